What follows belongs to an exercise in optimizing a design on an open flow for small area and a short achievable clock period; a production flow would make more cautious choices.
RTL that was checked went through simulation tests only; none was proved equivalent to the original.
Runs are listed by start time; runs that overlapped did not see each other's results, and the first one shown may already differ from the original design.
Not every run is shown, and edits may drop behaviour that the tests do not exercise.
Function not checked in runs 1 to 6, 10 to 13, 15 to 17 and 23: the RTL went through the layout flow alone.
No driver is modelled on the clock port, so clocking that relies on it looks cheaper here than on a real chip.
Power and IR drop assume default switching activity.

===== flow/run.sh =====
#!/bin/bash
# synth_recipe.tcl (not shown) runs the flow's synth.tcl, then flattens the netlist and writes it again
# the make line also repeats each setting of config.mk as NAME=value (left out here)
make -C /OpenROAD-flow-scripts/flow DESIGN_CONFIG=/design/flow/config.mk WORK_HOME=/design/flow/orfs CLKGATE_MAP_FILE= SYNTH_SCRIPT=/design/flow/synth_recipe.tcl finish

===== flow/config.mk =====
export PLATFORM = sky130hd
export DESIGN_NAME = fp_mult
export DESIGN_NICKNAME = fp_mult
export VERILOG_FILES = /design/flow/design.v
export SDC_FILE = /design/flow/constraint.sdc
export NUM_CORES = 4
export LEC_CHECK = 0
export CAP_MARGIN = 20
export CORE_MARGIN = 2
export CORE_UTILIZATION = 40
export SLEW_MARGIN = 20

===== flow/constraint.sdc =====
create_clock -name core_clock -period 9.0 [get_ports {clock}]
set_input_delay 1.8000 -clock core_clock [delete_from_list [all_inputs] [get_ports {clock}]]
set_output_delay 1.8000 -clock core_clock [all_outputs]
set_load 0.01 [all_outputs]

===== flow/design.v =====
module fp_mult( 
input logic [31:0]    dataA,
input logic [31:0]    dataB,
input logic clock,
output logic [31:0]   result
);
logic          sign_a; 
logic          sign_b;
logic          sign_result;
logic [7:0]    exp_a;
logic [7:0]    exp_b;
logic [8:0]    exp_result;
logic [8:0]    exp_result_final;
logic [23:0]   mantissa_a; 
logic [23:0]   mantissa_b;
logic [47:0]   mantissa_result; 
logic [22:0]   normalized_mantissa;
logic          overflow;
assign sign_a = dataA[31];
assign sign_b = dataB[31];
assign exp_a = dataA[30:23];
assign exp_b = dataB[30:23];
assign mantissa_a = {1'b1, dataA[22:0]};
assign mantissa_b = {1'b1, dataB[22:0]};
assign mantissa_result = mantissa_a * mantissa_b;
assign exp_result = exp_a + exp_b - 8'd127;
assign sign_result = sign_a ^ sign_b;
logic          sign_result_1;
logic [7:0]    exp_a_1;
logic [7:0]    exp_b_1;
logic [31:0]   dataA_1;
logic [31:0]   dataB_1;
always_ff @(posedge clock) begin
    sign_result_1 <= sign_result;
    exp_a_1 <= exp_a;
    exp_b_1 <= exp_b;
    dataA_1 <= dataA;
    dataB_1 <= dataB;
end
always_ff @(posedge clock) begin
    if (mantissa_result[47]) begin
        exp_result_final <= exp_result + 1'b1;
        normalized_mantissa <= mantissa_result[46:23];
    end
    else begin
        normalized_mantissa <= mantissa_result[45:22];
        exp_result_final <= exp_result;
    end
end
assign overflow = exp_result_final[8];
logic          sign_result_2;
logic [7:0]    exp_a_2;
logic [7:0]    exp_b_2;
logic [31:0]   dataA_2;
logic [31:0]   dataB_2;
logic          overflow_2;
logic [8:0]    exp_result_final_2;
logic [22:0]   normalized_mantissa_2;
always_ff @(posedge clock) begin
    sign_result_2 <= sign_result_1;
    exp_a_2 <= exp_a_1;
    exp_b_2 <= exp_b_1;
    dataA_2 <= dataA_1;
    dataB_2 <= dataB_1;
    overflow_2 <= overflow;
    exp_result_final_2 <= exp_result_final;
    normalized_mantissa_2 <= normalized_mantissa;
end
always@(posedge clock) begin
    if (exp_a_2==8'hff || exp_b_2==8'hff) begin
        if ((exp_a_2==8'hff && dataA_2[22:0]==0 && dataB_2>0 && dataB_2[30:0]<=31'h7f000000)
           ||(exp_b_2==8'hff && dataB_2[22:0]==0 && dataA_2>0 && dataA_2[30:0]<=31'h7f000000)) begin
            result <= {sign_result_2, 8'hff, 23'b0};
           end
        else begin
            result <= {sign_result_2, 8'hff, 23'b1};
        end
    end
    else if (dataA_2==32'b0 || dataB_2==32'b0) begin
        result <= 32'b0;
    end
    else if (overflow_2) begin
        result <= {sign_result_2, 8'hff, 23'b0};
    end
    else begin
        result <= {sign_result_2, exp_result_final_2[7:0], normalized_mantissa_2};
    end
end
endmodule

==> flow_metrics.env, run 1 <==
export IMPL_status="timing/DRC/antenna clean"
export IMPL_setup_ws_ns=0.361
export IMPL_avgRoutedWirePerCell_um=18.3
export IMPL_wl_um=63500
export IMPL_start_kind="input port"
export IMPL_synth_cell_types=56
export IMPL_first_global_vias=18500
export IMPL_synth_area_leader_cell="fa_1"
export IMPL_layout_nets=3413
export IMPL_synth_top_area_share_pct=39.9
export IMPL_fp_coreArea_um2=60100
export IMPL_gr_total_overflow=0
export IMPL_whs_endpoint="dataA_2[23]$_DFF_P_"
export IMPL_r2r_end="result[31]$_DFF_P_"
export IMPL_async_flop_share_pct=0
export IMPL_max_clock_freq_mhz=116
export IMPL_cts_tree="yes"
export IMPL_rows=90
export IMPL_min_path_cells=0
export IMPL_syn_to_final_growth_pct=15.9
export IMPL_criticalPathCategory="input port to flop"
export IMPL_hold_start="dataA_1[23]$_DFF_P_"
export IMPL_reg2reg_from="dataA_2[0]$_DFF_P_"
export IMPL_slew_limit_headroom_pct=49.6
export IMPL_gr_usage_all_layers_pct=20.9
export IMPL_h_tree_depth=1
export IMPL_tightest_slew_ns=0.751
export IMPL_cts_path_max_buffers=3
export IMPL_synthesis_nets=3255
export IMPL_die_x_um=250
export IMPL_cp_required_ns=9.38
export IMPL_critPathLaunch="dataA[8]"
export IMPL_drv_cap=0
export IMPL_worstSkewPairLatency_ns=0.51
export IMPL_post_place_ws_ns=-0.197
export IMPL_gp_congestion=0.920
export IMPL_ctsHoldBuffers=0
export IMPL_setup_viol=0
export IMPL_r2r_setup_slack_ns=6.27
export IMPL_ff2ff_path_depth=6
export IMPL_synth_edff_count=0
export IMPL_cts_root_buf="clkbuf_16"
export IMPL_vias=16900
export IMPL_cp_max_fo=13
export IMPL_post_dp_hpwl_um=53400
export IMPL_ys_warn_count=1
export IMPL_fin_worst_skew_ns=0.0218
export IMPL_synth_cells=2523
export IMPL_synthTopCellsByArea="fa_1, dfxtp_1, ha_1, inv_1, and2_1"
export IMPL_synth_main_ff_cell="dfxtp_1"
export IMPL_syn_area_per_cell_um2=9.59
export IMPL_clk_pin_slew_ns=0.06
export IMPL_io_pin_count=97
export IMPL_grt_pass1_wl_um=102000
export IMPL_die_area_um2=62500
export IMPL_hp_class="flop to flop"
export IMPL_via_per_inst=4.86
export IMPL_grt_setup_unrepaired="no"
export IMPL_endpoint_kind="flop"
export IMPL_final_min_clock_period_ns=8.64
export IMPL_grt_max_degree=29
export IMPL_cts_buffers=22
export IMPL_drt_iter0_markers=1003
export IMPL_drive_gt1_share_pct=7.30
export IMPL_drv_slew=0
export IMPL_netlist_area_um2=24200
export IMPL_firstDrtPassIters=5
export IMPL_die_h_um=250
export IMPL_antenna_left=0
export IMPL_initial_utilization_pct=40.2
export IMPL_port_buffers=96
export IMPL_synth_seq_cells=226
export IMPL_tns_ns=0
export IMPL_critPathArrivalTime_ns=9.01
export IMPL_seq_area_frac_synth_pct=18.7
export IMPL_drc=0
export IMPL_diodes=0
export IMPL_antenna_found_initial=0
export IMPL_finalCritPeriodShare_pct=96.0
export IMPL_cts_sinks=226
export IMPL_hold_viol=0
==> placed cells by master, fill, tap and decap left out, types with 15 or more instances in the layout <==
cell	count
nand3_1	15
a21oi_1	56
buf_12	35
xnor2_1	26
nor2_1	58
clkdlybuf4s50_1	96
fa_1	482
o21ai_0	29
ha_1	185
dfxtp_1	226
buf_4	107
nand2_1	298
inv_1	607
xor2_1	18
nand4_1	20
nor4_1	15
and2_1	263
clkbuf_16	22
==> worst max-delay path by stage <==
stage	end	slack, ns	depth (start not counted)
after global placement	normalized_mantissa[13]$_DFF_P_	-0.21	26
after detailed placement	normalized_mantissa[13]$_DFF_P_	-0.20	26
final	normalized_mantissa[19]$_DFF_P_	0.36	24
after CTS	normalized_mantissa[0]$_DFF_P_	0.32	25
after floorplan	normalized_mantissa[6]$_DFF_P_	0.66	27
after global routing	normalized_mantissa[10]$_DFF_P_	0.05	28
==> Yosys cell counts, types with 3 or more instances <==
library cell,n
xnor2_1,26
xor2_1,18
a21oi_1,56
inv_1,607
buf_1,3
and3_1,4
nor3_1,8
and2_1,263
dfxtp_1,226
o21ai_0,29
nand4_1,20
mux2_2,13
a211oi_1,4
nand2b_1,4
nor2b_1,3
mux2i_1,6
o21bai_1,10
nand2_1,298
ha_1,185
and4_1,3
a31oi_1,5
clkbuf_1,97
nor2_1,59
nand3_1,15
or3_1,3
o21a_1,12
fa_1,482
nor4_1,15
a21o_1,14
==> flip-flops by register name (all words and copies together), names as in the netlist, 8 cells and up <==
signal,cells
result,32
normalized_mantissa,23
exp_result_final,9
dataA_2,32
dataB_1,32
dataA_1,32
dataB_2,32
normalized_mantissa_2,23
exp_result_final_2,8
==> critical path: stages <==
cell and delay [ns]:
clkdlybuf4s50_1 0.76, buf_4 0.29, nand2_1 0.10, fa_1 0.52, inv_1 0.06, fa_1 0.58
fa_1 0.46, fa_1 0.55, fa_1 0.43, fa_1 0.49, inv_1 0.05, fa_1 0.57
inv_1 0.07, ha_1 0.30, a21oi_1 0.26, nand2_1 0.08, a211oi_1 0.33, nand3_1 0.14
o21ai_0 0.31, o21ai_0 0.15, buf_4 0.16, a31oi_1 0.19, xor2_1 0.23, mux2i_1 0.12
==> per-stage QoR <==
stage	instance area, um^2	utilization (%)	hold slack (ns)	std cells
floorplan	24200	-	0.310	2523
global placement	27300	45.3	0.310	3439
detailed placement	27300	45.3	0.312	3439
CTS	28000	46.6	0.313	3479
global route	28100	46.7	0.323	3479
finish	28100	46.7	0.315	3479
==> cells by family after synthesis <==
logic type / share of synthesized area, %
flip-flops: 18.7
multiplexers: 0.853
buffers and inverters: 11.1
AND/OR/NAND/NOR: 14.3
AO/OA/AOI/OAI: 3.96
adder cells (fa/ha/maj): 49.4
XOR/XNOR: 1.59
==> metal layers <==
metal	global-route usage, %	vias to the layer above	wire (um)	part of all wire [%]
met5	0	-	0	0
met4	4.84	0	1600	2.5
met3	3.22	97	4940	7.8
met2	33.7	565	28700	45
met1	29.6	8525	28300	45
li1	-	7723	-	-
==> final cells by class <==
type	instances	area, um^2
Clock buffer	27	589
Clock inverter	13	206
Fill cell	5656	32100
Inverter	609	2290
Multi-Input combinational cell	1584	17000
Sequential cell	226	4520
Tap cell	782	978
Timing Repair Buffer	238	2460
==> what timing repair did <==
item                       CTS  global route
resized for setup            0             1
setup buffers                0             0
setup endpoints to repair    0            19
Power of run 1 is not shown: default switching activity piles up to over one toggle a cycle in this logic, so the estimate is an artifact.
==> run 2, diff against run 1 <==
==> flow/design.v (replaced) <==
module fp_mult(
input logic [31:0]    dataA,
input logic [31:0]    dataB,
input logic clock,
output logic [31:0]   result
);
logic [7:0] ea, eb;
assign ea = dataA[30:23];
assign eb = dataB[30:23];
logic a_ff, b_ff, a_zero, b_zero, a_small, b_small;
assign a_ff = &ea;
assign b_ff = &eb;
assign a_zero = (dataA == 32'h0);
assign b_zero = (dataB == 32'h0);
assign a_small = (dataA[30:0] <= 31'h7f000000);
assign b_small = (dataB[30:0] <= 31'h7f000000);
logic sp_any, sp_inf;
assign sp_any = a_ff | b_ff;
assign sp_inf = (a_ff & (dataA[22:0] == 23'h0) & ~b_zero & b_small)
              | (b_ff & (dataB[22:0] == 23'h0) & ~a_zero & a_small);
logic [8:0] er;
assign er = {1'b0, ea} + {1'b0, eb} + 9'h181;    
logic [22:0] ma, mb;
logic        s1, nan1, inf1, zero1;
logic [8:0]  er1;
always_ff @(posedge clock) begin
    ma    <= dataA[22:0];
    mb    <= dataB[22:0];
    s1    <= dataA[31] ^ dataB[31];
    nan1  <= sp_any & ~sp_inf;
    inf1  <= sp_any & sp_inf;
    zero1 <= ~sp_any & (a_zero | b_zero);    
    er1   <= er;
end
wire bo0;
wire bt0;
wire pp0_0;
wire pp0_1;
wire pp0_2;
wire pp0_3;
wire pp0_4;
wire pp0_5;
wire pp0_6;
wire pp0_7;
wire pp0_8;
wire pp0_9;
wire pp0_10;
wire pp0_11;
wire pp0_12;
wire pp0_13;
wire pp0_14;
wire pp0_15;
wire pp0_16;
wire pp0_17;
wire pp0_18;
wire pp0_19;
wire pp0_20;
wire pp0_21;
wire pp0_22;
wire pp0_23;
wire pp0_24;
wire bnn0;
wire bo1;
wire bt1;
wire pp1_0;
wire pp1_1;
wire pp1_2;
wire pp1_3;
wire pp1_4;
wire pp1_5;
wire pp1_6;
wire pp1_7;
wire pp1_8;
wire pp1_9;
wire pp1_10;
wire pp1_11;
wire pp1_12;
wire pp1_13;
wire pp1_14;
wire pp1_15;
wire pp1_16;
wire pp1_17;
wire pp1_18;
wire pp1_19;
wire pp1_20;
wire pp1_21;
wire pp1_22;
wire pp1_23;
wire pp1_24;
wire bnn1;
wire bo2;
wire bt2;
wire pp2_0;
wire pp2_1;
wire pp2_2;
wire pp2_3;
wire pp2_4;
wire pp2_5;
wire pp2_6;
wire pp2_7;
wire pp2_8;
wire pp2_9;
wire pp2_10;
wire pp2_11;
wire pp2_12;
wire pp2_13;
wire pp2_14;
wire pp2_15;
wire pp2_16;
wire pp2_17;
wire pp2_18;
wire pp2_19;
wire pp2_20;
wire pp2_21;
wire pp2_22;
wire pp2_23;
wire pp2_24;
wire bnn2;
wire bo3;
wire bt3;
wire pp3_0;
wire pp3_1;
wire pp3_2;
wire pp3_3;
wire pp3_4;
wire pp3_5;
wire pp3_6;
wire pp3_7;
wire pp3_8;
wire pp3_9;
wire pp3_10;
wire pp3_11;
wire pp3_12;
wire pp3_13;
wire pp3_14;
wire pp3_15;
wire pp3_16;
wire pp3_17;
wire pp3_18;
wire pp3_19;
wire pp3_20;
wire pp3_21;
wire pp3_22;
wire pp3_23;
wire pp3_24;
wire bnn3;
wire bo4;
wire bt4;
wire pp4_0;
wire pp4_1;
wire pp4_2;
wire pp4_3;
wire pp4_4;
wire pp4_5;
wire pp4_6;
wire pp4_7;
wire pp4_8;
wire pp4_9;
wire pp4_10;
wire pp4_11;
wire pp4_12;
wire pp4_13;
wire pp4_14;
wire pp4_15;
wire pp4_16;
wire pp4_17;
wire pp4_18;
wire pp4_19;
wire pp4_20;
wire pp4_21;
wire pp4_22;
wire pp4_23;
wire pp4_24;
wire bnn4;
wire bo5;
wire bt5;
wire pp5_0;
wire pp5_1;
wire pp5_2;
wire pp5_3;
wire pp5_4;
wire pp5_5;
wire pp5_6;
wire pp5_7;
wire pp5_8;
wire pp5_9;
wire pp5_10;
wire pp5_11;
wire pp5_12;
wire pp5_13;
wire pp5_14;
wire pp5_15;
wire pp5_16;
wire pp5_17;
wire pp5_18;
wire pp5_19;
wire pp5_20;
wire pp5_21;
wire pp5_22;
wire pp5_23;
wire pp5_24;
wire bnn5;
wire bo6;
wire bt6;
wire pp6_0;
wire pp6_1;
wire pp6_2;
wire pp6_3;
wire pp6_4;
wire pp6_5;
wire pp6_6;
wire pp6_7;
wire pp6_8;
wire pp6_9;
wire pp6_10;
wire pp6_11;
wire pp6_12;
wire pp6_13;
wire pp6_14;
wire pp6_15;
wire pp6_16;
wire pp6_17;
wire pp6_18;
wire pp6_19;
wire pp6_20;
wire pp6_21;
wire pp6_22;
wire pp6_23;
wire pp6_24;
wire bnn6;
wire bo7;
wire bt7;
wire pp7_0;
wire pp7_1;
wire pp7_2;
wire pp7_3;
wire pp7_4;
wire pp7_5;
wire pp7_6;
wire pp7_7;
wire pp7_8;
wire pp7_9;
wire pp7_10;
wire pp7_11;
wire pp7_12;
wire pp7_13;
wire pp7_14;
wire pp7_15;
wire pp7_16;
wire pp7_17;
wire pp7_18;
wire pp7_19;
wire pp7_20;
wire pp7_21;
wire pp7_22;
wire pp7_23;
wire pp7_24;
wire bnn7;
wire bo8;
wire bt8;
wire pp8_0;
wire pp8_1;
wire pp8_2;
wire pp8_3;
wire pp8_4;
wire pp8_5;
wire pp8_6;
wire pp8_7;
wire pp8_8;
wire pp8_9;
wire pp8_10;
wire pp8_11;
wire pp8_12;
wire pp8_13;
wire pp8_14;
wire pp8_15;
wire pp8_16;
wire pp8_17;
wire pp8_18;
wire pp8_19;
wire pp8_20;
wire pp8_21;
wire pp8_22;
wire pp8_23;
wire pp8_24;
wire bnn8;
wire bo9;
wire bt9;
wire pp9_0;
wire pp9_1;
wire pp9_2;
wire pp9_3;
wire pp9_4;
wire pp9_5;
wire pp9_6;
wire pp9_7;
wire pp9_8;
wire pp9_9;
wire pp9_10;
wire pp9_11;
wire pp9_12;
wire pp9_13;
wire pp9_14;
wire pp9_15;
wire pp9_16;
wire pp9_17;
wire pp9_18;
wire pp9_19;
wire pp9_20;
wire pp9_21;
wire pp9_22;
wire pp9_23;
wire pp9_24;
wire bnn9;
wire bo10;
wire bt10;
wire pp10_0;
wire pp10_1;
wire pp10_2;
wire pp10_3;
wire pp10_4;
wire pp10_5;
wire pp10_6;
wire pp10_7;
wire pp10_8;
wire pp10_9;
wire pp10_10;
wire pp10_11;
wire pp10_12;
wire pp10_13;
wire pp10_14;
wire pp10_15;
wire pp10_16;
wire pp10_17;
wire pp10_18;
wire pp10_19;
wire pp10_20;
wire pp10_21;
wire pp10_22;
wire pp10_23;
wire pp10_24;
wire bnn10;
wire bo11;
wire bt11;
wire pp11_0;
wire pp11_1;
wire pp11_2;
wire pp11_3;
wire pp11_4;
wire pp11_5;
wire pp11_6;
wire pp11_7;
wire pp11_8;
wire pp11_9;
wire pp11_10;
wire pp11_11;
wire pp11_12;
wire pp11_13;
wire pp11_14;
wire pp11_15;
wire pp11_16;
wire pp11_17;
wire pp11_18;
wire pp11_19;
wire pp11_20;
wire pp11_21;
wire pp11_22;
wire pp11_23;
wire pp11_24;
wire pp12_0;
wire pp12_1;
wire pp12_2;
wire pp12_3;
wire pp12_4;
wire pp12_5;
wire pp12_6;
wire pp12_7;
wire pp12_8;
wire pp12_9;
wire pp12_10;
wire pp12_11;
wire pp12_12;
wire pp12_13;
wire pp12_14;
wire pp12_15;
wire pp12_16;
wire pp12_17;
wire pp12_18;
wire pp12_19;
wire pp12_20;
wire pp12_21;
wire pp12_22;
wire k1;
wire k2;
wire k3;
wire k4;
wire k5;
wire k6;
wire k7;
wire k8;
wire k9;
wire k10;
wire k11;
wire k12;
wire k13;
wire k14;
wire s15;
wire c16;
wire s17;
wire c18;
wire s19;
wire c20;
wire s21;
wire c22;
wire s23;
wire c24;
wire s25;
wire c26;
wire s27;
wire c28;
wire s29;
wire c30;
wire s31;
wire c32;
wire s33;
wire c34;
wire s35;
wire c36;
wire s37;
wire c38;
wire s39;
wire c40;
wire s41;
wire c42;
wire s43;
wire c44;
wire s45;
wire c46;
wire s47;
wire c48;
wire s49;
wire c50;
wire s51;
wire c52;
wire s53;
wire c54;
wire s55;
wire c56;
wire s57;
wire c58;
wire s59;
wire c60;
wire s61;
wire c62;
wire s63;
wire c64;
wire s65;
wire c66;
wire s67;
wire c68;
wire s69;
wire c70;
wire s71;
wire c72;
wire s73;
wire c74;
wire s75;
wire c76;
wire s77;
wire c78;
wire s79;
wire c80;
wire s81;
wire c82;
wire s83;
wire c84;
wire s85;
wire c86;
wire s87;
wire c88;
wire s89;
wire c90;
wire s91;
wire c92;
wire s93;
wire c94;
wire s95;
wire c96;
wire s97;
wire c98;
wire s99;
wire c100;
wire s101;
wire c102;
wire s103;
wire c104;
wire s105;
wire c106;
wire s107;
wire c108;
wire s109;
wire c110;
wire s111;
wire c112;
wire s113;
wire c114;
wire s115;
wire c116;
wire s117;
wire c118;
wire s119;
wire c120;
wire s121;
wire c122;
wire s123;
wire c124;
wire s125;
wire c126;
wire s127;
wire c128;
wire s129;
wire c130;
wire s131;
wire c132;
wire s133;
wire c134;
wire s135;
wire c136;
wire s137;
wire c138;
wire s139;
wire c140;
wire s141;
wire c142;
wire s143;
wire c144;
wire s145;
wire c146;
wire s147;
wire c148;
wire s149;
wire c150;
wire s151;
wire c152;
wire s153;
wire c154;
wire s155;
wire c156;
wire s157;
wire c158;
wire s159;
wire c160;
wire s161;
wire c162;
wire s163;
wire c164;
wire s165;
wire c166;
wire s167;
wire c168;
wire s169;
wire c170;
wire s171;
wire c172;
wire s173;
wire c174;
wire s175;
wire c176;
wire s177;
wire c178;
wire s179;
wire c180;
wire s181;
wire c182;
wire s183;
wire c184;
wire s185;
wire c186;
wire s187;
wire c188;
wire s189;
wire c190;
wire s191;
wire c192;
wire s193;
wire c194;
wire s195;
wire c196;
wire s197;
wire c198;
wire s199;
wire c200;
wire s201;
wire c202;
wire s203;
wire c204;
wire s205;
wire c206;
wire s207;
wire c208;
wire s209;
wire c210;
wire s211;
wire c212;
wire s213;
wire c214;
wire s215;
wire c216;
wire s217;
wire c218;
wire s219;
wire c220;
wire s221;
wire c222;
wire s223;
wire c224;
wire s225;
wire c226;
wire s227;
wire c228;
wire s229;
wire c230;
wire s231;
wire c232;
wire s233;
wire c234;
wire s235;
wire c236;
wire s237;
wire c238;
wire s239;
wire c240;
wire s241;
wire c242;
wire s243;
wire c244;
wire s245;
wire c246;
wire s247;
wire c248;
wire s249;
wire c250;
wire s251;
wire c252;
wire s253;
wire c254;
wire s255;
wire c256;
wire s257;
wire c258;
wire s259;
wire c260;
wire s261;
wire c262;
wire s263;
wire c264;
wire s265;
wire c266;
wire s267;
wire c268;
wire s269;
wire c270;
wire s271;
wire c272;
wire s273;
wire c274;
wire s275;
wire c276;
wire s277;
wire c278;
wire s279;
wire c280;
wire s281;
wire c282;
wire s283;
wire c284;
wire s285;
wire c286;
wire s287;
wire c288;
wire s289;
wire c290;
wire s291;
wire c292;
wire s293;
wire c294;
wire s295;
wire c296;
wire s297;
wire c298;
wire s299;
wire c300;
wire s301;
wire c302;
wire s303;
wire c304;
wire s305;
wire c306;
wire s307;
wire c308;
wire s309;
wire c310;
wire s311;
wire c312;
wire s313;
wire c314;
wire s315;
wire c316;
wire s317;
wire c318;
wire s319;
wire c320;
wire s321;
wire c322;
wire s323;
wire c324;
wire s325;
wire c326;
wire s327;
wire c328;
wire s329;
wire c330;
wire s331;
wire c332;
wire s333;
wire c334;
wire s335;
wire c336;
wire s337;
wire c338;
wire s339;
wire c340;
wire s341;
wire c342;
wire s343;
wire c344;
wire s345;
wire c346;
wire s347;
wire c348;
wire s349;
wire c350;
wire s351;
wire c352;
wire s353;
wire c354;
wire s355;
wire c356;
wire s357;
wire c358;
wire s359;
wire c360;
wire s361;
wire c362;
wire s363;
wire c364;
wire s365;
wire c366;
wire s367;
wire c368;
wire s369;
wire c370;
wire s371;
wire c372;
wire s373;
wire c374;
wire s375;
wire c376;
wire s377;
wire c378;
wire s379;
wire c380;
wire s381;
wire c382;
wire s383;
wire c384;
wire s385;
wire c386;
wire s387;
wire c388;
wire s389;
wire c390;
wire s391;
wire c392;
wire s393;
wire c394;
wire s395;
wire c396;
wire s397;
wire c398;
wire s399;
wire c400;
wire s401;
wire c402;
wire s403;
wire c404;
wire s405;
wire c406;
wire s407;
wire c408;
wire s409;
wire c410;
wire s411;
wire c412;
wire s413;
wire c414;
wire s415;
wire c416;
wire s417;
wire c418;
wire s419;
wire c420;
wire s421;
wire c422;
wire s423;
wire c424;
wire s425;
wire c426;
wire s427;
wire c428;
wire s429;
wire c430;
wire s431;
wire c432;
wire s433;
wire c434;
wire s435;
wire c436;
wire s437;
wire c438;
wire s439;
wire c440;
wire s441;
wire c442;
wire s443;
wire c444;
wire s445;
wire c446;
wire s447;
wire c448;
wire s449;
wire c450;
wire s451;
wire c452;
wire s453;
wire c454;
wire s455;
wire c456;
wire s457;
wire c458;
wire s459;
wire c460;
wire s461;
wire c462;
wire s463;
wire c464;
wire s465;
wire c466;
wire s467;
wire c468;
wire s469;
wire c470;
wire s471;
wire c472;
wire s473;
wire c474;
wire s475;
wire c476;
wire s477;
wire c478;
wire s479;
wire c480;
wire s481;
wire c482;
wire s483;
wire c484;
wire s485;
wire c486;
wire s487;
wire c488;
wire s489;
wire c490;
wire s491;
wire c492;
wire s493;
wire c494;
wire s495;
wire c496;
wire s497;
wire c498;
wire s499;
wire c500;
wire s501;
wire c502;
wire s503;
wire c504;
wire s505;
wire c506;
wire s507;
wire c508;
wire s509;
wire c510;
wire s511;
wire c512;
wire s513;
wire c514;
wire s515;
wire c516;
wire s517;
wire c518;
wire s519;
wire c520;
wire s521;
wire c522;
wire s523;
wire c524;
wire s525;
wire c526;
wire s527;
wire c528;
wire s529;
wire c530;
wire s531;
wire c532;
wire s533;
wire c534;
wire s535;
wire c536;
wire s537;
wire c538;
wire s539;
wire c540;
wire s541;
wire c542;
wire s543;
wire c544;
wire s545;
wire c546;
wire s547;
wire c548;
wire s549;
wire c550;
wire s551;
wire c552;
wire s553;
wire c554;
wire s555;
wire c556;
wire s557;
wire c558;
wire s559;
wire c560;
wire s561;
wire c562;
wire s563;
wire c564;
wire s565;
wire c566;
wire s567;
wire c568;
wire s569;
wire c570;
wire s571;
wire c572;
wire s573;
wire c574;
wire s575;
wire c576;
wire s577;
wire c578;
wire s579;
wire c580;
wire s581;
wire c582;
logic r2_0_0;
logic r2_0_1;
logic r2_1_0;
logic r2_2_0;
logic r2_2_1;
logic r2_2_2;
logic r2_3_0;
logic r2_3_1;
logic r2_4_0;
logic r2_4_1;
logic r2_4_2;
logic r2_5_0;
logic r2_5_1;
logic r2_5_2;
logic r2_6_0;
logic r2_6_1;
logic r2_6_2;
logic r2_7_0;
logic r2_7_1;
logic r2_7_2;
logic r2_8_0;
logic r2_8_1;
logic r2_8_2;
logic r2_9_0;
logic r2_9_1;
logic r2_9_2;
logic r2_10_0;
logic r2_10_1;
logic r2_10_2;
logic r2_11_0;
logic r2_11_1;
logic r2_11_2;
logic r2_12_0;
logic r2_12_1;
logic r2_12_2;
logic r2_13_0;
logic r2_13_1;
logic r2_13_2;
logic r2_14_0;
logic r2_14_1;
logic r2_14_2;
logic r2_15_0;
logic r2_15_1;
logic r2_15_2;
logic r2_16_0;
logic r2_16_1;
logic r2_16_2;
logic r2_17_0;
logic r2_17_1;
logic r2_17_2;
logic r2_18_0;
logic r2_18_1;
logic r2_18_2;
logic r2_19_0;
logic r2_19_1;
logic r2_19_2;
logic r2_20_0;
logic r2_20_1;
logic r2_20_2;
logic r2_21_0;
logic r2_21_1;
logic r2_21_2;
logic r2_22_0;
logic r2_22_1;
logic r2_22_2;
logic r2_23_0;
logic r2_23_1;
logic r2_23_2;
logic r2_24_0;
logic r2_24_1;
logic r2_24_2;
logic r2_25_0;
logic r2_25_1;
logic r2_25_2;
logic r2_26_0;
logic r2_26_1;
logic r2_26_2;
logic r2_27_0;
logic r2_27_1;
logic r2_27_2;
logic r2_28_0;
logic r2_28_1;
logic r2_28_2;
logic r2_29_0;
logic r2_29_1;
logic r2_29_2;
logic r2_30_0;
logic r2_30_1;
logic r2_30_2;
logic r2_31_0;
logic r2_31_1;
logic r2_31_2;
logic r2_32_0;
logic r2_32_1;
logic r2_32_2;
logic r2_33_0;
logic r2_33_1;
logic r2_33_2;
logic r2_34_0;
logic r2_34_1;
logic r2_34_2;
logic r2_35_0;
logic r2_35_1;
logic r2_35_2;
logic r2_36_0;
logic r2_36_1;
logic r2_36_2;
logic r2_37_0;
logic r2_37_1;
logic r2_37_2;
logic r2_38_0;
logic r2_38_1;
logic r2_38_2;
logic r2_39_0;
logic r2_39_1;
logic r2_39_2;
logic r2_40_0;
logic r2_40_1;
logic r2_40_2;
logic r2_41_0;
logic r2_41_1;
logic r2_41_2;
logic r2_42_0;
logic r2_42_1;
logic r2_42_2;
logic r2_43_0;
logic r2_43_1;
logic r2_43_2;
logic r2_44_0;
logic r2_44_1;
logic r2_44_2;
logic r2_45_0;
logic r2_45_1;
logic r2_45_2;
logic r2_46_0;
logic r2_46_1;
logic r2_46_2;
logic r2_47_0;
assign bo0 = mb[0];
assign bt0 = ((mb[1] & ~mb[0]));
assign pp0_0 = (((bo0 & ma[0])) ^ mb[1]);
assign pp0_1 = (((bo0 & ma[1]) | (bt0 & ma[0])) ^ mb[1]);
assign pp0_2 = (((bo0 & ma[2]) | (bt0 & ma[1])) ^ mb[1]);
assign pp0_3 = (((bo0 & ma[3]) | (bt0 & ma[2])) ^ mb[1]);
assign pp0_4 = (((bo0 & ma[4]) | (bt0 & ma[3])) ^ mb[1]);
assign pp0_5 = (((bo0 & ma[5]) | (bt0 & ma[4])) ^ mb[1]);
assign pp0_6 = (((bo0 & ma[6]) | (bt0 & ma[5])) ^ mb[1]);
assign pp0_7 = (((bo0 & ma[7]) | (bt0 & ma[6])) ^ mb[1]);
assign pp0_8 = (((bo0 & ma[8]) | (bt0 & ma[7])) ^ mb[1]);
assign pp0_9 = (((bo0 & ma[9]) | (bt0 & ma[8])) ^ mb[1]);
assign pp0_10 = (((bo0 & ma[10]) | (bt0 & ma[9])) ^ mb[1]);
assign pp0_11 = (((bo0 & ma[11]) | (bt0 & ma[10])) ^ mb[1]);
assign pp0_12 = (((bo0 & ma[12]) | (bt0 & ma[11])) ^ mb[1]);
assign pp0_13 = (((bo0 & ma[13]) | (bt0 & ma[12])) ^ mb[1]);
assign pp0_14 = (((bo0 & ma[14]) | (bt0 & ma[13])) ^ mb[1]);
assign pp0_15 = (((bo0 & ma[15]) | (bt0 & ma[14])) ^ mb[1]);
assign pp0_16 = (((bo0 & ma[16]) | (bt0 & ma[15])) ^ mb[1]);
assign pp0_17 = (((bo0 & ma[17]) | (bt0 & ma[16])) ^ mb[1]);
assign pp0_18 = (((bo0 & ma[18]) | (bt0 & ma[17])) ^ mb[1]);
assign pp0_19 = (((bo0 & ma[19]) | (bt0 & ma[18])) ^ mb[1]);
assign pp0_20 = (((bo0 & ma[20]) | (bt0 & ma[19])) ^ mb[1]);
assign pp0_21 = (((bo0 & ma[21]) | (bt0 & ma[20])) ^ mb[1]);
assign pp0_22 = (((bo0 & ma[22]) | (bt0 & ma[21])) ^ mb[1]);
assign pp0_23 = (((bo0) | (bt0 & ma[22])) ^ mb[1]);
assign pp0_24 = (((bt0)) ^ mb[1]);
assign bnn0 = ~mb[1];
assign bo1 = (mb[2] ^ mb[1]);
assign bt1 = ((mb[3] & ~mb[2] & ~mb[1]) | (~mb[3] & mb[2] & mb[1]));
assign pp1_0 = (((bo1 & ma[0])) ^ mb[3]);
assign pp1_1 = (((bo1 & ma[1]) | (bt1 & ma[0])) ^ mb[3]);
assign pp1_2 = (((bo1 & ma[2]) | (bt1 & ma[1])) ^ mb[3]);
assign pp1_3 = (((bo1 & ma[3]) | (bt1 & ma[2])) ^ mb[3]);
assign pp1_4 = (((bo1 & ma[4]) | (bt1 & ma[3])) ^ mb[3]);
assign pp1_5 = (((bo1 & ma[5]) | (bt1 & ma[4])) ^ mb[3]);
assign pp1_6 = (((bo1 & ma[6]) | (bt1 & ma[5])) ^ mb[3]);
assign pp1_7 = (((bo1 & ma[7]) | (bt1 & ma[6])) ^ mb[3]);
assign pp1_8 = (((bo1 & ma[8]) | (bt1 & ma[7])) ^ mb[3]);
assign pp1_9 = (((bo1 & ma[9]) | (bt1 & ma[8])) ^ mb[3]);
assign pp1_10 = (((bo1 & ma[10]) | (bt1 & ma[9])) ^ mb[3]);
assign pp1_11 = (((bo1 & ma[11]) | (bt1 & ma[10])) ^ mb[3]);
assign pp1_12 = (((bo1 & ma[12]) | (bt1 & ma[11])) ^ mb[3]);
assign pp1_13 = (((bo1 & ma[13]) | (bt1 & ma[12])) ^ mb[3]);
assign pp1_14 = (((bo1 & ma[14]) | (bt1 & ma[13])) ^ mb[3]);
assign pp1_15 = (((bo1 & ma[15]) | (bt1 & ma[14])) ^ mb[3]);
assign pp1_16 = (((bo1 & ma[16]) | (bt1 & ma[15])) ^ mb[3]);
assign pp1_17 = (((bo1 & ma[17]) | (bt1 & ma[16])) ^ mb[3]);
assign pp1_18 = (((bo1 & ma[18]) | (bt1 & ma[17])) ^ mb[3]);
assign pp1_19 = (((bo1 & ma[19]) | (bt1 & ma[18])) ^ mb[3]);
assign pp1_20 = (((bo1 & ma[20]) | (bt1 & ma[19])) ^ mb[3]);
assign pp1_21 = (((bo1 & ma[21]) | (bt1 & ma[20])) ^ mb[3]);
assign pp1_22 = (((bo1 & ma[22]) | (bt1 & ma[21])) ^ mb[3]);
assign pp1_23 = (((bo1) | (bt1 & ma[22])) ^ mb[3]);
assign pp1_24 = (((bt1)) ^ mb[3]);
assign bnn1 = ~mb[3];
assign bo2 = (mb[4] ^ mb[3]);
assign bt2 = ((mb[5] & ~mb[4] & ~mb[3]) | (~mb[5] & mb[4] & mb[3]));
assign pp2_0 = (((bo2 & ma[0])) ^ mb[5]);
assign pp2_1 = (((bo2 & ma[1]) | (bt2 & ma[0])) ^ mb[5]);
assign pp2_2 = (((bo2 & ma[2]) | (bt2 & ma[1])) ^ mb[5]);
assign pp2_3 = (((bo2 & ma[3]) | (bt2 & ma[2])) ^ mb[5]);
assign pp2_4 = (((bo2 & ma[4]) | (bt2 & ma[3])) ^ mb[5]);
assign pp2_5 = (((bo2 & ma[5]) | (bt2 & ma[4])) ^ mb[5]);
assign pp2_6 = (((bo2 & ma[6]) | (bt2 & ma[5])) ^ mb[5]);
assign pp2_7 = (((bo2 & ma[7]) | (bt2 & ma[6])) ^ mb[5]);
assign pp2_8 = (((bo2 & ma[8]) | (bt2 & ma[7])) ^ mb[5]);
assign pp2_9 = (((bo2 & ma[9]) | (bt2 & ma[8])) ^ mb[5]);
assign pp2_10 = (((bo2 & ma[10]) | (bt2 & ma[9])) ^ mb[5]);
assign pp2_11 = (((bo2 & ma[11]) | (bt2 & ma[10])) ^ mb[5]);
assign pp2_12 = (((bo2 & ma[12]) | (bt2 & ma[11])) ^ mb[5]);
assign pp2_13 = (((bo2 & ma[13]) | (bt2 & ma[12])) ^ mb[5]);
assign pp2_14 = (((bo2 & ma[14]) | (bt2 & ma[13])) ^ mb[5]);
assign pp2_15 = (((bo2 & ma[15]) | (bt2 & ma[14])) ^ mb[5]);
assign pp2_16 = (((bo2 & ma[16]) | (bt2 & ma[15])) ^ mb[5]);
assign pp2_17 = (((bo2 & ma[17]) | (bt2 & ma[16])) ^ mb[5]);
assign pp2_18 = (((bo2 & ma[18]) | (bt2 & ma[17])) ^ mb[5]);
assign pp2_19 = (((bo2 & ma[19]) | (bt2 & ma[18])) ^ mb[5]);
assign pp2_20 = (((bo2 & ma[20]) | (bt2 & ma[19])) ^ mb[5]);
assign pp2_21 = (((bo2 & ma[21]) | (bt2 & ma[20])) ^ mb[5]);
assign pp2_22 = (((bo2 & ma[22]) | (bt2 & ma[21])) ^ mb[5]);
assign pp2_23 = (((bo2) | (bt2 & ma[22])) ^ mb[5]);
assign pp2_24 = (((bt2)) ^ mb[5]);
assign bnn2 = ~mb[5];
assign bo3 = (mb[6] ^ mb[5]);
assign bt3 = ((mb[7] & ~mb[6] & ~mb[5]) | (~mb[7] & mb[6] & mb[5]));
assign pp3_0 = (((bo3 & ma[0])) ^ mb[7]);
assign pp3_1 = (((bo3 & ma[1]) | (bt3 & ma[0])) ^ mb[7]);
assign pp3_2 = (((bo3 & ma[2]) | (bt3 & ma[1])) ^ mb[7]);
assign pp3_3 = (((bo3 & ma[3]) | (bt3 & ma[2])) ^ mb[7]);
assign pp3_4 = (((bo3 & ma[4]) | (bt3 & ma[3])) ^ mb[7]);
assign pp3_5 = (((bo3 & ma[5]) | (bt3 & ma[4])) ^ mb[7]);
assign pp3_6 = (((bo3 & ma[6]) | (bt3 & ma[5])) ^ mb[7]);
assign pp3_7 = (((bo3 & ma[7]) | (bt3 & ma[6])) ^ mb[7]);
assign pp3_8 = (((bo3 & ma[8]) | (bt3 & ma[7])) ^ mb[7]);
assign pp3_9 = (((bo3 & ma[9]) | (bt3 & ma[8])) ^ mb[7]);
assign pp3_10 = (((bo3 & ma[10]) | (bt3 & ma[9])) ^ mb[7]);
assign pp3_11 = (((bo3 & ma[11]) | (bt3 & ma[10])) ^ mb[7]);
assign pp3_12 = (((bo3 & ma[12]) | (bt3 & ma[11])) ^ mb[7]);
assign pp3_13 = (((bo3 & ma[13]) | (bt3 & ma[12])) ^ mb[7]);
assign pp3_14 = (((bo3 & ma[14]) | (bt3 & ma[13])) ^ mb[7]);
assign pp3_15 = (((bo3 & ma[15]) | (bt3 & ma[14])) ^ mb[7]);
assign pp3_16 = (((bo3 & ma[16]) | (bt3 & ma[15])) ^ mb[7]);
assign pp3_17 = (((bo3 & ma[17]) | (bt3 & ma[16])) ^ mb[7]);
assign pp3_18 = (((bo3 & ma[18]) | (bt3 & ma[17])) ^ mb[7]);
assign pp3_19 = (((bo3 & ma[19]) | (bt3 & ma[18])) ^ mb[7]);
assign pp3_20 = (((bo3 & ma[20]) | (bt3 & ma[19])) ^ mb[7]);
assign pp3_21 = (((bo3 & ma[21]) | (bt3 & ma[20])) ^ mb[7]);
assign pp3_22 = (((bo3 & ma[22]) | (bt3 & ma[21])) ^ mb[7]);
assign pp3_23 = (((bo3) | (bt3 & ma[22])) ^ mb[7]);
assign pp3_24 = (((bt3)) ^ mb[7]);
assign bnn3 = ~mb[7];
assign bo4 = (mb[8] ^ mb[7]);
assign bt4 = ((mb[9] & ~mb[8] & ~mb[7]) | (~mb[9] & mb[8] & mb[7]));
assign pp4_0 = (((bo4 & ma[0])) ^ mb[9]);
assign pp4_1 = (((bo4 & ma[1]) | (bt4 & ma[0])) ^ mb[9]);
assign pp4_2 = (((bo4 & ma[2]) | (bt4 & ma[1])) ^ mb[9]);
assign pp4_3 = (((bo4 & ma[3]) | (bt4 & ma[2])) ^ mb[9]);
assign pp4_4 = (((bo4 & ma[4]) | (bt4 & ma[3])) ^ mb[9]);
assign pp4_5 = (((bo4 & ma[5]) | (bt4 & ma[4])) ^ mb[9]);
assign pp4_6 = (((bo4 & ma[6]) | (bt4 & ma[5])) ^ mb[9]);
assign pp4_7 = (((bo4 & ma[7]) | (bt4 & ma[6])) ^ mb[9]);
assign pp4_8 = (((bo4 & ma[8]) | (bt4 & ma[7])) ^ mb[9]);
assign pp4_9 = (((bo4 & ma[9]) | (bt4 & ma[8])) ^ mb[9]);
assign pp4_10 = (((bo4 & ma[10]) | (bt4 & ma[9])) ^ mb[9]);
assign pp4_11 = (((bo4 & ma[11]) | (bt4 & ma[10])) ^ mb[9]);
assign pp4_12 = (((bo4 & ma[12]) | (bt4 & ma[11])) ^ mb[9]);
assign pp4_13 = (((bo4 & ma[13]) | (bt4 & ma[12])) ^ mb[9]);
assign pp4_14 = (((bo4 & ma[14]) | (bt4 & ma[13])) ^ mb[9]);
assign pp4_15 = (((bo4 & ma[15]) | (bt4 & ma[14])) ^ mb[9]);
assign pp4_16 = (((bo4 & ma[16]) | (bt4 & ma[15])) ^ mb[9]);
assign pp4_17 = (((bo4 & ma[17]) | (bt4 & ma[16])) ^ mb[9]);
assign pp4_18 = (((bo4 & ma[18]) | (bt4 & ma[17])) ^ mb[9]);
assign pp4_19 = (((bo4 & ma[19]) | (bt4 & ma[18])) ^ mb[9]);
assign pp4_20 = (((bo4 & ma[20]) | (bt4 & ma[19])) ^ mb[9]);
assign pp4_21 = (((bo4 & ma[21]) | (bt4 & ma[20])) ^ mb[9]);
assign pp4_22 = (((bo4 & ma[22]) | (bt4 & ma[21])) ^ mb[9]);
assign pp4_23 = (((bo4) | (bt4 & ma[22])) ^ mb[9]);
assign pp4_24 = (((bt4)) ^ mb[9]);
assign bnn4 = ~mb[9];
assign bo5 = (mb[10] ^ mb[9]);
assign bt5 = ((mb[11] & ~mb[10] & ~mb[9]) | (~mb[11] & mb[10] & mb[9]));
assign pp5_0 = (((bo5 & ma[0])) ^ mb[11]);
assign pp5_1 = (((bo5 & ma[1]) | (bt5 & ma[0])) ^ mb[11]);
assign pp5_2 = (((bo5 & ma[2]) | (bt5 & ma[1])) ^ mb[11]);
assign pp5_3 = (((bo5 & ma[3]) | (bt5 & ma[2])) ^ mb[11]);
assign pp5_4 = (((bo5 & ma[4]) | (bt5 & ma[3])) ^ mb[11]);
assign pp5_5 = (((bo5 & ma[5]) | (bt5 & ma[4])) ^ mb[11]);
assign pp5_6 = (((bo5 & ma[6]) | (bt5 & ma[5])) ^ mb[11]);
assign pp5_7 = (((bo5 & ma[7]) | (bt5 & ma[6])) ^ mb[11]);
assign pp5_8 = (((bo5 & ma[8]) | (bt5 & ma[7])) ^ mb[11]);
assign pp5_9 = (((bo5 & ma[9]) | (bt5 & ma[8])) ^ mb[11]);
assign pp5_10 = (((bo5 & ma[10]) | (bt5 & ma[9])) ^ mb[11]);
assign pp5_11 = (((bo5 & ma[11]) | (bt5 & ma[10])) ^ mb[11]);
assign pp5_12 = (((bo5 & ma[12]) | (bt5 & ma[11])) ^ mb[11]);
assign pp5_13 = (((bo5 & ma[13]) | (bt5 & ma[12])) ^ mb[11]);
assign pp5_14 = (((bo5 & ma[14]) | (bt5 & ma[13])) ^ mb[11]);
assign pp5_15 = (((bo5 & ma[15]) | (bt5 & ma[14])) ^ mb[11]);
assign pp5_16 = (((bo5 & ma[16]) | (bt5 & ma[15])) ^ mb[11]);
assign pp5_17 = (((bo5 & ma[17]) | (bt5 & ma[16])) ^ mb[11]);
assign pp5_18 = (((bo5 & ma[18]) | (bt5 & ma[17])) ^ mb[11]);
assign pp5_19 = (((bo5 & ma[19]) | (bt5 & ma[18])) ^ mb[11]);
assign pp5_20 = (((bo5 & ma[20]) | (bt5 & ma[19])) ^ mb[11]);
assign pp5_21 = (((bo5 & ma[21]) | (bt5 & ma[20])) ^ mb[11]);
assign pp5_22 = (((bo5 & ma[22]) | (bt5 & ma[21])) ^ mb[11]);
assign pp5_23 = (((bo5) | (bt5 & ma[22])) ^ mb[11]);
assign pp5_24 = (((bt5)) ^ mb[11]);
assign bnn5 = ~mb[11];
assign bo6 = (mb[12] ^ mb[11]);
assign bt6 = ((mb[13] & ~mb[12] & ~mb[11]) | (~mb[13] & mb[12] & mb[11]));
assign pp6_0 = (((bo6 & ma[0])) ^ mb[13]);
assign pp6_1 = (((bo6 & ma[1]) | (bt6 & ma[0])) ^ mb[13]);
assign pp6_2 = (((bo6 & ma[2]) | (bt6 & ma[1])) ^ mb[13]);
assign pp6_3 = (((bo6 & ma[3]) | (bt6 & ma[2])) ^ mb[13]);
assign pp6_4 = (((bo6 & ma[4]) | (bt6 & ma[3])) ^ mb[13]);
assign pp6_5 = (((bo6 & ma[5]) | (bt6 & ma[4])) ^ mb[13]);
assign pp6_6 = (((bo6 & ma[6]) | (bt6 & ma[5])) ^ mb[13]);
assign pp6_7 = (((bo6 & ma[7]) | (bt6 & ma[6])) ^ mb[13]);
assign pp6_8 = (((bo6 & ma[8]) | (bt6 & ma[7])) ^ mb[13]);
assign pp6_9 = (((bo6 & ma[9]) | (bt6 & ma[8])) ^ mb[13]);
assign pp6_10 = (((bo6 & ma[10]) | (bt6 & ma[9])) ^ mb[13]);
assign pp6_11 = (((bo6 & ma[11]) | (bt6 & ma[10])) ^ mb[13]);
assign pp6_12 = (((bo6 & ma[12]) | (bt6 & ma[11])) ^ mb[13]);
assign pp6_13 = (((bo6 & ma[13]) | (bt6 & ma[12])) ^ mb[13]);
assign pp6_14 = (((bo6 & ma[14]) | (bt6 & ma[13])) ^ mb[13]);
assign pp6_15 = (((bo6 & ma[15]) | (bt6 & ma[14])) ^ mb[13]);
assign pp6_16 = (((bo6 & ma[16]) | (bt6 & ma[15])) ^ mb[13]);
assign pp6_17 = (((bo6 & ma[17]) | (bt6 & ma[16])) ^ mb[13]);
assign pp6_18 = (((bo6 & ma[18]) | (bt6 & ma[17])) ^ mb[13]);
assign pp6_19 = (((bo6 & ma[19]) | (bt6 & ma[18])) ^ mb[13]);
assign pp6_20 = (((bo6 & ma[20]) | (bt6 & ma[19])) ^ mb[13]);
assign pp6_21 = (((bo6 & ma[21]) | (bt6 & ma[20])) ^ mb[13]);
assign pp6_22 = (((bo6 & ma[22]) | (bt6 & ma[21])) ^ mb[13]);
assign pp6_23 = (((bo6) | (bt6 & ma[22])) ^ mb[13]);
assign pp6_24 = (((bt6)) ^ mb[13]);
assign bnn6 = ~mb[13];
assign bo7 = (mb[14] ^ mb[13]);
assign bt7 = ((mb[15] & ~mb[14] & ~mb[13]) | (~mb[15] & mb[14] & mb[13]));
assign pp7_0 = (((bo7 & ma[0])) ^ mb[15]);
assign pp7_1 = (((bo7 & ma[1]) | (bt7 & ma[0])) ^ mb[15]);
assign pp7_2 = (((bo7 & ma[2]) | (bt7 & ma[1])) ^ mb[15]);
assign pp7_3 = (((bo7 & ma[3]) | (bt7 & ma[2])) ^ mb[15]);
assign pp7_4 = (((bo7 & ma[4]) | (bt7 & ma[3])) ^ mb[15]);
assign pp7_5 = (((bo7 & ma[5]) | (bt7 & ma[4])) ^ mb[15]);
assign pp7_6 = (((bo7 & ma[6]) | (bt7 & ma[5])) ^ mb[15]);
assign pp7_7 = (((bo7 & ma[7]) | (bt7 & ma[6])) ^ mb[15]);
assign pp7_8 = (((bo7 & ma[8]) | (bt7 & ma[7])) ^ mb[15]);
assign pp7_9 = (((bo7 & ma[9]) | (bt7 & ma[8])) ^ mb[15]);
assign pp7_10 = (((bo7 & ma[10]) | (bt7 & ma[9])) ^ mb[15]);
assign pp7_11 = (((bo7 & ma[11]) | (bt7 & ma[10])) ^ mb[15]);
assign pp7_12 = (((bo7 & ma[12]) | (bt7 & ma[11])) ^ mb[15]);
assign pp7_13 = (((bo7 & ma[13]) | (bt7 & ma[12])) ^ mb[15]);
assign pp7_14 = (((bo7 & ma[14]) | (bt7 & ma[13])) ^ mb[15]);
assign pp7_15 = (((bo7 & ma[15]) | (bt7 & ma[14])) ^ mb[15]);
assign pp7_16 = (((bo7 & ma[16]) | (bt7 & ma[15])) ^ mb[15]);
assign pp7_17 = (((bo7 & ma[17]) | (bt7 & ma[16])) ^ mb[15]);
assign pp7_18 = (((bo7 & ma[18]) | (bt7 & ma[17])) ^ mb[15]);
assign pp7_19 = (((bo7 & ma[19]) | (bt7 & ma[18])) ^ mb[15]);
assign pp7_20 = (((bo7 & ma[20]) | (bt7 & ma[19])) ^ mb[15]);
assign pp7_21 = (((bo7 & ma[21]) | (bt7 & ma[20])) ^ mb[15]);
assign pp7_22 = (((bo7 & ma[22]) | (bt7 & ma[21])) ^ mb[15]);
assign pp7_23 = (((bo7) | (bt7 & ma[22])) ^ mb[15]);
assign pp7_24 = (((bt7)) ^ mb[15]);
assign bnn7 = ~mb[15];
assign bo8 = (mb[16] ^ mb[15]);
assign bt8 = ((mb[17] & ~mb[16] & ~mb[15]) | (~mb[17] & mb[16] & mb[15]));
assign pp8_0 = (((bo8 & ma[0])) ^ mb[17]);
assign pp8_1 = (((bo8 & ma[1]) | (bt8 & ma[0])) ^ mb[17]);
assign pp8_2 = (((bo8 & ma[2]) | (bt8 & ma[1])) ^ mb[17]);
assign pp8_3 = (((bo8 & ma[3]) | (bt8 & ma[2])) ^ mb[17]);
assign pp8_4 = (((bo8 & ma[4]) | (bt8 & ma[3])) ^ mb[17]);
assign pp8_5 = (((bo8 & ma[5]) | (bt8 & ma[4])) ^ mb[17]);
assign pp8_6 = (((bo8 & ma[6]) | (bt8 & ma[5])) ^ mb[17]);
assign pp8_7 = (((bo8 & ma[7]) | (bt8 & ma[6])) ^ mb[17]);
assign pp8_8 = (((bo8 & ma[8]) | (bt8 & ma[7])) ^ mb[17]);
assign pp8_9 = (((bo8 & ma[9]) | (bt8 & ma[8])) ^ mb[17]);
assign pp8_10 = (((bo8 & ma[10]) | (bt8 & ma[9])) ^ mb[17]);
assign pp8_11 = (((bo8 & ma[11]) | (bt8 & ma[10])) ^ mb[17]);
assign pp8_12 = (((bo8 & ma[12]) | (bt8 & ma[11])) ^ mb[17]);
assign pp8_13 = (((bo8 & ma[13]) | (bt8 & ma[12])) ^ mb[17]);
assign pp8_14 = (((bo8 & ma[14]) | (bt8 & ma[13])) ^ mb[17]);
assign pp8_15 = (((bo8 & ma[15]) | (bt8 & ma[14])) ^ mb[17]);
assign pp8_16 = (((bo8 & ma[16]) | (bt8 & ma[15])) ^ mb[17]);
assign pp8_17 = (((bo8 & ma[17]) | (bt8 & ma[16])) ^ mb[17]);
assign pp8_18 = (((bo8 & ma[18]) | (bt8 & ma[17])) ^ mb[17]);
assign pp8_19 = (((bo8 & ma[19]) | (bt8 & ma[18])) ^ mb[17]);
assign pp8_20 = (((bo8 & ma[20]) | (bt8 & ma[19])) ^ mb[17]);
assign pp8_21 = (((bo8 & ma[21]) | (bt8 & ma[20])) ^ mb[17]);
assign pp8_22 = (((bo8 & ma[22]) | (bt8 & ma[21])) ^ mb[17]);
assign pp8_23 = (((bo8) | (bt8 & ma[22])) ^ mb[17]);
assign pp8_24 = (((bt8)) ^ mb[17]);
assign bnn8 = ~mb[17];
assign bo9 = (mb[18] ^ mb[17]);
assign bt9 = ((mb[19] & ~mb[18] & ~mb[17]) | (~mb[19] & mb[18] & mb[17]));
assign pp9_0 = (((bo9 & ma[0])) ^ mb[19]);
assign pp9_1 = (((bo9 & ma[1]) | (bt9 & ma[0])) ^ mb[19]);
assign pp9_2 = (((bo9 & ma[2]) | (bt9 & ma[1])) ^ mb[19]);
assign pp9_3 = (((bo9 & ma[3]) | (bt9 & ma[2])) ^ mb[19]);
assign pp9_4 = (((bo9 & ma[4]) | (bt9 & ma[3])) ^ mb[19]);
assign pp9_5 = (((bo9 & ma[5]) | (bt9 & ma[4])) ^ mb[19]);
assign pp9_6 = (((bo9 & ma[6]) | (bt9 & ma[5])) ^ mb[19]);
assign pp9_7 = (((bo9 & ma[7]) | (bt9 & ma[6])) ^ mb[19]);
assign pp9_8 = (((bo9 & ma[8]) | (bt9 & ma[7])) ^ mb[19]);
assign pp9_9 = (((bo9 & ma[9]) | (bt9 & ma[8])) ^ mb[19]);
assign pp9_10 = (((bo9 & ma[10]) | (bt9 & ma[9])) ^ mb[19]);
assign pp9_11 = (((bo9 & ma[11]) | (bt9 & ma[10])) ^ mb[19]);
assign pp9_12 = (((bo9 & ma[12]) | (bt9 & ma[11])) ^ mb[19]);
assign pp9_13 = (((bo9 & ma[13]) | (bt9 & ma[12])) ^ mb[19]);
assign pp9_14 = (((bo9 & ma[14]) | (bt9 & ma[13])) ^ mb[19]);
assign pp9_15 = (((bo9 & ma[15]) | (bt9 & ma[14])) ^ mb[19]);
assign pp9_16 = (((bo9 & ma[16]) | (bt9 & ma[15])) ^ mb[19]);
assign pp9_17 = (((bo9 & ma[17]) | (bt9 & ma[16])) ^ mb[19]);
assign pp9_18 = (((bo9 & ma[18]) | (bt9 & ma[17])) ^ mb[19]);
assign pp9_19 = (((bo9 & ma[19]) | (bt9 & ma[18])) ^ mb[19]);
assign pp9_20 = (((bo9 & ma[20]) | (bt9 & ma[19])) ^ mb[19]);
assign pp9_21 = (((bo9 & ma[21]) | (bt9 & ma[20])) ^ mb[19]);
assign pp9_22 = (((bo9 & ma[22]) | (bt9 & ma[21])) ^ mb[19]);
assign pp9_23 = (((bo9) | (bt9 & ma[22])) ^ mb[19]);
assign pp9_24 = (((bt9)) ^ mb[19]);
assign bnn9 = ~mb[19];
assign bo10 = (mb[20] ^ mb[19]);
assign bt10 = ((mb[21] & ~mb[20] & ~mb[19]) | (~mb[21] & mb[20] & mb[19]));
assign pp10_0 = (((bo10 & ma[0])) ^ mb[21]);
assign pp10_1 = (((bo10 & ma[1]) | (bt10 & ma[0])) ^ mb[21]);
assign pp10_2 = (((bo10 & ma[2]) | (bt10 & ma[1])) ^ mb[21]);
assign pp10_3 = (((bo10 & ma[3]) | (bt10 & ma[2])) ^ mb[21]);
assign pp10_4 = (((bo10 & ma[4]) | (bt10 & ma[3])) ^ mb[21]);
assign pp10_5 = (((bo10 & ma[5]) | (bt10 & ma[4])) ^ mb[21]);
assign pp10_6 = (((bo10 & ma[6]) | (bt10 & ma[5])) ^ mb[21]);
assign pp10_7 = (((bo10 & ma[7]) | (bt10 & ma[6])) ^ mb[21]);
assign pp10_8 = (((bo10 & ma[8]) | (bt10 & ma[7])) ^ mb[21]);
assign pp10_9 = (((bo10 & ma[9]) | (bt10 & ma[8])) ^ mb[21]);
assign pp10_10 = (((bo10 & ma[10]) | (bt10 & ma[9])) ^ mb[21]);
assign pp10_11 = (((bo10 & ma[11]) | (bt10 & ma[10])) ^ mb[21]);
assign pp10_12 = (((bo10 & ma[12]) | (bt10 & ma[11])) ^ mb[21]);
assign pp10_13 = (((bo10 & ma[13]) | (bt10 & ma[12])) ^ mb[21]);
assign pp10_14 = (((bo10 & ma[14]) | (bt10 & ma[13])) ^ mb[21]);
assign pp10_15 = (((bo10 & ma[15]) | (bt10 & ma[14])) ^ mb[21]);
assign pp10_16 = (((bo10 & ma[16]) | (bt10 & ma[15])) ^ mb[21]);
assign pp10_17 = (((bo10 & ma[17]) | (bt10 & ma[16])) ^ mb[21]);
assign pp10_18 = (((bo10 & ma[18]) | (bt10 & ma[17])) ^ mb[21]);
assign pp10_19 = (((bo10 & ma[19]) | (bt10 & ma[18])) ^ mb[21]);
assign pp10_20 = (((bo10 & ma[20]) | (bt10 & ma[19])) ^ mb[21]);
assign pp10_21 = (((bo10 & ma[21]) | (bt10 & ma[20])) ^ mb[21]);
assign pp10_22 = (((bo10 & ma[22]) | (bt10 & ma[21])) ^ mb[21]);
assign pp10_23 = (((bo10) | (bt10 & ma[22])) ^ mb[21]);
assign pp10_24 = (((bt10)) ^ mb[21]);
assign bnn10 = ~mb[21];
assign bo11 = (mb[22] ^ mb[21]);
assign bt11 = ((~mb[22] & ~mb[21]));
assign pp11_0 = ~((bo11 & ma[0]));
assign pp11_1 = ~((bo11 & ma[1]) | (bt11 & ma[0]));
assign pp11_2 = ~((bo11 & ma[2]) | (bt11 & ma[1]));
assign pp11_3 = ~((bo11 & ma[3]) | (bt11 & ma[2]));
assign pp11_4 = ~((bo11 & ma[4]) | (bt11 & ma[3]));
assign pp11_5 = ~((bo11 & ma[5]) | (bt11 & ma[4]));
assign pp11_6 = ~((bo11 & ma[6]) | (bt11 & ma[5]));
assign pp11_7 = ~((bo11 & ma[7]) | (bt11 & ma[6]));
assign pp11_8 = ~((bo11 & ma[8]) | (bt11 & ma[7]));
assign pp11_9 = ~((bo11 & ma[9]) | (bt11 & ma[8]));
assign pp11_10 = ~((bo11 & ma[10]) | (bt11 & ma[9]));
assign pp11_11 = ~((bo11 & ma[11]) | (bt11 & ma[10]));
assign pp11_12 = ~((bo11 & ma[12]) | (bt11 & ma[11]));
assign pp11_13 = ~((bo11 & ma[13]) | (bt11 & ma[12]));
assign pp11_14 = ~((bo11 & ma[14]) | (bt11 & ma[13]));
assign pp11_15 = ~((bo11 & ma[15]) | (bt11 & ma[14]));
assign pp11_16 = ~((bo11 & ma[16]) | (bt11 & ma[15]));
assign pp11_17 = ~((bo11 & ma[17]) | (bt11 & ma[16]));
assign pp11_18 = ~((bo11 & ma[18]) | (bt11 & ma[17]));
assign pp11_19 = ~((bo11 & ma[19]) | (bt11 & ma[18]));
assign pp11_20 = ~((bo11 & ma[20]) | (bt11 & ma[19]));
assign pp11_21 = ~((bo11 & ma[21]) | (bt11 & ma[20]));
assign pp11_22 = ~((bo11 & ma[22]) | (bt11 & ma[21]));
assign pp11_23 = ~((bo11) | (bt11 & ma[22]));
assign pp11_24 = ~((bt11));
assign pp12_0 = ((ma[0]));
assign pp12_1 = ((ma[1]));
assign pp12_2 = ((ma[2]));
assign pp12_3 = ((ma[3]));
assign pp12_4 = ((ma[4]));
assign pp12_5 = ((ma[5]));
assign pp12_6 = ((ma[6]));
assign pp12_7 = ((ma[7]));
assign pp12_8 = ((ma[8]));
assign pp12_9 = ((ma[9]));
assign pp12_10 = ((ma[10]));
assign pp12_11 = ((ma[11]));
assign pp12_12 = ((ma[12]));
assign pp12_13 = ((ma[13]));
assign pp12_14 = ((ma[14]));
assign pp12_15 = ((ma[15]));
assign pp12_16 = ((ma[16]));
assign pp12_17 = ((ma[17]));
assign pp12_18 = ((ma[18]));
assign pp12_19 = ((ma[19]));
assign pp12_20 = ((ma[20]));
assign pp12_21 = ((ma[21]));
assign pp12_22 = ((ma[22]));
assign k1 = ~pp0_22;
assign k2 = ~bnn0;
assign k3 = ~bnn0;
assign k4 = ~pp2_24;
assign k5 = ~pp3_24;
assign k6 = ~pp4_24;
assign k7 = ~pp5_24;
assign k8 = ~pp6_24;
assign k9 = ~pp7_24;
assign k10 = ~pp8_24;
assign k11 = ~pp9_24;
assign k12 = ~pp10_24;
assign k13 = ~pp11_24;
assign k14 = ~pp11_24;
assign s15 = mb[17] ^ pp0_16;
assign c16 = mb[17] & pp0_16;
assign s17 = pp0_17 ^ pp1_15;
assign c18 = pp0_17 & pp1_15;
assign s19 = mb[19] ^ pp0_18 ^ pp1_16;
assign c20 = (mb[19] & pp0_18) | (mb[19] & pp1_16) | (pp0_18 & pp1_16);
assign s21 = pp2_14 ^ pp3_12;
assign c22 = pp2_14 & pp3_12;
assign s23 = pp0_19 ^ pp1_17 ^ pp2_15;
assign c24 = (pp0_19 & pp1_17) | (pp0_19 & pp2_15) | (pp1_17 & pp2_15);
assign s25 = pp3_13 ^ pp4_11;
assign c26 = pp3_13 & pp4_11;
assign s27 = mb[21] ^ pp0_20 ^ pp1_18;
assign c28 = (mb[21] & pp0_20) | (mb[21] & pp1_18) | (pp0_20 & pp1_18);
assign s29 = pp2_16 ^ pp3_14 ^ pp4_12;
assign c30 = (pp2_16 & pp3_14) | (pp2_16 & pp4_12) | (pp3_14 & pp4_12);
assign s31 = pp5_10 ^ pp6_8;
assign c32 = pp5_10 & pp6_8;
assign s33 = pp0_21 ^ pp1_19 ^ pp2_17;
assign c34 = (pp0_21 & pp1_19) | (pp0_21 & pp2_17) | (pp1_19 & pp2_17);
assign s35 = pp3_15 ^ pp4_13 ^ pp5_11;
assign c36 = (pp3_15 & pp4_13) | (pp3_15 & pp5_11) | (pp4_13 & pp5_11);
assign s37 = pp6_9 ^ pp7_7;
assign c38 = pp6_9 & pp7_7;
assign s39 = pp1_20 ^ pp2_18 ^ pp3_16;
assign c40 = (pp1_20 & pp2_18) | (pp1_20 & pp3_16) | (pp2_18 & pp3_16);
assign s41 = pp4_14 ^ pp5_12 ^ pp6_10;
assign c42 = (pp4_14 & pp5_12) | (pp4_14 & pp6_10) | (pp5_12 & pp6_10);
assign s43 = pp7_8 ^ pp8_6 ^ pp9_4;
assign c44 = (pp7_8 & pp8_6) | (pp7_8 & pp9_4) | (pp8_6 & pp9_4);
assign s45 = pp0_23 ^ pp1_21 ^ pp2_19;
assign c46 = (pp0_23 & pp1_21) | (pp0_23 & pp2_19) | (pp1_21 & pp2_19);
assign s47 = pp3_17 ^ pp4_15 ^ pp5_13;
assign c48 = (pp3_17 & pp4_15) | (pp3_17 & pp5_13) | (pp4_15 & pp5_13);
assign s49 = pp6_11 ^ pp7_9 ^ pp8_7;
assign c50 = (pp6_11 & pp7_9) | (pp6_11 & pp8_7) | (pp7_9 & pp8_7);
assign s51 = pp9_5 ^ pp10_3;
assign c52 = pp9_5 & pp10_3;
assign s53 = pp0_24 ^ pp1_22 ^ pp2_20;
assign c54 = (pp0_24 & pp1_22) | (pp0_24 & pp2_20) | (pp1_22 & pp2_20);
assign s55 = pp3_18 ^ pp4_16 ^ pp5_14;
assign c56 = (pp3_18 & pp4_16) | (pp3_18 & pp5_14) | (pp4_16 & pp5_14);
assign s57 = pp6_12 ^ pp7_10 ^ pp8_8;
assign c58 = (pp6_12 & pp7_10) | (pp6_12 & pp8_8) | (pp7_10 & pp8_8);
assign s59 = pp9_6 ^ pp10_4 ^ pp11_2;
assign c60 = (pp9_6 & pp10_4) | (pp9_6 & pp11_2) | (pp10_4 & pp11_2);
assign s61 = k2 ^ pp1_23 ^ pp2_21;
assign c62 = (k2 & pp1_23) | (k2 & pp2_21) | (pp1_23 & pp2_21);
assign s63 = pp3_19 ^ pp4_17 ^ pp5_15;
assign c64 = (pp3_19 & pp4_17) | (pp3_19 & pp5_15) | (pp4_17 & pp5_15);
assign s65 = pp6_13 ^ pp7_11 ^ pp8_9;
assign c66 = (pp6_13 & pp7_11) | (pp6_13 & pp8_9) | (pp7_11 & pp8_9);
assign s67 = pp9_7 ^ pp10_5 ^ pp11_3;
assign c68 = (pp9_7 & pp10_5) | (pp9_7 & pp11_3) | (pp10_5 & pp11_3);
assign s69 = k3 ^ pp1_24 ^ pp2_22;
assign c70 = (k3 & pp1_24) | (k3 & pp2_22) | (pp1_24 & pp2_22);
assign s71 = pp3_20 ^ pp4_18 ^ pp5_16;
assign c72 = (pp3_20 & pp4_18) | (pp3_20 & pp5_16) | (pp4_18 & pp5_16);
assign s73 = pp6_14 ^ pp7_12 ^ pp8_10;
assign c74 = (pp6_14 & pp7_12) | (pp6_14 & pp8_10) | (pp7_12 & pp8_10);
assign s75 = pp9_8 ^ pp10_6 ^ pp11_4;
assign c76 = (pp9_8 & pp10_6) | (pp9_8 & pp11_4) | (pp10_6 & pp11_4);
assign s77 = bnn1 ^ bnn0 ^ pp2_23;
assign c78 = (bnn1 & bnn0) | (bnn1 & pp2_23) | (bnn0 & pp2_23);
assign s79 = pp3_21 ^ pp4_19 ^ pp5_17;
assign c80 = (pp3_21 & pp4_19) | (pp3_21 & pp5_17) | (pp4_19 & pp5_17);
assign s81 = pp6_15 ^ pp7_13 ^ pp8_11;
assign c82 = (pp6_15 & pp7_13) | (pp6_15 & pp8_11) | (pp7_13 & pp8_11);
assign s83 = pp9_9 ^ pp10_7 ^ pp11_5;
assign c84 = (pp9_9 & pp10_7) | (pp9_9 & pp11_5) | (pp10_7 & pp11_5);
assign s85 = pp3_22 ^ pp4_20 ^ pp5_18;
assign c86 = (pp3_22 & pp4_20) | (pp3_22 & pp5_18) | (pp4_20 & pp5_18);
assign s87 = pp6_16 ^ pp7_14 ^ pp8_12;
assign c88 = (pp6_16 & pp7_14) | (pp6_16 & pp8_12) | (pp7_14 & pp8_12);
assign s89 = pp9_10 ^ pp10_8 ^ pp11_6;
assign c90 = (pp9_10 & pp10_8) | (pp9_10 & pp11_6) | (pp10_8 & pp11_6);
assign s91 = bnn2 ^ pp3_23 ^ pp4_21;
assign c92 = (bnn2 & pp3_23) | (bnn2 & pp4_21) | (pp3_23 & pp4_21);
assign s93 = pp5_19 ^ pp6_17 ^ pp7_15;
assign c94 = (pp5_19 & pp6_17) | (pp5_19 & pp7_15) | (pp6_17 & pp7_15);
assign s95 = pp8_13 ^ pp9_11 ^ pp10_9;
assign c96 = (pp8_13 & pp9_11) | (pp8_13 & pp10_9) | (pp9_11 & pp10_9);
assign s97 = pp4_22 ^ pp5_20 ^ pp6_18;
assign c98 = (pp4_22 & pp5_20) | (pp4_22 & pp6_18) | (pp5_20 & pp6_18);
assign s99 = pp7_16 ^ pp8_14 ^ pp9_12;
assign c100 = (pp7_16 & pp8_14) | (pp7_16 & pp9_12) | (pp8_14 & pp9_12);
assign s101 = bnn3 ^ pp4_23 ^ pp5_21;
assign c102 = (bnn3 & pp4_23) | (bnn3 & pp5_21) | (pp4_23 & pp5_21);
assign s103 = pp6_19 ^ pp7_17 ^ pp8_15;
assign c104 = (pp6_19 & pp7_17) | (pp6_19 & pp8_15) | (pp7_17 & pp8_15);
assign s105 = pp5_22 ^ pp6_20 ^ pp7_18;
assign c106 = (pp5_22 & pp6_20) | (pp5_22 & pp7_18) | (pp6_20 & pp7_18);
assign s107 = bnn4 ^ pp5_23 ^ pp6_21;
assign c108 = (bnn4 & pp5_23) | (bnn4 & pp6_21) | (pp5_23 & pp6_21);
assign s109 = mb[11] ^ pp0_10;
assign c110 = mb[11] & pp0_10;
assign s111 = pp0_11 ^ pp1_9;
assign c112 = pp0_11 & pp1_9;
assign s113 = mb[13] ^ pp0_12 ^ pp1_10;
assign c114 = (mb[13] & pp0_12) | (mb[13] & pp1_10) | (pp0_12 & pp1_10);
assign s115 = pp2_8 ^ pp3_6;
assign c116 = pp2_8 & pp3_6;
assign s117 = pp0_13 ^ pp1_11 ^ pp2_9;
assign c118 = (pp0_13 & pp1_11) | (pp0_13 & pp2_9) | (pp1_11 & pp2_9);
assign s119 = pp3_7 ^ pp4_5;
assign c120 = pp3_7 & pp4_5;
assign s121 = mb[15] ^ pp0_14 ^ pp1_12;
assign c122 = (mb[15] & pp0_14) | (mb[15] & pp1_12) | (pp0_14 & pp1_12);
assign s123 = pp2_10 ^ pp3_8 ^ pp4_6;
assign c124 = (pp2_10 & pp3_8) | (pp2_10 & pp4_6) | (pp3_8 & pp4_6);
assign s125 = pp5_4 ^ pp6_2;
assign c126 = pp5_4 & pp6_2;
assign s127 = pp0_15 ^ pp1_13 ^ pp2_11;
assign c128 = (pp0_15 & pp1_13) | (pp0_15 & pp2_11) | (pp1_13 & pp2_11);
assign s129 = pp3_9 ^ pp4_7 ^ pp5_5;
assign c130 = (pp3_9 & pp4_7) | (pp3_9 & pp5_5) | (pp4_7 & pp5_5);
assign s131 = pp6_3 ^ pp7_1;
assign c132 = pp6_3 & pp7_1;
assign s133 = pp1_14 ^ pp2_12 ^ pp3_10;
assign c134 = (pp1_14 & pp2_12) | (pp1_14 & pp3_10) | (pp2_12 & pp3_10);
assign s135 = pp4_8 ^ pp5_6 ^ pp6_4;
assign c136 = (pp4_8 & pp5_6) | (pp4_8 & pp6_4) | (pp5_6 & pp6_4);
assign s137 = pp7_2 ^ pp8_0 ^ s15;
assign c138 = (pp7_2 & pp8_0) | (pp7_2 & s15) | (pp8_0 & s15);
assign s139 = pp2_13 ^ pp3_11 ^ pp4_9;
assign c140 = (pp2_13 & pp3_11) | (pp2_13 & pp4_9) | (pp3_11 & pp4_9);
assign s141 = pp5_7 ^ pp6_5 ^ pp7_3;
assign c142 = (pp5_7 & pp6_5) | (pp5_7 & pp7_3) | (pp6_5 & pp7_3);
assign s143 = pp8_1 ^ c16 ^ s17;
assign c144 = (pp8_1 & c16) | (pp8_1 & s17) | (c16 & s17);
assign s145 = pp4_10 ^ pp5_8 ^ pp6_6;
assign c146 = (pp4_10 & pp5_8) | (pp4_10 & pp6_6) | (pp5_8 & pp6_6);
assign s147 = pp7_4 ^ pp8_2 ^ pp9_0;
assign c148 = (pp7_4 & pp8_2) | (pp7_4 & pp9_0) | (pp8_2 & pp9_0);
assign s149 = c18 ^ s21 ^ s19;
assign c150 = (c18 & s21) | (c18 & s19) | (s21 & s19);
assign s151 = pp5_9 ^ pp6_7 ^ pp7_5;
assign c152 = (pp5_9 & pp6_7) | (pp5_9 & pp7_5) | (pp6_7 & pp7_5);
assign s153 = pp8_3 ^ pp9_1 ^ c22;
assign c154 = (pp8_3 & pp9_1) | (pp8_3 & c22) | (pp9_1 & c22);
assign s155 = s25 ^ c20 ^ s23;
assign c156 = (s25 & c20) | (s25 & s23) | (c20 & s23);
assign s157 = pp7_6 ^ pp8_4 ^ pp9_2;
assign c158 = (pp7_6 & pp8_4) | (pp7_6 & pp9_2) | (pp8_4 & pp9_2);
assign s159 = pp10_0 ^ c26 ^ s31;
assign c160 = (pp10_0 & c26) | (pp10_0 & s31) | (c26 & s31);
assign s161 = c24 ^ s27 ^ s29;
assign c162 = (c24 & s27) | (c24 & s29) | (s27 & s29);
assign s163 = pp8_5 ^ pp9_3 ^ pp10_1;
assign c164 = (pp8_5 & pp9_3) | (pp8_5 & pp10_1) | (pp9_3 & pp10_1);
assign s165 = c32 ^ s37 ^ c28;
assign c166 = (c32 & s37) | (c32 & c28) | (s37 & c28);
assign s167 = c30 ^ s33 ^ s35;
assign c168 = (c30 & s33) | (c30 & s35) | (s33 & s35);
assign s169 = pp10_2 ^ pp11_0 ^ k1;
assign c170 = (pp10_2 & pp11_0) | (pp10_2 & k1) | (pp11_0 & k1);
assign s171 = c38 ^ c34 ^ c36;
assign c172 = (c38 & c34) | (c38 & c36) | (c34 & c36);
assign s173 = s39 ^ s41 ^ s43;
assign c174 = (s39 & s41) | (s39 & s43) | (s41 & s43);
assign s175 = pp11_1 ^ pp0_22 ^ s51;
assign c176 = (pp11_1 & pp0_22) | (pp11_1 & s51) | (pp0_22 & s51);
assign s177 = c40 ^ c42 ^ c44;
assign c178 = (c40 & c42) | (c40 & c44) | (c42 & c44);
assign s179 = s45 ^ s47 ^ s49;
assign c180 = (s45 & s47) | (s45 & s49) | (s47 & s49);
assign s181 = pp12_0 ^ c52 ^ c46;
assign c182 = (pp12_0 & c52) | (pp12_0 & c46) | (c52 & c46);
assign s183 = c48 ^ c50 ^ s53;
assign c184 = (c48 & c50) | (c48 & s53) | (c50 & s53);
assign s185 = s55 ^ s57 ^ s59;
assign c186 = (s55 & s57) | (s55 & s59) | (s57 & s59);
assign s187 = pp12_1 ^ c54 ^ c56;
assign c188 = (pp12_1 & c54) | (pp12_1 & c56) | (c54 & c56);
assign s189 = c58 ^ c60 ^ s61;
assign c190 = (c58 & c60) | (c58 & s61) | (c60 & s61);
assign s191 = s63 ^ s65 ^ s67;
assign c192 = (s63 & s65) | (s63 & s67) | (s65 & s67);
assign s193 = pp12_2 ^ c62 ^ c64;
assign c194 = (pp12_2 & c62) | (pp12_2 & c64) | (c62 & c64);
assign s195 = c66 ^ c68 ^ s69;
assign c196 = (c66 & c68) | (c66 & s69) | (c68 & s69);
assign s197 = s71 ^ s73 ^ s75;
assign c198 = (s71 & s73) | (s71 & s75) | (s73 & s75);
assign s199 = pp12_3 ^ c70 ^ c72;
assign c200 = (pp12_3 & c70) | (pp12_3 & c72) | (c70 & c72);
assign s201 = c74 ^ c76 ^ s77;
assign c202 = (c74 & c76) | (c74 & s77) | (c76 & s77);
assign s203 = s79 ^ s81 ^ s83;
assign c204 = (s79 & s81) | (s79 & s83) | (s81 & s83);
assign s205 = pp12_4 ^ k4 ^ c78;
assign c206 = (pp12_4 & k4) | (pp12_4 & c78) | (k4 & c78);
assign s207 = c80 ^ c82 ^ c84;
assign c208 = (c80 & c82) | (c80 & c84) | (c82 & c84);
assign s209 = s85 ^ s87 ^ s89;
assign c210 = (s85 & s87) | (s85 & s89) | (s87 & s89);
assign s211 = pp11_7 ^ pp12_5 ^ pp2_24;
assign c212 = (pp11_7 & pp12_5) | (pp11_7 & pp2_24) | (pp12_5 & pp2_24);
assign s213 = c86 ^ c88 ^ c90;
assign c214 = (c86 & c88) | (c86 & c90) | (c88 & c90);
assign s215 = s91 ^ s93 ^ s95;
assign c216 = (s91 & s93) | (s91 & s95) | (s93 & s95);
assign s217 = pp10_10 ^ pp11_8 ^ pp12_6;
assign c218 = (pp10_10 & pp11_8) | (pp10_10 & pp12_6) | (pp11_8 & pp12_6);
assign s219 = k5 ^ c92 ^ c94;
assign c220 = (k5 & c92) | (k5 & c94) | (c92 & c94);
assign s221 = c96 ^ s97 ^ s99;
assign c222 = (c96 & s97) | (c96 & s99) | (s97 & s99);
assign s223 = pp9_13 ^ pp10_11 ^ pp11_9;
assign c224 = (pp9_13 & pp10_11) | (pp9_13 & pp11_9) | (pp10_11 & pp11_9);
assign s225 = pp12_7 ^ pp3_24 ^ c98;
assign c226 = (pp12_7 & pp3_24) | (pp12_7 & c98) | (pp3_24 & c98);
assign s227 = c100 ^ s101 ^ s103;
assign c228 = (c100 & s101) | (c100 & s103) | (s101 & s103);
assign s229 = pp8_16 ^ pp9_14 ^ pp10_12;
assign c230 = (pp8_16 & pp9_14) | (pp8_16 & pp10_12) | (pp9_14 & pp10_12);
assign s231 = pp11_10 ^ pp12_8 ^ k6;
assign c232 = (pp11_10 & pp12_8) | (pp11_10 & k6) | (pp12_8 & k6);
assign s233 = c102 ^ c104 ^ s105;
assign c234 = (c102 & c104) | (c102 & s105) | (c104 & s105);
assign s235 = pp7_19 ^ pp8_17 ^ pp9_15;
assign c236 = (pp7_19 & pp8_17) | (pp7_19 & pp9_15) | (pp8_17 & pp9_15);
assign s237 = pp10_13 ^ pp11_11 ^ pp12_9;
assign c238 = (pp10_13 & pp11_11) | (pp10_13 & pp12_9) | (pp11_11 & pp12_9);
assign s239 = pp4_24 ^ c106 ^ s107;
assign c240 = (pp4_24 & c106) | (pp4_24 & s107) | (c106 & s107);
assign s241 = pp6_22 ^ pp7_20 ^ pp8_18;
assign c242 = (pp6_22 & pp7_20) | (pp6_22 & pp8_18) | (pp7_20 & pp8_18);
assign s243 = pp9_16 ^ pp10_14 ^ pp11_12;
assign c244 = (pp9_16 & pp10_14) | (pp9_16 & pp11_12) | (pp10_14 & pp11_12);
assign s245 = pp12_10 ^ k7 ^ c108;
assign c246 = (pp12_10 & k7) | (pp12_10 & c108) | (k7 & c108);
assign s247 = bnn5 ^ pp6_23 ^ pp7_21;
assign c248 = (bnn5 & pp6_23) | (bnn5 & pp7_21) | (pp6_23 & pp7_21);
assign s249 = pp8_19 ^ pp9_17 ^ pp10_15;
assign c250 = (pp8_19 & pp9_17) | (pp8_19 & pp10_15) | (pp9_17 & pp10_15);
assign s251 = pp11_13 ^ pp12_11 ^ pp5_24;
assign c252 = (pp11_13 & pp12_11) | (pp11_13 & pp5_24) | (pp12_11 & pp5_24);
assign s253 = pp7_22 ^ pp8_20 ^ pp9_18;
assign c254 = (pp7_22 & pp8_20) | (pp7_22 & pp9_18) | (pp8_20 & pp9_18);
assign s255 = pp10_16 ^ pp11_14 ^ pp12_12;
assign c256 = (pp10_16 & pp11_14) | (pp10_16 & pp12_12) | (pp11_14 & pp12_12);
assign s257 = bnn6 ^ pp7_23 ^ pp8_21;
assign c258 = (bnn6 & pp7_23) | (bnn6 & pp8_21) | (pp7_23 & pp8_21);
assign s259 = pp9_19 ^ pp10_17 ^ pp11_15;
assign c260 = (pp9_19 & pp10_17) | (pp9_19 & pp11_15) | (pp10_17 & pp11_15);
assign s261 = pp8_22 ^ pp9_20 ^ pp10_18;
assign c262 = (pp8_22 & pp9_20) | (pp8_22 & pp10_18) | (pp9_20 & pp10_18);
assign s263 = bnn7 ^ pp8_23 ^ pp9_21;
assign c264 = (bnn7 & pp8_23) | (bnn7 & pp9_21) | (pp8_23 & pp9_21);
assign s265 = mb[7] ^ pp0_6;
assign c266 = mb[7] & pp0_6;
assign s267 = pp0_7 ^ pp1_5;
assign c268 = pp0_7 & pp1_5;
assign s269 = mb[9] ^ pp0_8 ^ pp1_6;
assign c270 = (mb[9] & pp0_8) | (mb[9] & pp1_6) | (pp0_8 & pp1_6);
assign s271 = pp2_4 ^ pp3_2;
assign c272 = pp2_4 & pp3_2;
assign s273 = pp0_9 ^ pp1_7 ^ pp2_5;
assign c274 = (pp0_9 & pp1_7) | (pp0_9 & pp2_5) | (pp1_7 & pp2_5);
assign s275 = pp3_3 ^ pp4_1;
assign c276 = pp3_3 & pp4_1;
assign s277 = pp1_8 ^ pp2_6 ^ pp3_4;
assign c278 = (pp1_8 & pp2_6) | (pp1_8 & pp3_4) | (pp2_6 & pp3_4);
assign s279 = pp4_2 ^ pp5_0 ^ s109;
assign c280 = (pp4_2 & pp5_0) | (pp4_2 & s109) | (pp5_0 & s109);
assign s281 = pp2_7 ^ pp3_5 ^ pp4_3;
assign c282 = (pp2_7 & pp3_5) | (pp2_7 & pp4_3) | (pp3_5 & pp4_3);
assign s283 = pp5_1 ^ c110 ^ s111;
assign c284 = (pp5_1 & c110) | (pp5_1 & s111) | (c110 & s111);
assign s285 = pp4_4 ^ pp5_2 ^ pp6_0;
assign c286 = (pp4_4 & pp5_2) | (pp4_4 & pp6_0) | (pp5_2 & pp6_0);
assign s287 = c112 ^ s115 ^ s113;
assign c288 = (c112 & s115) | (c112 & s113) | (s115 & s113);
assign s289 = pp5_3 ^ pp6_1 ^ c116;
assign c290 = (pp5_3 & pp6_1) | (pp5_3 & c116) | (pp6_1 & c116);
assign s291 = s119 ^ c114 ^ s117;
assign c292 = (s119 & c114) | (s119 & s117) | (c114 & s117);
assign s293 = pp7_0 ^ c120 ^ s125;
assign c294 = (pp7_0 & c120) | (pp7_0 & s125) | (c120 & s125);
assign s295 = c118 ^ s121 ^ s123;
assign c296 = (c118 & s121) | (c118 & s123) | (s121 & s123);
assign s297 = c126 ^ s131 ^ c122;
assign c298 = (c126 & s131) | (c126 & c122) | (s131 & c122);
assign s299 = c124 ^ s127 ^ s129;
assign c300 = (c124 & s127) | (c124 & s129) | (s127 & s129);
assign s301 = c132 ^ c128 ^ c130;
assign c302 = (c132 & c128) | (c132 & c130) | (c128 & c130);
assign s303 = s133 ^ s135 ^ s137;
assign c304 = (s133 & s135) | (s133 & s137) | (s135 & s137);
assign s305 = c134 ^ c136 ^ s139;
assign c306 = (c134 & c136) | (c134 & s139) | (c136 & s139);
assign s307 = s141 ^ c138 ^ s143;
assign c308 = (s141 & c138) | (s141 & s143) | (c138 & s143);
assign s309 = c140 ^ c142 ^ s145;
assign c310 = (c140 & c142) | (c140 & s145) | (c142 & s145);
assign s311 = s147 ^ c144 ^ s149;
assign c312 = (s147 & c144) | (s147 & s149) | (c144 & s149);
assign s313 = c146 ^ c148 ^ s151;
assign c314 = (c146 & c148) | (c146 & s151) | (c148 & s151);
assign s315 = s153 ^ c150 ^ s155;
assign c316 = (s153 & c150) | (s153 & s155) | (c150 & s155);
assign s317 = c152 ^ s157 ^ c154;
assign c318 = (c152 & s157) | (c152 & c154) | (s157 & c154);
assign s319 = s159 ^ c156 ^ s161;
assign c320 = (s159 & c156) | (s159 & s161) | (c156 & s161);
assign s321 = c158 ^ s163 ^ c160;
assign c322 = (c158 & s163) | (c158 & c160) | (s163 & c160);
assign s323 = c162 ^ s165 ^ s167;
assign c324 = (c162 & s165) | (c162 & s167) | (s165 & s167);
assign s325 = c164 ^ s169 ^ c166;
assign c326 = (c164 & s169) | (c164 & c166) | (s169 & c166);
assign s327 = c168 ^ s171 ^ s173;
assign c328 = (c168 & s171) | (c168 & s173) | (s171 & s173);
assign s329 = c170 ^ c172 ^ s175;
assign c330 = (c170 & c172) | (c170 & s175) | (c172 & s175);
assign s331 = c174 ^ s177 ^ s179;
assign c332 = (c174 & s177) | (c174 & s179) | (s177 & s179);
assign s333 = c176 ^ c178 ^ c180;
assign c334 = (c176 & c178) | (c176 & c180) | (c178 & c180);
assign s335 = s181 ^ s183 ^ s185;
assign c336 = (s181 & s183) | (s181 & s185) | (s183 & s185);
assign s337 = c182 ^ c184 ^ c186;
assign c338 = (c182 & c184) | (c182 & c186) | (c184 & c186);
assign s339 = s187 ^ s189 ^ s191;
assign c340 = (s187 & s189) | (s187 & s191) | (s189 & s191);
assign s341 = c188 ^ c190 ^ c192;
assign c342 = (c188 & c190) | (c188 & c192) | (c190 & c192);
assign s343 = s193 ^ s195 ^ s197;
assign c344 = (s193 & s195) | (s193 & s197) | (s195 & s197);
assign s345 = c194 ^ c196 ^ c198;
assign c346 = (c194 & c196) | (c194 & c198) | (c196 & c198);
assign s347 = s199 ^ s201 ^ s203;
assign c348 = (s199 & s201) | (s199 & s203) | (s201 & s203);
assign s349 = c200 ^ c202 ^ c204;
assign c350 = (c200 & c202) | (c200 & c204) | (c202 & c204);
assign s351 = s205 ^ s207 ^ s209;
assign c352 = (s205 & s207) | (s205 & s209) | (s207 & s209);
assign s353 = s211 ^ c206 ^ c208;
assign c354 = (s211 & c206) | (s211 & c208) | (c206 & c208);
assign s355 = c210 ^ s213 ^ s215;
assign c356 = (c210 & s213) | (c210 & s215) | (s213 & s215);
assign s357 = c212 ^ s217 ^ c214;
assign c358 = (c212 & s217) | (c212 & c214) | (s217 & c214);
assign s359 = c216 ^ s219 ^ s221;
assign c360 = (c216 & s219) | (c216 & s221) | (s219 & s221);
assign s361 = c218 ^ s223 ^ c220;
assign c362 = (c218 & s223) | (c218 & c220) | (s223 & c220);
assign s363 = c222 ^ s225 ^ s227;
assign c364 = (c222 & s225) | (c222 & s227) | (s225 & s227);
assign s365 = c224 ^ s229 ^ s231;
assign c366 = (c224 & s229) | (c224 & s231) | (s229 & s231);
assign s367 = c226 ^ c228 ^ s233;
assign c368 = (c226 & c228) | (c226 & s233) | (c228 & s233);
assign s369 = c230 ^ c232 ^ s235;
assign c370 = (c230 & c232) | (c230 & s235) | (c232 & s235);
assign s371 = s237 ^ c234 ^ s239;
assign c372 = (s237 & c234) | (s237 & s239) | (c234 & s239);
assign s373 = c236 ^ c238 ^ s241;
assign c374 = (c236 & c238) | (c236 & s241) | (c238 & s241);
assign s375 = s243 ^ c240 ^ s245;
assign c376 = (s243 & c240) | (s243 & s245) | (c240 & s245);
assign s377 = c242 ^ c244 ^ s247;
assign c378 = (c242 & c244) | (c242 & s247) | (c244 & s247);
assign s379 = s249 ^ s251 ^ c246;
assign c380 = (s249 & s251) | (s249 & c246) | (s251 & c246);
assign s381 = k8 ^ c248 ^ c250;
assign c382 = (k8 & c248) | (k8 & c250) | (c248 & c250);
assign s383 = c252 ^ s253 ^ s255;
assign c384 = (c252 & s253) | (c252 & s255) | (s253 & s255);
assign s385 = pp12_13 ^ pp6_24 ^ c254;
assign c386 = (pp12_13 & pp6_24) | (pp12_13 & c254) | (pp6_24 & c254);
assign s387 = c256 ^ s257 ^ s259;
assign c388 = (c256 & s257) | (c256 & s259) | (s257 & s259);
assign s389 = pp11_16 ^ pp12_14 ^ k9;
assign c390 = (pp11_16 & pp12_14) | (pp11_16 & k9) | (pp12_14 & k9);
assign s391 = c258 ^ c260 ^ s261;
assign c392 = (c258 & c260) | (c258 & s261) | (c260 & s261);
assign s393 = pp10_19 ^ pp11_17 ^ pp12_15;
assign c394 = (pp10_19 & pp11_17) | (pp10_19 & pp12_15) | (pp11_17 & pp12_15);
assign s395 = pp7_24 ^ c262 ^ s263;
assign c396 = (pp7_24 & c262) | (pp7_24 & s263) | (c262 & s263);
assign s397 = pp9_22 ^ pp10_20 ^ pp11_18;
assign c398 = (pp9_22 & pp10_20) | (pp9_22 & pp11_18) | (pp10_20 & pp11_18);
assign s399 = pp12_16 ^ k10 ^ c264;
assign c400 = (pp12_16 & k10) | (pp12_16 & c264) | (k10 & c264);
assign s401 = bnn8 ^ pp9_23 ^ pp10_21;
assign c402 = (bnn8 & pp9_23) | (bnn8 & pp10_21) | (pp9_23 & pp10_21);
assign s403 = pp11_19 ^ pp12_17 ^ pp8_24;
assign c404 = (pp11_19 & pp12_17) | (pp11_19 & pp8_24) | (pp12_17 & pp8_24);
assign s405 = pp10_22 ^ pp11_20 ^ pp12_18;
assign c406 = (pp10_22 & pp11_20) | (pp10_22 & pp12_18) | (pp11_20 & pp12_18);
assign s407 = bnn9 ^ pp10_23 ^ pp11_21;
assign c408 = (bnn9 & pp10_23) | (bnn9 & pp11_21) | (pp10_23 & pp11_21);
assign s409 = mb[5] ^ pp0_4;
assign c410 = mb[5] & pp0_4;
assign s411 = pp0_5 ^ pp1_3;
assign c412 = pp0_5 & pp1_3;
assign s413 = pp1_4 ^ pp2_2 ^ pp3_0;
assign c414 = (pp1_4 & pp2_2) | (pp1_4 & pp3_0) | (pp2_2 & pp3_0);
assign s415 = pp2_3 ^ pp3_1 ^ c266;
assign c416 = (pp2_3 & pp3_1) | (pp2_3 & c266) | (pp3_1 & c266);
assign s417 = pp4_0 ^ c268 ^ s271;
assign c418 = (pp4_0 & c268) | (pp4_0 & s271) | (c268 & s271);
assign s419 = c272 ^ s275 ^ c270;
assign c420 = (c272 & s275) | (c272 & c270) | (s275 & c270);
assign s421 = c276 ^ c274 ^ s277;
assign c422 = (c276 & c274) | (c276 & s277) | (c274 & s277);
assign s423 = c278 ^ s281 ^ c280;
assign c424 = (c278 & s281) | (c278 & c280) | (s281 & c280);
assign s425 = c282 ^ s285 ^ c284;
assign c426 = (c282 & s285) | (c282 & c284) | (s285 & c284);
assign s427 = c286 ^ s289 ^ c288;
assign c428 = (c286 & s289) | (c286 & c288) | (s289 & c288);
assign s429 = c290 ^ s293 ^ c292;
assign c430 = (c290 & s293) | (c290 & c292) | (s293 & c292);
assign s431 = c294 ^ c296 ^ s297;
assign c432 = (c294 & c296) | (c294 & s297) | (c296 & s297);
assign s433 = c298 ^ c300 ^ s301;
assign c434 = (c298 & c300) | (c298 & s301) | (c300 & s301);
assign s435 = c302 ^ s305 ^ c304;
assign c436 = (c302 & s305) | (c302 & c304) | (s305 & c304);
assign s437 = c306 ^ s309 ^ c308;
assign c438 = (c306 & s309) | (c306 & c308) | (s309 & c308);
assign s439 = c310 ^ s313 ^ c312;
assign c440 = (c310 & s313) | (c310 & c312) | (s313 & c312);
assign s441 = c314 ^ s317 ^ c316;
assign c442 = (c314 & s317) | (c314 & c316) | (s317 & c316);
assign s443 = c318 ^ s321 ^ c320;
assign c444 = (c318 & s321) | (c318 & c320) | (s321 & c320);
assign s445 = c322 ^ s325 ^ c324;
assign c446 = (c322 & s325) | (c322 & c324) | (s325 & c324);
assign s447 = c326 ^ s329 ^ c328;
assign c448 = (c326 & s329) | (c326 & c328) | (s329 & c328);
assign s449 = c330 ^ c332 ^ s333;
assign c450 = (c330 & c332) | (c330 & s333) | (c332 & s333);
assign s451 = c334 ^ c336 ^ s337;
assign c452 = (c334 & c336) | (c334 & s337) | (c336 & s337);
assign s453 = c338 ^ c340 ^ s341;
assign c454 = (c338 & c340) | (c338 & s341) | (c340 & s341);
assign s455 = c342 ^ c344 ^ s345;
assign c456 = (c342 & c344) | (c342 & s345) | (c344 & s345);
assign s457 = c346 ^ c348 ^ s349;
assign c458 = (c346 & c348) | (c346 & s349) | (c348 & s349);
assign s459 = c350 ^ s353 ^ c352;
assign c460 = (c350 & s353) | (c350 & c352) | (s353 & c352);
assign s461 = c354 ^ s357 ^ c356;
assign c462 = (c354 & s357) | (c354 & c356) | (s357 & c356);
assign s463 = c358 ^ s361 ^ c360;
assign c464 = (c358 & s361) | (c358 & c360) | (s361 & c360);
assign s465 = s365 ^ c362 ^ c364;
assign c466 = (s365 & c362) | (s365 & c364) | (c362 & c364);
assign s467 = c366 ^ s369 ^ c368;
assign c468 = (c366 & s369) | (c366 & c368) | (s369 & c368);
assign s469 = c370 ^ s373 ^ c372;
assign c470 = (c370 & s373) | (c370 & c372) | (s373 & c372);
assign s471 = c374 ^ s377 ^ c376;
assign c472 = (c374 & s377) | (c374 & c376) | (s377 & c376);
assign s473 = c378 ^ s381 ^ s383;
assign c474 = (c378 & s381) | (c378 & s383) | (s381 & s383);
assign s475 = c382 ^ c384 ^ s385;
assign c476 = (c382 & c384) | (c382 & s385) | (c384 & s385);
assign s477 = s389 ^ c386 ^ c388;
assign c478 = (s389 & c386) | (s389 & c388) | (c386 & c388);
assign s479 = c390 ^ s393 ^ c392;
assign c480 = (c390 & s393) | (c390 & c392) | (s393 & c392);
assign s481 = c394 ^ s397 ^ c396;
assign c482 = (c394 & s397) | (c394 & c396) | (s397 & c396);
assign s483 = c398 ^ s401 ^ s403;
assign c484 = (c398 & s401) | (c398 & s403) | (s401 & s403);
assign s485 = k11 ^ c402 ^ c404;
assign c486 = (k11 & c402) | (k11 & c404) | (c402 & c404);
assign s487 = pp12_19 ^ pp9_24 ^ c406;
assign c488 = (pp12_19 & pp9_24) | (pp12_19 & c406) | (pp9_24 & c406);
assign s489 = pp11_22 ^ pp12_20 ^ k12;
assign c490 = (pp11_22 & pp12_20) | (pp11_22 & k12) | (pp12_20 & k12);
assign s491 = bnn10 ^ pp11_23 ^ pp12_21;
assign c492 = (bnn10 & pp11_23) | (bnn10 & pp12_21) | (pp11_23 & pp12_21);
assign s493 = r2_2_0 ^ r2_2_1;
assign c494 = r2_2_0 & r2_2_1;
assign s495 = r2_3_0 ^ r2_3_1;
assign c496 = r2_3_0 & r2_3_1;
assign s497 = r2_4_0 ^ r2_4_1 ^ r2_4_2;
assign c498 = (r2_4_0 & r2_4_1) | (r2_4_0 & r2_4_2) | (r2_4_1 & r2_4_2);
assign s499 = r2_5_0 ^ r2_5_1 ^ r2_5_2;
assign c500 = (r2_5_0 & r2_5_1) | (r2_5_0 & r2_5_2) | (r2_5_1 & r2_5_2);
assign s501 = r2_6_0 ^ r2_6_1 ^ r2_6_2;
assign c502 = (r2_6_0 & r2_6_1) | (r2_6_0 & r2_6_2) | (r2_6_1 & r2_6_2);
assign s503 = r2_7_0 ^ r2_7_1 ^ r2_7_2;
assign c504 = (r2_7_0 & r2_7_1) | (r2_7_0 & r2_7_2) | (r2_7_1 & r2_7_2);
assign s505 = r2_8_0 ^ r2_8_1 ^ r2_8_2;
assign c506 = (r2_8_0 & r2_8_1) | (r2_8_0 & r2_8_2) | (r2_8_1 & r2_8_2);
assign s507 = r2_9_0 ^ r2_9_1 ^ r2_9_2;
assign c508 = (r2_9_0 & r2_9_1) | (r2_9_0 & r2_9_2) | (r2_9_1 & r2_9_2);
assign s509 = r2_10_0 ^ r2_10_1 ^ r2_10_2;
assign c510 = (r2_10_0 & r2_10_1) | (r2_10_0 & r2_10_2) | (r2_10_1 & r2_10_2);
assign s511 = r2_11_0 ^ r2_11_1 ^ r2_11_2;
assign c512 = (r2_11_0 & r2_11_1) | (r2_11_0 & r2_11_2) | (r2_11_1 & r2_11_2);
assign s513 = r2_12_0 ^ r2_12_1 ^ r2_12_2;
assign c514 = (r2_12_0 & r2_12_1) | (r2_12_0 & r2_12_2) | (r2_12_1 & r2_12_2);
assign s515 = r2_13_0 ^ r2_13_1 ^ r2_13_2;
assign c516 = (r2_13_0 & r2_13_1) | (r2_13_0 & r2_13_2) | (r2_13_1 & r2_13_2);
assign s517 = r2_14_0 ^ r2_14_1 ^ r2_14_2;
assign c518 = (r2_14_0 & r2_14_1) | (r2_14_0 & r2_14_2) | (r2_14_1 & r2_14_2);
assign s519 = r2_15_0 ^ r2_15_1 ^ r2_15_2;
assign c520 = (r2_15_0 & r2_15_1) | (r2_15_0 & r2_15_2) | (r2_15_1 & r2_15_2);
assign s521 = r2_16_0 ^ r2_16_1 ^ r2_16_2;
assign c522 = (r2_16_0 & r2_16_1) | (r2_16_0 & r2_16_2) | (r2_16_1 & r2_16_2);
assign s523 = r2_17_0 ^ r2_17_1 ^ r2_17_2;
assign c524 = (r2_17_0 & r2_17_1) | (r2_17_0 & r2_17_2) | (r2_17_1 & r2_17_2);
assign s525 = r2_18_0 ^ r2_18_1 ^ r2_18_2;
assign c526 = (r2_18_0 & r2_18_1) | (r2_18_0 & r2_18_2) | (r2_18_1 & r2_18_2);
assign s527 = r2_19_0 ^ r2_19_1 ^ r2_19_2;
assign c528 = (r2_19_0 & r2_19_1) | (r2_19_0 & r2_19_2) | (r2_19_1 & r2_19_2);
assign s529 = r2_20_0 ^ r2_20_1 ^ r2_20_2;
assign c530 = (r2_20_0 & r2_20_1) | (r2_20_0 & r2_20_2) | (r2_20_1 & r2_20_2);
assign s531 = r2_21_0 ^ r2_21_1 ^ r2_21_2;
assign c532 = (r2_21_0 & r2_21_1) | (r2_21_0 & r2_21_2) | (r2_21_1 & r2_21_2);
assign s533 = r2_22_0 ^ r2_22_1 ^ r2_22_2;
assign c534 = (r2_22_0 & r2_22_1) | (r2_22_0 & r2_22_2) | (r2_22_1 & r2_22_2);
assign s535 = r2_23_0 ^ r2_23_1 ^ r2_23_2;
assign c536 = (r2_23_0 & r2_23_1) | (r2_23_0 & r2_23_2) | (r2_23_1 & r2_23_2);
assign s537 = r2_24_0 ^ r2_24_1 ^ r2_24_2;
assign c538 = (r2_24_0 & r2_24_1) | (r2_24_0 & r2_24_2) | (r2_24_1 & r2_24_2);
assign s539 = r2_25_0 ^ r2_25_1 ^ r2_25_2;
assign c540 = (r2_25_0 & r2_25_1) | (r2_25_0 & r2_25_2) | (r2_25_1 & r2_25_2);
assign s541 = r2_26_0 ^ r2_26_1 ^ r2_26_2;
assign c542 = (r2_26_0 & r2_26_1) | (r2_26_0 & r2_26_2) | (r2_26_1 & r2_26_2);
assign s543 = r2_27_0 ^ r2_27_1 ^ r2_27_2;
assign c544 = (r2_27_0 & r2_27_1) | (r2_27_0 & r2_27_2) | (r2_27_1 & r2_27_2);
assign s545 = r2_28_0 ^ r2_28_1 ^ r2_28_2;
assign c546 = (r2_28_0 & r2_28_1) | (r2_28_0 & r2_28_2) | (r2_28_1 & r2_28_2);
assign s547 = r2_29_0 ^ r2_29_1 ^ r2_29_2;
assign c548 = (r2_29_0 & r2_29_1) | (r2_29_0 & r2_29_2) | (r2_29_1 & r2_29_2);
assign s549 = r2_30_0 ^ r2_30_1 ^ r2_30_2;
assign c550 = (r2_30_0 & r2_30_1) | (r2_30_0 & r2_30_2) | (r2_30_1 & r2_30_2);
assign s551 = r2_31_0 ^ r2_31_1 ^ r2_31_2;
assign c552 = (r2_31_0 & r2_31_1) | (r2_31_0 & r2_31_2) | (r2_31_1 & r2_31_2);
assign s553 = r2_32_0 ^ r2_32_1 ^ r2_32_2;
assign c554 = (r2_32_0 & r2_32_1) | (r2_32_0 & r2_32_2) | (r2_32_1 & r2_32_2);
assign s555 = r2_33_0 ^ r2_33_1 ^ r2_33_2;
assign c556 = (r2_33_0 & r2_33_1) | (r2_33_0 & r2_33_2) | (r2_33_1 & r2_33_2);
assign s557 = r2_34_0 ^ r2_34_1 ^ r2_34_2;
assign c558 = (r2_34_0 & r2_34_1) | (r2_34_0 & r2_34_2) | (r2_34_1 & r2_34_2);
assign s559 = r2_35_0 ^ r2_35_1 ^ r2_35_2;
assign c560 = (r2_35_0 & r2_35_1) | (r2_35_0 & r2_35_2) | (r2_35_1 & r2_35_2);
assign s561 = r2_36_0 ^ r2_36_1 ^ r2_36_2;
assign c562 = (r2_36_0 & r2_36_1) | (r2_36_0 & r2_36_2) | (r2_36_1 & r2_36_2);
assign s563 = r2_37_0 ^ r2_37_1 ^ r2_37_2;
assign c564 = (r2_37_0 & r2_37_1) | (r2_37_0 & r2_37_2) | (r2_37_1 & r2_37_2);
assign s565 = r2_38_0 ^ r2_38_1 ^ r2_38_2;
assign c566 = (r2_38_0 & r2_38_1) | (r2_38_0 & r2_38_2) | (r2_38_1 & r2_38_2);
assign s567 = r2_39_0 ^ r2_39_1 ^ r2_39_2;
assign c568 = (r2_39_0 & r2_39_1) | (r2_39_0 & r2_39_2) | (r2_39_1 & r2_39_2);
assign s569 = r2_40_0 ^ r2_40_1 ^ r2_40_2;
assign c570 = (r2_40_0 & r2_40_1) | (r2_40_0 & r2_40_2) | (r2_40_1 & r2_40_2);
assign s571 = r2_41_0 ^ r2_41_1 ^ r2_41_2;
assign c572 = (r2_41_0 & r2_41_1) | (r2_41_0 & r2_41_2) | (r2_41_1 & r2_41_2);
assign s573 = r2_42_0 ^ r2_42_1 ^ r2_42_2;
assign c574 = (r2_42_0 & r2_42_1) | (r2_42_0 & r2_42_2) | (r2_42_1 & r2_42_2);
assign s575 = r2_43_0 ^ r2_43_1 ^ r2_43_2;
assign c576 = (r2_43_0 & r2_43_1) | (r2_43_0 & r2_43_2) | (r2_43_1 & r2_43_2);
assign s577 = r2_44_0 ^ r2_44_1 ^ r2_44_2;
assign c578 = (r2_44_0 & r2_44_1) | (r2_44_0 & r2_44_2) | (r2_44_1 & r2_44_2);
assign s579 = r2_45_0 ^ r2_45_1 ^ r2_45_2;
assign c580 = (r2_45_0 & r2_45_1) | (r2_45_0 & r2_45_2) | (r2_45_1 & r2_45_2);
assign s581 = r2_46_0 ^ r2_46_1 ^ r2_46_2;
assign c582 = (r2_46_0 & r2_46_1) | (r2_46_0 & r2_46_2) | (r2_46_1 & r2_46_2);
logic s2, nan2, inf2, zero2;
logic [8:0] er2;
always_ff @(posedge clock) begin
    s2    <= s1;
    nan2  <= nan1;
    inf2  <= inf1;
    zero2 <= zero1;
    er2   <= er1;
    r2_0_0 <= mb[1];
    r2_0_1 <= pp0_0;
    r2_1_0 <= pp0_1;
    r2_2_0 <= mb[3];
    r2_2_1 <= pp0_2;
    r2_2_2 <= pp1_0;
    r2_3_0 <= pp0_3;
    r2_3_1 <= pp1_1;
    r2_4_0 <= s409;
    r2_4_1 <= pp1_2;
    r2_4_2 <= pp2_0;
    r2_5_0 <= c410;
    r2_5_1 <= s411;
    r2_5_2 <= pp2_1;
    r2_6_0 <= c412;
    r2_6_1 <= s413;
    r2_6_2 <= s265;
    r2_7_0 <= c414;
    r2_7_1 <= s415;
    r2_7_2 <= s267;
    r2_8_0 <= c416;
    r2_8_1 <= s417;
    r2_8_2 <= s269;
    r2_9_0 <= c418;
    r2_9_1 <= s419;
    r2_9_2 <= s273;
    r2_10_0 <= c420;
    r2_10_1 <= s421;
    r2_10_2 <= s279;
    r2_11_0 <= c422;
    r2_11_1 <= s423;
    r2_11_2 <= s283;
    r2_12_0 <= c424;
    r2_12_1 <= s425;
    r2_12_2 <= s287;
    r2_13_0 <= c426;
    r2_13_1 <= s427;
    r2_13_2 <= s291;
    r2_14_0 <= c428;
    r2_14_1 <= s429;
    r2_14_2 <= s295;
    r2_15_0 <= c430;
    r2_15_1 <= s431;
    r2_15_2 <= s299;
    r2_16_0 <= c432;
    r2_16_1 <= s433;
    r2_16_2 <= s303;
    r2_17_0 <= c434;
    r2_17_1 <= s435;
    r2_17_2 <= s307;
    r2_18_0 <= c436;
    r2_18_1 <= s437;
    r2_18_2 <= s311;
    r2_19_0 <= c438;
    r2_19_1 <= s439;
    r2_19_2 <= s315;
    r2_20_0 <= c440;
    r2_20_1 <= s441;
    r2_20_2 <= s319;
    r2_21_0 <= c442;
    r2_21_1 <= s443;
    r2_21_2 <= s323;
    r2_22_0 <= c444;
    r2_22_1 <= s445;
    r2_22_2 <= s327;
    r2_23_0 <= c446;
    r2_23_1 <= s447;
    r2_23_2 <= s331;
    r2_24_0 <= c448;
    r2_24_1 <= s449;
    r2_24_2 <= s335;
    r2_25_0 <= c450;
    r2_25_1 <= s451;
    r2_25_2 <= s339;
    r2_26_0 <= c452;
    r2_26_1 <= s453;
    r2_26_2 <= s343;
    r2_27_0 <= c454;
    r2_27_1 <= s455;
    r2_27_2 <= s347;
    r2_28_0 <= c456;
    r2_28_1 <= s457;
    r2_28_2 <= s351;
    r2_29_0 <= c458;
    r2_29_1 <= s459;
    r2_29_2 <= s355;
    r2_30_0 <= c460;
    r2_30_1 <= s461;
    r2_30_2 <= s359;
    r2_31_0 <= c462;
    r2_31_1 <= s463;
    r2_31_2 <= s363;
    r2_32_0 <= c464;
    r2_32_1 <= s465;
    r2_32_2 <= s367;
    r2_33_0 <= c466;
    r2_33_1 <= s467;
    r2_33_2 <= s371;
    r2_34_0 <= c468;
    r2_34_1 <= s469;
    r2_34_2 <= s375;
    r2_35_0 <= c470;
    r2_35_1 <= s471;
    r2_35_2 <= s379;
    r2_36_0 <= c472;
    r2_36_1 <= s473;
    r2_36_2 <= c380;
    r2_37_0 <= c474;
    r2_37_1 <= s475;
    r2_37_2 <= s387;
    r2_38_0 <= c476;
    r2_38_1 <= s477;
    r2_38_2 <= s391;
    r2_39_0 <= c478;
    r2_39_1 <= s479;
    r2_39_2 <= s395;
    r2_40_0 <= c480;
    r2_40_1 <= s481;
    r2_40_2 <= s399;
    r2_41_0 <= c482;
    r2_41_1 <= s483;
    r2_41_2 <= c400;
    r2_42_0 <= c484;
    r2_42_1 <= s485;
    r2_42_2 <= s405;
    r2_43_0 <= c486;
    r2_43_1 <= s487;
    r2_43_2 <= s407;
    r2_44_0 <= c488;
    r2_44_1 <= s489;
    r2_44_2 <= c408;
    r2_45_0 <= c490;
    r2_45_1 <= s491;
    r2_45_2 <= pp10_24;
    r2_46_0 <= c492;
    r2_46_1 <= pp12_22;
    r2_46_2 <= k13;
    r2_47_0 <= k14;
end
wire [47:0] px = {c582, c580, c578, c576, c574, c572, c570, c568, c566, c564, c562, c560, c558, c556, c554, c552, c550, c548, c546, c544, c542, c540, c538, c536, c534, c532, c530, c528, c526, c524, c522, c520, c518, c516, c514, c512, c510, c508, c506, c504, c502, c500, c498, c496, c494, s493, r2_1_0, r2_0_0};
wire [47:0] py = {r2_47_0, s581, s579, s577, s575, s573, s571, s569, s567, s565, s563, s561, s559, s557, s555, s553, s551, s549, s547, s545, s543, s541, s539, s537, s535, s533, s531, s529, s527, s525, s523, s521, s519, s517, s515, s513, s511, s509, s507, s505, s503, s501, s499, s497, s495, r2_2_2, 1'b0, r2_0_1};
wire [47:0] p = px + py;      
wire [8:0]  e = er2 + {8'h0, p[47]};
wire [22:0] m = p[47] ? p[45:23] : p[44:22];
always_ff @(posedge clock) begin
    if (nan2)
        result <= {s2, 8'hff, 23'h1};
    else if (inf2)
        result <= {s2, 8'hff, 23'h0};
    else if (zero2)
        result <= 32'h0;
    else if (e[8])
        result <= {s2, 8'hff, 23'h0};
    else
        result <= {s2, e[7:0], m};
end
endmodule
==> run 2 against run 1 <==
Worst setup slack better by 2.8 ns. Die area increased by 3.2%. Synthesized area is 3.3% higher. Largest cell class unchanged.
==> flow_metrics.env, run 2 <==
export IMPL_status="timing/DRC/antenna clean"
export IMPL_synthesis_nets=3683
export IMPL_critPathArrivalTime_ns=6.36
export IMPL_holdWs_ns=0.324
export IMPL_cts_path_max_buffers=3
export IMPL_async_flop_share_pct=0
export IMPL_via_per_inst=5.90
export IMPL_fin_worst_skew_ns=0.0273
export IMPL_endpoint_kind="flop"
export IMPL_ys_warn_count=1
export IMPL_synth_main_ff_cell="dfxtp_1"
export IMPL_seq_area_frac_synth_pct=19.3
export IMPL_antenna_found_initial=1
export IMPL_final_cell_mix="a21oi_1, nor2_1, nand2_1"
export IMPL_syn_to_final_growth_pct=8.18
export IMPL_synth_edff_count=0
export IMPL_fp_coreArea_um2=61700
export IMPL_rows=91
export IMPL_drive_gt1_share_pct=4.80
export IMPL_yosysMostFrequentCell="a21oi_1"
export IMPL_final_min_clock_period_ns=5.87
export IMPL_synthTopCellsByArea="fa_1, dfxtp_1, a21oi_1, nor2_1, nand2_1"
export IMPL_cts_root_buf="clkbuf_16"
export IMPL_hp_class="flop to flop"
export IMPL_grt_setup_unrepaired="no"
export IMPL_total_power_mw=9.21
export IMPL_powerDensity_nw_per_um2=341
export IMPL_slowest_delay_ns=0.62
export IMPL_slew_limit_headroom_pct=27.8
export IMPL_cts_tree="yes"
export IMPL_cp_max_fo=26
export IMPL_tns_ns=0
export IMPL_synth_top_area_share_pct=21.1
export IMPL_clk_pin_slew_ns=0.06
export IMPL_tightest_slew_ns=1.08
export IMPL_critPathTopFamily="compound AO/OA/AOI/OAI gates"
export IMPL_gp_congestion=0.906
export IMPL_criticalPathCategory="flop to flop"
export IMPL_avgRoutedWirePerCell_um=21.0
export IMPL_setup_ws_ns=3.13
export IMPL_finalCritPeriodShare_pct=65.2
export IMPL_synth_cells=3271
export IMPL_firstDrtPassIters=8
export IMPL_worstSkewPairLatency_ns=0.59
export IMPL_netlist_area_um2=25000
export IMPL_hold_viol=0
export IMPL_drv_cap=0
export IMPL_final_common_cell="a21oi_1"
export IMPL_cts_buffers=27
export IMPL_drc=0
export IMPL_vias=23400
export IMPL_max_clock_freq_mhz=170
export IMPL_synth_common_cells="a21oi_1, nor2_1, nand2_1"
export IMPL_wl_um=83400
export IMPL_initial_utilization_pct=40.5
export IMPL_syn_area_per_cell_um2=7.64
export IMPL_die_h_um=254
export IMPL_drv_slew=0
export IMPL_diodes=0
export IMPL_synth_area_leader_cell="fa_1"
export IMPL_port_buffers=96
export IMPL_crit_chain="inv_1, fa_1, inv_1, ha_1, nor3_1, a221oi_1, o2111ai_1, a21oi_1, o311a_1, o211a_4, o211ai_4, inv_2, ha_1, ha_1, nand3_1, nor2_1, nand3_1, nor2_1, nor4b_2, nand2b_1, buf_4, or2_1, o22ai_1"
export IMPL_largest_register_ffs=32
export IMPL_cp_required_ns=9.50
export IMPL_die_area_um2=64500
export IMPL_crit_slowest_cell="nor4b_2"
export IMPL_h_tree_depth=1
export IMPL_crit_path_frequent_cell="ha_1"
export IMPL_grt_pass1_wl_um=129000
export IMPL_largest_register="result"
export IMPL_io_pin_count=97
export IMPL_cts_sinks=241
export IMPL_gr_usage_all_layers_pct=25.4
export IMPL_die_x_um=254
export IMPL_grt_max_degree=92
export IMPL_antenna_left=0
export IMPL_postCtsSetupBuffers=0
export IMPL_worst_path_buf_inv=4
export IMPL_first_global_vias=22000
export IMPL_cts_resized_gates=0
export IMPL_reg_largest_list="result x32, ma x23, mb x23"
export IMPL_ctsHoldBuffers=0
export IMPL_gr_total_overflow=0
export IMPL_p_leak_nw=11.0
export IMPL_ir_worst_vdd_v=0.000228
export IMPL_setup_viol=0
export IMPL_post_dp_hpwl_um=58500
export IMPL_synth_seq_cells=241
export IMPL_synth_cell_types=69
export IMPL_post_place_ws_ns=3.10
export IMPL_drt_iter0_markers=2816
export IMPL_layout_nets=3519
export IMPL_start_kind="flop"
-- run 2: cell types whose count changed in the layout (fill, tap and decap cells not counted), sizes merged, moves of 193 or more --
cell,change
nor2,+285
and2,-244
o21ai,+193
fa,-219
inv,-327
a21oi,+301
-- run 2: worst paths after layout --
check                 startpoint               endpoint  slack (ns)  cells past startpoint
hold / removal    er1[3]$_DFF_P_         er2[3]$_DFF_P_        0.32                      0
hold reg to reg   er1[3]$_DFF_P_         er2[3]$_DFF_P_        0.32                      0
setup reg to reg  r2_4_0$_DFF_P_  result[19]$_SDFF_PP0_        3.13                     23
setup / recovery  r2_4_0$_DFF_P_  result[19]$_SDFF_PP0_        3.13                     23
-- run 2: kinds of logic (layout without fill, tap and decap cells) --
family                   after synthesis  after routing  synth area share (%)
adder cells (fa/ha/maj)              407            407                  27.7
XOR/XNOR                              76             76                  2.66
AND/OR/NAND/NOR                      828            828                  13.8
AO/OA/AOI/OAI                       1078           1078                  26.8
multiplexers                           2              2                0.0801
flip-flops                           241            241                  19.3
buffers and inverters                639            495                  9.68
-- run 2: metal layers --
metal,vias up,track usage (%),share of wire (%)
met5,-,0,0
met4,0,7.43,2.6
met3,138,4.50,9.4
met2,1092,38.7,43
met1,11300,36.8,45
li1,10900,-,-
-- run 2: final cells by class --
type | instances | area [um^2]
tap | 837 | 1050
clock inverter | 12 | 87.6
fill | 6223 | 34700
inverter | 286 | 1070
multi-input combinational | 2391 | 17800
sequential | 241 | 4860
timing repair buffer | 160 | 1440
clock buffer | 37 | 753
-- run 2: where the power goes --
group | switching [mW] | total (mW) | internal, mW
registers | 0.181 | 1.65 | 1.47
logic | 3.94 | 6.49 | 2.55
clock network | 0.476 | 1.07 | 0.590
total | 4.60 | 9.21 | 4.61
-- run 2: per-stage QoR --
stage	cell area, um^2	util (%)	std cells
final	27000	43.8	3964
after global routing	27000	43.8	3964
after CTS	27000	43.8	3964
after detailed placement	26200	42.4	3915
after global placement	26200	42.4	3915
after floorplan	25000	-	3271
==> run 3, diff against run 2 <==
--- a/flow/design.v
+++ b/flow/design.v
@@ -977,139 +977,96 @@
 logic r2_1_0;
 logic r2_2_0;
 logic r2_2_1;
-logic r2_2_2;
 logic r2_3_0;
 logic r2_3_1;
 logic r2_4_0;
 logic r2_4_1;
-logic r2_4_2;
 logic r2_5_0;
 logic r2_5_1;
-logic r2_5_2;
 logic r2_6_0;
 logic r2_6_1;
-logic r2_6_2;
 logic r2_7_0;
 logic r2_7_1;
-logic r2_7_2;
 logic r2_8_0;
 logic r2_8_1;
-logic r2_8_2;
 logic r2_9_0;
 logic r2_9_1;
-logic r2_9_2;
 logic r2_10_0;
 logic r2_10_1;
-logic r2_10_2;
 logic r2_11_0;
 logic r2_11_1;
-logic r2_11_2;
 logic r2_12_0;
 logic r2_12_1;
-logic r2_12_2;
 logic r2_13_0;
 logic r2_13_1;
-logic r2_13_2;
 logic r2_14_0;
 logic r2_14_1;
-logic r2_14_2;
 logic r2_15_0;
 logic r2_15_1;
-logic r2_15_2;
 logic r2_16_0;
 logic r2_16_1;
-logic r2_16_2;
 logic r2_17_0;
 logic r2_17_1;
-logic r2_17_2;
 logic r2_18_0;
 logic r2_18_1;
-logic r2_18_2;
 logic r2_19_0;
 logic r2_19_1;
-logic r2_19_2;
 logic r2_20_0;
 logic r2_20_1;
-logic r2_20_2;
 logic r2_21_0;
 logic r2_21_1;
-logic r2_21_2;
 logic r2_22_0;
 logic r2_22_1;
-logic r2_22_2;
 logic r2_23_0;
 logic r2_23_1;
-logic r2_23_2;
 logic r2_24_0;
 logic r2_24_1;
-logic r2_24_2;
 logic r2_25_0;
 logic r2_25_1;
-logic r2_25_2;
 logic r2_26_0;
 logic r2_26_1;
-logic r2_26_2;
 logic r2_27_0;
 logic r2_27_1;
-logic r2_27_2;
 logic r2_28_0;
 logic r2_28_1;
-logic r2_28_2;
 logic r2_29_0;
 logic r2_29_1;
-logic r2_29_2;
 logic r2_30_0;
 logic r2_30_1;
-logic r2_30_2;
 logic r2_31_0;
 logic r2_31_1;
-logic r2_31_2;
 logic r2_32_0;
 logic r2_32_1;
-logic r2_32_2;
 logic r2_33_0;
 logic r2_33_1;
-logic r2_33_2;
 logic r2_34_0;
 logic r2_34_1;
-logic r2_34_2;
 logic r2_35_0;
 logic r2_35_1;
-logic r2_35_2;
 logic r2_36_0;
 logic r2_36_1;
-logic r2_36_2;
 logic r2_37_0;
 logic r2_37_1;
-logic r2_37_2;
 logic r2_38_0;
 logic r2_38_1;
-logic r2_38_2;
 logic r2_39_0;
 logic r2_39_1;
-logic r2_39_2;
 logic r2_40_0;
 logic r2_40_1;
-logic r2_40_2;
 logic r2_41_0;
 logic r2_41_1;
-logic r2_41_2;
 logic r2_42_0;
 logic r2_42_1;
-logic r2_42_2;
 logic r2_43_0;
 logic r2_43_1;
-logic r2_43_2;
 logic r2_44_0;
 logic r2_44_1;
-logic r2_44_2;
 logic r2_45_0;
 logic r2_45_1;
-logic r2_45_2;
 logic r2_46_0;
 logic r2_46_1;
-logic r2_46_2;
 logic r2_47_0;
+logic r2_47_1;
 assign bo0 = mb[0];
 assign bt0 = ((mb[1] & ~mb[0]));
 assign pp0_0 = (((bo0 & ma[0])) ^ mb[1]);
@@ -1960,96 +1917,96 @@
 assign c490 = (pp11_22 & pp12_20) | (pp11_22 & k12) | (pp12_20 & k12);
 assign s491 = bnn10 ^ pp11_23 ^ pp12_21;
 assign c492 = (bnn10 & pp11_23) | (bnn10 & pp12_21) | (pp11_23 & pp12_21);
-assign s493 = r2_2_0 ^ r2_2_1;
-assign c494 = r2_2_0 & r2_2_1;
-assign s495 = r2_3_0 ^ r2_3_1;
-assign c496 = r2_3_0 & r2_3_1;
-assign s497 = r2_4_0 ^ r2_4_1 ^ r2_4_2;
-assign c498 = (r2_4_0 & r2_4_1) | (r2_4_0 & r2_4_2) | (r2_4_1 & r2_4_2);
-assign s499 = r2_5_0 ^ r2_5_1 ^ r2_5_2;
-assign c500 = (r2_5_0 & r2_5_1) | (r2_5_0 & r2_5_2) | (r2_5_1 & r2_5_2);
-assign s501 = r2_6_0 ^ r2_6_1 ^ r2_6_2;
-assign c502 = (r2_6_0 & r2_6_1) | (r2_6_0 & r2_6_2) | (r2_6_1 & r2_6_2);
-assign s503 = r2_7_0 ^ r2_7_1 ^ r2_7_2;
-assign c504 = (r2_7_0 & r2_7_1) | (r2_7_0 & r2_7_2) | (r2_7_1 & r2_7_2);
-assign s505 = r2_8_0 ^ r2_8_1 ^ r2_8_2;
-assign c506 = (r2_8_0 & r2_8_1) | (r2_8_0 & r2_8_2) | (r2_8_1 & r2_8_2);
-assign s507 = r2_9_0 ^ r2_9_1 ^ r2_9_2;
-assign c508 = (r2_9_0 & r2_9_1) | (r2_9_0 & r2_9_2) | (r2_9_1 & r2_9_2);
-assign s509 = r2_10_0 ^ r2_10_1 ^ r2_10_2;
-assign c510 = (r2_10_0 & r2_10_1) | (r2_10_0 & r2_10_2) | (r2_10_1 & r2_10_2);
-assign s511 = r2_11_0 ^ r2_11_1 ^ r2_11_2;
-assign c512 = (r2_11_0 & r2_11_1) | (r2_11_0 & r2_11_2) | (r2_11_1 & r2_11_2);
-assign s513 = r2_12_0 ^ r2_12_1 ^ r2_12_2;
-assign c514 = (r2_12_0 & r2_12_1) | (r2_12_0 & r2_12_2) | (r2_12_1 & r2_12_2);
-assign s515 = r2_13_0 ^ r2_13_1 ^ r2_13_2;
-assign c516 = (r2_13_0 & r2_13_1) | (r2_13_0 & r2_13_2) | (r2_13_1 & r2_13_2);
-assign s517 = r2_14_0 ^ r2_14_1 ^ r2_14_2;
-assign c518 = (r2_14_0 & r2_14_1) | (r2_14_0 & r2_14_2) | (r2_14_1 & r2_14_2);
-assign s519 = r2_15_0 ^ r2_15_1 ^ r2_15_2;
-assign c520 = (r2_15_0 & r2_15_1) | (r2_15_0 & r2_15_2) | (r2_15_1 & r2_15_2);
-assign s521 = r2_16_0 ^ r2_16_1 ^ r2_16_2;
-assign c522 = (r2_16_0 & r2_16_1) | (r2_16_0 & r2_16_2) | (r2_16_1 & r2_16_2);
-assign s523 = r2_17_0 ^ r2_17_1 ^ r2_17_2;
-assign c524 = (r2_17_0 & r2_17_1) | (r2_17_0 & r2_17_2) | (r2_17_1 & r2_17_2);
-assign s525 = r2_18_0 ^ r2_18_1 ^ r2_18_2;
-assign c526 = (r2_18_0 & r2_18_1) | (r2_18_0 & r2_18_2) | (r2_18_1 & r2_18_2);
-assign s527 = r2_19_0 ^ r2_19_1 ^ r2_19_2;
-assign c528 = (r2_19_0 & r2_19_1) | (r2_19_0 & r2_19_2) | (r2_19_1 & r2_19_2);
-assign s529 = r2_20_0 ^ r2_20_1 ^ r2_20_2;
-assign c530 = (r2_20_0 & r2_20_1) | (r2_20_0 & r2_20_2) | (r2_20_1 & r2_20_2);
-assign s531 = r2_21_0 ^ r2_21_1 ^ r2_21_2;
-assign c532 = (r2_21_0 & r2_21_1) | (r2_21_0 & r2_21_2) | (r2_21_1 & r2_21_2);
-assign s533 = r2_22_0 ^ r2_22_1 ^ r2_22_2;
-assign c534 = (r2_22_0 & r2_22_1) | (r2_22_0 & r2_22_2) | (r2_22_1 & r2_22_2);
-assign s535 = r2_23_0 ^ r2_23_1 ^ r2_23_2;
-assign c536 = (r2_23_0 & r2_23_1) | (r2_23_0 & r2_23_2) | (r2_23_1 & r2_23_2);
-assign s537 = r2_24_0 ^ r2_24_1 ^ r2_24_2;
-assign c538 = (r2_24_0 & r2_24_1) | (r2_24_0 & r2_24_2) | (r2_24_1 & r2_24_2);
-assign s539 = r2_25_0 ^ r2_25_1 ^ r2_25_2;
-assign c540 = (r2_25_0 & r2_25_1) | (r2_25_0 & r2_25_2) | (r2_25_1 & r2_25_2);
-assign s541 = r2_26_0 ^ r2_26_1 ^ r2_26_2;
-assign c542 = (r2_26_0 & r2_26_1) | (r2_26_0 & r2_26_2) | (r2_26_1 & r2_26_2);
-assign s543 = r2_27_0 ^ r2_27_1 ^ r2_27_2;
-assign c544 = (r2_27_0 & r2_27_1) | (r2_27_0 & r2_27_2) | (r2_27_1 & r2_27_2);
-assign s545 = r2_28_0 ^ r2_28_1 ^ r2_28_2;
-assign c546 = (r2_28_0 & r2_28_1) | (r2_28_0 & r2_28_2) | (r2_28_1 & r2_28_2);
-assign s547 = r2_29_0 ^ r2_29_1 ^ r2_29_2;
-assign c548 = (r2_29_0 & r2_29_1) | (r2_29_0 & r2_29_2) | (r2_29_1 & r2_29_2);
-assign s549 = r2_30_0 ^ r2_30_1 ^ r2_30_2;
-assign c550 = (r2_30_0 & r2_30_1) | (r2_30_0 & r2_30_2) | (r2_30_1 & r2_30_2);
-assign s551 = r2_31_0 ^ r2_31_1 ^ r2_31_2;
-assign c552 = (r2_31_0 & r2_31_1) | (r2_31_0 & r2_31_2) | (r2_31_1 & r2_31_2);
-assign s553 = r2_32_0 ^ r2_32_1 ^ r2_32_2;
-assign c554 = (r2_32_0 & r2_32_1) | (r2_32_0 & r2_32_2) | (r2_32_1 & r2_32_2);
-assign s555 = r2_33_0 ^ r2_33_1 ^ r2_33_2;
-assign c556 = (r2_33_0 & r2_33_1) | (r2_33_0 & r2_33_2) | (r2_33_1 & r2_33_2);
-assign s557 = r2_34_0 ^ r2_34_1 ^ r2_34_2;
-assign c558 = (r2_34_0 & r2_34_1) | (r2_34_0 & r2_34_2) | (r2_34_1 & r2_34_2);
-assign s559 = r2_35_0 ^ r2_35_1 ^ r2_35_2;
-assign c560 = (r2_35_0 & r2_35_1) | (r2_35_0 & r2_35_2) | (r2_35_1 & r2_35_2);
-assign s561 = r2_36_0 ^ r2_36_1 ^ r2_36_2;
-assign c562 = (r2_36_0 & r2_36_1) | (r2_36_0 & r2_36_2) | (r2_36_1 & r2_36_2);
-assign s563 = r2_37_0 ^ r2_37_1 ^ r2_37_2;
-assign c564 = (r2_37_0 & r2_37_1) | (r2_37_0 & r2_37_2) | (r2_37_1 & r2_37_2);
-assign s565 = r2_38_0 ^ r2_38_1 ^ r2_38_2;
-assign c566 = (r2_38_0 & r2_38_1) | (r2_38_0 & r2_38_2) | (r2_38_1 & r2_38_2);
-assign s567 = r2_39_0 ^ r2_39_1 ^ r2_39_2;
-assign c568 = (r2_39_0 & r2_39_1) | (r2_39_0 & r2_39_2) | (r2_39_1 & r2_39_2);
-assign s569 = r2_40_0 ^ r2_40_1 ^ r2_40_2;
-assign c570 = (r2_40_0 & r2_40_1) | (r2_40_0 & r2_40_2) | (r2_40_1 & r2_40_2);
-assign s571 = r2_41_0 ^ r2_41_1 ^ r2_41_2;
-assign c572 = (r2_41_0 & r2_41_1) | (r2_41_0 & r2_41_2) | (r2_41_1 & r2_41_2);
-assign s573 = r2_42_0 ^ r2_42_1 ^ r2_42_2;
-assign c574 = (r2_42_0 & r2_42_1) | (r2_42_0 & r2_42_2) | (r2_42_1 & r2_42_2);
-assign s575 = r2_43_0 ^ r2_43_1 ^ r2_43_2;
-assign c576 = (r2_43_0 & r2_43_1) | (r2_43_0 & r2_43_2) | (r2_43_1 & r2_43_2);
-assign s577 = r2_44_0 ^ r2_44_1 ^ r2_44_2;
-assign c578 = (r2_44_0 & r2_44_1) | (r2_44_0 & r2_44_2) | (r2_44_1 & r2_44_2);
-assign s579 = r2_45_0 ^ r2_45_1 ^ r2_45_2;
-assign c580 = (r2_45_0 & r2_45_1) | (r2_45_0 & r2_45_2) | (r2_45_1 & r2_45_2);
-assign s581 = r2_46_0 ^ r2_46_1 ^ r2_46_2;
-assign c582 = (r2_46_0 & r2_46_1) | (r2_46_0 & r2_46_2) | (r2_46_1 & r2_46_2);
+assign s493 = mb[3] ^ pp0_2;
+assign c494 = mb[3] & pp0_2;
+assign s495 = pp0_3 ^ pp1_1;
+assign c496 = pp0_3 & pp1_1;
+assign s497 = pp1_2 ^ pp2_0 ^ s409;
+assign c498 = (pp1_2 & pp2_0) | (pp1_2 & s409) | (pp2_0 & s409);
+assign s499 = pp2_1 ^ c410 ^ s411;
+assign c500 = (pp2_1 & c410) | (pp2_1 & s411) | (c410 & s411);
+assign s501 = c412 ^ s265 ^ s413;
+assign c502 = (c412 & s265) | (c412 & s413) | (s265 & s413);
+assign s503 = s267 ^ c414 ^ s415;
+assign c504 = (s267 & c414) | (s267 & s415) | (c414 & s415);
+assign s505 = s269 ^ c416 ^ s417;
+assign c506 = (s269 & c416) | (s269 & s417) | (c416 & s417);
+assign s507 = s273 ^ c418 ^ s419;
+assign c508 = (s273 & c418) | (s273 & s419) | (c418 & s419);
+assign s509 = c420 ^ s279 ^ s421;
+assign c510 = (c420 & s279) | (c420 & s421) | (s279 & s421);
+assign s511 = s283 ^ c422 ^ s423;
+assign c512 = (s283 & c422) | (s283 & s423) | (c422 & s423);
+assign s513 = s287 ^ c424 ^ s425;
+assign c514 = (s287 & c424) | (s287 & s425) | (c424 & s425);
+assign s515 = s291 ^ c426 ^ s427;
+assign c516 = (s291 & c426) | (s291 & s427) | (c426 & s427);
+assign s517 = s295 ^ c428 ^ s429;
+assign c518 = (s295 & c428) | (s295 & s429) | (c428 & s429);
+assign s519 = s299 ^ c430 ^ s431;
+assign c520 = (s299 & c430) | (s299 & s431) | (c430 & s431);
+assign s521 = c432 ^ s303 ^ s433;
+assign c522 = (c432 & s303) | (c432 & s433) | (s303 & s433);
+assign s523 = c434 ^ s307 ^ s435;
+assign c524 = (c434 & s307) | (c434 & s435) | (s307 & s435);
+assign s525 = s311 ^ c436 ^ s437;
+assign c526 = (s311 & c436) | (s311 & s437) | (c436 & s437);
+assign s527 = s315 ^ c438 ^ s439;
+assign c528 = (s315 & c438) | (s315 & s439) | (c438 & s439);
+assign s529 = s319 ^ c440 ^ s441;
+assign c530 = (s319 & c440) | (s319 & s441) | (c440 & s441);
+assign s531 = s323 ^ c442 ^ s443;
+assign c532 = (s323 & c442) | (s323 & s443) | (c442 & s443);
+assign s533 = s327 ^ c444 ^ s445;
+assign c534 = (s327 & c444) | (s327 & s445) | (c444 & s445);
+assign s535 = s331 ^ c446 ^ s447;
+assign c536 = (s331 & c446) | (s331 & s447) | (c446 & s447);
+assign s537 = s335 ^ c448 ^ s449;
+assign c538 = (s335 & c448) | (s335 & s449) | (c448 & s449);
+assign s539 = s339 ^ c450 ^ s451;
+assign c540 = (s339 & c450) | (s339 & s451) | (c450 & s451);
+assign s541 = s343 ^ c452 ^ s453;
+assign c542 = (s343 & c452) | (s343 & s453) | (c452 & s453);
+assign s543 = s347 ^ c454 ^ s455;
+assign c544 = (s347 & c454) | (s347 & s455) | (c454 & s455);
+assign s545 = s351 ^ c456 ^ s457;
+assign c546 = (s351 & c456) | (s351 & s457) | (c456 & s457);
+assign s547 = s355 ^ c458 ^ s459;
+assign c548 = (s355 & c458) | (s355 & s459) | (c458 & s459);
+assign s549 = s359 ^ c460 ^ s461;
+assign c550 = (s359 & c460) | (s359 & s461) | (c460 & s461);
+assign s551 = s363 ^ c462 ^ s463;
+assign c552 = (s363 & c462) | (s363 & s463) | (c462 & s463);
+assign s553 = s367 ^ c464 ^ s465;
+assign c554 = (s367 & c464) | (s367 & s465) | (c464 & s465);
+assign s555 = s371 ^ c466 ^ s467;
+assign c556 = (s371 & c466) | (s371 & s467) | (c466 & s467);
+assign s557 = s375 ^ c468 ^ s469;
+assign c558 = (s375 & c468) | (s375 & s469) | (c468 & s469);
+assign s559 = s379 ^ c470 ^ s471;
+assign c560 = (s379 & c470) | (s379 & s471) | (c470 & s471);
+assign s561 = c380 ^ s473 ^ c472;
+assign c562 = (c380 & s473) | (c380 & c472) | (s473 & c472);
+assign s563 = s387 ^ c474 ^ s475;
+assign c564 = (s387 & c474) | (s387 & s475) | (c474 & s475);
+assign s565 = s391 ^ c476 ^ s477;
+assign c566 = (s391 & c476) | (s391 & s477) | (c476 & s477);
+assign s567 = s395 ^ c478 ^ s479;
+assign c568 = (s395 & c478) | (s395 & s479) | (c478 & s479);
+assign s569 = s399 ^ c480 ^ s481;
+assign c570 = (s399 & c480) | (s399 & s481) | (c480 & s481);
+assign s571 = c400 ^ s483 ^ c482;
+assign c572 = (c400 & s483) | (c400 & c482) | (s483 & c482);
+assign s573 = s405 ^ c484 ^ s485;
+assign c574 = (s405 & c484) | (s405 & s485) | (c484 & s485);
+assign s575 = s407 ^ c486 ^ s487;
+assign c576 = (s407 & c486) | (s407 & s487) | (c486 & s487);
+assign s577 = c408 ^ s489 ^ c488;
+assign c578 = (c408 & s489) | (c408 & c488) | (s489 & c488);
+assign s579 = pp10_24 ^ c490 ^ s491;
+assign c580 = (pp10_24 & c490) | (pp10_24 & s491) | (c490 & s491);
+assign s581 = pp12_22 ^ k13 ^ c492;
+assign c582 = (pp12_22 & k13) | (pp12_22 & c492) | (k13 & c492);
 logic s2, nan2, inf2, zero2;
 logic [8:0] er2;
 always_ff @(posedge clock) begin
@@ -2061,144 +2018,101 @@
     r2_0_0 <= mb[1];
     r2_0_1 <= pp0_0;
     r2_1_0 <= pp0_1;
-    r2_2_0 <= mb[3];
-    r2_2_1 <= pp0_2;
-    r2_2_2 <= pp1_0;
-    r2_3_0 <= pp0_3;
-    r2_3_1 <= pp1_1;
-    r2_4_0 <= s409;
-    r2_4_1 <= pp1_2;
-    r2_4_2 <= pp2_0;
-    r2_5_0 <= c410;
-    r2_5_1 <= s411;
-    r2_5_2 <= pp2_1;
-    r2_6_0 <= c412;
-    r2_6_1 <= s413;
-    r2_6_2 <= s265;
-    r2_7_0 <= c414;
-    r2_7_1 <= s415;
-    r2_7_2 <= s267;
-    r2_8_0 <= c416;
-    r2_8_1 <= s417;
-    r2_8_2 <= s269;
-    r2_9_0 <= c418;
-    r2_9_1 <= s419;
-    r2_9_2 <= s273;
-    r2_10_0 <= c420;
-    r2_10_1 <= s421;
-    r2_10_2 <= s279;
-    r2_11_0 <= c422;
-    r2_11_1 <= s423;
-    r2_11_2 <= s283;
-    r2_12_0 <= c424;
-    r2_12_1 <= s425;
-    r2_12_2 <= s287;
-    r2_13_0 <= c426;
-    r2_13_1 <= s427;
-    r2_13_2 <= s291;
-    r2_14_0 <= c428;
-    r2_14_1 <= s429;
-    r2_14_2 <= s295;
-    r2_15_0 <= c430;
-    r2_15_1 <= s431;
-    r2_15_2 <= s299;
-    r2_16_0 <= c432;
-    r2_16_1 <= s433;
-    r2_16_2 <= s303;
-    r2_17_0 <= c434;
-    r2_17_1 <= s435;
-    r2_17_2 <= s307;
-    r2_18_0 <= c436;
-    r2_18_1 <= s437;
-    r2_18_2 <= s311;
-    r2_19_0 <= c438;
-    r2_19_1 <= s439;
-    r2_19_2 <= s315;
-    r2_20_0 <= c440;
-    r2_20_1 <= s441;
-    r2_20_2 <= s319;
-    r2_21_0 <= c442;
-    r2_21_1 <= s443;
-    r2_21_2 <= s323;
-    r2_22_0 <= c444;
-    r2_22_1 <= s445;
-    r2_22_2 <= s327;
-    r2_23_0 <= c446;
-    r2_23_1 <= s447;
-    r2_23_2 <= s331;
-    r2_24_0 <= c448;
-    r2_24_1 <= s449;
-    r2_24_2 <= s335;
-    r2_25_0 <= c450;
-    r2_25_1 <= s451;
-    r2_25_2 <= s339;
-    r2_26_0 <= c452;
-    r2_26_1 <= s453;
-    r2_26_2 <= s343;
-    r2_27_0 <= c454;
-    r2_27_1 <= s455;
-    r2_27_2 <= s347;
-    r2_28_0 <= c456;
-    r2_28_1 <= s457;
-    r2_28_2 <= s351;
-    r2_29_0 <= c458;
-    r2_29_1 <= s459;
-    r2_29_2 <= s355;
-    r2_30_0 <= c460;
-    r2_30_1 <= s461;
-    r2_30_2 <= s359;
-    r2_31_0 <= c462;
-    r2_31_1 <= s463;
-    r2_31_2 <= s363;
-    r2_32_0 <= c464;
-    r2_32_1 <= s465;
-    r2_32_2 <= s367;
-    r2_33_0 <= c466;
-    r2_33_1 <= s467;
-    r2_33_2 <= s371;
-    r2_34_0 <= c468;
-    r2_34_1 <= s469;
-    r2_34_2 <= s375;
-    r2_35_0 <= c470;
-    r2_35_1 <= s471;
-    r2_35_2 <= s379;
-    r2_36_0 <= c472;
-    r2_36_1 <= s473;
-    r2_36_2 <= c380;
-    r2_37_0 <= c474;
-    r2_37_1 <= s475;
-    r2_37_2 <= s387;
-    r2_38_0 <= c476;
-    r2_38_1 <= s477;
-    r2_38_2 <= s391;
-    r2_39_0 <= c478;
-    r2_39_1 <= s479;
-    r2_39_2 <= s395;
-    r2_40_0 <= c480;
-    r2_40_1 <= s481;
-    r2_40_2 <= s399;
-    r2_41_0 <= c482;
-    r2_41_1 <= s483;
-    r2_41_2 <= c400;
-    r2_42_0 <= c484;
-    r2_42_1 <= s485;
-    r2_42_2 <= s405;
-    r2_43_0 <= c486;
-    r2_43_1 <= s487;
-    r2_43_2 <= s407;
-    r2_44_0 <= c488;
-    r2_44_1 <= s489;
-    r2_44_2 <= c408;
-    r2_45_0 <= c490;
-    r2_45_1 <= s491;
-    r2_45_2 <= pp10_24;
-    r2_46_0 <= c492;
-    r2_46_1 <= pp12_22;
-    r2_46_2 <= k13;
-    r2_47_0 <= k14;
+    r2_2_0 <= s493;
+    r2_2_1 <= pp1_0;
+    r2_3_0 <= c494;
+    r2_3_1 <= s495;
+    r2_4_0 <= c496;
+    r2_4_1 <= s497;
+    r2_5_0 <= c498;
+    r2_5_1 <= s499;
+    r2_6_0 <= c500;
+    r2_6_1 <= s501;
+    r2_7_0 <= c502;
+    r2_7_1 <= s503;
+    r2_8_0 <= c504;
+    r2_8_1 <= s505;
+    r2_9_0 <= c506;
+    r2_9_1 <= s507;
+    r2_10_0 <= c508;
+    r2_10_1 <= s509;
+    r2_11_0 <= c510;
+    r2_11_1 <= s511;
+    r2_12_0 <= c512;
+    r2_12_1 <= s513;
+    r2_13_0 <= c514;
+    r2_13_1 <= s515;
+    r2_14_0 <= c516;
+    r2_14_1 <= s517;
+    r2_15_0 <= c518;
+    r2_15_1 <= s519;
+    r2_16_0 <= c520;
+    r2_16_1 <= s521;
+    r2_17_0 <= c522;
+    r2_17_1 <= s523;
+    r2_18_0 <= c524;
+    r2_18_1 <= s525;
+    r2_19_0 <= c526;
+    r2_19_1 <= s527;
+    r2_20_0 <= c528;
+    r2_20_1 <= s529;
+    r2_21_0 <= c530;
+    r2_21_1 <= s531;
+    r2_22_0 <= c532;
+    r2_22_1 <= s533;
+    r2_23_0 <= c534;
+    r2_23_1 <= s535;
+    r2_24_0 <= c536;
+    r2_24_1 <= s537;
+    r2_25_0 <= c538;
+    r2_25_1 <= s539;
+    r2_26_0 <= c540;
+    r2_26_1 <= s541;
+    r2_27_0 <= c542;
+    r2_27_1 <= s543;
+    r2_28_0 <= c544;
+    r2_28_1 <= s545;
+    r2_29_0 <= c546;
+    r2_29_1 <= s547;
+    r2_30_0 <= c548;
+    r2_30_1 <= s549;
+    r2_31_0 <= c550;
+    r2_31_1 <= s551;
+    r2_32_0 <= c552;
+    r2_32_1 <= s553;
+    r2_33_0 <= c554;
+    r2_33_1 <= s555;
+    r2_34_0 <= c556;
+    r2_34_1 <= s557;
+    r2_35_0 <= c558;
+    r2_35_1 <= s559;
+    r2_36_0 <= c560;
+    r2_36_1 <= s561;
+    r2_37_0 <= c562;
+    r2_37_1 <= s563;
+    r2_38_0 <= c564;
+    r2_38_1 <= s565;
+    r2_39_0 <= c566;
+    r2_39_1 <= s567;
+    r2_40_0 <= c568;
+    r2_40_1 <= s569;
+    r2_41_0 <= c570;
+    r2_41_1 <= s571;
+    r2_42_0 <= c572;
+    r2_42_1 <= s573;
+    r2_43_0 <= c574;
+    r2_43_1 <= s575;
+    r2_44_0 <= c576;
+    r2_44_1 <= s577;
+    r2_45_0 <= c578;
+    r2_45_1 <= s579;
+    r2_46_0 <= c580;
+    r2_46_1 <= s581;
+    r2_47_0 <= c582;
+    r2_47_1 <= k14;
 end
-wire [47:0] px = {c582, c580, c578, c576, c574, c572, c570, c568, c566, c564, c562, c560, c558, c556, c554, c552, c550, c548, c546, c544, c542, c540, c538, c536, c534, c532, c530, c528, c526, c524, c522, c520, c518, c516, c514, c512, c510, c508, c506, c504, c502, c500, c498, c496, c494, s493, r2_1_0, r2_0_0};
-wire [47:0] py = {r2_47_0, s581, s579, s577, s575, s573, s571, s569, s567, s565, s563, s561, s559, s557, s555, s553, s551, s549, s547, s545, s543, s541, s539, s537, s535, s533, s531, s529, s527, s525, s523, s521, s519, s517, s515, s513, s511, s509, s507, s505, s503, s501, s499, s497, s495, r2_2_2, 1'b0, r2_0_1};
+wire [47:0] px = {r2_47_0, r2_46_0, r2_45_0, r2_44_0, r2_43_0, r2_42_0, r2_41_0, r2_40_0, r2_39_0, r2_38_0, r2_37_0, r2_36_0, r2_35_0, r2_34_0, r2_33_0, r2_32_0, r2_31_0, r2_30_0, r2_29_0, r2_28_0, r2_27_0, r2_26_0, r2_25_0, r2_24_0, r2_23_0, r2_22_0, r2_21_0, r2_20_0, r2_19_0, r2_18_0, r2_17_0, r2_16_0, r2_15_0, r2_14_0, r2_13_0, r2_12_0, r2_11_0, r2_10_0, r2_9_0, r2_8_0, r2_7_0, r2_6_0, r2_5_0, r2_4_0, r2_3_0, r2_2_0, r2_1_0, r2_0_0};
+wire [47:0] py = {r2_47_1, r2_46_1, r2_45_1, r2_44_1, r2_43_1, r2_42_1, r2_41_1, r2_40_1, r2_39_1, r2_38_1, r2_37_1, r2_36_1, r2_35_1, r2_34_1, r2_33_1, r2_32_1, r2_31_1, r2_30_1, r2_29_1, r2_28_1, r2_27_1, r2_26_1, r2_25_1, r2_24_1, r2_23_1, r2_22_1, r2_21_1, r2_20_1, r2_19_1, r2_18_1, r2_17_1, r2_16_1, r2_15_1, r2_14_1, r2_13_1, r2_12_1, r2_11_1, r2_10_1, r2_9_1, r2_8_1, r2_7_1, r2_6_1, r2_5_1, r2_4_1, r2_3_1, r2_2_1, 1'b0, r2_0_1};
 wire [47:0] p = px + py;      
 wire [8:0]  e = er2 + {8'h0, p[47]};
 wire [22:0] m = p[47] ? p[45:23] : p[44:22];
==> run 3 against run 2 <==
Still clean on timing, DRC and antenna. Via count decreased by 0.35%. Sequential power decreased by 17%. Worst setup slack improved by 0.38 ns. Die area decreased by 2.5%. Register-to-register slack improved by 0.38 ns. Combinational power decreased by about 20%. Critical path depth decreased by 4. Largest cell class unchanged.
==> flow_metrics.env, run 3 <==
export IMPL_tightest_slew_ns=1.14
export IMPL_total_power_mw=7.39
export IMPL_async_flop_share_pct=0
export IMPL_gr_usage_all_layers_pct=26.7
export IMPL_drv_cap=0
export IMPL_grt_setup_unrepaired="no"
export IMPL_gr_total_overflow=0
export IMPL_syn_area_per_cell_um2=7.61
export IMPL_crit_path_frequent_cell="ha_1"
export IMPL_finalCritPeriodShare_pct=61.0
export IMPL_final_min_clock_period_ns=5.49
export IMPL_reg_largest_list="result x32, ma x23, mb x23"
export IMPL_setup_viol=0
export IMPL_clk_pin_slew_ns=0.09
export IMPL_slew_limit_headroom_pct=24.2
export IMPL_drc=0
export IMPL_vias=23300
export IMPL_final_cell_mix="a21oi_1, nor2_1, inv_1"
export IMPL_max_clock_freq_mhz=182
export IMPL_drv_slew=0
export IMPL_worst_path_buf_inv=1
export IMPL_endpoint_kind="flop"
export IMPL_gp_congestion=0.924
export IMPL_synth_cells=3199
export IMPL_wl_met1_um=36200
export IMPL_ctsHoldBuffers=0
export IMPL_die_area_um2=62900
export IMPL_die_x_um=251
export IMPL_via_per_inst=6.08
export IMPL_synth_area_leader_cell="fa_1"
export IMPL_rows=90
export IMPL_synth_edff_count=0
export IMPL_postCtsSetupBuffers=0
export IMPL_setup_ws_ns=3.51
export IMPL_yosysMostFrequentCell="nor2_1"
export IMPL_ir_worst_vdd_v=0.000154
export IMPL_layout_nets=3451
export IMPL_port_buffers=96
export IMPL_netlist_area_um2=24400
export IMPL_crit_chain="ha_1, a21oi_1, o21ai_1, o31ai_1, a31oi_1, a221oi_2, a21boi_1, nor4_1, a211oi_4, inv_1, ha_1, ha_1, nand3_1, nor2_1, nand3_1, nand2_1, nor4b_2, nand2b_1, a211oi_1"
export IMPL_grt_max_degree=96
export IMPL_hp_class="flop to flop"
export IMPL_crit_slowest_cell="nand2b_1"
export IMPL_seq_area_frac_synth_pct=16.4
export IMPL_final_common_cell="a21oi_1"
export IMPL_synth_cell_types=66
export IMPL_die_h_um=251
export IMPL_multi_input_area_um2=17900
export IMPL_critPathArrivalTime_ns=5.88
export IMPL_h_tree_depth=4
export IMPL_drt_iter0_markers=2875
export IMPL_firstDrtPassIters=9
export IMPL_largest_register="result"
export IMPL_cts_root_buf="clkbuf_16"
export IMPL_slowest_delay_ns=0.68
export IMPL_start_kind="flop"
export IMPL_highest_layer="met5"
export IMPL_cp_max_fo=23
export IMPL_critPathTopFamily="simple AND/OR/NAND/NOR gates"
export IMPL_fillers=5896
export IMPL_synth_seq_cells=199
export IMPL_powerDensity_nw_per_um2=282
export IMPL_largest_register_ffs=32
export IMPL_synth_main_ff_cell="dfxtp_1"
export IMPL_antenna_found_initial=4
export IMPL_synthesis_nets=3612
export IMPL_cts_path_max_buffers=2
export IMPL_criticalPathCategory="flop to flop"
export IMPL_avgRoutedWirePerCell_um=22.1
export IMPL_first_global_vias=22100
export IMPL_cts_buffers=17
export IMPL_cts_resized_gates=0
export IMPL_wl_um=84800
export IMPL_hold_viol=0
export IMPL_wl_met2_um=36700
export IMPL_initial_utilization_pct=40.4
export IMPL_fin_worst_skew_ns=0.0275
export IMPL_drive_gt1_share_pct=4.39
export IMPL_post_place_ws_ns=3.53
export IMPL_grt_pass1_wl_um=130000
export IMPL_ys_warn_count=1
export IMPL_status="timing/DRC/antenna clean"
export IMPL_antenna_left=0
export IMPL_synth_common_cells="nor2_1, a21oi_1, inv_1"
export IMPL_regArea_um2=4020
export IMPL_syn_to_final_growth_pct=7.56
export IMPL_cts_tree="yes"
export IMPL_post_dp_hpwl_um=58800
export IMPL_worstSkewPairLatency_ns=0.50
export IMPL_fin_util_pct=43.5
export IMPL_cts_sinks=199
export IMPL_synth_top_area_share_pct=21.6
export IMPL_p_leak_nw=10.7
export IMPL_synthTopCellsByArea="fa_1, dfxtp_1, a21oi_1, nor2_1, inv_1"
export IMPL_tns_ns=0
export IMPL_wl_met3_um=9270
export IMPL_cp_required_ns=9.39
export IMPL_io_pin_count=97
export IMPL_fp_coreArea_um2=60200
==> run 3: cell types whose count changed in the layout (fill, tap and decap cells not counted), moves of 22 or more <==
| cell | before | now |
|---|---|---|
| a211oi_1 | 53 | 108 |
| a21oi_1 | 357 | 327 |
| a221oi_1 | 68 | 44 |
| dfxtp_1 | 219 | 178 |
| inv_1 | 278 | 318 |
| nand2_1 | 334 | 273 |
| o21ai_0 | 219 | 189 |
| o22ai_1 | 132 | 94 |
| o311a_1 | 19 | 41 |
==> run 3: kinds of logic after synthesis <==
| logic type | Yosys count | share of synthesized area [%] |
|---|---|---|
| multiplexers | 23 | 0.945 |
| adder cells (fa/ha/maj) | 404 | 28.3 |
| buffers and inverters | 666 | 10.3 |
| AO/OA/AOI/OAI | 1056 | 27.8 |
| AND/OR/NAND/NOR | 774 | 13.5 |
| XOR/XNOR | 77 | 2.77 |
| flip-flops | 199 | 16.4 |
==> run 3: cell type report <==
type,count,area share (%)
Multi-Input combinational cell,2334,68.3
Sequential cell,199,15.3
Clock buffer,17,1.62
Timing Repair Buffer,161,5.53
Antenna cell,2,0.0191
Clock inverter,15,0.802
Tap cell,782,3.74
Inverter,325,4.66
==> run 3: power breakdown <==
group / internal, mW / switching (mW) / leakage [nW]
Clock: 0.387 / 0.434 / 0.305
Sequential: 1.25 / 0.123 / 1.68
Combinational: 2.08 / 3.12 / 8.72
==> run 3: path summary, 6_finish.rpt <==
check | end | depth (start not counted) | slack, ns | from
hold / removal | er2[4]$_DFF_P_ | 0 | 0.33 | er1[4]$_DFF_P_
setup reg to reg | result[18]$_SDFF_PP0_ | 19 | 3.51 | r2_10_1$_DFF_P_
hold reg to reg | er2[4]$_DFF_P_ | 0 | 0.33 | er1[4]$_DFF_P_
setup / recovery | result[18]$_SDFF_PP0_ | 19 | 3.51 | r2_10_1$_DFF_P_
==> run 3: stage by stage <==
step | std cells | hold slack (ns) | instance area, um^2
after floorplan | 3199 | 0.310 | 24400
after global placement | 3801 | 0.313 | 25500
after detailed placement | 3801 | 0.313 | 25500
after CTS | 3833 | 0.332 | 26200
after global routing | 3833 | 0.335 | 26200
final | 3835 | 0.330 | 26200
==> run 3: metal layers <==
| metal | up-vias | GRT usage [%] |
|---|---|---|
| met3 | 153 | 7.08 |
| met5 | - | 0 |
| met4 | 2 | 9.14 |
| met1 | 11200 | 37.0 |
| li1 | 10700 | - |
| met2 | 1307 | 40.1 |
## Run 4: large edit since run 3, in outline
flow/design.v: 2131 -> 2722 lines; modules unchanged: 0
  fp_mult: edited, 2131 -> 2714 lines, shown in part
  fp_mult_fa: new, 4 lines
  fp_mult_ha: new, 4 lines
==> module fp_mult, changes in run 4, first 18 of 4259 lines <==
@@ -4,740 +4,537 @@
 input logic clock,
 output logic [31:0]   result
 );
-logic [7:0] ea, eb;
-assign ea = dataA[30:23];
-assign eb = dataB[30:23];
-logic a_ff, b_ff, a_zero, b_zero, a_small, b_small;
-assign a_ff = &ea;
-assign b_ff = &eb;
-assign a_zero = (dataA == 32'h0);
-assign b_zero = (dataB == 32'h0);
-assign a_small = (dataA[30:0] <= 31'h7f000000);
-assign b_small = (dataB[30:0] <= 31'h7f000000);
+logic a_ff, b_ff, a_zero, b_zero, a_small, b_small, a_mz, b_mz;
+assign a_ff = &dataA[30:23];
+assign b_ff = &dataB[30:23];
+assign a_mz = ~|dataA[22:0];
==> module fp_mult_fa as of run 4 <==
module fp_mult_fa(input logic a, input logic b, input logic c, output logic s, output logic co);
assign s = a ^ b ^ c;
assign co = (a & b) | (a & c) | (b & c);
endmodule
==> module fp_mult_ha as of run 4 <==
module fp_mult_ha(input logic a, input logic b, output logic s, output logic co);
assign s = a ^ b;
assign co = a & b;
endmodule
--- a/flow/config.mk
+++ b/flow/config.mk
@@ -8,4 +8,6 @@
 export CAP_MARGIN = 20
 export CORE_MARGIN = 2
 export CORE_UTILIZATION = 40
+export SETUP_SLACK_MARGIN = 5
 export SLEW_MARGIN = 20
+export SYNTH_HIERARCHICAL = 1
==> run 4 against run 3 <==
Die area shrank 22%. Fmax up 43%. Register-to-register slack better by 1.6 ns. Clock skew rose by 0.0016 ns.
==> flow_metrics.env, run 4 <==
export IMPL_reg2reg_from="r2_16_0$_DFF_P_"
export IMPL_fin_area_um2=21700
export IMPL_netlist_area_um2=18900
export IMPL_cts_buffers=31
export IMPL_final_min_clock_period_ns=3.85
export IMPL_status="timing/DRC/antenna clean"
export IMPL_largest_register_ffs=32
export IMPL_drv_slew=0
export IMPL_synthSimpleGateAreaFrac_pct=5.18
export IMPL_antenna_found_initial=1
export IMPL_synth_seq_cells=260
export IMPL_synth_xor_area_share_pct=14.5
export IMPL_p_leak_nw=8.20
export IMPL_max_clock_freq_mhz=260
export IMPL_tightest_slew_ns=1.09
export IMPL_synth_edff_count=0
export IMPL_final_common_cell="xnor2_1"
export IMPL_worstSkewPairLatency_ns=0.58
export IMPL_crit_chain="fa_1, ha_1, nand4_1, nor4_4, a211oi_2, a21oi_2, or3_1, fa_1, xnor2_1, or4_1, a21oi_1"
export IMPL_firstDrtPassIters=18
export IMPL_syn_to_final_growth_pct=14.6
export IMPL_powerDensity_nw_per_um2=398
export IMPL_crit_end="result[10]$_DFF_P_"
export IMPL_min_path_cells=0
export IMPL_grt_setup_unrepaired="no"
export IMPL_cp_depth=11
export IMPL_post_dp_hpwl_um=35700
export IMPL_rows=79
export IMPL_largest_register="result"
export IMPL_gr_usage_all_layers_pct=22.7
export IMPL_critPathArrivalTime_ns=4.34
export IMPL_cts_tree="yes"
export IMPL_die_h_um=222
export IMPL_yosysMostFrequentCell="xnor2_1"
export IMPL_drv_cap=0
export IMPL_final_cell_mix="xnor2_1, fa_1, a22oi_1"
export IMPL_wl_um=55900
export IMPL_crit_path_frequent_cell="fa_1"
export IMPL_setup_viol=0
export IMPL_fp_coreArea_um2=46700
export IMPL_port_buffers=96
export IMPL_placed_cell_area_um2=20500
export IMPL_clk_pin_slew_ns=0.06
export IMPL_grt_max_degree=31
export IMPL_synthTopCellsByArea="fa_1, dfxtp_1, xnor2_1, a22oi_1, ha_1"
export IMPL_tns_ns=0
export IMPL_cts_path_max_buffers=3
export IMPL_synth_area_leader_cell="fa_1"
export IMPL_fillers=4287
export IMPL_cp_max_fo=4
export IMPL_post_place_ws_ns=4.56
export IMPL_r2r_setup_slack_ns=5.15
export IMPL_critPathLaunch="r2_16_0$_DFF_P_"
export IMPL_ff2ff_path_depth=11
export IMPL_h_tree_depth=1
export IMPL_drive_gt1_share_pct=8.37
export IMPL_endpoint_kind="flop"
export IMPL_total_power_mw=8.64
export IMPL_gr_total_overflow=0
export IMPL_slowest_delay_ns=0.52
export IMPL_cts_root_buf="clkbuf_16"
export IMPL_die_area_um2=49100
export IMPL_synth_compound_gate_area_share_pct=15.6
export IMPL_drc=0
export IMPL_critPathTopFamily="adder cells"
export IMPL_synth_top_family_by_area="adder cells"
export IMPL_die_x_um=222
export IMPL_avgRoutedWirePerCell_um=23.8
export IMPL_hold_start="s1$_DFF_P_"
export IMPL_synth_main_ff_cell="dfxtp_1"
export IMPL_async_flop_share_pct=0
export IMPL_cp_required_ns=9.50
export IMPL_diodes=0
export IMPL_grtUsageMet2_pct=37.0
export IMPL_synth_cells=1671
export IMPL_first_global_vias=15100
export IMPL_synthesis_nets=2080
export IMPL_fin_worst_skew_ns=0.0291
export IMPL_crit_slowest_cell="fa_1"
export IMPL_hp_class="flop to flop"
export IMPL_reg_largest_list="result x32, ma x23, er2 x9"
export IMPL_start_kind="flop"
export IMPL_seq_area_frac_synth_pct=27.5
export IMPL_synth_fa_ha_area_share_pct=33.3
export IMPL_antenna_left=0
export IMPL_synth_cell_types=68
export IMPL_fin_util_pct=46.5
export IMPL_setup_ws_ns=5.15
export IMPL_io_pin_count=97
export IMPL_slew_limit_headroom_pct=27.3
export IMPL_grt_pass1_wl_um=86700
export IMPL_gp_congestion=0.835
export IMPL_r2r_end="result[10]$_DFF_P_"
export IMPL_ir_worst_vdd_v=0.000227
export IMPL_syn_area_per_cell_um2=11.3
export IMPL_drt_iter0_markers=1228
export IMPL_worst_path_buf_inv=0
export IMPL_hold_viol=0
export IMPL_top_usage_layer="met2"
export IMPL_via_per_inst=5.87
export IMPL_gr_usage_met1_pct=29.5
export IMPL_ys_warn_count=7
export IMPL_grt_use_met3_pct=5.19
export IMPL_synth_top_area_share_pct=28.2
export IMPL_finalCritPeriodShare_pct=42.7
export IMPL_synth_common_cells="xnor2_1, fa_1, a22oi_1"
export IMPL_criticalPathCategory="flop to flop"
export IMPL_cts_sinks=260
export IMPL_vias=13800
export IMPL_initial_utilization_pct=40.6
export IMPL_muxShareOfSynthArea_pct=0.271
export IMPL_layout_nets=2130
## run 4: cell types whose count changed after synthesis, moves of 106 or more
cell and delta:
nand2_1 -233, a21oi_1 -292, o21ai_0 -167, nor2_1 -296
xnor2_1 +246, a211oi_1 -106, a22oi_1 +176, clkbuf_1 -166
inv_1 -279
## run 4: how the worst min path moves through the flow
stage,end,slack [ns]
after floorplan,inf2$_DFF_P_,0.31
after global placement,s2$_DFF_P_,0.32
after detailed placement,s2$_DFF_P_,0.31
after CTS,s2$_DFF_P_,0.34
after global routing,s2$_DFF_P_,0.34
final,s2$_DFF_P_,0.33
## run 4: cell type report
| class | instances | area [um^2] | share of cell area, % |
|---|---|---|---|
| Clock buffer | 41 | 883 | 4.07 |
| Clock inverter | 15 | 250 | 1.15 |
| Inverter | 39 | 146 | 0.675 |
| Multi-Input combinational cell | 1239 | 13100 | 60.3 |
| Sequential cell | 260 | 5210 | 24.0 |
| Tap cell | 607 | 759 | 3.50 |
| Timing Repair Buffer | 150 | 1370 | 6.30 |
## run 4: power breakdown
group          internal (mW)  switching [mW]
registers               1.60           0.197
logic                   2.36            3.11
clock network          0.861           0.513
## run 4: worst reg2reg max path: stages, from the launching register on
cell,delay [ns]
dfxtp_1,0.33
fa_1,0.52
ha_1,0.32
nand4_1,0.20
nor4_4,0.07
a211oi_2,0.42
a21oi_2,0.17
or3_1,0.46
fa_1,0.43
xnor2_1,0.25
or4_1,0.44
a21oi_1,0.15
## run 4: repair_timing
action | 4_1_cts | 5_1_grt
pin swaps | 2 | 0
hold buffers | 0 | 0
setup buffers | 1 | 0
gates cloned | 1 | 0
resized for setup | 1 | 2
endpoints found under the setup margin | 15 | 3
## run 4: per-module statistics from Yosys, one instance, submodules excluded
module,flops+latches,cell area (um^2)
fp_mult_fa,0,20.0
fp_mult_ha,0,12.5
fp_mult,260,13400
## run 4: cells by family (layout without fill, tap and decap cells)
family,Yosys count,in the layout
AO/OA/AOI/OAI,395,395
adder cells (fa/ha/maj),344,344
XOR/XNOR,314,314
flip-flops,260,260
AND/OR/NAND/NOR,180,181
buffers and inverters,173,245
multiplexers,5,5
## run 4: layer usage
layer  vias up  share of wire [%]
met5         -              0.032
met4         2                3.2
met3       145                9.8
met2       824                 46
met1      6924                 41
li1       5900                  -
## run 4: metrics by stage
step           hold slack [ns]  std cells
2_1_floorplan            0.310       1671
3_3_place_gp             0.317       2293
5_1_grt                  0.341       2351
6_report                 0.330       2351
3_5_place_dp             0.314       2293
4_1_cts                  0.336       2351
==> run 5, diff against run 4 <==
--- a/flow/config.mk
+++ b/flow/config.mk
@@ -8,6 +8,5 @@
 export CAP_MARGIN = 20
 export CORE_MARGIN = 2
 export CORE_UTILIZATION = 40
-export SETUP_SLACK_MARGIN = 5
 export SLEW_MARGIN = 20
 export SYNTH_HIERARCHICAL = 1
==> run 5 against run 4 <==
Still clean. Via count about the same. Clock power hardly changed. Register-to-register slack got worse by 0.34 ns. Sequential power is essentially flat. Wire length is 0.19% lower. Utilization down 0.072 points.
==> flow_metrics.env, run 5 <==
export IMPL_worstSkewPairLatency_ns=0.59
export IMPL_cp_max_fo=33
export IMPL_slowest_delay_ns=0.64
export IMPL_vias=13800
export IMPL_largest_register_ffs=32
export IMPL_largest_register="result"
export IMPL_seq_area_frac_synth_pct=27.5
export IMPL_final_min_clock_period_ns=4.19
export IMPL_setup_ws_ns=4.81
export IMPL_crit_chain="fa_1, ha_1, nand4_1, nor4_2, a211oi_1, a21oi_2, o31ai_4, or3_4, nand3_4, or4_1, a21oi_1"
export IMPL_critPathArrivalTime_ns=4.69
export IMPL_synth_area_leader_cell="fa_1"
export IMPL_tightest_slew_ns=1.06
export IMPL_synth_top_area_share_pct=28.2
export IMPL_die_h_um=222
export IMPL_post_place_ws_ns=4.56
export IMPL_post_dp_hpwl_um=35700
export IMPL_synthTopCellsByArea="fa_1, dfxtp_1, xnor2_1, a22oi_1, ha_1"
export IMPL_synth_seq_cells=260
export IMPL_endpoint_kind="flop"
export IMPL_avgRoutedWirePerCell_um=23.7
export IMPL_r2r_setup_slack_ns=4.81
export IMPL_wl_um=55800
export IMPL_netlist_area_um2=18900
export IMPL_io_pin_count=97
export IMPL_async_flop_share_pct=0
export IMPL_synth_edff_count=0
export IMPL_gr_total_overflow=0
export IMPL_fp_coreArea_um2=46700
export IMPL_slew_limit_headroom_pct=29.2
export IMPL_final_cell_mix="xnor2_1, fa_1, a22oi_1"
export IMPL_gp_congestion=0.835
export IMPL_via_per_inst=5.88
export IMPL_syn_area_per_cell_um2=11.3
export IMPL_cts_path_max_buffers=3
export IMPL_finalCritPeriodShare_pct=46.6
export IMPL_grt_max_degree=34
export IMPL_cts_resized_gates=0
export IMPL_grt_pass1_wl_um=86400
export IMPL_synth_cell_types=68
export IMPL_drc=0
export IMPL_cts_buffers=31
export IMPL_diodes=0
export IMPL_antenna_found_initial=1
export IMPL_postCtsSetupBuffers=0
export IMPL_powerDensity_nw_per_um2=398
export IMPL_ys_warn_count=7
export IMPL_cts_root_buf="clkbuf_16"
export IMPL_synth_common_cells="xnor2_1, fa_1, a22oi_1"
export IMPL_grt_setup_unrepaired="no"
export IMPL_h_tree_depth=1
export IMPL_die_area_um2=49100
export IMPL_yosysMostFrequentCell="xnor2_1"
export IMPL_p_leak_nw=8.18
export IMPL_hp_class="flop to flop"
export IMPL_synthesis_nets=2080
export IMPL_drive_gt1_share_pct=8.15
export IMPL_die_x_um=222
export IMPL_crit_slowest_cell="a211oi_1"
export IMPL_start_kind="flop"
export IMPL_reg_largest_list="result x32, ma x23, er2 x9"
export IMPL_ir_worst_vdd_v=0.000229
export IMPL_drv_cap=0
export IMPL_final_common_cell="xnor2_1"
export IMPL_syn_to_final_growth_pct=14.5
export IMPL_drv_slew=0
export IMPL_criticalPathCategory="flop to flop"
export IMPL_antenna_left=0
export IMPL_gr_usage_all_layers_pct=22.6
export IMPL_hold_viol=0
export IMPL_fin_worst_skew_ns=0.0312
export IMPL_clk_pin_slew_ns=0.06
export IMPL_cts_sinks=260
export IMPL_rows=79
export IMPL_drt_iter0_markers=1225
export IMPL_layout_nets=2128
export IMPL_status="timing/DRC/antenna clean"
export IMPL_synth_cells=1671
export IMPL_initial_utilization_pct=40.6
export IMPL_first_global_vias=15000
export IMPL_cp_required_ns=9.50
export IMPL_ctsHoldBuffers=0
export IMPL_firstDrtPassIters=17
export IMPL_tns_ns=0
export IMPL_setup_viol=0
export IMPL_port_buffers=96
export IMPL_synth_main_ff_cell="dfxtp_1"
export IMPL_cts_tree="yes"
export IMPL_max_clock_freq_mhz=239
==> run 5: cell counts after synthesis <==
No cell type changed its count.
==> run 5: power breakdown <==
part	internal (mW)	switching, mW
sequential	1.60	0.196
combinational	2.35	3.10
clock	0.861	0.514
total	4.81	3.81
==> run 5: layer usage <==
layer  track usage (%)  up-vias  wire length, um
met5                 0        -               18
met4              8.61        2             2000
met3              5.18      170             5410
met2              36.9      817            25700
met1              29.4     6926            22700
li1                  -     5892                -
==> run 5: kinds of logic (layout without fill, tap and decap cells) <==
| kind of cell | after synthesis | count (layout) | share of synthesized area [%] |
|---|---|---|---|
| buf+inv | 173 | 244 | 3.57 |
| simple gates | 180 | 180 | 5.18 |
| fa+ha+maj | 344 | 344 | 33.3 |
| xor+xnor | 314 | 314 | 14.5 |
| mux | 5 | 5 | 0.271 |
| flops | 260 | 260 | 27.5 |
| compound gates | 395 | 395 | 15.6 |
==> run 5: final timing paths <==
path | start | endpoint | depth (start not counted)
min | s1$_DFF_P_ | s2$_DFF_P_ | 0
max reg2reg | r2_16_0$_DFF_P_ | result[14]$_DFF_P_ | 11
max | r2_16_0$_DFF_P_ | result[14]$_DFF_P_ | 11
min reg2reg | s1$_DFF_P_ | s2$_DFF_P_ | 0
==> run 5: per-stage QoR <==
step / utilization (%) / std cells / hold slack (ns) / power [mW] / cell area, um^2
floorplan: - / 1671 / 0.310 / 5.57 / 18900
global placement: 44.0 / 2293 / 0.317 / 7.11 / 20500
detailed placement: 44.0 / 2293 / 0.314 / 7.22 / 20500
CTS: 46.4 / 2349 / 0.336 / 8.64 / 21700
global route: 46.4 / 2349 / 0.341 / 9.33 / 21700
finish: 46.4 / 2349 / 0.330 / 8.62 / 21700
==> run 5: modules after synthesis (local to each module, per instance) <==
module | times used | flip-flops and latches
fp_mult | 1 | 260
fp_mult_fa | 263 | 0
fp_mult_ha | 21 | 0
==> run 5: worst max-delay path: cells and delay by family, from the launching register on <==
kind	cells	cell delay, ns
DFF	1	0.33
AOI/OAI and AO/OA	4	1.49
adders and majority gates	2	0.84
and+or+nand+nor	5	1.43
==> run 5: final cells by class <==
cell class	instances	area [um^2]
Tap cell	607	759
Sequential cell	260	5210
Fill cell	4291	25000
Inverter	39	146
Timing Repair Buffer	149	1360
Multi-Input combinational cell	1238	13100
Clock buffer	41	883
Clock inverter	15	250
==> run 6, diff against run 5 <==
--- a/flow/design.v
+++ b/flow/design.v
@@ -4,19 +4,98 @@
 input logic clock,
 output logic [31:0]   result
 );
+logic [22:0] ma;
+logic [7:0]  ea1, eb1;
+logic        sa1, sb1;
+logic bo0;
+logic bt0;
+logic bn0;
+logic bo1;
+logic bt1;
+logic bn1;
+logic bo2;
+logic bt2;
+logic bn2;
+logic bo3;
+logic bt3;
+logic bn3;
+logic bo4;
+logic bt4;
+logic bn4;
+logic bo5;
+logic bt5;
+logic bn5;
+logic bo6;
+logic bt6;
+logic bn6;
+logic bo7;
+logic bt7;
+logic bn7;
+logic bo8;
+logic bt8;
+logic bn8;
+logic bo9;
+logic bt9;
+logic bn9;
+logic bo10;
+logic bt10;
+logic bn10;
+logic bo11;
+logic bt11;
+always_ff @(posedge clock) begin
+    ma  <= dataA[22:0];
+    ea1 <= dataA[30:23];
+    eb1 <= dataB[30:23];
+    sa1 <= dataA[31];
+    sb1 <= dataB[31];
+    bo0 <= dataB[0];
+    bt0 <= (dataB[1] & ~dataB[0]);
+    bn0 <= dataB[1];
+    bo1 <= (dataB[2] ^ dataB[1]);
+    bt1 <= ((dataB[3] & ~dataB[2] & ~dataB[1]) | (~dataB[3] & dataB[2] & dataB[1]));
+    bn1 <= dataB[3];
+    bo2 <= (dataB[4] ^ dataB[3]);
+    bt2 <= ((dataB[5] & ~dataB[4] & ~dataB[3]) | (~dataB[5] & dataB[4] & dataB[3]));
+    bn2 <= dataB[5];
+    bo3 <= (dataB[6] ^ dataB[5]);
+    bt3 <= ((dataB[7] & ~dataB[6] & ~dataB[5]) | (~dataB[7] & dataB[6] & dataB[5]));
+    bn3 <= dataB[7];
+    bo4 <= (dataB[8] ^ dataB[7]);
+    bt4 <= ((dataB[9] & ~dataB[8] & ~dataB[7]) | (~dataB[9] & dataB[8] & dataB[7]));
+    bn4 <= dataB[9];
+    bo5 <= (dataB[10] ^ dataB[9]);
+    bt5 <= ((dataB[11] & ~dataB[10] & ~dataB[9]) | (~dataB[11] & dataB[10] & dataB[9]));
+    bn5 <= dataB[11];
+    bo6 <= (dataB[12] ^ dataB[11]);
+    bt6 <= ((dataB[13] & ~dataB[12] & ~dataB[11]) | (~dataB[13] & dataB[12] & dataB[11]));
+    bn6 <= dataB[13];
+    bo7 <= (dataB[14] ^ dataB[13]);
+    bt7 <= ((dataB[15] & ~dataB[14] & ~dataB[13]) | (~dataB[15] & dataB[14] & dataB[13]));
+    bn7 <= dataB[15];
+    bo8 <= (dataB[16] ^ dataB[15]);
+    bt8 <= ((dataB[17] & ~dataB[16] & ~dataB[15]) | (~dataB[17] & dataB[16] & dataB[15]));
+    bn8 <= dataB[17];
+    bo9 <= (dataB[18] ^ dataB[17]);
+    bt9 <= ((dataB[19] & ~dataB[18] & ~dataB[17]) | (~dataB[19] & dataB[18] & dataB[17]));
+    bn9 <= dataB[19];
+    bo10 <= (dataB[20] ^ dataB[19]);
+    bt10 <= ((dataB[21] & ~dataB[20] & ~dataB[19]) | (~dataB[21] & dataB[20] & dataB[19]));
+    bn10 <= dataB[21];
+    bo11 <= (dataB[22] ^ dataB[21]);
+    bt11 <= (~dataB[22] & ~dataB[21]);
+end
 logic a_ff, b_ff, a_zero, b_zero, a_small, b_small, a_mz, b_mz;
-assign a_ff = &dataA[30:23];
-assign b_ff = &dataB[30:23];
-assign a_mz = ~|dataA[22:0];
-assign b_mz = ~|dataB[22:0];
-assign a_zero = a_mz & ~|dataA[31:23];
-assign b_zero = b_mz & ~|dataB[31:23];
-assign a_small = ~&dataA[30:24] | ~|dataA[23:0];
-assign b_small = ~&dataB[30:24] | ~|dataB[23:0];
+assign a_ff = &ea1;
+assign b_ff = &eb1;
+assign a_mz = ~|ma;
+assign b_mz = ~|{bo0, bo1, bo2, bo3, bo4, bo5, bo6, bo7, bo8, bo9, bo10, bo11, bn0, bn1, bn2, bn3, bn4, bn5, bn6, bn7, bn8, bn9, bn10};
+assign a_zero = a_mz & ~|ea1 & ~sa1;
+assign b_zero = b_mz & ~|eb1 & ~sb1;
+assign a_small = ~&ea1[7:1] | (~ea1[0] & a_mz);
+assign b_small = ~&eb1[7:1] | (~eb1[0] & b_mz);
 logic sp_any, sp_inf;
 assign sp_any = a_ff | b_ff;
 assign sp_inf = (a_ff & a_mz & ~b_zero & b_small) | (b_ff & b_mz & ~a_zero & a_small);
-logic [7:0] ea1, eb1;
 logic [8:0] ex, er;
 wire g1248;
 wire g1249;
@@ -106,87 +185,6 @@
 assign sum1290 = gg1281;
 assign ex = {sum1290, sum1289, sum1288, sum1287, sum1286, sum1285, sum1284, sum1283, sum1282};
 assign er = {~(ex[8] ^ ex[7]), ~ex[7], ex[6:0]};
-logic [22:0] ma;
-logic        s1, nan1, inf1, zero1;
-logic bo0;
-logic bt0;
-logic bn0;
-logic bo1;
-logic bt1;
-logic bn1;
-logic bo2;
-logic bt2;
-logic bn2;
-logic bo3;
-logic bt3;
-logic bn3;
-logic bo4;
-logic bt4;
-logic bn4;
-logic bo5;
-logic bt5;
-logic bn5;
-logic bo6;
-logic bt6;
-logic bn6;
-logic bo7;
-logic bt7;
-logic bn7;
-logic bo8;
-logic bt8;
-logic bn8;
-logic bo9;
-logic bt9;
-logic bn9;
-logic bo10;
-logic bt10;
-logic bn10;
-logic bo11;
-logic bt11;
-always_ff @(posedge clock) begin
-    ma    <= dataA[22:0];
-    s1    <= dataA[31] ^ dataB[31];
-    nan1  <= sp_any & ~sp_inf;
-    inf1  <= sp_any & sp_inf;
-    zero1 <= ~sp_any & (a_zero | b_zero);    
-    ea1   <= dataA[30:23];
-    eb1   <= dataB[30:23];
-    bo0 <= dataB[0];
-    bt0 <= (dataB[1] & ~dataB[0]);
-    bn0 <= dataB[1];
-    bo1 <= (dataB[2] ^ dataB[1]);
-    bt1 <= ((dataB[3] & ~dataB[2] & ~dataB[1]) | (~dataB[3] & dataB[2] & dataB[1]));
-    bn1 <= dataB[3];
-    bo2 <= (dataB[4] ^ dataB[3]);
-    bt2 <= ((dataB[5] & ~dataB[4] & ~dataB[3]) | (~dataB[5] & dataB[4] & dataB[3]));
-    bn2 <= dataB[5];
-    bo3 <= (dataB[6] ^ dataB[5]);
-    bt3 <= ((dataB[7] & ~dataB[6] & ~dataB[5]) | (~dataB[7] & dataB[6] & dataB[5]));
-    bn3 <= dataB[7];
-    bo4 <= (dataB[8] ^ dataB[7]);
-    bt4 <= ((dataB[9] & ~dataB[8] & ~dataB[7]) | (~dataB[9] & dataB[8] & dataB[7]));
-    bn4 <= dataB[9];
-    bo5 <= (dataB[10] ^ dataB[9]);
-    bt5 <= ((dataB[11] & ~dataB[10] & ~dataB[9]) | (~dataB[11] & dataB[10] & dataB[9]));
-    bn5 <= dataB[11];
-    bo6 <= (dataB[12] ^ dataB[11]);
-    bt6 <= ((dataB[13] & ~dataB[12] & ~dataB[11]) | (~dataB[13] & dataB[12] & dataB[11]));
-    bn6 <= dataB[13];
-    bo7 <= (dataB[14] ^ dataB[13]);
-    bt7 <= ((dataB[15] & ~dataB[14] & ~dataB[13]) | (~dataB[15] & dataB[14] & dataB[13]));
-    bn7 <= dataB[15];
-    bo8 <= (dataB[16] ^ dataB[15]);
-    bt8 <= ((dataB[17] & ~dataB[16] & ~dataB[15]) | (~dataB[17] & dataB[16] & dataB[15]));
-    bn8 <= dataB[17];
-    bo9 <= (dataB[18] ^ dataB[17]);
-    bt9 <= ((dataB[19] & ~dataB[18] & ~dataB[17]) | (~dataB[19] & dataB[18] & dataB[17]));
-    bn9 <= dataB[19];
-    bo10 <= (dataB[20] ^ dataB[19]);
-    bt10 <= ((dataB[21] & ~dataB[20] & ~dataB[19]) | (~dataB[21] & dataB[20] & dataB[19]));
-    bn10 <= dataB[21];
-    bo11 <= (dataB[22] ^ dataB[21]);
-    bt11 <= (~dataB[22] & ~dataB[21]);
-end
 wire pp0_0_1;
 wire pp0_1_2;
 wire pp0_2_3;
@@ -2538,10 +2536,10 @@
 logic s2, nan2, inf2, zero2;
 logic [8:0] er2;
 always_ff @(posedge clock) begin
-    s2    <= s1;
-    nan2  <= nan1;
-    inf2  <= inf1;
-    zero2 <= zero1;
+    s2    <= sa1 ^ sb1;
+    nan2  <= sp_any & ~sp_inf;
+    inf2  <= sp_any & sp_inf;
+    zero2 <= ~sp_any & (a_zero | b_zero);    
     er2   <= er;
     r2_0_0 <= bn0;
     r2_0_1 <= pp0_0_1;
--- a/flow/config.mk
+++ b/flow/config.mk
@@ -8,5 +8,6 @@
 export CAP_MARGIN = 20
 export CORE_MARGIN = 2
 export CORE_UTILIZATION = 40
+export SETUP_SLACK_MARGIN = 5
 export SLEW_MARGIN = 20
 export SYNTH_HIERARCHICAL = 1
==> run 6 against run 5 <==
Still clean on timing, DRC and antenna. Sequential share of layout area is essentially flat. Hold slack gained 0.14 ns. Combinational power is essentially flat. Largest power group unchanged. Highest routed layer is now met4.
==> flow_metrics.env, run 6 <==
export IMPL_status="timing/DRC/antenna clean"
export IMPL_avgRoutedWirePerCell_um=24.5
export IMPL_cts_root_buf="clkbuf_16"
export IMPL_die_area_um2=48900
export IMPL_wl_met3_um=5700
export IMPL_synthesis_nets=2107
export IMPL_p_seq_share_pct=20.8
export IMPL_setup_ws_ns=5.17
export IMPL_gr_total_overflow=0
export IMPL_syn_area_per_cell_um2=11.1
export IMPL_ir_worst_vdd_v=0.000196
export IMPL_setup_viol=0
export IMPL_holdWs_ns=0.472
export IMPL_drv_slew=0
export IMPL_cp_required_ns=9.50
export IMPL_rows=79
export IMPL_synthTopCellsByArea="fa_1, dfxtp_1, xnor2_1, a22oi_1, ha_1"
export IMPL_first_global_vias=15200
export IMPL_powerDensity_nw_per_um2=398
export IMPL_tightest_slew_ns=0.959
export IMPL_reg_largest_list="result x32, ma x23, er2 x9"
export IMPL_async_flop_share_pct=0
export IMPL_final_common_cell="xnor2_1"
export IMPL_swShare_pct=44.1
export IMPL_grt_max_degree=34
export IMPL_wl_met1_um=24200
export IMPL_antenna_left=0
export IMPL_hp_class="flop to flop"
export IMPL_synth_edff_count=0
export IMPL_layout_nets=2123
export IMPL_worstSkewPairLatency_ns=0.58
export IMPL_combPwrFrac_pct=63.7
export IMPL_cp_max_fo=16
export IMPL_synth_seq_cells=258
export IMPL_drc=0
export IMPL_syn_to_final_growth_pct=14.0
export IMPL_slew_limit_headroom_pct=34.4
export IMPL_gp_congestion=0.826
export IMPL_post_place_ws_ns=4.84
export IMPL_synth_top_area_share_pct=28.3
export IMPL_criticalPathCategory="flop to flop"
export IMPL_grt_pass1_wl_um=89300
export IMPL_max_clock_freq_mhz=261
export IMPL_p_clk_share_pct=15.6
export IMPL_largest_register_ffs=32
export IMPL_critPathArrivalTime_ns=4.32
export IMPL_crit_end="result[10]$_DFF_P_"
export IMPL_cts_path_max_buffers=3
export IMPL_cts_buffers=31
export IMPL_synth_cell_types=62
export IMPL_gr_usage_all_layers_pct=23.3
export IMPL_antenna_found_initial=0
export IMPL_yosysMostFrequentCell="xnor2_1"
export IMPL_firstDrtPassIters=6
export IMPL_fp_coreArea_um2=46600
export IMPL_r2r_end="result[10]$_DFF_P_"
export IMPL_reg2reg_from="r2_21_0$_DFF_P_"
export IMPL_fin_worst_skew_ns=0.0155
export IMPL_endpoint_kind="flop"
export IMPL_initial_utilization_pct=40.5
export IMPL_io_pin_count=97
export IMPL_clk_pin_slew_ns=0.06
export IMPL_synth_main_ff_cell="dfxtp_1"
export IMPL_vias=13900
export IMPL_die_h_um=221
export IMPL_netlist_area_um2=18900
export IMPL_p_int_mw=4.79
export IMPL_cts_tree="yes"
export IMPL_ctsHoldBuffers=0
export IMPL_final_cell_mix="xnor2_1, fa_1, a22oi_1"
export IMPL_synth_common_cells="xnor2_1, fa_1, a22oi_1"
export IMPL_highest_layer="met4"
export IMPL_post_dp_hpwl_um=35900
export IMPL_wl_met2_um=25600
export IMPL_finalCritPeriodShare_pct=42.5
export IMPL_ys_warn_count=7
export IMPL_final_min_clock_period_ns=3.83
export IMPL_hold_viol=0
export IMPL_largest_register="result"
export IMPL_die_x_um=221
export IMPL_h_tree_depth=1
export IMPL_synth_area_leader_cell="fa_1"
export IMPL_power_switching_mw=3.77
export IMPL_drt_iter0_markers=1528
export IMPL_wl_um=57500
export IMPL_tns_ns=0
export IMPL_port_buffers=96
export IMPL_grt_setup_unrepaired="yes"
export IMPL_total_power_mw=8.57
export IMPL_drive_gt1_share_pct=7.71
export IMPL_seq_area_frac_synth_pct=27.4
export IMPL_critPathLaunch="r2_21_0$_DFF_P_"
export IMPL_cts_sinks=258
export IMPL_drv_cap=0
export IMPL_synth_cells=1698
export IMPL_via_per_inst=5.94
export IMPL_ff2ff_path_depth=11
export IMPL_r2r_setup_slack_ns=5.17
export IMPL_start_kind="flop"
export IMPL_p_leak_nw=8.05
-- run 6: routing by layer --
layer | vias up | GRT usage, %
li1 | 5884 | -
met5 | - | 0
met4 | 0 | 8.62
met1 | 7013 | 31.8
met3 | 172 | 5.54
met2 | 873 | 36.0
-- run 6: per-stage QoR --
step	utilization [%]	instance area (um^2)	std cells
after floorplan	-	18900	1698
after CTS	46.2	21500	2345
after global routing	46.2	21500	2346
after detailed placement	43.8	20400	2287
after global placement	43.8	20400	2287
final	46.2	21500	2347
-- run 6: kinds of logic after synthesis --
logic type	after synthesis	share of synthesized area, %
compound gates	394	15.1
xor+xnor	315	14.6
fa+ha+maj	344	33.4
buf+inv	207	4.14
flops	258	27.4
mux	5	0.278
simple gates	175	5.08
-- run 6: power by group through the flow --
stage          combinational [mW]  clock [mW]  sequential, mW
4_1_cts                      5.38        1.36            1.79
6_report                     5.46        1.33            1.78
3_3_place_gp                 5.27           0            1.80
5_1_grt                      6.06        1.41            1.82
2_1_floorplan                3.67           0            1.79
3_5_place_dp                 5.35           0            1.81
-- run 6: how the worst min path moves through the flow --
stage | cells after the start | from | end
6_report | 1 | sb1$_DFF_P_ | s2$_DFF_P_
5_1_grt | 1 | sa1$_DFF_P_ | s2$_DFF_P_
4_1_cts | 1 | s2$_DFF_P_ | result[31]$_DFF_P_
3_5_place_dp | 1 | s2$_DFF_P_ | result[31]$_DFF_P_
3_3_place_gp | 1 | s2$_DFF_P_ | result[31]$_DFF_P_
2_1_floorplan | 0 | bn1$_DFF_P_ | r2_2_0$_DFF_P_
-- run 6: timing repair --
item	in CTS	in global routing
endpoints found under the setup margin	16	28
pin swaps	1	2
setup buffers	0	1
hold endpoints to repair	0	0
resized for setup	1	2
-- run 6: cell type report --
class | count | area, um^2
timing repair buffer | 153 | 1390
clock inverter | 20 | 251
inverter | 37 | 139
sequential | 258 | 5170
fill | 4229 | 25000
antenna | 1 | 2.50
tap | 607 | 759
multi-input combinational | 1233 | 12900
clock buffer | 38 | 862
-- run 6: Yosys stat by module, one instance, submodules excluded --
| module | copies in the design | cells | cell area [um^2] |
|---|---|---|---|
| fp_mult | 1 | 1414 | 13300 |
| fp_mult_ha | 21 | 1 | 12.5 |
| fp_mult_fa | 263 | 1 | 20.0 |
-- run 6: critical path, cell delays in order, from the launching register on --
cell	delay, ns
dfxtp_1	0.31
fa_1	0.49
ha_1	0.31
nand3_1	0.15
nor4_4	0.39
o211ai_1	0.19
a21oi_2	0.33
o31ai_4	0.13
o211a_4	0.30
or3_4	0.47
or4_1	0.52
a21oi_1	0.16
==> run 7, diff against run 6 <==
--- a/flow/design.v
+++ b/flow/design.v
@@ -1437,139 +1437,96 @@
 logic r2_1_0;
 logic r2_2_0;
 logic r2_2_1;
-logic r2_2_2;
 logic r2_3_0;
 logic r2_3_1;
 logic r2_4_0;
 logic r2_4_1;
-logic r2_4_2;
 logic r2_5_0;
 logic r2_5_1;
-logic r2_5_2;
 logic r2_6_0;
 logic r2_6_1;
-logic r2_6_2;
 logic r2_7_0;
 logic r2_7_1;
-logic r2_7_2;
 logic r2_8_0;
 logic r2_8_1;
-logic r2_8_2;
 logic r2_9_0;
 logic r2_9_1;
-logic r2_9_2;
 logic r2_10_0;
 logic r2_10_1;
-logic r2_10_2;
 logic r2_11_0;
 logic r2_11_1;
-logic r2_11_2;
 logic r2_12_0;
 logic r2_12_1;
-logic r2_12_2;
 logic r2_13_0;
 logic r2_13_1;
-logic r2_13_2;
 logic r2_14_0;
 logic r2_14_1;
-logic r2_14_2;
 logic r2_15_0;
 logic r2_15_1;
-logic r2_15_2;
 logic r2_16_0;
 logic r2_16_1;
-logic r2_16_2;
 logic r2_17_0;
 logic r2_17_1;
-logic r2_17_2;
 logic r2_18_0;
 logic r2_18_1;
-logic r2_18_2;
 logic r2_19_0;
 logic r2_19_1;
-logic r2_19_2;
 logic r2_20_0;
 logic r2_20_1;
-logic r2_20_2;
 logic r2_21_0;
 logic r2_21_1;
-logic r2_21_2;
 logic r2_22_0;
 logic r2_22_1;
-logic r2_22_2;
 logic r2_23_0;
 logic r2_23_1;
-logic r2_23_2;
 logic r2_24_0;
 logic r2_24_1;
-logic r2_24_2;
 logic r2_25_0;
 logic r2_25_1;
-logic r2_25_2;
 logic r2_26_0;
 logic r2_26_1;
-logic r2_26_2;
 logic r2_27_0;
 logic r2_27_1;
-logic r2_27_2;
 logic r2_28_0;
 logic r2_28_1;
-logic r2_28_2;
 logic r2_29_0;
 logic r2_29_1;
-logic r2_29_2;
 logic r2_30_0;
 logic r2_30_1;
-logic r2_30_2;
 logic r2_31_0;
 logic r2_31_1;
-logic r2_31_2;
 logic r2_32_0;
 logic r2_32_1;
-logic r2_32_2;
 logic r2_33_0;
 logic r2_33_1;
-logic r2_33_2;
 logic r2_34_0;
 logic r2_34_1;
-logic r2_34_2;
 logic r2_35_0;
 logic r2_35_1;
-logic r2_35_2;
 logic r2_36_0;
 logic r2_36_1;
-logic r2_36_2;
 logic r2_37_0;
 logic r2_37_1;
-logic r2_37_2;
 logic r2_38_0;
 logic r2_38_1;
-logic r2_38_2;
 logic r2_39_0;
 logic r2_39_1;
-logic r2_39_2;
 logic r2_40_0;
 logic r2_40_1;
-logic r2_40_2;
 logic r2_41_0;
 logic r2_41_1;
-logic r2_41_2;
 logic r2_42_0;
 logic r2_42_1;
-logic r2_42_2;
 logic r2_43_0;
 logic r2_43_1;
-logic r2_43_2;
 logic r2_44_0;
 logic r2_44_1;
-logic r2_44_2;
 logic r2_45_0;
 logic r2_45_1;
-logic r2_45_2;
 logic r2_46_0;
 logic r2_46_1;
-logic r2_46_2;
 logic r2_47_0;
+logic r2_47_1;
 assign pp0_0_1 = ((bo0 & ma[0]) ^ bn0);
 assign pp0_1_2 = (((bo0 & ma[1]) | (bt0 & ma[0])) ^ bn0);
 assign pp0_2_3 = (((bo0 & ma[2]) | (bt0 & ma[1])) ^ bn0);
@@ -2157,146 +2114,146 @@
 fp_mult_fa u_s821 (.a(pp12_19_331), .b(pp9_24_259), .c(c740), .s(s821), .co(c822));
 fp_mult_fa u_s823 (.a(pp11_22_309), .b(pp12_20_332), .c(k346), .s(s823), .co(c824));
 fp_mult_fa u_s825 (.a(nn286), .b(pp11_23_310), .c(pp12_21_333), .s(s825), .co(c826));
-fp_mult_ha u_s827 (.a(r2_2_0), .b(r2_2_1), .s(s827), .co(c828));
-fp_mult_ha u_s829 (.a(r2_3_0), .b(r2_3_1), .s(s829), .co(c830));
-fp_mult_fa u_s831 (.a(r2_4_0), .b(r2_4_1), .c(r2_4_2), .s(s831), .co(c832));
-fp_mult_fa u_s833 (.a(r2_5_0), .b(r2_5_1), .c(r2_5_2), .s(s833), .co(c834));
-fp_mult_fa u_s835 (.a(r2_6_0), .b(r2_6_1), .c(r2_6_2), .s(s835), .co(c836));
-fp_mult_fa u_s837 (.a(r2_7_0), .b(r2_7_1), .c(r2_7_2), .s(s837), .co(c838));
-fp_mult_fa u_s839 (.a(r2_8_0), .b(r2_8_1), .c(r2_8_2), .s(s839), .co(c840));
-fp_mult_fa u_s841 (.a(r2_9_0), .b(r2_9_1), .c(r2_9_2), .s(s841), .co(c842));
-fp_mult_fa u_s843 (.a(r2_10_0), .b(r2_10_1), .c(r2_10_2), .s(s843), .co(c844));
-fp_mult_fa u_s845 (.a(r2_11_0), .b(r2_11_1), .c(r2_11_2), .s(s845), .co(c846));
-fp_mult_fa u_s847 (.a(r2_12_0), .b(r2_12_1), .c(r2_12_2), .s(s847), .co(c848));
-fp_mult_fa u_s849 (.a(r2_13_0), .b(r2_13_1), .c(r2_13_2), .s(s849), .co(c850));
-fp_mult_fa u_s851 (.a(r2_14_0), .b(r2_14_1), .c(r2_14_2), .s(s851), .co(c852));
-fp_mult_fa u_s853 (.a(r2_15_0), .b(r2_15_1), .c(r2_15_2), .s(s853), .co(c854));
-fp_mult_fa u_s855 (.a(r2_16_0), .b(r2_16_1), .c(r2_16_2), .s(s855), .co(c856));
-fp_mult_fa u_s857 (.a(r2_17_0), .b(r2_17_1), .c(r2_17_2), .s(s857), .co(c858));
-fp_mult_fa u_s859 (.a(r2_18_0), .b(r2_18_1), .c(r2_18_2), .s(s859), .co(c860));
-fp_mult_fa u_s861 (.a(r2_19_0), .b(r2_19_1), .c(r2_19_2), .s(s861), .co(c862));
-fp_mult_fa u_s863 (.a(r2_20_0), .b(r2_20_1), .c(r2_20_2), .s(s863), .co(c864));
-fp_mult_fa u_s865 (.a(r2_21_0), .b(r2_21_1), .c(r2_21_2), .s(s865), .co(c866));
-fp_mult_fa u_s867 (.a(r2_22_0), .b(r2_22_1), .c(r2_22_2), .s(s867), .co(c868));
-fp_mult_fa u_s869 (.a(r2_23_0), .b(r2_23_1), .c(r2_23_2), .s(s869), .co(c870));
-fp_mult_fa u_s871 (.a(r2_24_0), .b(r2_24_1), .c(r2_24_2), .s(s871), .co(c872));
-fp_mult_fa u_s873 (.a(r2_25_0), .b(r2_25_1), .c(r2_25_2), .s(s873), .co(c874));
-fp_mult_fa u_s875 (.a(r2_26_0), .b(r2_26_1), .c(r2_26_2), .s(s875), .co(c876));
-fp_mult_fa u_s877 (.a(r2_27_0), .b(r2_27_1), .c(r2_27_2), .s(s877), .co(c878));
-fp_mult_fa u_s879 (.a(r2_28_0), .b(r2_28_1), .c(r2_28_2), .s(s879), .co(c880));
-fp_mult_fa u_s881 (.a(r2_29_0), .b(r2_29_1), .c(r2_29_2), .s(s881), .co(c882));
-fp_mult_fa u_s883 (.a(r2_30_0), .b(r2_30_1), .c(r2_30_2), .s(s883), .co(c884));
-fp_mult_fa u_s885 (.a(r2_31_0), .b(r2_31_1), .c(r2_31_2), .s(s885), .co(c886));
-fp_mult_fa u_s887 (.a(r2_32_0), .b(r2_32_1), .c(r2_32_2), .s(s887), .co(c888));
-fp_mult_fa u_s889 (.a(r2_33_0), .b(r2_33_1), .c(r2_33_2), .s(s889), .co(c890));
-fp_mult_fa u_s891 (.a(r2_34_0), .b(r2_34_1), .c(r2_34_2), .s(s891), .co(c892));
-fp_mult_fa u_s893 (.a(r2_35_0), .b(r2_35_1), .c(r2_35_2), .s(s893), .co(c894));
-fp_mult_fa u_s895 (.a(r2_36_0), .b(r2_36_1), .c(r2_36_2), .s(s895), .co(c896));
-fp_mult_fa u_s897 (.a(r2_37_0), .b(r2_37_1), .c(r2_37_2), .s(s897), .co(c898));
-fp_mult_fa u_s899 (.a(r2_38_0), .b(r2_38_1), .c(r2_38_2), .s(s899), .co(c900));
-fp_mult_fa u_s901 (.a(r2_39_0), .b(r2_39_1), .c(r2_39_2), .s(s901), .co(c902));
-fp_mult_fa u_s903 (.a(r2_40_0), .b(r2_40_1), .c(r2_40_2), .s(s903), .co(c904));
-fp_mult_fa u_s905 (.a(r2_41_0), .b(r2_41_1), .c(r2_41_2), .s(s905), .co(c906));
-fp_mult_fa u_s907 (.a(r2_42_0), .b(r2_42_1), .c(r2_42_2), .s(s907), .co(c908));
-fp_mult_fa u_s909 (.a(r2_43_0), .b(r2_43_1), .c(r2_43_2), .s(s909), .co(c910));
-fp_mult_fa u_s911 (.a(r2_44_0), .b(r2_44_1), .c(r2_44_2), .s(s911), .co(c912));
-fp_mult_fa u_s913 (.a(r2_45_0), .b(r2_45_1), .c(r2_45_2), .s(s913), .co(c914));
-fp_mult_fa u_s915 (.a(r2_46_0), .b(r2_46_1), .c(r2_46_2), .s(s915), .co(c916));
+fp_mult_ha u_s827 (.a(bn1), .b(pp0_2_3), .s(s827), .co(c828));
+fp_mult_ha u_s829 (.a(pp0_3_4), .b(pp1_1_28), .s(s829), .co(c830));
+fp_mult_fa u_s831 (.a(pp1_2_29), .b(pp2_0_53), .c(s743), .s(s831), .co(c832));
+fp_mult_fa u_s833 (.a(pp2_1_54), .b(c744), .c(s745), .s(s833), .co(c834));
+fp_mult_fa u_s835 (.a(c746), .b(s599), .c(s747), .s(s835), .co(c836));
+fp_mult_fa u_s837 (.a(s601), .b(c748), .c(s749), .s(s837), .co(c838));
+fp_mult_fa u_s839 (.a(s603), .b(c750), .c(s751), .s(s839), .co(c840));
+fp_mult_fa u_s841 (.a(s607), .b(c752), .c(s753), .s(s841), .co(c842));
+fp_mult_fa u_s843 (.a(c754), .b(s613), .c(s755), .s(s843), .co(c844));
+fp_mult_fa u_s845 (.a(s617), .b(c756), .c(s757), .s(s845), .co(c846));
+fp_mult_fa u_s847 (.a(s621), .b(c758), .c(s759), .s(s847), .co(c848));
+fp_mult_fa u_s849 (.a(s625), .b(c760), .c(s761), .s(s849), .co(c850));
+fp_mult_fa u_s851 (.a(s629), .b(c762), .c(s763), .s(s851), .co(c852));
+fp_mult_fa u_s853 (.a(s633), .b(c764), .c(s765), .s(s853), .co(c854));
+fp_mult_fa u_s855 (.a(c766), .b(s637), .c(s767), .s(s855), .co(c856));
+fp_mult_fa u_s857 (.a(c768), .b(s641), .c(s769), .s(s857), .co(c858));
+fp_mult_fa u_s859 (.a(s645), .b(c770), .c(s771), .s(s859), .co(c860));
+fp_mult_fa u_s861 (.a(s649), .b(c772), .c(s773), .s(s861), .co(c862));
+fp_mult_fa u_s863 (.a(s653), .b(c774), .c(s775), .s(s863), .co(c864));
+fp_mult_fa u_s865 (.a(s657), .b(c776), .c(s777), .s(s865), .co(c866));
+fp_mult_fa u_s867 (.a(s661), .b(c778), .c(s779), .s(s867), .co(c868));
+fp_mult_fa u_s869 (.a(s665), .b(c780), .c(s781), .s(s869), .co(c870));
+fp_mult_fa u_s871 (.a(s669), .b(c782), .c(s783), .s(s871), .co(c872));
+fp_mult_fa u_s873 (.a(s673), .b(c784), .c(s785), .s(s873), .co(c874));
+fp_mult_fa u_s875 (.a(s677), .b(c786), .c(s787), .s(s875), .co(c876));
+fp_mult_fa u_s877 (.a(s681), .b(c788), .c(s789), .s(s877), .co(c878));
+fp_mult_fa u_s879 (.a(s685), .b(c790), .c(s791), .s(s879), .co(c880));
+fp_mult_fa u_s881 (.a(s689), .b(c792), .c(s793), .s(s881), .co(c882));
+fp_mult_fa u_s883 (.a(s693), .b(c794), .c(s795), .s(s883), .co(c884));
+fp_mult_fa u_s885 (.a(s697), .b(c796), .c(s797), .s(s885), .co(c886));
+fp_mult_fa u_s887 (.a(s701), .b(c798), .c(s799), .s(s887), .co(c888));
+fp_mult_fa u_s889 (.a(s705), .b(c800), .c(s801), .s(s889), .co(c890));
+fp_mult_fa u_s891 (.a(s709), .b(c802), .c(s803), .s(s891), .co(c892));
+fp_mult_fa u_s893 (.a(s713), .b(c804), .c(s805), .s(s893), .co(c894));
+fp_mult_fa u_s895 (.a(c714), .b(s807), .c(c806), .s(s895), .co(c896));
+fp_mult_fa u_s897 (.a(s721), .b(c808), .c(s809), .s(s897), .co(c898));
+fp_mult_fa u_s899 (.a(s725), .b(c810), .c(s811), .s(s899), .co(c900));
+fp_mult_fa u_s901 (.a(s729), .b(c812), .c(s813), .s(s901), .co(c902));
+fp_mult_fa u_s903 (.a(s733), .b(c814), .c(s815), .s(s903), .co(c904));
+fp_mult_fa u_s905 (.a(c734), .b(s817), .c(c816), .s(s905), .co(c906));
+fp_mult_fa u_s907 (.a(s739), .b(c818), .c(s819), .s(s907), .co(c908));
+fp_mult_fa u_s909 (.a(s741), .b(c820), .c(s821), .s(s909), .co(c910));
+fp_mult_fa u_s911 (.a(c742), .b(s823), .c(c822), .s(s911), .co(c912));
+fp_mult_fa u_s913 (.a(pp10_24_285), .b(c824), .c(s825), .s(s913), .co(c914));
+fp_mult_fa u_s915 (.a(pp12_22_334), .b(k347), .c(c826), .s(s915), .co(c916));
 assign g917 = (r2_0_0 & r2_0_1);
-assign g918 = (s827 & r2_2_2);
-assign g919 = (c828 & s829);
-assign g920 = (c830 & s831);
-assign g921 = (c832 & s833);
-assign g922 = (c834 & s835);
-assign g923 = (c836 & s837);
-assign g924 = (c838 & s839);
-assign g925 = (c840 & s841);
-assign g926 = (c842 & s843);
-assign g927 = (c844 & s845);
-assign g928 = (c846 & s847);
-assign g929 = (c848 & s849);
-assign g930 = (c850 & s851);
-assign g931 = (c852 & s853);
-assign g932 = (c854 & s855);
-assign g933 = (c856 & s857);
-assign g934 = (c858 & s859);
-assign g935 = (c860 & s861);
-assign g936 = (c862 & s863);
-assign g937 = (c864 & s865);
-assign g938 = (c866 & s867);
-assign g939 = (c868 & s869);
-assign g940 = (c870 & s871);
-assign g941 = (c872 & s873);
-assign g942 = (c874 & s875);
-assign g943 = (c876 & s877);
-assign g944 = (c878 & s879);
-assign g945 = (c880 & s881);
-assign g946 = (c882 & s883);
-assign g947 = (c884 & s885);
-assign g948 = (c886 & s887);
-assign g949 = (c888 & s889);
-assign g950 = (c890 & s891);
-assign g951 = (c892 & s893);
-assign g952 = (c894 & s895);
-assign g953 = (c896 & s897);
-assign g954 = (c898 & s899);
-assign g955 = (c900 & s901);
-assign g956 = (c902 & s903);
-assign g957 = (c904 & s905);
-assign g958 = (c906 & s907);
-assign g959 = (c908 & s909);
-assign g960 = (c910 & s911);
-assign g961 = (c912 & s913);
-assign g962 = (c914 & s915);
-assign g963 = (c916 & r2_47_0);
+assign g918 = (r2_2_0 & r2_2_1);
+assign g919 = (r2_3_0 & r2_3_1);
+assign g920 = (r2_4_0 & r2_4_1);
+assign g921 = (r2_5_0 & r2_5_1);
+assign g922 = (r2_6_0 & r2_6_1);
+assign g923 = (r2_7_0 & r2_7_1);
+assign g924 = (r2_8_0 & r2_8_1);
+assign g925 = (r2_9_0 & r2_9_1);
+assign g926 = (r2_10_0 & r2_10_1);
+assign g927 = (r2_11_0 & r2_11_1);
+assign g928 = (r2_12_0 & r2_12_1);
+assign g929 = (r2_13_0 & r2_13_1);
+assign g930 = (r2_14_0 & r2_14_1);
+assign g931 = (r2_15_0 & r2_15_1);
+assign g932 = (r2_16_0 & r2_16_1);
+assign g933 = (r2_17_0 & r2_17_1);
+assign g934 = (r2_18_0 & r2_18_1);
+assign g935 = (r2_19_0 & r2_19_1);
+assign g936 = (r2_20_0 & r2_20_1);
+assign g937 = (r2_21_0 & r2_21_1);
+assign g938 = (r2_22_0 & r2_22_1);
+assign g939 = (r2_23_0 & r2_23_1);
+assign g940 = (r2_24_0 & r2_24_1);
+assign g941 = (r2_25_0 & r2_25_1);
+assign g942 = (r2_26_0 & r2_26_1);
+assign g943 = (r2_27_0 & r2_27_1);
+assign g944 = (r2_28_0 & r2_28_1);
+assign g945 = (r2_29_0 & r2_29_1);
+assign g946 = (r2_30_0 & r2_30_1);
+assign g947 = (r2_31_0 & r2_31_1);
+assign g948 = (r2_32_0 & r2_32_1);
+assign g949 = (r2_33_0 & r2_33_1);
+assign g950 = (r2_34_0 & r2_34_1);
+assign g951 = (r2_35_0 & r2_35_1);
+assign g952 = (r2_36_0 & r2_36_1);
+assign g953 = (r2_37_0 & r2_37_1);
+assign g954 = (r2_38_0 & r2_38_1);
+assign g955 = (r2_39_0 & r2_39_1);
+assign g956 = (r2_40_0 & r2_40_1);
+assign g957 = (r2_41_0 & r2_41_1);
+assign g958 = (r2_42_0 & r2_42_1);
+assign g959 = (r2_43_0 & r2_43_1);
+assign g960 = (r2_44_0 & r2_44_1);
+assign g961 = (r2_45_0 & r2_45_1);
+assign g962 = (r2_46_0 & r2_46_1);
+assign g963 = (r2_47_0 & r2_47_1);
 assign p964 = (r2_0_0 ^ r2_0_1);
 assign p965 = r2_1_0;
-assign p966 = (s827 ^ r2_2_2);
-assign p967 = (c828 ^ s829);
-assign p968 = (c830 ^ s831);
-assign p969 = (c832 ^ s833);
-assign p970 = (c834 ^ s835);
-assign p971 = (c836 ^ s837);
-assign p972 = (c838 ^ s839);
-assign p973 = (c840 ^ s841);
-assign p974 = (c842 ^ s843);
-assign p975 = (c844 ^ s845);
-assign p976 = (c846 ^ s847);
-assign p977 = (c848 ^ s849);
-assign p978 = (c850 ^ s851);
-assign p979 = (c852 ^ s853);
-assign p980 = (c854 ^ s855);
-assign p981 = (c856 ^ s857);
-assign p982 = (c858 ^ s859);
-assign p983 = (c860 ^ s861);
-assign p984 = (c862 ^ s863);
-assign p985 = (c864 ^ s865);
-assign p986 = (c866 ^ s867);
-assign p987 = (c868 ^ s869);
-assign p988 = (c870 ^ s871);
-assign p989 = (c872 ^ s873);
-assign p990 = (c874 ^ s875);
-assign p991 = (c876 ^ s877);
-assign p992 = (c878 ^ s879);
-assign p993 = (c880 ^ s881);
-assign p994 = (c882 ^ s883);
-assign p995 = (c884 ^ s885);
-assign p996 = (c886 ^ s887);
-assign p997 = (c888 ^ s889);
-assign p998 = (c890 ^ s891);
-assign p999 = (c892 ^ s893);
-assign p1000 = (c894 ^ s895);
-assign p1001 = (c896 ^ s897);
-assign p1002 = (c898 ^ s899);
-assign p1003 = (c900 ^ s901);
-assign p1004 = (c902 ^ s903);
-assign p1005 = (c904 ^ s905);
-assign p1006 = (c906 ^ s907);
-assign p1007 = (c908 ^ s909);
-assign p1008 = (c910 ^ s911);
-assign p1009 = (c912 ^ s913);
-assign p1010 = (c914 ^ s915);
-assign p1011 = (c916 ^ r2_47_0);
+assign p966 = (r2_2_0 ^ r2_2_1);
+assign p967 = (r2_3_0 ^ r2_3_1);
+assign p968 = (r2_4_0 ^ r2_4_1);
+assign p969 = (r2_5_0 ^ r2_5_1);
+assign p970 = (r2_6_0 ^ r2_6_1);
+assign p971 = (r2_7_0 ^ r2_7_1);
+assign p972 = (r2_8_0 ^ r2_8_1);
+assign p973 = (r2_9_0 ^ r2_9_1);
+assign p974 = (r2_10_0 ^ r2_10_1);
+assign p975 = (r2_11_0 ^ r2_11_1);
+assign p976 = (r2_12_0 ^ r2_12_1);
+assign p977 = (r2_13_0 ^ r2_13_1);
+assign p978 = (r2_14_0 ^ r2_14_1);
+assign p979 = (r2_15_0 ^ r2_15_1);
+assign p980 = (r2_16_0 ^ r2_16_1);
+assign p981 = (r2_17_0 ^ r2_17_1);
+assign p982 = (r2_18_0 ^ r2_18_1);
+assign p983 = (r2_19_0 ^ r2_19_1);
+assign p984 = (r2_20_0 ^ r2_20_1);
+assign p985 = (r2_21_0 ^ r2_21_1);
+assign p986 = (r2_22_0 ^ r2_22_1);
+assign p987 = (r2_23_0 ^ r2_23_1);
+assign p988 = (r2_24_0 ^ r2_24_1);
+assign p989 = (r2_25_0 ^ r2_25_1);
+assign p990 = (r2_26_0 ^ r2_26_1);
+assign p991 = (r2_27_0 ^ r2_27_1);
+assign p992 = (r2_28_0 ^ r2_28_1);
+assign p993 = (r2_29_0 ^ r2_29_1);
+assign p994 = (r2_30_0 ^ r2_30_1);
+assign p995 = (r2_31_0 ^ r2_31_1);
+assign p996 = (r2_32_0 ^ r2_32_1);
+assign p997 = (r2_33_0 ^ r2_33_1);
+assign p998 = (r2_34_0 ^ r2_34_1);
+assign p999 = (r2_35_0 ^ r2_35_1);
+assign p1000 = (r2_36_0 ^ r2_36_1);
+assign p1001 = (r2_37_0 ^ r2_37_1);
+assign p1002 = (r2_38_0 ^ r2_38_1);
+assign p1003 = (r2_39_0 ^ r2_39_1);
+assign p1004 = (r2_40_0 ^ r2_40_1);
+assign p1005 = (r2_41_0 ^ r2_41_1);
+assign p1006 = (r2_42_0 ^ r2_42_1);
+assign p1007 = (r2_43_0 ^ r2_43_1);
+assign p1008 = (r2_44_0 ^ r2_44_1);
+assign p1009 = (r2_45_0 ^ r2_45_1);
+assign p1010 = (r2_46_0 ^ r2_46_1);
+assign p1011 = (r2_47_0 ^ r2_47_1);
 assign g1012 = g917;
 assign gg1013 = (p965 & g1012);
 assign gg1014 = (g919 | (p967 & g918));
@@ -2544,141 +2501,98 @@
     r2_0_0 <= bn0;
     r2_0_1 <= pp0_0_1;
     r2_1_0 <= pp0_1_2;
-    r2_2_0 <= bn1;
-    r2_2_1 <= pp0_2_3;
-    r2_2_2 <= pp1_0_27;
-    r2_3_0 <= pp0_3_4;
-    r2_3_1 <= pp1_1_28;
-    r2_4_0 <= s743;
-    r2_4_1 <= pp1_2_29;
-    r2_4_2 <= pp2_0_53;
-    r2_5_0 <= c744;
-    r2_5_1 <= s745;
-    r2_5_2 <= pp2_1_54;
-    r2_6_0 <= c746;
-    r2_6_1 <= s747;
-    r2_6_2 <= s599;
-    r2_7_0 <= c748;
-    r2_7_1 <= s749;
-    r2_7_2 <= s601;
-    r2_8_0 <= c750;
-    r2_8_1 <= s751;
-    r2_8_2 <= s603;
-    r2_9_0 <= c752;
-    r2_9_1 <= s753;
-    r2_9_2 <= s607;
-    r2_10_0 <= c754;
-    r2_10_1 <= s755;
-    r2_10_2 <= s613;
-    r2_11_0 <= c756;
-    r2_11_1 <= s757;
-    r2_11_2 <= s617;
-    r2_12_0 <= c758;
-    r2_12_1 <= s759;
-    r2_12_2 <= s621;
-    r2_13_0 <= c760;
-    r2_13_1 <= s761;
-    r2_13_2 <= s625;
-    r2_14_0 <= c762;
-    r2_14_1 <= s763;
-    r2_14_2 <= s629;
-    r2_15_0 <= c764;
-    r2_15_1 <= s765;
-    r2_15_2 <= s633;
-    r2_16_0 <= c766;
-    r2_16_1 <= s767;
-    r2_16_2 <= s637;
-    r2_17_0 <= c768;
-    r2_17_1 <= s769;
-    r2_17_2 <= s641;
-    r2_18_0 <= c770;
-    r2_18_1 <= s771;
-    r2_18_2 <= s645;
-    r2_19_0 <= c772;
-    r2_19_1 <= s773;
-    r2_19_2 <= s649;
-    r2_20_0 <= c774;
-    r2_20_1 <= s775;
-    r2_20_2 <= s653;
-    r2_21_0 <= c776;
-    r2_21_1 <= s777;
-    r2_21_2 <= s657;
-    r2_22_0 <= c778;
-    r2_22_1 <= s779;
-    r2_22_2 <= s661;
-    r2_23_0 <= c780;
-    r2_23_1 <= s781;
-    r2_23_2 <= s665;
-    r2_24_0 <= c782;
-    r2_24_1 <= s783;
-    r2_24_2 <= s669;
-    r2_25_0 <= c784;
-    r2_25_1 <= s785;
-    r2_25_2 <= s673;
-    r2_26_0 <= c786;
-    r2_26_1 <= s787;
-    r2_26_2 <= s677;
-    r2_27_0 <= c788;
-    r2_27_1 <= s789;
-    r2_27_2 <= s681;
-    r2_28_0 <= c790;
-    r2_28_1 <= s791;
-    r2_28_2 <= s685;
-    r2_29_0 <= c792;
-    r2_29_1 <= s793;
-    r2_29_2 <= s689;
-    r2_30_0 <= c794;
-    r2_30_1 <= s795;
-    r2_30_2 <= s693;
-    r2_31_0 <= c796;
-    r2_31_1 <= s797;
-    r2_31_2 <= s697;
-    r2_32_0 <= c798;
-    r2_32_1 <= s799;
-    r2_32_2 <= s701;
-    r2_33_0 <= c800;
-    r2_33_1 <= s801;
-    r2_33_2 <= s705;
-    r2_34_0 <= c802;
-    r2_34_1 <= s803;
-    r2_34_2 <= s709;
-    r2_35_0 <= c804;
-    r2_35_1 <= s805;
-    r2_35_2 <= s713;
-    r2_36_0 <= c806;
-    r2_36_1 <= s807;
-    r2_36_2 <= c714;
-    r2_37_0 <= c808;
-    r2_37_1 <= s809;
-    r2_37_2 <= s721;
-    r2_38_0 <= c810;
-    r2_38_1 <= s811;
-    r2_38_2 <= s725;
-    r2_39_0 <= c812;
-    r2_39_1 <= s813;
-    r2_39_2 <= s729;
-    r2_40_0 <= c814;
-    r2_40_1 <= s815;
-    r2_40_2 <= s733;
-    r2_41_0 <= c816;
-    r2_41_1 <= s817;
-    r2_41_2 <= c734;
-    r2_42_0 <= c818;
-    r2_42_1 <= s819;
-    r2_42_2 <= s739;
-    r2_43_0 <= c820;
-    r2_43_1 <= s821;
-    r2_43_2 <= s741;
-    r2_44_0 <= c822;
-    r2_44_1 <= s823;
-    r2_44_2 <= c742;
-    r2_45_0 <= c824;
-    r2_45_1 <= s825;
-    r2_45_2 <= pp10_24_285;
-    r2_46_0 <= c826;
-    r2_46_1 <= pp12_22_334;
-    r2_46_2 <= k347;
-    r2_47_0 <= k348;
+    r2_2_0 <= s827;
+    r2_2_1 <= pp1_0_27;
+    r2_3_0 <= c828;
+    r2_3_1 <= s829;
+    r2_4_0 <= c830;
+    r2_4_1 <= s831;
+    r2_5_0 <= c832;
+    r2_5_1 <= s833;
+    r2_6_0 <= c834;
+    r2_6_1 <= s835;
+    r2_7_0 <= c836;
+    r2_7_1 <= s837;
+    r2_8_0 <= c838;
+    r2_8_1 <= s839;
+    r2_9_0 <= c840;
+    r2_9_1 <= s841;
+    r2_10_0 <= c842;
+    r2_10_1 <= s843;
+    r2_11_0 <= c844;
+    r2_11_1 <= s845;
+    r2_12_0 <= c846;
+    r2_12_1 <= s847;
+    r2_13_0 <= c848;
+    r2_13_1 <= s849;
+    r2_14_0 <= c850;
+    r2_14_1 <= s851;
+    r2_15_0 <= c852;
+    r2_15_1 <= s853;
+    r2_16_0 <= c854;
+    r2_16_1 <= s855;
+    r2_17_0 <= c856;
+    r2_17_1 <= s857;
+    r2_18_0 <= c858;
+    r2_18_1 <= s859;
+    r2_19_0 <= c860;
+    r2_19_1 <= s861;
+    r2_20_0 <= c862;
+    r2_20_1 <= s863;
+    r2_21_0 <= c864;
+    r2_21_1 <= s865;
+    r2_22_0 <= c866;
+    r2_22_1 <= s867;
+    r2_23_0 <= c868;
+    r2_23_1 <= s869;
+    r2_24_0 <= c870;
+    r2_24_1 <= s871;
+    r2_25_0 <= c872;
+    r2_25_1 <= s873;
+    r2_26_0 <= c874;
+    r2_26_1 <= s875;
+    r2_27_0 <= c876;
+    r2_27_1 <= s877;
+    r2_28_0 <= c878;
+    r2_28_1 <= s879;
+    r2_29_0 <= c880;
+    r2_29_1 <= s881;
+    r2_30_0 <= c882;
+    r2_30_1 <= s883;
+    r2_31_0 <= c884;
+    r2_31_1 <= s885;
+    r2_32_0 <= c886;
+    r2_32_1 <= s887;
+    r2_33_0 <= c888;
+    r2_33_1 <= s889;
+    r2_34_0 <= c890;
+    r2_34_1 <= s891;
+    r2_35_0 <= c892;
+    r2_35_1 <= s893;
+    r2_36_0 <= c894;
+    r2_36_1 <= s895;
+    r2_37_0 <= c896;
+    r2_37_1 <= s897;
+    r2_38_0 <= c898;
+    r2_38_1 <= s899;
+    r2_39_0 <= c900;
+    r2_39_1 <= s901;
+    r2_40_0 <= c902;
+    r2_40_1 <= s903;
+    r2_41_0 <= c904;
+    r2_41_1 <= s905;
+    r2_42_0 <= c906;
+    r2_42_1 <= s907;
+    r2_43_0 <= c908;
+    r2_43_1 <= s909;
+    r2_44_0 <= c910;
+    r2_44_1 <= s911;
+    r2_45_0 <= c912;
+    r2_45_1 <= s913;
+    r2_46_0 <= c914;
+    r2_46_1 <= s915;
+    r2_47_0 <= c916;
+    r2_47_1 <= k348;
 end
 logic [47:22] p;
 assign p = {sum1247, sum1246, sum1245, sum1244, sum1243, sum1242, sum1241, sum1240, sum1239, sum1238, sum1237, sum1236, sum1235, sum1234, sum1233, sum1232, sum1231, sum1230, sum1229, sum1228, sum1227, sum1226, sum1225, sum1224, sum1223, sum1222};
==> run 7 against run 6 <==
Still clean. Die area is 3.8% lower. Non-clock buffer count fell by 14. Sequential share of layout area down 2.8 points. Clock-buffer cell count fell by 6. Combinational power shrank 16%. Synthesized area is 3.9% lower. Critical endpoint is now r2_22_1$_DFF_P_. Highest routed layer unchanged.
==> flow_metrics.env, run 7 <==
export IMPL_ff2ff_path_depth=6
export IMPL_worst_path_buf_inv=0
export IMPL_largest_register_ffs=32
export IMPL_rows=78
export IMPL_reg2reg_from="bn0$_DFF_P_"
export IMPL_synth_main_ff_cell="dfxtp_1"
export IMPL_avgRoutedWirePerCell_um=23.5
export IMPL_hp_class="flop to flop"
export IMPL_die_area_um2=47100
export IMPL_fillers=4173
export IMPL_r2r_setup_slack_ns=5.16
export IMPL_grt_max_degree=34
export IMPL_slowest_delay_ns=1.00
export IMPL_antenna_found_initial=0
export IMPL_power_switching_mw=3.14
export IMPL_status="timing/DRC/antenna clean"
export IMPL_drt_iter0_markers=1543
export IMPL_netlist_area_um2=18100
export IMPL_antenna_left=0
export IMPL_async_flop_share_pct=0
export IMPL_cts_buffers=26
export IMPL_final_common_cell="xnor2_1"
export IMPL_die_h_um=217
export IMPL_synth_seq_cells=216
export IMPL_synth_cells=1654
export IMPL_criticalPathCategory="flop to flop"
export IMPL_h_tree_depth=1
export IMPL_ys_warn_count=7
export IMPL_synthesis_nets=2063
export IMPL_synth_edff_count=0
export IMPL_swShare_pct=43.2
export IMPL_ctsHoldBuffers=0
export IMPL_port_buffers=96
export IMPL_clk_pin_slew_ns=0.06
export IMPL_synth_common_cells="xnor2_1, fa_1, a22oi_1"
export IMPL_combPwrFrac_pct=63.5
export IMPL_firstDrtPassIters=6
export IMPL_syn_area_per_cell_um2=11.0
export IMPL_layout_nets=2061
export IMPL_cts_path_max_buffers=3
export IMPL_first_global_vias=14100
export IMPL_critPathTopFamily="adder cells"
export IMPL_cp_depth=6
export IMPL_seq_area_frac_synth_pct=23.8
export IMPL_fin_worst_skew_ns=0.0423
export IMPL_cts_sinks=216
export IMPL_worstSkewPairLatency_ns=0.59
export IMPL_finalCritPeriodShare_pct=42.6
export IMPL_synth_area_leader_cell="fa_1"
export IMPL_syn_to_final_growth_pct=12.8
export IMPL_ir_worst_vdd_v=0.000211
export IMPL_crit_chain="xnor2_1, fa_1, fa_1, fa_1, fa_1, fa_1"
export IMPL_via_per_inst=5.85
export IMPL_endpoint_kind="flop"
export IMPL_cts_tree="yes"
export IMPL_tightest_slew_ns=1.02
export IMPL_final_cell_mix="xnor2_1, fa_1, a22oi_1"
export IMPL_p_seq_share_pct=21.1
export IMPL_dpl_cell_count=2224
export IMPL_wl_um=53300
export IMPL_drv_cap=0
export IMPL_post_dp_hpwl_um=34300
export IMPL_cp_required_ns=9.44
export IMPL_grt_setup_unrepaired="no"
export IMPL_max_clock_freq_mhz=261
export IMPL_synth_cell_types=68
export IMPL_start_kind="flop"
export IMPL_drv_slew=0
export IMPL_fp_coreArea_um2=45100
export IMPL_critPathArrivalTime_ns=4.27
export IMPL_synth_top_area_share_pct=29.5
export IMPL_p_clk_share_pct=15.4
export IMPL_cts_root_buf="clkbuf_16"
export IMPL_gr_usage_all_layers_pct=23.0
export IMPL_final_min_clock_period_ns=3.84
export IMPL_io_pin_count=97
export IMPL_diodes=0
export IMPL_p_int_mw=4.13
export IMPL_tns_ns=0
export IMPL_gp_congestion=0.913
export IMPL_gr_total_overflow=0
export IMPL_crit_path_frequent_cell="fa_1"
export IMPL_postCtsSetupBuffers=0
export IMPL_cp_max_fo=30
export IMPL_yosysMostFrequentCell="xnor2_1"
export IMPL_largest_register="result"
export IMPL_drc=0
export IMPL_drive_gt1_share_pct=7.91
export IMPL_slew_limit_headroom_pct=31.8
export IMPL_vias=13300
export IMPL_fin_cells=2269
export IMPL_critPathLaunch="bn0$_DFF_P_"
export IMPL_die_x_um=217
export IMPL_min_path_cells=1
export IMPL_synthTopCellsByArea="fa_1, dfxtp_1, xnor2_1, a22oi_1, ha_1"
export IMPL_powerDensity_nw_per_um2=355
export IMPL_hold_viol=0
export IMPL_setup_viol=0
export IMPL_initial_utilization_pct=40.2
export IMPL_crit_end="r2_22_1$_DFF_P_"
export IMPL_grt_pass1_wl_um=83100
export IMPL_crit_slowest_cell="dfxtp_2"
export IMPL_reg_largest_list="result x32, ma x23, er2 x9"
export IMPL_r2r_end="r2_22_1$_DFF_P_"
export IMPL_p_leak_nw=7.55
## run 7: per-stage QoR
stage | setup slack [ns] | total power [mW] | util (%) | area (um^2) | hold slack [ns]
floorplan | 5.21 | 4.69 | - | 18100 | 0.408
CTS | 5.00 | 7.27 | 45.3 | 20400 | 0.466
global placement | 4.89 | 5.99 | 43.3 | 19500 | 0.456
detailed placement | 4.86 | 6.12 | 43.3 | 19500 | 0.448
finish | 5.16 | 7.27 | 45.4 | 20500 | 0.462
global route | 5.04 | 7.96 | 45.4 | 20500 | 0.490
## run 7: how the worst min path moves through the flow
stage | start | to | slack [ns]
2_1_floorplan | bn0$_DFF_P_ | r2_0_0$_DFF_P_ | 0.41
6_report | s2$_DFF_P_ | result[31]$_DFF_P_ | 0.46
4_1_cts | s2$_DFF_P_ | result[31]$_DFF_P_ | 0.47
5_1_grt | s2$_DFF_P_ | result[31]$_DFF_P_ | 0.49
3_5_place_dp | sb1$_DFF_P_ | s2$_DFF_P_ | 0.45
3_3_place_gp | s2$_DFF_P_ | result[31]$_DFF_P_ | 0.46
## run 7: modules after synthesis, one instance, submodules excluded
module,copies in the design,area (um^2)
fp_mult_fa,263,20.0
fp_mult_ha,21,12.5
fp_mult,1,12600
## run 7: layout make-up
type	instances	area, um^2	share of cell area (%)
timing repair buffer	139	1280	6.28
multi-input combinational	1232	13000	63.7
sequential	216	4340	21.2
tap	600	751	3.67
inverter	37	139	0.679
clock inverter	13	201	0.985
clock buffer	32	703	3.44
## run 7: what timing repair did
action	in CTS	in global routing
gates resized for setup	10	5
pin swaps	0	0
endpoints found under the setup margin	29	25
## run 7: power by group through the flow
stage                     Sequential (mW)  Combinational, mW  Clock (mW)
final                                1.54               4.61        1.12
after floorplan                      1.49               3.19           0
after global routing                 1.56               5.21        1.18
after global placement               1.55               4.44           0
after detailed placement             1.55               4.57           0
after CTS                            1.53               4.60        1.14
## run 7: kinds of logic after synthesis
kind of cell	synth area share (%)
and+or+nand+nor	5.36
DFF	23.8
AOI/OAI and AO/OA	16.2
adders and majority gates	34.8
muxes	0.276
buffers and inverters	4.41
xor gates and xnor gates	15.1
## run 7: worst reg2reg max path, delay by kind of cell (launching register included)
family / cells / cell delay (ns)
adder cells (fa/ha/maj): 5 / 2.45
flip-flops: 1 / 1.00
XOR/XNOR: 1 / 0.25
## run 7: metal layers
metal	part of all wire [%]	vias to the layer above	routed length, um	GRT usage [%]
met4	3.0	0	1620	6.89
li1	-	5705	-	-
met3	11	119	5860	6.32
met2	43	782	23100	34.8
met5	0	-	0	0
met1	43	6678	22700	32.0
==> run 8, diff against run 7 <==
--- a/flow/config.mk
+++ b/flow/config.mk
@@ -5,9 +5,9 @@
 export SDC_FILE = /design/flow/constraint.sdc
 export NUM_CORES = 4
 export LEC_CHECK = 0
-export CAP_MARGIN = 20
+export CAP_MARGIN = 80
 export CORE_MARGIN = 2
 export CORE_UTILIZATION = 40
 export SETUP_SLACK_MARGIN = 5
-export SLEW_MARGIN = 20
+export SLEW_MARGIN = 80
 export SYNTH_HIERARCHICAL = 1
==> run 8 against run 7 <==
Still clean. Critical path depth rose by 11. Hold slack improved by 0.0019 ns. Sequential power about the same. Utilization increased by 2.9 points. Worst setup slack better by 0.024 ns. Sequential share of layout area down 1.1 points. Clock-buffer cell count grew 2. Clock power fell by 5%. Highest routed layer unchanged.
==> flow_metrics.env, run 8 <==
export IMPL_status="timing/DRC/antenna clean"
export IMPL_r2r_setup_slack_ns=5.19
export IMPL_holdWs_ns=0.464
export IMPL_synthesis_nets=2063
export IMPL_worstSkewPairLatency_ns=0.57
export IMPL_drv_cap=0
export IMPL_h_tree_depth=1
export IMPL_synth_cell_types=68
export IMPL_port_buffers=96
export IMPL_initial_utilization_pct=40.2
export IMPL_syn_area_per_cell_um2=11.0
export IMPL_synth_cells=1654
export IMPL_ff2ff_path_depth=17
export IMPL_avgRoutedWirePerCell_um=23.0
export IMPL_critPathArrivalTime_ns=4.26
export IMPL_multi_input_area_um2=13300
export IMPL_tightest_slew_ns=0.301
export IMPL_cp_max_fo=7
export IMPL_synth_main_ff_cell="dfxtp_1"
export IMPL_setup_viol=0
export IMPL_total_power_mw=7.50
export IMPL_synthTopCellsByArea="fa_1, dfxtp_1, xnor2_1, a22oi_1, ha_1"
export IMPL_placed_cell_area_um2=20600
export IMPL_first_global_vias=14300
export IMPL_fin_area_um2=21800
export IMPL_ys_warn_count=7
export IMPL_synth_seq_cells=216
export IMPL_setup_ws_ns=5.19
export IMPL_fin_cells=2330
export IMPL_ir_worst_vdd_v=0.000203
export IMPL_finalCritPeriodShare_pct=42.4
export IMPL_drive_gt1_share_pct=12.4
export IMPL_die_h_um=217
export IMPL_syn_to_final_growth_pct=20.1
export IMPL_io_pin_count=97
export IMPL_min_path_cells=1
export IMPL_power_switching_mw=3.25
export IMPL_layout_nets=2123
export IMPL_slowest_delay_ns=0.42
export IMPL_fin_util_pct=48.3
export IMPL_fillers=4082
export IMPL_whs_endpoint="result[31]$_DFF_P_"
export IMPL_regArea_um2=4390
export IMPL_post_dp_hpwl_um=37200
export IMPL_final_common_cell="xnor2_1"
export IMPL_drt_iter0_markers=1555
export IMPL_netlist_area_um2=18100
export IMPL_rows=78
export IMPL_cts_path_max_buffers=3
export IMPL_synth_area_leader_cell="fa_1"
export IMPL_start_kind="flop"
export IMPL_final_min_clock_period_ns=3.81
export IMPL_grt_setup_unrepaired="no"
export IMPL_fin_worst_skew_ns=0.0152
export IMPL_cts_root_buf="clkbuf_16"
export IMPL_criticalPathCategory="flop to flop"
export IMPL_cts_buffers=27
export IMPL_final_cell_mix="xnor2_1, fa_1, a22oi_1"
export IMPL_die_area_um2=47100
export IMPL_r2r_end="result[30]$_DFF_P_"
export IMPL_combPwrFrac_pct=65.8
export IMPL_swShare_pct=43.4
export IMPL_gr_usage_all_layers_pct=22.8
export IMPL_slew_limit_headroom_pct=79.8
export IMPL_fp_coreArea_um2=45100
export IMPL_reg_largest_list="result x32, ma x23, er2 x9"
export IMPL_hold_viol=0
export IMPL_p_clk_share_pct=14.1
export IMPL_cts_sinks=216
export IMPL_grt_max_degree=31
export IMPL_cp_required_ns=9.45
export IMPL_firstDrtPassIters=7
export IMPL_clk_pin_slew_ns=0.05
export IMPL_drv_slew=0
export IMPL_gr_total_overflow=0
export IMPL_seq_area_frac_synth_pct=23.8
export IMPL_largest_register="result"
export IMPL_wl_um=53600
export IMPL_p_int_mw=4.25
export IMPL_drc=0
export IMPL_die_x_um=217
export IMPL_vias=13400
export IMPL_async_flop_share_pct=0
export IMPL_p_leak_nw=8.09
export IMPL_max_clock_freq_mhz=262
export IMPL_grt_pass1_wl_um=83100
export IMPL_crit_chain="ha_1, nand3_2, nor4_4, buf_2, buf_1, o211ai_1, buf_2, clkdlybuf4s25_1, a21oi_4, o31ai_4, clkbuf_2, or3_4, a31oi_4, buf_2, o21bai_4, clkbuf_4, o211ai_2"
export IMPL_hold_start="s2$_DFF_P_"
export IMPL_antenna_left=0
export IMPL_hp_class="flop to flop"
export IMPL_crit_path_frequent_cell="buf_2"
export IMPL_largest_register_ffs=32
export IMPL_gp_congestion=0.913
export IMPL_p_seq_share_pct=20.1
export IMPL_endpoint_kind="flop"
export IMPL_tns_ns=0
export IMPL_cts_tree="yes"
export IMPL_antenna_found_initial=0
export IMPL_diodes=0
export IMPL_yosysMostFrequentCell="xnor2_1"
export IMPL_crit_slowest_cell="or3_4"
export IMPL_synth_common_cells="xnor2_1, fa_1, a22oi_1"
export IMPL_via_per_inst=5.75
export IMPL_post_place_ws_ns=4.86
export IMPL_synth_edff_count=0
export IMPL_powerDensity_nw_per_um2=344
export IMPL_dpl_cell_count=2277
export IMPL_synth_top_area_share_pct=29.5
export IMPL_reg2reg_from="r2_20_1$_DFF_P_"
run 8: Yosys stat by module (local to each module, per instance):
| module | flip-flops and latches | area, um^2 | copies in the design |
|---|---|---|---|
| fp_mult_fa | 0 | 20.0 | 263 |
| fp_mult | 216 | 12600 | 1 |
| fp_mult_ha | 0 | 12.5 | 21 |
run 8: repair_timing:
item / 4_1_cts / 5_1_grt
endpoints found under the setup margin: 6 / 8
gates resized for setup: 3 / 2
buffers inserted: 0 / 1
pin swaps: 0 / 1
hold buffers: 0 / 0
run 8: how the worst max path moves through the flow:
stage,startpoint,to,slack (ns),cells after the start
final,r2_20_1$_DFF_P_,result[30]$_DFF_P_,5.19,17
after global routing,r2_19_1$_DFF_P_,result[30]$_DFF_P_,5.01,17
after CTS,r2_21_0$_DFF_P_,result[30]$_DFF_P_,5.06,17
after floorplan,bn6$_DFF_P_,r2_25_1$_DFF_P_,5.21,8
after global placement,ma[20]$_DFF_P_,r2_24_1$_DFF_P_,4.89,7
after detailed placement,r2_20_1$_DFF_P_,result[30]$_DFF_P_,4.86,17
run 8: routing by layer:
layer / routed length, um / vias up / track usage, %
met1: 22800 / 6717 / 31.6
li1: - / 5829 / -
met5: 0 / - / 0
met4: 1470 / 0 / 6.53
met3: 5210 / 109 / 5.42
met2: 24100 / 735 / 35.8
run 8: logic make-up after synthesis:
kind of cell | count (synthesis) | share of synthesized area, %
AOI/OAI and AO/OA | 392 | 16.2
adders and majority gates | 344 | 34.8
xor gates and xnor gates | 313 | 15.1
DFF | 216 | 23.8
buffers and inverters | 206 | 4.41
and+or+nand+nor | 178 | 5.36
muxes | 5 | 0.276
run 8: critical path, delay by kind of cell (launching register included):
kind / cells / cell delay [ns]
flip-flops: 1 / 0.32
AO/OA/AOI/OAI: 6 / 0.83
AND/OR/NAND/NOR: 3 / 0.86
adder cells (fa/ha/maj): 1 / 0.31
buffers and inverters: 7 / 1.36
run 8: final cells by class:
class                           instances  share of cell area [%]
Tap cell                              600                    3.45
Clock inverter                         11                   0.632
Clock buffer                           34                    3.31
Inverter                               37                   0.638
Multi-Input combinational cell       1232                    61.2
Timing Repair Buffer                  200                    10.6
Sequential cell                       216                    20.1
run 8: power groups by stage:
stage	clock [mW]	combinational (mW)	sequential [mW]
6_report	1.06	4.94	1.51
5_1_grt	1.13	5.51	1.53
4_1_cts	1.09	4.86	1.51
3_5_place_dp	0	4.82	1.53
3_3_place_gp	0	4.44	1.55
2_1_floorplan	0	3.19	1.49
==> run 9, diff against run 8 <==
--- a/flow/config.mk
+++ b/flow/config.mk
@@ -5,9 +5,9 @@
 export SDC_FILE = /design/flow/constraint.sdc
 export NUM_CORES = 4
 export LEC_CHECK = 0
-export CAP_MARGIN = 80
+export CAP_MARGIN = 50
 export CORE_MARGIN = 2
 export CORE_UTILIZATION = 40
 export SETUP_SLACK_MARGIN = 5
-export SLEW_MARGIN = 80
+export SLEW_MARGIN = 60
 export SYNTH_HIERARCHICAL = 1
==> run 9 against run 8 <==
Still clean on timing, DRC and antenna. First-iteration DRC count is 1.9% lower. Sequential power hardly changed. Utilization is 2.8 points lower. Synthesized cell count stayed put. Hold slack worse by 0.0017 ns. Non-clock buffer count is 56 lower. Wire length is 1.9% lower. Clock power is 4% lower. Critical endpoint is now r2_27_1$_DFF_P_. Highest routed layer unchanged.
==> flow_metrics.env, run 9 <==
export IMPL_status="timing/DRC/antenna clean"
export IMPL_synth_area_leader_cell="fa_1"
export IMPL_synthesis_nets=2063
export IMPL_cts_sinks=216
export IMPL_avgRoutedWirePerCell_um=23.1
export IMPL_antenna_found_initial=0
export IMPL_cts_resized_gates=0
export IMPL_post_dp_hpwl_um=34300
export IMPL_yosysMostFrequentCell="xnor2_1"
export IMPL_worstSkewPairLatency_ns=0.57
export IMPL_syn_area_per_cell_um2=11.0
export IMPL_synth_top_area_share_pct=29.5
export IMPL_final_common_cell="xnor2_1"
export IMPL_fin_util_pct=45.5
export IMPL_ff2ff_path_depth=8
export IMPL_seq_area_frac_synth_pct=23.8
export IMPL_synth_common_cells="xnor2_1, fa_1, a22oi_1"
export IMPL_tns_ns=0
export IMPL_drt_iter0_markers=1525
export IMPL_ys_warn_count=7
export IMPL_grt_setup_unrepaired="no"
export IMPL_multi_input_area_um2=13000
export IMPL_cts_tree="yes"
export IMPL_cp_max_fo=26
export IMPL_synthTopCellsByArea="fa_1, dfxtp_1, xnor2_1, a22oi_1, ha_1"
export IMPL_cts_root_buf="clkbuf_16"
export IMPL_ir_worst_vdd_v=0.000208
export IMPL_via_per_inst=5.77
export IMPL_synth_edff_count=0
export IMPL_netlist_area_um2=18100
export IMPL_largest_register_ffs=32
export IMPL_gr_total_overflow=0
export IMPL_fp_coreArea_um2=45100
export IMPL_fillers=4219
export IMPL_drv_slew=0
export IMPL_drc=0
export IMPL_first_global_vias=14100
export IMPL_vias=13100
export IMPL_die_area_um2=47100
export IMPL_regArea_um2=4380
export IMPL_start_kind="flop"
export IMPL_synth_cells=1654
export IMPL_reg_largest_list="result x32, ma x23, er2 x9"
export IMPL_layout_nets=2066
export IMPL_reg2reg_from="ma[14]$_DFF_P_"
export IMPL_synth_cell_types=68
export IMPL_die_h_um=217
export IMPL_endpoint_kind="flop"
export IMPL_r2r_setup_slack_ns=5.35
export IMPL_fin_worst_skew_ns=0.0190
export IMPL_slew_limit_headroom_pct=60.3
export IMPL_setup_viol=0
export IMPL_cts_path_max_buffers=3
export IMPL_grt_max_degree=34
export IMPL_drive_gt1_share_pct=8.11
export IMPL_ctsHoldBuffers=0
export IMPL_hold_start="s2$_DFF_P_"
export IMPL_final_cell_mix="xnor2_1, fa_1, a22oi_1"
export IMPL_r2r_end="r2_27_1$_DFF_P_"
export IMPL_drv_cap=0
export IMPL_initial_utilization_pct=40.2
export IMPL_max_clock_freq_mhz=274
export IMPL_hold_viol=0
export IMPL_finalCritPeriodShare_pct=40.6
export IMPL_postCtsSetupBuffers=0
export IMPL_synth_main_ff_cell="dfxtp_1"
export IMPL_async_flop_share_pct=0
export IMPL_syn_to_final_growth_pct=13.1
export IMPL_largest_register="result"
export IMPL_critPathArrivalTime_ns=4.08
export IMPL_h_tree_depth=1
export IMPL_powerDensity_nw_per_um2=349
export IMPL_port_buffers=96
export IMPL_criticalPathCategory="flop to flop"
export IMPL_synth_seq_cells=216
export IMPL_whs_endpoint="result[31]$_DFF_P_"
export IMPL_grt_pass1_wl_um=82400
export IMPL_antenna_left=0
export IMPL_rows=78
export IMPL_gp_congestion=0.913
export IMPL_firstDrtPassIters=5
export IMPL_final_min_clock_period_ns=3.65
export IMPL_p_leak_nw=7.55
export IMPL_clk_pin_slew_ns=0.06
export IMPL_wl_um=52600
export IMPL_diodes=0
export IMPL_die_x_um=217
export IMPL_gr_usage_all_layers_pct=22.7
export IMPL_hp_class="flop to flop"
export IMPL_cts_buffers=26
export IMPL_min_path_cells=1
export IMPL_tightest_slew_ns=0.596
export IMPL_cp_required_ns=9.43
export IMPL_io_pin_count=97
run 9: cell types whose count changed in the layout (fill, tap and decap cells not counted), sizes merged, moves of 2 or more:
cell	before	now
clkbuf	42	34
clkdlybuf4s50	103	96
clkinv	2	5
buf	87	48
clkinvlp	4	6
run 9: how the worst max path moves through the flow:
stage          depth (start not counted)                 end       startpoint  slack, ns
2_1_floorplan                          8     r2_25_1$_DFF_P_      bn6$_DFF_P_       5.21
3_3_place_gp                           7     r2_24_1$_DFF_P_   ma[20]$_DFF_P_       4.89
3_5_place_dp                          10  result[10]$_DFF_P_  r2_21_0$_DFF_P_       5.25
4_1_cts                               10  result[10]$_DFF_P_  r2_20_1$_DFF_P_       5.25
5_1_grt                               10  result[10]$_DFF_P_  r2_20_1$_DFF_P_       5.17
6_report                               8     r2_27_1$_DFF_P_   ma[14]$_DFF_P_       5.35
run 9: modules after synthesis, one instance, submodules excluded:
| module | flops+latches | cell area (um^2) |
|---|---|---|
| fp_mult | 216 | 12600 |
| fp_mult_fa | 0 | 20.0 |
| fp_mult_ha | 0 | 12.5 |
run 9: routing by layer:
layer / vias to the layer above / share of wire, % / global-route usage (%)
li1: 5725 / - / -
met1: 6592 / 44 / 31.9
met2: 708 / 44 / 35.2
met3: 118 / 9.6 / 5.12
met4: 0 / 2.7 / 6.05
met5: - / 0 / 0
run 9: cell type report:
type,instances,area share [%]
inverters,37,0.677
well taps,600,3.66
clock inverters,14,0.640
flip-flops and latches,216,21.3
clock buffers,34,3.46
multi-input cells,1232,63.5
repair buffers,144,6.68
run 9: power breakdown:
group,switching [mW],internal (mW),total (mW)
clock,0.432,0.590,1.02
sequential,0.169,1.36,1.53
combinational,2.52,2.10,4.61
run 9: metrics by stage:
| step | std cells | area [um^2] | setup slack [ns] | hold WS, ns | power [mW] |
|---|---|---|---|---|---|
| floorplan | 1654 | 18100 | 5.21 | 0.408 | 4.69 |
| global placement | 2224 | 19500 | 4.89 | 0.456 | 5.99 |
| detailed placement | 2226 | 19600 | 5.25 | 0.439 | 6.11 |
| CTS | 2274 | 20400 | 5.25 | 0.462 | 7.16 |
| global route | 2277 | 20500 | 5.17 | 0.484 | 7.84 |
| finish | 2277 | 20500 | 5.35 | 0.462 | 7.17 |
run 9: kinds of logic after synthesis:
group	share of synthesized area [%]
AOI/OAI and AO/OA	16.2
xor gates and xnor gates	15.1
adders and majority gates	34.8
buffers and inverters	4.41
DFF	23.8
muxes	0.276
and+or+nand+nor	5.36
run 9: worst max-delay path, stage by stage (launching register included):
cell	delay [ns]
dfxtp_1	0.31
buf_4	0.38
a22oi_1	0.18
xnor2_1	0.18
fa_1	0.64
fa_1	0.45
fa_1	0.41
fa_1	0.54
fa_1	0.40
--- run 10: outline of the changes from run 9 ---
flow/design.v: 2634 -> 2506 lines; modules unchanged: 2
  fp_mult: edited, 2626 -> 2498 lines, shown in part
==> module fp_mult, changes in run 10, first 57 of 1436 lines <==
@@ -97,93 +97,93 @@
 assign sp_any = a_ff | b_ff;
 assign sp_inf = (a_ff & a_mz & ~b_zero & b_small) | (b_ff & b_mz & ~a_zero & a_small);
 logic [8:0] ex, er;
-wire g1248;
-wire g1249;
-wire g1250;
-wire g1251;
-wire g1252;
-wire g1253;
-wire g1254;
-wire g1255;
-wire p1256;
-wire p1257;
-wire p1258;
-wire p1259;
-wire p1260;
-wire p1261;
-wire p1262;
-wire p1263;
-wire g1264;
-wire gg1265;
-wire gg1266;
-wire pp1267;
-wire gg1268;
-wire pp1269;
-wire gg1270;
-wire pp1271;
-wire gg1272;
-wire gg1273;
-wire gg1274;
-wire pp1275;
-wire gg1276;
-wire pp1277;
-wire gg1278;
-wire gg1279;
-wire gg1280;
-wire gg1281;
-wire sum1282;
-wire sum1283;
-wire sum1284;
-wire sum1285;
-wire sum1286;
-wire sum1287;
-wire sum1288;
-wire sum1289;
-wire sum1290;
-assign g1248 = (ea1[0] & eb1[0]);
-assign g1249 = (ea1[1] & eb1[1]);
-assign g1250 = (ea1[2] & eb1[2]);
-assign g1251 = (ea1[3] & eb1[3]);
-assign g1252 = (ea1[4] & eb1[4]);
-assign g1253 = (ea1[5] & eb1[5]);
-assign g1254 = (ea1[6] & eb1[6]);
-assign g1255 = (ea1[7] & eb1[7]);
-assign p1256 = (ea1[0] ^ eb1[0]);
-assign p1257 = (ea1[1] ^ eb1[1]);
==> run 10 against run 9 <==
Register-to-register slack got worse by 0.12 ns. Clock-buffer cell count fell by 17. Via count shrank 0.11%. Global-route usage up 0.22 points. Clock power decreased by about 20%. Worst setup slack got worse by 0.12 ns. Sequential power is 9.8% lower. Sequential share of layout area is 1.6 points lower. Wire length fell by 0.82%. Clock skew down 0.0028 ns. Synthesized cell count fell by 0.48%.
==> flow_metrics.env, run 10 <==
export IMPL_status="timing/DRC/antenna clean"
export IMPL_ys_warn_count=7
export IMPL_worstSkewPairLatency_ns=0.48
export IMPL_wl_met1_um=22200
export IMPL_drv_cap=0
export IMPL_cp_max_fo=7
export IMPL_largest_register="result"
export IMPL_antenna_left=0
export IMPL_start_kind="flop"
export IMPL_finalCritPeriodShare_pct=41.9
export IMPL_firstDrtPassIters=6
export IMPL_cts_sinks=196
export IMPL_via_per_inst=5.83
export IMPL_synth_top_area_share_pct=30.3
export IMPL_max_clock_freq_mhz=265
export IMPL_synth_area_leader_cell="fa_1"
export IMPL_wl_met2_um=23900
export IMPL_fin_util_pct=45.4
export IMPL_cp_required_ns=9.40
export IMPL_drive_gt1_share_pct=6.98
export IMPL_synth_cell_types=65
export IMPL_tns_ns=0
export IMPL_p_leak_nw=7.41
export IMPL_wl_um=52100
export IMPL_clk_pin_slew_ns=0.08
export IMPL_slew_limit_headroom_pct=60.8
export IMPL_syn_area_per_cell_um2=10.8
export IMPL_port_buffers=96
export IMPL_synthTopCellsByArea="fa_1, dfxtp_1, xnor2_1, a22oi_1, ha_1"
export IMPL_synth_cells=1646
export IMPL_hold_viol=0
export IMPL_die_area_um2=46000
export IMPL_die_h_um=215
export IMPL_cts_tree="yes"
export IMPL_cts_buffers=17
export IMPL_die_x_um=215
export IMPL_vias=13100
export IMPL_highest_layer="met4"
export IMPL_fin_worst_skew_ns=0.0162
export IMPL_grt_max_degree=29
export IMPL_gr_usage_all_layers_pct=22.9
export IMPL_seq_area_frac_synth_pct=22.1
export IMPL_wl_met3_um=4650
export IMPL_yosysMostFrequentCell="xnor2_1"
export IMPL_reg2reg_from="r2_13_0$_DFF_P_"
export IMPL_ir_worst_vdd_v=0.000164
export IMPL_gp_congestion=0.872
export IMPL_synth_common_cells="xnor2_1, fa_1, a22oi_1"
export IMPL_gr_total_overflow=0
export IMPL_drv_slew=0
export IMPL_fp_coreArea_um2=44000
export IMPL_endpoint_kind="flop"
export IMPL_critPathArrivalTime_ns=4.17
export IMPL_r2r_end="result[22]$_DFF_P_"
export IMPL_synth_main_ff_cell="dfxtp_1"
export IMPL_whs_endpoint="s2$_DFF_P_"
export IMPL_layout_nets=2058
export IMPL_grt_setup_unrepaired="no"
export IMPL_hold_start="sb1$_DFF_P_"
export IMPL_h_tree_depth=4
export IMPL_powerDensity_nw_per_um2=339
export IMPL_antenna_found_initial=1
export IMPL_diodes=0
export IMPL_io_pin_count=97
export IMPL_setup_viol=0
export IMPL_final_common_cell="xnor2_1"
export IMPL_async_flop_share_pct=0
export IMPL_hp_class="flop to flop"
export IMPL_cts_root_buf="clkbuf_16"
export IMPL_syn_to_final_growth_pct=12.6
export IMPL_ctsHoldBuffers=0
export IMPL_drc=0
export IMPL_min_path_cells=1
export IMPL_drt_iter0_markers=1292
export IMPL_initial_utilization_pct=40.3
export IMPL_reg_largest_list="result x32, ma x23, er2 x9"
export IMPL_cts_path_max_buffers=2
export IMPL_largest_register_ffs=32
export IMPL_final_cell_mix="xnor2_1, fa_1, a22oi_1"
export IMPL_ff2ff_path_depth=13
export IMPL_grt_pass1_wl_um=81200
export IMPL_postCtsSetupBuffers=0
export IMPL_rows=77
export IMPL_synth_seq_cells=196
export IMPL_criticalPathCategory="flop to flop"
export IMPL_final_min_clock_period_ns=3.77
export IMPL_tightest_slew_ns=0.588
export IMPL_post_dp_hpwl_um=34400
export IMPL_netlist_area_um2=17700
export IMPL_first_global_vias=14000
export IMPL_synthesis_nets=2056
export IMPL_total_power_mw=6.77
export IMPL_r2r_setup_slack_ns=5.23
export IMPL_synth_edff_count=0
export IMPL_holdWs_ns=0.466
export IMPL_avgRoutedWirePerCell_um=23.1
run 10: worst max-delay path by stage:
stage / startpoint / endpoint / slack [ns] / cells past startpoint
after floorplan: bn6$_DFF_P_ / r2_25_1$_DFF_P_ / 5.21 / 8
after global placement: ma[18]$_DFF_P_ / r2_30_1$_DFF_P_ / 4.80 / 7
after detailed placement: r2_13_0$_DFF_P_ / result[22]$_DFF_P_ / 4.99 / 13
after CTS: r2_13_0$_DFF_P_ / result[22]$_DFF_P_ / 5.06 / 13
after global routing: r2_13_0$_DFF_P_ / result[22]$_DFF_P_ / 5.05 / 13
final: r2_13_0$_DFF_P_ / result[22]$_DFF_P_ / 5.23 / 13
run 10: area by class of cell:
| cell class | count | area, um^2 |
|---|---|---|
| Clock buffer | 17 | 425 |
| Clock inverter | 15 | 218 |
| Fill cell | 4103 | 24000 |
| Inverter | 41 | 154 |
| Multi-Input combinational cell | 1240 | 13100 |
| Sequential cell | 196 | 3940 |
| Tap cell | 592 | 741 |
| Timing Repair Buffer | 152 | 1440 |
run 10: layer usage:
layer	track usage [%]	up-vias
met3	5.56	106
met2	36.0	672
li1	-	5724
met5	0	-
met1	30.8	6626
met4	8.19	0
run 10: worst max-delay path, cell delays in order, from the launching register on:
cell and delay [ns]:
dfxtp_1 0.31, ha_1 0.32, a211o_1 0.29, a31oi_2 0.31, nor3_2 0.15, o21ai_2 0.31
a21o_2 0.28, a21boi_0 0.13, o31ai_1 0.36, nand2b_1 0.13, fa_1 0.39, xnor2_1 0.15
or4_1 0.40, o22ai_1 0.16
run 10: stage by stage:
step	cells	worst slack (ns)	cell area (um^2)
after detailed placement	2219	4.99	19200
after global placement	2218	4.80	19200
after floorplan	1646	5.21	17700
after global routing	2253	5.05	20000
final	2253	5.23	20000
after CTS	2251	5.06	19900
run 10: logic make-up (layout without fill, tap and decap cells):
family / after synthesis / in the layout / share of synthesized area [%]
AO/OA/AOI/OAI: 407 / 407 / 16.6
XOR/XNOR: 308 / 308 / 15.3
adder cells (fa/ha/maj): 345 / 345 / 35.7
buffers and inverters: 210 / 225 / 4.51
flip-flops: 196 / 196 / 22.1
multiplexers: 5 / 5 / 0.282
AND/OR/NAND/NOR: 175 / 175 / 5.50
run 10: power by group:
group	total, mW	internal (mW)	switching (mW)
registers	1.38	1.24	0.133
clock network	0.818	0.410	0.408
logic	4.58	2.11	2.46
run 10: Yosys stat by module (local to each module, per instance):
module      cells inside  copies in the design  area (um^2)  flops+latches
fp_mult             1362                     1        12200            196
fp_mult_fa             1                   263         20.0              0
fp_mult_ha             1                    21         12.5              0
run 10: repair_timing:
action	CTS	global route
pin swaps	0	0
resized for setup	1	2
setup endpoints to repair	2	2
==> run 11, diff against run 10 <==
==> flow/flow/run.sh (new file) <==
#!/bin/bash
set -o pipefail
export BUFFER_PORTS_ARGS="-buffer_cell sky130_fd_sc_hd__buf_2"
echo "export BUFFER_PORTS_ARGS = -buffer_cell sky130_fd_sc_hd__buf_2" >> config.mk
bash standard.sh > standard.log 2>&1
==> flow/standard.sh (new file) <==
#!/bin/bash
# synth_recipe.tcl (not shown) runs the flow's synth.tcl, then flattens the netlist and writes it again
# the make line also repeats each setting of config.mk as NAME=value (left out here)
make -C /OpenROAD-flow-scripts/flow DESIGN_CONFIG=/design/flow/config.mk WORK_HOME=/design/flow/orfs CLKGATE_MAP_FILE= SYNTH_SCRIPT=/design/flow/synth_recipe.tcl "${@:-finish}"
--- a/flow/config.mk
+++ b/flow/config.mk
@@ -11,3 +11,4 @@
 export SETUP_SLACK_MARGIN = 5
 export SLEW_MARGIN = 60
 export SYNTH_HIERARCHICAL = 1
+export BUFFER_PORTS_ARGS = -buffer_cell sky130_fd_sc_hd__buf_2
removed: flow/run.sh
==> run 11 against run 10 <==
Non-clock buffer count down 4. Critical path type unchanged. Clock skew is 0.0053 ns lower. Utilization fell by 1.2 points. Still clean. Total power shrank 1.2%. Clock power rose by 1%. Synthesized cell count did not move. Hold slack worse by 0.0037 ns. Flip-flop and latch count did not move.
==> flow_metrics.env, run 11 <==
export IMPL_fin_cells=2249
export IMPL_grt_max_degree=29
export IMPL_setup_ws_ns=5.28
export IMPL_ys_warn_count=7
export IMPL_fillers=4186
export IMPL_layout_nets=2054
export IMPL_criticalPathCategory="flop to flop"
export IMPL_syn_to_final_growth_pct=9.66
export IMPL_synthesis_nets=2056
export IMPL_synth_cell_types=65
export IMPL_die_h_um=215
export IMPL_tightest_slew_ns=0.598
export IMPL_cp_required_ns=9.41
export IMPL_regArea_um2=3950
export IMPL_wl_um=51300
export IMPL_tns_ns=0
export IMPL_post_dp_hpwl_um=34000
export IMPL_synth_top_area_share_pct=30.3
export IMPL_crit_slowest_cell="fa_1"
export IMPL_powerDensity_nw_per_um2=344
export IMPL_vias=13200
export IMPL_final_cell_mix="xnor2_1, fa_1, a22oi_1"
export IMPL_h_tree_depth=4
export IMPL_synth_cells=1646
export IMPL_drive_gt1_share_pct=12.6
export IMPL_gp_congestion=0.816
export IMPL_rows=77
export IMPL_via_per_inst=5.87
export IMPL_cts_sinks=196
export IMPL_largest_register_ffs=32
export IMPL_setup_viol=0
export IMPL_fin_worst_skew_ns=0.0109
export IMPL_drc=0
export IMPL_fp_coreArea_um2=44000
export IMPL_antenna_found_initial=3
export IMPL_avgRoutedWirePerCell_um=22.8
export IMPL_largest_register="result"
export IMPL_ctsHoldBuffers=0
export IMPL_first_global_vias=14200
export IMPL_reg_largest_list="result x32, ma x23, er2 x9"
export IMPL_cp_max_fo=7
export IMPL_dpl_cell_count=2216
export IMPL_hold_viol=0
export IMPL_drv_cap=0
export IMPL_gr_usage_all_layers_pct=22.7
export IMPL_final_min_clock_period_ns=3.72
export IMPL_start_kind="flop"
export IMPL_die_area_um2=46000
export IMPL_cts_resized_gates=0
export IMPL_gr_total_overflow=0
export IMPL_max_clock_freq_mhz=269
export IMPL_io_pin_count=97
export IMPL_synth_main_ff_cell="dfxtp_1"
export IMPL_synth_area_leader_cell="fa_1"
export IMPL_slew_limit_headroom_pct=60.1
export IMPL_multi_input_area_um2=13100
export IMPL_drt_iter0_markers=1327
export IMPL_drv_slew=0
export IMPL_synthTopCellsByArea="fa_1, dfxtp_1, xnor2_1, a22oi_1, ha_1"
export IMPL_netlist_area_um2=17700
export IMPL_slowest_delay_ns=0.39
export IMPL_finalCritPeriodShare_pct=41.3
export IMPL_postCtsSetupBuffers=0
export IMPL_diodes=0
export IMPL_hp_class="flop to flop"
export IMPL_worstSkewPairLatency_ns=0.49
export IMPL_synth_seq_cells=196
export IMPL_grt_pass1_wl_um=80900
export IMPL_crit_chain="ha_1, a211o_1, a31oi_1, nor3_2, o21ai_2, a21o_1, a21boi_0, o31ai_1, nand2b_1, fa_1, xnor2_1, or4_1, o22ai_1"
export IMPL_endpoint_kind="flop"
export IMPL_firstDrtPassIters=5
export IMPL_cts_path_max_buffers=2
export IMPL_syn_area_per_cell_um2=10.8
export IMPL_status="timing/DRC/antenna clean"
export IMPL_port_buffers=96
export IMPL_fin_util_pct=44.2
export IMPL_seq_area_frac_synth_pct=22.1
export IMPL_cts_root_buf="clkbuf_16"
export IMPL_ir_worst_vdd_v=0.000173
export IMPL_cts_tree="yes"
export IMPL_async_flop_share_pct=0
export IMPL_antenna_left=0
export IMPL_initial_utilization_pct=40.3
export IMPL_die_x_um=215
export IMPL_post_place_ws_ns=5.18
export IMPL_grt_setup_unrepaired="no"
export IMPL_cts_buffers=17
export IMPL_synth_common_cells="xnor2_1, fa_1, a22oi_1"
export IMPL_yosysMostFrequentCell="xnor2_1"
export IMPL_critPathArrivalTime_ns=4.13
export IMPL_clk_pin_slew_ns=0.08
export IMPL_synth_edff_count=0
export IMPL_final_common_cell="xnor2_1"
export IMPL_p_leak_nw=7.40
run 11: changes by cell type in the layout (fill, tap and decap cells not counted), moves of 2 or more:
cell             delta
inv_8               -2
dfxtp_1             -2
buf_4               -2
buf_2              +96
clkdlybuf4s50_1    -96
buf_12              -2
inv_12              +3
run 11: metal layers:
| metal | up-vias | GRT usage [%] | part of all wire, % |
|---|---|---|---|
| met3 | 115 | 5.93 | 9.1 |
| met2 | 728 | 36.5 | 47 |
| li1 | 5720 | - | - |
| met5 | - | 0 | 0.072 |
| met1 | 6622 | 29.3 | 42 |
| met4 | 6 | 8.43 | 2.7 |
run 11: stage by stage:
stage                     hold slack, ns  instance area, um^2  total power [mW]
after floorplan                    0.416                17700              4.58
after global placement             0.444                18700              5.69
after detailed placement           0.450                18700              5.86
after CTS                          0.467                19400              6.71
after global routing               0.491                19400              7.36
final                              0.462                19400              6.69
run 11: final cells by class:
| cell class | instances | area share (%) |
|---|---|---|
| Multi-Input combinational cell | 1240 | 67.1 |
| Sequential cell | 196 | 20.3 |
| Timing Repair Buffer | 148 | 4.64 |
| Tap cell | 592 | 3.81 |
| Clock buffer | 17 | 2.19 |
| Clock inverter | 15 | 1.16 |
| Inverter | 41 | 0.791 |
run 11: cells by family (layout without fill, tap and decap cells):
family / Yosys count / count (layout) / share of synthesized area, %
compound gates: 407 / 407 / 16.6
fa+ha+maj: 345 / 345 / 35.7
xor+xnor: 308 / 308 / 15.3
buf+inv: 210 / 221 / 4.51
flops: 196 / 196 / 22.1
simple gates: 175 / 175 / 5.50
mux: 5 / 5 / 0.282
run 11: critical path: cells and delay by family, from the launching register on:
family          cells  cell delay (ns)
fa+ha+maj           2             0.70
xor+xnor            1             0.14
compound gates      7             1.83
simple gates        3             0.66
flops               1             0.31
run 11: power by group:
part	switching, mW	internal [mW]	total (mW)
Clock	0.435	0.393	0.828
Sequential	0.134	1.24	1.38
Combinational	2.45	2.03	4.48
run 11: Yosys stat by module, one instance, submodules excluded:
module	cells	flip-flops and latches	times used
fp_mult_fa	1	0	263
fp_mult_ha	1	0	21
fp_mult	1362	196	1
run 11: worst paths after layout:
kind / endpoint / slack (ns) / depth (start not counted) / from
min: s2$_DFF_P_ / 0.46 / 1 / sb1$_DFF_P_
max: result[22]$_DFF_P_ / 5.28 / 13 / r2_13_0$_DFF_P_
min reg2reg: s2$_DFF_P_ / 0.46 / 1 / sb1$_DFF_P_
max reg2reg: result[22]$_DFF_P_ / 5.28 / 13 / r2_13_0$_DFF_P_
==> run 12, diff against run 11 <==
==> flow/run.sh (new file) <==
#!/bin/bash
# synth_recipe.tcl (not shown) runs the flow's synth.tcl, then flattens the netlist and writes it again
# the make line also repeats each setting of config.mk as NAME=value (left out here)
make -C /OpenROAD-flow-scripts/flow DESIGN_CONFIG=/design/flow/config.mk WORK_HOME=/design/flow/orfs CLKGATE_MAP_FILE= SYNTH_SCRIPT=/design/flow/synth_recipe.tcl finish
--- a/flow/config.mk
+++ b/flow/config.mk
@@ -7,8 +7,7 @@
 export LEC_CHECK = 0
 export CAP_MARGIN = 50
 export CORE_MARGIN = 2
-export CORE_UTILIZATION = 40
+export CORE_UTILIZATION = 60
 export SETUP_SLACK_MARGIN = 5
 export SLEW_MARGIN = 60
 export SYNTH_HIERARCHICAL = 1
-export BUFFER_PORTS_ARGS = -buffer_cell sky130_fd_sc_hd__buf_2
removed: flow/flow/run.sh
removed: flow/standard.sh
==> run 12 against run 11 <==
Still clean on timing, DRC and antenna. Utilization rose by 24 points. Clock skew up 0.0073 ns. Final area increased by 0.75%. Synthesized cell count did not move. Highest routed layer is now met4.
==> flow_metrics.env, run 12 <==
export IMPL_syn_area_per_cell_um2=10.8
export IMPL_fin_util_pct=67.7
export IMPL_setup_ws_ns=5.15
export IMPL_netlist_area_um2=17700
export IMPL_min_path_cells=1
export IMPL_cts_path_max_buffers=2
export IMPL_r2r_end="r2_28_1$_DFF_P_"
export IMPL_firstDrtPassIters=6
export IMPL_drive_gt1_share_pct=6.82
export IMPL_criticalPathCategory="flop to flop"
export IMPL_ff2ff_path_depth=8
export IMPL_final_min_clock_period_ns=3.85
export IMPL_status="timing/DRC/antenna clean"
export IMPL_reg_largest_list="result x32, ma x23, er2 x9"
export IMPL_synth_edff_count=0
export IMPL_synth_top_family_by_area="adder cells"
export IMPL_synthSimpleGateAreaFrac_pct=5.50
export IMPL_hold_viol=0
export IMPL_slew_limit_headroom_pct=58.7
export IMPL_final_common_cell="xnor2_1"
export IMPL_vias=13400
export IMPL_port_buffers=96
export IMPL_drc=0
export IMPL_cts_sinks=196
export IMPL_largest_register_ffs=32
export IMPL_async_flop_share_pct=0
export IMPL_drv_cap=0
export IMPL_post_dp_hpwl_um=32300
export IMPL_setup_viol=0
export IMPL_antenna_found_initial=1
export IMPL_whs_endpoint="result[31]$_DFF_P_"
export IMPL_hp_class="flop to flop"
export IMPL_ir_worst_vdd_v=0.000165
export IMPL_synth_cells=1646
export IMPL_ys_warn_count=7
export IMPL_gr_total_overflow=0
export IMPL_drv_slew=0
export IMPL_gp_congestion=0.871
export IMPL_cp_required_ns=9.33
export IMPL_synth_seq_cells=196
export IMPL_critPathArrivalTime_ns=4.19
export IMPL_via_per_inst=6.55
export IMPL_yosysMostFrequentCell="xnor2_1"
export IMPL_cts_tree="yes"
export IMPL_powerDensity_nw_per_um2=342
export IMPL_clk_pin_slew_ns=0.07
export IMPL_start_kind="flop"
export IMPL_antenna_left=0
export IMPL_diodes=0
export IMPL_cts_buffers=17
export IMPL_avgRoutedWirePerCell_um=24.5
export IMPL_post_place_ws_ns=4.95
export IMPL_synth_area_leader_cell="fa_1"
export IMPL_synthTopCellsByArea="fa_1, dfxtp_1, xnor2_1, a22oi_1, ha_1"
export IMPL_cp_max_fo=23
export IMPL_synth_compound_gate_area_share_pct=16.6
export IMPL_synth_top_area_share_pct=30.3
export IMPL_largest_register="result"
export IMPL_cts_root_buf="clkbuf_16"
export IMPL_muxShareOfSynthArea_pct=0.282
export IMPL_endpoint_kind="flop"
export IMPL_initial_utilization_pct=61.3
export IMPL_p_leak_nw=7.34
export IMPL_layout_nets=2054
export IMPL_tns_ns=0
export IMPL_r2r_setup_slack_ns=5.15
export IMPL_rows=62
export IMPL_fp_coreArea_um2=28900
export IMPL_synth_common_cells="xnor2_1, fa_1, a22oi_1"
export IMPL_die_h_um=176
export IMPL_reg2reg_from="bo5$_DFF_P_"
export IMPL_final_cell_mix="xnor2_1, fa_1, a22oi_1"
export IMPL_finalCritPeriodShare_pct=42.8
export IMPL_synth_fa_ha_area_share_pct=35.7
export IMPL_tightest_slew_ns=0.620
export IMPL_synth_main_ff_cell="dfxtp_1"
export IMPL_hold_start="s2$_DFF_P_"
export IMPL_synth_cell_types=65
export IMPL_synth_xor_area_share_pct=15.3
export IMPL_max_clock_freq_mhz=259
export IMPL_h_tree_depth=4
export IMPL_worstSkewPairLatency_ns=0.47
export IMPL_holdWs_ns=0.449
export IMPL_syn_to_final_growth_pct=10.5
export IMPL_total_power_mw=6.70
export IMPL_die_x_um=176
export IMPL_gr_usage_all_layers_pct=33.5
export IMPL_seq_area_frac_synth_pct=22.1
export IMPL_wl_um=49900
export IMPL_drt_iter0_markers=1387
export IMPL_grt_max_degree=29
export IMPL_fin_worst_skew_ns=0.0182
export IMPL_first_global_vias=14200
export IMPL_grt_setup_unrepaired="no"
export IMPL_ctsHoldBuffers=0
export IMPL_io_pin_count=97
export IMPL_grt_pass1_wl_um=78800
export IMPL_die_area_um2=31000
export IMPL_synthesis_nets=2056
-- run 12: kinds of logic (layout without fill, tap and decap cells) --
group	after synthesis	count (layout)
flip-flops	196	196
AND/OR/NAND/NOR	175	175
multiplexers	5	5
AO/OA/AOI/OAI	407	407
adder cells (fa/ha/maj)	345	345
XOR/XNOR	308	308
buffers and inverters	210	221
-- run 12: worst max-delay path by stage --
stage	slack, ns	from	end
finish	5.15	bo5$_DFF_P_	r2_28_1$_DFF_P_
global route	5.09	r2_13_0$_DFF_P_	result[22]$_DFF_P_
CTS	5.04	r2_13_0$_DFF_P_	result[22]$_DFF_P_
detailed placement	4.95	r2_13_0$_DFF_P_	result[22]$_DFF_P_
global placement	4.91	ma[19]$_DFF_P_	r2_29_1$_DFF_P_
floorplan	5.21	bn6$_DFF_P_	r2_25_1$_DFF_P_
-- run 12: where the power goes --
| group | internal [mW] | leakage (nW) | total [mW] | switching, mW |
|---|---|---|---|---|
| clock | 0.398 | 0.287 | 0.780 | 0.382 |
| sequential | 1.24 | 1.65 | 1.38 | 0.140 |
| combinational | 2.11 | 5.40 | 4.54 | 2.44 |
| total | 3.75 | 7.34 | 6.70 | 2.96 |
-- run 12: routing by layer --
metal / vias to the layer above / routed length (um) / global-route usage, %
li1: 5715 / - / -
met1: 6668 / 19700 / 42.9
met4: 0 / 1650 / 13.3
met5: - / 0 / 0
met2: 837 / 23600 / 54.2
met3: 143 / 4970 / 9.45
-- run 12: worst max-delay path, stage by stage, from the launching register on --
cell     delay, ns
dfxtp_1       0.48
buf_4         0.40
a22oi_1       0.16
xnor2_1       0.25
fa_1          0.50
fa_1          0.55
fa_1          0.41
fa_1          0.54
fa_1          0.43
-- run 12: timing repair --
item,CTS,global route
resized for setup,1,2
setup endpoints to repair,2,2
cloned,0,0
setup buffers,0,0
-- run 12: cell type report --
cell class / count / area [um^2]
flip-flops and latches: 196 / 3960
multi-input cells: 1240 / 13100
fillers: 2225 / 9340
clock buffers: 19 / 433
clock inverters: 13 / 164
repair buffers: 148 / 1350
inverters: 41 / 154
well taps: 384 / 480
-- run 12: per-module statistics from Yosys, one instance, submodules excluded --
module      flip-flops and latches  cell area (um^2)  cells  times used
fp_mult                        196             12200   1362           1
fp_mult_fa                       0              20.0      1         263
fp_mult_ha                       0              12.5      1          21
-- run 12: stage by stage --
step | cells | cell area [um^2]
5_1_grt | 2041 | 19600
3_3_place_gp | 2008 | 18900
3_5_place_dp | 2009 | 19000
6_report | 2041 | 19600
4_1_cts | 2041 | 19600
2_1_floorplan | 1646 | 17700
==> run 13, diff against run 12 <==
==> flow/flow/run.sh (new file) <==
#!/bin/bash
set -o pipefail
export BUFFER_PORTS_ARGS="-buffer_cell sky130_fd_sc_hd__buf_2"
bash standard.sh SETUP_SLACK_MARGIN=6.3 finish > standard.log 2>&1
==> flow/standard.sh (new file) <==
#!/bin/bash
# synth_recipe.tcl (not shown) runs the flow's synth.tcl, then flattens the netlist and writes it again
# the make line also repeats each setting of config.mk as NAME=value (left out here)
make -C /OpenROAD-flow-scripts/flow DESIGN_CONFIG=/design/flow/config.mk WORK_HOME=/design/flow/orfs CLKGATE_MAP_FILE= SYNTH_SCRIPT=/design/flow/synth_recipe.tcl "${@:-finish}"
--- a/flow/config.mk
+++ b/flow/config.mk
@@ -7,7 +7,7 @@
 export LEC_CHECK = 0
 export CAP_MARGIN = 50
 export CORE_MARGIN = 2
-export CORE_UTILIZATION = 60
+export CORE_UTILIZATION = 40
 export SETUP_SLACK_MARGIN = 5
 export SLEW_MARGIN = 60
 export SYNTH_HIERARCHICAL = 1
removed: flow/run.sh
==> run 13 against run 12 <==
Combinational power grew 43%. Worst setup slack gained 0.35 ns. Utilization shrank 12 points. Critical path depth is the same. First-iteration DRC count grew 17%. Non-clock buffer count grew 149. Die area grew 49%. Global-route usage shrank 5.5 points. Synthesized area is the same.
==> flow_metrics.env, run 13 <==
export IMPL_async_flop_share_pct=0
export IMPL_holdWs_ns=0.476
export IMPL_die_x_um=215
export IMPL_synth_main_ff_cell="dfxtp_1"
export IMPL_antenna_left=0
export IMPL_antenna_found_initial=0
export IMPL_initial_utilization_pct=40.3
export IMPL_hold_start="sb1$_DFF_P_"
export IMPL_synth_top_area_share_pct=30.3
export IMPL_diodes=0
export IMPL_total_power_mw=8.67
export IMPL_gr_usage_all_layers_pct=28.0
export IMPL_drv_cap=0
export IMPL_grt_setup_unrepaired="yes"
export IMPL_reg2reg_from="ma[9]$_DFF_P_"
export IMPL_grt_max_degree=29
export IMPL_port_buffers=96
export IMPL_max_clock_freq_mhz=285
export IMPL_cts_tree="yes"
export IMPL_worstSkewPairLatency_ns=0.52
export IMPL_reg_largest_list="result x32, ma x23, er2 x9"
export IMPL_ys_warn_count=7
export IMPL_critPathArrivalTime_ns=3.90
export IMPL_min_path_cells=1
export IMPL_fin_worst_skew_ns=0.0256
export IMPL_fin_area_um2=24400
export IMPL_drt_iter0_markers=1629
export IMPL_p_leak_nw=9.06
export IMPL_muxShareOfSynthArea_pct=0.282
export IMPL_drv_slew=0
export IMPL_synth_fa_ha_area_share_pct=35.7
export IMPL_die_area_um2=46000
export IMPL_largest_register="result"
export IMPL_wl_met3_um=7840
export IMPL_status="timing/DRC/antenna clean"
export IMPL_wl_met1_um=23900
export IMPL_setup_viol=0
export IMPL_endpoint_kind="flop"
export IMPL_die_h_um=215
export IMPL_ir_worst_vdd_v=0.000233
export IMPL_r2r_setup_slack_ns=5.50
export IMPL_yosysMostFrequentCell="xnor2_1"
export IMPL_fp_coreArea_um2=44000
export IMPL_via_per_inst=6.12
export IMPL_synth_xor_area_share_pct=15.3
export IMPL_tns_ns=0
export IMPL_start_kind="flop"
export IMPL_criticalPathCategory="flop to flop"
export IMPL_largest_register_ffs=32
export IMPL_synthTopCellsByArea="fa_1, dfxtp_1, xnor2_1, a22oi_1, ha_1"
export IMPL_synth_compound_gate_area_share_pct=16.6
export IMPL_synth_cell_types=65
export IMPL_synthSimpleGateAreaFrac_pct=5.50
export IMPL_wl_um=65100
export IMPL_clk_pin_slew_ns=0.08
export IMPL_seq_area_frac_synth_pct=22.1
export IMPL_cp_required_ns=9.39
export IMPL_dpl_cell_count=2213
export IMPL_layout_nets=2203
export IMPL_post_dp_hpwl_um=34700
export IMPL_highest_layer="met4"
export IMPL_grt_pass1_wl_um=95800
export IMPL_cp_max_fo=10
export IMPL_placed_cell_area_um2=19400
export IMPL_hold_viol=0
export IMPL_slew_limit_headroom_pct=61.8
export IMPL_cts_sinks=196
export IMPL_fillers=3545
export IMPL_synth_top_family_by_area="adder cells"
export IMPL_netlist_area_um2=17700
export IMPL_final_min_clock_period_ns=3.50
export IMPL_synth_seq_cells=196
export IMPL_fin_cells=2398
export IMPL_syn_to_final_growth_pct=37.4
export IMPL_synthesis_nets=2056
export IMPL_vias=14700
export IMPL_rows=77
export IMPL_cts_buffers=17
export IMPL_hp_class="flop to flop"
export IMPL_avgRoutedWirePerCell_um=27.1
export IMPL_gp_congestion=0.868
export IMPL_drc=0
export IMPL_synth_edff_count=0
export IMPL_ff2ff_path_depth=8
export IMPL_wl_met2_um=29700
export IMPL_io_pin_count=97
export IMPL_first_global_vias=15400
export IMPL_r2r_end="r2_30_1$_DFF_P_"
export IMPL_powerDensity_nw_per_um2=356
export IMPL_final_cell_mix="xnor2_1, fa_2, a22oi_2"
export IMPL_gr_total_overflow=0
export IMPL_synth_cells=1646
export IMPL_finalCritPeriodShare_pct=38.9
export IMPL_synth_common_cells="xnor2_1, fa_1, a22oi_1"
export IMPL_drive_gt1_share_pct=45.0
export IMPL_final_common_cell="xnor2_1"
export IMPL_synth_area_leader_cell="fa_1"
export IMPL_firstDrtPassIters=6
export IMPL_cts_path_max_buffers=2
export IMPL_whs_endpoint="s2$_DFF_P_"
export IMPL_h_tree_depth=4
export IMPL_syn_area_per_cell_um2=10.8
export IMPL_cts_root_buf="clkbuf_16"
export IMPL_tightest_slew_ns=0.567
==> run 13: Yosys stat by module (local to each module, per instance) <==
module | cell area [um^2] | cells inside
fp_mult_fa | 20.0 | 1
fp_mult | 12200 | 1362
fp_mult_ha | 12.5 | 1
==> run 13: layer usage <==
layer	vias up	track usage (%)
li1	6041	-
met1	7370	34.2
met2	1007	43.6
met3	257	9.35
met4	0	15.9
met5	-	0
==> run 13: final cells by class <==
type	instances	area (um^2)	area share [%]
multi-input cells	1240	15100	61.9
well taps	592	741	3.04
clock buffers	19	433	1.78
flip-flops and latches	196	4070	16.7
repair buffers	297	3720	15.3
inverters	41	154	0.632
clock inverters	13	163	0.667
==> run 13: cells by family after synthesis <==
family,Yosys count
flip-flops,196
XOR/XNOR,308
AND/OR/NAND/NOR,175
multiplexers,5
buffers and inverters,210
AO/OA/AOI/OAI,407
adder cells (fa/ha/maj),345
==> run 13: worst max-delay path by stage <==
stage	startpoint	endpoint
2_1_floorplan	bo5$_DFF_P_	r2_24_1$_DFF_P_
3_3_place_gp	ma[13]$_DFF_P_	r2_26_1$_DFF_P_
3_5_place_dp	ma[20]$_DFF_P_	r2_30_1$_DFF_P_
4_1_cts	bo6$_DFF_P_	r2_33_1$_DFF_P_
5_1_grt	bo8$_DFF_P_	r2_30_1$_DFF_P_
6_report	ma[9]$_DFF_P_	r2_30_1$_DFF_P_
==> run 13: worst max-delay path: stages (launching register included) <==
cell	delay, ns
dfxtp_4	0.43
buf_12	0.18
a22oi_2	0.09
xnor2_1	0.27
fa_1	0.52
fa_2	0.51
fa_2	0.37
fa_2	0.57
fa_2	0.43
==> run 13: stage by stage <==
| stage | util (%) | worst slack [ns] |
|---|---|---|
| final | 55.3 | 5.50 |
| after global routing | 55.3 | 5.47 |
| after CTS | 52.6 | 5.59 |
| after detailed placement | 44.0 | 5.17 |
| after global placement | 43.9 | 5.14 |
| after floorplan | - | 5.71 |
==> run 13: what timing repair did <==
action / in CTS / in global routing
resized for setup: 392 / 175
setup buffers: 99 / 28
endpoints found under the setup margin: 130 / 127
hold buffers: 0 / 0
pin swaps: 138 / 99
endpoints found under the hold margin: 0 / 0
cloned: 20 / 6
==> run 13: report_power, final <==
part	internal [mW]	switching, mW	total (mW)
sequential	1.26	0.154	1.41
clock	0.397	0.387	0.784
combinational	3.23	3.25	6.48
total	4.89	3.79	8.67
## Run 14: large edit since run 13, in outline
flow/design.v: 2506 -> 2484 lines; modules unchanged: 2
  fp_mult: edited, 2498 -> 2476 lines, shown in part
==> module fp_mult, changes in run 14, first 44 of 1083 lines <==
@@ -97,93 +97,93 @@
 assign sp_any = a_ff | b_ff;
 assign sp_inf = (a_ff & a_mz & ~b_zero & b_small) | (b_ff & b_mz & ~a_zero & a_small);
 logic [8:0] ex, er;
+wire g1197;
+wire g1198;
+wire g1199;
+wire g1200;
+wire g1201;
+wire g1202;
+wire g1203;
 wire g1204;
-wire g1205;
-wire g1206;
-wire g1207;
-wire g1208;
-wire g1209;
-wire g1210;
-wire g1211;
+wire p1205;
+wire p1206;
+wire p1207;
+wire p1208;
+wire p1209;
+wire p1210;
+wire p1211;
 wire p1212;
-wire p1213;
-wire p1214;
-wire p1215;
-wire p1216;
-wire p1217;
-wire p1218;
-wire p1219;
-wire g1220;
+wire g1213;
+wire gg1214;
+wire gg1215;
+wire pp1216;
+wire gg1217;
+wire pp1218;
+wire gg1219;
+wire pp1220;
 wire gg1221;
==> flow/flow/run.sh (replaced) <==
#!/bin/bash
set -o pipefail
export BUFFER_PORTS_ARGS="-buffer_cell sky130_fd_sc_hd__buf_2"
echo "export BUFFER_PORTS_ARGS = -buffer_cell sky130_fd_sc_hd__buf_2" >> config.mk
bash standard.sh > standard.log 2>&1
--- a/flow/config.mk
+++ b/flow/config.mk
@@ -11,3 +11,4 @@
 export SETUP_SLACK_MARGIN = 5
 export SLEW_MARGIN = 60
 export SYNTH_HIERARCHICAL = 1
+export BUFFER_PORTS_ARGS = -buffer_cell sky130_fd_sc_hd__buf_2
==> run 14 against run 13 <==
First-iteration DRC count is 19% lower. Die area fell by 1.2%. Worst setup slack got worse by 0.15 ns. Synthesized area down 1.3%. Flip-flop and latch count stayed put. Clock power fell by 3.3%. Clock-buffer cell count did not move. Fmax fell by 4.2%. Critical endpoint is now r2_32_1$_DFF_P_. Utilization decreased by 11 points. Non-clock buffer count down 145. Synthesized cell count is 2.2% lower. Via count shrank 11%.
==> flow_metrics.env, run 14 <==
export IMPL_hold_viol=0
export IMPL_dpl_cell_count=2180
export IMPL_final_common_cell="xnor2_1"
export IMPL_grt_use_met3_pct=6.90
export IMPL_final_min_clock_period_ns=3.66
export IMPL_synth_cells=1609
export IMPL_vias=13000
export IMPL_rows=76
export IMPL_slowest_delay_ns=0.52
export IMPL_synth_edff_count=0
export IMPL_critPathArrivalTime_ns=4.03
export IMPL_finalCritPeriodShare_pct=40.6
export IMPL_reg_largest_list="result x32, ma x23, er2 x9"
export IMPL_crit_chain="buf_4, a22oi_1, xnor2_1, fa_1, fa_1, fa_1, fa_1, fa_1"
export IMPL_grt_setup_unrepaired="no"
export IMPL_drc=0
export IMPL_post_place_ws_ns=5.39
export IMPL_status="timing/DRC/antenna clean"
export IMPL_critPathLaunch="ma[21]$_DFF_P_"
export IMPL_layout_nets=2024
export IMPL_grtUsageMet2_pct=36.1
export IMPL_grt_max_degree=29
export IMPL_avgRoutedWirePerCell_um=23.6
export IMPL_endpoint_kind="flop"
export IMPL_crit_slowest_cell="fa_1"
export IMPL_r2r_setup_slack_ns=5.34
export IMPL_synth_top_area_share_pct=30.6
export IMPL_top_usage_layer="met2"
export IMPL_syn_area_per_cell_um2=10.9
export IMPL_synthTopCellsByArea="fa_1, dfxtp_1, xnor2_1, a22oi_1, ha_1"
export IMPL_initial_utilization_pct=40.6
export IMPL_via_per_inst=5.89
export IMPL_synthesis_nets=2019
export IMPL_gr_usage_all_layers_pct=23.5
export IMPL_gr_total_overflow=0
export IMPL_async_flop_share_pct=0
export IMPL_p_leak_nw=7.30
export IMPL_max_clock_freq_mhz=273
export IMPL_tns_ns=0
export IMPL_cp_max_fo=26
export IMPL_antenna_left=0
export IMPL_synth_seq_cells=196
export IMPL_first_global_vias=13600
export IMPL_ir_worst_vdd_v=0.000177
export IMPL_port_buffers=96
export IMPL_fin_area_um2=19100
export IMPL_crit_path_frequent_cell="fa_1"
export IMPL_crit_end="r2_32_1$_DFF_P_"
export IMPL_synth_cell_types=63
export IMPL_die_h_um=213
export IMPL_syn_to_final_growth_pct=9.17
export IMPL_drv_cap=0
export IMPL_cts_path_max_buffers=2
export IMPL_cts_resized_gates=0
export IMPL_start_kind="flop"
export IMPL_ys_warn_count=7
export IMPL_drt_iter0_markers=1325
export IMPL_worstSkewPairLatency_ns=0.49
export IMPL_drive_gt1_share_pct=12.6
export IMPL_gr_usage_met1_pct=30.5
export IMPL_setup_viol=0
export IMPL_antenna_found_initial=0
export IMPL_criticalPathCategory="flop to flop"
export IMPL_wl_um=52200
export IMPL_die_area_um2=45500
export IMPL_io_pin_count=97
export IMPL_drv_slew=0
export IMPL_firstDrtPassIters=6
export IMPL_post_dp_hpwl_um=33500
export IMPL_total_power_mw=6.47
export IMPL_largest_register="result"
export IMPL_synth_main_ff_cell="dfxtp_1"
export IMPL_seq_area_frac_synth_pct=22.4
export IMPL_postCtsSetupBuffers=0
export IMPL_fin_worst_skew_ns=0.0182
export IMPL_grt_pass1_wl_um=79200
export IMPL_fin_cells=2212
export IMPL_fp_coreArea_um2=43200
export IMPL_yosysMostFrequentCell="xnor2_1"
export IMPL_ctsHoldBuffers=0
export IMPL_synth_area_leader_cell="fa_1"
export IMPL_gp_congestion=0.885
export IMPL_synth_common_cells="xnor2_1, fa_1, a22oi_1"
export IMPL_placed_cell_area_um2=18500
export IMPL_ff2ff_path_depth=8
export IMPL_largest_register_ffs=32
export IMPL_tightest_slew_ns=0.610
export IMPL_cts_sinks=196
export IMPL_slew_limit_headroom_pct=59.4
export IMPL_h_tree_depth=4
export IMPL_diodes=0
export IMPL_final_cell_mix="xnor2_1, fa_1, a22oi_1"
export IMPL_netlist_area_um2=17500
export IMPL_hp_class="flop to flop"
export IMPL_die_x_um=213
export IMPL_r2r_end="r2_32_1$_DFF_P_"
export IMPL_powerDensity_nw_per_um2=339
export IMPL_cts_buffers=17
export IMPL_clk_pin_slew_ns=0.09
export IMPL_setup_ws_ns=5.34
export IMPL_cp_required_ns=9.38
export IMPL_cts_root_buf="clkbuf_16"
export IMPL_reg2reg_from="ma[21]$_DFF_P_"
export IMPL_cts_tree="yes"
[run 14: report_power, final]
part / internal (mW) / switching, mW / leakage (nW)
logic: 1.97 / 2.38 / 5.37
clock network: 0.375 / 0.383 / 0.283
registers: 1.24 / 0.123 / 1.65
[run 14: through the flow]
| stage | hold slack, ns | util (%) |
|---|---|---|
| final | 0.454 | 44.3 |
| after global routing | 0.482 | 44.3 |
| after CTS | 0.457 | 44.2 |
| after detailed placement | 0.445 | 42.9 |
| after global placement | 0.429 | 42.8 |
| after floorplan | 0.414 | - |
[run 14: layout make-up]
cell class	count	area, um^2
Fill cell	4104	24100
Clock inverter	13	135
Timing Repair Buffer	152	908
Multi-Input combinational cell	1214	12800
Tap cell	585	732
Clock buffer	19	443
Inverter	33	124
Sequential cell	196	3940
[run 14: modules after synthesis (local to each module, per instance)]
module | times used | flip-flops and latches | cells | cell area (um^2)
fp_mult_fa | 263 | 0 | 1 | 20.0
fp_mult | 1 | 196 | 1325 | 12000
fp_mult_ha | 21 | 0 | 1 | 12.5
[run 14: worst min-delay path by stage]
stage	startpoint	to	slack, ns	cells after the start
final	s2$_DFF_P_	result[31]$_DFF_P_	0.45	1
after global routing	s2$_DFF_P_	result[31]$_DFF_P_	0.48	1
after CTS	s2$_DFF_P_	result[31]$_DFF_P_	0.46	1
after detailed placement	s2$_DFF_P_	result[31]$_DFF_P_	0.44	1
after global placement	s2$_DFF_P_	result[31]$_DFF_P_	0.43	1
after floorplan	s2$_DFF_P_	result[31]$_DFF_P_	0.41	1
[run 14: metal layers]
metal | part of all wire (%) | wire, um
met5 | 0 | 0
met4 | 3.5 | 1810
met3 | 11 | 5550
met2 | 45 | 23300
met1 | 41 | 21500
[run 14: logic make-up after synthesis]
kind of cell | share of synthesized area, %
adders and majority gates | 36.1
xor gates and xnor gates | 15.8
muxes | 0.379
DFF | 22.4
and+or+nand+nor | 4.42
buffers and inverters | 4.38
AOI/OAI and AO/OA | 16.5
[run 14: critical path, delay by kind of cell, from the launching register on]
kind | cells | cell delay, ns
AO/OA/AOI/OAI | 1 | 0.18
XOR/XNOR | 1 | 0.34
adder cells (fa/ha/maj) | 5 | 2.35
buffers and inverters | 1 | 0.38
flip-flops | 1 | 0.31
## Run 15: large edit since run 14, in outline
flow/design.v: 2484 -> 2518 lines; modules unchanged: 2
  fp_mult: edited, 2476 -> 2498 lines, not shown
  fp_mult_fx: new, 6 lines
  fp_mult_x2: new, 3 lines
  fp_mult_mj: new, 3 lines
==> module fp_mult_fx as of run 15 <==
module fp_mult_fx(input logic a, input logic b, input logic c, output logic s, output logic co);
logic ab;
fp_mult_x2 u_x0 (.a(a), .b(b), .y(ab));
fp_mult_x2 u_x1 (.a(ab), .b(c), .y(s));
fp_mult_mj u_mj (.a(a), .b(b), .c(c), .y(co));
endmodule
==> module fp_mult_x2 as of run 15 <==
module fp_mult_x2(input logic a, input logic b, output logic y);
assign y = a ^ b;
endmodule
==> module fp_mult_mj as of run 15 <==
module fp_mult_mj(input logic a, input logic b, input logic c, output logic y);
assign y = (a & b) | (a & c) | (b & c);
endmodule
==> run 15 against run 14 <==
Clock power shrank 1%. Worst setup slack improved by 0.011 ns. Synthesized area grew 6.0%. Fmax grew 0.29%. Clock skew down 0.0042 ns. Non-clock buffer count grew 2. Die area is 5.9% higher. Global-route usage increased by 0.36 points. Clock-buffer cell count shrank 1. Sequential share of layout area shrank 0.72 points. Flip-flop and latch count increased by 4. Still clean on timing, DRC and antenna.
==> flow_metrics.env, run 15 <==
export IMPL_start_kind="flop"
export IMPL_cts_resized_gates=0
export IMPL_final_cell_mix="xnor2_1, xor2_1, a22oi_1"
export IMPL_synth_edff_count=0
export IMPL_diodes=0
export IMPL_hp_class="flop to flop"
export IMPL_ff2ff_path_depth=10
export IMPL_initial_utilization_pct=40.7
export IMPL_gr_usage_all_layers_pct=23.9
export IMPL_slowest_delay_ns=0.59
export IMPL_gp_congestion=0.887
export IMPL_die_x_um=219
export IMPL_cts_tree="yes"
export IMPL_cp_required_ns=9.37
export IMPL_synth_seq_cells=200
export IMPL_critPathArrivalTime_ns=4.02
export IMPL_p_seq_share_pct=18.8
export IMPL_synth_compound_gate_area_share_pct=15.5
export IMPL_p_int_mw=3.92
export IMPL_final_min_clock_period_ns=3.65
export IMPL_synthTopCellsByArea="dfxtp_1, fa_1, xnor2_1, xor2_1, a22oi_1"
export IMPL_synth_top_family_by_area="adder cells"
export IMPL_grt_pass1_wl_um=86600
export IMPL_synthSimpleGateAreaFrac_pct=4.43
export IMPL_synth_cell_types=61
export IMPL_swShare_pct=46.6
export IMPL_largest_register="result"
export IMPL_layout_nets=2131
export IMPL_cp_max_fo=12
export IMPL_netlist_area_um2=18600
export IMPL_finalCritPeriodShare_pct=40.5
export IMPL_p_clk_share_pct=10.2
export IMPL_tightest_slew_ns=0.619
export IMPL_via_per_inst=5.86
export IMPL_powerDensity_nw_per_um2=364
export IMPL_avgRoutedWirePerCell_um=23.2
export IMPL_drv_cap=0
export IMPL_setup_viol=0
export IMPL_largest_register_ffs=32
export IMPL_total_power_mw=7.34
export IMPL_slew_limit_headroom_pct=58.7
export IMPL_fin_worst_skew_ns=0.0140
export IMPL_seq_area_frac_synth_pct=21.6
export IMPL_min_path_cells=1
export IMPL_drv_slew=0
export IMPL_final_common_cell="xnor2_1"
export IMPL_syn_to_final_growth_pct=8.76
export IMPL_die_h_um=219
export IMPL_antenna_left=0
export IMPL_combPwrFrac_pct=71.0
export IMPL_synth_xor_area_share_pct=25.7
export IMPL_p_leak_nw=7.84
export IMPL_criticalPathCategory="flop to flop"
export IMPL_synth_top_area_share_pct=21.6
export IMPL_async_flop_share_pct=0
export IMPL_synth_fa_ha_area_share_pct=28.6
export IMPL_status="timing/DRC/antenna clean"
export IMPL_syn_area_per_cell_um2=10.1
export IMPL_rows=78
export IMPL_cts_buffers=17
export IMPL_synthesis_nets=2125
export IMPL_ir_worst_vdd_v=0.000214
export IMPL_worstSkewPairLatency_ns=0.48
export IMPL_reg_largest_list="result x32, ma x23, er2 x9"
export IMPL_hold_viol=0
export IMPL_crit_chain="ha_1, nand4_1, o21bai_1, o21ai_0, a311oi_4, o31ai_4, o221ai_4, nor2_4, or4_4, o31ai_2"
export IMPL_muxShareOfSynthArea_pct=0
export IMPL_antenna_found_initial=0
export IMPL_power_switching_mw=3.42
export IMPL_drive_gt1_share_pct=17.3
export IMPL_firstDrtPassIters=6
export IMPL_synth_main_ff_cell="dfxtp_1"
export IMPL_fp_coreArea_um2=45600
export IMPL_synth_cells=1832
export IMPL_clk_pin_slew_ns=0.08
export IMPL_ctsHoldBuffers=0
export IMPL_endpoint_kind="flop"
export IMPL_max_clock_freq_mhz=274
export IMPL_grt_setup_unrepaired="no"
export IMPL_cts_sinks=200
export IMPL_synth_common_cells="xnor2_1, xor2_1, a22oi_1"
export IMPL_vias=14400
export IMPL_synth_area_leader_cell="dfxtp_1"
export IMPL_cts_path_max_buffers=2
export IMPL_drt_iter0_markers=1305
export IMPL_wl_um=56800
export IMPL_ys_warn_count=7
export IMPL_drc=0
export IMPL_io_pin_count=97
export IMPL_grt_max_degree=31
export IMPL_post_dp_hpwl_um=36700
export IMPL_h_tree_depth=4
export IMPL_cts_root_buf="clkbuf_16"
export IMPL_port_buffers=96
export IMPL_tns_ns=0
export IMPL_gr_total_overflow=0
export IMPL_die_area_um2=48200
export IMPL_postCtsSetupBuffers=0
export IMPL_yosysMostFrequentCell="xnor2_1"
export IMPL_first_global_vias=14900
export IMPL_crit_slowest_cell="or4_4"
run 15: critical path: cells and delay by family (launching register included):
kind                     cells  cell delay, ns
flip-flops                   1            0.31
AO/OA/AOI/OAI                6            1.93
AND/OR/NAND/NOR              3            0.99
adder cells (fa/ha/maj)      1            0.29
run 15: power by group through the flow:
stage | sequential, mW | clock [mW] | combinational (mW)
after CTS | 1.38 | 0.768 | 5.18
after global placement | 1.40 | 0 | 5.02
final | 1.38 | 0.749 | 5.21
after floorplan | 1.40 | 0 | 3.94
after global routing | 1.41 | 0.799 | 5.72
after detailed placement | 1.40 | 0 | 5.15
run 15: stage by stage:
| stage | cell area [um^2] | worst slack (ns) | hold WS [ns] | instances | utilization (%) |
|---|---|---|---|---|---|
| floorplan | 18600 | 5.53 | 0.414 | 1832 | - |
| global placement | 19600 | 5.19 | 0.422 | 2416 | 42.9 |
| detailed placement | 19600 | 5.42 | 0.427 | 2419 | 43.1 |
| CTS | 20200 | 5.39 | 0.445 | 2451 | 44.3 |
| global route | 20200 | 5.20 | 0.456 | 2451 | 44.3 |
| finish | 20200 | 5.35 | 0.440 | 2451 | 44.3 |
run 15: routing by layer:
layer  up-vias  global-route usage (%)  wire length (um)
li1       6376                       -                 -
met1      7155                    28.8             22800
met2       683                    41.0             27700
met3       152                    3.85              4110
met4         0                    11.9              2260
met5         -                       0                 0
run 15: cell families after synthesis:
group / Yosys count
xor gates and xnor gates: 545
buffers and inverters: 202
AOI/OAI and AO/OA: 394
DFF: 200
adders and majority gates: 345
and+or+nand+nor: 146
run 15: worst paths after layout:
check / startpoint / end / slack (ns)
worst max-delay path: r2_19_0$_DFF_P_ / result[22]$_DFF_P_ / 5.35
worst min-delay path: s2$_DFF_P_ / result[31]$_DFF_P_ / 0.44
worst max register to register: r2_19_0$_DFF_P_ / result[22]$_DFF_P_ / 5.35
worst min register to register: s2$_DFF_P_ / result[31]$_DFF_P_ / 0.44
run 15: layout make-up:
type	count	area, um^2
fillers	4320	25400
multi-input cells	1430	13800
flip-flops and latches	200	4020
repair buffers	154	922
well taps	600	751
clock buffers	18	429
clock inverters	14	136
inverters	35	131
run 15: per-module statistics from Yosys, one instance, submodules excluded, a selection:
module,cells,copies in the design
fp_mult,1314,1
fp_mult_fa,1,146
fp_mult_ha,1,21
fp_mult_mj,1,117
fp_mult_x2,1,234
==> run 16: too many edits to list; what changed since run 15 <==
flow/design.v: 2518 -> 2540 lines; modules unchanged: 5
  fp_mult: edited, 2498 -> 2520 lines, shown in part
==> module fp_mult, changes in run 16, first 74 of 1686 lines <==
@@ -97,93 +97,93 @@
 assign sp_any = a_ff | b_ff;
 assign sp_inf = (a_ff & a_mz & ~b_zero & b_small) | (b_ff & b_mz & ~a_zero & a_small);
 logic [8:0] ex, er;
-wire g1204;
-wire g1205;
-wire g1206;
-wire g1207;
-wire g1208;
-wire g1209;
-wire g1210;
 wire g1211;
-wire p1212;
-wire p1213;
-wire p1214;
-wire p1215;
-wire p1216;
-wire p1217;
-wire p1218;
+wire g1212;
+wire g1213;
+wire g1214;
+wire g1215;
+wire g1216;
+wire g1217;
+wire g1218;
 wire p1219;
-wire g1220;
-wire gg1221;
-wire gg1222;
-wire pp1223;
-wire gg1224;
-wire pp1225;
-wire gg1226;
-wire pp1227;
+wire p1220;
+wire p1221;
+wire p1222;
+wire p1223;
+wire p1224;
+wire p1225;
+wire p1226;
+wire g1227;
 wire gg1228;
 wire gg1229;
-wire gg1230;
-wire pp1231;
-wire gg1232;
-wire pp1233;
-wire gg1234;
+wire pp1230;
+wire gg1231;
+wire pp1232;
+wire gg1233;
+wire pp1234;
 wire gg1235;
 wire gg1236;
 wire gg1237;
-wire sum1238;
-wire sum1239;
-wire sum1240;
-wire sum1241;
-wire sum1242;
-wire sum1243;
-wire sum1244;
+wire pp1238;
+wire gg1239;
+wire pp1240;
+wire gg1241;
+wire gg1242;
+wire gg1243;
+wire gg1244;
 wire sum1245;
 wire sum1246;
==> run 16 against run 15 <==
First-iteration DRC count is 2.0% higher. Combinational power increased by 4.8%. Total power increased by 8.5%. Worst setup slack better by 0.020 ns. Synthesized area increased by 2.2%. Final area is 3.5% higher. Sequential power up 9%. Non-clock buffer count increased by 1. Largest cell class unchanged. Global-route usage down 1.4 points. Via count increased by 4.0%.
==> flow_metrics.env, run 16 <==
export IMPL_status="timing/DRC/antenna clean"
export IMPL_synth_fa_ha_area_share_pct=26.8
export IMPL_antenna_found_initial=0
export IMPL_synth_top_area_share_pct=21.4
export IMPL_cts_resized_gates=0
export IMPL_ff2ff_path_depth=12
export IMPL_finalCritPeriodShare_pct=40.3
export IMPL_max_clock_freq_mhz=276
export IMPL_fin_cells=2546
export IMPL_cts_root_buf="clkbuf_16"
export IMPL_drive_gt1_share_pct=18.1
export IMPL_hold_start="s2$_DFF_P_"
export IMPL_die_x_um=222
export IMPL_cp_required_ns=9.44
export IMPL_cts_tree="yes"
export IMPL_post_place_ws_ns=5.49
export IMPL_cts_sinks=203
export IMPL_io_pin_count=97
export IMPL_seq_area_frac_synth_pct=21.4
export IMPL_grt_setup_unrepaired="no"
export IMPL_synthSimpleGateAreaFrac_pct=4.60
export IMPL_wl_um=56100
export IMPL_layout_nets=2195
export IMPL_powerDensity_nw_per_um2=381
export IMPL_syn_area_per_cell_um2=9.92
export IMPL_grt_max_degree=31
export IMPL_regArea_um2=4080
export IMPL_grt_pass1_wl_um=87700
export IMPL_dpl_cell_count=2504
export IMPL_synth_top_family_by_area="XOR/XNOR gates"
export IMPL_rows=79
export IMPL_initial_utilization_pct=40.7
export IMPL_final_common_cell="xor2_1"
export IMPL_endpoint_kind="flop"
export IMPL_vias=14900
export IMPL_synth_area_leader_cell="dfxtp_1"
export IMPL_via_per_inst=5.87
export IMPL_synth_common_cells="xor2_1, xnor2_1, a22oi_1"
export IMPL_first_global_vias=15200
export IMPL_reg_largest_list="result x32, ma x23, er2 x9"
export IMPL_synth_compound_gate_area_share_pct=15.4
export IMPL_largest_register_ffs=32
export IMPL_diodes=0
export IMPL_post_dp_hpwl_um=37000
export IMPL_cp_max_fo=26
export IMPL_fillers=4504
export IMPL_criticalPathCategory="flop to flop"
export IMPL_avgRoutedWirePerCell_um=22.0
export IMPL_muxShareOfSynthArea_pct=0.211
export IMPL_die_area_um2=49200
export IMPL_fin_worst_skew_ns=0.0266
export IMPL_gr_total_overflow=0
export IMPL_hp_class="flop to flop"
export IMPL_largest_register="result"
export IMPL_final_cell_mix="xor2_1, xnor2_1, a22oi_1"
export IMPL_antenna_left=0
export IMPL_synth_seq_cells=203
export IMPL_r2r_end="r2_25_p$_DFF_P_"
export IMPL_async_flop_share_pct=0
export IMPL_synth_cell_types=63
export IMPL_clk_pin_slew_ns=0.05
export IMPL_reg2reg_from="ma[17]$_DFF_P_"
export IMPL_hold_viol=0
export IMPL_synth_cells=1913
export IMPL_r2r_setup_slack_ns=5.37
export IMPL_whs_endpoint="result[31]$_DFF_P_"
export IMPL_min_path_cells=1
export IMPL_h_tree_depth=1
export IMPL_final_min_clock_period_ns=3.63
export IMPL_firstDrtPassIters=7
export IMPL_drt_iter0_markers=1331
export IMPL_ir_worst_vdd_v=0.000190
export IMPL_tns_ns=0
export IMPL_setup_ws_ns=5.37
export IMPL_synthTopCellsByArea="dfxtp_1, xor2_1, fa_1, xnor2_1, a22oi_1"
export IMPL_ctsHoldBuffers=0
export IMPL_port_buffers=96
export IMPL_critPathArrivalTime_ns=4.07
export IMPL_syn_to_final_growth_pct=10.1
export IMPL_fp_coreArea_um2=46700
export IMPL_multi_input_area_um2=14200
export IMPL_synth_edff_count=0
export IMPL_yosysMostFrequentCell="xor2_1"
export IMPL_slew_limit_headroom_pct=59.7
export IMPL_synthesis_nets=2182
export IMPL_drc=0
export IMPL_p_leak_nw=8.18
export IMPL_drv_cap=0
export IMPL_synth_main_ff_cell="dfxtp_1"
export IMPL_worstSkewPairLatency_ns=0.57
export IMPL_gr_usage_all_layers_pct=22.5
export IMPL_gp_congestion=0.837
export IMPL_drv_slew=0
export IMPL_setup_viol=0
export IMPL_die_h_um=222
export IMPL_cts_path_max_buffers=3
export IMPL_netlist_area_um2=19000
export IMPL_tightest_slew_ns=0.604
export IMPL_synth_xor_area_share_pct=27.5
export IMPL_ys_warn_count=7
export IMPL_postCtsSetupBuffers=0
export IMPL_cts_buffers=25
export IMPL_start_kind="flop"
## run 16: changes by cell type after synthesis, moves of 4 or more
cell,change
fa_1,-26
nor4_1,-5
mux2i_1,+4
a21o_1,-5
xor2_1,+48
nor2_1,+15
nand2b_1,+10
a21oi_1,+5
and4_1,+4
clkbuf_1,-4
o21ai_0,+10
nor3_1,-9
o31ai_1,-6
maj3_2,+24
## run 16: modules after synthesis (local to each module, per instance), a selection
module	flip-flops and latches	area, um^2	times used
fp_mult_fa	0	20.0	122
fp_mult_mj	0	11.3	141
fp_mult	203	12200	1
fp_mult_x2	0	8.76	282
fp_mult_ha	0	12.5	21
## run 16: worst max path at each step
| stage | startpoint | to |
|---|---|---|
| global route | ma[17]$_DFF_P_ | r2_25_p$_DFF_P_ |
| floorplan | bn0$_DFF_P_ | r2_16_p$_DFF_P_ |
| finish | ma[17]$_DFF_P_ | r2_25_p$_DFF_P_ |
| global placement | ma[19]$_DFF_P_ | r2_25_p$_DFF_P_ |
| detailed placement | ma[17]$_DFF_P_ | r2_25_p$_DFF_P_ |
| CTS | ma[17]$_DFF_P_ | r2_25_p$_DFF_P_ |
## run 16: stage by stage
stage                     utilization, %  power (mW)  hold WS, ns  area, um^2
after floorplan                        -        5.70        0.414       19000
after global placement              42.9        6.78        0.422       20000
after detailed placement            43.0        6.99        0.432       20000
after CTS                           44.7        8.04        0.445       20800
after global routing                44.8        8.75        0.466       20900
final                               44.8        7.96        0.442       20900
## run 16: area by class of cell
| cell class | count | area share (%) |
|---|---|---|
| clock buffers | 32 | 3.31 |
| clock inverters | 8 | 0.539 |
| inverters | 35 | 0.629 |
| multi-input cells | 1506 | 67.9 |
| repair buffers | 155 | 4.52 |
| flip-flops and latches | 203 | 19.5 |
| well taps | 607 | 3.64 |
## run 16: cell families (layout without fill, tap and decap cells)
| group | count (synthesis) | count (layout) |
|---|---|---|
| AO/OA/AOI/OAI | 404 | 404 |
| XOR/XNOR | 593 | 593 |
| adder cells (fa/ha/maj) | 345 | 345 |
| buffers and inverters | 204 | 230 |
| flip-flops | 203 | 203 |
| multiplexers | 4 | 4 |
| AND/OR/NAND/NOR | 160 | 160 |
## run 16: power breakdown
part           switching [mW]  internal, mW
logic                    2.99          2.47
clock network           0.409         0.597
registers               0.172          1.33
total                    3.57          4.39
## run 16: worst max-delay path, cell delays in order (launching register included)
cell	delay (ns)
dfxtp_1	0.34
buf_4	0.39
a22oi_1	0.18
xnor2_1	0.29
xor2_1	0.22
xor2_1	0.32
xor2_1	0.22
xor2_1	0.33
maj3_2	0.30
xor2_1	0.16
xor2_1	0.12
maj3_2	0.32
ha_1	0.28
## run 16: per-layer routing
metal  wire [um]  GRT usage, %  vias up
li1            -             -     6672
met1       23100          28.6     7471
met2       26700          38.2      654
met3        4350          3.98      137
met4        1900          8.22        0
met5           0             0        -
## Run 17: large edit since run 16, in outline
flow/design.v: 2540 -> 2518 lines; modules unchanged: 5
  fp_mult: edited, 2520 -> 2498 lines, shown in part
==> module fp_mult, changes in run 17, first 74 of 1387 lines <==
@@ -97,93 +97,93 @@
 assign sp_any = a_ff | b_ff;
 assign sp_inf = (a_ff & a_mz & ~b_zero & b_small) | (b_ff & b_mz & ~a_zero & a_small);
 logic [8:0] ex, er;
+wire g1204;
+wire g1205;
+wire g1206;
+wire g1207;
+wire g1208;
+wire g1209;
+wire g1210;
 wire g1211;
-wire g1212;
-wire g1213;
-wire g1214;
-wire g1215;
-wire g1216;
-wire g1217;
-wire g1218;
+wire p1212;
+wire p1213;
+wire p1214;
+wire p1215;
+wire p1216;
+wire p1217;
+wire p1218;
 wire p1219;
-wire p1220;
-wire p1221;
-wire p1222;
-wire p1223;
-wire p1224;
-wire p1225;
-wire p1226;
-wire g1227;
+wire g1220;
+wire gg1221;
+wire gg1222;
+wire pp1223;
+wire gg1224;
+wire pp1225;
+wire gg1226;
+wire pp1227;
 wire gg1228;
 wire gg1229;
-wire pp1230;
-wire gg1231;
-wire pp1232;
-wire gg1233;
-wire pp1234;
+wire gg1230;
+wire pp1231;
+wire gg1232;
+wire pp1233;
+wire gg1234;
 wire gg1235;
 wire gg1236;
 wire gg1237;
-wire pp1238;
-wire gg1239;
-wire pp1240;
-wire gg1241;
-wire gg1242;
-wire gg1243;
-wire gg1244;
+wire sum1238;
+wire sum1239;
+wire sum1240;
+wire sum1241;
+wire sum1242;
+wire sum1243;
+wire sum1244;
 wire sum1245;
 wire sum1246;
==> run 17 against run 16 <==
Critical path type unchanged. Utilization shrank 0.86 points. Cell count shrank 2.4%. Synthesized cell count shrank 2.6%. Global-route usage grew 0.91 points. Final area shrank 2.6%. Critical endpoint is now r2_26_p$_DFF_P_. Still clean on timing, DRC and antenna. Highest routed layer unchanged. Sequential share of layout area grew 0.17 points. Total power shrank 3.0%. Critical path depth shrank 1.
==> flow_metrics.env, run 17 <==
export IMPL_status="timing/DRC/antenna clean"
export IMPL_post_dp_hpwl_um=36700
export IMPL_max_clock_freq_mhz=263
export IMPL_post_place_ws_ns=5.34
export IMPL_drc=0
export IMPL_netlist_area_um2=18700
export IMPL_grt_max_degree=31
export IMPL_diodes=0
export IMPL_drive_gt1_share_pct=17.3
export IMPL_grtUsageMet2_pct=38.5
export IMPL_reg2reg_from="bn6$_DFF_P_"
export IMPL_finalCritPeriodShare_pct=42.2
export IMPL_hold_viol=0
export IMPL_worstSkewPairLatency_ns=0.51
export IMPL_reg_largest_list="result x32, ma x23, er2 x9"
export IMPL_cts_path_max_buffers=2
export IMPL_final_cell_mix="xnor2_1, a22oi_1, xor2_1"
export IMPL_final_min_clock_period_ns=3.80
export IMPL_final_common_cell="xnor2_1"
export IMPL_wl_um=56100
export IMPL_drv_cap=0
export IMPL_fin_util_pct=43.9
export IMPL_fin_cells=2486
export IMPL_endpoint_kind="flop"
export IMPL_firstDrtPassIters=5
export IMPL_gr_total_overflow=0
export IMPL_cp_required_ns=9.40
export IMPL_die_h_um=220
export IMPL_crit_slowest_cell="dfxtp_1"
export IMPL_yosysMostFrequentCell="xnor2_1"
export IMPL_synth_edff_count=0
export IMPL_drv_slew=0
export IMPL_synth_top_area_share_pct=21.3
export IMPL_critPathLaunch="bn6$_DFF_P_"
export IMPL_async_flop_share_pct=0
export IMPL_p_leak_nw=7.89
export IMPL_clk_pin_slew_ns=0.09
export IMPL_synth_cell_types=66
export IMPL_grt_use_met3_pct=5.98
export IMPL_top_usage_layer="met2"
export IMPL_synthTopCellsByArea="dfxtp_1, fa_1, xnor2_1, xor2_1, a22oi_1"
export IMPL_slowest_delay_ns=0.55
export IMPL_tns_ns=0
export IMPL_tightest_slew_ns=0.621
export IMPL_postCtsSetupBuffers=0
export IMPL_largest_register_ffs=32
export IMPL_fin_worst_skew_ns=0.0120
export IMPL_fin_area_um2=20400
export IMPL_first_global_vias=14700
export IMPL_vias=14400
export IMPL_ys_warn_count=7
export IMPL_r2r_setup_slack_ns=5.20
export IMPL_synthesis_nets=2156
export IMPL_synth_main_ff_cell="dfxtp_1"
export IMPL_ir_worst_vdd_v=0.000263
export IMPL_cp_max_fo=22
export IMPL_start_kind="flop"
export IMPL_crit_chain="buf_4, xnor2_1, xor2_1, xor2_1, xor2_1, xor2_1, maj3_2, xor2_1, xor2_1, maj3_2, ha_1"
export IMPL_placed_cell_area_um2=19700
export IMPL_holdWs_ns=0.447
export IMPL_io_pin_count=97
export IMPL_powerDensity_nw_per_um2=379
export IMPL_setup_viol=0
export IMPL_die_area_um2=48500
export IMPL_via_per_inst=5.78
export IMPL_fp_coreArea_um2=46400
export IMPL_crit_end="r2_26_p$_DFF_P_"
export IMPL_die_x_um=220
export IMPL_synth_cells=1863
export IMPL_seq_area_frac_synth_pct=21.3
export IMPL_cts_root_buf="clkbuf_16"
export IMPL_dpl_cell_count=2454
export IMPL_synth_common_cells="xnor2_1, a22oi_1, xor2_1"
export IMPL_cts_buffers=17
export IMPL_drt_iter0_markers=1152
export IMPL_gr_usage_all_layers_pct=23.4
export IMPL_cts_tree="yes"
export IMPL_criticalPathCategory="flop to flop"
export IMPL_r2r_end="r2_26_p$_DFF_P_"
export IMPL_ctsHoldBuffers=0
export IMPL_slew_limit_headroom_pct=58.6
export IMPL_total_power_mw=7.72
export IMPL_gr_usage_met1_pct=29.2
export IMPL_synth_area_leader_cell="dfxtp_1"
export IMPL_crit_path_frequent_cell="xor2_1"
export IMPL_initial_utilization_pct=40.3
export IMPL_antenna_found_initial=1
export IMPL_syn_area_per_cell_um2=10.0
export IMPL_port_buffers=96
export IMPL_ff2ff_path_depth=11
export IMPL_largest_register="result"
export IMPL_grt_pass1_wl_um=84900
export IMPL_setup_ws_ns=5.20
export IMPL_synth_seq_cells=199
export IMPL_gp_congestion=0.906
export IMPL_h_tree_depth=4
export IMPL_grt_setup_unrepaired="no"
export IMPL_syn_to_final_growth_pct=8.96
export IMPL_avgRoutedWirePerCell_um=22.6
export IMPL_cts_resized_gates=0
export IMPL_antenna_left=0
export IMPL_rows=79
export IMPL_layout_nets=2159
export IMPL_cts_sinks=199
export IMPL_hp_class="flop to flop"
export IMPL_critPathArrivalTime_ns=4.20
==> run 17: cell families after synthesis <==
logic type | synth area share, %
xor+xnor | 25.4
flops | 21.3
compound gates | 16.1
simple gates | 4.65
buf+inv | 4.27
fa+ha+maj | 28.3
==> run 17: per-module statistics from Yosys (local to each module, per instance), a selection <==
module      flops+latches  cells  area [um^2]  times used
fp_mult_ha              0      1         12.5          21
fp_mult_x2              0      1         8.76         234
fp_mult               199   1345        12100           1
fp_mult_fa              0      1         20.0         146
fp_mult_mj              0      1         11.3         117
==> run 17: layer usage <==
| layer | wire length [um] | up-vias | part of all wire, % |
|---|---|---|---|
| met4 | 1670 | 0 | 3.0 |
| met2 | 26700 | 614 | 48 |
| met1 | 23000 | 7150 | 41 |
| met5 | 0 | - | 0 |
| met3 | 4650 | 115 | 8.3 |
| li1 | - | 6485 | - |
==> run 17: critical path: cells and delay by family, from the launching register on <==
family / cells / cell delay (ns)
xor+xnor: 7 / 1.79
fa+ha+maj: 3 / 0.80
buf+inv: 1 / 0.52
flops: 1 / 0.55
==> run 17: worst min-delay path by stage <==
stage,from,end,cells past startpoint
3_3_place_gp,s2$_DFF_P_,result[31]$_DFF_P_,1
5_1_grt,s2$_DFF_P_,result[31]$_DFF_P_,1
2_1_floorplan,s2$_DFF_P_,result[31]$_DFF_P_,1
6_report,s2$_DFF_P_,result[31]$_DFF_P_,1
4_1_cts,s2$_DFF_P_,result[31]$_DFF_P_,1
3_5_place_dp,s2$_DFF_P_,result[31]$_DFF_P_,1
==> run 17: area by class of cell <==
| cell class | instances | area, um^2 |
|---|---|---|
| Clock buffer | 18 | 439 |
| Clock inverter | 14 | 176 |
| Fill cell | 4355 | 26000 |
| Inverter | 37 | 139 |
| Multi-Input combinational cell | 1459 | 13900 |
| Sequential cell | 199 | 4010 |
| Tap cell | 607 | 759 |
| Timing Repair Buffer | 152 | 913 |
==> run 17: power by group <==
group / internal (mW) / switching [mW] / total [mW]
Sequential: 1.30 / 0.194 / 1.49
Combinational: 2.46 / 2.97 / 5.43
Clock: 0.384 / 0.424 / 0.807
==> run 18, diff against run 17 <==
==> flow/design.v: back to that of run 14 <==
--- a/flow/config.mk
+++ b/flow/config.mk
@@ -5,10 +5,10 @@
 export SDC_FILE = /design/flow/constraint.sdc
 export NUM_CORES = 4
 export LEC_CHECK = 0
-export CAP_MARGIN = 50
+export CAP_MARGIN = 40
 export CORE_MARGIN = 2
 export CORE_UTILIZATION = 40
 export SETUP_SLACK_MARGIN = 5
-export SLEW_MARGIN = 60
+export SLEW_MARGIN = 40
 export SYNTH_HIERARCHICAL = 1
 export BUFFER_PORTS_ARGS = -buffer_cell sky130_fd_sc_hd__buf_2
==> run 18 against run 17 <==
Still clean on timing, DRC and antenna. Final area is 6.2% lower. Combinational power is about 20% lower. Synthesized area is 6.3% lower. Register-to-register slack better by 0.03 ns. Non-clock buffer count is 1 lower. Clock power is 2% lower. Sequential share of layout area is 0.90 points higher. Clock skew is 0.0023 ns higher. Flip-flop and latch count is 3 lower. Global-route usage is 0.18 points higher. Cell count is 11% lower. Critical endpoint is now r2_28_1$_DFF_P_. Highest routed layer unchanged.
==> flow_metrics.env, run 18 <==
export IMPL_cts_sinks=196
export IMPL_tns_ns=0
export IMPL_die_h_um=213
export IMPL_cts_tree="yes"
export IMPL_endpoint_kind="flop"
export IMPL_cp_max_fo=24
export IMPL_grt_pass1_wl_um=79600
export IMPL_postCtsSetupBuffers=0
export IMPL_grt_max_degree=29
export IMPL_r2r_end="r2_28_1$_DFF_P_"
export IMPL_ir_worst_vdd_v=0.000173
export IMPL_hp_class="flop to flop"
export IMPL_hold_start="s2$_DFF_P_"
export IMPL_cp_required_ns=9.37
export IMPL_combPwrFrac_pct=66.7
export IMPL_synth_seq_cells=196
export IMPL_cts_root_buf="clkbuf_16"
export IMPL_synthTopCellsByArea="fa_1, dfxtp_1, xnor2_1, a22oi_1, ha_1"
export IMPL_cts_path_max_buffers=2
export IMPL_p_leak_nw=7.29
export IMPL_first_global_vias=13600
export IMPL_r2r_setup_slack_ns=5.23
export IMPL_cts_resized_gates=0
export IMPL_drv_cap=0
export IMPL_synth_top_area_share_pct=30.6
export IMPL_initial_utilization_pct=40.6
export IMPL_cts_buffers=17
export IMPL_ctsHoldBuffers=0
export IMPL_h_tree_depth=4
export IMPL_synth_common_cells="xnor2_1, fa_1, a22oi_1"
export IMPL_setup_ws_ns=5.23
export IMPL_fp_coreArea_um2=43200
export IMPL_p_int_mw=3.60
export IMPL_reg_largest_list="result x32, ma x23, er2 x9"
export IMPL_p_seq_share_pct=21.1
export IMPL_synth_area_leader_cell="fa_1"
export IMPL_swShare_pct=44.4
export IMPL_criticalPathCategory="flop to flop"
export IMPL_grt_setup_unrepaired="no"
export IMPL_final_min_clock_period_ns=3.77
export IMPL_powerDensity_nw_per_um2=339
export IMPL_synth_main_ff_cell="dfxtp_1"
export IMPL_post_place_ws_ns=5.33
export IMPL_placed_cell_area_um2=18500
export IMPL_diodes=0
export IMPL_drv_slew=0
export IMPL_worstSkewPairLatency_ns=0.49
export IMPL_whs_endpoint="result[31]$_DFF_P_"
export IMPL_port_buffers=96
export IMPL_max_clock_freq_mhz=265
export IMPL_io_pin_count=97
export IMPL_start_kind="flop"
export IMPL_via_per_inst=5.90
export IMPL_critPathArrivalTime_ns=4.14
export IMPL_yosysMostFrequentCell="xnor2_1"
export IMPL_gp_congestion=0.885
export IMPL_reg2reg_from="bt4$_DFF_P_"
export IMPL_min_path_cells=1
export IMPL_fin_area_um2=19100
export IMPL_rows=76
export IMPL_syn_area_per_cell_um2=10.9
export IMPL_antenna_found_initial=0
export IMPL_ys_warn_count=7
export IMPL_synth_cell_types=63
export IMPL_final_common_cell="xnor2_1"
export IMPL_async_flop_share_pct=0
export IMPL_hold_viol=0
export IMPL_avgRoutedWirePerCell_um=23.6
export IMPL_finalCritPeriodShare_pct=41.9
export IMPL_largest_register_ffs=32
export IMPL_setup_viol=0
export IMPL_layout_nets=2023
export IMPL_power_switching_mw=2.88
export IMPL_antenna_left=0
export IMPL_drt_iter0_markers=1345
export IMPL_gr_usage_all_layers_pct=23.6
export IMPL_die_area_um2=45500
export IMPL_largest_register="result"
export IMPL_firstDrtPassIters=8
export IMPL_syn_to_final_growth_pct=9.07
export IMPL_drc=0
export IMPL_post_dp_hpwl_um=33600
export IMPL_p_clk_share_pct=12.2
export IMPL_vias=13000
export IMPL_tightest_slew_ns=0.685
export IMPL_slew_limit_headroom_pct=54.3
export IMPL_ff2ff_path_depth=7
export IMPL_wl_um=52200
export IMPL_status="timing/DRC/antenna clean"
export IMPL_fin_worst_skew_ns=0.0142
export IMPL_gr_total_overflow=0
export IMPL_final_cell_mix="xnor2_1, fa_1, a22oi_1"
export IMPL_clk_pin_slew_ns=0.08
export IMPL_netlist_area_um2=17500
export IMPL_die_x_um=213
export IMPL_synth_cells=1609
export IMPL_drive_gt1_share_pct=12.4
export IMPL_synthesis_nets=2019
export IMPL_seq_area_frac_synth_pct=22.4
export IMPL_synth_edff_count=0
## run 18: changes by cell type after synthesis, sizes merged, moves of 5 or more
cell	change
o21a	-5
xnor2	+6
nor3	-7
a21oi	+7
xor2	-231
maj3	-117
fa	+119
a22oi	-5
## run 18: area by class of cell
type	count	area, um^2
flip-flops and latches	196	3930
repair buffers	151	893
fillers	4088	24100
clock inverters	13	169
well taps	585	732
inverters	33	124
multi-input cells	1214	12800
clock buffers	19	433
## run 18: kinds of logic (layout without fill, tap and decap cells)
kind of cell	after synthesis	after routing	synth area share (%)
AOI/OAI and AO/OA	401	401	16.5
DFF	196	196	22.4
xor gates and xnor gates	316	316	15.8
muxes	4	4	0.379
adders and majority gates	345	345	36.1
buffers and inverters	199	216	4.38
and+or+nand+nor	148	148	4.42
## run 18: worst max-delay path, stage by stage (launching register included)
cell and delay (ns):
dfxtp_2 0.75, a22oi_1 0.20, xnor2_1 0.26, fa_1 0.48, fa_1 0.47, fa_1 0.50, fa_1 0.59, fa_1 0.40
## run 18: worst max-delay path by stage
stage | from | end | slack [ns] | cells past startpoint
after global placement | bt10$_DFF_P_ | r2_28_1$_DFF_P_ | 4.94 | 7
after CTS | bt10$_DFF_P_ | r2_28_1$_DFF_P_ | 5.32 | 7
after detailed placement | bt10$_DFF_P_ | r2_28_1$_DFF_P_ | 5.33 | 7
after floorplan | bn6$_DFF_P_ | r2_25_1$_DFF_P_ | 5.21 | 8
final | bt4$_DFF_P_ | r2_28_1$_DFF_P_ | 5.23 | 7
after global routing | bt10$_DFF_P_ | r2_28_1$_DFF_P_ | 5.15 | 7
## run 18: modules after synthesis, one instance, submodules excluded
module / flops+latches / copies in the design / cells inside
fp_mult: 196 / 1 / 1325
fp_mult_fa: 0 / 263 / 1
fp_mult_ha: 0 / 21 / 1
## run 18: metal layers
metal,global-route usage [%],share of wire [%]
met1,31.2,41
met2,36.3,45
met3,6.44,10
met4,10.2,3.7
met5,0,0
## run 18: stage by stage
| step | utilization (%) | total power [mW] | instances | hold WS, ns |
|---|---|---|---|---|
| after floorplan | - | 4.47 | 1609 | 0.414 |
| after global placement | 42.8 | 5.56 | 2179 | 0.429 |
| after detailed placement | 42.9 | 5.68 | 2179 | 0.445 |
| after CTS | 44.2 | 6.50 | 2211 | 0.457 |
| after global routing | 44.2 | 7.11 | 2211 | 0.482 |
| final | 44.2 | 6.48 | 2211 | 0.454 |
## run 18: power by group through the flow
stage / combinational [mW] / sequential (mW) / clock [mW]
after floorplan: 3.09 / 1.37 / 0
after global placement: 4.17 / 1.38 / 0
after global routing: 4.89 / 1.39 / 0.838
after CTS: 4.33 / 1.37 / 0.811
final: 4.32 / 1.37 / 0.789
after detailed placement: 4.30 / 1.38 / 0
==> run 19, diff against run 18 <==
==> flow/flow/run.sh (replaced) <==
#!/bin/bash
set -o pipefail
export BUFFER_PORTS_ARGS="-buffer_cell sky130_fd_sc_hd__buf_2"
export PRE_CTS_TCL="$PWD/flow/skew.tcl"
export SKEW_CELL="sky130_fd_sc_hd__clkdlybuf4s25_1"
bash standard.sh > standard.log 2>&1
==> flow/flow/skew.tcl (new file) <==
set block [ord::get_db_block]
set db [ord::get_db]
set clk_net [$block findNet clock]
set dly_master [$db findMaster $::env(SKEW_CELL)]
set late_net [odb::dbNet_create $block clk_late]
$late_net setSigType CLOCK
set dly [odb::dbInst_create $block $dly_master clk_late_dly]
[$dly findITerm A] connect $clk_net
[$dly findITerm X] connect $late_net
set n 0
set sx 0
set sy 0
foreach inst [$block getInsts] {
  set nm [$inst getName]
  if {![regexp {^(r2_|cl\$|s2\$|nan2\$|inf2\$|zero2\$|er2\[|result\[)} $nm]} continue
  set it [$inst findITerm CLK]
  if {$it eq "NULL" || $it eq ""} continue
  $it disconnect
  $it connect $late_net
  set loc [$inst getLocation]
  incr sx [lindex $loc 0]
  incr sy [lindex $loc 1]
  incr n
}
puts "skew: $n registers moved to clk_late"
$dly setLocation [expr {$sx / $n}] [expr {$sy / $n}]
$dly setPlacementStatus PLACED
==> flow/config.mk (replaced) <==
export PLATFORM = sky130hd
export DESIGN_NAME = fp_mult
export DESIGN_NICKNAME = fp_mult
export VERILOG_FILES = /design/flow/design.v
export SDC_FILE = /design/flow/constraint.sdc
export NUM_CORES = 4
export LEC_CHECK = 0
export CAP_MARGIN = 50
export CORE_MARGIN = 2
export CORE_UTILIZATION = 40
export SETUP_SLACK_MARGIN = 5
export SLEW_MARGIN = 60
export SYNTH_HIERARCHICAL = 1
==> run 19 against run 18 <==
Critical endpoint unchanged. Still clean. Critical path depth rose by 1. Wire length increased by 1.8%. Combinational power grew 1%. Critical path type unchanged. Cell count is 1.1% higher.
==> flow_metrics.env, run 19 <==
export IMPL_status="timing/DRC/antenna clean"
export IMPL_synth_area_leader_cell="fa_1"
export IMPL_fin_cells=2235
export IMPL_syn_to_final_growth_pct=11.6
export IMPL_powerDensity_nw_per_um2=352
export IMPL_gp_congestion=0.885
export IMPL_syn_area_per_cell_um2=10.9
export IMPL_drv_slew=0
export IMPL_post_dp_hpwl_um=33500
export IMPL_yosysMostFrequentCell="xnor2_1"
export IMPL_synth_cell_types=63
export IMPL_avgRoutedWirePerCell_um=23.8
export IMPL_ff2ff_path_depth=8
export IMPL_diodes=0
export IMPL_vias=13100
export IMPL_dpl_cell_count=2180
export IMPL_gr_usage_all_layers_pct=24.0
export IMPL_tightest_slew_ns=0.608
export IMPL_largest_register="result"
export IMPL_reg2reg_from="bo6$_DFF_P_"
export IMPL_p_clk_share_pct=16.6
export IMPL_max_clock_freq_mhz=281
export IMPL_crit_path_frequent_cell="fa_1"
export IMPL_synth_main_ff_cell="dfxtp_1"
export IMPL_slowest_delay_ns=0.62
export IMPL_ir_worst_vdd_v=0.000184
export IMPL_seq_area_frac_synth_pct=22.4
export IMPL_r2r_setup_slack_ns=5.44
export IMPL_ctsHoldBuffers=0
export IMPL_criticalPathCategory="flop to flop"
export IMPL_drt_iter0_markers=1448
export IMPL_gr_total_overflow=0
export IMPL_synth_cells=1609
export IMPL_worst_path_buf_inv=1
export IMPL_critPathLaunch="bo6$_DFF_P_"
export IMPL_crit_chain="buf_4, a22oi_1, xnor2_1, fa_1, fa_1, fa_1, fa_1, fa_1"
export IMPL_start_kind="flop"
export IMPL_wl_um=53200
export IMPL_largest_register_ffs=32
export IMPL_grt_max_degree=29
export IMPL_antenna_found_initial=0
export IMPL_setup_viol=0
export IMPL_grt_setup_unrepaired="no"
export IMPL_endpoint_kind="flop"
export IMPL_worstSkewPairLatency_ns=0.93
export IMPL_cts_resized_gates=0
export IMPL_netlist_area_um2=17500
export IMPL_layout_nets=2040
export IMPL_synth_edff_count=0
export IMPL_first_global_vias=13700
export IMPL_rows=76
export IMPL_final_min_clock_period_ns=3.56
export IMPL_synthTopCellsByArea="fa_1, dfxtp_1, xnor2_1, a22oi_1, ha_1"
export IMPL_tns_ns=0
export IMPL_grt_pass1_wl_um=80200
export IMPL_synth_top_area_share_pct=30.6
export IMPL_fin_worst_skew_ns=0.128
export IMPL_die_h_um=213
export IMPL_initial_utilization_pct=40.6
export IMPL_cp_depth=8
export IMPL_p_seq_share_pct=19.9
export IMPL_drc=0
export IMPL_hp_class="flop to flop"
export IMPL_synth_seq_cells=196
export IMPL_async_flop_share_pct=0
export IMPL_critPathArrivalTime_ns=4.36
export IMPL_postCtsSetupBuffers=0
export IMPL_swShare_pct=43.6
export IMPL_p_int_mw=3.88
export IMPL_clk_pin_slew_ns=0.07
export IMPL_crit_end="r2_28_1$_DFF_P_"
export IMPL_power_switching_mw=3.00
export IMPL_firstDrtPassIters=6
export IMPL_synth_common_cells="xnor2_1, fa_1, a22oi_1"
export IMPL_drive_gt1_share_pct=13.8
export IMPL_final_common_cell="xnor2_1"
export IMPL_cts_tree="yes"
export IMPL_antenna_left=0
export IMPL_p_leak_nw=7.49
export IMPL_final_cell_mix="xnor2_1, fa_1, a22oi_1"
export IMPL_port_buffers=96
export IMPL_fp_coreArea_um2=43200
export IMPL_synthesis_nets=2019
export IMPL_drv_cap=0
export IMPL_finalCritPeriodShare_pct=39.5
export IMPL_die_x_um=213
export IMPL_ys_warn_count=7
export IMPL_reg_largest_list="result x32, ma x23, er2 x9"
export IMPL_die_area_um2=45500
export IMPL_io_pin_count=97
export IMPL_slew_limit_headroom_pct=59.5
export IMPL_cp_max_fo=25
export IMPL_combPwrFrac_pct=63.5
export IMPL_critPathTopFamily="adder cells"
export IMPL_crit_slowest_cell="fa_1"
export IMPL_via_per_inst=5.85
export IMPL_hold_viol=0
export IMPL_r2r_end="r2_28_1$_DFF_P_"
export IMPL_cp_required_ns=9.80
run 19: cell counts after synthesis:
Identical to the previous run, type by type.
run 19: kinds of logic (layout without fill, tap and decap cells):
kind of cell	Yosys count	after routing	share of synthesized area, %
AO/OA/AOI/OAI	401	401	16.5
XOR/XNOR	316	316	15.8
adder cells (fa/ha/maj)	345	345	36.1
buffers and inverters	199	240	4.38
flip-flops	196	196	22.4
multiplexers	4	4	0.379
AND/OR/NAND/NOR	148	148	4.42
run 19: worst min-delay path by stage:
| stage | end | start | cells after the start | slack [ns] |
|---|---|---|---|---|
| 6_report | s2$_DFF_P_ | sa1$_DFF_P_ | 1 | 0.33 |
| 5_1_grt | s2$_DFF_P_ | sa1$_DFF_P_ | 1 | 0.39 |
| 4_1_cts | s2$_DFF_P_ | sa1$_DFF_P_ | 1 | 0.39 |
| 3_5_place_dp | result[31]$_DFF_P_ | s2$_DFF_P_ | 1 | 0.44 |
| 3_3_place_gp | result[31]$_DFF_P_ | s2$_DFF_P_ | 1 | 0.43 |
| 2_1_floorplan | result[31]$_DFF_P_ | s2$_DFF_P_ | 1 | 0.41 |
run 19: layer usage:
layer / vias up / GRT usage (%) / wire length (um)
met5: - / 0.445 / 41
met4: 2 / 11.0 / 1910
met3: 155 / 7.21 / 5870
met2: 814 / 36.5 / 23700
met1: 6509 / 31.3 / 21600
li1: 5601 / - / -
run 19: power by group through the flow:
stage	Sequential [mW]	Clock, mW	Combinational [mW]
3_3_place_gp	1.38	0	4.17
6_report	1.37	1.14	4.37
4_1_cts	1.37	1.18	4.34
5_1_grt	1.39	1.21	4.92
2_1_floorplan	1.37	0	3.09
3_5_place_dp	1.38	0	4.31
run 19: Yosys stat by module, one instance, submodules excluded:
module | cell area (um^2) | copies in the design | flip-flops and latches | cells inside
fp_mult_ha | 12.5 | 21 | 0 | 1
fp_mult | 12000 | 1 | 196 | 1325
fp_mult_fa | 20.0 | 263 | 0 | 1
run 19: through the flow:
stage / util (%) / setup slack, ns / instance area [um^2] / total power [mW] / hold slack (ns)
final: 45.3 / 5.44 / 19500 / 6.87 / 0.328
after global routing: 45.3 / 5.33 / 19500 / 7.52 / 0.395
after CTS: 45.1 / 5.46 / 19500 / 6.89 / 0.391
after detailed placement: 42.9 / 5.39 / 18500 / 5.70 / 0.445
after global placement: 42.8 / 4.94 / 18500 / 5.56 / 0.429
after floorplan: - / 5.21 / 17500 / 4.47 / 0.414
run 19: layout make-up, without the clock buffers:
| class | instances | area (um^2) |
|---|---|---|
| inverters | 33 | 124 |
| well taps | 585 | 732 |
| fillers | 4078 | 23600 |
| clock inverters | 21 | 174 |
| repair buffers | 153 | 932 |
| plain buffers | 1 | 10.0 |
| multi-input cells | 1214 | 12800 |
| flip-flops and latches | 196 | 3940 |
run 19: worst register-to-register path: cells and delay by family, from the launching register on:
family | cells | cell delay, ns
buffers and inverters | 1 | 0.39
adders and majority gates | 5 | 2.47
AOI/OAI and AO/OA | 1 | 0.19
DFF | 1 | 0.31
xor gates and xnor gates | 1 | 0.19
==> run 20, diff against run 19 <==
--- a/flow/design.v
+++ b/flow/design.v
@@ -97,93 +97,113 @@
 assign sp_any = a_ff | b_ff;
 assign sp_inf = (a_ff & a_mz & ~b_zero & b_small) | (b_ff & b_mz & ~a_zero & a_small);
 logic [8:0] ex, er;
-wire g1197;
-wire g1198;
-wire g1199;
-wire g1200;
-wire g1201;
-wire g1202;
-wire g1203;
-wire g1204;
-wire p1205;
-wire p1206;
-wire p1207;
-wire p1208;
-wire p1209;
-wire p1210;
-wire p1211;
-wire p1212;
-wire g1213;
-wire gg1214;
-wire gg1215;
-wire pp1216;
-wire gg1217;
-wire pp1218;
-wire gg1219;
-wire pp1220;
-wire gg1221;
-wire gg1222;
-wire gg1223;
-wire pp1224;
-wire gg1225;
-wire pp1226;
-wire gg1227;
-wire gg1228;
-wire gg1229;
-wire gg1230;
-wire sum1231;
-wire sum1232;
-wire sum1233;
-wire sum1234;
-wire sum1235;
-wire sum1236;
-wire sum1237;
-wire sum1238;
-wire sum1239;
-assign g1197 = (ea1[0] & eb1[0]);
-assign g1198 = (ea1[1] & eb1[1]);
-assign g1199 = (ea1[2] & eb1[2]);
-assign g1200 = (ea1[3] & eb1[3]);
-assign g1201 = (ea1[4] & eb1[4]);
-assign g1202 = (ea1[5] & eb1[5]);
-assign g1203 = (ea1[6] & eb1[6]);
-assign g1204 = (ea1[7] & eb1[7]);
-assign p1205 = (ea1[0] ^ eb1[0]);
-assign p1206 = (ea1[1] ^ eb1[1]);
-assign p1207 = (ea1[2] ^ eb1[2]);
-assign p1208 = (ea1[3] ^ eb1[3]);
-assign p1209 = (ea1[4] ^ eb1[4]);
-assign p1210 = (ea1[5] ^ eb1[5]);
-assign p1211 = (ea1[6] ^ eb1[6]);
-assign p1212 = (ea1[7] ^ eb1[7]);
-assign g1213 = (g1197 | p1205);
-assign gg1214 = (g1198 | (p1206 & g1213));
-assign gg1215 = (g1200 | (p1208 & g1199));
-assign pp1216 = (p1208 & p1207);
-assign gg1217 = (g1202 | (p1210 & g1201));
-assign pp1218 = (p1210 & p1209);
-assign gg1219 = (g1204 | (p1212 & g1203));
-assign pp1220 = (p1212 & p1211);
-assign gg1221 = (g1199 | (p1207 & gg1214));
-assign gg1222 = (gg1215 | (pp1216 & gg1214));
-assign gg1223 = (g1203 | (p1211 & gg1217));
-assign pp1224 = (p1211 & pp1218);
-assign gg1225 = (gg1219 | (pp1220 & gg1217));
-assign pp1226 = (pp1220 & pp1218);
-assign gg1227 = (g1201 | (p1209 & gg1222));
-assign gg1228 = (gg1217 | (pp1218 & gg1222));
-assign gg1229 = (gg1223 | (pp1224 & gg1222));
-assign gg1230 = (gg1225 | (pp1226 & gg1222));
-assign sum1231 = ~p1205;
-assign sum1232 = (p1206 ^ g1213);
-assign sum1233 = (p1207 ^ gg1214);
-assign sum1234 = (p1208 ^ gg1221);
-assign sum1235 = (p1209 ^ gg1222);
-assign sum1236 = (p1210 ^ gg1227);
-assign sum1237 = (p1211 ^ gg1228);
-assign sum1238 = (p1212 ^ gg1229);
-assign sum1239 = gg1230;
-assign ex = {sum1239, sum1238, sum1237, sum1236, sum1235, sum1234, sum1233, sum1232, sum1231};
+wire g1335;
+wire g1336;
+wire g1337;
+wire g1338;
+wire g1339;
+wire g1340;
+wire g1341;
+wire g1342;
+wire p1343;
+wire p1344;
+wire p1345;
+wire p1346;
+wire p1347;
+wire p1348;
+wire p1349;
+wire p1350;
+wire g1351;
+wire gg1352;
+wire gg1353;
+wire pp1354;
+wire gg1355;
+wire pp1356;
+wire gg1357;
+wire pp1358;
+wire gg1359;
+wire pp1360;
+wire gg1361;
+wire pp1362;
+wire gg1363;
+wire pp1364;
+wire gg1365;
+wire gg1366;
+wire gg1367;
+wire pp1368;
+wire gg1369;
+wire pp1370;
+wire gg1371;
+wire pp1372;
+wire gg1373;
+wire pp1374;
+wire gg1375;
+wire gg1376;
+wire gg1377;
+wire gg1378;
+wire sum1379;
+wire sum1380;
+wire sum1381;
+wire sum1382;
+wire sum1383;
+wire sum1384;
+wire sum1385;
+wire sum1386;
+wire sum1387;
+assign g1335 = (ea1[0] & eb1[0]);
+assign g1336 = (ea1[1] & eb1[1]);
+assign g1337 = (ea1[2] & eb1[2]);
+assign g1338 = (ea1[3] & eb1[3]);
+assign g1339 = (ea1[4] & eb1[4]);
+assign g1340 = (ea1[5] & eb1[5]);
+assign g1341 = (ea1[6] & eb1[6]);
+assign g1342 = (ea1[7] & eb1[7]);
+assign p1343 = (ea1[0] ^ eb1[0]);
+assign p1344 = (ea1[1] ^ eb1[1]);
+assign p1345 = (ea1[2] ^ eb1[2]);
+assign p1346 = (ea1[3] ^ eb1[3]);
+assign p1347 = (ea1[4] ^ eb1[4]);
+assign p1348 = (ea1[5] ^ eb1[5]);
+assign p1349 = (ea1[6] ^ eb1[6]);
+assign p1350 = (ea1[7] ^ eb1[7]);
+assign g1351 = (g1335 | p1343);
+assign gg1352 = (g1336 | (p1344 & g1351));
+assign gg1353 = (g1337 | (p1345 & g1336));
+assign pp1354 = (p1345 & p1344);
+assign gg1355 = (g1338 | (p1346 & g1337));
+assign pp1356 = (p1346 & p1345);
+assign gg1357 = (g1339 | (p1347 & g1338));
+assign pp1358 = (p1347 & p1346);
+assign gg1359 = (g1340 | (p1348 & g1339));
+assign pp1360 = (p1348 & p1347);
+assign gg1361 = (g1341 | (p1349 & g1340));
+assign pp1362 = (p1349 & p1348);
+assign gg1363 = (g1342 | (p1350 & g1341));
+assign pp1364 = (p1350 & p1349);
+assign gg1365 = (gg1353 | (pp1354 & g1351));
+assign gg1366 = (gg1355 | (pp1356 & gg1352));
+assign gg1367 = (gg1357 | (pp1358 & gg1353));
+assign pp1368 = (pp1358 & pp1354);
+assign gg1369 = (gg1359 | (pp1360 & gg1355));
+assign pp1370 = (pp1360 & pp1356);
+assign gg1371 = (gg1361 | (pp1362 & gg1357));
+assign pp1372 = (pp1362 & pp1358);
+assign gg1373 = (gg1363 | (pp1364 & gg1359));
+assign pp1374 = (pp1364 & pp1360);
+assign gg1375 = (gg1367 | (pp1368 & g1351));
+assign gg1376 = (gg1369 | (pp1370 & gg1352));
+assign gg1377 = (gg1371 | (pp1372 & gg1365));
+assign gg1378 = (gg1373 | (pp1374 & gg1366));
+assign sum1379 = ~p1343;
+assign sum1380 = (p1344 ^ g1351);
+assign sum1381 = (p1345 ^ gg1352);
+assign sum1382 = (p1346 ^ gg1365);
+assign sum1383 = (p1347 ^ gg1366);
+assign sum1384 = (p1348 ^ gg1375);
+assign sum1385 = (p1349 ^ gg1376);
+assign sum1386 = (p1350 ^ gg1377);
+assign sum1387 = gg1378;
+assign ex = {sum1387, sum1386, sum1385, sum1384, sum1383, sum1382, sum1381, sum1380, sum1379};
 assign er = {~(ex[8] ^ ex[7]), ~ex[7], ex[6:0]};
 wire pp0_0_1;
 wire pp0_1_2;
@@ -1247,7 +1267,7 @@
 wire gg1060;
 wire pp1061;
 wire gg1062;
-wire gg1063;
+wire pp1063;
 wire gg1064;
 wire pp1065;
 wire gg1066;
@@ -1281,7 +1301,7 @@
 wire gg1094;
 wire pp1095;
 wire gg1096;
-wire gg1097;
+wire pp1097;
 wire gg1098;
 wire gg1099;
 wire gg1100;
@@ -1311,13 +1331,13 @@
 wire gg1124;
 wire pp1125;
 wire gg1126;
-wire gg1127;
+wire pp1127;
 wire gg1128;
-wire gg1129;
+wire pp1129;
 wire gg1130;
-wire gg1131;
+wire pp1131;
 wire gg1132;
-wire gg1133;
+wire pp1133;
 wire gg1134;
 wire pp1135;
 wire gg1136;
@@ -1335,52 +1355,190 @@
 wire gg1148;
 wire pp1149;
 wire gg1150;
-wire gg1151;
+wire pp1151;
 wire gg1152;
-wire gg1153;
+wire pp1153;
 wire gg1154;
-wire gg1155;
+wire pp1155;
 wire gg1156;
-wire gg1157;
+wire pp1157;
 wire gg1158;
-wire gg1159;
+wire pp1159;
 wire gg1160;
-wire gg1161;
+wire pp1161;
 wire gg1162;
-wire gg1163;
+wire pp1163;
 wire gg1164;
-wire gg1165;
+wire pp1165;
 wire gg1166;
 wire gg1167;
 wire gg1168;
 wire gg1169;
 wire gg1170;
-wire sum1171;
-wire sum1172;
-wire sum1173;
-wire sum1174;
-wire sum1175;
-wire sum1176;
-wire sum1177;
-wire sum1178;
-wire sum1179;
-wire sum1180;
-wire sum1181;
-wire sum1182;
-wire sum1183;
-wire sum1184;
-wire sum1185;
-wire sum1186;
-wire sum1187;
-wire sum1188;
-wire sum1189;
-wire sum1190;
-wire sum1191;
-wire sum1192;
-wire sum1193;
-wire sum1194;
-wire sum1195;
-wire sum1196;
+wire pp1171;
+wire gg1172;
+wire pp1173;
+wire gg1174;
+wire pp1175;
+wire gg1176;
+wire pp1177;
+wire gg1178;
+wire pp1179;
+wire gg1180;
+wire pp1181;
+wire gg1182;
+wire pp1183;
+wire gg1184;
+wire pp1185;
+wire gg1186;
+wire pp1187;
+wire gg1188;
+wire pp1189;
+wire gg1190;
+wire pp1191;
+wire gg1192;
+wire pp1193;
+wire gg1194;
+wire pp1195;
+wire gg1196;
+wire pp1197;
+wire gg1198;
+wire pp1199;
+wire gg1200;
+wire pp1201;
+wire gg1202;
+wire pp1203;
+wire gg1204;
+wire pp1205;
+wire gg1206;
+wire pp1207;
+wire gg1208;
+wire pp1209;
+wire gg1210;
+wire pp1211;
+wire gg1212;
+wire pp1213;
+wire gg1214;
+wire pp1215;
+wire gg1216;
+wire pp1217;
+wire gg1218;
+wire pp1219;
+wire gg1220;
+wire pp1221;
+wire gg1222;
+wire pp1223;
+wire gg1224;
+wire pp1225;
+wire gg1226;
+wire pp1227;
+wire gg1228;
+wire gg1229;
+wire gg1230;
+wire gg1231;
+wire gg1232;
+wire gg1233;
+wire gg1234;
+wire gg1235;
+wire gg1236;
+wire pp1237;
+wire gg1238;
+wire pp1239;
+wire gg1240;
+wire pp1241;
+wire gg1242;
+wire pp1243;
+wire gg1244;
+wire pp1245;
+wire gg1246;
+wire pp1247;
+wire gg1248;
+wire pp1249;
+wire gg1250;
+wire pp1251;
+wire gg1252;
+wire pp1253;
+wire gg1254;
+wire pp1255;
+wire gg1256;
+wire pp1257;
+wire gg1258;
+wire pp1259;
+wire gg1260;
+wire pp1261;
+wire gg1262;
+wire pp1263;
+wire gg1264;
+wire pp1265;
+wire gg1266;
+wire pp1267;
+wire gg1268;
+wire pp1269;
+wire gg1270;
+wire pp1271;
+wire gg1272;
+wire pp1273;
+wire gg1274;
+wire pp1275;
+wire gg1276;
+wire pp1277;
+wire gg1278;
+wire gg1279;
+wire gg1280;
+wire gg1281;
+wire gg1282;
+wire gg1283;
+wire gg1284;
+wire gg1285;
+wire gg1286;
+wire gg1287;
+wire gg1288;
+wire gg1289;
+wire gg1290;
+wire gg1291;
+wire gg1292;
+wire gg1293;
+wire gg1294;
+wire pp1295;
+wire gg1296;
+wire pp1297;
+wire gg1298;
+wire pp1299;
+wire gg1300;
+wire pp1301;
+wire gg1302;
+wire pp1303;
+wire gg1304;
+wire gg1305;
+wire gg1306;
+wire gg1307;
+wire gg1308;
+wire sum1309;
+wire sum1310;
+wire sum1311;
+wire sum1312;
+wire sum1313;
+wire sum1314;
+wire sum1315;
+wire sum1316;
+wire sum1317;
+wire sum1318;
+wire sum1319;
+wire sum1320;
+wire sum1321;
+wire sum1322;
+wire sum1323;
+wire sum1324;
+wire sum1325;
+wire sum1326;
+wire sum1327;
+wire sum1328;
+wire sum1329;
+wire sum1330;
+wire sum1331;
+wire sum1332;
+wire sum1333;
+wire sum1334;
 logic cl;
 logic r2_11_0;
 logic r2_11_1;
@@ -2199,175 +2357,313 @@
 assign p1025 = (r2_47_0 ^ r2_47_1);
 assign g1026 = (g952 | (p989 & cl));
 assign gg1027 = (g953 | (p990 & g1026));
-assign gg1028 = (g955 | (p992 & g954));
-assign pp1029 = (p992 & p991);
-assign gg1030 = (g957 | (p994 & g956));
-assign pp1031 = (p994 & p993);
-assign gg1032 = (g959 | (p996 & g958));
-assign pp1033 = (p996 & p995);
-assign gg1034 = (g961 | (p998 & g960));
-assign pp1035 = (p998 & p997);
-assign gg1036 = (g963 | (p1000 & g962));
-assign pp1037 = (p1000 & p999);
-assign gg1038 = (g965 | (p1002 & g964));
-assign pp1039 = (p1002 & p1001);
-assign gg1040 = (g967 | (p1004 & g966));
-assign pp1041 = (p1004 & p1003);
-assign gg1042 = (g969 | (p1006 & g968));
-assign pp1043 = (p1006 & p1005);
-assign gg1044 = (g971 | (p1008 & g970));
-assign pp1045 = (p1008 & p1007);
-assign gg1046 = (g973 | (p1010 & g972));
-assign pp1047 = (p1010 & p1009);
-assign gg1048 = (g975 | (p1012 & g974));
-assign pp1049 = (p1012 & p1011);
-assign gg1050 = (g977 | (p1014 & g976));
-assign pp1051 = (p1014 & p1013);
-assign gg1052 = (g979 | (p1016 & g978));
-assign pp1053 = (p1016 & p1015);
-assign gg1054 = (g981 | (p1018 & g980));
-assign pp1055 = (p1018 & p1017);
-assign gg1056 = (g983 | (p1020 & g982));
-assign pp1057 = (p1020 & p1019);
-assign gg1058 = (g985 | (p1022 & g984));
-assign pp1059 = (p1022 & p1021);
-assign gg1060 = (g987 | (p1024 & g986));
-assign pp1061 = (p1024 & p1023);
-assign gg1062 = (g954 | (p991 & gg1027));
-assign gg1063 = (gg1028 | (pp1029 & gg1027));
-assign gg1064 = (g958 | (p995 & gg1030));
-assign pp1065 = (p995 & pp1031);
-assign gg1066 = (gg1032 | (pp1033 & gg1030));
-assign pp1067 = (pp1033 & pp1031);
-assign gg1068 = (g962 | (p999 & gg1034));
-assign pp1069 = (p999 & pp1035);
-assign gg1070 = (gg1036 | (pp1037 & gg1034));
-assign pp1071 = (pp1037 & pp1035);
-assign gg1072 = (g966 | (p1003 & gg1038));
-assign pp1073 = (p1003 & pp1039);
-assign gg1074 = (gg1040 | (pp1041 & gg1038));
-assign pp1075 = (pp1041 & pp1039);
-assign gg1076 = (g970 | (p1007 & gg1042));
-assign pp1077 = (p1007 & pp1043);
-assign gg1078 = (gg1044 | (pp1045 & gg1042));
-assign pp1079 = (pp1045 & pp1043);
-assign gg1080 = (g974 | (p1011 & gg1046));
-assign pp1081 = (p1011 & pp1047);
-assign gg1082 = (gg1048 | (pp1049 & gg1046));
-assign pp1083 = (pp1049 & pp1047);
-assign gg1084 = (g978 | (p1015 & gg1050));
-assign pp1085 = (p1015 & pp1051);
-assign gg1086 = (gg1052 | (pp1053 & gg1050));
-assign pp1087 = (pp1053 & pp1051);
-assign gg1088 = (g982 | (p1019 & gg1054));
-assign pp1089 = (p1019 & pp1055);
-assign gg1090 = (gg1056 | (pp1057 & gg1054));
-assign pp1091 = (pp1057 & pp1055);
-assign gg1092 = (g986 | (p1023 & gg1058));
-assign pp1093 = (p1023 & pp1059);
-assign gg1094 = (gg1060 | (pp1061 & gg1058));
-assign pp1095 = (pp1061 & pp1059);
-assign gg1096 = (g956 | (p993 & gg1063));
-assign gg1097 = (gg1030 | (pp1031 & gg1063));
-assign gg1098 = (gg1064 | (pp1065 & gg1063));
-assign gg1099 = (gg1066 | (pp1067 & gg1063));
-assign gg1100 = (g964 | (p1001 & gg1070));
-assign pp1101 = (p1001 & pp1071);
-assign gg1102 = (gg1038 | (pp1039 & gg1070));
-assign pp1103 = (pp1039 & pp1071);
-assign gg1104 = (gg1072 | (pp1073 & gg1070));
-assign pp1105 = (pp1073 & pp1071);
-assign gg1106 = (gg1074 | (pp1075 & gg1070));
-assign pp1107 = (pp1075 & pp1071);
-assign gg1108 = (g972 | (p1009 & gg1078));
-assign pp1109 = (p1009 & pp1079);
-assign gg1110 = (gg1046 | (pp1047 & gg1078));
-assign pp1111 = (pp1047 & pp1079);
-assign gg1112 = (gg1080 | (pp1081 & gg1078));
-assign pp1113 = (pp1081 & pp1079);
-assign gg1114 = (gg1082 | (pp1083 & gg1078));
-assign pp1115 = (pp1083 & pp1079);
-assign gg1116 = (g980 | (p1017 & gg1086));
-assign pp1117 = (p1017 & pp1087);
-assign gg1118 = (gg1054 | (pp1055 & gg1086));
-assign pp1119 = (pp1055 & pp1087);
-assign gg1120 = (gg1088 | (pp1089 & gg1086));
-assign pp1121 = (pp1089 & pp1087);
-assign gg1122 = (gg1090 | (pp1091 & gg1086));
-assign pp1123 = (pp1091 & pp1087);
-assign gg1124 = (g988 | (p1025 & gg1094));
-assign pp1125 = (p1025 & pp1095);
-assign gg1126 = (g960 | (p997 & gg1099));
-assign gg1127 = (gg1034 | (pp1035 & gg1099));
-assign gg1128 = (gg1068 | (pp1069 & gg1099));
-assign gg1129 = (gg1070 | (pp1071 & gg1099));
-assign gg1130 = (gg1100 | (pp1101 & gg1099));
-assign gg1131 = (gg1102 | (pp1103 & gg1099));
-assign gg1132 = (gg1104 | (pp1105 & gg1099));
-assign gg1133 = (gg1106 | (pp1107 & gg1099));
-assign gg1134 = (g976 | (p1013 & gg1114));
-assign pp1135 = (p1013 & pp1115);
-assign gg1136 = (gg1050 | (pp1051 & gg1114));
-assign pp1137 = (pp1051 & pp1115);
-assign gg1138 = (gg1084 | (pp1085 & gg1114));
-assign pp1139 = (pp1085 & pp1115);
-assign gg1140 = (gg1086 | (pp1087 & gg1114));
-assign pp1141 = (pp1087 & pp1115);
-assign gg1142 = (gg1116 | (pp1117 & gg1114));
-assign pp1143 = (pp1117 & pp1115);
-assign gg1144 = (gg1118 | (pp1119 & gg1114));
-assign pp1145 = (pp1119 & pp1115);
-assign gg1146 = (gg1120 | (pp1121 & gg1114));
-assign pp1147 = (pp1121 & pp1115);
-assign gg1148 = (gg1122 | (pp1123 & gg1114));
-assign pp1149 = (pp1123 & pp1115);
-assign gg1150 = (g968 | (p1005 & gg1133));
-assign gg1151 = (gg1042 | (pp1043 & gg1133));
-assign gg1152 = (gg1076 | (pp1077 & gg1133));
-assign gg1153 = (gg1078 | (pp1079 & gg1133));
-assign gg1154 = (gg1108 | (pp1109 & gg1133));
-assign gg1155 = (gg1110 | (pp1111 & gg1133));
-assign gg1156 = (gg1112 | (pp1113 & gg1133));
-assign gg1157 = (gg1114 | (pp1115 & gg1133));
-assign gg1158 = (gg1134 | (pp1135 & gg1133));
-assign gg1159 = (gg1136 | (pp1137 & gg1133));
-assign gg1160 = (gg1138 | (pp1139 & gg1133));
-assign gg1161 = (gg1140 | (pp1141 & gg1133));
-assign gg1162 = (gg1142 | (pp1143 & gg1133));
-assign gg1163 = (gg1144 | (pp1145 & gg1133));
-assign gg1164 = (gg1146 | (pp1147 & gg1133));
-assign gg1165 = (gg1148 | (pp1149 & gg1133));
-assign gg1166 = (g984 | (p1021 & gg1165));
-assign gg1167 = (gg1058 | (pp1059 & gg1165));
-assign gg1168 = (gg1092 | (pp1093 & gg1165));
-assign gg1169 = (gg1094 | (pp1095 & gg1165));
-assign gg1170 = (gg1124 | (pp1125 & gg1165));
-assign sum1171 = (p1000 ^ gg1128);
-assign sum1172 = (p1001 ^ gg1129);
-assign sum1173 = (p1002 ^ gg1130);
-assign sum1174 = (p1003 ^ gg1131);
-assign sum1175 = (p1004 ^ gg1132);
-assign sum1176 = (p1005 ^ gg1133);
-assign sum1177 = (p1006 ^ gg1150);
-assign sum1178 = (p1007 ^ gg1151);
-assign sum1179 = (p1008 ^ gg1152);
-assign sum1180 = (p1009 ^ gg1153);
-assign sum1181 = (p1010 ^ gg1154);
-assign sum1182 = (p1011 ^ gg1155);
-assign sum1183 = (p1012 ^ gg1156);
-assign sum1184 = (p1013 ^ gg1157);
-assign sum1185 = (p1014 ^ gg1158);
-assign sum1186 = (p1015 ^ gg1159);
-assign sum1187 = (p1016 ^ gg1160);
-assign sum1188 = (p1017 ^ gg1161);
-assign sum1189 = (p1018 ^ gg1162);
-assign sum1190 = (p1019 ^ gg1163);
-assign sum1191 = (p1020 ^ gg1164);
-assign sum1192 = (p1021 ^ gg1165);
-assign sum1193 = (p1022 ^ gg1166);
-assign sum1194 = (p1023 ^ gg1167);
-assign sum1195 = (p1024 ^ gg1168);
-assign sum1196 = (p1025 ^ gg1169);
+assign gg1028 = (g954 | (p991 & g953));
+assign pp1029 = (p991 & p990);
+assign gg1030 = (g955 | (p992 & g954));
+assign pp1031 = (p992 & p991);
+assign gg1032 = (g956 | (p993 & g955));
+assign pp1033 = (p993 & p992);
+assign gg1034 = (g957 | (p994 & g956));
+assign pp1035 = (p994 & p993);
+assign gg1036 = (g958 | (p995 & g957));
+assign pp1037 = (p995 & p994);
+assign gg1038 = (g959 | (p996 & g958));
+assign pp1039 = (p996 & p995);
+assign gg1040 = (g960 | (p997 & g959));
+assign pp1041 = (p997 & p996);
+assign gg1042 = (g961 | (p998 & g960));
+assign pp1043 = (p998 & p997);
+assign gg1044 = (g962 | (p999 & g961));
+assign pp1045 = (p999 & p998);
+assign gg1046 = (g963 | (p1000 & g962));
+assign pp1047 = (p1000 & p999);
+assign gg1048 = (g964 | (p1001 & g963));
+assign pp1049 = (p1001 & p1000);
+assign gg1050 = (g965 | (p1002 & g964));
+assign pp1051 = (p1002 & p1001);
+assign gg1052 = (g966 | (p1003 & g965));
+assign pp1053 = (p1003 & p1002);
+assign gg1054 = (g967 | (p1004 & g966));
+assign pp1055 = (p1004 & p1003);
+assign gg1056 = (g968 | (p1005 & g967));
+assign pp1057 = (p1005 & p1004);
+assign gg1058 = (g969 | (p1006 & g968));
+assign pp1059 = (p1006 & p1005);
+assign gg1060 = (g970 | (p1007 & g969));
+assign pp1061 = (p1007 & p1006);
+assign gg1062 = (g971 | (p1008 & g970));
+assign pp1063 = (p1008 & p1007);
+assign gg1064 = (g972 | (p1009 & g971));
+assign pp1065 = (p1009 & p1008);
+assign gg1066 = (g973 | (p1010 & g972));
+assign pp1067 = (p1010 & p1009);
+assign gg1068 = (g974 | (p1011 & g973));
+assign pp1069 = (p1011 & p1010);
+assign gg1070 = (g975 | (p1012 & g974));
+assign pp1071 = (p1012 & p1011);
+assign gg1072 = (g976 | (p1013 & g975));
+assign pp1073 = (p1013 & p1012);
+assign gg1074 = (g977 | (p1014 & g976));
+assign pp1075 = (p1014 & p1013);
+assign gg1076 = (g978 | (p1015 & g977));
+assign pp1077 = (p1015 & p1014);
+assign gg1078 = (g979 | (p1016 & g978));
+assign pp1079 = (p1016 & p1015);
+assign gg1080 = (g980 | (p1017 & g979));
+assign pp1081 = (p1017 & p1016);
+assign gg1082 = (g981 | (p1018 & g980));
+assign pp1083 = (p1018 & p1017);
+assign gg1084 = (g982 | (p1019 & g981));
+assign pp1085 = (p1019 & p1018);
+assign gg1086 = (g983 | (p1020 & g982));
+assign pp1087 = (p1020 & p1019);
+assign gg1088 = (g984 | (p1021 & g983));
+assign pp1089 = (p1021 & p1020);
+assign gg1090 = (g985 | (p1022 & g984));
+assign pp1091 = (p1022 & p1021);
+assign gg1092 = (g986 | (p1023 & g985));
+assign pp1093 = (p1023 & p1022);
+assign gg1094 = (g987 | (p1024 & g986));
+assign pp1095 = (p1024 & p1023);
+assign gg1096 = (g988 | (p1025 & g987));
+assign pp1097 = (p1025 & p1024);
+assign gg1098 = (gg1028 | (pp1029 & g1026));
+assign gg1099 = (gg1030 | (pp1031 & gg1027));
+assign gg1100 = (gg1032 | (pp1033 & gg1028));
+assign pp1101 = (pp1033 & pp1029);
+assign gg1102 = (gg1034 | (pp1035 & gg1030));
+assign pp1103 = (pp1035 & pp1031);
+assign gg1104 = (gg1036 | (pp1037 & gg1032));
+assign pp1105 = (pp1037 & pp1033);
+assign gg1106 = (gg1038 | (pp1039 & gg1034));
+assign pp1107 = (pp1039 & pp1035);
+assign gg1108 = (gg1040 | (pp1041 & gg1036));
+assign pp1109 = (pp1041 & pp1037);
+assign gg1110 = (gg1042 | (pp1043 & gg1038));
+assign pp1111 = (pp1043 & pp1039);
+assign gg1112 = (gg1044 | (pp1045 & gg1040));
+assign pp1113 = (pp1045 & pp1041);
+assign gg1114 = (gg1046 | (pp1047 & gg1042));
+assign pp1115 = (pp1047 & pp1043);
+assign gg1116 = (gg1048 | (pp1049 & gg1044));
+assign pp1117 = (pp1049 & pp1045);
+assign gg1118 = (gg1050 | (pp1051 & gg1046));
+assign pp1119 = (pp1051 & pp1047);
+assign gg1120 = (gg1052 | (pp1053 & gg1048));
+assign pp1121 = (pp1053 & pp1049);
+assign gg1122 = (gg1054 | (pp1055 & gg1050));
+assign pp1123 = (pp1055 & pp1051);
+assign gg1124 = (gg1056 | (pp1057 & gg1052));
+assign pp1125 = (pp1057 & pp1053);
+assign gg1126 = (gg1058 | (pp1059 & gg1054));
+assign pp1127 = (pp1059 & pp1055);
+assign gg1128 = (gg1060 | (pp1061 & gg1056));
+assign pp1129 = (pp1061 & pp1057);
+assign gg1130 = (gg1062 | (pp1063 & gg1058));
+assign pp1131 = (pp1063 & pp1059);
+assign gg1132 = (gg1064 | (pp1065 & gg1060));
+assign pp1133 = (pp1065 & pp1061);
+assign gg1134 = (gg1066 | (pp1067 & gg1062));
+assign pp1135 = (pp1067 & pp1063);
+assign gg1136 = (gg1068 | (pp1069 & gg1064));
+assign pp1137 = (pp1069 & pp1065);
+assign gg1138 = (gg1070 | (pp1071 & gg1066));
+assign pp1139 = (pp1071 & pp1067);
+assign gg1140 = (gg1072 | (pp1073 & gg1068));
+assign pp1141 = (pp1073 & pp1069);
+assign gg1142 = (gg1074 | (pp1075 & gg1070));
+assign pp1143 = (pp1075 & pp1071);
+assign gg1144 = (gg1076 | (pp1077 & gg1072));
+assign pp1145 = (pp1077 & pp1073);
+assign gg1146 = (gg1078 | (pp1079 & gg1074));
+assign pp1147 = (pp1079 & pp1075);
+assign gg1148 = (gg1080 | (pp1081 & gg1076));
+assign pp1149 = (pp1081 & pp1077);
+assign gg1150 = (gg1082 | (pp1083 & gg1078));
+assign pp1151 = (pp1083 & pp1079);
+assign gg1152 = (gg1084 | (pp1085 & gg1080));
+assign pp1153 = (pp1085 & pp1081);
+assign gg1154 = (gg1086 | (pp1087 & gg1082));
+assign pp1155 = (pp1087 & pp1083);
+assign gg1156 = (gg1088 | (pp1089 & gg1084));
+assign pp1157 = (pp1089 & pp1085);
+assign gg1158 = (gg1090 | (pp1091 & gg1086));
+assign pp1159 = (pp1091 & pp1087);
+assign gg1160 = (gg1092 | (pp1093 & gg1088));
+assign pp1161 = (pp1093 & pp1089);
+assign gg1162 = (gg1094 | (pp1095 & gg1090));
+assign pp1163 = (pp1095 & pp1091);
+assign gg1164 = (gg1096 | (pp1097 & gg1092));
+assign pp1165 = (pp1097 & pp1093);
+assign gg1166 = (gg1100 | (pp1101 & g1026));
+assign gg1167 = (gg1102 | (pp1103 & gg1027));
+assign gg1168 = (gg1104 | (pp1105 & gg1098));
+assign gg1169 = (gg1106 | (pp1107 & gg1099));
+assign gg1170 = (gg1108 | (pp1109 & gg1100));
+assign pp1171 = (pp1109 & pp1101);
+assign gg1172 = (gg1110 | (pp1111 & gg1102));
+assign pp1173 = (pp1111 & pp1103);
+assign gg1174 = (gg1112 | (pp1113 & gg1104));
+assign pp1175 = (pp1113 & pp1105);
+assign gg1176 = (gg1114 | (pp1115 & gg1106));
+assign pp1177 = (pp1115 & pp1107);
+assign gg1178 = (gg1116 | (pp1117 & gg1108));
+assign pp1179 = (pp1117 & pp1109);
+assign gg1180 = (gg1118 | (pp1119 & gg1110));
+assign pp1181 = (pp1119 & pp1111);
+assign gg1182 = (gg1120 | (pp1121 & gg1112));
+assign pp1183 = (pp1121 & pp1113);
+assign gg1184 = (gg1122 | (pp1123 & gg1114));
+assign pp1185 = (pp1123 & pp1115);
+assign gg1186 = (gg1124 | (pp1125 & gg1116));
+assign pp1187 = (pp1125 & pp1117);
+assign gg1188 = (gg1126 | (pp1127 & gg1118));
+assign pp1189 = (pp1127 & pp1119);
+assign gg1190 = (gg1128 | (pp1129 & gg1120));
+assign pp1191 = (pp1129 & pp1121);
+assign gg1192 = (gg1130 | (pp1131 & gg1122));
+assign pp1193 = (pp1131 & pp1123);
+assign gg1194 = (gg1132 | (pp1133 & gg1124));
+assign pp1195 = (pp1133 & pp1125);
+assign gg1196 = (gg1134 | (pp1135 & gg1126));
+assign pp1197 = (pp1135 & pp1127);
+assign gg1198 = (gg1136 | (pp1137 & gg1128));
+assign pp1199 = (pp1137 & pp1129);
+assign gg1200 = (gg1138 | (pp1139 & gg1130));
+assign pp1201 = (pp1139 & pp1131);
+assign gg1202 = (gg1140 | (pp1141 & gg1132));
+assign pp1203 = (pp1141 & pp1133);
+assign gg1204 = (gg1142 | (pp1143 & gg1134));
+assign pp1205 = (pp1143 & pp1135);
+assign gg1206 = (gg1144 | (pp1145 & gg1136));
+assign pp1207 = (pp1145 & pp1137);
+assign gg1208 = (gg1146 | (pp1147 & gg1138));
+assign pp1209 = (pp1147 & pp1139);
+assign gg1210 = (gg1148 | (pp1149 & gg1140));
+assign pp1211 = (pp1149 & pp1141);
+assign gg1212 = (gg1150 | (pp1151 & gg1142));
+assign pp1213 = (pp1151 & pp1143);
+assign gg1214 = (gg1152 | (pp1153 & gg1144));
+assign pp1215 = (pp1153 & pp1145);
+assign gg1216 = (gg1154 | (pp1155 & gg1146));
+assign pp1217 = (pp1155 & pp1147);
+assign gg1218 = (gg1156 | (pp1157 & gg1148));
+assign pp1219 = (pp1157 & pp1149);
+assign gg1220 = (gg1158 | (pp1159 & gg1150));
+assign pp1221 = (pp1159 & pp1151);
+assign gg1222 = (gg1160 | (pp1161 & gg1152));
+assign pp1223 = (pp1161 & pp1153);
+assign gg1224 = (gg1162 | (pp1163 & gg1154));
+assign pp1225 = (pp1163 & pp1155);
+assign gg1226 = (gg1164 | (pp1165 & gg1156));
+assign pp1227 = (pp1165 & pp1157);
+assign gg1228 = (gg1170 | (pp1171 & g1026));
+assign gg1229 = (gg1172 | (pp1173 & gg1027));
+assign gg1230 = (gg1174 | (pp1175 & gg1098));
+assign gg1231 = (gg1176 | (pp1177 & gg1099));
+assign gg1232 = (gg1178 | (pp1179 & gg1166));
+assign gg1233 = (gg1180 | (pp1181 & gg1167));
+assign gg1234 = (gg1182 | (pp1183 & gg1168));
+assign gg1235 = (gg1184 | (pp1185 & gg1169));
+assign gg1236 = (gg1186 | (pp1187 & gg1170));
+assign pp1237 = (pp1187 & pp1171);
+assign gg1238 = (gg1188 | (pp1189 & gg1172));
+assign pp1239 = (pp1189 & pp1173);
+assign gg1240 = (gg1190 | (pp1191 & gg1174));
+assign pp1241 = (pp1191 & pp1175);
+assign gg1242 = (gg1192 | (pp1193 & gg1176));
+assign pp1243 = (pp1193 & pp1177);
+assign gg1244 = (gg1194 | (pp1195 & gg1178));
+assign pp1245 = (pp1195 & pp1179);
+assign gg1246 = (gg1196 | (pp1197 & gg1180));
+assign pp1247 = (pp1197 & pp1181);
+assign gg1248 = (gg1198 | (pp1199 & gg1182));
+assign pp1249 = (pp1199 & pp1183);
+assign gg1250 = (gg1200 | (pp1201 & gg1184));
+assign pp1251 = (pp1201 & pp1185);
+assign gg1252 = (gg1202 | (pp1203 & gg1186));
+assign pp1253 = (pp1203 & pp1187);
+assign gg1254 = (gg1204 | (pp1205 & gg1188));
+assign pp1255 = (pp1205 & pp1189);
+assign gg1256 = (gg1206 | (pp1207 & gg1190));
+assign pp1257 = (pp1207 & pp1191);
+assign gg1258 = (gg1208 | (pp1209 & gg1192));
+assign pp1259 = (pp1209 & pp1193);
+assign gg1260 = (gg1210 | (pp1211 & gg1194));
+assign pp1261 = (pp1211 & pp1195);
+assign gg1262 = (gg1212 | (pp1213 & gg1196));
+assign pp1263 = (pp1213 & pp1197);
+assign gg1264 = (gg1214 | (pp1215 & gg1198));
+assign pp1265 = (pp1215 & pp1199);
+assign gg1266 = (gg1216 | (pp1217 & gg1200));
+assign pp1267 = (pp1217 & pp1201);
+assign gg1268 = (gg1218 | (pp1219 & gg1202));
+assign pp1269 = (pp1219 & pp1203);
+assign gg1270 = (gg1220 | (pp1221 & gg1204));
+assign pp1271 = (pp1221 & pp1205);
+assign gg1272 = (gg1222 | (pp1223 & gg1206));
+assign pp1273 = (pp1223 & pp1207);
+assign gg1274 = (gg1224 | (pp1225 & gg1208));
+assign pp1275 = (pp1225 & pp1209);
+assign gg1276 = (gg1226 | (pp1227 & gg1210));
+assign pp1277 = (pp1227 & pp1211);
+assign gg1278 = (gg1236 | (pp1237 & g1026));
+assign gg1279 = (gg1238 | (pp1239 & gg1027));
+assign gg1280 = (gg1240 | (pp1241 & gg1098));
+assign gg1281 = (gg1242 | (pp1243 & gg1099));
+assign gg1282 = (gg1244 | (pp1245 & gg1166));
+assign gg1283 = (gg1246 | (pp1247 & gg1167));
+assign gg1284 = (gg1248 | (pp1249 & gg1168));
+assign gg1285 = (gg1250 | (pp1251 & gg1169));
+assign gg1286 = (gg1252 | (pp1253 & gg1228));
+assign gg1287 = (gg1254 | (pp1255 & gg1229));
+assign gg1288 = (gg1256 | (pp1257 & gg1230));
+assign gg1289 = (gg1258 | (pp1259 & gg1231));
+assign gg1290 = (gg1260 | (pp1261 & gg1232));
+assign gg1291 = (gg1262 | (pp1263 & gg1233));
+assign gg1292 = (gg1264 | (pp1265 & gg1234));
+assign gg1293 = (gg1266 | (pp1267 & gg1235));
+assign gg1294 = (gg1268 | (pp1269 & gg1236));
+assign pp1295 = (pp1269 & pp1237);
+assign gg1296 = (gg1270 | (pp1271 & gg1238));
+assign pp1297 = (pp1271 & pp1239);
+assign gg1298 = (gg1272 | (pp1273 & gg1240));
+assign pp1299 = (pp1273 & pp1241);
+assign gg1300 = (gg1274 | (pp1275 & gg1242));
+assign pp1301 = (pp1275 & pp1243);
+assign gg1302 = (gg1276 | (pp1277 & gg1244));
+assign pp1303 = (pp1277 & pp1245);
+assign gg1304 = (gg1294 | (pp1295 & g1026));
+assign gg1305 = (gg1296 | (pp1297 & gg1027));
+assign gg1306 = (gg1298 | (pp1299 & gg1098));
+assign gg1307 = (gg1300 | (pp1301 & gg1099));
+assign gg1308 = (gg1302 | (pp1303 & gg1166));
+assign sum1309 = (p1000 ^ gg1230);
+assign sum1310 = (p1001 ^ gg1231);
+assign sum1311 = (p1002 ^ gg1232);
+assign sum1312 = (p1003 ^ gg1233);
+assign sum1313 = (p1004 ^ gg1234);
+assign sum1314 = (p1005 ^ gg1235);
+assign sum1315 = (p1006 ^ gg1278);
+assign sum1316 = (p1007 ^ gg1279);
+assign sum1317 = (p1008 ^ gg1280);
+assign sum1318 = (p1009 ^ gg1281);
+assign sum1319 = (p1010 ^ gg1282);
+assign sum1320 = (p1011 ^ gg1283);
+assign sum1321 = (p1012 ^ gg1284);
+assign sum1322 = (p1013 ^ gg1285);
+assign sum1323 = (p1014 ^ gg1286);
+assign sum1324 = (p1015 ^ gg1287);
+assign sum1325 = (p1016 ^ gg1288);
+assign sum1326 = (p1017 ^ gg1289);
+assign sum1327 = (p1018 ^ gg1290);
+assign sum1328 = (p1019 ^ gg1291);
+assign sum1329 = (p1020 ^ gg1292);
+assign sum1330 = (p1021 ^ gg1293);
+assign sum1331 = (p1022 ^ gg1304);
+assign sum1332 = (p1023 ^ gg1305);
+assign sum1333 = (p1024 ^ gg1306);
+assign sum1334 = (p1025 ^ gg1307);
 logic s2, nan2, inf2, zero2;
 logic [8:0] er2;
 always_ff @(posedge clock) begin
@@ -2453,7 +2749,7 @@
     r2_47_1 <= k348;
 end
 logic [47:22] p;
-assign p = {sum1196, sum1195, sum1194, sum1193, sum1192, sum1191, sum1190, sum1189, sum1188, sum1187, sum1186, sum1185, sum1184, sum1183, sum1182, sum1181, sum1180, sum1179, sum1178, sum1177, sum1176, sum1175, sum1174, sum1173, sum1172, sum1171};
+assign p = {sum1334, sum1333, sum1332, sum1331, sum1330, sum1329, sum1328, sum1327, sum1326, sum1325, sum1324, sum1323, sum1322, sum1321, sum1320, sum1319, sum1318, sum1317, sum1316, sum1315, sum1314, sum1313, sum1312, sum1311, sum1310, sum1309};
 logic [8:0] er2i;
 assign er2i[0] = ~er2[0];
 genvar k;
==> run 20 against run 19 <==
Still clean. Critical path depth stayed put. Flip-flop and latch count stayed put. Cell count is 4.5% higher. Register-to-register slack worse by 0.05 ns. Critical endpoint unchanged.
==> flow_metrics.env, run 20 <==
export IMPL_yosysMostFrequentCell="xnor2_1"
export IMPL_p_leak_nw=7.63
export IMPL_reg2reg_from="ma[8]$_DFF_P_"
export IMPL_synth_area_leader_cell="fa_1"
export IMPL_post_place_ws_ns=5.36
export IMPL_postCtsSetupBuffers=0
export IMPL_p_seq_share_pct=18.4
export IMPL_die_area_um2=46900
export IMPL_slew_limit_headroom_pct=59.1
export IMPL_largest_register_ffs=32
export IMPL_gp_congestion=0.929
export IMPL_endpoint_kind="flop"
export IMPL_cts_resized_gates=0
export IMPL_wl_um=55600
export IMPL_max_clock_freq_mhz=277
export IMPL_layout_nets=2130
export IMPL_synth_main_ff_cell="dfxtp_1"
export IMPL_min_path_cells=1
export IMPL_synth_edff_count=0
export IMPL_ir_worst_vdd_v=0.000183
export IMPL_total_power_mw=7.46
export IMPL_fin_area_um2=20100
export IMPL_drt_iter0_markers=1643
export IMPL_seq_area_frac_synth_pct=21.7
export IMPL_initial_utilization_pct=40.7
export IMPL_drc=0
export IMPL_first_global_vias=14800
export IMPL_combPwrFrac_pct=65.6
export IMPL_whs_endpoint="s2$_DFF_P_"
export IMPL_netlist_area_um2=18100
export IMPL_syn_to_final_growth_pct=11.1
export IMPL_synth_common_cells="xnor2_1, a22oi_1, fa_1"
export IMPL_drive_gt1_share_pct=13.5
export IMPL_setup_ws_ns=5.39
export IMPL_synthTopCellsByArea="fa_1, dfxtp_1, xnor2_1, a22oi_1, ha_1"
export IMPL_io_pin_count=97
export IMPL_reg_largest_list="result x32, ma x23, er2 x9"
export IMPL_hold_start="sb1$_DFF_P_"
export IMPL_power_switching_mw=3.37
export IMPL_tns_ns=0
export IMPL_synth_seq_cells=196
export IMPL_final_min_clock_period_ns=3.61
export IMPL_cp_max_fo=26
export IMPL_r2r_end="r2_28_1$_DFF_P_"
export IMPL_post_dp_hpwl_um=35500
export IMPL_async_flop_share_pct=0
export IMPL_grt_pass1_wl_um=86400
export IMPL_diodes=0
export IMPL_hp_class="flop to flop"
export IMPL_synth_top_area_share_pct=29.2
export IMPL_vias=14000
export IMPL_finalCritPeriodShare_pct=40.1
export IMPL_syn_area_per_cell_um2=10.6
export IMPL_port_buffers=96
export IMPL_grt_max_degree=29
export IMPL_avgRoutedWirePerCell_um=23.8
export IMPL_cts_tree="yes"
export IMPL_p_clk_share_pct=15.9
export IMPL_hold_viol=0
export IMPL_largest_register="result"
export IMPL_via_per_inst=5.98
export IMPL_firstDrtPassIters=7
export IMPL_die_x_um=217
export IMPL_r2r_setup_slack_ns=5.39
export IMPL_gr_usage_all_layers_pct=24.4
export IMPL_die_h_um=217
export IMPL_rows=77
export IMPL_synth_cell_types=69
export IMPL_synth_cells=1710
export IMPL_drv_slew=0
export IMPL_criticalPathCategory="flop to flop"
export IMPL_powerDensity_nw_per_um2=371
export IMPL_ff2ff_path_depth=8
export IMPL_setup_viol=0
export IMPL_antenna_found_initial=0
export IMPL_grt_setup_unrepaired="no"
export IMPL_ys_warn_count=7
export IMPL_start_kind="flop"
export IMPL_status="timing/DRC/antenna clean"
export IMPL_gr_total_overflow=0
export IMPL_ctsHoldBuffers=0
export IMPL_placed_cell_area_um2=19100
export IMPL_cp_required_ns=9.82
export IMPL_clk_pin_slew_ns=0.07
export IMPL_tightest_slew_ns=0.613
export IMPL_final_cell_mix="xnor2_1, a22oi_1, fa_1"
export IMPL_synthesis_nets=2117
export IMPL_fin_worst_skew_ns=0.128
export IMPL_swShare_pct=45.1
export IMPL_final_common_cell="xnor2_1"
export IMPL_fp_coreArea_um2=44400
export IMPL_critPathArrivalTime_ns=4.43
export IMPL_p_int_mw=4.09
export IMPL_antenna_left=0
export IMPL_drv_cap=0
export IMPL_worstSkewPairLatency_ns=0.95
[run 20: cell count changes after synthesis, moves of 5 or more]
cell / change
buf_2: +5
nor2_1: +14
nand4_1: +6
nor4_1: +7
a21oi_1: +6
o21ai_0: +10
xor2_1: -6
o21a_1: +8
o211ai_1: +7
nand2_1: +13
inv_1: +12
[run 20: worst max path at each step]
stage | cells past startpoint | endpoint | startpoint | slack, ns
detailed placement | 7 | r2_23_1$_DFF_P_ | bo0$_DFF_P_ | 5.36
finish | 8 | r2_28_1$_DFF_P_ | ma[8]$_DFF_P_ | 5.39
floorplan | 8 | r2_25_1$_DFF_P_ | bn6$_DFF_P_ | 5.21
global placement | 7 | r2_28_1$_DFF_P_ | ma[18]$_DFF_P_ | 4.86
global route | 7 | r2_25_1$_DFF_P_ | bo1$_DFF_P_ | 5.32
CTS | 7 | r2_23_1$_DFF_P_ | bo0$_DFF_P_ | 5.42
[run 20: logic make-up (layout without fill, tap and decap cells)]
| logic type | Yosys count | after routing | share of synthesized area (%) |
|---|---|---|---|
| flip-flops | 196 | 196 | 21.7 |
| XOR/XNOR | 314 | 314 | 15.2 |
| adder cells (fa/ha/maj) | 342 | 342 | 34.6 |
| buffers and inverters | 216 | 249 | 4.65 |
| AND/OR/NAND/NOR | 194 | 194 | 5.71 |
| AO/OA/AOI/OAI | 448 | 448 | 18.2 |
[run 20: worst max-delay path, stage by stage (launching register included)]
cell,delay (ns)
dfxtp_1,0.31
buf_4,0.39
a22oi_1,0.19
xnor2_1,0.19
fa_1,0.65
fa_1,0.46
fa_1,0.41
fa_1,0.50
fa_1,0.47
[run 20: power by group through the flow]
stage	Combinational (mW)	Clock [mW]	Sequential, mW
floorplan	3.47	0	1.36
global placement	4.70	0	1.39
detailed placement	4.84	0	1.39
CTS	4.87	1.22	1.37
global route	5.52	1.25	1.40
finish	4.89	1.19	1.37
[run 20: Yosys stat by module, one instance, submodules excluded]
module / flops+latches / times used / area, um^2
fp_mult: 196 / 1 / 12600
fp_mult_fa: 0 / 263 / 20.0
fp_mult_ha: 0 / 21 / 12.5
[run 20: area by class of cell, without the clock buffers]
type | count | area, um^2
buffer | 1 | 10.0
clock inverter | 22 | 233
fill | 4092 | 24300
inverter | 45 | 169
multi-input combinational | 1298 | 13300
sequential | 196 | 3940
tap | 592 | 741
timing repair buffer | 150 | 902
[run 20: metal layers]
layer  wire length [um]  part of all wire (%)  global-route usage, %
met2              24900                    45                   37.5
met5                  0                     0                      0
met4               1840                   3.3                   10.8
met1              23100                    41                   31.8
met3               5800                    10                   7.06
[run 20: stage by stage]
| stage | hold slack [ns] | utilization, % | std cells |
|---|---|---|---|
| 2_1_floorplan | 0.414 | - | 1710 |
| 3_3_place_gp | 0.431 | 42.9 | 2280 |
| 3_5_place_dp | 0.428 | 42.9 | 2280 |
| 4_1_cts | 0.392 | 45.2 | 2334 |
| 5_1_grt | 0.396 | 45.3 | 2335 |
| 6_report | 0.349 | 45.3 | 2335 |
==> run 21, diff against run 20 <==
==> flow/flow/run.sh (replaced) <==
#!/bin/bash
set -o pipefail
export BUFFER_PORTS_ARGS="-buffer_cell sky130_fd_sc_hd__buf_2"
export POST_CTS_TCL="$PWD/flow/skew.tcl"
export SKEW_CELL="${SKEW_CELL:-sky130_fd_sc_hd__clkdlybuf4s50_1}"
export SKEW_BUF="${SKEW_BUF:-sky130_fd_sc_hd__clkbuf_8}"
bash standard.sh > standard.log 2>&1
==> flow/flow/skew.tcl (replaced) <==
set block [ord::get_db_block]
set db [ord::get_db]
set dly_master [$db findMaster $::env(SKEW_CELL)]
set buf_master [$db findMaster $::env(SKEW_BUF)]
set late {^(r2_|cl\$|s2\$|nan2\$|inf2\$|zero2\$|er2\\?\[|result\\?\[)}
set groups [dict create]
foreach inst [$block getInsts] {
  if {![regexp $late [$inst getName]]} continue
  set it [$inst findITerm CLK]
  if {$it eq "NULL" || $it eq ""} continue
  set net [$it getNet]
  dict lappend groups [$net getName] $it
}
set k 0
set moved 0
dict for {netname iterms} $groups {
  set net [$block findNet $netname]
  set mid_net [odb::dbNet_create $block "clk_late_mid_$k"]
  $mid_net setSigType CLOCK
  set late_net [odb::dbNet_create $block "clk_late_$k"]
  $late_net setSigType CLOCK
  set dly [odb::dbInst_create $block $dly_master "clk_late_dly_$k"]
  [$dly findITerm A] connect $net
  [$dly findITerm X] connect $mid_net
  set buf [odb::dbInst_create $block $buf_master "clk_late_buf_$k"]
  [$buf findITerm A] connect $mid_net
  [$buf findITerm X] connect $late_net
  set sx 0; set sy 0
  foreach it $iterms {
    $it disconnect
    $it connect $late_net
    set loc [[$it getInst] getLocation]
    set sx [expr {$sx + [lindex $loc 0]}]
    set sy [expr {$sy + [lindex $loc 1]}]
  }
  set n [llength $iterms]
  incr moved $n
  $dly setLocation [expr {$sx / $n}] [expr {$sy / $n}]
  $dly setPlacementStatus PLACED
  $buf setLocation [expr {$sx / $n}] [expr {$sy / $n}]
  $buf setPlacementStatus PLACED
  incr k
}
puts "skew: $moved registers on $k leaf nets moved behind $::env(SKEW_CELL) and $::env(SKEW_BUF)"
detailed_placement
check_placement -verbose
estimate_parasitics -placement
report_clock_skew
--- a/flow/config.mk
+++ b/flow/config.mk
@@ -8,6 +8,7 @@
 export CAP_MARGIN = 50
 export CORE_MARGIN = 2
 export CORE_UTILIZATION = 40
+export HOLD_SLACK_MARGIN = 0.1
 export SETUP_SLACK_MARGIN = 5
 export SLEW_MARGIN = 60
 export SYNTH_HIERARCHICAL = 1
==> run 21 against run 20 <==
Fmax increased by 5.1%. Final area increased by 0.56%. Still clean. Sequential share of layout area decreased by 0.11 points. Highest routed layer unchanged. Flip-flop and latch count unchanged. Utilization increased by 0.25 points.
==> flow_metrics.env, run 21 <==
export IMPL_synth_main_ff_cell="dfxtp_1"
export IMPL_die_area_um2=46900
export IMPL_fp_coreArea_um2=44400
export IMPL_tns_ns=0
export IMPL_grt_max_degree=29
export IMPL_setup_ws_ns=5.56
export IMPL_criticalPathCategory="flop to output port"
export IMPL_clk_pin_slew_ns=0.09
export IMPL_synth_cells=1710
export IMPL_start_kind="flop"
export IMPL_fin_worst_skew_ns=0.686
export IMPL_antenna_left=0
export IMPL_gp_congestion=0.929
export IMPL_highest_layer="met4"
export IMPL_synth_top_family_by_area="adder cells"
export IMPL_via_per_inst=5.96
export IMPL_gr_usage_all_layers_pct=23.9
export IMPL_port_buffers=96
export IMPL_die_h_um=217
export IMPL_ys_warn_count=7
export IMPL_wl_met2_um=25100
export IMPL_reg2reg_from="bt11$_DFF_P_"
export IMPL_critPathArrivalTime_ns=1.64
export IMPL_fin_area_um2=20200
export IMPL_diodes=0
export IMPL_firstDrtPassIters=7
export IMPL_post_place_ws_ns=5.36
export IMPL_initial_utilization_pct=40.7
export IMPL_worst_path_buf_inv=1
export IMPL_vias=14000
export IMPL_tightest_slew_ns=0.612
export IMPL_gr_total_overflow=0
export IMPL_max_clock_freq_mhz=291
export IMPL_synth_common_cells="xnor2_1, a22oi_1, fa_1"
export IMPL_critPathTopFamily="flip-flops"
export IMPL_synth_top_area_share_pct=29.2
export IMPL_seq_area_frac_synth_pct=21.7
export IMPL_hold_viol=0
export IMPL_final_cell_mix="xnor2_1, a22oi_1, fa_1"
export IMPL_dpl_cell_count=2280
export IMPL_whs_endpoint="er2[5]$_DFF_P_"
export IMPL_drc=0
export IMPL_synth_fa_ha_area_share_pct=34.6
export IMPL_cts_tree="yes"
export IMPL_drv_cap=0
export IMPL_netlist_area_um2=18100
export IMPL_final_min_clock_period_ns=3.44
export IMPL_yosysMostFrequentCell="xnor2_1"
export IMPL_synth_cell_types=69
export IMPL_placed_cell_area_um2=19100
export IMPL_drive_gt1_share_pct=13.0
export IMPL_syn_to_final_growth_pct=11.7
export IMPL_status="timing/DRC/antenna clean"
export IMPL_drt_iter0_markers=1382
export IMPL_endpoint_kind="output port"
export IMPL_cts_sinks=196
export IMPL_synth_compound_gate_area_share_pct=18.2
export IMPL_syn_area_per_cell_um2=10.6
export IMPL_crit_slowest_cell="dfxtp_1"
export IMPL_synthSimpleGateAreaFrac_pct=5.71
export IMPL_total_power_mw=7.36
export IMPL_async_flop_share_pct=0
export IMPL_wl_met1_um=22900
export IMPL_setup_viol=0
export IMPL_crit_chain="buf_2"
export IMPL_p_leak_nw=7.67
export IMPL_finalCritPeriodShare_pct=38.2
export IMPL_rows=77
export IMPL_final_common_cell="xnor2_1"
export IMPL_avgRoutedWirePerCell_um=23.5
export IMPL_hp_class="flop to flop"
export IMPL_slowest_delay_ns=0.37
export IMPL_synthesis_nets=2117
export IMPL_fin_cells=2356
export IMPL_synthTopCellsByArea="fa_1, dfxtp_1, xnor2_1, a22oi_1, ha_1"
export IMPL_synth_edff_count=0
export IMPL_slew_limit_headroom_pct=59.2
export IMPL_grt_pass1_wl_um=85600
export IMPL_largest_register_ffs=32
export IMPL_layout_nets=2158
export IMPL_r2r_setup_slack_ns=5.75
export IMPL_min_path_cells=3
export IMPL_muxShareOfSynthArea_pct=0
export IMPL_synth_area_leader_cell="fa_1"
export IMPL_wl_met3_um=5710
export IMPL_reg_largest_list="result x32, ma x23, er2 x9"
export IMPL_r2r_end="r2_28_1$_DFF_P_"
export IMPL_grt_setup_unrepaired="no"
export IMPL_first_global_vias=14800
export IMPL_synth_seq_cells=196
export IMPL_drv_slew=0
export IMPL_ff2ff_path_depth=8
export IMPL_io_pin_count=97
export IMPL_powerDensity_nw_per_um2=364
export IMPL_ir_worst_vdd_v=0.000161
export IMPL_cp_max_fo=1
export IMPL_die_x_um=217
export IMPL_hold_start="ea1[5]$_DFF_P_"
export IMPL_synth_xor_area_share_pct=15.2
export IMPL_worstSkewPairLatency_ns=1.15
export IMPL_wl_um=55300
export IMPL_cp_required_ns=7.20
export IMPL_largest_register="result"
export IMPL_antenna_found_initial=0
export IMPL_post_dp_hpwl_um=35500
## run 21: changes by cell type in the layout (fill, tap and decap cells not counted), moves of 2 or more
cell,delta
clkinvlp_4,-2
inv_6,-7
inv_8,-2
clkbuf_16,-14
clkdlybuf4s50_1,+13
clkinv_4,-3
inv_12,+6
clkbuf_8,+13
clkinv_8,+2
dlygate4sd3_1,+15
## run 21: metrics by stage
stage          util, %  hold WS [ns]
2_1_floorplan        -         0.414
3_3_place_gp      42.9         0.431
3_5_place_dp      42.9         0.428
5_1_grt           45.5         0.117
6_report          45.5        0.0862
## run 21: cells by family (layout without fill, tap and decap cells)
group,count (synthesis),count (layout)
AOI/OAI and AO/OA,448,448
xor gates and xnor gates,314,314
DFF,196,196
buffers and inverters,216,270
adders and majority gates,342,342
and+or+nand+nor,194,194
## run 21: worst max path at each step
stage | startpoint | to | slack, ns | cells past startpoint
after floorplan | bn6$_DFF_P_ | r2_25_1$_DFF_P_ | 5.21 | 8
after global placement | ma[18]$_DFF_P_ | r2_28_1$_DFF_P_ | 4.86 | 7
after global routing | result[22]$_DFF_P_ | result[22] | 5.52 | 1
final | result[22]$_DFF_P_ | result[22] | 5.56 | 1
after detailed placement | bo0$_DFF_P_ | r2_23_1$_DFF_P_ | 5.36 | 7
## run 21: per-layer routing
metal	track usage, %	vias up
li1	-	6024
met1	31.6	7065
met2	37.2	830
met3	6.01	123
met4	10.1	0
met5	0	-
## run 21: where the power goes
part | internal [mW] | leakage (nW) | switching (mW) | total (mW)
Sequential | 1.24 | 1.65 | 0.131 | 1.37
Clock | 0.611 | 0.447 | 0.485 | 1.10
Combinational | 2.17 | 5.57 | 2.73 | 4.90
## run 21: cell type report, without the clock buffers
type	count	area [um^2]
timing repair buffer	167	1090
buffer	26	309
clock inverter	15	208
tap	592	741
inverter	45	169
fill	4082	24200
sequential	196	3940
multi-input combinational	1298	13300
## run 21: Yosys stat by module, one instance, submodules excluded
module	times used	cells	cell area (um^2)
fp_mult	1	1426	12600
fp_mult_fa	263	1	20.0
fp_mult_ha	21	1	12.5
==> run 22, diff against run 21 <==
==> flow/flow/run.sh (replaced) <==
#!/bin/bash
set -o pipefail
export BUFFER_PORTS_ARGS="-buffer_cell sky130_fd_sc_hd__buf_2"
export POST_CTS_TCL="$PWD/flow/skew.tcl"
export SKEW_CELL="${SKEW_CELL:-sky130_fd_sc_hd__clkdlybuf4s25_1}"
export SKEW_BUF="${SKEW_BUF:-sky130_fd_sc_hd__clkbuf_8}"
bash standard.sh > standard.log 2>&1
==> run 22 against run 21 <==
Final area decreased by 0.64%. Global-route usage about the same. Worst setup slack improved by 0.21 ns. Combinational power about the same. Critical path depth increased by 7. Utilization decreased by 0.29 points. Critical endpoint is now r2_28_1$_DFF_P_. Largest power group unchanged. Highest routed layer unchanged.
==> flow_metrics.env, run 22 <==
export IMPL_status="timing/DRC/antenna clean"
export IMPL_powerDensity_nw_per_um2=366
export IMPL_diodes=0
export IMPL_firstDrtPassIters=5
export IMPL_grt_pass1_wl_um=85600
export IMPL_combPwrFrac_pct=66.7
export IMPL_synth_top_area_share_pct=29.2
export IMPL_synth_cell_types=69
export IMPL_vias=14000
export IMPL_p_seq_share_pct=18.7
export IMPL_post_dp_hpwl_um=35500
export IMPL_layout_nets=2145
export IMPL_synth_main_ff_cell="dfxtp_1"
export IMPL_tns_ns=0
export IMPL_swShare_pct=45.6
export IMPL_crit_path_frequent_cell="fa_1"
export IMPL_antenna_left=0
export IMPL_ff2ff_path_depth=8
export IMPL_syn_to_final_growth_pct=11.0
export IMPL_seq_area_frac_synth_pct=21.7
export IMPL_largest_register_ffs=32
export IMPL_initial_utilization_pct=40.7
export IMPL_power_switching_mw=3.35
export IMPL_criticalPathCategory="flop to flop"
export IMPL_synth_area_leader_cell="fa_1"
export IMPL_synth_cells=1710
export IMPL_r2r_end="r2_28_1$_DFF_P_"
export IMPL_max_clock_freq_mhz=310
export IMPL_gr_usage_all_layers_pct=23.9
export IMPL_die_h_um=217
export IMPL_p_clk_share_pct=14.7
export IMPL_whs_endpoint="inf2$_DFF_P_"
export IMPL_grt_setup_unrepaired="no"
export IMPL_die_area_um2=46900
export IMPL_antenna_found_initial=0
export IMPL_drt_iter0_markers=1472
export IMPL_rows=77
export IMPL_crit_chain="buf_4, a22oi_1, xnor2_1, fa_1, fa_1, fa_1, fa_1, fa_1"
export IMPL_critPathArrivalTime_ns=4.03
export IMPL_cp_max_fo=26
export IMPL_drv_slew=0
export IMPL_cts_tree="yes"
export IMPL_reg_largest_list="result x32, ma x23, er2 x9"
export IMPL_fin_worst_skew_ns=0.458
export IMPL_fp_coreArea_um2=44400
export IMPL_gr_total_overflow=0
export IMPL_hold_viol=0
export IMPL_slowest_delay_ns=0.63
export IMPL_r2r_setup_slack_ns=5.78
export IMPL_io_pin_count=97
export IMPL_via_per_inst=5.97
export IMPL_avgRoutedWirePerCell_um=23.5
export IMPL_start_kind="flop"
export IMPL_yosysMostFrequentCell="xnor2_1"
export IMPL_drive_gt1_share_pct=13.1
export IMPL_worstSkewPairLatency_ns=0.92
export IMPL_reg2reg_from="ma[8]$_DFF_P_"
export IMPL_synthesis_nets=2117
export IMPL_final_common_cell="xnor2_1"
export IMPL_final_min_clock_period_ns=3.22
export IMPL_wl_um=55200
export IMPL_synthTopCellsByArea="fa_1, dfxtp_1, xnor2_1, a22oi_1, ha_1"
export IMPL_drc=0
export IMPL_final_cell_mix="xnor2_1, a22oi_1, fa_1"
export IMPL_netlist_area_um2=18100
export IMPL_synth_edff_count=0
export IMPL_p_leak_nw=7.61
export IMPL_crit_slowest_cell="fa_1"
export IMPL_ys_warn_count=7
export IMPL_port_buffers=96
export IMPL_hp_class="flop to flop"
export IMPL_finalCritPeriodShare_pct=35.8
export IMPL_endpoint_kind="flop"
export IMPL_tightest_slew_ns=0.625
export IMPL_async_flop_share_pct=0
export IMPL_syn_area_per_cell_um2=10.6
export IMPL_cp_required_ns=9.81
export IMPL_clk_pin_slew_ns=0.09
export IMPL_synth_common_cells="xnor2_1, a22oi_1, fa_1"
export IMPL_setup_viol=0
export IMPL_drv_cap=0
export IMPL_min_path_cells=2
export IMPL_synth_seq_cells=196
export IMPL_critPathTopFamily="adder cells"
export IMPL_grt_max_degree=29
export IMPL_gp_congestion=0.929
export IMPL_p_int_mw=4.00
export IMPL_fin_util_pct=45.2
export IMPL_largest_register="result"
export IMPL_hold_start="eb1[0]$_DFF_P_"
export IMPL_ir_worst_vdd_v=0.000161
export IMPL_slew_limit_headroom_pct=58.3
export IMPL_first_global_vias=14800
export IMPL_die_x_um=217
export IMPL_worst_path_buf_inv=1
export IMPL_cts_sinks=196
==> run 22: cell counts after synthesis <==
Identical to the previous run, type by type.
==> run 22: worst max path at each step <==
stage               slack [ns]           start               to  cells after the start
global route              5.71  ma[13]$_DFF_P_  r2_28_1$_DFF_P_                      8
detailed placement        5.36     bo0$_DFF_P_  r2_23_1$_DFF_P_                      7
finish                    5.78   ma[8]$_DFF_P_  r2_28_1$_DFF_P_                      8
global placement          4.86  ma[18]$_DFF_P_  r2_28_1$_DFF_P_                      7
floorplan                 5.21     bn6$_DFF_P_  r2_25_1$_DFF_P_                      8
==> run 22: cells by family (layout without fill, tap and decap cells) <==
logic type	after synthesis	after routing	synth area share (%)
adders and majority gates	342	342	34.6
buffers and inverters	216	257	4.65
DFF	196	196	21.7
xor gates and xnor gates	314	314	15.2
AOI/OAI and AO/OA	448	448	18.2
and+or+nand+nor	194	194	5.71
==> run 22: modules after synthesis, one instance, submodules excluded <==
module / cell area, um^2 / flops+latches / cells inside
fp_mult_ha: 12.5 / 0 / 1
fp_mult: 12600 / 196 / 1426
fp_mult_fa: 20.0 / 0 / 1
==> run 22: power groups by stage <==
stage | logic, mW | registers [mW] | clock network (mW)
6_report | 4.90 | 1.37 | 1.08
3_5_place_dp | 4.84 | 1.39 | 0
2_1_floorplan | 3.47 | 1.36 | 0
5_1_grt | 5.53 | 1.39 | 1.14
3_3_place_gp | 4.70 | 1.39 | 0
==> run 22: worst reg2reg max path, cell delays in order (launching register included) <==
cell and delay [ns]:
dfxtp_1 0.31, buf_4 0.39, a22oi_1 0.21, xnor2_1 0.19
fa_1 0.63, fa_1 0.46, fa_1 0.41, fa_1 0.50
fa_1 0.47
==> run 22: per-stage QoR <==
stage / setup slack [ns] / cells / total power [mW] / area [um^2] / hold WS, ns
2_1_floorplan: 5.21 / 1710 / 4.84 / 18100 / 0.414
3_3_place_gp: 4.86 / 2280 / 6.09 / 19000 / 0.431
3_5_place_dp: 5.36 / 2280 / 6.23 / 19100 / 0.428
5_1_grt: 5.71 / 2343 / 8.07 / 20100 / 0.125
6_report: 5.78 / 2343 / 7.34 / 20100 / 0.111
==> run 22: routing by layer <==
metal	global-route usage, %	vias up	share of wire (%)	wire length, um
met5	0	-	0	0
met4	10.1	0	3.0	1660
met3	6.13	140	9.8	5420
met2	37.2	777	45	24900
met1	31.5	7084	42	23200
li1	-	5995	-	-
==> run 22: final cells by class, without the clock buffers <==
cell class              instances  area (um^2)
plain buffers                  26          309
clock inverters                15          208
fillers                      4083        24300
inverters                      45          169
multi-input cells            1298        13300
flip-flops and latches        196         3940
well taps                     592          741
repair buffers                154          961
==> run 23, diff against run 22 <==
--- a/flow/design.v
+++ b/flow/design.v
@@ -97,113 +97,93 @@
 assign sp_any = a_ff | b_ff;
 assign sp_inf = (a_ff & a_mz & ~b_zero & b_small) | (b_ff & b_mz & ~a_zero & a_small);
 logic [8:0] ex, er;
-wire g1335;
-wire g1336;
-wire g1337;
-wire g1338;
-wire g1339;
-wire g1340;
-wire g1341;
-wire g1342;
-wire p1343;
-wire p1344;
-wire p1345;
-wire p1346;
-wire p1347;
-wire p1348;
-wire p1349;
-wire p1350;
-wire g1351;
-wire gg1352;
-wire gg1353;
-wire pp1354;
-wire gg1355;
-wire pp1356;
-wire gg1357;
-wire pp1358;
-wire gg1359;
-wire pp1360;
-wire gg1361;
-wire pp1362;
-wire gg1363;
-wire pp1364;
-wire gg1365;
-wire gg1366;
-wire gg1367;
-wire pp1368;
-wire gg1369;
-wire pp1370;
-wire gg1371;
-wire pp1372;
-wire gg1373;
-wire pp1374;
-wire gg1375;
-wire gg1376;
-wire gg1377;
-wire gg1378;
-wire sum1379;
-wire sum1380;
-wire sum1381;
-wire sum1382;
-wire sum1383;
-wire sum1384;
-wire sum1385;
-wire sum1386;
-wire sum1387;
-assign g1335 = (ea1[0] & eb1[0]);
-assign g1336 = (ea1[1] & eb1[1]);
-assign g1337 = (ea1[2] & eb1[2]);
-assign g1338 = (ea1[3] & eb1[3]);
-assign g1339 = (ea1[4] & eb1[4]);
-assign g1340 = (ea1[5] & eb1[5]);
-assign g1341 = (ea1[6] & eb1[6]);
-assign g1342 = (ea1[7] & eb1[7]);
-assign p1343 = (ea1[0] ^ eb1[0]);
-assign p1344 = (ea1[1] ^ eb1[1]);
-assign p1345 = (ea1[2] ^ eb1[2]);
-assign p1346 = (ea1[3] ^ eb1[3]);
-assign p1347 = (ea1[4] ^ eb1[4]);
-assign p1348 = (ea1[5] ^ eb1[5]);
-assign p1349 = (ea1[6] ^ eb1[6]);
-assign p1350 = (ea1[7] ^ eb1[7]);
-assign g1351 = (g1335 | p1343);
-assign gg1352 = (g1336 | (p1344 & g1351));
-assign gg1353 = (g1337 | (p1345 & g1336));
-assign pp1354 = (p1345 & p1344);
-assign gg1355 = (g1338 | (p1346 & g1337));
-assign pp1356 = (p1346 & p1345);
-assign gg1357 = (g1339 | (p1347 & g1338));
-assign pp1358 = (p1347 & p1346);
-assign gg1359 = (g1340 | (p1348 & g1339));
-assign pp1360 = (p1348 & p1347);
-assign gg1361 = (g1341 | (p1349 & g1340));
-assign pp1362 = (p1349 & p1348);
-assign gg1363 = (g1342 | (p1350 & g1341));
-assign pp1364 = (p1350 & p1349);
-assign gg1365 = (gg1353 | (pp1354 & g1351));
-assign gg1366 = (gg1355 | (pp1356 & gg1352));
-assign gg1367 = (gg1357 | (pp1358 & gg1353));
-assign pp1368 = (pp1358 & pp1354);
-assign gg1369 = (gg1359 | (pp1360 & gg1355));
-assign pp1370 = (pp1360 & pp1356);
-assign gg1371 = (gg1361 | (pp1362 & gg1357));
-assign pp1372 = (pp1362 & pp1358);
-assign gg1373 = (gg1363 | (pp1364 & gg1359));
-assign pp1374 = (pp1364 & pp1360);
-assign gg1375 = (gg1367 | (pp1368 & g1351));
-assign gg1376 = (gg1369 | (pp1370 & gg1352));
-assign gg1377 = (gg1371 | (pp1372 & gg1365));
-assign gg1378 = (gg1373 | (pp1374 & gg1366));
-assign sum1379 = ~p1343;
-assign sum1380 = (p1344 ^ g1351);
-assign sum1381 = (p1345 ^ gg1352);
-assign sum1382 = (p1346 ^ gg1365);
-assign sum1383 = (p1347 ^ gg1366);
-assign sum1384 = (p1348 ^ gg1375);
-assign sum1385 = (p1349 ^ gg1376);
-assign sum1386 = (p1350 ^ gg1377);
-assign sum1387 = gg1378;
-assign ex = {sum1387, sum1386, sum1385, sum1384, sum1383, sum1382, sum1381, sum1380, sum1379};
+wire g1207;
+wire g1208;
+wire g1209;
+wire g1210;
+wire g1211;
+wire g1212;
+wire g1213;
+wire g1214;
+wire p1215;
+wire p1216;
+wire p1217;
+wire p1218;
+wire p1219;
+wire p1220;
+wire p1221;
+wire p1222;
+wire g1223;
+wire gg1224;
+wire gg1225;
+wire pp1226;
+wire gg1227;
+wire pp1228;
+wire gg1229;
+wire pp1230;
+wire gg1231;
+wire gg1232;
+wire pp1233;
+wire gg1234;
+wire pp1235;
+wire gg1236;
+wire gg1237;
+wire gg1238;
+wire gg1239;
+wire gg1240;
+wire sum1241;
+wire sum1242;
+wire sum1243;
+wire sum1244;
+wire sum1245;
+wire sum1246;
+wire sum1247;
+wire sum1248;
+wire sum1249;
+assign g1207 = (ea1[0] & eb1[0]);
+assign g1208 = (ea1[1] & eb1[1]);
+assign g1209 = (ea1[2] & eb1[2]);
+assign g1210 = (ea1[3] & eb1[3]);
+assign g1211 = (ea1[4] & eb1[4]);
+assign g1212 = (ea1[5] & eb1[5]);
+assign g1213 = (ea1[6] & eb1[6]);
+assign g1214 = (ea1[7] & eb1[7]);
+assign p1215 = (ea1[0] ^ eb1[0]);
+assign p1216 = (ea1[1] ^ eb1[1]);
+assign p1217 = (ea1[2] ^ eb1[2]);
+assign p1218 = (ea1[3] ^ eb1[3]);
+assign p1219 = (ea1[4] ^ eb1[4]);
+assign p1220 = (ea1[5] ^ eb1[5]);
+assign p1221 = (ea1[6] ^ eb1[6]);
+assign p1222 = (ea1[7] ^ eb1[7]);
+assign g1223 = (g1207 | p1215);
+assign gg1224 = (g1208 | (p1216 & g1223));
+assign gg1225 = (g1210 | (p1218 & g1209));
+assign pp1226 = (p1218 & p1217);
+assign gg1227 = (g1212 | (p1220 & g1211));
+assign pp1228 = (p1220 & p1219);
+assign gg1229 = (g1214 | (p1222 & g1213));
+assign pp1230 = (p1222 & p1221);
+assign gg1231 = (gg1225 | (pp1226 & gg1224));
+assign gg1232 = (gg1227 | (pp1228 & gg1225));
+assign pp1233 = (pp1228 & pp1226);
+assign gg1234 = (gg1229 | (pp1230 & gg1227));
+assign pp1235 = (pp1230 & pp1228);
+assign gg1236 = (gg1232 | (pp1233 & gg1224));
+assign gg1237 = (gg1234 | (pp1235 & gg1231));
+assign gg1238 = (g1209 | (p1217 & gg1224));
+assign gg1239 = (g1211 | (p1219 & gg1231));
+assign gg1240 = (g1213 | (p1221 & gg1236));
+assign sum1241 = ~p1215;
+assign sum1242 = (p1216 ^ g1223);
+assign sum1243 = (p1217 ^ gg1224);
+assign sum1244 = (p1218 ^ gg1238);
+assign sum1245 = (p1219 ^ gg1231);
+assign sum1246 = (p1220 ^ gg1239);
+assign sum1247 = (p1221 ^ gg1236);
+assign sum1248 = (p1222 ^ gg1240);
+assign sum1249 = gg1237;
+assign ex = {sum1249, sum1248, sum1247, sum1246, sum1245, sum1244, sum1243, sum1242, sum1241};
 assign er = {~(ex[8] ^ ex[7]), ~ex[7], ex[6:0]};
 wire pp0_0_1;
 wire pp0_1_2;
@@ -1267,278 +1247,150 @@
 wire gg1060;
 wire pp1061;
 wire gg1062;
-wire pp1063;
-wire gg1064;
-wire pp1065;
-wire gg1066;
-wire pp1067;
-wire gg1068;
-wire pp1069;
-wire gg1070;
-wire pp1071;
-wire gg1072;
-wire pp1073;
-wire gg1074;
-wire pp1075;
-wire gg1076;
-wire pp1077;
-wire gg1078;
-wire pp1079;
-wire gg1080;
-wire pp1081;
-wire gg1082;
-wire pp1083;
-wire gg1084;
-wire pp1085;
-wire gg1086;
-wire pp1087;
-wire gg1088;
-wire pp1089;
-wire gg1090;
-wire pp1091;
-wire gg1092;
-wire pp1093;
-wire gg1094;
-wire pp1095;
+wire gg1063;
+wire pp1064;
+wire gg1065;
+wire pp1066;
+wire gg1067;
+wire pp1068;
+wire gg1069;
+wire pp1070;
+wire gg1071;
+wire pp1072;
+wire gg1073;
+wire pp1074;
+wire gg1075;
+wire pp1076;
+wire gg1077;
+wire pp1078;
+wire gg1079;
+wire pp1080;
+wire gg1081;
+wire pp1082;
+wire gg1083;
+wire pp1084;
+wire gg1085;
+wire pp1086;
+wire gg1087;
+wire pp1088;
+wire gg1089;
+wire pp1090;
+wire gg1091;
+wire pp1092;
+wire gg1093;
+wire pp1094;
+wire gg1095;
 wire gg1096;
-wire pp1097;
-wire gg1098;
+wire gg1097;
+wire pp1098;
 wire gg1099;
-wire gg1100;
-wire pp1101;
-wire gg1102;
-wire pp1103;
-wire gg1104;
-wire pp1105;
-wire gg1106;
-wire pp1107;
-wire gg1108;
-wire pp1109;
-wire gg1110;
-wire pp1111;
-wire gg1112;
-wire pp1113;
-wire gg1114;
-wire pp1115;
-wire gg1116;
-wire pp1117;
-wire gg1118;
-wire pp1119;
-wire gg1120;
-wire pp1121;
-wire gg1122;
-wire pp1123;
-wire gg1124;
-wire pp1125;
+wire pp1100;
+wire gg1101;
+wire pp1102;
+wire gg1103;
+wire pp1104;
+wire gg1105;
+wire pp1106;
+wire gg1107;
+wire pp1108;
+wire gg1109;
+wire pp1110;
+wire gg1111;
+wire pp1112;
+wire gg1113;
+wire pp1114;
+wire gg1115;
+wire pp1116;
+wire gg1117;
+wire pp1118;
+wire gg1119;
+wire pp1120;
+wire gg1121;
+wire pp1122;
+wire gg1123;
+wire pp1124;
+wire gg1125;
 wire gg1126;
-wire pp1127;
+wire gg1127;
 wire gg1128;
-wire pp1129;
-wire gg1130;
-wire pp1131;
-wire gg1132;
-wire pp1133;
-wire gg1134;
-wire pp1135;
-wire gg1136;
-wire pp1137;
-wire gg1138;
-wire pp1139;
-wire gg1140;
-wire pp1141;
-wire gg1142;
-wire pp1143;
-wire gg1144;
-wire pp1145;
-wire gg1146;
-wire pp1147;
-wire gg1148;
-wire pp1149;
+wire gg1129;
+wire pp1130;
+wire gg1131;
+wire pp1132;
+wire gg1133;
+wire pp1134;
+wire gg1135;
+wire pp1136;
+wire gg1137;
+wire pp1138;
+wire gg1139;
+wire pp1140;
+wire gg1141;
+wire pp1142;
+wire gg1143;
+wire pp1144;
+wire gg1145;
+wire pp1146;
+wire gg1147;
+wire pp1148;
+wire gg1149;
 wire gg1150;
-wire pp1151;
+wire gg1151;
 wire gg1152;
-wire pp1153;
+wire gg1153;
 wire gg1154;
-wire pp1155;
+wire gg1155;
 wire gg1156;
-wire pp1157;
-wire gg1158;
-wire pp1159;
-wire gg1160;
-wire pp1161;
+wire gg1157;
+wire pp1158;
+wire gg1159;
+wire pp1160;
+wire gg1161;
 wire gg1162;
-wire pp1163;
+wire gg1163;
 wire gg1164;
-wire pp1165;
+wire gg1165;
 wire gg1166;
 wire gg1167;
 wire gg1168;
 wire gg1169;
 wire gg1170;
-wire pp1171;
+wire gg1171;
 wire gg1172;
-wire pp1173;
+wire gg1173;
 wire gg1174;
-wire pp1175;
+wire gg1175;
 wire gg1176;
-wire pp1177;
+wire gg1177;
 wire gg1178;
-wire pp1179;
+wire gg1179;
 wire gg1180;
-wire pp1181;
-wire gg1182;
-wire pp1183;
-wire gg1184;
-wire pp1185;
-wire gg1186;
-wire pp1187;
-wire gg1188;
-wire pp1189;
-wire gg1190;
-wire pp1191;
-wire gg1192;
-wire pp1193;
-wire gg1194;
-wire pp1195;
-wire gg1196;
-wire pp1197;
-wire gg1198;
-wire pp1199;
-wire gg1200;
-wire pp1201;
-wire gg1202;
-wire pp1203;
-wire gg1204;
-wire pp1205;
-wire gg1206;
-wire pp1207;
-wire gg1208;
-wire pp1209;
-wire gg1210;
-wire pp1211;
-wire gg1212;
-wire pp1213;
-wire gg1214;
-wire pp1215;
-wire gg1216;
-wire pp1217;
-wire gg1218;
-wire pp1219;
-wire gg1220;
-wire pp1221;
-wire gg1222;
-wire pp1223;
-wire gg1224;
-wire pp1225;
-wire gg1226;
-wire pp1227;
-wire gg1228;
-wire gg1229;
-wire gg1230;
-wire gg1231;
-wire gg1232;
-wire gg1233;
-wire gg1234;
-wire gg1235;
-wire gg1236;
-wire pp1237;
-wire gg1238;
-wire pp1239;
-wire gg1240;
-wire pp1241;
-wire gg1242;
-wire pp1243;
-wire gg1244;
-wire pp1245;
-wire gg1246;
-wire pp1247;
-wire gg1248;
-wire pp1249;
-wire gg1250;
-wire pp1251;
-wire gg1252;
-wire pp1253;
-wire gg1254;
-wire pp1255;
-wire gg1256;
-wire pp1257;
-wire gg1258;
-wire pp1259;
-wire gg1260;
-wire pp1261;
-wire gg1262;
-wire pp1263;
-wire gg1264;
-wire pp1265;
-wire gg1266;
-wire pp1267;
-wire gg1268;
-wire pp1269;
-wire gg1270;
-wire pp1271;
-wire gg1272;
-wire pp1273;
-wire gg1274;
-wire pp1275;
-wire gg1276;
-wire pp1277;
-wire gg1278;
-wire gg1279;
-wire gg1280;
-wire gg1281;
-wire gg1282;
-wire gg1283;
-wire gg1284;
-wire gg1285;
-wire gg1286;
-wire gg1287;
-wire gg1288;
-wire gg1289;
-wire gg1290;
-wire gg1291;
-wire gg1292;
-wire gg1293;
-wire gg1294;
-wire pp1295;
-wire gg1296;
-wire pp1297;
-wire gg1298;
-wire pp1299;
-wire gg1300;
-wire pp1301;
-wire gg1302;
-wire pp1303;
-wire gg1304;
-wire gg1305;
-wire gg1306;
-wire gg1307;
-wire gg1308;
-wire sum1309;
-wire sum1310;
-wire sum1311;
-wire sum1312;
-wire sum1313;
-wire sum1314;
-wire sum1315;
-wire sum1316;
-wire sum1317;
-wire sum1318;
-wire sum1319;
-wire sum1320;
-wire sum1321;
-wire sum1322;
-wire sum1323;
-wire sum1324;
-wire sum1325;
-wire sum1326;
-wire sum1327;
-wire sum1328;
-wire sum1329;
-wire sum1330;
-wire sum1331;
-wire sum1332;
-wire sum1333;
-wire sum1334;
+wire sum1181;
+wire sum1182;
+wire sum1183;
+wire sum1184;
+wire sum1185;
+wire sum1186;
+wire sum1187;
+wire sum1188;
+wire sum1189;
+wire sum1190;
+wire sum1191;
+wire sum1192;
+wire sum1193;
+wire sum1194;
+wire sum1195;
+wire sum1196;
+wire sum1197;
+wire sum1198;
+wire sum1199;
+wire sum1200;
+wire sum1201;
+wire sum1202;
+wire sum1203;
+wire sum1204;
+wire sum1205;
+wire sum1206;
 logic cl;
 logic r2_11_0;
 logic r2_11_1;
@@ -2357,313 +2209,185 @@
 assign p1025 = (r2_47_0 ^ r2_47_1);
 assign g1026 = (g952 | (p989 & cl));
 assign gg1027 = (g953 | (p990 & g1026));
-assign gg1028 = (g954 | (p991 & g953));
-assign pp1029 = (p991 & p990);
-assign gg1030 = (g955 | (p992 & g954));
-assign pp1031 = (p992 & p991);
-assign gg1032 = (g956 | (p993 & g955));
-assign pp1033 = (p993 & p992);
-assign gg1034 = (g957 | (p994 & g956));
-assign pp1035 = (p994 & p993);
-assign gg1036 = (g958 | (p995 & g957));
-assign pp1037 = (p995 & p994);
-assign gg1038 = (g959 | (p996 & g958));
-assign pp1039 = (p996 & p995);
-assign gg1040 = (g960 | (p997 & g959));
-assign pp1041 = (p997 & p996);
-assign gg1042 = (g961 | (p998 & g960));
-assign pp1043 = (p998 & p997);
-assign gg1044 = (g962 | (p999 & g961));
-assign pp1045 = (p999 & p998);
-assign gg1046 = (g963 | (p1000 & g962));
-assign pp1047 = (p1000 & p999);
-assign gg1048 = (g964 | (p1001 & g963));
-assign pp1049 = (p1001 & p1000);
-assign gg1050 = (g965 | (p1002 & g964));
-assign pp1051 = (p1002 & p1001);
-assign gg1052 = (g966 | (p1003 & g965));
-assign pp1053 = (p1003 & p1002);
-assign gg1054 = (g967 | (p1004 & g966));
-assign pp1055 = (p1004 & p1003);
-assign gg1056 = (g968 | (p1005 & g967));
-assign pp1057 = (p1005 & p1004);
-assign gg1058 = (g969 | (p1006 & g968));
-assign pp1059 = (p1006 & p1005);
-assign gg1060 = (g970 | (p1007 & g969));
-assign pp1061 = (p1007 & p1006);
-assign gg1062 = (g971 | (p1008 & g970));
-assign pp1063 = (p1008 & p1007);
-assign gg1064 = (g972 | (p1009 & g971));
-assign pp1065 = (p1009 & p1008);
-assign gg1066 = (g973 | (p1010 & g972));
-assign pp1067 = (p1010 & p1009);
-assign gg1068 = (g974 | (p1011 & g973));
-assign pp1069 = (p1011 & p1010);
-assign gg1070 = (g975 | (p1012 & g974));
-assign pp1071 = (p1012 & p1011);
-assign gg1072 = (g976 | (p1013 & g975));
-assign pp1073 = (p1013 & p1012);
-assign gg1074 = (g977 | (p1014 & g976));
-assign pp1075 = (p1014 & p1013);
-assign gg1076 = (g978 | (p1015 & g977));
-assign pp1077 = (p1015 & p1014);
-assign gg1078 = (g979 | (p1016 & g978));
-assign pp1079 = (p1016 & p1015);
-assign gg1080 = (g980 | (p1017 & g979));
-assign pp1081 = (p1017 & p1016);
-assign gg1082 = (g981 | (p1018 & g980));
-assign pp1083 = (p1018 & p1017);
-assign gg1084 = (g982 | (p1019 & g981));
-assign pp1085 = (p1019 & p1018);
-assign gg1086 = (g983 | (p1020 & g982));
-assign pp1087 = (p1020 & p1019);
-assign gg1088 = (g984 | (p1021 & g983));
-assign pp1089 = (p1021 & p1020);
-assign gg1090 = (g985 | (p1022 & g984));
-assign pp1091 = (p1022 & p1021);
-assign gg1092 = (g986 | (p1023 & g985));
-assign pp1093 = (p1023 & p1022);
-assign gg1094 = (g987 | (p1024 & g986));
-assign pp1095 = (p1024 & p1023);
-assign gg1096 = (g988 | (p1025 & g987));
-assign pp1097 = (p1025 & p1024);
-assign gg1098 = (gg1028 | (pp1029 & g1026));
-assign gg1099 = (gg1030 | (pp1031 & gg1027));
-assign gg1100 = (gg1032 | (pp1033 & gg1028));
-assign pp1101 = (pp1033 & pp1029);
-assign gg1102 = (gg1034 | (pp1035 & gg1030));
-assign pp1103 = (pp1035 & pp1031);
-assign gg1104 = (gg1036 | (pp1037 & gg1032));
-assign pp1105 = (pp1037 & pp1033);
-assign gg1106 = (gg1038 | (pp1039 & gg1034));
-assign pp1107 = (pp1039 & pp1035);
-assign gg1108 = (gg1040 | (pp1041 & gg1036));
-assign pp1109 = (pp1041 & pp1037);
-assign gg1110 = (gg1042 | (pp1043 & gg1038));
-assign pp1111 = (pp1043 & pp1039);
-assign gg1112 = (gg1044 | (pp1045 & gg1040));
-assign pp1113 = (pp1045 & pp1041);
-assign gg1114 = (gg1046 | (pp1047 & gg1042));
-assign pp1115 = (pp1047 & pp1043);
-assign gg1116 = (gg1048 | (pp1049 & gg1044));
-assign pp1117 = (pp1049 & pp1045);
-assign gg1118 = (gg1050 | (pp1051 & gg1046));
-assign pp1119 = (pp1051 & pp1047);
-assign gg1120 = (gg1052 | (pp1053 & gg1048));
-assign pp1121 = (pp1053 & pp1049);
-assign gg1122 = (gg1054 | (pp1055 & gg1050));
-assign pp1123 = (pp1055 & pp1051);
-assign gg1124 = (gg1056 | (pp1057 & gg1052));
-assign pp1125 = (pp1057 & pp1053);
-assign gg1126 = (gg1058 | (pp1059 & gg1054));
-assign pp1127 = (pp1059 & pp1055);
-assign gg1128 = (gg1060 | (pp1061 & gg1056));
-assign pp1129 = (pp1061 & pp1057);
-assign gg1130 = (gg1062 | (pp1063 & gg1058));
-assign pp1131 = (pp1063 & pp1059);
-assign gg1132 = (gg1064 | (pp1065 & gg1060));
-assign pp1133 = (pp1065 & pp1061);
-assign gg1134 = (gg1066 | (pp1067 & gg1062));
-assign pp1135 = (pp1067 & pp1063);
-assign gg1136 = (gg1068 | (pp1069 & gg1064));
-assign pp1137 = (pp1069 & pp1065);
-assign gg1138 = (gg1070 | (pp1071 & gg1066));
-assign pp1139 = (pp1071 & pp1067);
-assign gg1140 = (gg1072 | (pp1073 & gg1068));
-assign pp1141 = (pp1073 & pp1069);
-assign gg1142 = (gg1074 | (pp1075 & gg1070));
-assign pp1143 = (pp1075 & pp1071);
-assign gg1144 = (gg1076 | (pp1077 & gg1072));
-assign pp1145 = (pp1077 & pp1073);
-assign gg1146 = (gg1078 | (pp1079 & gg1074));
-assign pp1147 = (pp1079 & pp1075);
-assign gg1148 = (gg1080 | (pp1081 & gg1076));
-assign pp1149 = (pp1081 & pp1077);
-assign gg1150 = (gg1082 | (pp1083 & gg1078));
-assign pp1151 = (pp1083 & pp1079);
-assign gg1152 = (gg1084 | (pp1085 & gg1080));
-assign pp1153 = (pp1085 & pp1081);
-assign gg1154 = (gg1086 | (pp1087 & gg1082));
-assign pp1155 = (pp1087 & pp1083);
-assign gg1156 = (gg1088 | (pp1089 & gg1084));
-assign pp1157 = (pp1089 & pp1085);
-assign gg1158 = (gg1090 | (pp1091 & gg1086));
-assign pp1159 = (pp1091 & pp1087);
-assign gg1160 = (gg1092 | (pp1093 & gg1088));
-assign pp1161 = (pp1093 & pp1089);
-assign gg1162 = (gg1094 | (pp1095 & gg1090));
-assign pp1163 = (pp1095 & pp1091);
-assign gg1164 = (gg1096 | (pp1097 & gg1092));
-assign pp1165 = (pp1097 & pp1093);
-assign gg1166 = (gg1100 | (pp1101 & g1026));
-assign gg1167 = (gg1102 | (pp1103 & gg1027));
-assign gg1168 = (gg1104 | (pp1105 & gg1098));
-assign gg1169 = (gg1106 | (pp1107 & gg1099));
-assign gg1170 = (gg1108 | (pp1109 & gg1100));
-assign pp1171 = (pp1109 & pp1101);
-assign gg1172 = (gg1110 | (pp1111 & gg1102));
-assign pp1173 = (pp1111 & pp1103);
-assign gg1174 = (gg1112 | (pp1113 & gg1104));
-assign pp1175 = (pp1113 & pp1105);
-assign gg1176 = (gg1114 | (pp1115 & gg1106));
-assign pp1177 = (pp1115 & pp1107);
-assign gg1178 = (gg1116 | (pp1117 & gg1108));
-assign pp1179 = (pp1117 & pp1109);
-assign gg1180 = (gg1118 | (pp1119 & gg1110));
-assign pp1181 = (pp1119 & pp1111);
-assign gg1182 = (gg1120 | (pp1121 & gg1112));
-assign pp1183 = (pp1121 & pp1113);
-assign gg1184 = (gg1122 | (pp1123 & gg1114));
-assign pp1185 = (pp1123 & pp1115);
-assign gg1186 = (gg1124 | (pp1125 & gg1116));
-assign pp1187 = (pp1125 & pp1117);
-assign gg1188 = (gg1126 | (pp1127 & gg1118));
-assign pp1189 = (pp1127 & pp1119);
-assign gg1190 = (gg1128 | (pp1129 & gg1120));
-assign pp1191 = (pp1129 & pp1121);
-assign gg1192 = (gg1130 | (pp1131 & gg1122));
-assign pp1193 = (pp1131 & pp1123);
-assign gg1194 = (gg1132 | (pp1133 & gg1124));
-assign pp1195 = (pp1133 & pp1125);
-assign gg1196 = (gg1134 | (pp1135 & gg1126));
-assign pp1197 = (pp1135 & pp1127);
-assign gg1198 = (gg1136 | (pp1137 & gg1128));
-assign pp1199 = (pp1137 & pp1129);
-assign gg1200 = (gg1138 | (pp1139 & gg1130));
-assign pp1201 = (pp1139 & pp1131);
-assign gg1202 = (gg1140 | (pp1141 & gg1132));
-assign pp1203 = (pp1141 & pp1133);
-assign gg1204 = (gg1142 | (pp1143 & gg1134));
-assign pp1205 = (pp1143 & pp1135);
-assign gg1206 = (gg1144 | (pp1145 & gg1136));
-assign pp1207 = (pp1145 & pp1137);
-assign gg1208 = (gg1146 | (pp1147 & gg1138));
-assign pp1209 = (pp1147 & pp1139);
-assign gg1210 = (gg1148 | (pp1149 & gg1140));
-assign pp1211 = (pp1149 & pp1141);
-assign gg1212 = (gg1150 | (pp1151 & gg1142));
-assign pp1213 = (pp1151 & pp1143);
-assign gg1214 = (gg1152 | (pp1153 & gg1144));
-assign pp1215 = (pp1153 & pp1145);
-assign gg1216 = (gg1154 | (pp1155 & gg1146));
-assign pp1217 = (pp1155 & pp1147);
-assign gg1218 = (gg1156 | (pp1157 & gg1148));
-assign pp1219 = (pp1157 & pp1149);
-assign gg1220 = (gg1158 | (pp1159 & gg1150));
-assign pp1221 = (pp1159 & pp1151);
-assign gg1222 = (gg1160 | (pp1161 & gg1152));
-assign pp1223 = (pp1161 & pp1153);
-assign gg1224 = (gg1162 | (pp1163 & gg1154));
-assign pp1225 = (pp1163 & pp1155);
-assign gg1226 = (gg1164 | (pp1165 & gg1156));
-assign pp1227 = (pp1165 & pp1157);
-assign gg1228 = (gg1170 | (pp1171 & g1026));
-assign gg1229 = (gg1172 | (pp1173 & gg1027));
-assign gg1230 = (gg1174 | (pp1175 & gg1098));
-assign gg1231 = (gg1176 | (pp1177 & gg1099));
-assign gg1232 = (gg1178 | (pp1179 & gg1166));
-assign gg1233 = (gg1180 | (pp1181 & gg1167));
-assign gg1234 = (gg1182 | (pp1183 & gg1168));
-assign gg1235 = (gg1184 | (pp1185 & gg1169));
-assign gg1236 = (gg1186 | (pp1187 & gg1170));
-assign pp1237 = (pp1187 & pp1171);
-assign gg1238 = (gg1188 | (pp1189 & gg1172));
-assign pp1239 = (pp1189 & pp1173);
-assign gg1240 = (gg1190 | (pp1191 & gg1174));
-assign pp1241 = (pp1191 & pp1175);
-assign gg1242 = (gg1192 | (pp1193 & gg1176));
-assign pp1243 = (pp1193 & pp1177);
-assign gg1244 = (gg1194 | (pp1195 & gg1178));
-assign pp1245 = (pp1195 & pp1179);
-assign gg1246 = (gg1196 | (pp1197 & gg1180));
-assign pp1247 = (pp1197 & pp1181);
-assign gg1248 = (gg1198 | (pp1199 & gg1182));
-assign pp1249 = (pp1199 & pp1183);
-assign gg1250 = (gg1200 | (pp1201 & gg1184));
-assign pp1251 = (pp1201 & pp1185);
-assign gg1252 = (gg1202 | (pp1203 & gg1186));
-assign pp1253 = (pp1203 & pp1187);
-assign gg1254 = (gg1204 | (pp1205 & gg1188));
-assign pp1255 = (pp1205 & pp1189);
-assign gg1256 = (gg1206 | (pp1207 & gg1190));
-assign pp1257 = (pp1207 & pp1191);
-assign gg1258 = (gg1208 | (pp1209 & gg1192));
-assign pp1259 = (pp1209 & pp1193);
-assign gg1260 = (gg1210 | (pp1211 & gg1194));
-assign pp1261 = (pp1211 & pp1195);
-assign gg1262 = (gg1212 | (pp1213 & gg1196));
-assign pp1263 = (pp1213 & pp1197);
-assign gg1264 = (gg1214 | (pp1215 & gg1198));
-assign pp1265 = (pp1215 & pp1199);
-assign gg1266 = (gg1216 | (pp1217 & gg1200));
-assign pp1267 = (pp1217 & pp1201);
-assign gg1268 = (gg1218 | (pp1219 & gg1202));
-assign pp1269 = (pp1219 & pp1203);
-assign gg1270 = (gg1220 | (pp1221 & gg1204));
-assign pp1271 = (pp1221 & pp1205);
-assign gg1272 = (gg1222 | (pp1223 & gg1206));
-assign pp1273 = (pp1223 & pp1207);
-assign gg1274 = (gg1224 | (pp1225 & gg1208));
-assign pp1275 = (pp1225 & pp1209);
-assign gg1276 = (gg1226 | (pp1227 & gg1210));
-assign pp1277 = (pp1227 & pp1211);
-assign gg1278 = (gg1236 | (pp1237 & g1026));
-assign gg1279 = (gg1238 | (pp1239 & gg1027));
-assign gg1280 = (gg1240 | (pp1241 & gg1098));
-assign gg1281 = (gg1242 | (pp1243 & gg1099));
-assign gg1282 = (gg1244 | (pp1245 & gg1166));
-assign gg1283 = (gg1246 | (pp1247 & gg1167));
-assign gg1284 = (gg1248 | (pp1249 & gg1168));
-assign gg1285 = (gg1250 | (pp1251 & gg1169));
-assign gg1286 = (gg1252 | (pp1253 & gg1228));
-assign gg1287 = (gg1254 | (pp1255 & gg1229));
-assign gg1288 = (gg1256 | (pp1257 & gg1230));
-assign gg1289 = (gg1258 | (pp1259 & gg1231));
-assign gg1290 = (gg1260 | (pp1261 & gg1232));
-assign gg1291 = (gg1262 | (pp1263 & gg1233));
-assign gg1292 = (gg1264 | (pp1265 & gg1234));
-assign gg1293 = (gg1266 | (pp1267 & gg1235));
-assign gg1294 = (gg1268 | (pp1269 & gg1236));
-assign pp1295 = (pp1269 & pp1237);
-assign gg1296 = (gg1270 | (pp1271 & gg1238));
-assign pp1297 = (pp1271 & pp1239);
-assign gg1298 = (gg1272 | (pp1273 & gg1240));
-assign pp1299 = (pp1273 & pp1241);
-assign gg1300 = (gg1274 | (pp1275 & gg1242));
-assign pp1301 = (pp1275 & pp1243);
-assign gg1302 = (gg1276 | (pp1277 & gg1244));
-assign pp1303 = (pp1277 & pp1245);
-assign gg1304 = (gg1294 | (pp1295 & g1026));
-assign gg1305 = (gg1296 | (pp1297 & gg1027));
-assign gg1306 = (gg1298 | (pp1299 & gg1098));
-assign gg1307 = (gg1300 | (pp1301 & gg1099));
-assign gg1308 = (gg1302 | (pp1303 & gg1166));
-assign sum1309 = (p1000 ^ gg1230);
-assign sum1310 = (p1001 ^ gg1231);
-assign sum1311 = (p1002 ^ gg1232);
-assign sum1312 = (p1003 ^ gg1233);
-assign sum1313 = (p1004 ^ gg1234);
-assign sum1314 = (p1005 ^ gg1235);
-assign sum1315 = (p1006 ^ gg1278);
-assign sum1316 = (p1007 ^ gg1279);
-assign sum1317 = (p1008 ^ gg1280);
-assign sum1318 = (p1009 ^ gg1281);
-assign sum1319 = (p1010 ^ gg1282);
-assign sum1320 = (p1011 ^ gg1283);
-assign sum1321 = (p1012 ^ gg1284);
-assign sum1322 = (p1013 ^ gg1285);
-assign sum1323 = (p1014 ^ gg1286);
-assign sum1324 = (p1015 ^ gg1287);
-assign sum1325 = (p1016 ^ gg1288);
-assign sum1326 = (p1017 ^ gg1289);
-assign sum1327 = (p1018 ^ gg1290);
-assign sum1328 = (p1019 ^ gg1291);
-assign sum1329 = (p1020 ^ gg1292);
-assign sum1330 = (p1021 ^ gg1293);
-assign sum1331 = (p1022 ^ gg1304);
-assign sum1332 = (p1023 ^ gg1305);
-assign sum1333 = (p1024 ^ gg1306);
-assign sum1334 = (p1025 ^ gg1307);
+assign gg1028 = (g955 | (p992 & g954));
+assign pp1029 = (p992 & p991);
+assign gg1030 = (g957 | (p994 & g956));
+assign pp1031 = (p994 & p993);
+assign gg1032 = (g959 | (p996 & g958));
+assign pp1033 = (p996 & p995);
+assign gg1034 = (g961 | (p998 & g960));
+assign pp1035 = (p998 & p997);
+assign gg1036 = (g963 | (p1000 & g962));
+assign pp1037 = (p1000 & p999);
+assign gg1038 = (g965 | (p1002 & g964));
+assign pp1039 = (p1002 & p1001);
+assign gg1040 = (g967 | (p1004 & g966));
+assign pp1041 = (p1004 & p1003);
+assign gg1042 = (g969 | (p1006 & g968));
+assign pp1043 = (p1006 & p1005);
+assign gg1044 = (g971 | (p1008 & g970));
+assign pp1045 = (p1008 & p1007);
+assign gg1046 = (g973 | (p1010 & g972));
+assign pp1047 = (p1010 & p1009);
+assign gg1048 = (g975 | (p1012 & g974));
+assign pp1049 = (p1012 & p1011);
+assign gg1050 = (g977 | (p1014 & g976));
+assign pp1051 = (p1014 & p1013);
+assign gg1052 = (g979 | (p1016 & g978));
+assign pp1053 = (p1016 & p1015);
+assign gg1054 = (g981 | (p1018 & g980));
+assign pp1055 = (p1018 & p1017);
+assign gg1056 = (g983 | (p1020 & g982));
+assign pp1057 = (p1020 & p1019);
+assign gg1058 = (g985 | (p1022 & g984));
+assign pp1059 = (p1022 & p1021);
+assign gg1060 = (g987 | (p1024 & g986));
+assign pp1061 = (p1024 & p1023);
+assign gg1062 = (gg1028 | (pp1029 & gg1027));
+assign gg1063 = (gg1030 | (pp1031 & gg1028));
+assign pp1064 = (pp1031 & pp1029);
+assign gg1065 = (gg1032 | (pp1033 & gg1030));
+assign pp1066 = (pp1033 & pp1031);
+assign gg1067 = (gg1034 | (pp1035 & gg1032));
+assign pp1068 = (pp1035 & pp1033);
+assign gg1069 = (gg1036 | (pp1037 & gg1034));
+assign pp1070 = (pp1037 & pp1035);
+assign gg1071 = (gg1038 | (pp1039 & gg1036));
+assign pp1072 = (pp1039 & pp1037);
+assign gg1073 = (gg1040 | (pp1041 & gg1038));
+assign pp1074 = (pp1041 & pp1039);
+assign gg1075 = (gg1042 | (pp1043 & gg1040));
+assign pp1076 = (pp1043 & pp1041);
+assign gg1077 = (gg1044 | (pp1045 & gg1042));
+assign pp1078 = (pp1045 & pp1043);
+assign gg1079 = (gg1046 | (pp1047 & gg1044));
+assign pp1080 = (pp1047 & pp1045);
+assign gg1081 = (gg1048 | (pp1049 & gg1046));
+assign pp1082 = (pp1049 & pp1047);
+assign gg1083 = (gg1050 | (pp1051 & gg1048));
+assign pp1084 = (pp1051 & pp1049);
+assign gg1085 = (gg1052 | (pp1053 & gg1050));
+assign pp1086 = (pp1053 & pp1051);
+assign gg1087 = (gg1054 | (pp1055 & gg1052));
+assign pp1088 = (pp1055 & pp1053);
+assign gg1089 = (gg1056 | (pp1057 & gg1054));
+assign pp1090 = (pp1057 & pp1055);
+assign gg1091 = (gg1058 | (pp1059 & gg1056));
+assign pp1092 = (pp1059 & pp1057);
+assign gg1093 = (gg1060 | (pp1061 & gg1058));
+assign pp1094 = (pp1061 & pp1059);
+assign gg1095 = (gg1063 | (pp1064 & gg1027));
+assign gg1096 = (gg1065 | (pp1066 & gg1062));
+assign gg1097 = (gg1067 | (pp1068 & gg1063));
+assign pp1098 = (pp1068 & pp1064);
+assign gg1099 = (gg1069 | (pp1070 & gg1065));
+assign pp1100 = (pp1070 & pp1066);
+assign gg1101 = (gg1071 | (pp1072 & gg1067));
+assign pp1102 = (pp1072 & pp1068);
+assign gg1103 = (gg1073 | (pp1074 & gg1069));
+assign pp1104 = (pp1074 & pp1070);
+assign gg1105 = (gg1075 | (pp1076 & gg1071));
+assign pp1106 = (pp1076 & pp1072);
+assign gg1107 = (gg1077 | (pp1078 & gg1073));
+assign pp1108 = (pp1078 & pp1074);
+assign gg1109 = (gg1079 | (pp1080 & gg1075));
+assign pp1110 = (pp1080 & pp1076);
+assign gg1111 = (gg1081 | (pp1082 & gg1077));
+assign pp1112 = (pp1082 & pp1078);
+assign gg1113 = (gg1083 | (pp1084 & gg1079));
+assign pp1114 = (pp1084 & pp1080);
+assign gg1115 = (gg1085 | (pp1086 & gg1081));
+assign pp1116 = (pp1086 & pp1082);
+assign gg1117 = (gg1087 | (pp1088 & gg1083));
+assign pp1118 = (pp1088 & pp1084);
+assign gg1119 = (gg1089 | (pp1090 & gg1085));
+assign pp1120 = (pp1090 & pp1086);
+assign gg1121 = (gg1091 | (pp1092 & gg1087));
+assign pp1122 = (pp1092 & pp1088);
+assign gg1123 = (gg1093 | (pp1094 & gg1089));
+assign pp1124 = (pp1094 & pp1090);
+assign gg1125 = (gg1097 | (pp1098 & gg1027));
+assign gg1126 = (gg1099 | (pp1100 & gg1062));
+assign gg1127 = (gg1101 | (pp1102 & gg1095));
+assign gg1128 = (gg1103 | (pp1104 & gg1096));
+assign gg1129 = (gg1105 | (pp1106 & gg1097));
+assign pp1130 = (pp1106 & pp1098);
+assign gg1131 = (gg1107 | (pp1108 & gg1099));
+assign pp1132 = (pp1108 & pp1100);
+assign gg1133 = (gg1109 | (pp1110 & gg1101));
+assign pp1134 = (pp1110 & pp1102);
+assign gg1135 = (gg1111 | (pp1112 & gg1103));
+assign pp1136 = (pp1112 & pp1104);
+assign gg1137 = (gg1113 | (pp1114 & gg1105));
+assign pp1138 = (pp1114 & pp1106);
+assign gg1139 = (gg1115 | (pp1116 & gg1107));
+assign pp1140 = (pp1116 & pp1108);
+assign gg1141 = (gg1117 | (pp1118 & gg1109));
+assign pp1142 = (pp1118 & pp1110);
+assign gg1143 = (gg1119 | (pp1120 & gg1111));
+assign pp1144 = (pp1120 & pp1112);
+assign gg1145 = (gg1121 | (pp1122 & gg1113));
+assign pp1146 = (pp1122 & pp1114);
+assign gg1147 = (gg1123 | (pp1124 & gg1115));
+assign pp1148 = (pp1124 & pp1116);
+assign gg1149 = (gg1129 | (pp1130 & gg1027));
+assign gg1150 = (gg1131 | (pp1132 & gg1062));
+assign gg1151 = (gg1133 | (pp1134 & gg1095));
+assign gg1152 = (gg1135 | (pp1136 & gg1096));
+assign gg1153 = (gg1137 | (pp1138 & gg1125));
+assign gg1154 = (gg1139 | (pp1140 & gg1126));
+assign gg1155 = (gg1141 | (pp1142 & gg1127));
+assign gg1156 = (gg1143 | (pp1144 & gg1128));
+assign gg1157 = (gg1145 | (pp1146 & gg1129));
+assign pp1158 = (pp1146 & pp1130);
+assign gg1159 = (gg1147 | (pp1148 & gg1131));
+assign pp1160 = (pp1148 & pp1132);
+assign gg1161 = (gg1157 | (pp1158 & gg1027));
+assign gg1162 = (gg1159 | (pp1160 & gg1062));
+assign gg1163 = (g954 | (p991 & gg1027));
+assign gg1164 = (g956 | (p993 & gg1062));
+assign gg1165 = (g958 | (p995 & gg1095));
+assign gg1166 = (g960 | (p997 & gg1096));
+assign gg1167 = (g962 | (p999 & gg1125));
+assign gg1168 = (g964 | (p1001 & gg1126));
+assign gg1169 = (g966 | (p1003 & gg1127));
+assign gg1170 = (g968 | (p1005 & gg1128));
+assign gg1171 = (g970 | (p1007 & gg1149));
+assign gg1172 = (g972 | (p1009 & gg1150));
+assign gg1173 = (g974 | (p1011 & gg1151));
+assign gg1174 = (g976 | (p1013 & gg1152));
+assign gg1175 = (g978 | (p1015 & gg1153));
+assign gg1176 = (g980 | (p1017 & gg1154));
+assign gg1177 = (g982 | (p1019 & gg1155));
+assign gg1178 = (g984 | (p1021 & gg1156));
+assign gg1179 = (g986 | (p1023 & gg1161));
+assign gg1180 = (g988 | (p1025 & gg1162));
+assign sum1181 = (p1000 ^ gg1167);
+assign sum1182 = (p1001 ^ gg1126);
+assign sum1183 = (p1002 ^ gg1168);
+assign sum1184 = (p1003 ^ gg1127);
+assign sum1185 = (p1004 ^ gg1169);
+assign sum1186 = (p1005 ^ gg1128);
+assign sum1187 = (p1006 ^ gg1170);
+assign sum1188 = (p1007 ^ gg1149);
+assign sum1189 = (p1008 ^ gg1171);
+assign sum1190 = (p1009 ^ gg1150);
+assign sum1191 = (p1010 ^ gg1172);
+assign sum1192 = (p1011 ^ gg1151);
+assign sum1193 = (p1012 ^ gg1173);
+assign sum1194 = (p1013 ^ gg1152);
+assign sum1195 = (p1014 ^ gg1174);
+assign sum1196 = (p1015 ^ gg1153);
+assign sum1197 = (p1016 ^ gg1175);
+assign sum1198 = (p1017 ^ gg1154);
+assign sum1199 = (p1018 ^ gg1176);
+assign sum1200 = (p1019 ^ gg1155);
+assign sum1201 = (p1020 ^ gg1177);
+assign sum1202 = (p1021 ^ gg1156);
+assign sum1203 = (p1022 ^ gg1178);
+assign sum1204 = (p1023 ^ gg1161);
+assign sum1205 = (p1024 ^ gg1179);
+assign sum1206 = (p1025 ^ gg1162);
 logic s2, nan2, inf2, zero2;
 logic [8:0] er2;
 always_ff @(posedge clock) begin
@@ -2749,7 +2473,7 @@
     r2_47_1 <= k348;
 end
 logic [47:22] p;
-assign p = {sum1334, sum1333, sum1332, sum1331, sum1330, sum1329, sum1328, sum1327, sum1326, sum1325, sum1324, sum1323, sum1322, sum1321, sum1320, sum1319, sum1318, sum1317, sum1316, sum1315, sum1314, sum1313, sum1312, sum1311, sum1310, sum1309};
+assign p = {sum1206, sum1205, sum1204, sum1203, sum1202, sum1201, sum1200, sum1199, sum1198, sum1197, sum1196, sum1195, sum1194, sum1193, sum1192, sum1191, sum1190, sum1189, sum1188, sum1187, sum1186, sum1185, sum1184, sum1183, sum1182, sum1181};
 logic [8:0] er2i;
 assign er2i[0] = ~er2[0];
 genvar k;
==> run 23 against run 22 <==
Still clean. Total power shrank 8.6%. Clock skew shrank 0.0068 ns. Global-route usage shrank 0.69 points. Final area down 2.4%. Register-to-register slack got worse by 0.52 ns. Combinational power down 12%. Wire length down 5.3%. Clock power down 4%. Die area shrank 2.4%. Critical path depth up 4. Synthesized area down 2.5%.
==> flow_metrics.env, run 23 <==
export IMPL_status="timing/DRC/antenna clean"
export IMPL_crit_chain="ha_1, nand4_1, o21bai_1, nor3_1, a21o_1, and3b_1, o31a_1, o31ai_1, a211oi_1, nor2_1, fa_1, a22o_1"
export IMPL_avgRoutedWirePerCell_um=23.3
export IMPL_cp_required_ns=9.76
export IMPL_die_x_um=214
export IMPL_final_common_cell="fa_1"
export IMPL_synth_area_leader_cell="fa_1"
export IMPL_die_h_um=214
export IMPL_slowest_delay_ns=0.45
export IMPL_antenna_left=0
export IMPL_max_clock_freq_mhz=267
export IMPL_synth_common_cells="fa_1, a22oi_1, xnor2_1"
export IMPL_wl_um=52200
export IMPL_reg2reg_from="r2_19_0$_DFF_P_"
export IMPL_ys_warn_count=7
export IMPL_largest_register_ffs=32
export IMPL_min_path_cells=1
export IMPL_fp_coreArea_um2=43300
export IMPL_synthTopCellsByArea="fa_1, dfxtp_1, xnor2_1, a22oi_1, ha_1"
export IMPL_hp_class="flop to flop"
export IMPL_finalCritPeriodShare_pct=41.6
export IMPL_layout_nets=2070
export IMPL_synth_seq_cells=196
export IMPL_grt_max_degree=29
export IMPL_synthesis_nets=2040
export IMPL_worstSkewPairLatency_ns=0.89
export IMPL_crit_slowest_cell="o31ai_1"
export IMPL_gp_congestion=0.854
export IMPL_tightest_slew_ns=0.586
export IMPL_antenna_found_initial=1
export IMPL_synth_cells=1620
export IMPL_yosysMostFrequentCell="fa_1"
export IMPL_criticalPathCategory="flop to flop"
export IMPL_syn_to_final_growth_pct=11.1
export IMPL_first_global_vias=14200
export IMPL_final_cell_mix="fa_1, a22oi_1, xnor2_1"
export IMPL_post_dp_hpwl_um=34200
export IMPL_grt_setup_unrepaired="no"
export IMPL_diodes=0
export IMPL_synth_cell_types=57
export IMPL_tns_ns=0
export IMPL_powerDensity_nw_per_um2=342
export IMPL_fin_util_pct=45.3
export IMPL_fin_worst_skew_ns=0.452
export IMPL_vias=13100
export IMPL_synth_top_area_share_pct=31.5
export IMPL_reg_largest_list="result x32, ma x23, er2 x9"
export IMPL_start_kind="flop"
export IMPL_final_min_clock_period_ns=3.74
export IMPL_rows=76
export IMPL_p_leak_nw=7.57
export IMPL_setup_viol=0
export IMPL_syn_area_per_cell_um2=10.9
export IMPL_drive_gt1_share_pct=13.2
export IMPL_critPathArrivalTime_ns=4.50
export IMPL_synth_edff_count=0
export IMPL_grt_pass1_wl_um=81900
export IMPL_endpoint_kind="flop"
export IMPL_gr_usage_all_layers_pct=23.2
export IMPL_io_pin_count=97
export IMPL_netlist_area_um2=17600
export IMPL_gr_total_overflow=0
export IMPL_slew_limit_headroom_pct=60.9
export IMPL_hold_start="sb1$_DFF_P_"
export IMPL_drv_slew=0
export IMPL_ir_worst_vdd_v=0.000150
export IMPL_synth_main_ff_cell="dfxtp_1"
export IMPL_r2r_end="result[18]$_DFF_P_"
export IMPL_hold_viol=0
export IMPL_ff2ff_path_depth=12
export IMPL_firstDrtPassIters=8
export IMPL_die_area_um2=45800
export IMPL_initial_utilization_pct=40.8
export IMPL_via_per_inst=5.84
export IMPL_seq_area_frac_synth_pct=22.2
export IMPL_drt_iter0_markers=1307
export IMPL_r2r_setup_slack_ns=5.26
export IMPL_drc=0
export IMPL_cts_sinks=196
export IMPL_port_buffers=96
export IMPL_cts_tree="yes"
export IMPL_drv_cap=0
export IMPL_whs_endpoint="s2$_DFF_P_"
export IMPL_holdWs_ns=0.0841
export IMPL_largest_register="result"
export IMPL_async_flop_share_pct=0
export IMPL_clk_pin_slew_ns=0.07
export IMPL_cp_max_fo=4
-- run 23: worst max-delay path by stage --
stage / startpoint / end / slack (ns) / cells after the start
2_1_floorplan: bn6$_DFF_P_ / r2_25_1$_DFF_P_ / 5.21 / 8
3_3_place_gp: bo5$_DFF_P_ / r2_24_1$_DFF_P_ / 4.95 / 7
3_5_place_dp: ma[20]$_DFF_P_ / r2_25_1$_DFF_P_ / 5.33 / 7
5_1_grt: r2_17_0$_DFF_P_ / result[19]$_DFF_P_ / 5.08 / 12
6_report: r2_19_0$_DFF_P_ / result[18]$_DFF_P_ / 5.26 / 12
-- run 23: logic make-up after synthesis --
logic type	after synthesis	share of synthesized area, %
simple gates	154	4.59
fa+ha+maj	355	37.0
compound gates	395	16.2
flops	196	22.2
xor+xnor	303	15.1
mux	3	0.255
buf+inv	214	4.61
-- run 23: metrics by stage --
step	total power [mW]	area [um^2]	cells	worst slack (ns)
2_1_floorplan	4.39	17600	1620	5.21
3_3_place_gp	5.52	18600	2187	4.95
3_5_place_dp	5.67	18700	2188	5.33
5_1_grt	7.39	19600	2247	5.08
6_report	6.71	19600	2247	5.26
-- run 23: per-module statistics from Yosys (local to each module, per instance) --
module      copies in the design  flip-flops and latches
fp_mult                        1                     196
fp_mult_fa                   263                       0
fp_mult_ha                    21                       0
-- run 23: final cells by class, without the clock buffers --
type / count / area, um^2
inverters: 48 / 180
repair buffers: 151 / 922
clock inverters: 11 / 126
well taps: 585 / 732
flip-flops and latches: 196 / 3940
plain buffers: 26 / 309
multi-input cells: 1210 / 12900
fillers: 4066 / 23700
-- run 23: worst max-delay path, delay by kind of cell, from the launching register on --
family | cells | cell delay (ns)
flops | 1 | 0.31
compound gates | 6 | 1.82
simple gates | 4 | 0.75
fa+ha+maj | 2 | 0.73
-- run 23: per-layer routing --
| layer | track usage (%) | routed length [um] | up-vias |
|---|---|---|---|
| li1 | - | - | 5630 |
| met1 | 30.5 | 21500 | 6643 |
| met2 | 35.6 | 24000 | 736 |
| met3 | 7.28 | 5260 | 118 |
| met4 | 9.02 | 1450 | 2 |
| met5 | 0 | 13 | - |
-- run 23: report_power, final --
group / leakage [nW] / switching (mW) / internal [mW]
clock network: 0.433 / 0.432 / 0.609
logic: 5.49 / 2.35 / 1.95
registers: 1.65 / 0.138 / 1.23
total: 7.57 / 2.92 / 3.79
==> run 24, diff against run 23 <==
==> flow/design.v: back to that of run 20 <==
==> flow/flow/run.sh (replaced) <==
#!/bin/bash
set -o pipefail
export BUFFER_PORTS_ARGS="-buffer_cell sky130_fd_sc_hd__buf_2"
export POST_CTS_TCL="$PWD/flow/skew.tcl"
export SKEW_R2="${SKEW_R2:-sky130_fd_sc_hd__clkdlybuf4s18_1 sky130_fd_sc_hd__clkdlybuf4s15_1 sky130_fd_sc_hd__clkbuf_8}"
export SKEW_R3="${SKEW_R3:-sky130_fd_sc_hd__clkdlybuf4s15_1 sky130_fd_sc_hd__clkbuf_8}"
bash standard.sh > standard.log 2>&1
==> flow/flow/skew.tcl (replaced) <==
set block [ord::get_db_block]
set db [ord::get_db]
set rank2 {^(r2_|cl\$|s2\$|nan2\$|inf2\$|zero2\$|er2\\?\[)}
set rank3 {^result\\?\[}
set groups [dict create]
foreach inst [$block getInsts] {
  set nm [$inst getName]
  if {[regexp $rank2 $nm]} {
    set r 2
  } elseif {[regexp $rank3 $nm]} {
    set r 3
  } else {
    continue
  }
  set it [$inst findITerm CLK]
  if {$it eq "NULL" || $it eq ""} continue
  dict lappend groups "$r [[$it getNet] getName]" $it
}
set k 0
set moved 0
dict for {key iterms} $groups {
  lassign $key r netname
  set net [$block findNet $netname]
  set sx 0; set sy 0
  foreach it $iterms {
    set loc [[$it getInst] getLocation]
    set sx [expr {$sx + [lindex $loc 0]}]
    set sy [expr {$sy + [lindex $loc 1]}]
  }
  set n [llength $iterms]
  set x [expr {$sx / $n}]
  set y [expr {$sy / $n}]
  set j 0
  foreach cell $::env(SKEW_R$r) {
    set out [odb::dbNet_create $block "clk_skew_net_${k}_$j"]
    $out setSigType CLOCK
    set c [odb::dbInst_create $block [$db findMaster $cell] "clk_skew_${k}_$j"]
    [$c findITerm A] connect $net
    [$c findITerm X] connect $out
    $c setLocation $x $y
    $c setPlacementStatus PLACED
    set net $out
    incr j
  }
  foreach it $iterms {
    $it disconnect
    $it connect $net
  }
  incr moved $n
  incr k
}
puts "skew: $moved registers in $k groups; rank 2 behind $::env(SKEW_R2); rank 3 behind $::env(SKEW_R3)"
detailed_placement
check_placement -verbose
estimate_parasitics -placement
report_clock_skew
==> run 24 against run 23 <==
Combinational power up 14%. Largest cell class unchanged. Flip-flop and latch count unchanged. Sequential power about the same. Clock skew up 0.11 ns. Hold slack better by 0.029 ns. Highest routed layer is now met4. Utilization up 0.43 points. Via count up 7.0%.
==> flow_metrics.env, run 24 <==
export IMPL_worstSkewPairLatency_ns=1.03
export IMPL_power_switching_mw=3.38
export IMPL_antenna_left=0
export IMPL_combPwrFrac_pct=65.6
export IMPL_swShare_pct=45.2
export IMPL_async_flop_share_pct=0
export IMPL_gp_congestion=0.929
export IMPL_crit_chain="dlygate4sd3_1, buf_4, a22oi_1, fa_1, fa_1, fa_1, fa_1, fa_1"
export IMPL_syn_area_per_cell_um2=10.6
export IMPL_drc=0
export IMPL_final_min_clock_period_ns=3.36
export IMPL_synth_seq_cells=196
export IMPL_synth_area_leader_cell="fa_1"
export IMPL_synth_compound_gate_area_share_pct=18.2
export IMPL_ys_warn_count=7
export IMPL_cp_required_ns=9.92
export IMPL_start_kind="flop"
export IMPL_drive_gt1_share_pct=13.1
export IMPL_grt_pass1_wl_um=86000
export IMPL_synthSimpleGateAreaFrac_pct=5.71
export IMPL_fp_coreArea_um2=44400
export IMPL_final_common_cell="xnor2_1"
export IMPL_first_global_vias=15000
export IMPL_synth_common_cells="xnor2_1, a22oi_1, fa_1"
export IMPL_worst_path_buf_inv=2
export IMPL_drv_slew=0
export IMPL_status="timing/DRC/antenna clean"
export IMPL_p_seq_share_pct=18.3
export IMPL_synth_cell_types=69
export IMPL_total_power_mw=7.47
export IMPL_slowest_delay_ns=0.59
export IMPL_tns_ns=0
export IMPL_p_clk_share_pct=16.1
export IMPL_crit_path_frequent_cell="fa_1"
export IMPL_synth_main_ff_cell="dfxtp_1"
export IMPL_wl_um=55300
export IMPL_largest_register="result"
export IMPL_drt_iter0_markers=1454
export IMPL_slew_limit_headroom_pct=59.2
export IMPL_cts_sinks=196
export IMPL_drv_cap=0
export IMPL_die_h_um=217
export IMPL_finalCritPeriodShare_pct=37.3
export IMPL_critPathTopFamily="adder cells"
export IMPL_layout_nets=2167
export IMPL_max_clock_freq_mhz=298
export IMPL_synthTopCellsByArea="fa_1, dfxtp_1, xnor2_1, a22oi_1, ha_1"
export IMPL_yosysMostFrequentCell="xnor2_1"
export IMPL_p_int_mw=4.10
export IMPL_ir_worst_vdd_v=0.000161
export IMPL_hold_viol=0
export IMPL_syn_to_final_growth_pct=12.3
export IMPL_antenna_found_initial=0
export IMPL_gr_usage_all_layers_pct=24.0
export IMPL_final_cell_mix="xnor2_1, a22oi_1, fa_1"
export IMPL_initial_utilization_pct=40.7
export IMPL_diodes=0
export IMPL_avgRoutedWirePerCell_um=23.4
export IMPL_hp_class="flop to flop"
export IMPL_reg_largest_list="result x32, ma x23, er2 x9"
export IMPL_cts_tree="yes"
export IMPL_fin_worst_skew_ns=0.566
export IMPL_port_buffers=96
export IMPL_grt_setup_unrepaired="no"
export IMPL_seq_area_frac_synth_pct=21.7
export IMPL_firstDrtPassIters=7
export IMPL_synth_top_area_share_pct=29.2
export IMPL_vias=14100
export IMPL_grt_max_degree=29
export IMPL_p_leak_nw=7.73
export IMPL_synth_edff_count=0
export IMPL_synth_xor_area_share_pct=15.2
export IMPL_synth_fa_ha_area_share_pct=34.6
export IMPL_largest_register_ffs=32
export IMPL_criticalPathCategory="flop to flop"
export IMPL_crit_slowest_cell="fa_1"
export IMPL_synth_cells=1710
export IMPL_io_pin_count=97
export IMPL_endpoint_kind="flop"
export IMPL_die_area_um2=46900
export IMPL_cp_max_fo=25
export IMPL_via_per_inst=5.94
export IMPL_tightest_slew_ns=0.612
export IMPL_critPathArrivalTime_ns=4.28
export IMPL_rows=77
export IMPL_synth_top_family_by_area="adder cells"
export IMPL_muxShareOfSynthArea_pct=0
export IMPL_gr_total_overflow=0
export IMPL_powerDensity_nw_per_um2=368
export IMPL_setup_viol=0
export IMPL_post_dp_hpwl_um=35500
export IMPL_synthesis_nets=2117
export IMPL_clk_pin_slew_ns=0.09
export IMPL_netlist_area_um2=18100
export IMPL_die_x_um=217
==> run 24: changes by cell type after synthesis, moves of 5 or more <==
cell      previous run  this run
a21o_1              20         8
a21oi_1             30        52
a31oi_1              2         7
fa_1               278       264
nand2_1             41        55
nand3_1              5        14
nor2_1              25        34
o211ai_1             1         8
o21ai_0             22        34
o22ai_1             14         5
xnor2_1            265       286
xor2_1              37        28
==> run 24: path summary, 6_finish.rpt <==
kind                        from               to  slack (ns)  cells past startpoint
setup / recovery    bt11$_DFF_P_  r2_28_1$_DFF_P_        5.64                      8
hold / removal    ea1[0]$_DFF_P_     nan2$_DFF_P_        0.11                      3
hold reg to reg   ea1[0]$_DFF_P_     nan2$_DFF_P_        0.11                      3
setup reg to reg    bt11$_DFF_P_  r2_28_1$_DFF_P_        5.64                      8
==> run 24: per-stage QoR <==
stage / worst slack [ns] / util (%) / instance area [um^2] / hold WS, ns / std cells
2_1_floorplan: 5.21 / - / 18100 / 0.414 / 1710
3_3_place_gp: 4.86 / 42.9 / 19000 / 0.431 / 2280
3_5_place_dp: 5.36 / 42.9 / 19100 / 0.428 / 2280
5_1_grt: 5.59 / 45.7 / 20300 / 0.123 / 2365
6_report: 5.64 / 45.7 / 20300 / 0.113 / 2365
==> run 24: worst register-to-register path, stage by stage, from the launching register on <==
cell           delay, ns
dfxtp_1             0.30
dlygate4sd3_1       0.54
buf_4               0.36
a22oi_1             0.16
fa_1                0.59
fa_1                0.46
fa_1                0.41
fa_1                0.50
fa_1                0.47
==> run 24: modules after synthesis, one instance, submodules excluded <==
module,times used,flops+latches,cells inside
fp_mult,1,196,1426
fp_mult_fa,263,0,1
fp_mult_ha,21,0,1
==> run 24: cell families (layout without fill, tap and decap cells) <==
family | count (synthesis) | after routing
xor+xnor | 314 | 314
fa+ha+maj | 342 | 342
flops | 196 | 196
buf+inv | 216 | 279
compound gates | 448 | 448
simple gates | 194 | 194
==> run 24: cell type report, without the clock buffers <==
cell class,instances,area [um^2]
buffer,44,500
clock inverter,15,208
tap,592,741
timing repair buffer,158,1000
multi-input combinational,1298,13300
fill,4068,24100
sequential,196,3940
inverter,45,169
==> run 24: routing by layer <==
metal	vias to the layer above	part of all wire, %	track usage [%]
li1	6038	-	-
met1	7071	42	31.6
met3	132	10	6.13
met2	813	45	37.3
met4	0	2.9	10.5
met5	-	0	0
==> run 24: power by group through the flow <==
stage	clock network, mW	logic (mW)	registers (mW)
global placement	0	4.70	1.39
finish	1.20	4.90	1.37
detailed placement	0	4.84	1.39
global route	1.28	5.54	1.39
floorplan	0	3.47	1.36
==> run 25, diff against run 24 <==
==> flow/flow/run.sh (replaced) <==
#!/bin/bash
set -o pipefail
export BUFFER_PORTS_ARGS="-buffer_cell sky130_fd_sc_hd__buf_2"
export POST_CTS_TCL="$PWD/flow/skew.tcl"
export SKEW_CELL="${SKEW_CELL:-sky130_fd_sc_hd__clkdlybuf4s25_1}"
export SKEW_BUF="${SKEW_BUF:-sky130_fd_sc_hd__clkbuf_8}"
bash standard.sh > standard.log 2>&1
==> flow/flow/skew.tcl (replaced) <==
set block [ord::get_db_block]
set db [ord::get_db]
set dly_master [$db findMaster $::env(SKEW_CELL)]
set buf_master [$db findMaster $::env(SKEW_BUF)]
set late {^(r2_|cl\$|s2\$|nan2\$|inf2\$|zero2\$|er2\\?\[|result\\?\[)}
set groups [dict create]
foreach inst [$block getInsts] {
  if {![regexp $late [$inst getName]]} continue
  set it [$inst findITerm CLK]
  if {$it eq "NULL" || $it eq ""} continue
  set net [$it getNet]
  dict lappend groups [$net getName] $it
}
set k 0
set moved 0
dict for {netname iterms} $groups {
  set net [$block findNet $netname]
  set mid_net [odb::dbNet_create $block "clk_late_mid_$k"]
  $mid_net setSigType CLOCK
  set late_net [odb::dbNet_create $block "clk_late_$k"]
  $late_net setSigType CLOCK
  set dly [odb::dbInst_create $block $dly_master "clk_late_dly_$k"]
  [$dly findITerm A] connect $net
  [$dly findITerm X] connect $mid_net
  set buf [odb::dbInst_create $block $buf_master "clk_late_buf_$k"]
  [$buf findITerm A] connect $mid_net
  [$buf findITerm X] connect $late_net
  set sx 0; set sy 0
  foreach it $iterms {
    $it disconnect
    $it connect $late_net
    set loc [[$it getInst] getLocation]
    set sx [expr {$sx + [lindex $loc 0]}]
    set sy [expr {$sy + [lindex $loc 1]}]
  }
  set n [llength $iterms]
  incr moved $n
  $dly setLocation [expr {$sx / $n}] [expr {$sy / $n}]
  $dly setPlacementStatus PLACED
  $buf setLocation [expr {$sx / $n}] [expr {$sy / $n}]
  $buf setPlacementStatus PLACED
  incr k
}
puts "skew: $moved registers on $k leaf nets moved behind $::env(SKEW_CELL) and $::env(SKEW_BUF)"
detailed_placement
check_placement -verbose
estimate_parasitics -placement
report_clock_skew
--- a/flow/config.mk
+++ b/flow/config.mk
@@ -8,6 +8,8 @@
 export CAP_MARGIN = 50
 export CORE_MARGIN = 2
 export CORE_UTILIZATION = 40
+export CTS_CLUSTER_DIAMETER = 60
+export CTS_CLUSTER_SIZE = 30
 export HOLD_SLACK_MARGIN = 0.1
 export SETUP_SLACK_MARGIN = 5
 export SLEW_MARGIN = 60
==> run 25 against run 24 <==
Flip-flop and latch count stayed put. Via count fell by 0.41%. Register-to-register slack improved by 0.14 ns. Utilization fell by 0.52 points. Hold slack got worse by 0.0019 ns. Wire length down 0.33%. Fmax up 4.2%. Final area fell by 1.1%. Clock power down about 10%. Critical path depth unchanged. Synthesized area unchanged. Largest cell class unchanged.
==> flow_metrics.env, run 25 <==
export IMPL_fillers=4083
export IMPL_finalCritPeriodShare_pct=35.8
export IMPL_total_power_mw=7.34
export IMPL_hp_class="flop to flop"
export IMPL_cp_required_ns=9.81
export IMPL_fin_area_um2=20100
export IMPL_placed_cell_area_um2=19100
export IMPL_firstDrtPassIters=5
export IMPL_wl_um=55200
export IMPL_port_buffers=96
export IMPL_via_per_inst=5.97
export IMPL_drt_iter0_markers=1472
export IMPL_gr_total_overflow=0
export IMPL_clk_pin_slew_ns=0.09
export IMPL_synth_main_ff_cell="dfxtp_1"
export IMPL_synth_common_cells="xnor2_1, a22oi_1, fa_1"
export IMPL_synth_cells=1710
export IMPL_tns_ns=0
export IMPL_ir_worst_vdd_v=0.000161
export IMPL_grt_max_degree=29
export IMPL_fin_worst_skew_ns=0.458
export IMPL_die_x_um=217
export IMPL_initial_utilization_pct=40.7
export IMPL_synth_top_family_by_area="adder cells"
export IMPL_worst_path_buf_inv=1
export IMPL_synth_edff_count=0
export IMPL_layout_nets=2145
export IMPL_post_place_ws_ns=5.36
export IMPL_slowest_delay_ns=0.63
export IMPL_synth_seq_cells=196
export IMPL_first_global_vias=14800
export IMPL_synth_compound_gate_area_share_pct=18.2
export IMPL_gr_usage_all_layers_pct=23.9
export IMPL_largest_register="result"
export IMPL_holdWs_ns=0.111
export IMPL_final_common_cell="xnor2_1"
export IMPL_powerDensity_nw_per_um2=366
export IMPL_vias=14000
export IMPL_gp_congestion=0.929
export IMPL_largest_register_ffs=32
export IMPL_antenna_found_initial=0
export IMPL_antenna_left=0
export IMPL_avgRoutedWirePerCell_um=23.5
export IMPL_muxShareOfSynthArea_pct=0
export IMPL_start_kind="flop"
export IMPL_synth_area_leader_cell="fa_1"
export IMPL_synthSimpleGateAreaFrac_pct=5.71
export IMPL_async_flop_share_pct=0
export IMPL_post_dp_hpwl_um=35500
export IMPL_crit_chain="buf_4, a22oi_1, xnor2_1, fa_1, fa_1, fa_1, fa_1, fa_1"
export IMPL_io_pin_count=97
export IMPL_fin_cells=2343
export IMPL_final_cell_mix="xnor2_1, a22oi_1, fa_1"
export IMPL_worstSkewPairLatency_ns=0.92
export IMPL_fp_coreArea_um2=44400
export IMPL_crit_slowest_cell="fa_1"
export IMPL_drv_cap=0
export IMPL_synth_fa_ha_area_share_pct=34.6
export IMPL_synth_cell_types=69
export IMPL_yosysMostFrequentCell="xnor2_1"
export IMPL_criticalPathCategory="flop to flop"
export IMPL_status="timing/DRC/antenna clean"
export IMPL_max_clock_freq_mhz=310
export IMPL_syn_to_final_growth_pct=11.0
export IMPL_cts_sinks=196
export IMPL_drc=0
export IMPL_setup_viol=0
export IMPL_crit_path_frequent_cell="fa_1"
export IMPL_seq_area_frac_synth_pct=21.7
export IMPL_die_h_um=217
export IMPL_p_leak_nw=7.61
export IMPL_die_area_um2=46900
export IMPL_rows=77
export IMPL_fin_util_pct=45.2
export IMPL_regArea_um2=3940
export IMPL_drive_gt1_share_pct=13.1
export IMPL_cp_max_fo=26
export IMPL_setup_ws_ns=5.78
export IMPL_tightest_slew_ns=0.625
export IMPL_critPathArrivalTime_ns=4.03
export IMPL_synthesis_nets=2117
export IMPL_synth_xor_area_share_pct=15.2
export IMPL_dpl_cell_count=2280
export IMPL_reg_largest_list="result x32, ma x23, er2 x9"
export IMPL_synthTopCellsByArea="fa_1, dfxtp_1, xnor2_1, a22oi_1, ha_1"
export IMPL_syn_area_per_cell_um2=10.6
export IMPL_synth_top_area_share_pct=29.2
export IMPL_final_min_clock_period_ns=3.22
export IMPL_critPathTopFamily="adder cells"
export IMPL_grt_pass1_wl_um=85600
export IMPL_cts_tree="yes"
export IMPL_diodes=0
export IMPL_endpoint_kind="flop"
export IMPL_slew_limit_headroom_pct=58.3
export IMPL_hold_viol=0
export IMPL_drv_slew=0
export IMPL_multi_input_area_um2=13300
export IMPL_netlist_area_um2=18100
export IMPL_ys_warn_count=7
export IMPL_grt_setup_unrepaired="no"
==> run 25: cell counts after synthesis <==
No cell type changed its count.
==> run 25: final cells by class, without the clock buffers <==
type	instances	share of cell area (%)
flip-flops and latches	196	19.6
plain buffers	26	1.54
inverters	45	0.841
multi-input cells	1298	66.4
well taps	592	3.69
repair buffers	154	4.78
clock inverters	15	1.03
==> run 25: tightest hold or removal path: stages, from the launching register on <==
cell,delay (ns)
dfxtp_1,0.33
nand4_1,0.07
nand2_1,0.07
==> run 25: modules after synthesis (local to each module, per instance) <==
module / times used / cell area (um^2)
fp_mult: 1 / 12600
fp_mult_fa: 263 / 20.0
fp_mult_ha: 21 / 12.5
==> run 25: kinds of logic after synthesis <==
group,Yosys count
AOI/OAI and AO/OA,448
xor gates and xnor gates,314
adders and majority gates,342
buffers and inverters,216
DFF,196
and+or+nand+nor,194
==> run 25: metal layers <==
| layer | GRT usage, % | vias to the layer above | part of all wire [%] |
|---|---|---|---|
| met1 | 31.5 | 7084 | 42 |
| met5 | 0 | - | 0 |
| met2 | 37.2 | 777 | 45 |
| met3 | 6.13 | 140 | 9.8 |
| li1 | - | 5995 | - |
| met4 | 10.1 | 0 | 3.0 |
==> run 25: final timing paths <==
path / startpoint / endpoint / slack [ns] / cells past startpoint
max reg2reg: ma[8]$_DFF_P_ / r2_28_1$_DFF_P_ / 5.78 / 8
min reg2reg: eb1[0]$_DFF_P_ / inf2$_DFF_P_ / 0.11 / 2
max: ma[8]$_DFF_P_ / r2_28_1$_DFF_P_ / 5.78 / 8
min: eb1[0]$_DFF_P_ / inf2$_DFF_P_ / 0.11 / 2
==> run 25: report_power, final <==
group	total (mW)	switching, mW	internal [mW]
Clock	1.08	0.485	0.591
Sequential	1.37	0.131	1.24
Combinational	4.90	2.73	2.16
==> run 26, diff against run 25 <==
--- a/flow/config.mk
+++ b/flow/config.mk
@@ -7,9 +7,7 @@
 export LEC_CHECK = 0
 export CAP_MARGIN = 50
 export CORE_MARGIN = 2
-export CORE_UTILIZATION = 40
-export CTS_CLUSTER_DIAMETER = 60
-export CTS_CLUSTER_SIZE = 30
+export CORE_UTILIZATION = 60
 export HOLD_SLACK_MARGIN = 0.1
 export SETUP_SLACK_MARGIN = 5
 export SLEW_MARGIN = 60
==> run 26 against run 25 <==
Sequential share of layout area up 0.26 points. Highest routed layer unchanged. Sequential power hardly changed. Flip-flop and latch count unchanged. Combinational power shrank 2%. Critical path depth is the same. Critical endpoint unchanged.
==> flow_metrics.env, run 26 <==
export IMPL_status="timing/DRC/antenna clean"
export IMPL_fp_coreArea_um2=29600
export IMPL_hp_class="flop to flop"
export IMPL_yosysMostFrequentCell="xnor2_1"
export IMPL_gr_usage_all_layers_pct=35.2
export IMPL_post_dp_hpwl_um=34600
export IMPL_grt_max_degree=29
export IMPL_first_global_vias=14700
export IMPL_drv_cap=0
export IMPL_async_flop_share_pct=0
export IMPL_port_buffers=96
export IMPL_syn_to_final_growth_pct=9.43
export IMPL_cts_tree="yes"
export IMPL_powerDensity_nw_per_um2=366
export IMPL_critPathLaunch="bt2$_DFF_P_"
export IMPL_io_pin_count=97
export IMPL_synthesis_nets=2117
export IMPL_worstSkewPairLatency_ns=0.87
export IMPL_wl_um=53700
export IMPL_reg2reg_from="bt2$_DFF_P_"
export IMPL_synth_cells=1710
export IMPL_tns_ns=0
export IMPL_tightest_slew_ns=0.661
export IMPL_syn_area_per_cell_um2=10.6
export IMPL_largest_register_ffs=32
export IMPL_antenna_found_initial=0
export IMPL_hold_viol=0
export IMPL_ys_warn_count=7
export IMPL_placed_cell_area_um2=18800
export IMPL_drv_slew=0
export IMPL_grt_use_met3_pct=10.5
export IMPL_drt_iter0_markers=1510
export IMPL_slew_limit_headroom_pct=55.8
export IMPL_drc=0
export IMPL_gp_congestion=0.902
export IMPL_initial_utilization_pct=61.0
export IMPL_total_power_mw=7.25
export IMPL_crit_path_frequent_cell="fa_1"
export IMPL_fillers=2370
export IMPL_seq_area_frac_synth_pct=21.7
export IMPL_crit_chain="buf_4, a22oi_1, xnor2_1, fa_1, fa_1, fa_1, fa_1, fa_1"
export IMPL_cp_max_fo=15
export IMPL_rows=63
export IMPL_final_min_clock_period_ns=3.40
export IMPL_crit_slowest_cell="dfxtp_1"
export IMPL_synthTopCellsByArea="fa_1, dfxtp_1, xnor2_1, a22oi_1, ha_1"
export IMPL_synth_main_ff_cell="dfxtp_1"
export IMPL_die_area_um2=31600
export IMPL_synth_seq_cells=196
export IMPL_synth_area_leader_cell="fa_1"
export IMPL_criticalPathCategory="flop to flop"
export IMPL_cp_required_ns=9.75
export IMPL_firstDrtPassIters=6
export IMPL_vias=14000
export IMPL_gr_total_overflow=0
export IMPL_grt_setup_unrepaired="no"
export IMPL_top_usage_layer="met2"
export IMPL_drive_gt1_share_pct=13.0
export IMPL_diodes=0
export IMPL_fin_area_um2=19800
export IMPL_max_clock_freq_mhz=295
export IMPL_fin_worst_skew_ns=0.447
export IMPL_netlist_area_um2=18100
export IMPL_ir_worst_vdd_v=0.000189
export IMPL_hold_start="ea1[0]$_DFF_P_"
export IMPL_slowest_delay_ns=0.62
export IMPL_final_common_cell="xnor2_1"
export IMPL_antenna_left=0
export IMPL_grtUsageMet2_pct=52.7
export IMPL_synth_edff_count=0
export IMPL_die_x_um=178
export IMPL_endpoint_kind="flop"
export IMPL_critPathArrivalTime_ns=4.14
export IMPL_finalCritPeriodShare_pct=37.7
export IMPL_holdWs_ns=0.0915
export IMPL_start_kind="flop"
export IMPL_grt_pass1_wl_um=83500
export IMPL_fin_util_pct=66.8
export IMPL_p_leak_nw=7.59
export IMPL_die_h_um=178
export IMPL_synth_common_cells="xnor2_1, a22oi_1, fa_1"
export IMPL_layout_nets=2144
export IMPL_setup_viol=0
export IMPL_final_cell_mix="xnor2_1, a22oi_1, fa_1"
export IMPL_cts_sinks=196
export IMPL_synth_cell_types=69
export IMPL_avgRoutedWirePerCell_um=25.1
export IMPL_largest_register="result"
export IMPL_via_per_inst=6.54
export IMPL_reg_largest_list="result x32, ma x23, er2 x9"
export IMPL_clk_pin_slew_ns=0.09
export IMPL_synth_top_area_share_pct=29.2
export IMPL_gr_usage_met1_pct=48.1
[run 26: cell counts after synthesis]
Identical to the previous run, type by type.
[run 26: area by class of cell, without the clock buffers]
| class | instances | area (um^2) | area share (%) |
|---|---|---|---|
| Inverter | 45 | 169 | 0.853 |
| Timing Repair Buffer | 153 | 937 | 4.73 |
| Clock inverter | 15 | 185 | 0.935 |
| Buffer | 26 | 309 | 1.56 |
| Multi-Input combinational cell | 1298 | 13300 | 67.4 |
| Tap cell | 390 | 488 | 2.46 |
| Sequential cell | 196 | 3940 | 19.9 |
[run 26: metal layers]
metal  share of wire (%)  wire [um]  up-vias
met5                   0          0        -
met1                  41      22200     6967
li1                    -          -     6010
met2                  44      23900      894
met4                 2.7       1470        0
met3                  11       6140      131
[run 26: logic make-up after synthesis]
kind of cell	share of synthesized area, %
compound gates	18.2
simple gates	5.71
flops	21.7
xor+xnor	15.2
buf+inv	4.65
fa+ha+maj	34.6
[run 26: worst paths after layout]
path | to | slack, ns | cells after the start
setup / recovery | r2_28_1$_DFF_P_ | 5.60 | 8
hold / removal | inf2$_DFF_P_ | 0.09 | 2
setup reg to reg | r2_28_1$_DFF_P_ | 5.60 | 8
hold reg to reg | inf2$_DFF_P_ | 0.09 | 2
[run 26: where the power goes]
| group | internal (mW) | leakage [nW] | switching, mW |
|---|---|---|---|
| Sequential | 1.24 | 1.65 | 0.130 |
| Clock | 0.624 | 0.438 | 0.452 |
| Combinational | 2.13 | 5.50 | 2.67 |
| Total | 3.99 | 7.59 | 3.25 |
[run 26: stage by stage]
stage | setup WS, ns | std cells
6_report | 5.60 | 2140
2_1_floorplan | 5.21 | 1710
3_3_place_gp | 4.93 | 2079
5_1_grt | 5.50 | 2140
3_5_place_dp | 5.25 | 2079
[run 26: per-module statistics from Yosys, one instance, submodules excluded]
module	flops+latches	copies in the design	cells inside
fp_mult_ha	0	21	1
fp_mult_fa	0	263	1
fp_mult	196	1	1426
[run 26: critical path, delay by kind of cell (launching register included)]
family | cells | cell delay (ns)
AO/OA/AOI/OAI | 1 | 0.13
XOR/XNOR | 1 | 0.21
adder cells (fa/ha/maj) | 5 | 2.38
buffers and inverters | 1 | 0.35
flip-flops | 1 | 0.62
==> run 27, diff against run 26 <==
--- a/flow/config.mk
+++ b/flow/config.mk
@@ -7,8 +7,9 @@
 export LEC_CHECK = 0
 export CAP_MARGIN = 50
 export CORE_MARGIN = 2
-export CORE_UTILIZATION = 60
+export CORE_UTILIZATION = 40
 export HOLD_SLACK_MARGIN = 0.1
+export PLACE_DENSITY = 0.75
 export SETUP_SLACK_MARGIN = 5
 export SLEW_MARGIN = 60
 export SYNTH_HIERARCHICAL = 1
==> run 27 against run 26 <==
Combinational power grew 7.7%. Hold slack improved by 0.019 ns. Flip-flop and latch count did not move. Critical path depth fell by 1. Clock skew barely moved. Global-route usage down 13 points. Synthesized area stayed put. Final area rose by 0.88%. Register-to-register slack gained 0.07 ns. Die area up 49%. Critical endpoint is now r2_27_1$_DFF_P_.
==> flow_metrics.env, run 27 <==
export IMPL_min_path_cells=2
export IMPL_whs_endpoint="inf2$_DFF_P_"
export IMPL_vias=14100
export IMPL_cp_max_fo=26
export IMPL_die_area_um2=46900
export IMPL_netlist_area_um2=18100
export IMPL_gr_usage_all_layers_pct=22.4
export IMPL_setup_viol=0
export IMPL_powerDensity_nw_per_um2=376
export IMPL_cp_required_ns=9.75
export IMPL_ir_worst_vdd_v=0.000187
export IMPL_synth_common_cells="xnor2_1, a22oi_1, fa_1"
export IMPL_drc=0
export IMPL_gr_total_overflow=0
export IMPL_cts_tree="yes"
export IMPL_grt_setup_unrepaired="no"
export IMPL_synth_cell_types=69
export IMPL_max_clock_freq_mhz=301
export IMPL_synth_top_area_share_pct=29.2
export IMPL_hp_class="flop to flop"
export IMPL_antenna_found_initial=3
export IMPL_synthSimpleGateAreaFrac_pct=5.71
export IMPL_worstSkewPairLatency_ns=0.87
export IMPL_synth_compound_gate_area_share_pct=18.2
export IMPL_critPathArrivalTime_ns=4.08
export IMPL_avgRoutedWirePerCell_um=22.6
export IMPL_r2r_end="r2_27_1$_DFF_P_"
export IMPL_finalCritPeriodShare_pct=37.0
export IMPL_reg_largest_list="result x32, ma x23, er2 x9"
export IMPL_synth_fa_ha_area_share_pct=34.6
export IMPL_status="timing/DRC/antenna clean"
export IMPL_rows=77
export IMPL_drive_gt1_share_pct=12.9
export IMPL_die_h_um=217
export IMPL_final_cell_mix="xnor2_1, a22oi_1, fa_1"
export IMPL_cts_sinks=196
export IMPL_io_pin_count=97
export IMPL_syn_to_final_growth_pct=10.4
export IMPL_firstDrtPassIters=9
export IMPL_ff2ff_path_depth=7
export IMPL_die_x_um=217
export IMPL_hold_start="ea1[0]$_DFF_P_"
export IMPL_tightest_slew_ns=0.604
export IMPL_holdWs_ns=0.111
export IMPL_tns_ns=0
export IMPL_port_buffers=96
export IMPL_final_min_clock_period_ns=3.33
export IMPL_largest_register_ffs=32
export IMPL_synthTopCellsByArea="fa_1, dfxtp_1, xnor2_1, a22oi_1, ha_1"
export IMPL_fin_worst_skew_ns=0.447
export IMPL_reg2reg_from="ma[17]$_DFF_P_"
export IMPL_grt_max_degree=29
export IMPL_largest_register="result"
export IMPL_ys_warn_count=7
export IMPL_fp_coreArea_um2=44400
export IMPL_synth_cells=1710
export IMPL_post_dp_hpwl_um=35300
export IMPL_initial_utilization_pct=40.7
export IMPL_antenna_left=0
export IMPL_drv_slew=0
export IMPL_fillers=4040
export IMPL_gp_congestion=0.904
export IMPL_wl_um=52700
export IMPL_seq_area_frac_synth_pct=21.7
export IMPL_final_common_cell="xnor2_1"
export IMPL_synth_xor_area_share_pct=15.2
export IMPL_criticalPathCategory="flop to flop"
export IMPL_drv_cap=0
export IMPL_synth_seq_cells=196
export IMPL_layout_nets=2135
export IMPL_via_per_inst=6.05
export IMPL_synth_edff_count=0
export IMPL_muxShareOfSynthArea_pct=0
export IMPL_clk_pin_slew_ns=0.09
export IMPL_grt_pass1_wl_um=81700
export IMPL_p_leak_nw=7.55
export IMPL_async_flop_share_pct=0
export IMPL_hold_viol=0
export IMPL_synth_top_family_by_area="adder cells"
export IMPL_synth_main_ff_cell="dfxtp_1"
export IMPL_first_global_vias=14700
export IMPL_syn_area_per_cell_um2=10.6
export IMPL_r2r_setup_slack_ns=5.67
export IMPL_synth_area_leader_cell="fa_1"
export IMPL_start_kind="flop"
export IMPL_yosysMostFrequentCell="xnor2_1"
export IMPL_endpoint_kind="flop"
export IMPL_synthesis_nets=2117
export IMPL_slew_limit_headroom_pct=59.7
export IMPL_drt_iter0_markers=1579
==> run 27: critical path, cell delays in order, from the launching register on <==
cell and delay, ns:
dfxtp_2 0.72, a22oi_1 0.17, xnor2_1 0.27, fa_1 0.53, fa_1 0.55, fa_1 0.43, fa_1 0.54, fa_1 0.40
==> run 27: final cells by class, without the clock buffers <==
cell class | instances | area (um^2) | area share (%)
clock inverter | 14 | 161 | 0.808
sequential | 196 | 3950 | 19.8
antenna | 2 | 5.00 | 0.0251
multi-input combinational | 1298 | 13300 | 66.8
inverter | 45 | 169 | 0.846
tap | 592 | 741 | 3.71
buffer | 22 | 262 | 1.31
timing repair buffer | 148 | 916 | 4.59
==> run 27: report_power, final <==
| part | switching (mW) | internal (mW) |
|---|---|---|
| combinational | 2.91 | 2.26 |
| sequential | 0.122 | 1.24 |
| clock | 0.413 | 0.563 |
| total | 3.44 | 4.07 |
==> run 27: logic make-up after synthesis <==
| kind of cell | after synthesis |
|---|---|
| AOI/OAI and AO/OA | 448 |
| xor gates and xnor gates | 314 |
| adders and majority gates | 342 |
| buffers and inverters | 216 |
| DFF | 196 |
| and+or+nand+nor | 194 |
==> run 27: layer usage <==
layer | track usage [%] | up-vias | share of wire [%] | routed length [um]
li1 | - | 5979 | - | -
met1 | 28.4 | 7054 | 40 | 20900
met2 | 35.1 | 946 | 46 | 24000
met3 | 7.06 | 136 | 12 | 6110
met4 | 9.77 | 4 | 3.1 | 1620
met5 | 0 | - | 0.12 | 63
==> run 27: per-stage QoR <==
stage               worst slack, ns  util (%)  total power, mW  instances  instance area (um^2)
finish                         5.67      45.0             7.51       2334                 20000
detailed placement             5.30      42.8             6.40       2275                 19000
global placement               4.96      42.8             6.18       2275                 19000
floorplan                      5.21         -             4.84       1710                 18100
global route                   5.62      45.0             8.08       2332                 20000
==> run 27: how the worst max path moves through the flow <==
| stage | from | end | slack (ns) | cells past startpoint |
|---|---|---|---|---|
| after floorplan | bn6$_DFF_P_ | r2_25_1$_DFF_P_ | 5.21 | 8 |
| after global placement | ma[21]$_DFF_P_ | r2_24_1$_DFF_P_ | 4.96 | 7 |
| after detailed placement | ma[20]$_DFF_P_ | r2_27_1$_DFF_P_ | 5.30 | 7 |
| after global routing | ma[17]$_DFF_P_ | r2_27_1$_DFF_P_ | 5.62 | 7 |
| final | ma[17]$_DFF_P_ | r2_27_1$_DFF_P_ | 5.67 | 7 |
==> run 27: per-module statistics from Yosys, one instance, submodules excluded <==
module,cells inside,flops+latches,times used
fp_mult,1426,196,1
fp_mult_ha,1,0,21
fp_mult_fa,1,0,263
==> run 28, diff against run 27 <==
==> flow/flow/run.sh (replaced) <==
#!/bin/bash
set -o pipefail
export BUFFER_PORTS_ARGS="-buffer_cell sky130_fd_sc_hd__buf_2"
export POST_CTS_TCL="$PWD/flow/skew.tcl"
export SKEW_R2="${SKEW_R2:-sky130_fd_sc_hd__clkdlybuf4s18_1 sky130_fd_sc_hd__clkdlybuf4s15_1 sky130_fd_sc_hd__clkbuf_8}"
export SKEW_R3="${SKEW_R3:-sky130_fd_sc_hd__clkdlybuf4s15_1 sky130_fd_sc_hd__clkbuf_8}"
bash standard.sh > standard.log 2>&1
==> flow/flow/skew.tcl (replaced) <==
set block [ord::get_db_block]
set db [ord::get_db]
set rank2 {^r2_(1[7-9]|2[0-9]|3[0-7])_}
set rank3 {^(r2_|cl\$|s2\$|nan2\$|inf2\$|zero2\$|er2\\?\[|result\\?\[)}
set groups [dict create]
foreach inst [$block getInsts] {
  set nm [$inst getName]
  if {[regexp $rank2 $nm]} {
    set r 2
  } elseif {[regexp $rank3 $nm]} {
    set r 3
  } else {
    continue
  }
  set it [$inst findITerm CLK]
  if {$it eq "NULL" || $it eq ""} continue
  dict lappend groups "$r [[$it getNet] getName]" $it
}
set k 0
set moved 0
dict for {key iterms} $groups {
  lassign $key r netname
  set net [$block findNet $netname]
  set sx 0; set sy 0
  foreach it $iterms {
    set loc [[$it getInst] getLocation]
    set sx [expr {$sx + [lindex $loc 0]}]
    set sy [expr {$sy + [lindex $loc 1]}]
  }
  set n [llength $iterms]
  set x [expr {$sx / $n}]
  set y [expr {$sy / $n}]
  set j 0
  foreach cell $::env(SKEW_R$r) {
    set out [odb::dbNet_create $block "clk_skew_net_${k}_$j"]
    $out setSigType CLOCK
    set c [odb::dbInst_create $block [$db findMaster $cell] "clk_skew_${k}_$j"]
    [$c findITerm A] connect $net
    [$c findITerm X] connect $out
    $c setLocation $x $y
    $c setPlacementStatus PLACED
    set net $out
    incr j
  }
  foreach it $iterms {
    $it disconnect
    $it connect $net
  }
  incr moved $n
  incr k
}
puts "skew: $moved registers in $k groups; rank 2 behind $::env(SKEW_R2); rank 3 behind $::env(SKEW_R3)"
detailed_placement
check_placement -verbose
estimate_parasitics -placement
report_clock_skew
--- a/flow/config.mk
+++ b/flow/config.mk
@@ -9,7 +9,6 @@
 export CORE_MARGIN = 2
 export CORE_UTILIZATION = 40
 export HOLD_SLACK_MARGIN = 0.1
-export PLACE_DENSITY = 0.75
 export SETUP_SLACK_MARGIN = 5
 export SLEW_MARGIN = 60
 export SYNTH_HIERARCHICAL = 1
==> run 28 against run 27 <==
Die area stayed put. Sequential power hardly changed. Flip-flop and latch count stayed put. Critical path type is now flop to output port. Combinational power is 5.4% lower. Critical path depth is 6 lower. Synthesized cell count stayed put. Sequential share of layout area is 0.26 points lower. Register-to-register slack better by 0.21 ns. Global-route usage is 1.6 points higher.
==> flow_metrics.env, run 28 <==
export IMPL_antenna_found_initial=0
export IMPL_via_per_inst=5.99
export IMPL_avgRoutedWirePerCell_um=23.5
export IMPL_placed_cell_area_um2=19100
export IMPL_crit_slowest_cell="dfxtp_1"
export IMPL_port_buffers=96
export IMPL_hold_viol=0
export IMPL_total_power_mw=7.44
export IMPL_cts_sinks=196
export IMPL_final_cell_mix="xnor2_1, a22oi_1, fa_1"
export IMPL_ys_warn_count=7
export IMPL_critPathTopFamily="flip-flops"
export IMPL_die_x_um=217
export IMPL_gr_usage_all_layers_pct=24.0
export IMPL_setup_ws_ns=5.86
export IMPL_regArea_um2=3940
export IMPL_synth_seq_cells=196
export IMPL_powerDensity_nw_per_um2=368
export IMPL_grt_max_degree=29
export IMPL_fin_worst_skew_ns=0.571
export IMPL_ir_worst_vdd_v=0.000161
export IMPL_post_place_ws_ns=5.36
export IMPL_fp_coreArea_um2=44400
export IMPL_endpoint_kind="output port"
export IMPL_hp_class="flop to flop"
export IMPL_clk_pin_slew_ns=0.09
export IMPL_async_flop_share_pct=0
export IMPL_cp_required_ns=7.20
export IMPL_synthesis_nets=2117
export IMPL_slew_limit_headroom_pct=59.3
export IMPL_synth_edff_count=0
export IMPL_drive_gt1_share_pct=13.2
export IMPL_drt_iter0_markers=1528
export IMPL_fin_cells=2354
export IMPL_synth_area_leader_cell="fa_1"
export IMPL_synth_top_area_share_pct=29.2
export IMPL_drv_slew=0
export IMPL_first_global_vias=14900
export IMPL_die_area_um2=46900
export IMPL_fin_area_um2=20200
export IMPL_die_h_um=217
export IMPL_criticalPathCategory="flop to output port"
export IMPL_gr_total_overflow=0
export IMPL_wl_um=55400
export IMPL_synth_main_ff_cell="dfxtp_1"
export IMPL_critPathArrivalTime_ns=1.34
export IMPL_worst_path_buf_inv=1
export IMPL_firstDrtPassIters=6
export IMPL_synth_cells=1710
export IMPL_synth_compound_gate_area_share_pct=18.2
export IMPL_finalCritPeriodShare_pct=34.9
export IMPL_synth_top_family_by_area="adder cells"
export IMPL_synthSimpleGateAreaFrac_pct=5.71
export IMPL_slowest_delay_ns=0.36
export IMPL_syn_to_final_growth_pct=11.7
export IMPL_final_min_clock_period_ns=3.14
export IMPL_muxShareOfSynthArea_pct=0
export IMPL_antenna_left=0
export IMPL_reg_largest_list="result x32, ma x23, er2 x9"
export IMPL_multi_input_area_um2=13300
export IMPL_syn_area_per_cell_um2=10.6
export IMPL_synthTopCellsByArea="fa_1, dfxtp_1, xnor2_1, a22oi_1, ha_1"
export IMPL_yosysMostFrequentCell="xnor2_1"
export IMPL_largest_register="result"
export IMPL_status="timing/DRC/antenna clean"
export IMPL_tightest_slew_ns=0.610
export IMPL_crit_chain="buf_2"
export IMPL_synth_cell_types=69
export IMPL_cts_tree="yes"
export IMPL_cp_max_fo=1
export IMPL_fillers=4076
export IMPL_fin_util_pct=45.5
export IMPL_worstSkewPairLatency_ns=1.04
export IMPL_drc=0
export IMPL_synth_fa_ha_area_share_pct=34.6
export IMPL_rows=77
export IMPL_drv_cap=0
export IMPL_grt_setup_unrepaired="no"
export IMPL_gp_congestion=0.929
export IMPL_start_kind="flop"
export IMPL_layout_nets=2156
export IMPL_max_clock_freq_mhz=319
export IMPL_dpl_cell_count=2280
export IMPL_tns_ns=0
export IMPL_final_common_cell="xnor2_1"
export IMPL_grt_pass1_wl_um=85900
export IMPL_post_dp_hpwl_um=35500
export IMPL_vias=14100
export IMPL_setup_viol=0
export IMPL_holdWs_ns=0.0847
export IMPL_io_pin_count=97
export IMPL_initial_utilization_pct=40.7
export IMPL_synth_common_cells="xnor2_1, a22oi_1, fa_1"
export IMPL_synth_xor_area_share_pct=15.2
export IMPL_p_leak_nw=7.68
export IMPL_seq_area_frac_synth_pct=21.7
export IMPL_largest_register_ffs=32
export IMPL_netlist_area_um2=18100
export IMPL_diodes=0
[run 28: changes by cell type in the layout (fill, tap and decap cells not counted), sizes merged, moves of 3 or more]
cell | before | now
clkdlybuf4s15 | 0 | 16
clkdlybuf4s25 | 11 | 0
inv | 53 | 56
clkbuf | 28 | 33
buf | 146 | 152
clkdlybuf4s18 | 0 | 7
[run 28: path summary, 6_finish.rpt]
path | from | end | slack (ns) | depth (start not counted)
hold / removal | sb1$_DFF_P_ | s2$_DFF_P_ | 0.08 | 1
setup reg to reg | ma[8]$_DFF_P_ | r2_28_1$_DFF_P_ | 5.88 | 8
setup / recovery | result[22]$_DFF_P_ | result[22] | 5.86 | 1
hold reg to reg | sb1$_DFF_P_ | s2$_DFF_P_ | 0.08 | 1
[run 28: cells by family (layout without fill, tap and decap cells)]
group,Yosys count,count (layout)
AOI/OAI and AO/OA,448,448
xor gates and xnor gates,314,314
adders and majority gates,342,342
buffers and inverters,216,268
DFF,196,196
and+or+nand+nor,194,194
[run 28: area by class of cell, without the clock buffers]
| class | count | area share (%) |
|---|---|---|
| clock inverters | 15 | 1.03 |
| well taps | 592 | 3.67 |
| inverters | 45 | 0.836 |
| flip-flops and latches | 196 | 19.5 |
| repair buffers | 152 | 4.66 |
| multi-input cells | 1298 | 66.0 |
| plain buffers | 39 | 2.23 |
[run 28: layer usage]
metal  vias to the layer above  share of wire [%]  wire (um)  global-route usage, %
met1                      7117                 42      23000                   31.7
met3                       131                 10       5670                   5.98
li1                       6013                  -          -                      -
met2                       829                 45      25100                   37.3
met5                         -                  0          0                      0
met4                         0                2.8       1580                   10.3
[run 28: Yosys stat by module (local to each module, per instance)]
module,flip-flops and latches,area [um^2],cells,copies in the design
fp_mult_fa,0,20.0,1,263
fp_mult,196,12600,1426,1
fp_mult_ha,0,12.5,1,21
[run 28: where the power goes]
group          internal (mW)  leakage (nW)  total (mW)  switching [mW]
clock                  0.665         0.521        1.17           0.506
sequential              1.24          1.65        1.37           0.132
combinational           2.16          5.51        4.89            2.73
total                   4.07          7.68        7.44            3.37

port drivers added, routing unchanged:
The flow's constraints put no driver on any port. The routed layouts listed below were extracted and timed again, unchanged, in two steps.
Step 1 (the two cells are an assumption about what drives the block):
set clk [get_ports {clock}]
set_driving_cell -lib_cell sky130_fd_sc_hd__clkbuf_16 $clk
set_driving_cell -lib_cell sky130_fd_sc_hd__buf_2 [delete_from_list [all_inputs] $clk]
Step 2, shift: input delay + t, output delay - t, t = (earliest + latest rising clock arrival at the registers) / 2. This alone moves slack from input paths to output paths.
Three values: ideal ports, drivers, drivers and shift; two values: the first two.
| run | shift t [ns] | slack for setup (ns) | hold WS [ns] | clock arrival spread, ns | slew at the worst register clock pin (ns) |
|---|---|---|---|---|---|
| run 1 | 0.546 | 0.361 / 0.379 / -0.167 | 0.315 / 0.315 / 0.315 | 0.023 / 0.023 | 0.07 / 0.07 |
| run 2 | 0.644 | 3.133 / 3.133 / 3.133 | 0.324 / 0.324 / 0.324 | 0.027 / 0.028 | 0.08 / 0.08 |
| run 3 | 0.541 | 3.509 / 3.509 / 3.509 | 0.330 / 0.330 / 0.330 | 0.027 / 0.028 | 0.10 / 0.10 |
| run 4 | 0.621 | 5.153 / 5.153 / 4.574 | 0.330 / 0.330 / 0.330 | 0.029 / 0.029 | 0.07 / 0.07 |
| run 5 | 0.623 | 4.808 / 4.808 / 4.577 | 0.330 / 0.330 / 0.330 | 0.031 / 0.031 | 0.07 / 0.07 |
| run 6 | 0.632 | 5.174 / 5.174 / 5.174 | 0.472 / 0.472 / 0.472 | 0.015 / 0.016 | 0.06 / 0.06 |
| run 7 | 0.621 | 5.164 / 5.164 / 5.164 | 0.462 / 0.462 / 0.462 | 0.043 / 0.043 | 0.07 / 0.07 |
| run 8 | 0.623 | 5.188 / 5.188 / 5.188 | 0.464 / 0.464 / 0.464 | 0.015 / 0.015 | 0.06 / 0.06 |
| run 9 | 0.611 | 5.350 / 5.350 / 5.350 | 0.462 / 0.462 / 0.462 | 0.019 / 0.019 | 0.06 / 0.06 |
| run 10 | 0.525 | 5.231 / 5.231 / 5.231 | 0.466 / 0.466 / 0.466 | 0.016 / 0.016 | 0.08 / 0.08 |
| run 11 | 0.534 | 5.280 / 5.280 / 5.280 | 0.462 / 0.462 / 0.462 | 0.011 / 0.011 | 0.09 / 0.09 |
| run 12 | 0.515 | 5.146 / 5.146 / 5.146 | 0.449 / 0.449 / 0.449 | 0.018 / 0.018 | 0.09 / 0.09 |
| run 13 | 0.560 | 5.495 / 5.495 / 5.495 | 0.476 / 0.476 / 0.476 | 0.025 / 0.025 | 0.08 / 0.08 |
| run 14 | 0.531 | 5.343 / 5.343 / 5.343 | 0.454 / 0.454 / 0.454 | 0.019 / 0.018 | 0.09 / 0.09 |
| run 15 | 0.530 | 5.353 / 5.353 / 5.353 | 0.440 / 0.440 / 0.440 | 0.014 / 0.014 | 0.08 / 0.08 |
| run 16 | 0.617 | 5.373 / 5.373 / 5.373 | 0.442 / 0.442 / 0.442 | 0.027 / 0.027 | 0.07 / 0.07 |
| run 17 | 0.565 | 5.200 / 5.200 / 5.200 | 0.447 / 0.447 / 0.447 | 0.012 / 0.013 | 0.09 / 0.09 |
| run 18 | 0.536 | 5.229 / 5.229 / 5.229 | 0.454 / 0.454 / 0.454 | 0.018 / 0.018 | 0.08 / 0.08 |
| run 19 | 0.932 | 5.443 / 5.443 / 5.443 | 0.328 / 0.328 / 0.328 | 0.128 / 0.128 | 0.07 / 0.07 |
| run 20 | 0.952 | 5.389 / 5.389 / 5.389 | 0.349 / 0.349 / 0.349 | 0.128 / 0.128 | 0.07 / 0.07 |
| run 21 | 0.858 | 5.563 / 5.510 / 5.746 | 0.086 / 0.086 / 0.086 | 0.686 / 0.687 | 0.10 / 0.10 |
| run 22 | 0.746 | 5.778 / 5.732 / 5.778 | 0.111 / 0.111 / 0.111 | 0.460 / 0.460 | 0.10 / 0.10 |
| run 23 | 0.725 | 5.259 / 5.259 / 5.259 | 0.084 / 0.084 / 0.084 | 0.452 / 0.452 | 0.11 / 0.11 |
| run 24 | 0.799 | 5.642 / 5.642 / 5.642 | 0.113 / 0.113 / 0.113 | 0.567 / 0.567 | 0.10 / 0.10 |
| run 25 | 0.746 | 5.778 / 5.732 / 5.778 | 0.111 / 0.111 / 0.111 | 0.460 / 0.460 | 0.10 / 0.10 |
| run 26 | 0.705 | 5.605 / 5.605 / 5.605 | 0.091 / 0.091 / 0.091 | 0.450 / 0.450 | 0.09 / 0.09 |
| run 27 | 0.704 | 5.673 / 5.673 / 5.673 | 0.111 / 0.111 / 0.111 | 0.454 / 0.454 | 0.11 / 0.11 |
| run 28 | 0.804 | 5.862 / 5.808 / 5.877 | 0.085 / 0.085 / 0.085 | 0.571 / 0.572 | 0.10 / 0.10 |
In 8 of these runs the clock reaches the registers at very different times; t lies between them, and the last value is a rough guide only. Met with ideal ports but missed after step 2: setup timing in run 1. For run 4, which loses most, drivers alone change the setup slack by 0.000 ns; drivers and shift together by -0.579 ns.
